Background: an optimization exercise with open tools, aiming at small area. Do not read the settings as production practice.
In this exercise RTL edits were held to simulation tests only and were not proved equivalent to the original.
The runs stand in the order in which they began. Some may have run side by side, so a run need not build on the results above it, and the first need not be the original design.
Some runs may be left out. An edit can pass the tests and still lose a function that they never use.
No activity file was given, so power comes from the tool's default toggle rates.

<file path="flow/config.mk">
export PLATFORM = sky130hd
export DESIGN_NAME = dsp_slice_combined
export DESIGN_NICKNAME = dsp_slice_combined
export VERILOG_FILES = /design/flow/design.v
export SDC_FILE = /design/flow/constraint.sdc
export NUM_CORES = 4
export LEC_CHECK = 0
export CAP_MARGIN = 20
export CORE_MARGIN = 2
export CORE_UTILIZATION = 60
export GPL_TIMING_DRIVEN = 0
export SLEW_MARGIN = 20
</file>
<file path="flow/constraint.sdc">
create_clock -name core_clock -period 22.0 [get_ports {clk}]
set_input_delay 4.4000 -clock core_clock [delete_from_list [all_inputs] [get_ports {clk}]]
set_output_delay 4.4000 -clock core_clock [all_outputs]
set_load 0.01 [all_outputs]
</file>
<file path="flow/design.v">
`timescale 1ns / 1ps
module dsp_slice_combined (
  clk,
  reset,
  enable,
  loadconst,
  accumulate,
  negate,
  sub,
  mode,
  mux9_select,
  internal_coeffa,
  internal_coeffb,
  stream,
  chainin,
  coeffbank_addr,
  coeffbank_data,
  coeffbank_we,
  coeffbank_sel,
  constant,
  resulta,
  resultb,
  chainout
);
input clk;
input reset;
input enable;
input loadconst;
input accumulate;
input negate;
input sub;
input [2:0] mode;
input mux9_select;
input internal_coeffa;
input internal_coeffb;
input [115:0] stream;
input [63:0] chainin;
input [2:0] coeffbank_addr;
input [17:0] coeffbank_data;
input coeffbank_we;
input coeffbank_sel;
input [63:0] constant;
output [63:0] resulta;
output [36:0] resultb;
output [63:0] chainout;
reg lc2, acc2, neg2, sub2, m9s2;
reg [2:0] mode2;
reg [115:0] s2;
reg [36:0] ip1_2, ip2_2;
reg [1:0] mb2;
reg [31:0] m1o2;
reg lc1, acc1, neg1, sub1, m9s1, ica1, icb1;
reg [2:0] mode1;
reg [115:0] s1;
always @(posedge clk) begin
  if (reset) begin
    lc1 <= 0; acc1 <= 0; neg1 <= 0; sub1 <= 0; mode1 <= 0; s1 <= 0;
    m9s1 <= 0; ica1 <= 0; icb1 <= 0;
  end else begin
    lc1 <= loadconst; acc1 <= accumulate; neg1 <= negate; sub1 <= sub;
    mode1 <= mode; s1 <= stream; m9s1 <= mux9_select;
    ica1 <= internal_coeffa; icb1 <= internal_coeffb;
  end
end
reg [17:0] coeffbank_a [0:7];
reg [17:0] coeffbank_b [0:7];
always @(posedge clk) begin
  if (coeffbank_we && coeffbank_sel)  coeffbank_a[coeffbank_addr] <= coeffbank_data;
  if (coeffbank_we && ~coeffbank_sel) coeffbank_b[coeffbank_addr] <= coeffbank_data;
end
wire [17:0] cfa = coeffbank_a[s1[112:110]];
wire [17:0] cfb = coeffbank_b[s1[115:113]];
wire pm = mode1[0];
wire [18:0] pa_lo = s1[18:0];
wire [18:0] pb_lo = pm ? {s1[44:37], s1[36:27]} : {1'b0, s1[36:19]};
wire [18:0] pa_hi = pm ? {11'd0, s1[26:19]} : s1[55:37];
wire [18:0] pb_hi = pm ? {11'd0, s1[52:45]} : {1'b0, s1[73:56]};
wire [18:0] pre_lo, pre_hi;
wire pc_lo, pc_hi;
rca #(19) pre0 (.a(pa_lo), .b(pb_lo), .ci(1'b0), .s(pre_lo), .co(pc_lo));
rca #(19) pre1 (.a(pa_hi), .b(pb_hi), .ci(pm & pc_lo), .s(pre_hi), .co(pc_hi));
wire [37:0] pre = {pre_hi, pre_lo};
reg [36:0] ip1, ip2;
reg [1:0] mbit;
always @(*) begin
  if (mode1[2]) begin
    ip1 = {1'b0, s2[35:0]};
    ip2 = {1'b0, s2[71:36]};
    mbit = 2'b10;
  end else if (!mode1[0]) begin
    ip1 = {ica1 ? cfa : s1[91:74], pre[18:0]};
    ip2 = {icb1 ? cfb : s1[109:92], pre[37:19]};
    mbit = 2'b00;
  end else begin
    ip1 = {9'd0, pre[27:0]};
    ip2 = ica1 ? {10'd0, cfb[8:0], cfa} : {10'd0, s1[79:53]};
    mbit = 2'b01;
  end
end
wire [3:0] f1 = s1[99:96];
wire [3:0] h1 = s1[89:86];
wire msel1_16 = ~h1[0];
wire msel1_32 = (f1[1] & f1[0]) | (f1[3] & ~f1[1]) | (f1[2] & ~f1[0]);
wire [1:0] msel3_16;
assign msel3_16[1] = (~h1[3] & ~h1[2] & ~h1[1]) | (~h1[3] & ~h1[2] & ~h1[0]);
assign msel3_16[0] = h1[3] | (h1[2] & h1[0]) | (h1[2] & h1[1]);
wire msel3_32 = (f1[3] & ~f1[1]) | (f1[2] & f1[1] & f1[0]);
wire fp32op = (~f1[3] & ~f1[2] & ~f1[0]) | (~f1[3] & ~f1[1] & ~f1[0]) | (f1[3] & ~f1[1] & f1[0]);
wire [31:0] mux1_out = mode1[0] ? (msel1_16 ? chainin[31:0] : s1[85:54]) : (msel1_32 ? chainin[31:0] : s2[31:0]);
always @(posedge clk) begin
  if (reset) begin
    lc2 <= 0; acc2 <= 0; neg2 <= 0; sub2 <= 0; mode2 <= 0; m9s2 <= 0;
    s2[31:0] <= 0; ip1_2 <= 0; ip2_2 <= 0; mb2 <= 0;
  end else begin
    lc2 <= lc1; acc2 <= acc1; neg2 <= neg1; sub2 <= sub1; mode2 <= mode1; m9s2 <= m9s1;
    s2[31:0] <= s1[31:0]; ip1_2 <= ip1; ip2_2 <= ip2; mb2 <= mbit;
  end
end
always @(posedge clk) begin
  s2[115:32] <= s1[115:32]; m1o2 <= mux1_out;
end
reg [36:0] in1, in2;
always @(*) begin
  if (mode2[1]) begin
    if (!mode2[0]) begin
      in1 = {13'd1, s2[54:32]};
      in2 = {30'd1, s2[86:81]};
    end else begin
      in1 = {7'd0, 1'b1, s2[25:16], 8'd0, 1'b1, s2[9:0]};
      in2 = {7'd0, 1'b1, 4'd0, s2[53:48], 8'd0, 1'b1, s2[41:32]};
    end
  end else begin
    in1 = ip1_2;
    in2 = ip2_2;
  end
end
wire is01 = (mb2 == 2'b01);
wire is00 = (mb2 == 2'b00);
wire is1x = mb2[1];
reg [17:0] rs, rt;
reg [26:0] v1lo, v1hi;
reg [18:0] wlo, whi;
integer ri;
always @(*) begin
  for (ri = 0; ri < 18; ri = ri + 1) begin
    rs[ri] = is01 ? in1[ri] : (is00 ? in1[19+ri] : (ri < 9 ? in1[9+ri] : in1[18+ri]));
    rt[ri] = is01 ? in1[18 + (ri % 9)] : (is00 ? in2[19+ri] : (ri < 9 ? in2[9+ri] : in2[18+ri]));
  end
  v1lo = is01 ? in2[26:0] : (is00 ? {8'd0, in1[18:0]} : {18'd0, in1[8:0]});
  v1hi = is01 ? in2[26:0] : (is00 ? {8'd0, in1[18:0]} : {9'd0, in1[26:18], 9'd0});
  wlo = is01 ? {1'b0, in2[17:0]} : (is00 ? in2[18:0] : {10'd0, in2[8:0]});
  whi = is00 ? in2[18:0] : {1'b0, in2[26:18], 9'd0};
end
wire [73:0] mca, mcb;
wire [47:0] fca, fcb;
mulcore mc (
  .s1(rs), .v1lo(v1lo), .v1hi(v1hi),
  .t(rt), .wlo(wlo), .whi(whi),
  .p01(is01), .p00(is00), .p1x(is1x),
  .fa({1'b1, s2[54:32]}), .fb(s2[80:64]),
  .ma(mca), .mb(mcb), .fpa(fca), .fpb(fcb));
wire [73:0] mult_out;
wire mco_unused;
csel #(74, 19) mcpa (.a(mca), .b(mcb), .ci(1'b0), .s(mult_out), .co(mco_unused));
wire [47:0] mp;
wire fco_unused;
csel #(48, 16) fcpa (.a(fca), .b(fcb), .ci(1'b0), .s(mp), .co(fco_unused));
wire [22:0] fnm = mp[47] ? mp[46:24] : mp[45:23];
wire fgrs = (mp[23] & mp[24]) | (|mp[22:0]);
wire [23:0] fm;
inc #(23) fminc (.a(fnm), .ci(fgrs), .s(fm[22:0]), .co(fm[23]));
wire fovf = fm[23];
wire [7:0] fe0, fe;
wire fe0c, fec;
rca #(8) fea (.a(s2[62:55]), .b(s2[94:87]), .ci(1'b1), .s(fe0), .co(fe0c));
rca #(8) feb (.a(fe0), .b({6'b100000, mp[47] & fovf, mp[47] ^ fovf}), .ci(1'b0), .s(fe), .co(fec));
wire [31:0] mult_out_fp = {s2[63] ^ s2[95], fe, fm[22:0] | {fovf, 22'd0}};
wire fm_anan = &s2[62:55];
wire fm_bnan = (&s2[94:87]) & (|s2[86:64]);
wire [21:0] mp16a = mult_out[21:0];
wire [21:0] mp16b = mult_out[58:37];
wire [4:0] e16a0, e16a;
wire e16a0c, e16ac;
rca #(5) e16x (.a(s2[14:10]), .b(s2[30:26]), .ci(1'b1), .s(e16a0), .co(e16a0c));
inc #(5) e16y (.a(e16a0 ^ 5'b10000), .ci(mp16a[21]), .s(e16a), .co(e16ac));
wire [15:0] fp16_bot_mult = {s2[15] ^ s2[31], e16a, mp16a[21] ? mp16a[20:11] : mp16a[19:10]};
wire [4:0] e16b;
wire e16bc;
rca #(5) e16z (.a(s2[46:42]), .b(5'd17), .ci(mp16b[21]), .s(e16b), .co(e16bc));
wire [15:0] fp16_top_mult = {s2[47], e16b, mp16b[21] ? mp16b[20:11] : mp16b[19:10]};
wire f16a_anan = &s2[14:10];
wire f16a_bnan = (&s2[30:26]) & (|s2[25:16]);
wire f16b_anan = &s2[46:42];
reg lc3, acc3, neg3, sub3, m9s3;
reg [2:0] mode3;
reg [115:0] s3;
reg [73:0] mo3;
reg [31:0] mofp3, m1o3;
reg [15:0] f16bot3, f16top3;
reg [1:0] fl16a3, fl32m3;
reg fl16b3;
always @(posedge clk) begin
  if (reset) begin
    lc3 <= 0; acc3 <= 0; neg3 <= 0; sub3 <= 0; mode3 <= 0; m9s3 <= 0;
    mo3 <= 0;
  end else begin
    lc3 <= lc2; acc3 <= acc2; neg3 <= neg2; sub3 <= sub2; mode3 <= mode2; m9s3 <= m9s2;
    mo3 <= mult_out;
  end
end
always @(posedge clk) begin
  s3 <= s2; mofp3 <= mult_out_fp; m1o3 <= m1o2;
  f16bot3 <= fp16_bot_mult; f16top3 <= fp16_top_mult;
  fl16a3 <= {f16a_anan | f16a_bnan, f16a_anan};
  fl32m3 <= {fm_anan | fm_bnan, fm_anan};
  fl16b3 <= f16b_anan;
end
wire [15:0] fp16_sum_raw;
wire [4:0] flags_fp16add;
fp16add fadd16 (.a(f16top3), .b(f16bot3), .op(sub3), .result(fp16_sum_raw), .flags(flags_fp16add));
wire [15:0] fp16_sum = reset ? 16'd0 : fp16_sum_raw;
wire [31:0] fp32_conv;
fp16to32 conv (.a(fp16_sum), .b(fp32_conv));
wire [3:0] f2 = s3[99:96];
wire [3:0] h2 = s3[89:86];
wire [1:0] msel2_32;
assign msel2_32[1] = (~f2[3] & ~f2[2] & ~f2[1]) | (~f2[3] & ~f2[2] & ~f2[0]) | (f2[3] & f2[1] & f2[0]);
assign msel2_32[0] = f2[2] | (f2[3] & ~f2[1]) | (f2[1] & f2[0]);
wire msel2_16 = (h2[2] & h2[0]) ^ (h2[2] & h2[1]) ^ h2[3];   
reg [31:0] aa4;    
wire [31:0] mux2_out = mode3[0] ? (msel2_16 ? aa4 : fp32_conv)
                              : (msel2_32[1] ? (msel2_32[0] ? s3[31:0] : s3[63:32])
                                             : (msel2_32[0] ? mofp3 : 32'd0));
wire t_int = mode3[2];
wire t_27 = ~mode3[2] & mode3[0];
wire t_sub = ~mode3[2] & ~mode3[0] & sub3;
wire [19:0] isum01, isum23;
wire ic0, ic1;
rca #(18) ia0 (.a(mo3[17:0]), .b(mo3[35:18]), .ci(1'b0), .s(isum01[17:0]), .co(ic0));
rca #(18) ia1 (.a(mo3[53:36]), .b(mo3[71:54]), .ci(1'b0), .s(isum23[17:0]), .co(ic1));
assign isum01[19:18] = {1'b0, ic0};
assign isum23[19:18] = {1'b0, ic1};
wire [36:0] ta = t_int ? {17'd0, isum01} : mo3[36:0];
wire [36:0] tb = t_int ? {17'd0, isum23} : (t_27 ? 37'd0 : (mo3[73:37] ^ {37{t_sub}}));
wire [36:0] tlo;
wire tc37;
csel #(37, 19) tadd (.a(ta), .b(tb), .ci(t_sub), .s(tlo), .co(tc37));
wire [16:0] thi = t_27 ? mo3[53:37] : (t_sub ? {17{~tc37}} : {16'd0, tc37 & ~t_int});
wire [53:0] temp_signal = {thi, tlo};
reg lc4, acc4, neg4, sub4, m9s4;
reg [2:0] mode4;
reg [115:0] s4;
reg [73:0] mo4;
reg [37:0] t4;    
reg [31:0] m2o4, m1o4;
reg [1:0] fl16a4, fl32m4;
reg fl16b4;
reg [4:0] fl16add4;
always @(posedge clk) begin
  if (reset) begin
    lc4 <= 0; acc4 <= 0; neg4 <= 0; sub4 <= 0; mode4 <= 0; m9s4 <= 0;
    mo4 <= 0;
  end else begin
    lc4 <= lc3; acc4 <= acc3; neg4 <= neg3; sub4 <= sub3; mode4 <= mode3; m9s4 <= m9s3;
    mo4 <= mo3;
  end
end
always @(posedge clk) begin
  s4 <= s3; t4 <= temp_signal[37:0]; m2o4 <= mux2_out; m1o4 <= m1o3; aa4 <= s3[85:54];
  fl16a4 <= fl16a3; fl32m4 <= fl32m3; fl16b4 <= fl16b3; fl16add4 <= flags_fp16add;
end
reg [63:0] bank_lo;     
reg [31:0] resulta_fp5;
wire ne = ~mode4[2] & neg4;
wire [63:0] yop = acc4 ? bank_lo : ((mode4[2] | neg4) ? chainin : 64'd0);
wire [15:0] t4hi = (~mode4[2] & mode4[0]) ? mo4[53:38]
                 : ((~mode4[2] & ~mode4[0] & sub4) ? {16{t4[37]}} : 16'd0);
wire [63:0] nop = {10'd0, t4hi, t4} ^ {64{ne}};
wire [63:0] dsum;
wire dco_unused;
csel #(64, 16) dadd (.a(nop), .b(yop), .ci(ne), .s(dsum), .co(dco_unused));
wire [63:0] data_out = (lc4 & ~acc4) ? constant : dsum;
wire [99:0] mux9_out = m9s4 ? {36'd0, data_out} : {mo4[72:37], 28'd0, mo4[35:0]};
wire [31:0] adder_a_in = acc4 ? resulta_fp5 : m1o4;
wire [31:0] adder_out;
wire [4:0] flags_fp32add;
fp32add fadd32 (.a(adder_a_in), .b(m2o4), .op(fp32op), .result(adder_out), .flags(flags_fp32add));
wire [3:0] f3 = s4[99:96];
wire [3:0] h3 = s4[89:86];
wire msel5_16 = h3[3] | (h3[2] & ~h3[0]) | (~h3[1] & h3[0]);
wire msel5_32 = f3[3] | (~f3[2] & f3[0]) | (f3[2] & ~f3[0]) | (f3[2] & ~f3[1]);
wire [31:0] mux5_out = mode4[0] ? (msel5_16 ? adder_out : m2o4) : (msel5_32 ? adder_out : mofp3);
reg [35:0] bank_hi;
reg [1:0] fl16a5, fl32m5;
reg fl16b5;
reg [4:0] fl16add5;
reg [4:0] fl32add5;
always @(posedge clk) begin
  if (reset) begin
    bank_lo <= 0; bank_hi <= 0;
  end else begin
    bank_lo <= mux9_out[63:0]; bank_hi <= mux9_out[99:64];
  end
end
always @(posedge clk) begin
  resulta_fp5 <= mux5_out;
  fl16a5 <= fl16a4; fl32m5 <= fl32m4; fl16b5 <= fl16b4; fl16add5 <= fl16add4;
  fl32add5 <= flags_fp32add;
end
wire [31:0] mux3_out = mode3[0] ? (msel3_16[1] ? resulta_fp5 : (msel3_16[0] ? fp32_conv : s3[85:54]))
                                : (msel3_32 ? s2[31:0] : resulta_fp5);
assign resulta = mode4[2] ? {27'd0, bank_lo[36:0]} : (mode4[1] ? {32'd0, resulta_fp5} : bank_lo);
assign resultb = mode4[1] ? (mode4[0] ? {25'd0, fl16a5, 2'b00, fl16b5, fl16b5, 2'b00, fl16add5[4:3], fl16add5[1:0]}
                                      : {29'd0, fl32m5, 2'b00, fl32add5[4:3], fl32add5[1:0]})
                          : bank_hi;
assign chainout = mode4[1] ? {32'd0, mux3_out} : bank_lo;
endmodule
module mulcore(
  input [17:0] s1, input [26:0] v1lo, input [26:0] v1hi,
  input [17:0] t, input [18:0] wlo, input [18:0] whi,
  input p01, input p00, input p1x,
  input [23:0] fa, input [16:0] fb,
  output [73:0] ma, output [73:0] mb, output [47:0] fpa, output [47:0] fpb);
wire p1;
wire p2;
wire p3;
wire p4;
wire p5;
wire p6;
wire p7;
wire p8;
wire p9;
wire p10;
wire p11;
wire p12;
wire p13;
wire p14;
wire p15;
wire p16;
wire p17;
wire p18;
wire p19;
wire p20;
wire p21;
wire p22;
wire p23;
wire p24;
wire p25;
wire p26;
wire p27;
wire p28;
wire p29;
wire p30;
wire p31;
wire p32;
wire p33;
wire p34;
wire p35;
wire p36;
wire p37;
wire p38;
wire p39;
wire p40;
wire p41;
wire p42;
wire p43;
wire p44;
wire p45;
wire p46;
wire p47;
wire p48;
wire p49;
wire p50;
wire p51;
wire p52;
wire p53;
wire p54;
wire p55;
wire p56;
wire p57;
wire p58;
wire p59;
wire p60;
wire p61;
wire p62;
wire p63;
wire p64;
wire p65;
wire p66;
wire p67;
wire p68;
wire p69;
wire p70;
wire p71;
wire p72;
wire p73;
wire p74;
wire p75;
wire p76;
wire p77;
wire p78;
wire p79;
wire p80;
wire p81;
wire p82;
wire p83;
wire p84;
wire p85;
wire p86;
wire p87;
wire p88;
wire p89;
wire p90;
wire p91;
wire p92;
wire p93;
wire p94;
wire p95;
wire p96;
wire p97;
wire p98;
wire p99;
wire p100;
wire p101;
wire p102;
wire p103;
wire p104;
wire p105;
wire p106;
wire p107;
wire p108;
wire p109;
wire p110;
wire p111;
wire p112;
wire p113;
wire p114;
wire p115;
wire p116;
wire p117;
wire p118;
wire p119;
wire p120;
wire p121;
wire p122;
wire p123;
wire p124;
wire p125;
wire p126;
wire p127;
wire p128;
wire p129;
wire p130;
wire p131;
wire p132;
wire p133;
wire p134;
wire p135;
wire p136;
wire p137;
wire p138;
wire p139;
wire p140;
wire p141;
wire p142;
wire p143;
wire p144;
wire p145;
wire p146;
wire p147;
wire p148;
wire p149;
wire p150;
wire p151;
wire p152;
wire p153;
wire p154;
wire p155;
wire p156;
wire p157;
wire p158;
wire p159;
wire p160;
wire p161;
wire p162;
wire p163;
wire p164;
wire p165;
wire p166;
wire p167;
wire p168;
wire p169;
wire p170;
wire p171;
wire p172;
wire p173;
wire p174;
wire p175;
wire p176;
wire p177;
wire p178;
wire p179;
wire p180;
wire p181;
wire p182;
wire p183;
wire p184;
wire p185;
wire p186;
wire p187;
wire p188;
wire p189;
wire p190;
wire p191;
wire p192;
wire p193;
wire p194;
wire p195;
wire p196;
wire p197;
wire p198;
wire p199;
wire p200;
wire p201;
wire p202;
wire p203;
wire p204;
wire p205;
wire p206;
wire p207;
wire p208;
wire p209;
wire p210;
wire p211;
wire p212;
wire p213;
wire p214;
wire p215;
wire p216;
wire p217;
wire p218;
wire p219;
wire p220;
wire p221;
wire p222;
wire p223;
wire p224;
wire p225;
wire p226;
wire p227;
wire p228;
wire p229;
wire p230;
wire p231;
wire p232;
wire p233;
wire p234;
wire p235;
wire p236;
wire p237;
wire p238;
wire p239;
wire p240;
wire p241;
wire p242;
wire p243;
wire p244;
wire p245;
wire p246;
wire p247;
wire p248;
wire p249;
wire p250;
wire p251;
wire p252;
wire p253;
wire p254;
wire p255;
wire p256;
wire p257;
wire p258;
wire p259;
wire p260;
wire p261;
wire p262;
wire p263;
wire p264;
wire p265;
wire p266;
wire p267;
wire p268;
wire p269;
wire p270;
wire p271;
wire p272;
wire p273;
wire p274;
wire p275;
wire p276;
wire p277;
wire p278;
wire p279;
wire p280;
wire p281;
wire p282;
wire p283;
wire p284;
wire p285;
wire p286;
wire p287;
wire p288;
wire p289;
wire p290;
wire p291;
wire p292;
wire p293;
wire p294;
wire p295;
wire p296;
wire p297;
wire p298;
wire p299;
wire p300;
wire p301;
wire p302;
wire p303;
wire p304;
wire p305;
wire p306;
wire p307;
wire p308;
wire p309;
wire p310;
wire p311;
wire p312;
wire p313;
wire p314;
wire p315;
wire p316;
wire p317;
wire p318;
wire p319;
wire p320;
wire p321;
wire p322;
wire p323;
wire p324;
wire p325;
wire p326;
wire p327;
wire p328;
wire p329;
wire p330;
wire p331;
wire p332;
wire p333;
wire p334;
wire p335;
wire p336;
wire p337;
wire p338;
wire p339;
wire p340;
wire p341;
wire p342;
wire p343;
wire p344;
wire p345;
wire p346;
wire p347;
wire p348;
wire p349;
wire p350;
wire p351;
wire p352;
wire p353;
wire p354;
wire p355;
wire p356;
wire p357;
wire p358;
wire p359;
wire p360;
wire p361;
wire p362;
wire p363;
wire p364;
wire p365;
wire p366;
wire p367;
wire p368;
wire p369;
wire p370;
wire p371;
wire p372;
wire p373;
wire p374;
wire p375;
wire p376;
wire p377;
wire p378;
wire p379;
wire p380;
wire p381;
wire p382;
wire p383;
wire p384;
wire p385;
wire p386;
wire p387;
wire p388;
wire p389;
wire p390;
wire p391;
wire p392;
wire p393;
wire p394;
wire p395;
wire p396;
wire p397;
wire p398;
wire p399;
wire p400;
wire p401;
wire p402;
wire p403;
wire p404;
wire p405;
wire p406;
wire p407;
wire p408;
wire p409;
wire p410;
wire p411;
wire p412;
wire p413;
wire p414;
wire p415;
wire p416;
wire p417;
wire p418;
wire p419;
wire p420;
wire p421;
wire p422;
wire p423;
wire p424;
wire p425;
wire p426;
wire p427;
wire p428;
wire p429;
wire p430;
wire p431;
wire p432;
wire p433;
wire p434;
wire p435;
wire p436;
wire p437;
wire p438;
wire p439;
wire p440;
wire p441;
wire p442;
wire p443;
wire p444;
wire p445;
wire p446;
wire p447;
wire p448;
wire p449;
wire p450;
wire p451;
wire p452;
wire p453;
wire p454;
wire p455;
wire p456;
wire p457;
wire p458;
wire p459;
wire p460;
wire p461;
wire p462;
wire p463;
wire p464;
wire p465;
wire p466;
wire p467;
wire p468;
wire p469;
wire p470;
wire p471;
wire p472;
wire p473;
wire p474;
wire p475;
wire p476;
wire p477;
wire p478;
wire p479;
wire p480;
wire p481;
wire p482;
wire p483;
wire p484;
wire p485;
wire p486;
wire p487;
wire p488;
wire p489;
wire p490;
wire p491;
wire p492;
wire p493;
wire p494;
wire p495;
wire p496;
wire p497;
wire p498;
wire p499;
wire p500;
wire p501;
wire p502;
wire p503;
wire p504;
wire p505;
wire p506;
wire p507;
wire p508;
wire p509;
wire p510;
wire p511;
wire p512;
wire p513;
wire p514;
wire p515;
wire p516;
wire p517;
wire p518;
wire p519;
wire p520;
wire p521;
wire p522;
wire p523;
wire p524;
wire p525;
wire p526;
wire p527;
wire p528;
wire p529;
wire p530;
wire p531;
wire p532;
wire p533;
wire p534;
wire p535;
wire p536;
wire p537;
wire p538;
wire p539;
wire p540;
wire p541;
wire p542;
wire p543;
wire p544;
wire p545;
wire p546;
wire p547;
wire p548;
wire p549;
wire p550;
wire p551;
wire p552;
wire p553;
wire p554;
wire p555;
wire p556;
wire p557;
wire p558;
wire p559;
wire p560;
wire p561;
wire p562;
wire p563;
wire p564;
wire p565;
wire p566;
wire p567;
wire p568;
wire p569;
wire p570;
wire p571;
wire p572;
wire p573;
wire p574;
wire p575;
wire p576;
wire p577;
wire p578;
wire p579;
wire p580;
wire p581;
wire p582;
wire p583;
wire p584;
wire p585;
wire p586;
wire p587;
wire p588;
wire p589;
wire p590;
wire p591;
wire p592;
wire p593;
wire p594;
wire p595;
wire p596;
wire p597;
wire p598;
wire p599;
wire p600;
wire p601;
wire p602;
wire p603;
wire p604;
wire p605;
wire p606;
wire p607;
wire p608;
wire p609;
wire p610;
wire p611;
wire p612;
wire p613;
wire p614;
wire p615;
wire p616;
wire p617;
wire p618;
wire p619;
wire p620;
wire p621;
wire p622;
wire p623;
wire p624;
wire p625;
wire p626;
wire p627;
wire p628;
wire p629;
wire p630;
wire p631;
wire p632;
wire p633;
wire p634;
wire p635;
wire p636;
wire p637;
wire p638;
wire p639;
wire p640;
wire p641;
wire p642;
wire p643;
wire p644;
wire p645;
wire p646;
wire p647;
wire p648;
wire p649;
wire p650;
wire p651;
wire p652;
wire p653;
wire p654;
wire p655;
wire p656;
wire p657;
wire p658;
wire p659;
wire p660;
wire p661;
wire p662;
wire p663;
wire p664;
wire p665;
wire p666;
wire p667;
wire p668;
wire p669;
wire p670;
wire p671;
wire p672;
wire p673;
wire p674;
wire p675;
wire p676;
wire p677;
wire p678;
wire p679;
wire p680;
wire p681;
wire p682;
wire p683;
wire p684;
wire p685;
wire p686;
wire p687;
wire p688;
wire p689;
wire p690;
wire p691;
wire p692;
wire p693;
wire p694;
wire p695;
wire p696;
wire p697;
wire p698;
wire p699;
wire p700;
wire p701;
wire p702;
wire p703;
wire p704;
wire p705;
wire p706;
wire p707;
wire p708;
wire p709;
wire p710;
wire p711;
wire p712;
wire p713;
wire p714;
wire p715;
wire p716;
wire p717;
wire p718;
wire p719;
wire p720;
wire p721;
wire p722;
wire p723;
wire p724;
wire p725;
wire p726;
wire p727;
wire p728;
wire p729;
wire p730;
wire p731;
wire p732;
wire p733;
wire p734;
wire p735;
wire p736;
wire p737;
wire p738;
wire p739;
wire p740;
wire p741;
wire p742;
wire p743;
wire p744;
wire p745;
wire p746;
wire p747;
wire p748;
wire p749;
wire p750;
wire p751;
wire p752;
wire p753;
wire p754;
wire p755;
wire p756;
wire p757;
wire p758;
wire p759;
wire p760;
wire p761;
wire p762;
wire p763;
wire p764;
wire p765;
wire p766;
wire p767;
wire p768;
wire p769;
wire p770;
wire p771;
wire p772;
wire p773;
wire p774;
wire p775;
wire p776;
wire p777;
wire p778;
wire p779;
wire p780;
wire p781;
wire p782;
wire p783;
wire p784;
wire p785;
wire p786;
wire p787;
wire p788;
wire p789;
wire p790;
wire p791;
wire p792;
wire p793;
wire p794;
wire p795;
wire p796;
wire p797;
wire p798;
wire p799;
wire p800;
wire p801;
wire p802;
wire p803;
wire p804;
wire p805;
wire p806;
wire p807;
wire p808;
wire p809;
wire p810;
wire p811;
wire p812;
wire p813;
wire p814;
wire p815;
wire p816;
wire p817;
wire p818;
wire p819;
wire p820;
wire p821;
wire p822;
wire p823;
wire p824;
wire p825;
wire p826;
wire p827;
wire p828;
wire s829;
wire c830;
wire s831;
wire c832;
wire s833;
wire c834;
wire s835;
wire c836;
wire s837;
wire c838;
wire s839;
wire c840;
wire s841;
wire c842;
wire s843;
wire c844;
wire s845;
wire c846;
wire s847;
wire c848;
wire s849;
wire c850;
wire s851;
wire c852;
wire s853;
wire c854;
wire s855;
wire c856;
wire s857;
wire c858;
wire s859;
wire c860;
wire s861;
wire c862;
wire s863;
wire c864;
wire s865;
wire c866;
wire s867;
wire c868;
wire s869;
wire c870;
wire s871;
wire c872;
wire s873;
wire c874;
wire s875;
wire c876;
wire s877;
wire c878;
wire s879;
wire c880;
wire s881;
wire c882;
wire s883;
wire c884;
wire s885;
wire c886;
wire s887;
wire c888;
wire s889;
wire c890;
wire s891;
wire c892;
wire s893;
wire c894;
wire s895;
wire c896;
wire s897;
wire c898;
wire s899;
wire c900;
wire s901;
wire c902;
wire s903;
wire c904;
wire s905;
wire c906;
wire s907;
wire c908;
wire s909;
wire c910;
wire s911;
wire c912;
wire s913;
wire c914;
wire s915;
wire c916;
wire s917;
wire c918;
wire s919;
wire c920;
wire s921;
wire c922;
wire s923;
wire c924;
wire s925;
wire c926;
wire s927;
wire c928;
wire s929;
wire c930;
wire s931;
wire c932;
wire s933;
wire c934;
wire s935;
wire c936;
wire s937;
wire c938;
wire s939;
wire c940;
wire s941;
wire c942;
wire s943;
wire c944;
wire s945;
wire c946;
wire s947;
wire c948;
wire s949;
wire c950;
wire s951;
wire c952;
wire s953;
wire c954;
wire s955;
wire c956;
wire s957;
wire c958;
wire s959;
wire c960;
wire s961;
wire c962;
wire s963;
wire c964;
wire s965;
wire c966;
wire s967;
wire c968;
wire s969;
wire c970;
wire s971;
wire c972;
wire s973;
wire c974;
wire s975;
wire c976;
wire s977;
wire c978;
wire s979;
wire c980;
wire s981;
wire c982;
wire s983;
wire c984;
wire s985;
wire c986;
wire s987;
wire c988;
wire s989;
wire c990;
wire s991;
wire c992;
wire s993;
wire c994;
wire s995;
wire c996;
wire s997;
wire c998;
wire s999;
wire c1000;
wire s1001;
wire c1002;
wire s1003;
wire c1004;
wire s1005;
wire c1006;
wire s1007;
wire c1008;
wire s1009;
wire c1010;
wire s1011;
wire c1012;
wire s1013;
wire c1014;
wire s1015;
wire c1016;
wire s1017;
wire c1018;
wire s1019;
wire c1020;
wire s1021;
wire c1022;
wire s1023;
wire c1024;
wire s1025;
wire c1026;
wire s1027;
wire c1028;
wire s1029;
wire c1030;
wire s1031;
wire c1032;
wire s1033;
wire c1034;
wire s1035;
wire c1036;
wire s1037;
wire c1038;
wire s1039;
wire c1040;
wire s1041;
wire c1042;
wire s1043;
wire c1044;
wire s1045;
wire c1046;
wire s1047;
wire c1048;
wire s1049;
wire c1050;
wire s1051;
wire c1052;
wire s1053;
wire c1054;
wire s1055;
wire c1056;
wire s1057;
wire c1058;
wire s1059;
wire c1060;
wire s1061;
wire c1062;
wire s1063;
wire c1064;
wire s1065;
wire c1066;
wire s1067;
wire c1068;
wire s1069;
wire c1070;
wire s1071;
wire c1072;
wire s1073;
wire c1074;
wire s1075;
wire c1076;
wire s1077;
wire c1078;
wire s1079;
wire c1080;
wire s1081;
wire c1082;
wire s1083;
wire c1084;
wire s1085;
wire c1086;
wire s1087;
wire c1088;
wire s1089;
wire c1090;
wire s1091;
wire c1092;
wire s1093;
wire c1094;
wire s1095;
wire c1096;
wire s1097;
wire c1098;
wire s1099;
wire c1100;
wire s1101;
wire c1102;
wire s1103;
wire c1104;
wire s1105;
wire c1106;
wire s1107;
wire c1108;
wire s1109;
wire c1110;
wire s1111;
wire c1112;
wire s1113;
wire c1114;
wire s1115;
wire c1116;
wire s1117;
wire c1118;
wire s1119;
wire c1120;
wire s1121;
wire c1122;
wire s1123;
wire c1124;
wire s1125;
wire c1126;
wire s1127;
wire c1128;
wire s1129;
wire c1130;
wire s1131;
wire c1132;
wire s1133;
wire c1134;
wire s1135;
wire c1136;
wire s1137;
wire c1138;
wire s1139;
wire c1140;
wire s1141;
wire c1142;
wire s1143;
wire c1144;
wire s1145;
wire c1146;
wire s1147;
wire c1148;
wire s1149;
wire c1150;
wire s1151;
wire c1152;
wire s1153;
wire c1154;
wire s1155;
wire c1156;
wire s1157;
wire c1158;
wire s1159;
wire c1160;
wire s1161;
wire c1162;
wire s1163;
wire c1164;
wire s1165;
wire c1166;
wire s1167;
wire c1168;
wire s1169;
wire c1170;
wire s1171;
wire c1172;
wire s1173;
wire c1174;
wire s1175;
wire c1176;
wire s1177;
wire c1178;
wire s1179;
wire c1180;
wire s1181;
wire c1182;
wire s1183;
wire c1184;
wire s1185;
wire c1186;
wire s1187;
wire c1188;
wire s1189;
wire c1190;
wire s1191;
wire c1192;
wire s1193;
wire c1194;
wire s1195;
wire c1196;
wire s1197;
wire c1198;
wire s1199;
wire c1200;
wire s1201;
wire c1202;
wire s1203;
wire c1204;
wire s1205;
wire c1206;
wire s1207;
wire c1208;
wire s1209;
wire c1210;
wire s1211;
wire c1212;
wire s1213;
wire c1214;
wire s1215;
wire c1216;
wire s1217;
wire c1218;
wire s1219;
wire c1220;
wire s1221;
wire c1222;
wire s1223;
wire c1224;
wire s1225;
wire c1226;
wire s1227;
wire c1228;
wire s1229;
wire c1230;
wire s1231;
wire c1232;
wire s1233;
wire c1234;
wire s1235;
wire c1236;
wire s1237;
wire c1238;
wire s1239;
wire c1240;
wire s1241;
wire c1242;
wire s1243;
wire c1244;
wire s1245;
wire c1246;
wire s1247;
wire c1248;
wire s1249;
wire c1250;
wire s1251;
wire c1252;
wire s1253;
wire c1254;
wire s1255;
wire c1256;
wire s1257;
wire c1258;
wire s1259;
wire c1260;
wire s1261;
wire c1262;
wire s1263;
wire c1264;
wire s1265;
wire c1266;
wire s1267;
wire c1268;
wire s1269;
wire c1270;
wire s1271;
wire c1272;
wire s1273;
wire c1274;
wire s1275;
wire c1276;
wire s1277;
wire c1278;
wire s1279;
wire c1280;
wire s1281;
wire c1282;
wire s1283;
wire c1284;
wire s1285;
wire c1286;
wire s1287;
wire c1288;
wire s1289;
wire c1290;
wire s1291;
wire c1292;
wire s1293;
wire c1294;
wire s1295;
wire c1296;
wire s1297;
wire c1298;
wire s1299;
wire c1300;
wire s1301;
wire c1302;
wire s1303;
wire c1304;
wire s1305;
wire c1306;
wire s1307;
wire c1308;
wire s1309;
wire c1310;
wire s1311;
wire c1312;
wire s1313;
wire c1314;
wire s1315;
wire c1316;
wire s1317;
wire c1318;
wire s1319;
wire c1320;
wire s1321;
wire c1322;
wire s1323;
wire c1324;
wire s1325;
wire c1326;
wire s1327;
wire c1328;
wire s1329;
wire c1330;
wire s1331;
wire c1332;
wire s1333;
wire c1334;
wire s1335;
wire c1336;
wire s1337;
wire c1338;
wire s1339;
wire c1340;
wire s1341;
wire c1342;
wire s1343;
wire c1344;
wire s1345;
wire c1346;
wire s1347;
wire c1348;
wire s1349;
wire c1350;
wire s1351;
wire c1352;
wire s1353;
wire c1354;
wire s1355;
wire c1356;
wire s1357;
wire c1358;
wire s1359;
wire c1360;
wire s1361;
wire c1362;
wire s1363;
wire c1364;
wire s1365;
wire c1366;
wire s1367;
wire c1368;
wire s1369;
wire c1370;
wire s1371;
wire c1372;
wire s1373;
wire c1374;
wire s1375;
wire c1376;
wire s1377;
wire c1378;
wire s1379;
wire c1380;
wire s1381;
wire c1382;
wire s1383;
wire c1384;
wire s1385;
wire c1386;
wire s1387;
wire c1388;
wire s1389;
wire c1390;
wire s1391;
wire c1392;
wire s1393;
wire c1394;
wire s1395;
wire c1396;
wire s1397;
wire c1398;
wire s1399;
wire c1400;
wire s1401;
wire c1402;
wire s1403;
wire c1404;
wire q1405;
wire q1406;
wire q1407;
wire q1408;
wire q1409;
wire q1410;
wire q1411;
wire q1412;
wire q1413;
wire q1414;
wire q1415;
wire q1416;
wire q1417;
wire q1418;
wire q1419;
wire q1420;
wire q1421;
wire q1422;
wire q1423;
wire q1424;
wire q1425;
wire q1426;
wire q1427;
wire q1428;
wire q1429;
wire q1430;
wire q1431;
wire q1432;
wire q1433;
wire q1434;
wire q1435;
wire q1436;
wire q1437;
wire q1438;
wire q1439;
wire q1440;
wire q1441;
wire q1442;
wire q1443;
wire q1444;
wire q1445;
wire q1446;
wire q1447;
wire q1448;
wire q1449;
wire q1450;
wire q1451;
wire q1452;
wire q1453;
wire q1454;
wire q1455;
wire q1456;
wire q1457;
wire q1458;
wire q1459;
wire q1460;
wire q1461;
wire q1462;
wire q1463;
wire q1464;
wire q1465;
wire q1466;
wire q1467;
wire q1468;
wire q1469;
wire q1470;
wire q1471;
wire q1472;
wire q1473;
wire q1474;
wire q1475;
wire q1476;
wire q1477;
wire q1478;
wire q1479;
wire q1480;
wire q1481;
wire q1482;
wire q1483;
wire q1484;
wire q1485;
wire q1486;
wire q1487;
wire q1488;
wire q1489;
wire q1490;
wire q1491;
wire q1492;
wire q1493;
wire q1494;
wire q1495;
wire q1496;
wire q1497;
wire q1498;
wire q1499;
wire q1500;
wire q1501;
wire q1502;
wire q1503;
wire q1504;
wire q1505;
wire q1506;
wire q1507;
wire q1508;
wire q1509;
wire q1510;
wire q1511;
wire q1512;
wire q1513;
wire s1514;
wire c1515;
wire s1516;
wire c1517;
wire s1518;
wire c1519;
wire s1520;
wire c1521;
wire s1522;
wire c1523;
wire s1524;
wire c1525;
wire s1526;
wire c1527;
wire s1528;
wire c1529;
wire s1530;
wire c1531;
wire s1532;
wire c1533;
wire s1534;
wire c1535;
wire s1536;
wire c1537;
wire s1538;
wire c1539;
wire s1540;
wire c1541;
wire s1542;
wire c1543;
wire s1544;
wire c1545;
wire s1546;
wire c1547;
wire s1548;
wire c1549;
wire s1550;
wire c1551;
wire s1552;
wire c1553;
wire s1554;
wire c1555;
wire s1556;
wire c1557;
wire s1558;
wire c1559;
wire s1560;
wire c1561;
wire s1562;
wire c1563;
wire s1564;
wire c1565;
wire s1566;
wire c1567;
wire s1568;
wire c1569;
wire s1570;
wire c1571;
wire s1572;
wire c1573;
wire s1574;
wire c1575;
wire s1576;
wire c1577;
wire s1578;
wire c1579;
wire s1580;
wire c1581;
wire s1582;
wire c1583;
wire s1584;
wire c1585;
wire s1586;
wire c1587;
wire s1588;
wire c1589;
wire s1590;
wire c1591;
wire s1592;
wire c1593;
wire s1594;
wire c1595;
wire s1596;
wire c1597;
wire s1598;
wire c1599;
wire s1600;
wire c1601;
wire s1602;
wire c1603;
wire s1604;
wire c1605;
wire s1606;
wire c1607;
wire s1608;
wire c1609;
wire s1610;
wire c1611;
wire s1612;
wire c1613;
wire s1614;
wire c1615;
wire s1616;
wire c1617;
wire s1618;
wire c1619;
wire s1620;
wire c1621;
wire s1622;
wire c1623;
wire s1624;
wire c1625;
wire s1626;
wire c1627;
wire s1628;
wire c1629;
wire s1630;
wire c1631;
wire s1632;
wire c1633;
wire s1634;
wire c1635;
wire s1636;
wire c1637;
wire s1638;
wire c1639;
wire s1640;
wire c1641;
wire s1642;
wire c1643;
wire s1644;
wire c1645;
wire s1646;
wire c1647;
wire s1648;
wire c1649;
wire s1650;
wire c1651;
wire s1652;
wire c1653;
wire s1654;
wire c1655;
wire s1656;
wire c1657;
wire s1658;
wire c1659;
wire s1660;
wire c1661;
wire s1662;
wire c1663;
wire s1664;
wire c1665;
wire s1666;
wire c1667;
wire s1668;
wire c1669;
wire s1670;
wire c1671;
wire s1672;
wire c1673;
wire s1674;
wire c1675;
wire s1676;
wire c1677;
wire s1678;
wire c1679;
wire s1680;
wire c1681;
wire s1682;
wire c1683;
wire s1684;
wire c1685;
wire s1686;
wire c1687;
wire s1688;
wire c1689;
wire s1690;
wire c1691;
wire s1692;
wire c1693;
wire s1694;
wire c1695;
wire s1696;
wire c1697;
wire s1698;
wire c1699;
wire s1700;
wire c1701;
wire s1702;
wire c1703;
wire s1704;
wire c1705;
wire s1706;
wire c1707;
wire s1708;
wire c1709;
wire s1710;
wire c1711;
wire s1712;
wire c1713;
wire s1714;
wire c1715;
wire s1716;
wire c1717;
wire s1718;
wire c1719;
wire s1720;
wire c1721;
wire s1722;
wire c1723;
wire s1724;
wire c1725;
wire s1726;
wire c1727;
wire s1728;
wire c1729;
wire s1730;
wire c1731;
wire s1732;
wire c1733;
wire s1734;
wire c1735;
wire s1736;
wire c1737;
wire s1738;
wire c1739;
wire s1740;
wire c1741;
wire s1742;
wire c1743;
wire s1744;
wire c1745;
wire s1746;
wire c1747;
wire s1748;
wire c1749;
wire s1750;
wire c1751;
wire s1752;
wire c1753;
wire s1754;
wire c1755;
wire s1756;
wire c1757;
wire s1758;
wire c1759;
wire s1760;
wire c1761;
wire s1762;
wire c1763;
wire s1764;
wire c1765;
wire s1766;
wire c1767;
wire s1768;
wire c1769;
wire s1770;
wire c1771;
wire s1772;
wire c1773;
wire s1774;
wire c1775;
wire s1776;
wire c1777;
wire s1778;
wire c1779;
wire s1780;
wire c1781;
wire s1782;
wire c1783;
wire s1784;
wire c1785;
wire s1786;
wire c1787;
wire s1788;
wire c1789;
wire s1790;
wire c1791;
wire s1792;
wire c1793;
wire s1794;
wire c1795;
wire s1796;
wire c1797;
wire s1798;
wire c1799;
wire s1800;
wire c1801;
wire s1802;
wire c1803;
wire s1804;
wire c1805;
wire s1806;
wire c1807;
wire s1808;
wire c1809;
wire s1810;
wire c1811;
wire s1812;
wire c1813;
wire s1814;
wire c1815;
wire s1816;
wire c1817;
wire s1818;
wire c1819;
wire s1820;
wire c1821;
wire s1822;
wire c1823;
wire s1824;
wire c1825;
wire s1826;
wire c1827;
wire s1828;
wire c1829;
wire s1830;
wire c1831;
wire s1832;
wire c1833;
wire s1834;
wire c1835;
wire s1836;
wire c1837;
wire s1838;
wire c1839;
wire s1840;
wire c1841;
wire s1842;
wire c1843;
wire s1844;
wire c1845;
wire s1846;
wire c1847;
wire s1848;
wire c1849;
wire s1850;
wire c1851;
wire s1852;
wire c1853;
wire s1854;
wire c1855;
wire s1856;
wire c1857;
wire s1858;
wire c1859;
wire s1860;
wire c1861;
wire s1862;
wire c1863;
wire s1864;
wire c1865;
wire s1866;
wire c1867;
wire s1868;
wire c1869;
wire s1870;
wire c1871;
wire s1872;
wire c1873;
wire s1874;
wire c1875;
wire s1876;
wire c1877;
wire s1878;
wire c1879;
wire s1880;
wire c1881;
wire s1882;
wire c1883;
wire s1884;
wire c1885;
wire s1886;
wire c1887;
wire s1888;
wire c1889;
wire s1890;
wire c1891;
wire s1892;
wire c1893;
wire s1894;
wire c1895;
wire s1896;
wire c1897;
wire s1898;
wire c1899;
wire s1900;
wire c1901;
wire s1902;
wire c1903;
wire s1904;
wire c1905;
wire s1906;
wire c1907;
wire s1908;
wire c1909;
wire s1910;
wire c1911;
wire s1912;
wire c1913;
wire s1914;
wire c1915;
wire s1916;
wire c1917;
wire s1918;
wire c1919;
wire s1920;
wire c1921;
wire s1922;
wire c1923;
wire s1924;
wire c1925;
wire s1926;
wire c1927;
wire s1928;
wire c1929;
wire s1930;
wire c1931;
wire s1932;
wire c1933;
wire s1934;
wire c1935;
wire s1936;
wire c1937;
wire s1938;
wire c1939;
wire s1940;
wire c1941;
wire s1942;
wire c1943;
wire s1944;
wire c1945;
wire s1946;
wire c1947;
wire s1948;
wire c1949;
wire s1950;
wire c1951;
wire s1952;
wire c1953;
wire s1954;
wire c1955;
wire s1956;
wire c1957;
wire s1958;
wire c1959;
wire s1960;
wire c1961;
wire s1962;
wire c1963;
wire s1964;
wire c1965;
wire s1966;
wire c1967;
wire s1968;
wire c1969;
wire s1970;
wire c1971;
wire s1972;
wire c1973;
wire s1974;
wire c1975;
wire s1976;
wire c1977;
wire s1978;
wire c1979;
wire s1980;
wire c1981;
wire s1982;
wire c1983;
wire s1984;
wire c1985;
wire s1986;
wire c1987;
wire s1988;
wire c1989;
wire s1990;
wire c1991;
wire s1992;
wire c1993;
wire s1994;
wire c1995;
wire s1996;
wire c1997;
wire s1998;
wire c1999;
wire s2000;
wire c2001;
wire s2002;
wire c2003;
wire s2004;
wire c2005;
wire s2006;
wire c2007;
wire s2008;
wire c2009;
wire s2010;
wire c2011;
wire s2012;
wire c2013;
wire s2014;
wire c2015;
wire s2016;
wire c2017;
wire s2018;
wire c2019;
wire s2020;
wire c2021;
wire s2022;
wire c2023;
wire s2024;
wire c2025;
wire s2026;
wire c2027;
wire s2028;
wire c2029;
wire s2030;
wire c2031;
wire s2032;
wire c2033;
wire s2034;
wire c2035;
wire s2036;
wire c2037;
wire s2038;
wire c2039;
wire s2040;
wire c2041;
wire s2042;
wire c2043;
wire s2044;
wire c2045;
wire s2046;
wire c2047;
wire s2048;
wire c2049;
wire s2050;
wire c2051;
wire s2052;
wire c2053;
wire s2054;
wire c2055;
wire s2056;
wire c2057;
wire s2058;
wire c2059;
wire s2060;
wire c2061;
wire s2062;
wire c2063;
wire s2064;
wire c2065;
wire s2066;
wire c2067;
wire s2068;
wire c2069;
wire s2070;
wire c2071;
wire s2072;
wire c2073;
wire s2074;
wire c2075;
wire s2076;
wire c2077;
wire s2078;
wire c2079;
wire s2080;
wire c2081;
wire s2082;
wire c2083;
wire s2084;
wire c2085;
wire s2086;
wire c2087;
wire s2088;
wire c2089;
wire s2090;
wire c2091;
wire s2092;
wire c2093;
wire s2094;
wire c2095;
wire s2096;
wire c2097;
wire s2098;
wire c2099;
wire s2100;
wire c2101;
wire s2102;
wire c2103;
wire s2104;
wire c2105;
wire s2106;
wire c2107;
wire s2108;
wire c2109;
wire s2110;
wire c2111;
wire s2112;
wire c2113;
wire s2114;
wire c2115;
wire s2116;
wire c2117;
wire s2118;
wire c2119;
wire s2120;
wire c2121;
wire s2122;
wire c2123;
wire s2124;
wire c2125;
wire s2126;
wire c2127;
wire s2128;
wire c2129;
wire s2130;
wire c2131;
wire s2132;
wire c2133;
wire s2134;
wire c2135;
wire s2136;
wire c2137;
wire s2138;
wire c2139;
wire s2140;
wire c2141;
wire s2142;
wire c2143;
wire s2144;
wire c2145;
wire s2146;
wire c2147;
wire s2148;
wire c2149;
wire s2150;
wire c2151;
wire s2152;
wire c2153;
wire s2154;
wire c2155;
wire s2156;
wire c2157;
wire s2158;
wire c2159;
wire s2160;
wire c2161;
wire s2162;
wire c2163;
wire s2164;
wire c2165;
wire s2166;
wire c2167;
wire s2168;
wire c2169;
wire s2170;
wire c2171;
wire s2172;
wire c2173;
wire s2174;
wire c2175;
wire s2176;
wire c2177;
wire s2178;
wire c2179;
wire s2180;
wire c2181;
wire s2182;
wire c2183;
wire s2184;
wire c2185;
wire s2186;
wire c2187;
wire s2188;
wire c2189;
wire s2190;
wire c2191;
wire s2192;
wire c2193;
wire s2194;
wire c2195;
wire s2196;
wire c2197;
wire s2198;
wire c2199;
wire s2200;
wire c2201;
wire s2202;
wire c2203;
wire s2204;
wire c2205;
wire s2206;
wire c2207;
wire s2208;
wire c2209;
wire s2210;
wire c2211;
wire s2212;
wire c2213;
wire s2214;
wire c2215;
wire s2216;
wire c2217;
wire s2218;
wire c2219;
wire s2220;
wire c2221;
wire s2222;
wire c2223;
wire s2224;
wire c2225;
wire s2226;
wire c2227;
wire s2228;
wire c2229;
wire s2230;
wire c2231;
wire s2232;
wire c2233;
wire s2234;
wire c2235;
wire s2236;
wire c2237;
wire s2238;
wire c2239;
wire s2240;
wire c2241;
wire s2242;
wire c2243;
wire s2244;
wire c2245;
wire s2246;
wire c2247;
wire s2248;
wire c2249;
wire s2250;
wire c2251;
wire s2252;
wire c2253;
wire s2254;
wire c2255;
wire s2256;
wire c2257;
wire s2258;
wire c2259;
wire s2260;
wire c2261;
wire s2262;
wire c2263;
wire s2264;
wire c2265;
wire s2266;
wire c2267;
wire s2268;
wire c2269;
wire s2270;
wire c2271;
wire s2272;
wire c2273;
wire s2274;
wire c2275;
wire s2276;
wire c2277;
wire s2278;
wire c2279;
wire s2280;
wire c2281;
wire s2282;
wire c2283;
wire s2284;
wire c2285;
wire s2286;
wire c2287;
wire s2288;
wire c2289;
wire s2290;
wire c2291;
wire s2292;
wire c2293;
wire s2294;
wire c2295;
wire s2296;
wire c2297;
wire s2298;
wire c2299;
wire s2300;
wire c2301;
wire s2302;
wire c2303;
wire s2304;
wire c2305;
wire s2306;
wire c2307;
wire s2308;
wire c2309;
wire s2310;
wire c2311;
wire s2312;
wire c2313;
wire s2314;
wire c2315;
wire s2316;
wire c2317;
wire s2318;
wire c2319;
wire s2320;
wire c2321;
wire s2322;
wire c2323;
wire s2324;
wire c2325;
wire s2326;
wire c2327;
wire s2328;
wire c2329;
wire s2330;
wire c2331;
wire s2332;
wire c2333;
wire s2334;
wire c2335;
wire s2336;
wire c2337;
wire s2338;
wire c2339;
wire s2340;
wire c2341;
wire s2342;
wire c2343;
wire s2344;
wire c2345;
wire s2346;
wire c2347;
wire s2348;
wire c2349;
wire s2350;
wire c2351;
wire s2352;
wire c2353;
wire s2354;
wire c2355;
wire s2356;
wire c2357;
wire s2358;
wire c2359;
wire s2360;
wire c2361;
wire s2362;
wire c2363;
wire s2364;
wire c2365;
wire s2366;
wire c2367;
wire s2368;
wire c2369;
wire s2370;
wire c2371;
wire s2372;
wire c2373;
wire s2374;
wire c2375;
wire s2376;
wire c2377;
wire s2378;
wire c2379;
wire s2380;
wire c2381;
wire s2382;
wire c2383;
wire s2384;
wire c2385;
wire s2386;
wire c2387;
wire s2388;
wire c2389;
wire s2390;
wire c2391;
wire s2392;
wire c2393;
wire s2394;
wire c2395;
wire s2396;
wire c2397;
wire s2398;
wire c2399;
wire s2400;
wire c2401;
wire s2402;
wire c2403;
wire s2404;
wire c2405;
wire s2406;
wire c2407;
wire s2408;
wire c2409;
wire s2410;
wire c2411;
wire s2412;
wire c2413;
wire s2414;
wire c2415;
wire s2416;
wire c2417;
wire s2418;
wire c2419;
wire s2420;
wire c2421;
wire s2422;
wire c2423;
wire s2424;
wire c2425;
wire s2426;
wire c2427;
wire s2428;
wire c2429;
wire s2430;
wire c2431;
wire s2432;
wire c2433;
wire s2434;
wire c2435;
wire s2436;
wire c2437;
wire s2438;
wire c2439;
wire s2440;
wire c2441;
wire s2442;
wire c2443;
wire s2444;
wire c2445;
wire s2446;
wire c2447;
wire s2448;
wire c2449;
wire s2450;
wire c2451;
wire s2452;
wire c2453;
wire s2454;
wire c2455;
wire s2456;
wire c2457;
wire s2458;
wire c2459;
wire s2460;
wire c2461;
wire s2462;
wire c2463;
wire s2464;
wire c2465;
wire s2466;
wire c2467;
wire s2468;
wire c2469;
wire s2470;
wire c2471;
wire s2472;
wire c2473;
wire s2474;
wire c2475;
wire s2476;
wire c2477;
wire s2478;
wire c2479;
wire s2480;
wire c2481;
wire s2482;
wire c2483;
wire s2484;
wire c2485;
wire s2486;
wire c2487;
wire s2488;
wire c2489;
wire s2490;
wire c2491;
wire s2492;
wire c2493;
wire s2494;
wire c2495;
wire s2496;
wire c2497;
wire s2498;
wire c2499;
wire s2500;
wire c2501;
wire s2502;
wire c2503;
wire s2504;
wire c2505;
wire p2506;
wire p2507;
wire p2508;
wire p2509;
wire p2510;
wire p2511;
wire p2512;
wire p2513;
wire p2514;
wire p2515;
wire p2516;
wire p2517;
wire p2518;
wire p2519;
wire p2520;
wire p2521;
wire p2522;
wire p2523;
wire p2524;
wire p2525;
wire p2526;
wire p2527;
wire p2528;
wire p2529;
wire p2530;
wire p2531;
wire p2532;
wire p2533;
wire p2534;
wire p2535;
wire p2536;
wire p2537;
wire p2538;
wire p2539;
wire p2540;
wire p2541;
wire p2542;
wire p2543;
wire p2544;
wire p2545;
wire p2546;
wire p2547;
wire p2548;
wire p2549;
wire p2550;
wire p2551;
wire p2552;
wire p2553;
wire p2554;
wire p2555;
wire p2556;
wire p2557;
wire p2558;
wire p2559;
wire p2560;
wire p2561;
wire p2562;
wire p2563;
wire p2564;
wire p2565;
wire p2566;
wire p2567;
wire p2568;
wire p2569;
wire p2570;
wire p2571;
wire p2572;
wire p2573;
wire p2574;
wire p2575;
wire p2576;
wire p2577;
wire p2578;
wire p2579;
wire p2580;
wire p2581;
wire p2582;
wire p2583;
wire p2584;
wire p2585;
wire p2586;
wire p2587;
wire p2588;
wire p2589;
wire p2590;
wire p2591;
wire p2592;
wire p2593;
wire p2594;
wire p2595;
wire p2596;
wire p2597;
wire p2598;
wire p2599;
wire p2600;
wire p2601;
wire p2602;
wire p2603;
wire p2604;
wire p2605;
wire p2606;
wire p2607;
wire p2608;
wire p2609;
wire p2610;
wire p2611;
wire p2612;
wire p2613;
wire p2614;
wire p2615;
wire p2616;
wire p2617;
wire p2618;
wire p2619;
wire p2620;
wire p2621;
wire p2622;
wire p2623;
wire p2624;
wire p2625;
wire p2626;
wire p2627;
wire p2628;
wire p2629;
wire p2630;
wire p2631;
wire p2632;
wire p2633;
wire p2634;
wire p2635;
wire p2636;
wire p2637;
wire p2638;
wire p2639;
wire p2640;
wire p2641;
wire p2642;
wire p2643;
wire p2644;
wire p2645;
wire p2646;
wire p2647;
wire p2648;
wire p2649;
wire p2650;
wire p2651;
wire p2652;
wire p2653;
wire p2654;
wire p2655;
wire p2656;
wire p2657;
wire p2658;
wire p2659;
wire p2660;
wire p2661;
wire p2662;
wire p2663;
wire p2664;
wire p2665;
wire p2666;
wire p2667;
wire p2668;
wire p2669;
wire p2670;
wire p2671;
wire p2672;
wire p2673;
wire p2674;
wire p2675;
wire p2676;
wire p2677;
wire p2678;
wire p2679;
wire p2680;
wire p2681;
wire p2682;
wire p2683;
wire p2684;
wire p2685;
wire p2686;
wire p2687;
wire p2688;
wire p2689;
wire p2690;
wire p2691;
wire p2692;
wire p2693;
wire p2694;
wire p2695;
wire p2696;
wire p2697;
wire p2698;
wire p2699;
wire p2700;
wire p2701;
wire p2702;
wire p2703;
wire p2704;
wire p2705;
wire p2706;
wire p2707;
wire p2708;
wire p2709;
wire p2710;
wire p2711;
wire p2712;
wire p2713;
wire p2714;
wire p2715;
wire p2716;
wire p2717;
wire p2718;
wire p2719;
wire p2720;
wire p2721;
wire p2722;
wire p2723;
wire p2724;
wire p2725;
wire p2726;
wire p2727;
wire p2728;
wire p2729;
wire p2730;
wire p2731;
wire p2732;
wire p2733;
wire p2734;
wire p2735;
wire p2736;
wire p2737;
wire p2738;
wire p2739;
wire p2740;
wire p2741;
wire p2742;
wire p2743;
wire p2744;
wire p2745;
wire p2746;
wire p2747;
wire p2748;
wire p2749;
wire p2750;
wire p2751;
wire p2752;
wire p2753;
wire p2754;
wire p2755;
wire p2756;
wire p2757;
wire p2758;
wire p2759;
wire p2760;
wire p2761;
wire p2762;
wire p2763;
wire p2764;
wire p2765;
wire p2766;
wire p2767;
wire p2768;
wire p2769;
wire p2770;
wire p2771;
wire p2772;
wire p2773;
wire p2774;
wire p2775;
wire p2776;
wire p2777;
wire p2778;
wire p2779;
wire p2780;
wire p2781;
wire p2782;
wire p2783;
wire p2784;
wire p2785;
wire p2786;
wire p2787;
wire p2788;
wire p2789;
wire p2790;
wire p2791;
wire p2792;
wire p2793;
wire p2794;
wire p2795;
wire p2796;
wire p2797;
wire p2798;
wire p2799;
wire p2800;
wire p2801;
wire p2802;
wire p2803;
wire p2804;
wire p2805;
wire p2806;
wire p2807;
wire p2808;
wire p2809;
wire p2810;
wire p2811;
wire p2812;
wire p2813;
wire p2814;
wire p2815;
wire p2816;
wire p2817;
wire p2818;
wire p2819;
wire p2820;
wire p2821;
wire p2822;
wire p2823;
wire p2824;
wire p2825;
wire p2826;
wire p2827;
wire p2828;
wire p2829;
wire p2830;
wire p2831;
wire p2832;
wire p2833;
wire p2834;
wire p2835;
wire p2836;
wire p2837;
wire p2838;
wire p2839;
wire p2840;
wire p2841;
wire p2842;
wire p2843;
wire p2844;
wire p2845;
wire p2846;
wire p2847;
wire p2848;
wire p2849;
wire p2850;
wire p2851;
wire p2852;
wire p2853;
wire p2854;
wire p2855;
wire p2856;
wire p2857;
wire p2858;
wire p2859;
wire p2860;
wire p2861;
wire p2862;
wire p2863;
wire p2864;
wire p2865;
wire p2866;
wire p2867;
wire p2868;
wire p2869;
wire p2870;
wire p2871;
wire p2872;
wire p2873;
wire p2874;
wire p2875;
wire p2876;
wire p2877;
wire p2878;
wire p2879;
wire p2880;
wire p2881;
wire p2882;
wire p2883;
wire p2884;
wire p2885;
wire p2886;
wire p2887;
wire p2888;
wire p2889;
wire p2890;
wire p2891;
wire p2892;
wire p2893;
wire p2894;
wire p2895;
wire p2896;
wire p2897;
wire p2898;
wire p2899;
wire p2900;
wire p2901;
wire p2902;
wire p2903;
wire p2904;
wire p2905;
wire p2906;
wire p2907;
wire p2908;
wire p2909;
wire p2910;
wire p2911;
wire p2912;
wire p2913;
wire s2914;
wire c2915;
wire s2916;
wire c2917;
wire s2918;
wire c2919;
wire s2920;
wire c2921;
wire s2922;
wire c2923;
wire s2924;
wire c2925;
wire s2926;
wire c2927;
wire s2928;
wire c2929;
wire s2930;
wire c2931;
wire s2932;
wire c2933;
wire s2934;
wire c2935;
wire s2936;
wire c2937;
wire s2938;
wire c2939;
wire s2940;
wire c2941;
wire s2942;
wire c2943;
wire s2944;
wire c2945;
wire s2946;
wire c2947;
wire s2948;
wire c2949;
wire s2950;
wire c2951;
wire s2952;
wire c2953;
wire s2954;
wire c2955;
wire s2956;
wire c2957;
wire s2958;
wire c2959;
wire s2960;
wire c2961;
wire s2962;
wire c2963;
wire s2964;
wire c2965;
wire s2966;
wire c2967;
wire s2968;
wire c2969;
wire s2970;
wire c2971;
wire s2972;
wire c2973;
wire s2974;
wire c2975;
wire s2976;
wire c2977;
wire s2978;
wire c2979;
wire s2980;
wire c2981;
wire s2982;
wire c2983;
wire s2984;
wire c2985;
wire s2986;
wire c2987;
wire s2988;
wire c2989;
wire s2990;
wire c2991;
wire s2992;
wire c2993;
wire s2994;
wire c2995;
wire s2996;
wire c2997;
wire s2998;
wire c2999;
wire s3000;
wire c3001;
wire s3002;
wire c3003;
wire s3004;
wire c3005;
wire s3006;
wire c3007;
wire s3008;
wire c3009;
wire s3010;
wire c3011;
wire s3012;
wire c3013;
wire s3014;
wire c3015;
wire s3016;
wire c3017;
wire s3018;
wire c3019;
wire s3020;
wire c3021;
wire s3022;
wire c3023;
wire s3024;
wire c3025;
wire s3026;
wire c3027;
wire s3028;
wire c3029;
wire s3030;
wire c3031;
wire s3032;
wire c3033;
wire s3034;
wire c3035;
wire s3036;
wire c3037;
wire s3038;
wire c3039;
wire s3040;
wire c3041;
wire s3042;
wire c3043;
wire s3044;
wire c3045;
wire s3046;
wire c3047;
wire s3048;
wire c3049;
wire s3050;
wire c3051;
wire s3052;
wire c3053;
wire s3054;
wire c3055;
wire s3056;
wire c3057;
wire s3058;
wire c3059;
wire s3060;
wire c3061;
wire s3062;
wire c3063;
wire s3064;
wire c3065;
wire s3066;
wire c3067;
wire s3068;
wire c3069;
wire s3070;
wire c3071;
wire s3072;
wire c3073;
wire s3074;
wire c3075;
wire s3076;
wire c3077;
wire s3078;
wire c3079;
wire s3080;
wire c3081;
wire s3082;
wire c3083;
wire s3084;
wire c3085;
wire s3086;
wire c3087;
wire s3088;
wire c3089;
wire s3090;
wire c3091;
wire s3092;
wire c3093;
wire s3094;
wire c3095;
wire s3096;
wire c3097;
wire s3098;
wire c3099;
wire s3100;
wire c3101;
wire s3102;
wire c3103;
wire s3104;
wire c3105;
wire s3106;
wire c3107;
wire s3108;
wire c3109;
wire s3110;
wire c3111;
wire s3112;
wire c3113;
wire s3114;
wire c3115;
wire s3116;
wire c3117;
wire s3118;
wire c3119;
wire s3120;
wire c3121;
wire s3122;
wire c3123;
wire s3124;
wire c3125;
wire s3126;
wire c3127;
wire s3128;
wire c3129;
wire s3130;
wire c3131;
wire s3132;
wire c3133;
wire s3134;
wire c3135;
wire s3136;
wire c3137;
wire s3138;
wire c3139;
wire s3140;
wire c3141;
wire s3142;
wire c3143;
wire s3144;
wire c3145;
wire s3146;
wire c3147;
wire s3148;
wire c3149;
wire s3150;
wire c3151;
wire s3152;
wire c3153;
wire s3154;
wire c3155;
wire s3156;
wire c3157;
wire s3158;
wire c3159;
wire s3160;
wire c3161;
wire s3162;
wire c3163;
wire s3164;
wire c3165;
wire s3166;
wire c3167;
wire s3168;
wire c3169;
wire s3170;
wire c3171;
wire s3172;
wire c3173;
wire s3174;
wire c3175;
wire s3176;
wire c3177;
wire s3178;
wire c3179;
wire s3180;
wire c3181;
wire s3182;
wire c3183;
wire s3184;
wire c3185;
wire s3186;
wire c3187;
wire s3188;
wire c3189;
wire s3190;
wire c3191;
wire s3192;
wire c3193;
wire s3194;
wire c3195;
wire s3196;
wire c3197;
wire s3198;
wire c3199;
wire s3200;
wire c3201;
wire s3202;
wire c3203;
wire s3204;
wire c3205;
wire s3206;
wire c3207;
wire s3208;
wire c3209;
wire s3210;
wire c3211;
wire s3212;
wire c3213;
wire s3214;
wire c3215;
wire s3216;
wire c3217;
wire s3218;
wire c3219;
wire s3220;
wire c3221;
wire s3222;
wire c3223;
wire s3224;
wire c3225;
wire s3226;
wire c3227;
wire s3228;
wire c3229;
wire s3230;
wire c3231;
wire s3232;
wire c3233;
wire s3234;
wire c3235;
wire s3236;
wire c3237;
wire s3238;
wire c3239;
wire s3240;
wire c3241;
wire s3242;
wire c3243;
wire s3244;
wire c3245;
wire s3246;
wire c3247;
wire s3248;
wire c3249;
wire s3250;
wire c3251;
wire s3252;
wire c3253;
wire s3254;
wire c3255;
wire s3256;
wire c3257;
wire s3258;
wire c3259;
wire s3260;
wire c3261;
wire s3262;
wire c3263;
wire s3264;
wire c3265;
wire s3266;
wire c3267;
wire s3268;
wire c3269;
wire s3270;
wire c3271;
wire s3272;
wire c3273;
wire s3274;
wire c3275;
wire s3276;
wire c3277;
wire s3278;
wire c3279;
wire s3280;
wire c3281;
wire s3282;
wire c3283;
wire s3284;
wire c3285;
wire s3286;
wire c3287;
wire s3288;
wire c3289;
wire s3290;
wire c3291;
wire s3292;
wire c3293;
wire s3294;
wire c3295;
wire s3296;
wire c3297;
wire s3298;
wire c3299;
wire s3300;
wire c3301;
wire s3302;
wire c3303;
wire s3304;
wire c3305;
wire s3306;
wire c3307;
wire s3308;
wire c3309;
wire s3310;
wire c3311;
wire s3312;
wire c3313;
wire s3314;
wire c3315;
wire s3316;
wire c3317;
wire s3318;
wire c3319;
wire s3320;
wire c3321;
wire s3322;
wire c3323;
wire s3324;
wire c3325;
wire s3326;
wire c3327;
wire s3328;
wire c3329;
wire s3330;
wire c3331;
wire s3332;
wire c3333;
wire s3334;
wire c3335;
wire s3336;
wire c3337;
wire s3338;
wire c3339;
wire s3340;
wire c3341;
wire s3342;
wire c3343;
wire s3344;
wire c3345;
wire s3346;
wire c3347;
wire s3348;
wire c3349;
wire s3350;
wire c3351;
wire s3352;
wire c3353;
wire s3354;
wire c3355;
wire s3356;
wire c3357;
wire s3358;
wire c3359;
wire s3360;
wire c3361;
wire s3362;
wire c3363;
wire s3364;
wire c3365;
wire s3366;
wire c3367;
wire s3368;
wire c3369;
wire s3370;
wire c3371;
wire s3372;
wire c3373;
wire s3374;
wire c3375;
wire s3376;
wire c3377;
wire s3378;
wire c3379;
wire s3380;
wire c3381;
wire s3382;
wire c3383;
wire s3384;
wire c3385;
wire s3386;
wire c3387;
wire s3388;
wire c3389;
wire s3390;
wire c3391;
wire s3392;
wire c3393;
wire s3394;
wire c3395;
wire s3396;
wire c3397;
wire s3398;
wire c3399;
wire s3400;
wire c3401;
wire s3402;
wire c3403;
wire s3404;
wire c3405;
wire s3406;
wire c3407;
wire s3408;
wire c3409;
wire s3410;
wire c3411;
wire s3412;
wire c3413;
wire s3414;
wire c3415;
wire s3416;
wire c3417;
wire s3418;
wire c3419;
wire s3420;
wire c3421;
wire s3422;
wire c3423;
wire s3424;
wire c3425;
wire s3426;
wire c3427;
wire s3428;
wire c3429;
wire s3430;
wire c3431;
wire s3432;
wire c3433;
wire s3434;
wire c3435;
wire s3436;
wire c3437;
wire s3438;
wire c3439;
wire s3440;
wire c3441;
wire s3442;
wire c3443;
wire s3444;
wire c3445;
wire s3446;
wire c3447;
wire s3448;
wire c3449;
wire s3450;
wire c3451;
wire s3452;
wire c3453;
wire s3454;
wire c3455;
wire s3456;
wire c3457;
wire s3458;
wire c3459;
wire s3460;
wire c3461;
wire s3462;
wire c3463;
wire s3464;
wire c3465;
wire s3466;
wire c3467;
wire s3468;
wire c3469;
wire s3470;
wire c3471;
wire s3472;
wire c3473;
wire s3474;
wire c3475;
wire s3476;
wire c3477;
wire s3478;
wire c3479;
wire s3480;
wire c3481;
wire s3482;
wire c3483;
wire s3484;
wire c3485;
wire s3486;
wire c3487;
wire s3488;
wire c3489;
wire s3490;
wire c3491;
wire s3492;
wire c3493;
wire s3494;
wire c3495;
wire s3496;
wire c3497;
wire s3498;
wire c3499;
wire s3500;
wire c3501;
wire s3502;
wire c3503;
wire s3504;
wire c3505;
wire s3506;
wire c3507;
wire s3508;
wire c3509;
wire s3510;
wire c3511;
wire s3512;
wire c3513;
wire s3514;
wire c3515;
wire s3516;
wire c3517;
wire s3518;
wire c3519;
wire s3520;
wire c3521;
wire s3522;
wire c3523;
wire s3524;
wire c3525;
wire s3526;
wire c3527;
wire s3528;
wire c3529;
wire s3530;
wire c3531;
wire s3532;
wire c3533;
wire s3534;
wire c3535;
wire s3536;
wire c3537;
wire s3538;
wire c3539;
wire s3540;
wire c3541;
wire s3542;
wire c3543;
wire s3544;
wire c3545;
wire s3546;
wire c3547;
wire s3548;
wire c3549;
wire s3550;
wire c3551;
wire s3552;
wire c3553;
wire s3554;
wire c3555;
wire s3556;
wire c3557;
wire s3558;
wire c3559;
wire s3560;
wire c3561;
wire s3562;
wire c3563;
wire s3564;
wire c3565;
wire s3566;
wire c3567;
wire s3568;
wire c3569;
wire s3570;
wire c3571;
wire s3572;
wire c3573;
wire s3574;
wire c3575;
wire s3576;
wire c3577;
wire s3578;
wire c3579;
wire s3580;
wire c3581;
wire s3582;
wire c3583;
wire s3584;
wire c3585;
wire s3586;
wire c3587;
wire s3588;
wire c3589;
wire s3590;
wire c3591;
wire s3592;
wire c3593;
wire s3594;
wire c3595;
wire s3596;
wire c3597;
wire s3598;
wire c3599;
wire s3600;
wire c3601;
wire s3602;
wire c3603;
wire s3604;
wire c3605;
wire s3606;
wire c3607;
wire s3608;
wire c3609;
wire s3610;
wire c3611;
wire s3612;
wire c3613;
wire s3614;
wire c3615;
wire s3616;
wire c3617;
wire s3618;
wire c3619;
wire s3620;
wire c3621;
wire s3622;
wire c3623;
wire s3624;
wire c3625;
wire s3626;
wire c3627;
wire s3628;
wire c3629;
wire s3630;
wire c3631;
wire s3632;
wire c3633;
wire s3634;
wire c3635;
wire s3636;
wire c3637;
wire s3638;
wire c3639;
wire s3640;
wire c3641;
wire s3642;
wire c3643;
wire s3644;
wire c3645;
wire s3646;
wire c3647;
wire s3648;
wire c3649;
wire s3650;
wire c3651;
wire s3652;
wire c3653;
wire s3654;
wire c3655;
wire s3656;
wire c3657;
wire s3658;
wire c3659;
wire s3660;
wire c3661;
wire s3662;
wire c3663;
wire s3664;
wire c3665;
wire s3666;
wire c3667;
wire s3668;
wire c3669;
wire s3670;
wire c3671;
wire s3672;
wire c3673;
wire s3674;
wire c3675;
wire s3676;
wire c3677;
wire s3678;
wire c3679;
wire s3680;
wire c3681;
wire s3682;
wire c3683;
wire s3684;
wire c3685;
wire s3686;
wire c3687;
wire s3688;
wire c3689;
wire s3690;
wire c3691;
wire s3692;
wire c3693;
wire s3694;
wire c3695;
wire s3696;
wire c3697;
wire s3698;
wire c3699;
wire s3700;
wire c3701;
wire s3702;
wire c3703;
wire s3704;
wire c3705;
wire s3706;
wire c3707;
wire s3708;
wire c3709;
assign p1 = s1[0] & v1lo[0];
assign p2 = s1[0] & v1lo[1];
assign p3 = s1[0] & v1lo[2];
assign p4 = s1[0] & v1lo[3];
assign p5 = s1[0] & v1lo[4];
assign p6 = s1[0] & v1lo[5];
assign p7 = s1[0] & v1lo[6];
assign p8 = s1[0] & v1lo[7];
assign p9 = s1[0] & v1lo[8];
assign p10 = s1[0] & v1lo[9];
assign p11 = s1[0] & v1lo[10];
assign p12 = s1[0] & v1lo[11];
assign p13 = s1[0] & v1lo[12];
assign p14 = s1[0] & v1lo[13];
assign p15 = s1[0] & v1lo[14];
assign p16 = s1[0] & v1lo[15];
assign p17 = s1[0] & v1lo[16];
assign p18 = s1[0] & v1lo[17];
assign p19 = s1[0] & v1lo[18];
assign p20 = s1[0] & v1lo[19];
assign p21 = s1[0] & v1lo[20];
assign p22 = s1[0] & v1lo[21];
assign p23 = s1[0] & v1lo[22];
assign p24 = s1[0] & v1lo[23];
assign p25 = s1[0] & v1lo[24];
assign p26 = s1[0] & v1lo[25];
assign p27 = s1[0] & v1lo[26];
assign p28 = s1[1] & v1lo[0];
assign p29 = s1[1] & v1lo[1];
assign p30 = s1[1] & v1lo[2];
assign p31 = s1[1] & v1lo[3];
assign p32 = s1[1] & v1lo[4];
assign p33 = s1[1] & v1lo[5];
assign p34 = s1[1] & v1lo[6];
assign p35 = s1[1] & v1lo[7];
assign p36 = s1[1] & v1lo[8];
assign p37 = s1[1] & v1lo[9];
assign p38 = s1[1] & v1lo[10];
assign p39 = s1[1] & v1lo[11];
assign p40 = s1[1] & v1lo[12];
assign p41 = s1[1] & v1lo[13];
assign p42 = s1[1] & v1lo[14];
assign p43 = s1[1] & v1lo[15];
assign p44 = s1[1] & v1lo[16];
assign p45 = s1[1] & v1lo[17];
assign p46 = s1[1] & v1lo[18];
assign p47 = s1[1] & v1lo[19];
assign p48 = s1[1] & v1lo[20];
assign p49 = s1[1] & v1lo[21];
assign p50 = s1[1] & v1lo[22];
assign p51 = s1[1] & v1lo[23];
assign p52 = s1[1] & v1lo[24];
assign p53 = s1[1] & v1lo[25];
assign p54 = s1[1] & v1lo[26];
assign p55 = s1[2] & v1lo[0];
assign p56 = s1[2] & v1lo[1];
assign p57 = s1[2] & v1lo[2];
assign p58 = s1[2] & v1lo[3];
assign p59 = s1[2] & v1lo[4];
assign p60 = s1[2] & v1lo[5];
assign p61 = s1[2] & v1lo[6];
assign p62 = s1[2] & v1lo[7];
assign p63 = s1[2] & v1lo[8];
assign p64 = s1[2] & v1lo[9];
assign p65 = s1[2] & v1lo[10];
assign p66 = s1[2] & v1lo[11];
assign p67 = s1[2] & v1lo[12];
assign p68 = s1[2] & v1lo[13];
assign p69 = s1[2] & v1lo[14];
assign p70 = s1[2] & v1lo[15];
assign p71 = s1[2] & v1lo[16];
assign p72 = s1[2] & v1lo[17];
assign p73 = s1[2] & v1lo[18];
assign p74 = s1[2] & v1lo[19];
assign p75 = s1[2] & v1lo[20];
assign p76 = s1[2] & v1lo[21];
assign p77 = s1[2] & v1lo[22];
assign p78 = s1[2] & v1lo[23];
assign p79 = s1[2] & v1lo[24];
assign p80 = s1[2] & v1lo[25];
assign p81 = s1[2] & v1lo[26];
assign p82 = s1[3] & v1lo[0];
assign p83 = s1[3] & v1lo[1];
assign p84 = s1[3] & v1lo[2];
assign p85 = s1[3] & v1lo[3];
assign p86 = s1[3] & v1lo[4];
assign p87 = s1[3] & v1lo[5];
assign p88 = s1[3] & v1lo[6];
assign p89 = s1[3] & v1lo[7];
assign p90 = s1[3] & v1lo[8];
assign p91 = s1[3] & v1lo[9];
assign p92 = s1[3] & v1lo[10];
assign p93 = s1[3] & v1lo[11];
assign p94 = s1[3] & v1lo[12];
assign p95 = s1[3] & v1lo[13];
assign p96 = s1[3] & v1lo[14];
assign p97 = s1[3] & v1lo[15];
assign p98 = s1[3] & v1lo[16];
assign p99 = s1[3] & v1lo[17];
assign p100 = s1[3] & v1lo[18];
assign p101 = s1[3] & v1lo[19];
assign p102 = s1[3] & v1lo[20];
assign p103 = s1[3] & v1lo[21];
assign p104 = s1[3] & v1lo[22];
assign p105 = s1[3] & v1lo[23];
assign p106 = s1[3] & v1lo[24];
assign p107 = s1[3] & v1lo[25];
assign p108 = s1[3] & v1lo[26];
assign p109 = s1[4] & v1lo[0];
assign p110 = s1[4] & v1lo[1];
assign p111 = s1[4] & v1lo[2];
assign p112 = s1[4] & v1lo[3];
assign p113 = s1[4] & v1lo[4];
assign p114 = s1[4] & v1lo[5];
assign p115 = s1[4] & v1lo[6];
assign p116 = s1[4] & v1lo[7];
assign p117 = s1[4] & v1lo[8];
assign p118 = s1[4] & v1lo[9];
assign p119 = s1[4] & v1lo[10];
assign p120 = s1[4] & v1lo[11];
assign p121 = s1[4] & v1lo[12];
assign p122 = s1[4] & v1lo[13];
assign p123 = s1[4] & v1lo[14];
assign p124 = s1[4] & v1lo[15];
assign p125 = s1[4] & v1lo[16];
assign p126 = s1[4] & v1lo[17];
assign p127 = s1[4] & v1lo[18];
assign p128 = s1[4] & v1lo[19];
assign p129 = s1[4] & v1lo[20];
assign p130 = s1[4] & v1lo[21];
assign p131 = s1[4] & v1lo[22];
assign p132 = s1[4] & v1lo[23];
assign p133 = s1[4] & v1lo[24];
assign p134 = s1[4] & v1lo[25];
assign p135 = s1[4] & v1lo[26];
assign p136 = s1[5] & v1lo[0];
assign p137 = s1[5] & v1lo[1];
assign p138 = s1[5] & v1lo[2];
assign p139 = s1[5] & v1lo[3];
assign p140 = s1[5] & v1lo[4];
assign p141 = s1[5] & v1lo[5];
assign p142 = s1[5] & v1lo[6];
assign p143 = s1[5] & v1lo[7];
assign p144 = s1[5] & v1lo[8];
assign p145 = s1[5] & v1lo[9];
assign p146 = s1[5] & v1lo[10];
assign p147 = s1[5] & v1lo[11];
assign p148 = s1[5] & v1lo[12];
assign p149 = s1[5] & v1lo[13];
assign p150 = s1[5] & v1lo[14];
assign p151 = s1[5] & v1lo[15];
assign p152 = s1[5] & v1lo[16];
assign p153 = s1[5] & v1lo[17];
assign p154 = s1[5] & v1lo[18];
assign p155 = s1[5] & v1lo[19];
assign p156 = s1[5] & v1lo[20];
assign p157 = s1[5] & v1lo[21];
assign p158 = s1[5] & v1lo[22];
assign p159 = s1[5] & v1lo[23];
assign p160 = s1[5] & v1lo[24];
assign p161 = s1[5] & v1lo[25];
assign p162 = s1[5] & v1lo[26];
assign p163 = s1[6] & v1lo[0];
assign p164 = s1[6] & v1lo[1];
assign p165 = s1[6] & v1lo[2];
assign p166 = s1[6] & v1lo[3];
assign p167 = s1[6] & v1lo[4];
assign p168 = s1[6] & v1lo[5];
assign p169 = s1[6] & v1lo[6];
assign p170 = s1[6] & v1lo[7];
assign p171 = s1[6] & v1lo[8];
assign p172 = s1[6] & v1lo[9];
assign p173 = s1[6] & v1lo[10];
assign p174 = s1[6] & v1lo[11];
assign p175 = s1[6] & v1lo[12];
assign p176 = s1[6] & v1lo[13];
assign p177 = s1[6] & v1lo[14];
assign p178 = s1[6] & v1lo[15];
assign p179 = s1[6] & v1lo[16];
assign p180 = s1[6] & v1lo[17];
assign p181 = s1[6] & v1lo[18];
assign p182 = s1[6] & v1lo[19];
assign p183 = s1[6] & v1lo[20];
assign p184 = s1[6] & v1lo[21];
assign p185 = s1[6] & v1lo[22];
assign p186 = s1[6] & v1lo[23];
assign p187 = s1[6] & v1lo[24];
assign p188 = s1[6] & v1lo[25];
assign p189 = s1[6] & v1lo[26];
assign p190 = s1[7] & v1lo[0];
assign p191 = s1[7] & v1lo[1];
assign p192 = s1[7] & v1lo[2];
assign p193 = s1[7] & v1lo[3];
assign p194 = s1[7] & v1lo[4];
assign p195 = s1[7] & v1lo[5];
assign p196 = s1[7] & v1lo[6];
assign p197 = s1[7] & v1lo[7];
assign p198 = s1[7] & v1lo[8];
assign p199 = s1[7] & v1lo[9];
assign p200 = s1[7] & v1lo[10];
assign p201 = s1[7] & v1lo[11];
assign p202 = s1[7] & v1lo[12];
assign p203 = s1[7] & v1lo[13];
assign p204 = s1[7] & v1lo[14];
assign p205 = s1[7] & v1lo[15];
assign p206 = s1[7] & v1lo[16];
assign p207 = s1[7] & v1lo[17];
assign p208 = s1[7] & v1lo[18];
assign p209 = s1[7] & v1lo[19];
assign p210 = s1[7] & v1lo[20];
assign p211 = s1[7] & v1lo[21];
assign p212 = s1[7] & v1lo[22];
assign p213 = s1[7] & v1lo[23];
assign p214 = s1[7] & v1lo[24];
assign p215 = s1[7] & v1lo[25];
assign p216 = s1[7] & v1lo[26];
assign p217 = s1[8] & v1lo[0];
assign p218 = s1[8] & v1lo[1];
assign p219 = s1[8] & v1lo[2];
assign p220 = s1[8] & v1lo[3];
assign p221 = s1[8] & v1lo[4];
assign p222 = s1[8] & v1lo[5];
assign p223 = s1[8] & v1lo[6];
assign p224 = s1[8] & v1lo[7];
assign p225 = s1[8] & v1lo[8];
assign p226 = s1[8] & v1lo[9];
assign p227 = s1[8] & v1lo[10];
assign p228 = s1[8] & v1lo[11];
assign p229 = s1[8] & v1lo[12];
assign p230 = s1[8] & v1lo[13];
assign p231 = s1[8] & v1lo[14];
assign p232 = s1[8] & v1lo[15];
assign p233 = s1[8] & v1lo[16];
assign p234 = s1[8] & v1lo[17];
assign p235 = s1[8] & v1lo[18];
assign p236 = s1[8] & v1lo[19];
assign p237 = s1[8] & v1lo[20];
assign p238 = s1[8] & v1lo[21];
assign p239 = s1[8] & v1lo[22];
assign p240 = s1[8] & v1lo[23];
assign p241 = s1[8] & v1lo[24];
assign p242 = s1[8] & v1lo[25];
assign p243 = s1[8] & v1lo[26];
assign p244 = s1[9] & v1hi[0];
assign p245 = s1[9] & v1hi[1];
assign p246 = s1[9] & v1hi[2];
assign p247 = s1[9] & v1hi[3];
assign p248 = s1[9] & v1hi[4];
assign p249 = s1[9] & v1hi[5];
assign p250 = s1[9] & v1hi[6];
assign p251 = s1[9] & v1hi[7];
assign p252 = s1[9] & v1hi[8];
assign p253 = s1[9] & v1hi[9];
assign p254 = s1[9] & v1hi[10];
assign p255 = s1[9] & v1hi[11];
assign p256 = s1[9] & v1hi[12];
assign p257 = s1[9] & v1hi[13];
assign p258 = s1[9] & v1hi[14];
assign p259 = s1[9] & v1hi[15];
assign p260 = s1[9] & v1hi[16];
assign p261 = s1[9] & v1hi[17];
assign p262 = s1[9] & v1hi[18];
assign p263 = s1[9] & v1hi[19];
assign p264 = s1[9] & v1hi[20];
assign p265 = s1[9] & v1hi[21];
assign p266 = s1[9] & v1hi[22];
assign p267 = s1[9] & v1hi[23];
assign p268 = s1[9] & v1hi[24];
assign p269 = s1[9] & v1hi[25];
assign p270 = s1[9] & v1hi[26];
assign p271 = s1[10] & v1hi[0];
assign p272 = s1[10] & v1hi[1];
assign p273 = s1[10] & v1hi[2];
assign p274 = s1[10] & v1hi[3];
assign p275 = s1[10] & v1hi[4];
assign p276 = s1[10] & v1hi[5];
assign p277 = s1[10] & v1hi[6];
assign p278 = s1[10] & v1hi[7];
assign p279 = s1[10] & v1hi[8];
assign p280 = s1[10] & v1hi[9];
assign p281 = s1[10] & v1hi[10];
assign p282 = s1[10] & v1hi[11];
assign p283 = s1[10] & v1hi[12];
assign p284 = s1[10] & v1hi[13];
assign p285 = s1[10] & v1hi[14];
assign p286 = s1[10] & v1hi[15];
assign p287 = s1[10] & v1hi[16];
assign p288 = s1[10] & v1hi[17];
assign p289 = s1[10] & v1hi[18];
assign p290 = s1[10] & v1hi[19];
assign p291 = s1[10] & v1hi[20];
assign p292 = s1[10] & v1hi[21];
assign p293 = s1[10] & v1hi[22];
assign p294 = s1[10] & v1hi[23];
assign p295 = s1[10] & v1hi[24];
assign p296 = s1[10] & v1hi[25];
assign p297 = s1[10] & v1hi[26];
assign p298 = s1[11] & v1hi[0];
assign p299 = s1[11] & v1hi[1];
assign p300 = s1[11] & v1hi[2];
assign p301 = s1[11] & v1hi[3];
assign p302 = s1[11] & v1hi[4];
assign p303 = s1[11] & v1hi[5];
assign p304 = s1[11] & v1hi[6];
assign p305 = s1[11] & v1hi[7];
assign p306 = s1[11] & v1hi[8];
assign p307 = s1[11] & v1hi[9];
assign p308 = s1[11] & v1hi[10];
assign p309 = s1[11] & v1hi[11];
assign p310 = s1[11] & v1hi[12];
assign p311 = s1[11] & v1hi[13];
assign p312 = s1[11] & v1hi[14];
assign p313 = s1[11] & v1hi[15];
assign p314 = s1[11] & v1hi[16];
assign p315 = s1[11] & v1hi[17];
assign p316 = s1[11] & v1hi[18];
assign p317 = s1[11] & v1hi[19];
assign p318 = s1[11] & v1hi[20];
assign p319 = s1[11] & v1hi[21];
assign p320 = s1[11] & v1hi[22];
assign p321 = s1[11] & v1hi[23];
assign p322 = s1[11] & v1hi[24];
assign p323 = s1[11] & v1hi[25];
assign p324 = s1[11] & v1hi[26];
assign p325 = s1[12] & v1hi[0];
assign p326 = s1[12] & v1hi[1];
assign p327 = s1[12] & v1hi[2];
assign p328 = s1[12] & v1hi[3];
assign p329 = s1[12] & v1hi[4];
assign p330 = s1[12] & v1hi[5];
assign p331 = s1[12] & v1hi[6];
assign p332 = s1[12] & v1hi[7];
assign p333 = s1[12] & v1hi[8];
assign p334 = s1[12] & v1hi[9];
assign p335 = s1[12] & v1hi[10];
assign p336 = s1[12] & v1hi[11];
assign p337 = s1[12] & v1hi[12];
assign p338 = s1[12] & v1hi[13];
assign p339 = s1[12] & v1hi[14];
assign p340 = s1[12] & v1hi[15];
assign p341 = s1[12] & v1hi[16];
assign p342 = s1[12] & v1hi[17];
assign p343 = s1[12] & v1hi[18];
assign p344 = s1[12] & v1hi[19];
assign p345 = s1[12] & v1hi[20];
assign p346 = s1[12] & v1hi[21];
assign p347 = s1[12] & v1hi[22];
assign p348 = s1[12] & v1hi[23];
assign p349 = s1[12] & v1hi[24];
assign p350 = s1[12] & v1hi[25];
assign p351 = s1[12] & v1hi[26];
assign p352 = s1[13] & v1hi[0];
assign p353 = s1[13] & v1hi[1];
assign p354 = s1[13] & v1hi[2];
assign p355 = s1[13] & v1hi[3];
assign p356 = s1[13] & v1hi[4];
assign p357 = s1[13] & v1hi[5];
assign p358 = s1[13] & v1hi[6];
assign p359 = s1[13] & v1hi[7];
assign p360 = s1[13] & v1hi[8];
assign p361 = s1[13] & v1hi[9];
assign p362 = s1[13] & v1hi[10];
assign p363 = s1[13] & v1hi[11];
assign p364 = s1[13] & v1hi[12];
assign p365 = s1[13] & v1hi[13];
assign p366 = s1[13] & v1hi[14];
assign p367 = s1[13] & v1hi[15];
assign p368 = s1[13] & v1hi[16];
assign p369 = s1[13] & v1hi[17];
assign p370 = s1[13] & v1hi[18];
assign p371 = s1[13] & v1hi[19];
assign p372 = s1[13] & v1hi[20];
assign p373 = s1[13] & v1hi[21];
assign p374 = s1[13] & v1hi[22];
assign p375 = s1[13] & v1hi[23];
assign p376 = s1[13] & v1hi[24];
assign p377 = s1[13] & v1hi[25];
assign p378 = s1[13] & v1hi[26];
assign p379 = s1[14] & v1hi[0];
assign p380 = s1[14] & v1hi[1];
assign p381 = s1[14] & v1hi[2];
assign p382 = s1[14] & v1hi[3];
assign p383 = s1[14] & v1hi[4];
assign p384 = s1[14] & v1hi[5];
assign p385 = s1[14] & v1hi[6];
assign p386 = s1[14] & v1hi[7];
assign p387 = s1[14] & v1hi[8];
assign p388 = s1[14] & v1hi[9];
assign p389 = s1[14] & v1hi[10];
assign p390 = s1[14] & v1hi[11];
assign p391 = s1[14] & v1hi[12];
assign p392 = s1[14] & v1hi[13];
assign p393 = s1[14] & v1hi[14];
assign p394 = s1[14] & v1hi[15];
assign p395 = s1[14] & v1hi[16];
assign p396 = s1[14] & v1hi[17];
assign p397 = s1[14] & v1hi[18];
assign p398 = s1[14] & v1hi[19];
assign p399 = s1[14] & v1hi[20];
assign p400 = s1[14] & v1hi[21];
assign p401 = s1[14] & v1hi[22];
assign p402 = s1[14] & v1hi[23];
assign p403 = s1[14] & v1hi[24];
assign p404 = s1[14] & v1hi[25];
assign p405 = s1[14] & v1hi[26];
assign p406 = s1[15] & v1hi[0];
assign p407 = s1[15] & v1hi[1];
assign p408 = s1[15] & v1hi[2];
assign p409 = s1[15] & v1hi[3];
assign p410 = s1[15] & v1hi[4];
assign p411 = s1[15] & v1hi[5];
assign p412 = s1[15] & v1hi[6];
assign p413 = s1[15] & v1hi[7];
assign p414 = s1[15] & v1hi[8];
assign p415 = s1[15] & v1hi[9];
assign p416 = s1[15] & v1hi[10];
assign p417 = s1[15] & v1hi[11];
assign p418 = s1[15] & v1hi[12];
assign p419 = s1[15] & v1hi[13];
assign p420 = s1[15] & v1hi[14];
assign p421 = s1[15] & v1hi[15];
assign p422 = s1[15] & v1hi[16];
assign p423 = s1[15] & v1hi[17];
assign p424 = s1[15] & v1hi[18];
assign p425 = s1[15] & v1hi[19];
assign p426 = s1[15] & v1hi[20];
assign p427 = s1[15] & v1hi[21];
assign p428 = s1[15] & v1hi[22];
assign p429 = s1[15] & v1hi[23];
assign p430 = s1[15] & v1hi[24];
assign p431 = s1[15] & v1hi[25];
assign p432 = s1[15] & v1hi[26];
assign p433 = s1[16] & v1hi[0];
assign p434 = s1[16] & v1hi[1];
assign p435 = s1[16] & v1hi[2];
assign p436 = s1[16] & v1hi[3];
assign p437 = s1[16] & v1hi[4];
assign p438 = s1[16] & v1hi[5];
assign p439 = s1[16] & v1hi[6];
assign p440 = s1[16] & v1hi[7];
assign p441 = s1[16] & v1hi[8];
assign p442 = s1[16] & v1hi[9];
assign p443 = s1[16] & v1hi[10];
assign p444 = s1[16] & v1hi[11];
assign p445 = s1[16] & v1hi[12];
assign p446 = s1[16] & v1hi[13];
assign p447 = s1[16] & v1hi[14];
assign p448 = s1[16] & v1hi[15];
assign p449 = s1[16] & v1hi[16];
assign p450 = s1[16] & v1hi[17];
assign p451 = s1[16] & v1hi[18];
assign p452 = s1[16] & v1hi[19];
assign p453 = s1[16] & v1hi[20];
assign p454 = s1[16] & v1hi[21];
assign p455 = s1[16] & v1hi[22];
assign p456 = s1[16] & v1hi[23];
assign p457 = s1[16] & v1hi[24];
assign p458 = s1[16] & v1hi[25];
assign p459 = s1[16] & v1hi[26];
assign p460 = s1[17] & v1hi[0];
assign p461 = s1[17] & v1hi[1];
assign p462 = s1[17] & v1hi[2];
assign p463 = s1[17] & v1hi[3];
assign p464 = s1[17] & v1hi[4];
assign p465 = s1[17] & v1hi[5];
assign p466 = s1[17] & v1hi[6];
assign p467 = s1[17] & v1hi[7];
assign p468 = s1[17] & v1hi[8];
assign p469 = s1[17] & v1hi[9];
assign p470 = s1[17] & v1hi[10];
assign p471 = s1[17] & v1hi[11];
assign p472 = s1[17] & v1hi[12];
assign p473 = s1[17] & v1hi[13];
assign p474 = s1[17] & v1hi[14];
assign p475 = s1[17] & v1hi[15];
assign p476 = s1[17] & v1hi[16];
assign p477 = s1[17] & v1hi[17];
assign p478 = s1[17] & v1hi[18];
assign p479 = s1[17] & v1hi[19];
assign p480 = s1[17] & v1hi[20];
assign p481 = s1[17] & v1hi[21];
assign p482 = s1[17] & v1hi[22];
assign p483 = s1[17] & v1hi[23];
assign p484 = s1[17] & v1hi[24];
assign p485 = s1[17] & v1hi[25];
assign p486 = s1[17] & v1hi[26];
assign p487 = t[0] & wlo[0];
assign p488 = t[0] & wlo[1];
assign p489 = t[0] & wlo[2];
assign p490 = t[0] & wlo[3];
assign p491 = t[0] & wlo[4];
assign p492 = t[0] & wlo[5];
assign p493 = t[0] & wlo[6];
assign p494 = t[0] & wlo[7];
assign p495 = t[0] & wlo[8];
assign p496 = t[0] & wlo[9];
assign p497 = t[0] & wlo[10];
assign p498 = t[0] & wlo[11];
assign p499 = t[0] & wlo[12];
assign p500 = t[0] & wlo[13];
assign p501 = t[0] & wlo[14];
assign p502 = t[0] & wlo[15];
assign p503 = t[0] & wlo[16];
assign p504 = t[0] & wlo[17];
assign p505 = t[0] & wlo[18];
assign p506 = t[1] & wlo[0];
assign p507 = t[1] & wlo[1];
assign p508 = t[1] & wlo[2];
assign p509 = t[1] & wlo[3];
assign p510 = t[1] & wlo[4];
assign p511 = t[1] & wlo[5];
assign p512 = t[1] & wlo[6];
assign p513 = t[1] & wlo[7];
assign p514 = t[1] & wlo[8];
assign p515 = t[1] & wlo[9];
assign p516 = t[1] & wlo[10];
assign p517 = t[1] & wlo[11];
assign p518 = t[1] & wlo[12];
assign p519 = t[1] & wlo[13];
assign p520 = t[1] & wlo[14];
assign p521 = t[1] & wlo[15];
assign p522 = t[1] & wlo[16];
assign p523 = t[1] & wlo[17];
assign p524 = t[1] & wlo[18];
assign p525 = t[2] & wlo[0];
assign p526 = t[2] & wlo[1];
assign p527 = t[2] & wlo[2];
assign p528 = t[2] & wlo[3];
assign p529 = t[2] & wlo[4];
assign p530 = t[2] & wlo[5];
assign p531 = t[2] & wlo[6];
assign p532 = t[2] & wlo[7];
assign p533 = t[2] & wlo[8];
assign p534 = t[2] & wlo[9];
assign p535 = t[2] & wlo[10];
assign p536 = t[2] & wlo[11];
assign p537 = t[2] & wlo[12];
assign p538 = t[2] & wlo[13];
assign p539 = t[2] & wlo[14];
assign p540 = t[2] & wlo[15];
assign p541 = t[2] & wlo[16];
assign p542 = t[2] & wlo[17];
assign p543 = t[2] & wlo[18];
assign p544 = t[3] & wlo[0];
assign p545 = t[3] & wlo[1];
assign p546 = t[3] & wlo[2];
assign p547 = t[3] & wlo[3];
assign p548 = t[3] & wlo[4];
assign p549 = t[3] & wlo[5];
assign p550 = t[3] & wlo[6];
assign p551 = t[3] & wlo[7];
assign p552 = t[3] & wlo[8];
assign p553 = t[3] & wlo[9];
assign p554 = t[3] & wlo[10];
assign p555 = t[3] & wlo[11];
assign p556 = t[3] & wlo[12];
assign p557 = t[3] & wlo[13];
assign p558 = t[3] & wlo[14];
assign p559 = t[3] & wlo[15];
assign p560 = t[3] & wlo[16];
assign p561 = t[3] & wlo[17];
assign p562 = t[3] & wlo[18];
assign p563 = t[4] & wlo[0];
assign p564 = t[4] & wlo[1];
assign p565 = t[4] & wlo[2];
assign p566 = t[4] & wlo[3];
assign p567 = t[4] & wlo[4];
assign p568 = t[4] & wlo[5];
assign p569 = t[4] & wlo[6];
assign p570 = t[4] & wlo[7];
assign p571 = t[4] & wlo[8];
assign p572 = t[4] & wlo[9];
assign p573 = t[4] & wlo[10];
assign p574 = t[4] & wlo[11];
assign p575 = t[4] & wlo[12];
assign p576 = t[4] & wlo[13];
assign p577 = t[4] & wlo[14];
assign p578 = t[4] & wlo[15];
assign p579 = t[4] & wlo[16];
assign p580 = t[4] & wlo[17];
assign p581 = t[4] & wlo[18];
assign p582 = t[5] & wlo[0];
assign p583 = t[5] & wlo[1];
assign p584 = t[5] & wlo[2];
assign p585 = t[5] & wlo[3];
assign p586 = t[5] & wlo[4];
assign p587 = t[5] & wlo[5];
assign p588 = t[5] & wlo[6];
assign p589 = t[5] & wlo[7];
assign p590 = t[5] & wlo[8];
assign p591 = t[5] & wlo[9];
assign p592 = t[5] & wlo[10];
assign p593 = t[5] & wlo[11];
assign p594 = t[5] & wlo[12];
assign p595 = t[5] & wlo[13];
assign p596 = t[5] & wlo[14];
assign p597 = t[5] & wlo[15];
assign p598 = t[5] & wlo[16];
assign p599 = t[5] & wlo[17];
assign p600 = t[5] & wlo[18];
assign p601 = t[6] & wlo[0];
assign p602 = t[6] & wlo[1];
assign p603 = t[6] & wlo[2];
assign p604 = t[6] & wlo[3];
assign p605 = t[6] & wlo[4];
assign p606 = t[6] & wlo[5];
assign p607 = t[6] & wlo[6];
assign p608 = t[6] & wlo[7];
assign p609 = t[6] & wlo[8];
assign p610 = t[6] & wlo[9];
assign p611 = t[6] & wlo[10];
assign p612 = t[6] & wlo[11];
assign p613 = t[6] & wlo[12];
assign p614 = t[6] & wlo[13];
assign p615 = t[6] & wlo[14];
assign p616 = t[6] & wlo[15];
assign p617 = t[6] & wlo[16];
assign p618 = t[6] & wlo[17];
assign p619 = t[6] & wlo[18];
assign p620 = t[7] & wlo[0];
assign p621 = t[7] & wlo[1];
assign p622 = t[7] & wlo[2];
assign p623 = t[7] & wlo[3];
assign p624 = t[7] & wlo[4];
assign p625 = t[7] & wlo[5];
assign p626 = t[7] & wlo[6];
assign p627 = t[7] & wlo[7];
assign p628 = t[7] & wlo[8];
assign p629 = t[7] & wlo[9];
assign p630 = t[7] & wlo[10];
assign p631 = t[7] & wlo[11];
assign p632 = t[7] & wlo[12];
assign p633 = t[7] & wlo[13];
assign p634 = t[7] & wlo[14];
assign p635 = t[7] & wlo[15];
assign p636 = t[7] & wlo[16];
assign p637 = t[7] & wlo[17];
assign p638 = t[7] & wlo[18];
assign p639 = t[8] & wlo[0];
assign p640 = t[8] & wlo[1];
assign p641 = t[8] & wlo[2];
assign p642 = t[8] & wlo[3];
assign p643 = t[8] & wlo[4];
assign p644 = t[8] & wlo[5];
assign p645 = t[8] & wlo[6];
assign p646 = t[8] & wlo[7];
assign p647 = t[8] & wlo[8];
assign p648 = t[8] & wlo[9];
assign p649 = t[8] & wlo[10];
assign p650 = t[8] & wlo[11];
assign p651 = t[8] & wlo[12];
assign p652 = t[8] & wlo[13];
assign p653 = t[8] & wlo[14];
assign p654 = t[8] & wlo[15];
assign p655 = t[8] & wlo[16];
assign p656 = t[8] & wlo[17];
assign p657 = t[8] & wlo[18];
assign p658 = t[9] & whi[0];
assign p659 = t[9] & whi[1];
assign p660 = t[9] & whi[2];
assign p661 = t[9] & whi[3];
assign p662 = t[9] & whi[4];
assign p663 = t[9] & whi[5];
assign p664 = t[9] & whi[6];
assign p665 = t[9] & whi[7];
assign p666 = t[9] & whi[8];
assign p667 = t[9] & whi[9];
assign p668 = t[9] & whi[10];
assign p669 = t[9] & whi[11];
assign p670 = t[9] & whi[12];
assign p671 = t[9] & whi[13];
assign p672 = t[9] & whi[14];
assign p673 = t[9] & whi[15];
assign p674 = t[9] & whi[16];
assign p675 = t[9] & whi[17];
assign p676 = t[9] & whi[18];
assign p677 = t[10] & whi[0];
assign p678 = t[10] & whi[1];
assign p679 = t[10] & whi[2];
assign p680 = t[10] & whi[3];
assign p681 = t[10] & whi[4];
assign p682 = t[10] & whi[5];
assign p683 = t[10] & whi[6];
assign p684 = t[10] & whi[7];
assign p685 = t[10] & whi[8];
assign p686 = t[10] & whi[9];
assign p687 = t[10] & whi[10];
assign p688 = t[10] & whi[11];
assign p689 = t[10] & whi[12];
assign p690 = t[10] & whi[13];
assign p691 = t[10] & whi[14];
assign p692 = t[10] & whi[15];
assign p693 = t[10] & whi[16];
assign p694 = t[10] & whi[17];
assign p695 = t[10] & whi[18];
assign p696 = t[11] & whi[0];
assign p697 = t[11] & whi[1];
assign p698 = t[11] & whi[2];
assign p699 = t[11] & whi[3];
assign p700 = t[11] & whi[4];
assign p701 = t[11] & whi[5];
assign p702 = t[11] & whi[6];
assign p703 = t[11] & whi[7];
assign p704 = t[11] & whi[8];
assign p705 = t[11] & whi[9];
assign p706 = t[11] & whi[10];
assign p707 = t[11] & whi[11];
assign p708 = t[11] & whi[12];
assign p709 = t[11] & whi[13];
assign p710 = t[11] & whi[14];
assign p711 = t[11] & whi[15];
assign p712 = t[11] & whi[16];
assign p713 = t[11] & whi[17];
assign p714 = t[11] & whi[18];
assign p715 = t[12] & whi[0];
assign p716 = t[12] & whi[1];
assign p717 = t[12] & whi[2];
assign p718 = t[12] & whi[3];
assign p719 = t[12] & whi[4];
assign p720 = t[12] & whi[5];
assign p721 = t[12] & whi[6];
assign p722 = t[12] & whi[7];
assign p723 = t[12] & whi[8];
assign p724 = t[12] & whi[9];
assign p725 = t[12] & whi[10];
assign p726 = t[12] & whi[11];
assign p727 = t[12] & whi[12];
assign p728 = t[12] & whi[13];
assign p729 = t[12] & whi[14];
assign p730 = t[12] & whi[15];
assign p731 = t[12] & whi[16];
assign p732 = t[12] & whi[17];
assign p733 = t[12] & whi[18];
assign p734 = t[13] & whi[0];
assign p735 = t[13] & whi[1];
assign p736 = t[13] & whi[2];
assign p737 = t[13] & whi[3];
assign p738 = t[13] & whi[4];
assign p739 = t[13] & whi[5];
assign p740 = t[13] & whi[6];
assign p741 = t[13] & whi[7];
assign p742 = t[13] & whi[8];
assign p743 = t[13] & whi[9];
assign p744 = t[13] & whi[10];
assign p745 = t[13] & whi[11];
assign p746 = t[13] & whi[12];
assign p747 = t[13] & whi[13];
assign p748 = t[13] & whi[14];
assign p749 = t[13] & whi[15];
assign p750 = t[13] & whi[16];
assign p751 = t[13] & whi[17];
assign p752 = t[13] & whi[18];
assign p753 = t[14] & whi[0];
assign p754 = t[14] & whi[1];
assign p755 = t[14] & whi[2];
assign p756 = t[14] & whi[3];
assign p757 = t[14] & whi[4];
assign p758 = t[14] & whi[5];
assign p759 = t[14] & whi[6];
assign p760 = t[14] & whi[7];
assign p761 = t[14] & whi[8];
assign p762 = t[14] & whi[9];
assign p763 = t[14] & whi[10];
assign p764 = t[14] & whi[11];
assign p765 = t[14] & whi[12];
assign p766 = t[14] & whi[13];
assign p767 = t[14] & whi[14];
assign p768 = t[14] & whi[15];
assign p769 = t[14] & whi[16];
assign p770 = t[14] & whi[17];
assign p771 = t[14] & whi[18];
assign p772 = t[15] & whi[0];
assign p773 = t[15] & whi[1];
assign p774 = t[15] & whi[2];
assign p775 = t[15] & whi[3];
assign p776 = t[15] & whi[4];
assign p777 = t[15] & whi[5];
assign p778 = t[15] & whi[6];
assign p779 = t[15] & whi[7];
assign p780 = t[15] & whi[8];
assign p781 = t[15] & whi[9];
assign p782 = t[15] & whi[10];
assign p783 = t[15] & whi[11];
assign p784 = t[15] & whi[12];
assign p785 = t[15] & whi[13];
assign p786 = t[15] & whi[14];
assign p787 = t[15] & whi[15];
assign p788 = t[15] & whi[16];
assign p789 = t[15] & whi[17];
assign p790 = t[15] & whi[18];
assign p791 = t[16] & whi[0];
assign p792 = t[16] & whi[1];
assign p793 = t[16] & whi[2];
assign p794 = t[16] & whi[3];
assign p795 = t[16] & whi[4];
assign p796 = t[16] & whi[5];
assign p797 = t[16] & whi[6];
assign p798 = t[16] & whi[7];
assign p799 = t[16] & whi[8];
assign p800 = t[16] & whi[9];
assign p801 = t[16] & whi[10];
assign p802 = t[16] & whi[11];
assign p803 = t[16] & whi[12];
assign p804 = t[16] & whi[13];
assign p805 = t[16] & whi[14];
assign p806 = t[16] & whi[15];
assign p807 = t[16] & whi[16];
assign p808 = t[16] & whi[17];
assign p809 = t[16] & whi[18];
assign p810 = t[17] & whi[0];
assign p811 = t[17] & whi[1];
assign p812 = t[17] & whi[2];
assign p813 = t[17] & whi[3];
assign p814 = t[17] & whi[4];
assign p815 = t[17] & whi[5];
assign p816 = t[17] & whi[6];
assign p817 = t[17] & whi[7];
assign p818 = t[17] & whi[8];
assign p819 = t[17] & whi[9];
assign p820 = t[17] & whi[10];
assign p821 = t[17] & whi[11];
assign p822 = t[17] & whi[12];
assign p823 = t[17] & whi[13];
assign p824 = t[17] & whi[14];
assign p825 = t[17] & whi[15];
assign p826 = t[17] & whi[16];
assign p827 = t[17] & whi[17];
assign p828 = t[17] & whi[18];
assign s829 = p500 ^ p518;
assign c830 = p500 & p518;
assign s831 = p501 ^ p519 ^ p537;
assign c832 = (p501 & p519) | (p501 & p537) | (p519 & p537);
assign s833 = p555 ^ p573;
assign c834 = p555 & p573;
assign s835 = p502 ^ p520 ^ p538;
assign c836 = (p502 & p520) | (p502 & p538) | (p520 & p538);
assign s837 = p556 ^ p574 ^ p592;
assign c838 = (p556 & p574) | (p556 & p592) | (p574 & p592);
assign s839 = p610 ^ p628;
assign c840 = p610 & p628;
assign s841 = p503 ^ p521 ^ p539;
assign c842 = (p503 & p521) | (p503 & p539) | (p521 & p539);
assign s843 = p557 ^ p575 ^ p593;
assign c844 = (p557 & p575) | (p557 & p593) | (p575 & p593);
assign s845 = p611 ^ p629 ^ p647;
assign c846 = (p611 & p629) | (p611 & p647) | (p629 & p647);
assign s847 = p665 ^ p683;
assign c848 = p665 & p683;
assign s849 = p504 ^ p522 ^ p540;
assign c850 = (p504 & p522) | (p504 & p540) | (p522 & p540);
assign s851 = p558 ^ p576 ^ p594;
assign c852 = (p558 & p576) | (p558 & p594) | (p576 & p594);
assign s853 = p612 ^ p630 ^ p648;
assign c854 = (p612 & p630) | (p612 & p648) | (p630 & p648);
assign s855 = p666 ^ p684 ^ p702;
assign c856 = (p666 & p684) | (p666 & p702) | (p684 & p702);
assign s857 = p720 ^ p738;
assign c858 = p720 & p738;
assign s859 = p505 ^ p523 ^ p541;
assign c860 = (p505 & p523) | (p505 & p541) | (p523 & p541);
assign s861 = p559 ^ p577 ^ p595;
assign c862 = (p559 & p577) | (p559 & p595) | (p577 & p595);
assign s863 = p613 ^ p631 ^ p649;
assign c864 = (p613 & p631) | (p613 & p649) | (p631 & p649);
assign s865 = p667 ^ p685 ^ p703;
assign c866 = (p667 & p685) | (p667 & p703) | (p685 & p703);
assign s867 = p721 ^ p739 ^ p757;
assign c868 = (p721 & p739) | (p721 & p757) | (p739 & p757);
assign s869 = p524 ^ p542 ^ p560;
assign c870 = (p524 & p542) | (p524 & p560) | (p542 & p560);
assign s871 = p578 ^ p596 ^ p614;
assign c872 = (p578 & p596) | (p578 & p614) | (p596 & p614);
assign s873 = p632 ^ p650 ^ p668;
assign c874 = (p632 & p650) | (p632 & p668) | (p650 & p668);
assign s875 = p686 ^ p704 ^ p722;
assign c876 = (p686 & p704) | (p686 & p722) | (p704 & p722);
assign s877 = p740 ^ p758;
assign c878 = p740 & p758;
assign s879 = p543 ^ p561 ^ p579;
assign c880 = (p543 & p561) | (p543 & p579) | (p561 & p579);
assign s881 = p597 ^ p615 ^ p633;
assign c882 = (p597 & p615) | (p597 & p633) | (p615 & p633);
assign s883 = p651 ^ p669 ^ p687;
assign c884 = (p651 & p669) | (p651 & p687) | (p669 & p687);
assign s885 = p705 ^ p723 ^ p741;
assign c886 = (p705 & p723) | (p705 & p741) | (p723 & p741);
assign s887 = p562 ^ p580 ^ p598;
assign c888 = (p562 & p580) | (p562 & p598) | (p580 & p598);
assign s889 = p616 ^ p634 ^ p652;
assign c890 = (p616 & p634) | (p616 & p652) | (p634 & p652);
assign s891 = p670 ^ p688 ^ p706;
assign c892 = (p670 & p688) | (p670 & p706) | (p688 & p706);
assign s893 = p581 ^ p599 ^ p617;
assign c894 = (p581 & p599) | (p581 & p617) | (p599 & p617);
assign s895 = p635 ^ p653 ^ p671;
assign c896 = (p635 & p653) | (p635 & p671) | (p653 & p671);
assign s897 = p600 ^ p618 ^ p636;
assign c898 = (p600 & p618) | (p600 & p636) | (p618 & p636);
assign s899 = p496 ^ p514;
assign c900 = p496 & p514;
assign s901 = p497 ^ p515 ^ p533;
assign c902 = (p497 & p515) | (p497 & p533) | (p515 & p533);
assign s903 = p551 ^ p569;
assign c904 = p551 & p569;
assign s905 = p498 ^ p516 ^ p534;
assign c906 = (p498 & p516) | (p498 & p534) | (p516 & p534);
assign s907 = p552 ^ p570 ^ p588;
assign c908 = (p552 & p570) | (p552 & p588) | (p570 & p588);
assign s909 = p606 ^ p624;
assign c910 = p606 & p624;
assign s911 = p499 ^ p517 ^ p535;
assign c912 = (p499 & p517) | (p499 & p535) | (p517 & p535);
assign s913 = p553 ^ p571 ^ p589;
assign c914 = (p553 & p571) | (p553 & p589) | (p571 & p589);
assign s915 = p607 ^ p625 ^ p643;
assign c916 = (p607 & p625) | (p607 & p643) | (p625 & p643);
assign s917 = p661 ^ p679;
assign c918 = p661 & p679;
assign s919 = s829 ^ p536 ^ p554;
assign c920 = (s829 & p536) | (s829 & p554) | (p536 & p554);
assign s921 = p572 ^ p590 ^ p608;
assign c922 = (p572 & p590) | (p572 & p608) | (p590 & p608);
assign s923 = p626 ^ p644 ^ p662;
assign c924 = (p626 & p644) | (p626 & p662) | (p644 & p662);
assign s925 = p680 ^ p698 ^ p716;
assign c926 = (p680 & p698) | (p680 & p716) | (p698 & p716);
assign s927 = s831 ^ s833 ^ p591;
assign c928 = (s831 & s833) | (s831 & p591) | (s833 & p591);
assign s929 = p609 ^ p627 ^ p645;
assign c930 = (p609 & p627) | (p609 & p645) | (p627 & p645);
assign s931 = p663 ^ p681 ^ p699;
assign c932 = (p663 & p681) | (p663 & p699) | (p681 & p699);
assign s933 = p717 ^ p735 ^ p753;
assign c934 = (p717 & p735) | (p717 & p753) | (p735 & p753);
assign s935 = s835 ^ s837 ^ s839;
assign c936 = (s835 & s837) | (s835 & s839) | (s837 & s839);
assign s937 = p646 ^ p664 ^ p682;
assign c938 = (p646 & p664) | (p646 & p682) | (p664 & p682);
assign s939 = p700 ^ p718 ^ p736;
assign c940 = (p700 & p718) | (p700 & p736) | (p718 & p736);
assign s941 = p754 ^ p772 ^ c832;
assign c942 = (p754 & p772) | (p754 & c832) | (p772 & c832);
assign s943 = s841 ^ s843 ^ s845;
assign c944 = (s841 & s843) | (s841 & s845) | (s843 & s845);
assign s945 = s847 ^ p701 ^ p719;
assign c946 = (s847 & p701) | (s847 & p719) | (p701 & p719);
assign s947 = p737 ^ p755 ^ p773;
assign c948 = (p737 & p755) | (p737 & p773) | (p755 & p773);
assign s949 = p791 ^ c836 ^ c838;
assign c950 = (p791 & c836) | (p791 & c838) | (c836 & c838);
assign s951 = s849 ^ s851 ^ s853;
assign c952 = (s849 & s851) | (s849 & s853) | (s851 & s853);
assign s953 = s855 ^ s857 ^ p756;
assign c954 = (s855 & s857) | (s855 & p756) | (s857 & p756);
assign s955 = p774 ^ p792 ^ p810;
assign c956 = (p774 & p792) | (p774 & p810) | (p792 & p810);
assign s957 = c842 ^ c844 ^ c846;
assign c958 = (c842 & c844) | (c842 & c846) | (c844 & c846);
assign s959 = s859 ^ s861 ^ s863;
assign c960 = (s859 & s861) | (s859 & s863) | (s861 & s863);
assign s961 = s865 ^ s867 ^ p775;
assign c962 = (s865 & s867) | (s865 & p775) | (s867 & p775);
assign s963 = p793 ^ p811 ^ c850;
assign c964 = (p793 & p811) | (p793 & c850) | (p811 & c850);
assign s965 = c852 ^ c854 ^ c856;
assign c966 = (c852 & c854) | (c852 & c856) | (c854 & c856);
assign s967 = s869 ^ s871 ^ s873;
assign c968 = (s869 & s871) | (s869 & s873) | (s871 & s873);
assign s969 = s875 ^ s877 ^ p776;
assign c970 = (s875 & s877) | (s875 & p776) | (s877 & p776);
assign s971 = p794 ^ p812 ^ c860;
assign c972 = (p794 & p812) | (p794 & c860) | (p812 & c860);
assign s973 = c862 ^ c864 ^ c866;
assign c974 = (c862 & c864) | (c862 & c866) | (c864 & c866);
assign s975 = s879 ^ s881 ^ s883;
assign c976 = (s879 & s881) | (s879 & s883) | (s881 & s883);
assign s977 = s885 ^ p759 ^ p777;
assign c978 = (s885 & p759) | (s885 & p777) | (p759 & p777);
assign s979 = p795 ^ p813 ^ c870;
assign c980 = (p795 & p813) | (p795 & c870) | (p813 & c870);
assign s981 = c872 ^ c874 ^ c876;
assign c982 = (c872 & c874) | (c872 & c876) | (c874 & c876);
assign s983 = s887 ^ s889 ^ s891;
assign c984 = (s887 & s889) | (s887 & s891) | (s889 & s891);
assign s985 = p724 ^ p742 ^ p760;
assign c986 = (p724 & p742) | (p724 & p760) | (p742 & p760);
assign s987 = p778 ^ p796 ^ p814;
assign c988 = (p778 & p796) | (p778 & p814) | (p796 & p814);
assign s989 = c880 ^ c882 ^ c884;
assign c990 = (c880 & c882) | (c880 & c884) | (c882 & c884);
assign s991 = s893 ^ s895 ^ p689;
assign c992 = (s893 & s895) | (s893 & p689) | (s895 & p689);
assign s993 = p707 ^ p725 ^ p743;
assign c994 = (p707 & p725) | (p707 & p743) | (p725 & p743);
assign s995 = p761 ^ p779 ^ p797;
assign c996 = (p761 & p779) | (p761 & p797) | (p779 & p797);
assign s997 = p815 ^ c888 ^ c890;
assign c998 = (p815 & c888) | (p815 & c890) | (c888 & c890);
assign s999 = s897 ^ p654 ^ p672;
assign c1000 = (s897 & p654) | (s897 & p672) | (p654 & p672);
assign s1001 = p690 ^ p708 ^ p726;
assign c1002 = (p690 & p708) | (p690 & p726) | (p708 & p726);
assign s1003 = p744 ^ p762 ^ p780;
assign c1004 = (p744 & p762) | (p744 & p780) | (p762 & p780);
assign s1005 = p798 ^ p816 ^ c894;
assign c1006 = (p798 & p816) | (p798 & c894) | (p816 & c894);
assign s1007 = p619 ^ p637 ^ p655;
assign c1008 = (p619 & p637) | (p619 & p655) | (p637 & p655);
assign s1009 = p673 ^ p691 ^ p709;
assign c1010 = (p673 & p691) | (p673 & p709) | (p691 & p709);
assign s1011 = p727 ^ p745 ^ p763;
assign c1012 = (p727 & p745) | (p727 & p763) | (p745 & p763);
assign s1013 = p781 ^ p799 ^ p817;
assign c1014 = (p781 & p799) | (p781 & p817) | (p799 & p817);
assign s1015 = p638 ^ p656 ^ p674;
assign c1016 = (p638 & p656) | (p638 & p674) | (p656 & p674);
assign s1017 = p692 ^ p710 ^ p728;
assign c1018 = (p692 & p710) | (p692 & p728) | (p710 & p728);
assign s1019 = p746 ^ p764 ^ p782;
assign c1020 = (p746 & p764) | (p746 & p782) | (p764 & p782);
assign s1021 = p657 ^ p675 ^ p693;
assign c1022 = (p657 & p675) | (p657 & p693) | (p675 & p693);
assign s1023 = p711 ^ p729 ^ p747;
assign c1024 = (p711 & p729) | (p711 & p747) | (p729 & p747);
assign s1025 = p676 ^ p694 ^ p712;
assign c1026 = (p676 & p694) | (p676 & p712) | (p694 & p712);
assign s1027 = p493 ^ p511;
assign c1028 = p493 & p511;
assign s1029 = p494 ^ p512 ^ p530;
assign c1030 = (p494 & p512) | (p494 & p530) | (p512 & p530);
assign s1031 = p548 ^ p566;
assign c1032 = p548 & p566;
assign s1033 = p495 ^ p513 ^ p531;
assign c1034 = (p495 & p513) | (p495 & p531) | (p513 & p531);
assign s1035 = p549 ^ p567 ^ p585;
assign c1036 = (p549 & p567) | (p549 & p585) | (p567 & p585);
assign s1037 = p603 ^ p621;
assign c1038 = p603 & p621;
assign s1039 = s899 ^ p532 ^ p550;
assign c1040 = (s899 & p532) | (s899 & p550) | (p532 & p550);
assign s1041 = p568 ^ p586 ^ p604;
assign c1042 = (p568 & p586) | (p568 & p604) | (p586 & p604);
assign s1043 = p622 ^ p640 ^ p658;
assign c1044 = (p622 & p640) | (p622 & p658) | (p640 & p658);
assign s1045 = s901 ^ s903 ^ p587;
assign c1046 = (s901 & s903) | (s901 & p587) | (s903 & p587);
assign s1047 = p605 ^ p623 ^ p641;
assign c1048 = (p605 & p623) | (p605 & p641) | (p623 & p641);
assign s1049 = p659 ^ p677 ^ c900;
assign c1050 = (p659 & p677) | (p659 & c900) | (p677 & c900);
assign s1051 = s905 ^ s907 ^ s909;
assign c1052 = (s905 & s907) | (s905 & s909) | (s907 & s909);
assign s1053 = p642 ^ p660 ^ p678;
assign c1054 = (p642 & p660) | (p642 & p678) | (p660 & p678);
assign s1055 = p696 ^ c902 ^ c904;
assign c1056 = (p696 & c902) | (p696 & c904) | (c902 & c904);
assign s1057 = s911 ^ s913 ^ s915;
assign c1058 = (s911 & s913) | (s911 & s915) | (s913 & s915);
assign s1059 = s917 ^ p697 ^ p715;
assign c1060 = (s917 & p697) | (s917 & p715) | (p697 & p715);
assign s1061 = c906 ^ c908 ^ c910;
assign c1062 = (c906 & c908) | (c906 & c910) | (c908 & c910);
assign s1063 = s919 ^ s921 ^ s923;
assign c1064 = (s919 & s921) | (s919 & s923) | (s921 & s923);
assign s1065 = s925 ^ p734 ^ c912;
assign c1066 = (s925 & p734) | (s925 & c912) | (p734 & c912);
assign s1067 = c914 ^ c916 ^ c918;
assign c1068 = (c914 & c916) | (c914 & c918) | (c916 & c918);
assign s1069 = s927 ^ s929 ^ s931;
assign c1070 = (s927 & s929) | (s927 & s931) | (s929 & s931);
assign s1071 = s933 ^ c830 ^ c920;
assign c1072 = (s933 & c830) | (s933 & c920) | (c830 & c920);
assign s1073 = c922 ^ c924 ^ c926;
assign c1074 = (c922 & c924) | (c922 & c926) | (c924 & c926);
assign s1075 = s935 ^ s937 ^ s939;
assign c1076 = (s935 & s937) | (s935 & s939) | (s937 & s939);
assign s1077 = s941 ^ c834 ^ c928;
assign c1078 = (s941 & c834) | (s941 & c928) | (c834 & c928);
assign s1079 = c930 ^ c932 ^ c934;
assign c1080 = (c930 & c932) | (c930 & c934) | (c932 & c934);
assign s1081 = s943 ^ s945 ^ s947;
assign c1082 = (s943 & s945) | (s943 & s947) | (s945 & s947);
assign s1083 = s949 ^ c840 ^ c936;
assign c1084 = (s949 & c840) | (s949 & c936) | (c840 & c936);
assign s1085 = c938 ^ c940 ^ c942;
assign c1086 = (c938 & c940) | (c938 & c942) | (c940 & c942);
assign s1087 = s951 ^ s953 ^ s955;
assign c1088 = (s951 & s953) | (s951 & s955) | (s953 & s955);
assign s1089 = s957 ^ c848 ^ c944;
assign c1090 = (s957 & c848) | (s957 & c944) | (c848 & c944);
assign s1091 = c946 ^ c948 ^ c950;
assign c1092 = (c946 & c948) | (c946 & c950) | (c948 & c950);
assign s1093 = s959 ^ s961 ^ s963;
assign c1094 = (s959 & s961) | (s959 & s963) | (s961 & s963);
assign s1095 = s965 ^ c858 ^ c952;
assign c1096 = (s965 & c858) | (s965 & c952) | (c858 & c952);
assign s1097 = c954 ^ c956 ^ c958;
assign c1098 = (c954 & c956) | (c954 & c958) | (c956 & c958);
assign s1099 = s967 ^ s969 ^ s971;
assign c1100 = (s967 & s969) | (s967 & s971) | (s969 & s971);
assign s1101 = s973 ^ c868 ^ c960;
assign c1102 = (s973 & c868) | (s973 & c960) | (c868 & c960);
assign s1103 = c962 ^ c964 ^ c966;
assign c1104 = (c962 & c964) | (c962 & c966) | (c964 & c966);
assign s1105 = s975 ^ s977 ^ s979;
assign c1106 = (s975 & s977) | (s975 & s979) | (s977 & s979);
assign s1107 = s981 ^ c878 ^ c968;
assign c1108 = (s981 & c878) | (s981 & c968) | (c878 & c968);
assign s1109 = c970 ^ c972 ^ c974;
assign c1110 = (c970 & c972) | (c970 & c974) | (c972 & c974);
assign s1111 = s983 ^ s985 ^ s987;
assign c1112 = (s983 & s985) | (s983 & s987) | (s985 & s987);
assign s1113 = s989 ^ c886 ^ c976;
assign c1114 = (s989 & c886) | (s989 & c976) | (c886 & c976);
assign s1115 = c978 ^ c980 ^ c982;
assign c1116 = (c978 & c980) | (c978 & c982) | (c980 & c982);
assign s1117 = s991 ^ s993 ^ s995;
assign c1118 = (s991 & s993) | (s991 & s995) | (s993 & s995);
assign s1119 = s997 ^ c892 ^ c984;
assign c1120 = (s997 & c892) | (s997 & c984) | (c892 & c984);
assign s1121 = c986 ^ c988 ^ c990;
assign c1122 = (c986 & c988) | (c986 & c990) | (c988 & c990);
assign s1123 = s999 ^ s1001 ^ s1003;
assign c1124 = (s999 & s1001) | (s999 & s1003) | (s1001 & s1003);
assign s1125 = s1005 ^ c896 ^ c992;
assign c1126 = (s1005 & c896) | (s1005 & c992) | (c896 & c992);
assign s1127 = c994 ^ c996 ^ c998;
assign c1128 = (c994 & c996) | (c994 & c998) | (c996 & c998);
assign s1129 = s1007 ^ s1009 ^ s1011;
assign c1130 = (s1007 & s1009) | (s1007 & s1011) | (s1009 & s1011);
assign s1131 = s1013 ^ c898 ^ c1000;
assign c1132 = (s1013 & c898) | (s1013 & c1000) | (c898 & c1000);
assign s1133 = c1002 ^ c1004 ^ c1006;
assign c1134 = (c1002 & c1004) | (c1002 & c1006) | (c1004 & c1006);
assign s1135 = s1015 ^ s1017 ^ s1019;
assign c1136 = (s1015 & s1017) | (s1015 & s1019) | (s1017 & s1019);
assign s1137 = p800 ^ p818 ^ c1008;
assign c1138 = (p800 & p818) | (p800 & c1008) | (p818 & c1008);
assign s1139 = c1010 ^ c1012 ^ c1014;
assign c1140 = (c1010 & c1012) | (c1010 & c1014) | (c1012 & c1014);
assign s1141 = s1021 ^ s1023 ^ p765;
assign c1142 = (s1021 & s1023) | (s1021 & p765) | (s1023 & p765);
assign s1143 = p783 ^ p801 ^ p819;
assign c1144 = (p783 & p801) | (p783 & p819) | (p801 & p819);
assign s1145 = c1016 ^ c1018 ^ c1020;
assign c1146 = (c1016 & c1018) | (c1016 & c1020) | (c1018 & c1020);
assign s1147 = s1025 ^ p730 ^ p748;
assign c1148 = (s1025 & p730) | (s1025 & p748) | (p730 & p748);
assign s1149 = p766 ^ p784 ^ p802;
assign c1150 = (p766 & p784) | (p766 & p802) | (p784 & p802);
assign s1151 = p820 ^ c1022 ^ c1024;
assign c1152 = (p820 & c1022) | (p820 & c1024) | (c1022 & c1024);
assign s1153 = p695 ^ p713 ^ p731;
assign c1154 = (p695 & p713) | (p695 & p731) | (p713 & p731);
assign s1155 = p749 ^ p767 ^ p785;
assign c1156 = (p749 & p767) | (p749 & p785) | (p767 & p785);
assign s1157 = p803 ^ p821 ^ c1026;
assign c1158 = (p803 & p821) | (p803 & c1026) | (p821 & c1026);
assign s1159 = p714 ^ p732 ^ p750;
assign c1160 = (p714 & p732) | (p714 & p750) | (p732 & p750);
assign s1161 = p768 ^ p786 ^ p804;
assign c1162 = (p768 & p786) | (p768 & p804) | (p786 & p804);
assign s1163 = p733 ^ p751 ^ p769;
assign c1164 = (p733 & p751) | (p733 & p769) | (p751 & p769);
assign s1165 = p491 ^ p509;
assign c1166 = p491 & p509;
assign s1167 = p492 ^ p510 ^ p528;
assign c1168 = (p492 & p510) | (p492 & p528) | (p510 & p528);
assign s1169 = p546 ^ p564;
assign c1170 = p546 & p564;
assign s1171 = s1027 ^ p529 ^ p547;
assign c1172 = (s1027 & p529) | (s1027 & p547) | (p529 & p547);
assign s1173 = p565 ^ p583 ^ p601;
assign c1174 = (p565 & p583) | (p565 & p601) | (p583 & p601);
assign s1175 = s1029 ^ s1031 ^ p584;
assign c1176 = (s1029 & s1031) | (s1029 & p584) | (s1031 & p584);
assign s1177 = p602 ^ p620 ^ c1028;
assign c1178 = (p602 & p620) | (p602 & c1028) | (p620 & c1028);
assign s1179 = s1033 ^ s1035 ^ s1037;
assign c1180 = (s1033 & s1035) | (s1033 & s1037) | (s1035 & s1037);
assign s1181 = p639 ^ c1030 ^ c1032;
assign c1182 = (p639 & c1030) | (p639 & c1032) | (c1030 & c1032);
assign s1183 = s1039 ^ s1041 ^ s1043;
assign c1184 = (s1039 & s1041) | (s1039 & s1043) | (s1041 & s1043);
assign s1185 = c1034 ^ c1036 ^ c1038;
assign c1186 = (c1034 & c1036) | (c1034 & c1038) | (c1036 & c1038);
assign s1187 = s1045 ^ s1047 ^ s1049;
assign c1188 = (s1045 & s1047) | (s1045 & s1049) | (s1047 & s1049);
assign s1189 = c1040 ^ c1042 ^ c1044;
assign c1190 = (c1040 & c1042) | (c1040 & c1044) | (c1042 & c1044);
assign s1191 = s1051 ^ s1053 ^ s1055;
assign c1192 = (s1051 & s1053) | (s1051 & s1055) | (s1053 & s1055);
assign s1193 = c1046 ^ c1048 ^ c1050;
assign c1194 = (c1046 & c1048) | (c1046 & c1050) | (c1048 & c1050);
assign s1195 = s1057 ^ s1059 ^ s1061;
assign c1196 = (s1057 & s1059) | (s1057 & s1061) | (s1059 & s1061);
assign s1197 = c1052 ^ c1054 ^ c1056;
assign c1198 = (c1052 & c1054) | (c1052 & c1056) | (c1054 & c1056);
assign s1199 = s1063 ^ s1065 ^ s1067;
assign c1200 = (s1063 & s1065) | (s1063 & s1067) | (s1065 & s1067);
assign s1201 = c1058 ^ c1060 ^ c1062;
assign c1202 = (c1058 & c1060) | (c1058 & c1062) | (c1060 & c1062);
assign s1203 = s1069 ^ s1071 ^ s1073;
assign c1204 = (s1069 & s1071) | (s1069 & s1073) | (s1071 & s1073);
assign s1205 = c1064 ^ c1066 ^ c1068;
assign c1206 = (c1064 & c1066) | (c1064 & c1068) | (c1066 & c1068);
assign s1207 = s1075 ^ s1077 ^ s1079;
assign c1208 = (s1075 & s1077) | (s1075 & s1079) | (s1077 & s1079);
assign s1209 = c1070 ^ c1072 ^ c1074;
assign c1210 = (c1070 & c1072) | (c1070 & c1074) | (c1072 & c1074);
assign s1211 = s1081 ^ s1083 ^ s1085;
assign c1212 = (s1081 & s1083) | (s1081 & s1085) | (s1083 & s1085);
assign s1213 = c1076 ^ c1078 ^ c1080;
assign c1214 = (c1076 & c1078) | (c1076 & c1080) | (c1078 & c1080);
assign s1215 = s1087 ^ s1089 ^ s1091;
assign c1216 = (s1087 & s1089) | (s1087 & s1091) | (s1089 & s1091);
assign s1217 = c1082 ^ c1084 ^ c1086;
assign c1218 = (c1082 & c1084) | (c1082 & c1086) | (c1084 & c1086);
assign s1219 = s1093 ^ s1095 ^ s1097;
assign c1220 = (s1093 & s1095) | (s1093 & s1097) | (s1095 & s1097);
assign s1221 = c1088 ^ c1090 ^ c1092;
assign c1222 = (c1088 & c1090) | (c1088 & c1092) | (c1090 & c1092);
assign s1223 = s1099 ^ s1101 ^ s1103;
assign c1224 = (s1099 & s1101) | (s1099 & s1103) | (s1101 & s1103);
assign s1225 = c1094 ^ c1096 ^ c1098;
assign c1226 = (c1094 & c1096) | (c1094 & c1098) | (c1096 & c1098);
assign s1227 = s1105 ^ s1107 ^ s1109;
assign c1228 = (s1105 & s1107) | (s1105 & s1109) | (s1107 & s1109);
assign s1229 = c1100 ^ c1102 ^ c1104;
assign c1230 = (c1100 & c1102) | (c1100 & c1104) | (c1102 & c1104);
assign s1231 = s1111 ^ s1113 ^ s1115;
assign c1232 = (s1111 & s1113) | (s1111 & s1115) | (s1113 & s1115);
assign s1233 = c1106 ^ c1108 ^ c1110;
assign c1234 = (c1106 & c1108) | (c1106 & c1110) | (c1108 & c1110);
assign s1235 = s1117 ^ s1119 ^ s1121;
assign c1236 = (s1117 & s1119) | (s1117 & s1121) | (s1119 & s1121);
assign s1237 = c1112 ^ c1114 ^ c1116;
assign c1238 = (c1112 & c1114) | (c1112 & c1116) | (c1114 & c1116);
assign s1239 = s1123 ^ s1125 ^ s1127;
assign c1240 = (s1123 & s1125) | (s1123 & s1127) | (s1125 & s1127);
assign s1241 = c1118 ^ c1120 ^ c1122;
assign c1242 = (c1118 & c1120) | (c1118 & c1122) | (c1120 & c1122);
assign s1243 = s1129 ^ s1131 ^ s1133;
assign c1244 = (s1129 & s1131) | (s1129 & s1133) | (s1131 & s1133);
assign s1245 = c1124 ^ c1126 ^ c1128;
assign c1246 = (c1124 & c1126) | (c1124 & c1128) | (c1126 & c1128);
assign s1247 = s1135 ^ s1137 ^ s1139;
assign c1248 = (s1135 & s1137) | (s1135 & s1139) | (s1137 & s1139);
assign s1249 = c1130 ^ c1132 ^ c1134;
assign c1250 = (c1130 & c1132) | (c1130 & c1134) | (c1132 & c1134);
assign s1251 = s1141 ^ s1143 ^ s1145;
assign c1252 = (s1141 & s1143) | (s1141 & s1145) | (s1143 & s1145);
assign s1253 = c1136 ^ c1138 ^ c1140;
assign c1254 = (c1136 & c1138) | (c1136 & c1140) | (c1138 & c1140);
assign s1255 = s1147 ^ s1149 ^ s1151;
assign c1256 = (s1147 & s1149) | (s1147 & s1151) | (s1149 & s1151);
assign s1257 = c1142 ^ c1144 ^ c1146;
assign c1258 = (c1142 & c1144) | (c1142 & c1146) | (c1144 & c1146);
assign s1259 = s1153 ^ s1155 ^ s1157;
assign c1260 = (s1153 & s1155) | (s1153 & s1157) | (s1155 & s1157);
assign s1261 = c1148 ^ c1150 ^ c1152;
assign c1262 = (c1148 & c1150) | (c1148 & c1152) | (c1150 & c1152);
assign s1263 = s1159 ^ s1161 ^ p822;
assign c1264 = (s1159 & s1161) | (s1159 & p822) | (s1161 & p822);
assign s1265 = c1154 ^ c1156 ^ c1158;
assign c1266 = (c1154 & c1156) | (c1154 & c1158) | (c1156 & c1158);
assign s1267 = s1163 ^ p787 ^ p805;
assign c1268 = (s1163 & p787) | (s1163 & p805) | (p787 & p805);
assign s1269 = p823 ^ c1160 ^ c1162;
assign c1270 = (p823 & c1160) | (p823 & c1162) | (c1160 & c1162);
assign s1271 = p752 ^ p770 ^ p788;
assign c1272 = (p752 & p770) | (p752 & p788) | (p770 & p788);
assign s1273 = p806 ^ p824 ^ c1164;
assign c1274 = (p806 & p824) | (p806 & c1164) | (p824 & c1164);
assign s1275 = p771 ^ p789 ^ p807;
assign c1276 = (p771 & p789) | (p771 & p807) | (p789 & p807);
assign s1277 = p490 ^ p508;
assign c1278 = p490 & p508;
assign s1279 = s1165 ^ p527 ^ p545;
assign c1280 = (s1165 & p527) | (s1165 & p545) | (p527 & p545);
assign s1281 = s1167 ^ s1169 ^ p582;
assign c1282 = (s1167 & s1169) | (s1167 & p582) | (s1169 & p582);
assign s1283 = s1171 ^ s1173 ^ c1168;
assign c1284 = (s1171 & s1173) | (s1171 & c1168) | (s1173 & c1168);
assign s1285 = s1175 ^ s1177 ^ c1172;
assign c1286 = (s1175 & s1177) | (s1175 & c1172) | (s1177 & c1172);
assign s1287 = s1179 ^ s1181 ^ c1176;
assign c1288 = (s1179 & s1181) | (s1179 & c1176) | (s1181 & c1176);
assign s1289 = s1183 ^ s1185 ^ c1180;
assign c1290 = (s1183 & s1185) | (s1183 & c1180) | (s1185 & c1180);
assign s1291 = s1187 ^ s1189 ^ c1184;
assign c1292 = (s1187 & s1189) | (s1187 & c1184) | (s1189 & c1184);
assign s1293 = s1191 ^ s1193 ^ c1188;
assign c1294 = (s1191 & s1193) | (s1191 & c1188) | (s1193 & c1188);
assign s1295 = s1195 ^ s1197 ^ c1192;
assign c1296 = (s1195 & s1197) | (s1195 & c1192) | (s1197 & c1192);
assign s1297 = s1199 ^ s1201 ^ c1196;
assign c1298 = (s1199 & s1201) | (s1199 & c1196) | (s1201 & c1196);
assign s1299 = s1203 ^ s1205 ^ c1200;
assign c1300 = (s1203 & s1205) | (s1203 & c1200) | (s1205 & c1200);
assign s1301 = s1207 ^ s1209 ^ c1204;
assign c1302 = (s1207 & s1209) | (s1207 & c1204) | (s1209 & c1204);
assign s1303 = s1211 ^ s1213 ^ c1208;
assign c1304 = (s1211 & s1213) | (s1211 & c1208) | (s1213 & c1208);
assign s1305 = s1215 ^ s1217 ^ c1212;
assign c1306 = (s1215 & s1217) | (s1215 & c1212) | (s1217 & c1212);
assign s1307 = s1219 ^ s1221 ^ c1216;
assign c1308 = (s1219 & s1221) | (s1219 & c1216) | (s1221 & c1216);
assign s1309 = s1223 ^ s1225 ^ c1220;
assign c1310 = (s1223 & s1225) | (s1223 & c1220) | (s1225 & c1220);
assign s1311 = s1227 ^ s1229 ^ c1224;
assign c1312 = (s1227 & s1229) | (s1227 & c1224) | (s1229 & c1224);
assign s1313 = s1231 ^ s1233 ^ c1228;
assign c1314 = (s1231 & s1233) | (s1231 & c1228) | (s1233 & c1228);
assign s1315 = s1235 ^ s1237 ^ c1232;
assign c1316 = (s1235 & s1237) | (s1235 & c1232) | (s1237 & c1232);
assign s1317 = s1239 ^ s1241 ^ c1236;
assign c1318 = (s1239 & s1241) | (s1239 & c1236) | (s1241 & c1236);
assign s1319 = s1243 ^ s1245 ^ c1240;
assign c1320 = (s1243 & s1245) | (s1243 & c1240) | (s1245 & c1240);
assign s1321 = s1247 ^ s1249 ^ c1244;
assign c1322 = (s1247 & s1249) | (s1247 & c1244) | (s1249 & c1244);
assign s1323 = s1251 ^ s1253 ^ c1248;
assign c1324 = (s1251 & s1253) | (s1251 & c1248) | (s1253 & c1248);
assign s1325 = s1255 ^ s1257 ^ c1252;
assign c1326 = (s1255 & s1257) | (s1255 & c1252) | (s1257 & c1252);
assign s1327 = s1259 ^ s1261 ^ c1256;
assign c1328 = (s1259 & s1261) | (s1259 & c1256) | (s1261 & c1256);
assign s1329 = s1263 ^ s1265 ^ c1260;
assign c1330 = (s1263 & s1265) | (s1263 & c1260) | (s1265 & c1260);
assign s1331 = s1267 ^ s1269 ^ c1264;
assign c1332 = (s1267 & s1269) | (s1267 & c1264) | (s1269 & c1264);
assign s1333 = s1271 ^ s1273 ^ c1268;
assign c1334 = (s1271 & s1273) | (s1271 & c1268) | (s1273 & c1268);
assign s1335 = s1275 ^ p825 ^ c1272;
assign c1336 = (s1275 & p825) | (s1275 & c1272) | (p825 & c1272);
assign s1337 = p790 ^ p808 ^ p826;
assign c1338 = (p790 & p808) | (p790 & p826) | (p808 & p826);
assign s1339 = p489 ^ p507;
assign c1340 = p489 & p507;
assign s1341 = s1277 ^ p526 ^ p544;
assign c1342 = (s1277 & p526) | (s1277 & p544) | (p526 & p544);
assign s1343 = s1279 ^ p563 ^ c1278;
assign c1344 = (s1279 & p563) | (s1279 & c1278) | (p563 & c1278);
assign s1345 = s1281 ^ c1166 ^ c1280;
assign c1346 = (s1281 & c1166) | (s1281 & c1280) | (c1166 & c1280);
assign s1347 = s1283 ^ c1170 ^ c1282;
assign c1348 = (s1283 & c1170) | (s1283 & c1282) | (c1170 & c1282);
assign s1349 = s1285 ^ c1174 ^ c1284;
assign c1350 = (s1285 & c1174) | (s1285 & c1284) | (c1174 & c1284);
assign s1351 = s1287 ^ c1178 ^ c1286;
assign c1352 = (s1287 & c1178) | (s1287 & c1286) | (c1178 & c1286);
assign s1353 = s1289 ^ c1182 ^ c1288;
assign c1354 = (s1289 & c1182) | (s1289 & c1288) | (c1182 & c1288);
assign s1355 = s1291 ^ c1186 ^ c1290;
assign c1356 = (s1291 & c1186) | (s1291 & c1290) | (c1186 & c1290);
assign s1357 = s1293 ^ c1190 ^ c1292;
assign c1358 = (s1293 & c1190) | (s1293 & c1292) | (c1190 & c1292);
assign s1359 = s1295 ^ c1194 ^ c1294;
assign c1360 = (s1295 & c1194) | (s1295 & c1294) | (c1194 & c1294);
assign s1361 = s1297 ^ c1198 ^ c1296;
assign c1362 = (s1297 & c1198) | (s1297 & c1296) | (c1198 & c1296);
assign s1363 = s1299 ^ c1202 ^ c1298;
assign c1364 = (s1299 & c1202) | (s1299 & c1298) | (c1202 & c1298);
assign s1365 = s1301 ^ c1206 ^ c1300;
assign c1366 = (s1301 & c1206) | (s1301 & c1300) | (c1206 & c1300);
assign s1367 = s1303 ^ c1210 ^ c1302;
assign c1368 = (s1303 & c1210) | (s1303 & c1302) | (c1210 & c1302);
assign s1369 = s1305 ^ c1214 ^ c1304;
assign c1370 = (s1305 & c1214) | (s1305 & c1304) | (c1214 & c1304);
assign s1371 = s1307 ^ c1218 ^ c1306;
assign c1372 = (s1307 & c1218) | (s1307 & c1306) | (c1218 & c1306);
assign s1373 = s1309 ^ c1222 ^ c1308;
assign c1374 = (s1309 & c1222) | (s1309 & c1308) | (c1222 & c1308);
assign s1375 = s1311 ^ c1226 ^ c1310;
assign c1376 = (s1311 & c1226) | (s1311 & c1310) | (c1226 & c1310);
assign s1377 = s1313 ^ c1230 ^ c1312;
assign c1378 = (s1313 & c1230) | (s1313 & c1312) | (c1230 & c1312);
assign s1379 = s1315 ^ c1234 ^ c1314;
assign c1380 = (s1315 & c1234) | (s1315 & c1314) | (c1234 & c1314);
assign s1381 = s1317 ^ c1238 ^ c1316;
assign c1382 = (s1317 & c1238) | (s1317 & c1316) | (c1238 & c1316);
assign s1383 = s1319 ^ c1242 ^ c1318;
assign c1384 = (s1319 & c1242) | (s1319 & c1318) | (c1242 & c1318);
assign s1385 = s1321 ^ c1246 ^ c1320;
assign c1386 = (s1321 & c1246) | (s1321 & c1320) | (c1246 & c1320);
assign s1387 = s1323 ^ c1250 ^ c1322;
assign c1388 = (s1323 & c1250) | (s1323 & c1322) | (c1250 & c1322);
assign s1389 = s1325 ^ c1254 ^ c1324;
assign c1390 = (s1325 & c1254) | (s1325 & c1324) | (c1254 & c1324);
assign s1391 = s1327 ^ c1258 ^ c1326;
assign c1392 = (s1327 & c1258) | (s1327 & c1326) | (c1258 & c1326);
assign s1393 = s1329 ^ c1262 ^ c1328;
assign c1394 = (s1329 & c1262) | (s1329 & c1328) | (c1262 & c1328);
assign s1395 = s1331 ^ c1266 ^ c1330;
assign c1396 = (s1331 & c1266) | (s1331 & c1330) | (c1266 & c1330);
assign s1397 = s1333 ^ c1270 ^ c1332;
assign c1398 = (s1333 & c1270) | (s1333 & c1332) | (c1270 & c1332);
assign s1399 = s1335 ^ c1274 ^ c1334;
assign c1400 = (s1335 & c1274) | (s1335 & c1334) | (c1274 & c1334);
assign s1401 = s1337 ^ c1276 ^ c1336;
assign c1402 = (s1337 & c1276) | (s1337 & c1336) | (c1276 & c1336);
assign s1403 = p809 ^ p827 ^ c1338;
assign c1404 = (p809 & p827) | (p809 & c1338) | (p827 & c1338);
assign q1405 = (p01 & p487);
assign q1406 = (p01 & p488);
assign q1407 = (p01 & s1339);
assign q1408 = (p01 & s1341);
assign q1409 = (p01 & s1343);
assign q1410 = (p01 & s1345);
assign q1411 = (p01 & s1347);
assign q1412 = (p01 & s1349);
assign q1413 = (p01 & s1351);
assign q1414 = (p01 & s1353);
assign q1415 = (p01 & s1355);
assign q1416 = (p01 & s1357);
assign q1417 = (p01 & s1359);
assign q1418 = (p01 & s1361);
assign q1419 = (p01 & s1363);
assign q1420 = (p01 & s1365);
assign q1421 = (p01 & s1367);
assign q1422 = (p01 & s1369);
assign q1423 = (p01 & s1371) | (p1x & p487);
assign q1424 = (p01 & s1373) | (p00 & p487) | (p1x & p488);
assign q1425 = (p01 & s1375) | (p00 & p488) | (p1x & s1339);
assign q1426 = (p01 & s1377) | (p00 & s1339) | (p1x & s1341);
assign q1427 = (p01 & s1379) | (p00 & s1341) | (p1x & s1343);
assign q1428 = (p01 & s1381) | (p00 & s1343) | (p1x & s1345);
assign q1429 = (p01 & s1383) | (p00 & s1345) | (p1x & s1347);
assign q1430 = (p01 & s1385) | (p00 & s1347) | (p1x & s1349);
assign q1431 = (p01 & s1387) | (p00 & s1349) | (p1x & s1351);
assign q1432 = (p01 & s1389) | (p00 & s1351) | (p1x & s1353);
assign q1433 = (p01 & s1391) | (p00 & s1353) | (p1x & s1355);
assign q1434 = (p01 & s1393) | (p00 & s1355) | (p1x & s1357);
assign q1435 = (p01 & s1395) | (p00 & s1357) | (p1x & s1359);
assign q1436 = (p01 & s1397) | (p00 & s1359) | (p1x & s1361);
assign q1437 = (p01 & s1399) | (p00 & s1361) | (p1x & s1363);
assign q1438 = (p01 & s1401) | (p00 & s1363) | (p1x & s1365);
assign q1439 = (p01 & s1403) | (p00 & s1365) | (p1x & s1367);
assign q1440 = (p01 & p828) | (p00 & s1367) | (p1x & s1369);
assign q1441 = (p00 & s1369) | (p1x & s1371);
assign q1442 = (p00 & s1371) | (p1x & s1373);
assign q1443 = (p00 & s1373) | (p1x & s1375);
assign q1444 = (p00 & s1375) | (p1x & s1377);
assign q1445 = (p00 & s1377) | (p1x & s1379);
assign q1446 = (p00 & s1379) | (p1x & s1381);
assign q1447 = (p00 & s1381) | (p1x & s1383);
assign q1448 = (p00 & s1383) | (p1x & s1385);
assign q1449 = (p00 & s1385) | (p1x & s1387);
assign q1450 = (p00 & s1387) | (p1x & s1389);
assign q1451 = (p00 & s1389) | (p1x & s1391);
assign q1452 = (p00 & s1391) | (p1x & s1393);
assign q1453 = (p00 & s1393) | (p1x & s1395);
assign q1454 = (p00 & s1395) | (p1x & s1397);
assign q1455 = (p00 & s1397) | (p1x & s1399);
assign q1456 = (p00 & s1399) | (p1x & s1401);
assign q1457 = (p00 & s1401) | (p1x & s1403);
assign q1458 = (p00 & s1403) | (p1x & p828);
assign q1459 = (p00 & p828);
assign q1460 = (p01 & p506);
assign q1461 = (p01 & p525);
assign q1462 = (p01 & c1340);
assign q1463 = (p01 & c1342);
assign q1464 = (p01 & c1344);
assign q1465 = (p01 & c1346);
assign q1466 = (p01 & c1348);
assign q1467 = (p01 & c1350);
assign q1468 = (p01 & c1352);
assign q1469 = (p01 & c1354);
assign q1470 = (p01 & c1356);
assign q1471 = (p01 & c1358);
assign q1472 = (p01 & c1360);
assign q1473 = (p01 & c1362);
assign q1474 = (p01 & c1364);
assign q1475 = (p01 & c1366);
assign q1476 = (p01 & c1368);
assign q1477 = (p01 & c1370);
assign q1478 = (p01 & c1372) | (p1x & p506);
assign q1479 = (p01 & c1374) | (p00 & p506) | (p1x & p525);
assign q1480 = (p01 & c1376) | (p00 & p525) | (p1x & c1340);
assign q1481 = (p01 & c1378) | (p00 & c1340) | (p1x & c1342);
assign q1482 = (p01 & c1380) | (p00 & c1342) | (p1x & c1344);
assign q1483 = (p01 & c1382) | (p00 & c1344) | (p1x & c1346);
assign q1484 = (p01 & c1384) | (p00 & c1346) | (p1x & c1348);
assign q1485 = (p01 & c1386) | (p00 & c1348) | (p1x & c1350);
assign q1486 = (p01 & c1388) | (p00 & c1350) | (p1x & c1352);
assign q1487 = (p01 & c1390) | (p00 & c1352) | (p1x & c1354);
assign q1488 = (p01 & c1392) | (p00 & c1354) | (p1x & c1356);
assign q1489 = (p01 & c1394) | (p00 & c1356) | (p1x & c1358);
assign q1490 = (p01 & c1396) | (p00 & c1358) | (p1x & c1360);
assign q1491 = (p01 & c1398) | (p00 & c1360) | (p1x & c1362);
assign q1492 = (p01 & c1400) | (p00 & c1362) | (p1x & c1364);
assign q1493 = (p01 & c1402) | (p00 & c1364) | (p1x & c1366);
assign q1494 = (p01 & c1404) | (p00 & c1366) | (p1x & c1368);
assign q1495 = (p00 & c1368) | (p1x & c1370);
assign q1496 = (p00 & c1370) | (p1x & c1372);
assign q1497 = (p00 & c1372) | (p1x & c1374);
assign q1498 = (p00 & c1374) | (p1x & c1376);
assign q1499 = (p00 & c1376) | (p1x & c1378);
assign q1500 = (p00 & c1378) | (p1x & c1380);
assign q1501 = (p00 & c1380) | (p1x & c1382);
assign q1502 = (p00 & c1382) | (p1x & c1384);
assign q1503 = (p00 & c1384) | (p1x & c1386);
assign q1504 = (p00 & c1386) | (p1x & c1388);
assign q1505 = (p00 & c1388) | (p1x & c1390);
assign q1506 = (p00 & c1390) | (p1x & c1392);
assign q1507 = (p00 & c1392) | (p1x & c1394);
assign q1508 = (p00 & c1394) | (p1x & c1396);
assign q1509 = (p00 & c1396) | (p1x & c1398);
assign q1510 = (p00 & c1398) | (p1x & c1400);
assign q1511 = (p00 & c1400) | (p1x & c1402);
assign q1512 = (p00 & c1402) | (p1x & c1404);
assign q1513 = (p00 & c1404);
assign s1514 = p20 ^ p46;
assign c1515 = p20 & p46;
assign s1516 = p21 ^ p47 ^ p73;
assign c1517 = (p21 & p47) | (p21 & p73) | (p47 & p73);
assign s1518 = p22 ^ p48 ^ p74;
assign c1519 = (p22 & p48) | (p22 & p74) | (p48 & p74);
assign s1520 = p23 ^ p49 ^ p75;
assign c1521 = (p23 & p49) | (p23 & p75) | (p49 & p75);
assign s1522 = p24 ^ p50 ^ p76;
assign c1523 = (p24 & p50) | (p24 & p76) | (p50 & p76);
assign s1524 = p25 ^ p51 ^ p77;
assign c1525 = (p25 & p51) | (p25 & p77) | (p51 & p77);
assign s1526 = p26 ^ p52 ^ p78;
assign c1527 = (p26 & p52) | (p26 & p78) | (p52 & p78);
assign s1528 = p27 ^ p53 ^ p79;
assign c1529 = (p27 & p53) | (p27 & p79) | (p53 & p79);
assign s1530 = p54 ^ p80;
assign c1531 = p54 & p80;
assign s1532 = p14 ^ p40;
assign c1533 = p14 & p40;
assign s1534 = p15 ^ p41 ^ p67;
assign c1535 = (p15 & p41) | (p15 & p67) | (p41 & p67);
assign s1536 = p93 ^ p119;
assign c1537 = p93 & p119;
assign s1538 = p16 ^ p42 ^ p68;
assign c1539 = (p16 & p42) | (p16 & p68) | (p42 & p68);
assign s1540 = p94 ^ p120 ^ p146;
assign c1541 = (p94 & p120) | (p94 & p146) | (p120 & p146);
assign s1542 = p172 ^ p198;
assign c1543 = p172 & p198;
assign s1544 = p17 ^ p43 ^ p69;
assign c1545 = (p17 & p43) | (p17 & p69) | (p43 & p69);
assign s1546 = p95 ^ p121 ^ p147;
assign c1547 = (p95 & p121) | (p95 & p147) | (p121 & p147);
assign s1548 = p173 ^ p199 ^ p225;
assign c1549 = (p173 & p199) | (p173 & p225) | (p199 & p225);
assign s1550 = p251 ^ p277;
assign c1551 = p251 & p277;
assign s1552 = p18 ^ p44 ^ p70;
assign c1553 = (p18 & p44) | (p18 & p70) | (p44 & p70);
assign s1554 = p96 ^ p122 ^ p148;
assign c1555 = (p96 & p122) | (p96 & p148) | (p122 & p148);
assign s1556 = p174 ^ p200 ^ p226;
assign c1557 = (p174 & p200) | (p174 & p226) | (p200 & p226);
assign s1558 = p252 ^ p278 ^ p304;
assign c1559 = (p252 & p278) | (p252 & p304) | (p278 & p304);
assign s1560 = p330 ^ p356;
assign c1561 = p330 & p356;
assign s1562 = p19 ^ p45 ^ p71;
assign c1563 = (p19 & p45) | (p19 & p71) | (p45 & p71);
assign s1564 = p97 ^ p123 ^ p149;
assign c1565 = (p97 & p123) | (p97 & p149) | (p123 & p149);
assign s1566 = p175 ^ p201 ^ p227;
assign c1567 = (p175 & p201) | (p175 & p227) | (p201 & p227);
assign s1568 = p253 ^ p279 ^ p305;
assign c1569 = (p253 & p279) | (p253 & p305) | (p279 & p305);
assign s1570 = p331 ^ p357 ^ p383;
assign c1571 = (p331 & p357) | (p331 & p383) | (p357 & p383);
assign s1572 = p409 ^ p435;
assign c1573 = p409 & p435;
assign s1574 = s1514 ^ p72 ^ p98;
assign c1575 = (s1514 & p72) | (s1514 & p98) | (p72 & p98);
assign s1576 = p124 ^ p150 ^ p176;
assign c1577 = (p124 & p150) | (p124 & p176) | (p150 & p176);
assign s1578 = p202 ^ p228 ^ p254;
assign c1579 = (p202 & p228) | (p202 & p254) | (p228 & p254);
assign s1580 = p280 ^ p306 ^ p332;
assign c1581 = (p280 & p306) | (p280 & p332) | (p306 & p332);
assign s1582 = p358 ^ p384 ^ p410;
assign c1583 = (p358 & p384) | (p358 & p410) | (p384 & p410);
assign s1584 = p436 ^ p462 ^ q1406;
assign c1585 = (p436 & p462) | (p436 & q1406) | (p462 & q1406);
assign s1586 = s1516 ^ p99 ^ p125;
assign c1587 = (s1516 & p99) | (s1516 & p125) | (p99 & p125);
assign s1588 = p151 ^ p177 ^ p203;
assign c1589 = (p151 & p177) | (p151 & p203) | (p177 & p203);
assign s1590 = p229 ^ p255 ^ p281;
assign c1591 = (p229 & p255) | (p229 & p281) | (p255 & p281);
assign s1592 = p307 ^ p333 ^ p359;
assign c1593 = (p307 & p333) | (p307 & p359) | (p333 & p359);
assign s1594 = p385 ^ p411 ^ p437;
assign c1595 = (p385 & p411) | (p385 & p437) | (p411 & p437);
assign s1596 = p463 ^ q1407 ^ q1461;
assign c1597 = (p463 & q1407) | (p463 & q1461) | (q1407 & q1461);
assign s1598 = s1518 ^ p100 ^ p126;
assign c1599 = (s1518 & p100) | (s1518 & p126) | (p100 & p126);
assign s1600 = p152 ^ p178 ^ p204;
assign c1601 = (p152 & p178) | (p152 & p204) | (p178 & p204);
assign s1602 = p230 ^ p256 ^ p282;
assign c1603 = (p230 & p256) | (p230 & p282) | (p256 & p282);
assign s1604 = p308 ^ p334 ^ p360;
assign c1605 = (p308 & p334) | (p308 & p360) | (p334 & p360);
assign s1606 = p386 ^ p412 ^ p438;
assign c1607 = (p386 & p412) | (p386 & p438) | (p412 & p438);
assign s1608 = p464 ^ q1408 ^ q1462;
assign c1609 = (p464 & q1408) | (p464 & q1462) | (q1408 & q1462);
assign s1610 = s1520 ^ p101 ^ p127;
assign c1611 = (s1520 & p101) | (s1520 & p127) | (p101 & p127);
assign s1612 = p153 ^ p179 ^ p205;
assign c1613 = (p153 & p179) | (p153 & p205) | (p179 & p205);
assign s1614 = p231 ^ p257 ^ p283;
assign c1615 = (p231 & p257) | (p231 & p283) | (p257 & p283);
assign s1616 = p309 ^ p335 ^ p361;
assign c1617 = (p309 & p335) | (p309 & p361) | (p335 & p361);
assign s1618 = p387 ^ p413 ^ p439;
assign c1619 = (p387 & p413) | (p387 & p439) | (p413 & p439);
assign s1620 = p465 ^ q1409 ^ q1463;
assign c1621 = (p465 & q1409) | (p465 & q1463) | (q1409 & q1463);
assign s1622 = s1522 ^ p102 ^ p128;
assign c1623 = (s1522 & p102) | (s1522 & p128) | (p102 & p128);
assign s1624 = p154 ^ p180 ^ p206;
assign c1625 = (p154 & p180) | (p154 & p206) | (p180 & p206);
assign s1626 = p232 ^ p258 ^ p284;
assign c1627 = (p232 & p258) | (p232 & p284) | (p258 & p284);
assign s1628 = p310 ^ p336 ^ p362;
assign c1629 = (p310 & p336) | (p310 & p362) | (p336 & p362);
assign s1630 = p388 ^ p414 ^ p440;
assign c1631 = (p388 & p414) | (p388 & p440) | (p414 & p440);
assign s1632 = p466 ^ q1410 ^ q1464;
assign c1633 = (p466 & q1410) | (p466 & q1464) | (q1410 & q1464);
assign s1634 = s1524 ^ p103 ^ p129;
assign c1635 = (s1524 & p103) | (s1524 & p129) | (p103 & p129);
assign s1636 = p155 ^ p181 ^ p207;
assign c1637 = (p155 & p181) | (p155 & p207) | (p181 & p207);
assign s1638 = p233 ^ p259 ^ p285;
assign c1639 = (p233 & p259) | (p233 & p285) | (p259 & p285);
assign s1640 = p311 ^ p337 ^ p363;
assign c1641 = (p311 & p337) | (p311 & p363) | (p337 & p363);
assign s1642 = p389 ^ p415 ^ p441;
assign c1643 = (p389 & p415) | (p389 & p441) | (p415 & p441);
assign s1644 = p467 ^ q1411 ^ q1465;
assign c1645 = (p467 & q1411) | (p467 & q1465) | (q1411 & q1465);
assign s1646 = s1526 ^ p104 ^ p130;
assign c1647 = (s1526 & p104) | (s1526 & p130) | (p104 & p130);
assign s1648 = p156 ^ p182 ^ p208;
assign c1649 = (p156 & p182) | (p156 & p208) | (p182 & p208);
assign s1650 = p234 ^ p260 ^ p286;
assign c1651 = (p234 & p260) | (p234 & p286) | (p260 & p286);
assign s1652 = p312 ^ p338 ^ p364;
assign c1653 = (p312 & p338) | (p312 & p364) | (p338 & p364);
assign s1654 = p390 ^ p416 ^ p442;
assign c1655 = (p390 & p416) | (p390 & p442) | (p416 & p442);
assign s1656 = p468 ^ q1412 ^ q1466;
assign c1657 = (p468 & q1412) | (p468 & q1466) | (q1412 & q1466);
assign s1658 = s1528 ^ p105 ^ p131;
assign c1659 = (s1528 & p105) | (s1528 & p131) | (p105 & p131);
assign s1660 = p157 ^ p183 ^ p209;
assign c1661 = (p157 & p183) | (p157 & p209) | (p183 & p209);
assign s1662 = p235 ^ p261 ^ p287;
assign c1663 = (p235 & p261) | (p235 & p287) | (p261 & p287);
assign s1664 = p313 ^ p339 ^ p365;
assign c1665 = (p313 & p339) | (p313 & p365) | (p339 & p365);
assign s1666 = p391 ^ p417 ^ p443;
assign c1667 = (p391 & p417) | (p391 & p443) | (p417 & p443);
assign s1668 = p469 ^ q1413 ^ q1467;
assign c1669 = (p469 & q1413) | (p469 & q1467) | (q1413 & q1467);
assign s1670 = s1530 ^ p106 ^ p132;
assign c1671 = (s1530 & p106) | (s1530 & p132) | (p106 & p132);
assign s1672 = p158 ^ p184 ^ p210;
assign c1673 = (p158 & p184) | (p158 & p210) | (p184 & p210);
assign s1674 = p236 ^ p262 ^ p288;
assign c1675 = (p236 & p262) | (p236 & p288) | (p262 & p288);
assign s1676 = p314 ^ p340 ^ p366;
assign c1677 = (p314 & p340) | (p314 & p366) | (p340 & p366);
assign s1678 = p392 ^ p418 ^ p444;
assign c1679 = (p392 & p418) | (p392 & p444) | (p418 & p444);
assign s1680 = p470 ^ q1414 ^ q1468;
assign c1681 = (p470 & q1414) | (p470 & q1468) | (q1414 & q1468);
assign s1682 = p81 ^ p107 ^ p133;
assign c1683 = (p81 & p107) | (p81 & p133) | (p107 & p133);
assign s1684 = p159 ^ p185 ^ p211;
assign c1685 = (p159 & p185) | (p159 & p211) | (p185 & p211);
assign s1686 = p237 ^ p263 ^ p289;
assign c1687 = (p237 & p263) | (p237 & p289) | (p263 & p289);
assign s1688 = p315 ^ p341 ^ p367;
assign c1689 = (p315 & p341) | (p315 & p367) | (p341 & p367);
assign s1690 = p393 ^ p419 ^ p445;
assign c1691 = (p393 & p419) | (p393 & p445) | (p419 & p445);
assign s1692 = p471 ^ q1415 ^ q1469;
assign c1693 = (p471 & q1415) | (p471 & q1469) | (q1415 & q1469);
assign s1694 = p108 ^ p134 ^ p160;
assign c1695 = (p108 & p134) | (p108 & p160) | (p134 & p160);
assign s1696 = p186 ^ p212 ^ p238;
assign c1697 = (p186 & p212) | (p186 & p238) | (p212 & p238);
assign s1698 = p264 ^ p290 ^ p316;
assign c1699 = (p264 & p290) | (p264 & p316) | (p290 & p316);
assign s1700 = p342 ^ p368 ^ p394;
assign c1701 = (p342 & p368) | (p342 & p394) | (p368 & p394);
assign s1702 = p420 ^ p446 ^ p472;
assign c1703 = (p420 & p446) | (p420 & p472) | (p446 & p472);
assign s1704 = p135 ^ p161 ^ p187;
assign c1705 = (p135 & p161) | (p135 & p187) | (p161 & p187);
assign s1706 = p213 ^ p239 ^ p265;
assign c1707 = (p213 & p239) | (p213 & p265) | (p239 & p265);
assign s1708 = p291 ^ p317 ^ p343;
assign c1709 = (p291 & p317) | (p291 & p343) | (p317 & p343);
assign s1710 = p369 ^ p395 ^ p421;
assign c1711 = (p369 & p395) | (p369 & p421) | (p395 & p421);
assign s1712 = p162 ^ p188 ^ p214;
assign c1713 = (p162 & p188) | (p162 & p214) | (p188 & p214);
assign s1714 = p240 ^ p266 ^ p292;
assign c1715 = (p240 & p266) | (p240 & p292) | (p266 & p292);
assign s1716 = p318 ^ p344 ^ p370;
assign c1717 = (p318 & p344) | (p318 & p370) | (p344 & p370);
assign s1718 = p189 ^ p215 ^ p241;
assign c1719 = (p189 & p215) | (p189 & p241) | (p215 & p241);
assign s1720 = p267 ^ p293 ^ p319;
assign c1721 = (p267 & p293) | (p267 & p319) | (p293 & p319);
assign s1722 = p216 ^ p242 ^ p268;
assign c1723 = (p216 & p242) | (p216 & p268) | (p242 & p268);
assign s1724 = p10 ^ p36;
assign c1725 = p10 & p36;
assign s1726 = p11 ^ p37 ^ p63;
assign c1727 = (p11 & p37) | (p11 & p63) | (p37 & p63);
assign s1728 = p89 ^ p115;
assign c1729 = p89 & p115;
assign s1730 = p12 ^ p38 ^ p64;
assign c1731 = (p12 & p38) | (p12 & p64) | (p38 & p64);
assign s1732 = p90 ^ p116 ^ p142;
assign c1733 = (p90 & p116) | (p90 & p142) | (p116 & p142);
assign s1734 = p168 ^ p194;
assign c1735 = p168 & p194;
assign s1736 = p13 ^ p39 ^ p65;
assign c1737 = (p13 & p39) | (p13 & p65) | (p39 & p65);
assign s1738 = p91 ^ p117 ^ p143;
assign c1739 = (p91 & p117) | (p91 & p143) | (p117 & p143);
assign s1740 = p169 ^ p195 ^ p221;
assign c1741 = (p169 & p195) | (p169 & p221) | (p195 & p221);
assign s1742 = p247 ^ p273;
assign c1743 = p247 & p273;
assign s1744 = s1532 ^ p66 ^ p92;
assign c1745 = (s1532 & p66) | (s1532 & p92) | (p66 & p92);
assign s1746 = p118 ^ p144 ^ p170;
assign c1747 = (p118 & p144) | (p118 & p170) | (p144 & p170);
assign s1748 = p196 ^ p222 ^ p248;
assign c1749 = (p196 & p222) | (p196 & p248) | (p222 & p248);
assign s1750 = p274 ^ p300 ^ p326;
assign c1751 = (p274 & p300) | (p274 & p326) | (p300 & p326);
assign s1752 = s1534 ^ s1536 ^ p145;
assign c1753 = (s1534 & s1536) | (s1534 & p145) | (s1536 & p145);
assign s1754 = p171 ^ p197 ^ p223;
assign c1755 = (p171 & p197) | (p171 & p223) | (p197 & p223);
assign s1756 = p249 ^ p275 ^ p301;
assign c1757 = (p249 & p275) | (p249 & p301) | (p275 & p301);
assign s1758 = p327 ^ p353 ^ p379;
assign c1759 = (p327 & p353) | (p327 & p379) | (p353 & p379);
assign s1760 = s1538 ^ s1540 ^ s1542;
assign c1761 = (s1538 & s1540) | (s1538 & s1542) | (s1540 & s1542);
assign s1762 = p224 ^ p250 ^ p276;
assign c1763 = (p224 & p250) | (p224 & p276) | (p250 & p276);
assign s1764 = p302 ^ p328 ^ p354;
assign c1765 = (p302 & p328) | (p302 & p354) | (p328 & p354);
assign s1766 = p380 ^ p406 ^ c1535;
assign c1767 = (p380 & p406) | (p380 & c1535) | (p406 & c1535);
assign s1768 = s1544 ^ s1546 ^ s1548;
assign c1769 = (s1544 & s1546) | (s1544 & s1548) | (s1546 & s1548);
assign s1770 = s1550 ^ p303 ^ p329;
assign c1771 = (s1550 & p303) | (s1550 & p329) | (p303 & p329);
assign s1772 = p355 ^ p381 ^ p407;
assign c1773 = (p355 & p381) | (p355 & p407) | (p381 & p407);
assign s1774 = p433 ^ c1539 ^ c1541;
assign c1775 = (p433 & c1539) | (p433 & c1541) | (c1539 & c1541);
assign s1776 = s1552 ^ s1554 ^ s1556;
assign c1777 = (s1552 & s1554) | (s1552 & s1556) | (s1554 & s1556);
assign s1778 = s1558 ^ s1560 ^ p382;
assign c1779 = (s1558 & s1560) | (s1558 & p382) | (s1560 & p382);
assign s1780 = p408 ^ p434 ^ p460;
assign c1781 = (p408 & p434) | (p408 & p460) | (p434 & p460);
assign s1782 = c1545 ^ c1547 ^ c1549;
assign c1783 = (c1545 & c1547) | (c1545 & c1549) | (c1547 & c1549);
assign s1784 = s1562 ^ s1564 ^ s1566;
assign c1785 = (s1562 & s1564) | (s1562 & s1566) | (s1564 & s1566);
assign s1786 = s1568 ^ s1570 ^ s1572;
assign c1787 = (s1568 & s1570) | (s1568 & s1572) | (s1570 & s1572);
assign s1788 = p461 ^ q1405 ^ c1553;
assign c1789 = (p461 & q1405) | (p461 & c1553) | (q1405 & c1553);
assign s1790 = c1555 ^ c1557 ^ c1559;
assign c1791 = (c1555 & c1557) | (c1555 & c1559) | (c1557 & c1559);
assign s1792 = s1574 ^ s1576 ^ s1578;
assign c1793 = (s1574 & s1576) | (s1574 & s1578) | (s1576 & s1578);
assign s1794 = s1580 ^ s1582 ^ s1584;
assign c1795 = (s1580 & s1582) | (s1580 & s1584) | (s1582 & s1584);
assign s1796 = q1460 ^ c1563 ^ c1565;
assign c1797 = (q1460 & c1563) | (q1460 & c1565) | (c1563 & c1565);
assign s1798 = c1567 ^ c1569 ^ c1571;
assign c1799 = (c1567 & c1569) | (c1567 & c1571) | (c1569 & c1571);
assign s1800 = s1586 ^ s1588 ^ s1590;
assign c1801 = (s1586 & s1588) | (s1586 & s1590) | (s1588 & s1590);
assign s1802 = s1592 ^ s1594 ^ s1596;
assign c1803 = (s1592 & s1594) | (s1592 & s1596) | (s1594 & s1596);
assign s1804 = c1515 ^ c1575 ^ c1577;
assign c1805 = (c1515 & c1575) | (c1515 & c1577) | (c1575 & c1577);
assign s1806 = c1579 ^ c1581 ^ c1583;
assign c1807 = (c1579 & c1581) | (c1579 & c1583) | (c1581 & c1583);
assign s1808 = s1598 ^ s1600 ^ s1602;
assign c1809 = (s1598 & s1600) | (s1598 & s1602) | (s1600 & s1602);
assign s1810 = s1604 ^ s1606 ^ s1608;
assign c1811 = (s1604 & s1606) | (s1604 & s1608) | (s1606 & s1608);
assign s1812 = c1517 ^ c1587 ^ c1589;
assign c1813 = (c1517 & c1587) | (c1517 & c1589) | (c1587 & c1589);
assign s1814 = c1591 ^ c1593 ^ c1595;
assign c1815 = (c1591 & c1593) | (c1591 & c1595) | (c1593 & c1595);
assign s1816 = s1610 ^ s1612 ^ s1614;
assign c1817 = (s1610 & s1612) | (s1610 & s1614) | (s1612 & s1614);
assign s1818 = s1616 ^ s1618 ^ s1620;
assign c1819 = (s1616 & s1618) | (s1616 & s1620) | (s1618 & s1620);
assign s1820 = c1519 ^ c1599 ^ c1601;
assign c1821 = (c1519 & c1599) | (c1519 & c1601) | (c1599 & c1601);
assign s1822 = c1603 ^ c1605 ^ c1607;
assign c1823 = (c1603 & c1605) | (c1603 & c1607) | (c1605 & c1607);
assign s1824 = s1622 ^ s1624 ^ s1626;
assign c1825 = (s1622 & s1624) | (s1622 & s1626) | (s1624 & s1626);
assign s1826 = s1628 ^ s1630 ^ s1632;
assign c1827 = (s1628 & s1630) | (s1628 & s1632) | (s1630 & s1632);
assign s1828 = c1521 ^ c1611 ^ c1613;
assign c1829 = (c1521 & c1611) | (c1521 & c1613) | (c1611 & c1613);
assign s1830 = c1615 ^ c1617 ^ c1619;
assign c1831 = (c1615 & c1617) | (c1615 & c1619) | (c1617 & c1619);
assign s1832 = s1634 ^ s1636 ^ s1638;
assign c1833 = (s1634 & s1636) | (s1634 & s1638) | (s1636 & s1638);
assign s1834 = s1640 ^ s1642 ^ s1644;
assign c1835 = (s1640 & s1642) | (s1640 & s1644) | (s1642 & s1644);
assign s1836 = c1523 ^ c1623 ^ c1625;
assign c1837 = (c1523 & c1623) | (c1523 & c1625) | (c1623 & c1625);
assign s1838 = c1627 ^ c1629 ^ c1631;
assign c1839 = (c1627 & c1629) | (c1627 & c1631) | (c1629 & c1631);
assign s1840 = s1646 ^ s1648 ^ s1650;
assign c1841 = (s1646 & s1648) | (s1646 & s1650) | (s1648 & s1650);
assign s1842 = s1652 ^ s1654 ^ s1656;
assign c1843 = (s1652 & s1654) | (s1652 & s1656) | (s1654 & s1656);
assign s1844 = c1525 ^ c1635 ^ c1637;
assign c1845 = (c1525 & c1635) | (c1525 & c1637) | (c1635 & c1637);
assign s1846 = c1639 ^ c1641 ^ c1643;
assign c1847 = (c1639 & c1641) | (c1639 & c1643) | (c1641 & c1643);
assign s1848 = s1658 ^ s1660 ^ s1662;
assign c1849 = (s1658 & s1660) | (s1658 & s1662) | (s1660 & s1662);
assign s1850 = s1664 ^ s1666 ^ s1668;
assign c1851 = (s1664 & s1666) | (s1664 & s1668) | (s1666 & s1668);
assign s1852 = c1527 ^ c1647 ^ c1649;
assign c1853 = (c1527 & c1647) | (c1527 & c1649) | (c1647 & c1649);
assign s1854 = c1651 ^ c1653 ^ c1655;
assign c1855 = (c1651 & c1653) | (c1651 & c1655) | (c1653 & c1655);
assign s1856 = s1670 ^ s1672 ^ s1674;
assign c1857 = (s1670 & s1672) | (s1670 & s1674) | (s1672 & s1674);
assign s1858 = s1676 ^ s1678 ^ s1680;
assign c1859 = (s1676 & s1678) | (s1676 & s1680) | (s1678 & s1680);
assign s1860 = c1529 ^ c1659 ^ c1661;
assign c1861 = (c1529 & c1659) | (c1529 & c1661) | (c1659 & c1661);
assign s1862 = c1663 ^ c1665 ^ c1667;
assign c1863 = (c1663 & c1665) | (c1663 & c1667) | (c1665 & c1667);
assign s1864 = s1682 ^ s1684 ^ s1686;
assign c1865 = (s1682 & s1684) | (s1682 & s1686) | (s1684 & s1686);
assign s1866 = s1688 ^ s1690 ^ s1692;
assign c1867 = (s1688 & s1690) | (s1688 & s1692) | (s1690 & s1692);
assign s1868 = c1531 ^ c1671 ^ c1673;
assign c1869 = (c1531 & c1671) | (c1531 & c1673) | (c1671 & c1673);
assign s1870 = c1675 ^ c1677 ^ c1679;
assign c1871 = (c1675 & c1677) | (c1675 & c1679) | (c1677 & c1679);
assign s1872 = s1694 ^ s1696 ^ s1698;
assign c1873 = (s1694 & s1696) | (s1694 & s1698) | (s1696 & s1698);
assign s1874 = s1700 ^ s1702 ^ q1416;
assign c1875 = (s1700 & s1702) | (s1700 & q1416) | (s1702 & q1416);
assign s1876 = q1470 ^ c1683 ^ c1685;
assign c1877 = (q1470 & c1683) | (q1470 & c1685) | (c1683 & c1685);
assign s1878 = c1687 ^ c1689 ^ c1691;
assign c1879 = (c1687 & c1689) | (c1687 & c1691) | (c1689 & c1691);
assign s1880 = s1704 ^ s1706 ^ s1708;
assign c1881 = (s1704 & s1706) | (s1704 & s1708) | (s1706 & s1708);
assign s1882 = s1710 ^ p447 ^ p473;
assign c1883 = (s1710 & p447) | (s1710 & p473) | (p447 & p473);
assign s1884 = q1417 ^ q1471 ^ c1695;
assign c1885 = (q1417 & q1471) | (q1417 & c1695) | (q1471 & c1695);
assign s1886 = c1697 ^ c1699 ^ c1701;
assign c1887 = (c1697 & c1699) | (c1697 & c1701) | (c1699 & c1701);
assign s1888 = s1712 ^ s1714 ^ s1716;
assign c1889 = (s1712 & s1714) | (s1712 & s1716) | (s1714 & s1716);
assign s1890 = p396 ^ p422 ^ p448;
assign c1891 = (p396 & p422) | (p396 & p448) | (p422 & p448);
assign s1892 = p474 ^ q1418 ^ q1472;
assign c1893 = (p474 & q1418) | (p474 & q1472) | (q1418 & q1472);
assign s1894 = c1705 ^ c1707 ^ c1709;
assign c1895 = (c1705 & c1707) | (c1705 & c1709) | (c1707 & c1709);
assign s1896 = s1718 ^ s1720 ^ p345;
assign c1897 = (s1718 & s1720) | (s1718 & p345) | (s1720 & p345);
assign s1898 = p371 ^ p397 ^ p423;
assign c1899 = (p371 & p397) | (p371 & p423) | (p397 & p423);
assign s1900 = p449 ^ p475 ^ q1419;
assign c1901 = (p449 & p475) | (p449 & q1419) | (p475 & q1419);
assign s1902 = q1473 ^ c1713 ^ c1715;
assign c1903 = (q1473 & c1713) | (q1473 & c1715) | (c1713 & c1715);
assign s1904 = s1722 ^ p294 ^ p320;
assign c1905 = (s1722 & p294) | (s1722 & p320) | (p294 & p320);
assign s1906 = p346 ^ p372 ^ p398;
assign c1907 = (p346 & p372) | (p346 & p398) | (p372 & p398);
assign s1908 = p424 ^ p450 ^ p476;
assign c1909 = (p424 & p450) | (p424 & p476) | (p450 & p476);
assign s1910 = q1420 ^ q1474 ^ c1719;
assign c1911 = (q1420 & q1474) | (q1420 & c1719) | (q1474 & c1719);
assign s1912 = p243 ^ p269 ^ p295;
assign c1913 = (p243 & p269) | (p243 & p295) | (p269 & p295);
assign s1914 = p321 ^ p347 ^ p373;
assign c1915 = (p321 & p347) | (p321 & p373) | (p347 & p373);
assign s1916 = p399 ^ p425 ^ p451;
assign c1917 = (p399 & p425) | (p399 & p451) | (p425 & p451);
assign s1918 = p477 ^ q1421 ^ q1475;
assign c1919 = (p477 & q1421) | (p477 & q1475) | (q1421 & q1475);
assign s1920 = p270 ^ p296 ^ p322;
assign c1921 = (p270 & p296) | (p270 & p322) | (p296 & p322);
assign s1922 = p348 ^ p374 ^ p400;
assign c1923 = (p348 & p374) | (p348 & p400) | (p374 & p400);
assign s1924 = p426 ^ p452 ^ p478;
assign c1925 = (p426 & p452) | (p426 & p478) | (p452 & p478);
assign s1926 = p297 ^ p323 ^ p349;
assign c1927 = (p297 & p323) | (p297 & p349) | (p323 & p349);
assign s1928 = p375 ^ p401 ^ p427;
assign c1929 = (p375 & p401) | (p375 & p427) | (p401 & p427);
assign s1930 = p324 ^ p350 ^ p376;
assign c1931 = (p324 & p350) | (p324 & p376) | (p350 & p376);
assign s1932 = p7 ^ p33;
assign c1933 = p7 & p33;
assign s1934 = p8 ^ p34 ^ p60;
assign c1935 = (p8 & p34) | (p8 & p60) | (p34 & p60);
assign s1936 = p86 ^ p112;
assign c1937 = p86 & p112;
assign s1938 = p9 ^ p35 ^ p61;
assign c1939 = (p9 & p35) | (p9 & p61) | (p35 & p61);
assign s1940 = p87 ^ p113 ^ p139;
assign c1941 = (p87 & p113) | (p87 & p139) | (p113 & p139);
assign s1942 = p165 ^ p191;
assign c1943 = p165 & p191;
assign s1944 = s1724 ^ p62 ^ p88;
assign c1945 = (s1724 & p62) | (s1724 & p88) | (p62 & p88);
assign s1946 = p114 ^ p140 ^ p166;
assign c1947 = (p114 & p140) | (p114 & p166) | (p140 & p166);
assign s1948 = p192 ^ p218 ^ p244;
assign c1949 = (p192 & p218) | (p192 & p244) | (p218 & p244);
assign s1950 = s1726 ^ s1728 ^ p141;
assign c1951 = (s1726 & s1728) | (s1726 & p141) | (s1728 & p141);
assign s1952 = p167 ^ p193 ^ p219;
assign c1953 = (p167 & p193) | (p167 & p219) | (p193 & p219);
assign s1954 = p245 ^ p271 ^ c1725;
assign c1955 = (p245 & p271) | (p245 & c1725) | (p271 & c1725);
assign s1956 = s1730 ^ s1732 ^ s1734;
assign c1957 = (s1730 & s1732) | (s1730 & s1734) | (s1732 & s1734);
assign s1958 = p220 ^ p246 ^ p272;
assign c1959 = (p220 & p246) | (p220 & p272) | (p246 & p272);
assign s1960 = p298 ^ c1727 ^ c1729;
assign c1961 = (p298 & c1727) | (p298 & c1729) | (c1727 & c1729);
assign s1962 = s1736 ^ s1738 ^ s1740;
assign c1963 = (s1736 & s1738) | (s1736 & s1740) | (s1738 & s1740);
assign s1964 = s1742 ^ p299 ^ p325;
assign c1965 = (s1742 & p299) | (s1742 & p325) | (p299 & p325);
assign s1966 = c1731 ^ c1733 ^ c1735;
assign c1967 = (c1731 & c1733) | (c1731 & c1735) | (c1733 & c1735);
assign s1968 = s1744 ^ s1746 ^ s1748;
assign c1969 = (s1744 & s1746) | (s1744 & s1748) | (s1746 & s1748);
assign s1970 = s1750 ^ p352 ^ c1737;
assign c1971 = (s1750 & p352) | (s1750 & c1737) | (p352 & c1737);
assign s1972 = c1739 ^ c1741 ^ c1743;
assign c1973 = (c1739 & c1741) | (c1739 & c1743) | (c1741 & c1743);
assign s1974 = s1752 ^ s1754 ^ s1756;
assign c1975 = (s1752 & s1754) | (s1752 & s1756) | (s1754 & s1756);
assign s1976 = s1758 ^ c1533 ^ c1745;
assign c1977 = (s1758 & c1533) | (s1758 & c1745) | (c1533 & c1745);
assign s1978 = c1747 ^ c1749 ^ c1751;
assign c1979 = (c1747 & c1749) | (c1747 & c1751) | (c1749 & c1751);
assign s1980 = s1760 ^ s1762 ^ s1764;
assign c1981 = (s1760 & s1762) | (s1760 & s1764) | (s1762 & s1764);
assign s1982 = s1766 ^ c1537 ^ c1753;
assign c1983 = (s1766 & c1537) | (s1766 & c1753) | (c1537 & c1753);
assign s1984 = c1755 ^ c1757 ^ c1759;
assign c1985 = (c1755 & c1757) | (c1755 & c1759) | (c1757 & c1759);
assign s1986 = s1768 ^ s1770 ^ s1772;
assign c1987 = (s1768 & s1770) | (s1768 & s1772) | (s1770 & s1772);
assign s1988 = s1774 ^ c1543 ^ c1761;
assign c1989 = (s1774 & c1543) | (s1774 & c1761) | (c1543 & c1761);
assign s1990 = c1763 ^ c1765 ^ c1767;
assign c1991 = (c1763 & c1765) | (c1763 & c1767) | (c1765 & c1767);
assign s1992 = s1776 ^ s1778 ^ s1780;
assign c1993 = (s1776 & s1778) | (s1776 & s1780) | (s1778 & s1780);
assign s1994 = s1782 ^ c1551 ^ c1769;
assign c1995 = (s1782 & c1551) | (s1782 & c1769) | (c1551 & c1769);
assign s1996 = c1771 ^ c1773 ^ c1775;
assign c1997 = (c1771 & c1773) | (c1771 & c1775) | (c1773 & c1775);
assign s1998 = s1784 ^ s1786 ^ s1788;
assign c1999 = (s1784 & s1786) | (s1784 & s1788) | (s1786 & s1788);
assign s2000 = s1790 ^ c1561 ^ c1777;
assign c2001 = (s1790 & c1561) | (s1790 & c1777) | (c1561 & c1777);
assign s2002 = c1779 ^ c1781 ^ c1783;
assign c2003 = (c1779 & c1781) | (c1779 & c1783) | (c1781 & c1783);
assign s2004 = s1792 ^ s1794 ^ s1796;
assign c2005 = (s1792 & s1794) | (s1792 & s1796) | (s1794 & s1796);
assign s2006 = s1798 ^ c1573 ^ c1785;
assign c2007 = (s1798 & c1573) | (s1798 & c1785) | (c1573 & c1785);
assign s2008 = c1787 ^ c1789 ^ c1791;
assign c2009 = (c1787 & c1789) | (c1787 & c1791) | (c1789 & c1791);
assign s2010 = s1800 ^ s1802 ^ s1804;
assign c2011 = (s1800 & s1802) | (s1800 & s1804) | (s1802 & s1804);
assign s2012 = s1806 ^ c1585 ^ c1793;
assign c2013 = (s1806 & c1585) | (s1806 & c1793) | (c1585 & c1793);
assign s2014 = c1795 ^ c1797 ^ c1799;
assign c2015 = (c1795 & c1797) | (c1795 & c1799) | (c1797 & c1799);
assign s2016 = s1808 ^ s1810 ^ s1812;
assign c2017 = (s1808 & s1810) | (s1808 & s1812) | (s1810 & s1812);
assign s2018 = s1814 ^ c1597 ^ c1801;
assign c2019 = (s1814 & c1597) | (s1814 & c1801) | (c1597 & c1801);
assign s2020 = c1803 ^ c1805 ^ c1807;
assign c2021 = (c1803 & c1805) | (c1803 & c1807) | (c1805 & c1807);
assign s2022 = s1816 ^ s1818 ^ s1820;
assign c2023 = (s1816 & s1818) | (s1816 & s1820) | (s1818 & s1820);
assign s2024 = s1822 ^ c1609 ^ c1809;
assign c2025 = (s1822 & c1609) | (s1822 & c1809) | (c1609 & c1809);
assign s2026 = c1811 ^ c1813 ^ c1815;
assign c2027 = (c1811 & c1813) | (c1811 & c1815) | (c1813 & c1815);
assign s2028 = s1824 ^ s1826 ^ s1828;
assign c2029 = (s1824 & s1826) | (s1824 & s1828) | (s1826 & s1828);
assign s2030 = s1830 ^ c1621 ^ c1817;
assign c2031 = (s1830 & c1621) | (s1830 & c1817) | (c1621 & c1817);
assign s2032 = c1819 ^ c1821 ^ c1823;
assign c2033 = (c1819 & c1821) | (c1819 & c1823) | (c1821 & c1823);
assign s2034 = s1832 ^ s1834 ^ s1836;
assign c2035 = (s1832 & s1834) | (s1832 & s1836) | (s1834 & s1836);
assign s2036 = s1838 ^ c1633 ^ c1825;
assign c2037 = (s1838 & c1633) | (s1838 & c1825) | (c1633 & c1825);
assign s2038 = c1827 ^ c1829 ^ c1831;
assign c2039 = (c1827 & c1829) | (c1827 & c1831) | (c1829 & c1831);
assign s2040 = s1840 ^ s1842 ^ s1844;
assign c2041 = (s1840 & s1842) | (s1840 & s1844) | (s1842 & s1844);
assign s2042 = s1846 ^ c1645 ^ c1833;
assign c2043 = (s1846 & c1645) | (s1846 & c1833) | (c1645 & c1833);
assign s2044 = c1835 ^ c1837 ^ c1839;
assign c2045 = (c1835 & c1837) | (c1835 & c1839) | (c1837 & c1839);
assign s2046 = s1848 ^ s1850 ^ s1852;
assign c2047 = (s1848 & s1850) | (s1848 & s1852) | (s1850 & s1852);
assign s2048 = s1854 ^ c1657 ^ c1841;
assign c2049 = (s1854 & c1657) | (s1854 & c1841) | (c1657 & c1841);
assign s2050 = c1843 ^ c1845 ^ c1847;
assign c2051 = (c1843 & c1845) | (c1843 & c1847) | (c1845 & c1847);
assign s2052 = s1856 ^ s1858 ^ s1860;
assign c2053 = (s1856 & s1858) | (s1856 & s1860) | (s1858 & s1860);
assign s2054 = s1862 ^ c1669 ^ c1849;
assign c2055 = (s1862 & c1669) | (s1862 & c1849) | (c1669 & c1849);
assign s2056 = c1851 ^ c1853 ^ c1855;
assign c2057 = (c1851 & c1853) | (c1851 & c1855) | (c1853 & c1855);
assign s2058 = s1864 ^ s1866 ^ s1868;
assign c2059 = (s1864 & s1866) | (s1864 & s1868) | (s1866 & s1868);
assign s2060 = s1870 ^ c1681 ^ c1857;
assign c2061 = (s1870 & c1681) | (s1870 & c1857) | (c1681 & c1857);
assign s2062 = c1859 ^ c1861 ^ c1863;
assign c2063 = (c1859 & c1861) | (c1859 & c1863) | (c1861 & c1863);
assign s2064 = s1872 ^ s1874 ^ s1876;
assign c2065 = (s1872 & s1874) | (s1872 & s1876) | (s1874 & s1876);
assign s2066 = s1878 ^ c1693 ^ c1865;
assign c2067 = (s1878 & c1693) | (s1878 & c1865) | (c1693 & c1865);
assign s2068 = c1867 ^ c1869 ^ c1871;
assign c2069 = (c1867 & c1869) | (c1867 & c1871) | (c1869 & c1871);
assign s2070 = s1880 ^ s1882 ^ s1884;
assign c2071 = (s1880 & s1882) | (s1880 & s1884) | (s1882 & s1884);
assign s2072 = s1886 ^ c1703 ^ c1873;
assign c2073 = (s1886 & c1703) | (s1886 & c1873) | (c1703 & c1873);
assign s2074 = c1875 ^ c1877 ^ c1879;
assign c2075 = (c1875 & c1877) | (c1875 & c1879) | (c1877 & c1879);
assign s2076 = s1888 ^ s1890 ^ s1892;
assign c2077 = (s1888 & s1890) | (s1888 & s1892) | (s1890 & s1892);
assign s2078 = s1894 ^ c1711 ^ c1881;
assign c2079 = (s1894 & c1711) | (s1894 & c1881) | (c1711 & c1881);
assign s2080 = c1883 ^ c1885 ^ c1887;
assign c2081 = (c1883 & c1885) | (c1883 & c1887) | (c1885 & c1887);
assign s2082 = s1896 ^ s1898 ^ s1900;
assign c2083 = (s1896 & s1898) | (s1896 & s1900) | (s1898 & s1900);
assign s2084 = s1902 ^ c1717 ^ c1889;
assign c2085 = (s1902 & c1717) | (s1902 & c1889) | (c1717 & c1889);
assign s2086 = c1891 ^ c1893 ^ c1895;
assign c2087 = (c1891 & c1893) | (c1891 & c1895) | (c1893 & c1895);
assign s2088 = s1904 ^ s1906 ^ s1908;
assign c2089 = (s1904 & s1906) | (s1904 & s1908) | (s1906 & s1908);
assign s2090 = s1910 ^ c1721 ^ c1897;
assign c2091 = (s1910 & c1721) | (s1910 & c1897) | (c1721 & c1897);
assign s2092 = c1899 ^ c1901 ^ c1903;
assign c2093 = (c1899 & c1901) | (c1899 & c1903) | (c1901 & c1903);
assign s2094 = s1912 ^ s1914 ^ s1916;
assign c2095 = (s1912 & s1914) | (s1912 & s1916) | (s1914 & s1916);
assign s2096 = s1918 ^ c1723 ^ c1905;
assign c2097 = (s1918 & c1723) | (s1918 & c1905) | (c1723 & c1905);
assign s2098 = c1907 ^ c1909 ^ c1911;
assign c2099 = (c1907 & c1909) | (c1907 & c1911) | (c1909 & c1911);
assign s2100 = s1920 ^ s1922 ^ s1924;
assign c2101 = (s1920 & s1922) | (s1920 & s1924) | (s1922 & s1924);
assign s2102 = q1422 ^ q1476 ^ c1913;
assign c2103 = (q1422 & q1476) | (q1422 & c1913) | (q1476 & c1913);
assign s2104 = c1915 ^ c1917 ^ c1919;
assign c2105 = (c1915 & c1917) | (c1915 & c1919) | (c1917 & c1919);
assign s2106 = s1926 ^ s1928 ^ p453;
assign c2107 = (s1926 & s1928) | (s1926 & p453) | (s1928 & p453);
assign s2108 = p479 ^ q1423 ^ q1477;
assign c2109 = (p479 & q1423) | (p479 & q1477) | (q1423 & q1477);
assign s2110 = c1921 ^ c1923 ^ c1925;
assign c2111 = (c1921 & c1923) | (c1921 & c1925) | (c1923 & c1925);
assign s2112 = s1930 ^ p402 ^ p428;
assign c2113 = (s1930 & p402) | (s1930 & p428) | (p402 & p428);
assign s2114 = p454 ^ p480 ^ q1424;
assign c2115 = (p454 & p480) | (p454 & q1424) | (p480 & q1424);
assign s2116 = q1478 ^ c1927 ^ c1929;
assign c2117 = (q1478 & c1927) | (q1478 & c1929) | (c1927 & c1929);
assign s2118 = p351 ^ p377 ^ p403;
assign c2119 = (p351 & p377) | (p351 & p403) | (p377 & p403);
assign s2120 = p429 ^ p455 ^ p481;
assign c2121 = (p429 & p455) | (p429 & p481) | (p455 & p481);
assign s2122 = q1425 ^ q1479 ^ c1931;
assign c2123 = (q1425 & q1479) | (q1425 & c1931) | (q1479 & c1931);
assign s2124 = p378 ^ p404 ^ p430;
assign c2125 = (p378 & p404) | (p378 & p430) | (p404 & p430);
assign s2126 = p456 ^ p482 ^ q1426;
assign c2127 = (p456 & p482) | (p456 & q1426) | (p482 & q1426);
assign s2128 = p405 ^ p431 ^ p457;
assign c2129 = (p405 & p431) | (p405 & p457) | (p431 & p457);
assign s2130 = p5 ^ p31;
assign c2131 = p5 & p31;
assign s2132 = p6 ^ p32 ^ p58;
assign c2133 = (p6 & p32) | (p6 & p58) | (p32 & p58);
assign s2134 = p84 ^ p110;
assign c2135 = p84 & p110;
assign s2136 = s1932 ^ p59 ^ p85;
assign c2137 = (s1932 & p59) | (s1932 & p85) | (p59 & p85);
assign s2138 = p111 ^ p137 ^ p163;
assign c2139 = (p111 & p137) | (p111 & p163) | (p137 & p163);
assign s2140 = s1934 ^ s1936 ^ p138;
assign c2141 = (s1934 & s1936) | (s1934 & p138) | (s1936 & p138);
assign s2142 = p164 ^ p190 ^ c1933;
assign c2143 = (p164 & p190) | (p164 & c1933) | (p190 & c1933);
assign s2144 = s1938 ^ s1940 ^ s1942;
assign c2145 = (s1938 & s1940) | (s1938 & s1942) | (s1940 & s1942);
assign s2146 = p217 ^ c1935 ^ c1937;
assign c2147 = (p217 & c1935) | (p217 & c1937) | (c1935 & c1937);
assign s2148 = s1944 ^ s1946 ^ s1948;
assign c2149 = (s1944 & s1946) | (s1944 & s1948) | (s1946 & s1948);
assign s2150 = c1939 ^ c1941 ^ c1943;
assign c2151 = (c1939 & c1941) | (c1939 & c1943) | (c1941 & c1943);
assign s2152 = s1950 ^ s1952 ^ s1954;
assign c2153 = (s1950 & s1952) | (s1950 & s1954) | (s1952 & s1954);
assign s2154 = c1945 ^ c1947 ^ c1949;
assign c2155 = (c1945 & c1947) | (c1945 & c1949) | (c1947 & c1949);
assign s2156 = s1956 ^ s1958 ^ s1960;
assign c2157 = (s1956 & s1958) | (s1956 & s1960) | (s1958 & s1960);
assign s2158 = c1951 ^ c1953 ^ c1955;
assign c2159 = (c1951 & c1953) | (c1951 & c1955) | (c1953 & c1955);
assign s2160 = s1962 ^ s1964 ^ s1966;
assign c2161 = (s1962 & s1964) | (s1962 & s1966) | (s1964 & s1966);
assign s2162 = c1957 ^ c1959 ^ c1961;
assign c2163 = (c1957 & c1959) | (c1957 & c1961) | (c1959 & c1961);
assign s2164 = s1968 ^ s1970 ^ s1972;
assign c2165 = (s1968 & s1970) | (s1968 & s1972) | (s1970 & s1972);
assign s2166 = c1963 ^ c1965 ^ c1967;
assign c2167 = (c1963 & c1965) | (c1963 & c1967) | (c1965 & c1967);
assign s2168 = s1974 ^ s1976 ^ s1978;
assign c2169 = (s1974 & s1976) | (s1974 & s1978) | (s1976 & s1978);
assign s2170 = c1969 ^ c1971 ^ c1973;
assign c2171 = (c1969 & c1971) | (c1969 & c1973) | (c1971 & c1973);
assign s2172 = s1980 ^ s1982 ^ s1984;
assign c2173 = (s1980 & s1982) | (s1980 & s1984) | (s1982 & s1984);
assign s2174 = c1975 ^ c1977 ^ c1979;
assign c2175 = (c1975 & c1977) | (c1975 & c1979) | (c1977 & c1979);
assign s2176 = s1986 ^ s1988 ^ s1990;
assign c2177 = (s1986 & s1988) | (s1986 & s1990) | (s1988 & s1990);
assign s2178 = c1981 ^ c1983 ^ c1985;
assign c2179 = (c1981 & c1983) | (c1981 & c1985) | (c1983 & c1985);
assign s2180 = s1992 ^ s1994 ^ s1996;
assign c2181 = (s1992 & s1994) | (s1992 & s1996) | (s1994 & s1996);
assign s2182 = c1987 ^ c1989 ^ c1991;
assign c2183 = (c1987 & c1989) | (c1987 & c1991) | (c1989 & c1991);
assign s2184 = s1998 ^ s2000 ^ s2002;
assign c2185 = (s1998 & s2000) | (s1998 & s2002) | (s2000 & s2002);
assign s2186 = c1993 ^ c1995 ^ c1997;
assign c2187 = (c1993 & c1995) | (c1993 & c1997) | (c1995 & c1997);
assign s2188 = s2004 ^ s2006 ^ s2008;
assign c2189 = (s2004 & s2006) | (s2004 & s2008) | (s2006 & s2008);
assign s2190 = c1999 ^ c2001 ^ c2003;
assign c2191 = (c1999 & c2001) | (c1999 & c2003) | (c2001 & c2003);
assign s2192 = s2010 ^ s2012 ^ s2014;
assign c2193 = (s2010 & s2012) | (s2010 & s2014) | (s2012 & s2014);
assign s2194 = c2005 ^ c2007 ^ c2009;
assign c2195 = (c2005 & c2007) | (c2005 & c2009) | (c2007 & c2009);
assign s2196 = s2016 ^ s2018 ^ s2020;
assign c2197 = (s2016 & s2018) | (s2016 & s2020) | (s2018 & s2020);
assign s2198 = c2011 ^ c2013 ^ c2015;
assign c2199 = (c2011 & c2013) | (c2011 & c2015) | (c2013 & c2015);
assign s2200 = s2022 ^ s2024 ^ s2026;
assign c2201 = (s2022 & s2024) | (s2022 & s2026) | (s2024 & s2026);
assign s2202 = c2017 ^ c2019 ^ c2021;
assign c2203 = (c2017 & c2019) | (c2017 & c2021) | (c2019 & c2021);
assign s2204 = s2028 ^ s2030 ^ s2032;
assign c2205 = (s2028 & s2030) | (s2028 & s2032) | (s2030 & s2032);
assign s2206 = c2023 ^ c2025 ^ c2027;
assign c2207 = (c2023 & c2025) | (c2023 & c2027) | (c2025 & c2027);
assign s2208 = s2034 ^ s2036 ^ s2038;
assign c2209 = (s2034 & s2036) | (s2034 & s2038) | (s2036 & s2038);
assign s2210 = c2029 ^ c2031 ^ c2033;
assign c2211 = (c2029 & c2031) | (c2029 & c2033) | (c2031 & c2033);
assign s2212 = s2040 ^ s2042 ^ s2044;
assign c2213 = (s2040 & s2042) | (s2040 & s2044) | (s2042 & s2044);
assign s2214 = c2035 ^ c2037 ^ c2039;
assign c2215 = (c2035 & c2037) | (c2035 & c2039) | (c2037 & c2039);
assign s2216 = s2046 ^ s2048 ^ s2050;
assign c2217 = (s2046 & s2048) | (s2046 & s2050) | (s2048 & s2050);
assign s2218 = c2041 ^ c2043 ^ c2045;
assign c2219 = (c2041 & c2043) | (c2041 & c2045) | (c2043 & c2045);
assign s2220 = s2052 ^ s2054 ^ s2056;
assign c2221 = (s2052 & s2054) | (s2052 & s2056) | (s2054 & s2056);
assign s2222 = c2047 ^ c2049 ^ c2051;
assign c2223 = (c2047 & c2049) | (c2047 & c2051) | (c2049 & c2051);
assign s2224 = s2058 ^ s2060 ^ s2062;
assign c2225 = (s2058 & s2060) | (s2058 & s2062) | (s2060 & s2062);
assign s2226 = c2053 ^ c2055 ^ c2057;
assign c2227 = (c2053 & c2055) | (c2053 & c2057) | (c2055 & c2057);
assign s2228 = s2064 ^ s2066 ^ s2068;
assign c2229 = (s2064 & s2066) | (s2064 & s2068) | (s2066 & s2068);
assign s2230 = c2059 ^ c2061 ^ c2063;
assign c2231 = (c2059 & c2061) | (c2059 & c2063) | (c2061 & c2063);
assign s2232 = s2070 ^ s2072 ^ s2074;
assign c2233 = (s2070 & s2072) | (s2070 & s2074) | (s2072 & s2074);
assign s2234 = c2065 ^ c2067 ^ c2069;
assign c2235 = (c2065 & c2067) | (c2065 & c2069) | (c2067 & c2069);
assign s2236 = s2076 ^ s2078 ^ s2080;
assign c2237 = (s2076 & s2078) | (s2076 & s2080) | (s2078 & s2080);
assign s2238 = c2071 ^ c2073 ^ c2075;
assign c2239 = (c2071 & c2073) | (c2071 & c2075) | (c2073 & c2075);
assign s2240 = s2082 ^ s2084 ^ s2086;
assign c2241 = (s2082 & s2084) | (s2082 & s2086) | (s2084 & s2086);
assign s2242 = c2077 ^ c2079 ^ c2081;
assign c2243 = (c2077 & c2079) | (c2077 & c2081) | (c2079 & c2081);
assign s2244 = s2088 ^ s2090 ^ s2092;
assign c2245 = (s2088 & s2090) | (s2088 & s2092) | (s2090 & s2092);
assign s2246 = c2083 ^ c2085 ^ c2087;
assign c2247 = (c2083 & c2085) | (c2083 & c2087) | (c2085 & c2087);
assign s2248 = s2094 ^ s2096 ^ s2098;
assign c2249 = (s2094 & s2096) | (s2094 & s2098) | (s2096 & s2098);
assign s2250 = c2089 ^ c2091 ^ c2093;
assign c2251 = (c2089 & c2091) | (c2089 & c2093) | (c2091 & c2093);
assign s2252 = s2100 ^ s2102 ^ s2104;
assign c2253 = (s2100 & s2102) | (s2100 & s2104) | (s2102 & s2104);
assign s2254 = c2095 ^ c2097 ^ c2099;
assign c2255 = (c2095 & c2097) | (c2095 & c2099) | (c2097 & c2099);
assign s2256 = s2106 ^ s2108 ^ s2110;
assign c2257 = (s2106 & s2108) | (s2106 & s2110) | (s2108 & s2110);
assign s2258 = c2101 ^ c2103 ^ c2105;
assign c2259 = (c2101 & c2103) | (c2101 & c2105) | (c2103 & c2105);
assign s2260 = s2112 ^ s2114 ^ s2116;
assign c2261 = (s2112 & s2114) | (s2112 & s2116) | (s2114 & s2116);
assign s2262 = c2107 ^ c2109 ^ c2111;
assign c2263 = (c2107 & c2109) | (c2107 & c2111) | (c2109 & c2111);
assign s2264 = s2118 ^ s2120 ^ s2122;
assign c2265 = (s2118 & s2120) | (s2118 & s2122) | (s2120 & s2122);
assign s2266 = c2113 ^ c2115 ^ c2117;
assign c2267 = (c2113 & c2115) | (c2113 & c2117) | (c2115 & c2117);
assign s2268 = s2124 ^ s2126 ^ q1480;
assign c2269 = (s2124 & s2126) | (s2124 & q1480) | (s2126 & q1480);
assign s2270 = c2119 ^ c2121 ^ c2123;
assign c2271 = (c2119 & c2121) | (c2119 & c2123) | (c2121 & c2123);
assign s2272 = s2128 ^ p483 ^ q1427;
assign c2273 = (s2128 & p483) | (s2128 & q1427) | (p483 & q1427);
assign s2274 = q1481 ^ c2125 ^ c2127;
assign c2275 = (q1481 & c2125) | (q1481 & c2127) | (c2125 & c2127);
assign s2276 = p432 ^ p458 ^ p484;
assign c2277 = (p432 & p458) | (p432 & p484) | (p458 & p484);
assign s2278 = q1428 ^ q1482 ^ c2129;
assign c2279 = (q1428 & q1482) | (q1428 & c2129) | (q1482 & c2129);
assign s2280 = p459 ^ p485 ^ q1429;
assign c2281 = (p459 & p485) | (p459 & q1429) | (p485 & q1429);
assign s2282 = p4 ^ p30;
assign c2283 = p4 & p30;
assign s2284 = s2130 ^ p57 ^ p83;
assign c2285 = (s2130 & p57) | (s2130 & p83) | (p57 & p83);
assign s2286 = s2132 ^ s2134 ^ p136;
assign c2287 = (s2132 & s2134) | (s2132 & p136) | (s2134 & p136);
assign s2288 = s2136 ^ s2138 ^ c2133;
assign c2289 = (s2136 & s2138) | (s2136 & c2133) | (s2138 & c2133);
assign s2290 = s2140 ^ s2142 ^ c2137;
assign c2291 = (s2140 & s2142) | (s2140 & c2137) | (s2142 & c2137);
assign s2292 = s2144 ^ s2146 ^ c2141;
assign c2293 = (s2144 & s2146) | (s2144 & c2141) | (s2146 & c2141);
assign s2294 = s2148 ^ s2150 ^ c2145;
assign c2295 = (s2148 & s2150) | (s2148 & c2145) | (s2150 & c2145);
assign s2296 = s2152 ^ s2154 ^ c2149;
assign c2297 = (s2152 & s2154) | (s2152 & c2149) | (s2154 & c2149);
assign s2298 = s2156 ^ s2158 ^ c2153;
assign c2299 = (s2156 & s2158) | (s2156 & c2153) | (s2158 & c2153);
assign s2300 = s2160 ^ s2162 ^ c2157;
assign c2301 = (s2160 & s2162) | (s2160 & c2157) | (s2162 & c2157);
assign s2302 = s2164 ^ s2166 ^ c2161;
assign c2303 = (s2164 & s2166) | (s2164 & c2161) | (s2166 & c2161);
assign s2304 = s2168 ^ s2170 ^ c2165;
assign c2305 = (s2168 & s2170) | (s2168 & c2165) | (s2170 & c2165);
assign s2306 = s2172 ^ s2174 ^ c2169;
assign c2307 = (s2172 & s2174) | (s2172 & c2169) | (s2174 & c2169);
assign s2308 = s2176 ^ s2178 ^ c2173;
assign c2309 = (s2176 & s2178) | (s2176 & c2173) | (s2178 & c2173);
assign s2310 = s2180 ^ s2182 ^ c2177;
assign c2311 = (s2180 & s2182) | (s2180 & c2177) | (s2182 & c2177);
assign s2312 = s2184 ^ s2186 ^ c2181;
assign c2313 = (s2184 & s2186) | (s2184 & c2181) | (s2186 & c2181);
assign s2314 = s2188 ^ s2190 ^ c2185;
assign c2315 = (s2188 & s2190) | (s2188 & c2185) | (s2190 & c2185);
assign s2316 = s2192 ^ s2194 ^ c2189;
assign c2317 = (s2192 & s2194) | (s2192 & c2189) | (s2194 & c2189);
assign s2318 = s2196 ^ s2198 ^ c2193;
assign c2319 = (s2196 & s2198) | (s2196 & c2193) | (s2198 & c2193);
assign s2320 = s2200 ^ s2202 ^ c2197;
assign c2321 = (s2200 & s2202) | (s2200 & c2197) | (s2202 & c2197);
assign s2322 = s2204 ^ s2206 ^ c2201;
assign c2323 = (s2204 & s2206) | (s2204 & c2201) | (s2206 & c2201);
assign s2324 = s2208 ^ s2210 ^ c2205;
assign c2325 = (s2208 & s2210) | (s2208 & c2205) | (s2210 & c2205);
assign s2326 = s2212 ^ s2214 ^ c2209;
assign c2327 = (s2212 & s2214) | (s2212 & c2209) | (s2214 & c2209);
assign s2328 = s2216 ^ s2218 ^ c2213;
assign c2329 = (s2216 & s2218) | (s2216 & c2213) | (s2218 & c2213);
assign s2330 = s2220 ^ s2222 ^ c2217;
assign c2331 = (s2220 & s2222) | (s2220 & c2217) | (s2222 & c2217);
assign s2332 = s2224 ^ s2226 ^ c2221;
assign c2333 = (s2224 & s2226) | (s2224 & c2221) | (s2226 & c2221);
assign s2334 = s2228 ^ s2230 ^ c2225;
assign c2335 = (s2228 & s2230) | (s2228 & c2225) | (s2230 & c2225);
assign s2336 = s2232 ^ s2234 ^ c2229;
assign c2337 = (s2232 & s2234) | (s2232 & c2229) | (s2234 & c2229);
assign s2338 = s2236 ^ s2238 ^ c2233;
assign c2339 = (s2236 & s2238) | (s2236 & c2233) | (s2238 & c2233);
assign s2340 = s2240 ^ s2242 ^ c2237;
assign c2341 = (s2240 & s2242) | (s2240 & c2237) | (s2242 & c2237);
assign s2342 = s2244 ^ s2246 ^ c2241;
assign c2343 = (s2244 & s2246) | (s2244 & c2241) | (s2246 & c2241);
assign s2344 = s2248 ^ s2250 ^ c2245;
assign c2345 = (s2248 & s2250) | (s2248 & c2245) | (s2250 & c2245);
assign s2346 = s2252 ^ s2254 ^ c2249;
assign c2347 = (s2252 & s2254) | (s2252 & c2249) | (s2254 & c2249);
assign s2348 = s2256 ^ s2258 ^ c2253;
assign c2349 = (s2256 & s2258) | (s2256 & c2253) | (s2258 & c2253);
assign s2350 = s2260 ^ s2262 ^ c2257;
assign c2351 = (s2260 & s2262) | (s2260 & c2257) | (s2262 & c2257);
assign s2352 = s2264 ^ s2266 ^ c2261;
assign c2353 = (s2264 & s2266) | (s2264 & c2261) | (s2266 & c2261);
assign s2354 = s2268 ^ s2270 ^ c2265;
assign c2355 = (s2268 & s2270) | (s2268 & c2265) | (s2270 & c2265);
assign s2356 = s2272 ^ s2274 ^ c2269;
assign c2357 = (s2272 & s2274) | (s2272 & c2269) | (s2274 & c2269);
assign s2358 = s2276 ^ s2278 ^ c2273;
assign c2359 = (s2276 & s2278) | (s2276 & c2273) | (s2278 & c2273);
assign s2360 = s2280 ^ q1483 ^ c2277;
assign c2361 = (s2280 & q1483) | (s2280 & c2277) | (q1483 & c2277);
assign s2362 = p486 ^ q1430 ^ q1484;
assign c2363 = (p486 & q1430) | (p486 & q1484) | (q1430 & q1484);
assign s2364 = p3 ^ p29;
assign c2365 = p3 & p29;
assign s2366 = s2282 ^ p56 ^ p82;
assign c2367 = (s2282 & p56) | (s2282 & p82) | (p56 & p82);
assign s2368 = s2284 ^ p109 ^ c2283;
assign c2369 = (s2284 & p109) | (s2284 & c2283) | (p109 & c2283);
assign s2370 = s2286 ^ c2131 ^ c2285;
assign c2371 = (s2286 & c2131) | (s2286 & c2285) | (c2131 & c2285);
assign s2372 = s2288 ^ c2135 ^ c2287;
assign c2373 = (s2288 & c2135) | (s2288 & c2287) | (c2135 & c2287);
assign s2374 = s2290 ^ c2139 ^ c2289;
assign c2375 = (s2290 & c2139) | (s2290 & c2289) | (c2139 & c2289);
assign s2376 = s2292 ^ c2143 ^ c2291;
assign c2377 = (s2292 & c2143) | (s2292 & c2291) | (c2143 & c2291);
assign s2378 = s2294 ^ c2147 ^ c2293;
assign c2379 = (s2294 & c2147) | (s2294 & c2293) | (c2147 & c2293);
assign s2380 = s2296 ^ c2151 ^ c2295;
assign c2381 = (s2296 & c2151) | (s2296 & c2295) | (c2151 & c2295);
assign s2382 = s2298 ^ c2155 ^ c2297;
assign c2383 = (s2298 & c2155) | (s2298 & c2297) | (c2155 & c2297);
assign s2384 = s2300 ^ c2159 ^ c2299;
assign c2385 = (s2300 & c2159) | (s2300 & c2299) | (c2159 & c2299);
assign s2386 = s2302 ^ c2163 ^ c2301;
assign c2387 = (s2302 & c2163) | (s2302 & c2301) | (c2163 & c2301);
assign s2388 = s2304 ^ c2167 ^ c2303;
assign c2389 = (s2304 & c2167) | (s2304 & c2303) | (c2167 & c2303);
assign s2390 = s2306 ^ c2171 ^ c2305;
assign c2391 = (s2306 & c2171) | (s2306 & c2305) | (c2171 & c2305);
assign s2392 = s2308 ^ c2175 ^ c2307;
assign c2393 = (s2308 & c2175) | (s2308 & c2307) | (c2175 & c2307);
assign s2394 = s2310 ^ c2179 ^ c2309;
assign c2395 = (s2310 & c2179) | (s2310 & c2309) | (c2179 & c2309);
assign s2396 = s2312 ^ c2183 ^ c2311;
assign c2397 = (s2312 & c2183) | (s2312 & c2311) | (c2183 & c2311);
assign s2398 = s2314 ^ c2187 ^ c2313;
assign c2399 = (s2314 & c2187) | (s2314 & c2313) | (c2187 & c2313);
assign s2400 = s2316 ^ c2191 ^ c2315;
assign c2401 = (s2316 & c2191) | (s2316 & c2315) | (c2191 & c2315);
assign s2402 = s2318 ^ c2195 ^ c2317;
assign c2403 = (s2318 & c2195) | (s2318 & c2317) | (c2195 & c2317);
assign s2404 = s2320 ^ c2199 ^ c2319;
assign c2405 = (s2320 & c2199) | (s2320 & c2319) | (c2199 & c2319);
assign s2406 = s2322 ^ c2203 ^ c2321;
assign c2407 = (s2322 & c2203) | (s2322 & c2321) | (c2203 & c2321);
assign s2408 = s2324 ^ c2207 ^ c2323;
assign c2409 = (s2324 & c2207) | (s2324 & c2323) | (c2207 & c2323);
assign s2410 = s2326 ^ c2211 ^ c2325;
assign c2411 = (s2326 & c2211) | (s2326 & c2325) | (c2211 & c2325);
assign s2412 = s2328 ^ c2215 ^ c2327;
assign c2413 = (s2328 & c2215) | (s2328 & c2327) | (c2215 & c2327);
assign s2414 = s2330 ^ c2219 ^ c2329;
assign c2415 = (s2330 & c2219) | (s2330 & c2329) | (c2219 & c2329);
assign s2416 = s2332 ^ c2223 ^ c2331;
assign c2417 = (s2332 & c2223) | (s2332 & c2331) | (c2223 & c2331);
assign s2418 = s2334 ^ c2227 ^ c2333;
assign c2419 = (s2334 & c2227) | (s2334 & c2333) | (c2227 & c2333);
assign s2420 = s2336 ^ c2231 ^ c2335;
assign c2421 = (s2336 & c2231) | (s2336 & c2335) | (c2231 & c2335);
assign s2422 = s2338 ^ c2235 ^ c2337;
assign c2423 = (s2338 & c2235) | (s2338 & c2337) | (c2235 & c2337);
assign s2424 = s2340 ^ c2239 ^ c2339;
assign c2425 = (s2340 & c2239) | (s2340 & c2339) | (c2239 & c2339);
assign s2426 = s2342 ^ c2243 ^ c2341;
assign c2427 = (s2342 & c2243) | (s2342 & c2341) | (c2243 & c2341);
assign s2428 = s2344 ^ c2247 ^ c2343;
assign c2429 = (s2344 & c2247) | (s2344 & c2343) | (c2247 & c2343);
assign s2430 = s2346 ^ c2251 ^ c2345;
assign c2431 = (s2346 & c2251) | (s2346 & c2345) | (c2251 & c2345);
assign s2432 = s2348 ^ c2255 ^ c2347;
assign c2433 = (s2348 & c2255) | (s2348 & c2347) | (c2255 & c2347);
assign s2434 = s2350 ^ c2259 ^ c2349;
assign c2435 = (s2350 & c2259) | (s2350 & c2349) | (c2259 & c2349);
assign s2436 = s2352 ^ c2263 ^ c2351;
assign c2437 = (s2352 & c2263) | (s2352 & c2351) | (c2263 & c2351);
assign s2438 = s2354 ^ c2267 ^ c2353;
assign c2439 = (s2354 & c2267) | (s2354 & c2353) | (c2267 & c2353);
assign s2440 = s2356 ^ c2271 ^ c2355;
assign c2441 = (s2356 & c2271) | (s2356 & c2355) | (c2271 & c2355);
assign s2442 = s2358 ^ c2275 ^ c2357;
assign c2443 = (s2358 & c2275) | (s2358 & c2357) | (c2275 & c2357);
assign s2444 = s2360 ^ c2279 ^ c2359;
assign c2445 = (s2360 & c2279) | (s2360 & c2359) | (c2279 & c2359);
assign s2446 = s2362 ^ c2281 ^ c2361;
assign c2447 = (s2362 & c2281) | (s2362 & c2361) | (c2281 & c2361);
assign s2448 = q1431 ^ q1485 ^ c2363;
assign c2449 = (q1431 & q1485) | (q1431 & c2363) | (q1485 & c2363);
assign s2450 = q1432 ^ q1486;
assign c2451 = q1432 & q1486;
assign s2452 = q1433 ^ q1487;
assign c2453 = q1433 & q1487;
assign s2454 = q1434 ^ q1488;
assign c2455 = q1434 & q1488;
assign s2456 = q1435 ^ q1489;
assign c2457 = q1435 & q1489;
assign s2458 = q1436 ^ q1490;
assign c2459 = q1436 & q1490;
assign s2460 = q1437 ^ q1491;
assign c2461 = q1437 & q1491;
assign s2462 = q1438 ^ q1492;
assign c2463 = q1438 & q1492;
assign s2464 = q1439 ^ q1493;
assign c2465 = q1439 & q1493;
assign s2466 = q1440 ^ q1494;
assign c2467 = q1440 & q1494;
assign s2468 = q1441 ^ q1495;
assign c2469 = q1441 & q1495;
assign s2470 = q1442 ^ q1496;
assign c2471 = q1442 & q1496;
assign s2472 = q1443 ^ q1497;
assign c2473 = q1443 & q1497;
assign s2474 = q1444 ^ q1498;
assign c2475 = q1444 & q1498;
assign s2476 = q1445 ^ q1499;
assign c2477 = q1445 & q1499;
assign s2478 = q1446 ^ q1500;
assign c2479 = q1446 & q1500;
assign s2480 = q1447 ^ q1501;
assign c2481 = q1447 & q1501;
assign s2482 = q1448 ^ q1502;
assign c2483 = q1448 & q1502;
assign s2484 = q1449 ^ q1503;
assign c2485 = q1449 & q1503;
assign s2486 = q1450 ^ q1504;
assign c2487 = q1450 & q1504;
assign s2488 = q1451 ^ q1505;
assign c2489 = q1451 & q1505;
assign s2490 = q1452 ^ q1506;
assign c2491 = q1452 & q1506;
assign s2492 = q1453 ^ q1507;
assign c2493 = q1453 & q1507;
assign s2494 = q1454 ^ q1508;
assign c2495 = q1454 & q1508;
assign s2496 = q1455 ^ q1509;
assign c2497 = q1455 & q1509;
assign s2498 = q1456 ^ q1510;
assign c2499 = q1456 & q1510;
assign s2500 = q1457 ^ q1511;
assign c2501 = q1457 & q1511;
assign s2502 = q1458 ^ q1512;
assign c2503 = q1458 & q1512;
assign s2504 = q1459 ^ q1513;
assign c2505 = q1459 & q1513;
assign p2506 = fb[0] & fa[0];
assign p2507 = fb[0] & fa[1];
assign p2508 = fb[0] & fa[2];
assign p2509 = fb[0] & fa[3];
assign p2510 = fb[0] & fa[4];
assign p2511 = fb[0] & fa[5];
assign p2512 = fb[0] & fa[6];
assign p2513 = fb[0] & fa[7];
assign p2514 = fb[0] & fa[8];
assign p2515 = fb[0] & fa[9];
assign p2516 = fb[0] & fa[10];
assign p2517 = fb[0] & fa[11];
assign p2518 = fb[0] & fa[12];
assign p2519 = fb[0] & fa[13];
assign p2520 = fb[0] & fa[14];
assign p2521 = fb[0] & fa[15];
assign p2522 = fb[0] & fa[16];
assign p2523 = fb[0] & fa[17];
assign p2524 = fb[0] & fa[18];
assign p2525 = fb[0] & fa[19];
assign p2526 = fb[0] & fa[20];
assign p2527 = fb[0] & fa[21];
assign p2528 = fb[0] & fa[22];
assign p2529 = fb[0] & fa[23];
assign p2530 = fb[1] & fa[0];
assign p2531 = fb[1] & fa[1];
assign p2532 = fb[1] & fa[2];
assign p2533 = fb[1] & fa[3];
assign p2534 = fb[1] & fa[4];
assign p2535 = fb[1] & fa[5];
assign p2536 = fb[1] & fa[6];
assign p2537 = fb[1] & fa[7];
assign p2538 = fb[1] & fa[8];
assign p2539 = fb[1] & fa[9];
assign p2540 = fb[1] & fa[10];
assign p2541 = fb[1] & fa[11];
assign p2542 = fb[1] & fa[12];
assign p2543 = fb[1] & fa[13];
assign p2544 = fb[1] & fa[14];
assign p2545 = fb[1] & fa[15];
assign p2546 = fb[1] & fa[16];
assign p2547 = fb[1] & fa[17];
assign p2548 = fb[1] & fa[18];
assign p2549 = fb[1] & fa[19];
assign p2550 = fb[1] & fa[20];
assign p2551 = fb[1] & fa[21];
assign p2552 = fb[1] & fa[22];
assign p2553 = fb[1] & fa[23];
assign p2554 = fb[2] & fa[0];
assign p2555 = fb[2] & fa[1];
assign p2556 = fb[2] & fa[2];
assign p2557 = fb[2] & fa[3];
assign p2558 = fb[2] & fa[4];
assign p2559 = fb[2] & fa[5];
assign p2560 = fb[2] & fa[6];
assign p2561 = fb[2] & fa[7];
assign p2562 = fb[2] & fa[8];
assign p2563 = fb[2] & fa[9];
assign p2564 = fb[2] & fa[10];
assign p2565 = fb[2] & fa[11];
assign p2566 = fb[2] & fa[12];
assign p2567 = fb[2] & fa[13];
assign p2568 = fb[2] & fa[14];
assign p2569 = fb[2] & fa[15];
assign p2570 = fb[2] & fa[16];
assign p2571 = fb[2] & fa[17];
assign p2572 = fb[2] & fa[18];
assign p2573 = fb[2] & fa[19];
assign p2574 = fb[2] & fa[20];
assign p2575 = fb[2] & fa[21];
assign p2576 = fb[2] & fa[22];
assign p2577 = fb[2] & fa[23];
assign p2578 = fb[3] & fa[0];
assign p2579 = fb[3] & fa[1];
assign p2580 = fb[3] & fa[2];
assign p2581 = fb[3] & fa[3];
assign p2582 = fb[3] & fa[4];
assign p2583 = fb[3] & fa[5];
assign p2584 = fb[3] & fa[6];
assign p2585 = fb[3] & fa[7];
assign p2586 = fb[3] & fa[8];
assign p2587 = fb[3] & fa[9];
assign p2588 = fb[3] & fa[10];
assign p2589 = fb[3] & fa[11];
assign p2590 = fb[3] & fa[12];
assign p2591 = fb[3] & fa[13];
assign p2592 = fb[3] & fa[14];
assign p2593 = fb[3] & fa[15];
assign p2594 = fb[3] & fa[16];
assign p2595 = fb[3] & fa[17];
assign p2596 = fb[3] & fa[18];
assign p2597 = fb[3] & fa[19];
assign p2598 = fb[3] & fa[20];
assign p2599 = fb[3] & fa[21];
assign p2600 = fb[3] & fa[22];
assign p2601 = fb[3] & fa[23];
assign p2602 = fb[4] & fa[0];
assign p2603 = fb[4] & fa[1];
assign p2604 = fb[4] & fa[2];
assign p2605 = fb[4] & fa[3];
assign p2606 = fb[4] & fa[4];
assign p2607 = fb[4] & fa[5];
assign p2608 = fb[4] & fa[6];
assign p2609 = fb[4] & fa[7];
assign p2610 = fb[4] & fa[8];
assign p2611 = fb[4] & fa[9];
assign p2612 = fb[4] & fa[10];
assign p2613 = fb[4] & fa[11];
assign p2614 = fb[4] & fa[12];
assign p2615 = fb[4] & fa[13];
assign p2616 = fb[4] & fa[14];
assign p2617 = fb[4] & fa[15];
assign p2618 = fb[4] & fa[16];
assign p2619 = fb[4] & fa[17];
assign p2620 = fb[4] & fa[18];
assign p2621 = fb[4] & fa[19];
assign p2622 = fb[4] & fa[20];
assign p2623 = fb[4] & fa[21];
assign p2624 = fb[4] & fa[22];
assign p2625 = fb[4] & fa[23];
assign p2626 = fb[5] & fa[0];
assign p2627 = fb[5] & fa[1];
assign p2628 = fb[5] & fa[2];
assign p2629 = fb[5] & fa[3];
assign p2630 = fb[5] & fa[4];
assign p2631 = fb[5] & fa[5];
assign p2632 = fb[5] & fa[6];
assign p2633 = fb[5] & fa[7];
assign p2634 = fb[5] & fa[8];
assign p2635 = fb[5] & fa[9];
assign p2636 = fb[5] & fa[10];
assign p2637 = fb[5] & fa[11];
assign p2638 = fb[5] & fa[12];
assign p2639 = fb[5] & fa[13];
assign p2640 = fb[5] & fa[14];
assign p2641 = fb[5] & fa[15];
assign p2642 = fb[5] & fa[16];
assign p2643 = fb[5] & fa[17];
assign p2644 = fb[5] & fa[18];
assign p2645 = fb[5] & fa[19];
assign p2646 = fb[5] & fa[20];
assign p2647 = fb[5] & fa[21];
assign p2648 = fb[5] & fa[22];
assign p2649 = fb[5] & fa[23];
assign p2650 = fb[6] & fa[0];
assign p2651 = fb[6] & fa[1];
assign p2652 = fb[6] & fa[2];
assign p2653 = fb[6] & fa[3];
assign p2654 = fb[6] & fa[4];
assign p2655 = fb[6] & fa[5];
assign p2656 = fb[6] & fa[6];
assign p2657 = fb[6] & fa[7];
assign p2658 = fb[6] & fa[8];
assign p2659 = fb[6] & fa[9];
assign p2660 = fb[6] & fa[10];
assign p2661 = fb[6] & fa[11];
assign p2662 = fb[6] & fa[12];
assign p2663 = fb[6] & fa[13];
assign p2664 = fb[6] & fa[14];
assign p2665 = fb[6] & fa[15];
assign p2666 = fb[6] & fa[16];
assign p2667 = fb[6] & fa[17];
assign p2668 = fb[6] & fa[18];
assign p2669 = fb[6] & fa[19];
assign p2670 = fb[6] & fa[20];
assign p2671 = fb[6] & fa[21];
assign p2672 = fb[6] & fa[22];
assign p2673 = fb[6] & fa[23];
assign p2674 = fb[7] & fa[0];
assign p2675 = fb[7] & fa[1];
assign p2676 = fb[7] & fa[2];
assign p2677 = fb[7] & fa[3];
assign p2678 = fb[7] & fa[4];
assign p2679 = fb[7] & fa[5];
assign p2680 = fb[7] & fa[6];
assign p2681 = fb[7] & fa[7];
assign p2682 = fb[7] & fa[8];
assign p2683 = fb[7] & fa[9];
assign p2684 = fb[7] & fa[10];
assign p2685 = fb[7] & fa[11];
assign p2686 = fb[7] & fa[12];
assign p2687 = fb[7] & fa[13];
assign p2688 = fb[7] & fa[14];
assign p2689 = fb[7] & fa[15];
assign p2690 = fb[7] & fa[16];
assign p2691 = fb[7] & fa[17];
assign p2692 = fb[7] & fa[18];
assign p2693 = fb[7] & fa[19];
assign p2694 = fb[7] & fa[20];
assign p2695 = fb[7] & fa[21];
assign p2696 = fb[7] & fa[22];
assign p2697 = fb[7] & fa[23];
assign p2698 = fb[8] & fa[0];
assign p2699 = fb[8] & fa[1];
assign p2700 = fb[8] & fa[2];
assign p2701 = fb[8] & fa[3];
assign p2702 = fb[8] & fa[4];
assign p2703 = fb[8] & fa[5];
assign p2704 = fb[8] & fa[6];
assign p2705 = fb[8] & fa[7];
assign p2706 = fb[8] & fa[8];
assign p2707 = fb[8] & fa[9];
assign p2708 = fb[8] & fa[10];
assign p2709 = fb[8] & fa[11];
assign p2710 = fb[8] & fa[12];
assign p2711 = fb[8] & fa[13];
assign p2712 = fb[8] & fa[14];
assign p2713 = fb[8] & fa[15];
assign p2714 = fb[8] & fa[16];
assign p2715 = fb[8] & fa[17];
assign p2716 = fb[8] & fa[18];
assign p2717 = fb[8] & fa[19];
assign p2718 = fb[8] & fa[20];
assign p2719 = fb[8] & fa[21];
assign p2720 = fb[8] & fa[22];
assign p2721 = fb[8] & fa[23];
assign p2722 = fb[9] & fa[0];
assign p2723 = fb[9] & fa[1];
assign p2724 = fb[9] & fa[2];
assign p2725 = fb[9] & fa[3];
assign p2726 = fb[9] & fa[4];
assign p2727 = fb[9] & fa[5];
assign p2728 = fb[9] & fa[6];
assign p2729 = fb[9] & fa[7];
assign p2730 = fb[9] & fa[8];
assign p2731 = fb[9] & fa[9];
assign p2732 = fb[9] & fa[10];
assign p2733 = fb[9] & fa[11];
assign p2734 = fb[9] & fa[12];
assign p2735 = fb[9] & fa[13];
assign p2736 = fb[9] & fa[14];
assign p2737 = fb[9] & fa[15];
assign p2738 = fb[9] & fa[16];
assign p2739 = fb[9] & fa[17];
assign p2740 = fb[9] & fa[18];
assign p2741 = fb[9] & fa[19];
assign p2742 = fb[9] & fa[20];
assign p2743 = fb[9] & fa[21];
assign p2744 = fb[9] & fa[22];
assign p2745 = fb[9] & fa[23];
assign p2746 = fb[10] & fa[0];
assign p2747 = fb[10] & fa[1];
assign p2748 = fb[10] & fa[2];
assign p2749 = fb[10] & fa[3];
assign p2750 = fb[10] & fa[4];
assign p2751 = fb[10] & fa[5];
assign p2752 = fb[10] & fa[6];
assign p2753 = fb[10] & fa[7];
assign p2754 = fb[10] & fa[8];
assign p2755 = fb[10] & fa[9];
assign p2756 = fb[10] & fa[10];
assign p2757 = fb[10] & fa[11];
assign p2758 = fb[10] & fa[12];
assign p2759 = fb[10] & fa[13];
assign p2760 = fb[10] & fa[14];
assign p2761 = fb[10] & fa[15];
assign p2762 = fb[10] & fa[16];
assign p2763 = fb[10] & fa[17];
assign p2764 = fb[10] & fa[18];
assign p2765 = fb[10] & fa[19];
assign p2766 = fb[10] & fa[20];
assign p2767 = fb[10] & fa[21];
assign p2768 = fb[10] & fa[22];
assign p2769 = fb[10] & fa[23];
assign p2770 = fb[11] & fa[0];
assign p2771 = fb[11] & fa[1];
assign p2772 = fb[11] & fa[2];
assign p2773 = fb[11] & fa[3];
assign p2774 = fb[11] & fa[4];
assign p2775 = fb[11] & fa[5];
assign p2776 = fb[11] & fa[6];
assign p2777 = fb[11] & fa[7];
assign p2778 = fb[11] & fa[8];
assign p2779 = fb[11] & fa[9];
assign p2780 = fb[11] & fa[10];
assign p2781 = fb[11] & fa[11];
assign p2782 = fb[11] & fa[12];
assign p2783 = fb[11] & fa[13];
assign p2784 = fb[11] & fa[14];
assign p2785 = fb[11] & fa[15];
assign p2786 = fb[11] & fa[16];
assign p2787 = fb[11] & fa[17];
assign p2788 = fb[11] & fa[18];
assign p2789 = fb[11] & fa[19];
assign p2790 = fb[11] & fa[20];
assign p2791 = fb[11] & fa[21];
assign p2792 = fb[11] & fa[22];
assign p2793 = fb[11] & fa[23];
assign p2794 = fb[12] & fa[0];
assign p2795 = fb[12] & fa[1];
assign p2796 = fb[12] & fa[2];
assign p2797 = fb[12] & fa[3];
assign p2798 = fb[12] & fa[4];
assign p2799 = fb[12] & fa[5];
assign p2800 = fb[12] & fa[6];
assign p2801 = fb[12] & fa[7];
assign p2802 = fb[12] & fa[8];
assign p2803 = fb[12] & fa[9];
assign p2804 = fb[12] & fa[10];
assign p2805 = fb[12] & fa[11];
assign p2806 = fb[12] & fa[12];
assign p2807 = fb[12] & fa[13];
assign p2808 = fb[12] & fa[14];
assign p2809 = fb[12] & fa[15];
assign p2810 = fb[12] & fa[16];
assign p2811 = fb[12] & fa[17];
assign p2812 = fb[12] & fa[18];
assign p2813 = fb[12] & fa[19];
assign p2814 = fb[12] & fa[20];
assign p2815 = fb[12] & fa[21];
assign p2816 = fb[12] & fa[22];
assign p2817 = fb[12] & fa[23];
assign p2818 = fb[13] & fa[0];
assign p2819 = fb[13] & fa[1];
assign p2820 = fb[13] & fa[2];
assign p2821 = fb[13] & fa[3];
assign p2822 = fb[13] & fa[4];
assign p2823 = fb[13] & fa[5];
assign p2824 = fb[13] & fa[6];
assign p2825 = fb[13] & fa[7];
assign p2826 = fb[13] & fa[8];
assign p2827 = fb[13] & fa[9];
assign p2828 = fb[13] & fa[10];
assign p2829 = fb[13] & fa[11];
assign p2830 = fb[13] & fa[12];
assign p2831 = fb[13] & fa[13];
assign p2832 = fb[13] & fa[14];
assign p2833 = fb[13] & fa[15];
assign p2834 = fb[13] & fa[16];
assign p2835 = fb[13] & fa[17];
assign p2836 = fb[13] & fa[18];
assign p2837 = fb[13] & fa[19];
assign p2838 = fb[13] & fa[20];
assign p2839 = fb[13] & fa[21];
assign p2840 = fb[13] & fa[22];
assign p2841 = fb[13] & fa[23];
assign p2842 = fb[14] & fa[0];
assign p2843 = fb[14] & fa[1];
assign p2844 = fb[14] & fa[2];
assign p2845 = fb[14] & fa[3];
assign p2846 = fb[14] & fa[4];
assign p2847 = fb[14] & fa[5];
assign p2848 = fb[14] & fa[6];
assign p2849 = fb[14] & fa[7];
assign p2850 = fb[14] & fa[8];
assign p2851 = fb[14] & fa[9];
assign p2852 = fb[14] & fa[10];
assign p2853 = fb[14] & fa[11];
assign p2854 = fb[14] & fa[12];
assign p2855 = fb[14] & fa[13];
assign p2856 = fb[14] & fa[14];
assign p2857 = fb[14] & fa[15];
assign p2858 = fb[14] & fa[16];
assign p2859 = fb[14] & fa[17];
assign p2860 = fb[14] & fa[18];
assign p2861 = fb[14] & fa[19];
assign p2862 = fb[14] & fa[20];
assign p2863 = fb[14] & fa[21];
assign p2864 = fb[14] & fa[22];
assign p2865 = fb[14] & fa[23];
assign p2866 = fb[15] & fa[0];
assign p2867 = fb[15] & fa[1];
assign p2868 = fb[15] & fa[2];
assign p2869 = fb[15] & fa[3];
assign p2870 = fb[15] & fa[4];
assign p2871 = fb[15] & fa[5];
assign p2872 = fb[15] & fa[6];
assign p2873 = fb[15] & fa[7];
assign p2874 = fb[15] & fa[8];
assign p2875 = fb[15] & fa[9];
assign p2876 = fb[15] & fa[10];
assign p2877 = fb[15] & fa[11];
assign p2878 = fb[15] & fa[12];
assign p2879 = fb[15] & fa[13];
assign p2880 = fb[15] & fa[14];
assign p2881 = fb[15] & fa[15];
assign p2882 = fb[15] & fa[16];
assign p2883 = fb[15] & fa[17];
assign p2884 = fb[15] & fa[18];
assign p2885 = fb[15] & fa[19];
assign p2886 = fb[15] & fa[20];
assign p2887 = fb[15] & fa[21];
assign p2888 = fb[15] & fa[22];
assign p2889 = fb[15] & fa[23];
assign p2890 = fb[16] & fa[0];
assign p2891 = fb[16] & fa[1];
assign p2892 = fb[16] & fa[2];
assign p2893 = fb[16] & fa[3];
assign p2894 = fb[16] & fa[4];
assign p2895 = fb[16] & fa[5];
assign p2896 = fb[16] & fa[6];
assign p2897 = fb[16] & fa[7];
assign p2898 = fb[16] & fa[8];
assign p2899 = fb[16] & fa[9];
assign p2900 = fb[16] & fa[10];
assign p2901 = fb[16] & fa[11];
assign p2902 = fb[16] & fa[12];
assign p2903 = fb[16] & fa[13];
assign p2904 = fb[16] & fa[14];
assign p2905 = fb[16] & fa[15];
assign p2906 = fb[16] & fa[16];
assign p2907 = fb[16] & fa[17];
assign p2908 = fb[16] & fa[18];
assign p2909 = fb[16] & fa[19];
assign p2910 = fb[16] & fa[20];
assign p2911 = fb[16] & fa[21];
assign p2912 = fb[16] & fa[22];
assign p2913 = fb[16] & fa[23];
assign s2914 = p2519 ^ p2542;
assign c2915 = p2519 & p2542;
assign s2916 = p2520 ^ p2543 ^ p2566;
assign c2917 = (p2520 & p2543) | (p2520 & p2566) | (p2543 & p2566);
assign s2918 = p2589 ^ p2612;
assign c2919 = p2589 & p2612;
assign s2920 = p2521 ^ p2544 ^ p2567;
assign c2921 = (p2521 & p2544) | (p2521 & p2567) | (p2544 & p2567);
assign s2922 = p2590 ^ p2613 ^ p2636;
assign c2923 = (p2590 & p2613) | (p2590 & p2636) | (p2613 & p2636);
assign s2924 = p2659 ^ p2682;
assign c2925 = p2659 & p2682;
assign s2926 = p2522 ^ p2545 ^ p2568;
assign c2927 = (p2522 & p2545) | (p2522 & p2568) | (p2545 & p2568);
assign s2928 = p2591 ^ p2614 ^ p2637;
assign c2929 = (p2591 & p2614) | (p2591 & p2637) | (p2614 & p2637);
assign s2930 = p2660 ^ p2683 ^ p2706;
assign c2931 = (p2660 & p2683) | (p2660 & p2706) | (p2683 & p2706);
assign s2932 = p2729 ^ p2752;
assign c2933 = p2729 & p2752;
assign s2934 = p2523 ^ p2546 ^ p2569;
assign c2935 = (p2523 & p2546) | (p2523 & p2569) | (p2546 & p2569);
assign s2936 = p2592 ^ p2615 ^ p2638;
assign c2937 = (p2592 & p2615) | (p2592 & p2638) | (p2615 & p2638);
assign s2938 = p2661 ^ p2684 ^ p2707;
assign c2939 = (p2661 & p2684) | (p2661 & p2707) | (p2684 & p2707);
assign s2940 = p2730 ^ p2753 ^ p2776;
assign c2941 = (p2730 & p2753) | (p2730 & p2776) | (p2753 & p2776);
assign s2942 = p2524 ^ p2547 ^ p2570;
assign c2943 = (p2524 & p2547) | (p2524 & p2570) | (p2547 & p2570);
assign s2944 = p2593 ^ p2616 ^ p2639;
assign c2945 = (p2593 & p2616) | (p2593 & p2639) | (p2616 & p2639);
assign s2946 = p2662 ^ p2685 ^ p2708;
assign c2947 = (p2662 & p2685) | (p2662 & p2708) | (p2685 & p2708);
assign s2948 = p2731 ^ p2754 ^ p2777;
assign c2949 = (p2731 & p2754) | (p2731 & p2777) | (p2754 & p2777);
assign s2950 = p2525 ^ p2548 ^ p2571;
assign c2951 = (p2525 & p2548) | (p2525 & p2571) | (p2548 & p2571);
assign s2952 = p2594 ^ p2617 ^ p2640;
assign c2953 = (p2594 & p2617) | (p2594 & p2640) | (p2617 & p2640);
assign s2954 = p2663 ^ p2686 ^ p2709;
assign c2955 = (p2663 & p2686) | (p2663 & p2709) | (p2686 & p2709);
assign s2956 = p2732 ^ p2755 ^ p2778;
assign c2957 = (p2732 & p2755) | (p2732 & p2778) | (p2755 & p2778);
assign s2958 = p2526 ^ p2549 ^ p2572;
assign c2959 = (p2526 & p2549) | (p2526 & p2572) | (p2549 & p2572);
assign s2960 = p2595 ^ p2618 ^ p2641;
assign c2961 = (p2595 & p2618) | (p2595 & p2641) | (p2618 & p2641);
assign s2962 = p2664 ^ p2687 ^ p2710;
assign c2963 = (p2664 & p2687) | (p2664 & p2710) | (p2687 & p2710);
assign s2964 = p2733 ^ p2756 ^ p2779;
assign c2965 = (p2733 & p2756) | (p2733 & p2779) | (p2756 & p2779);
assign s2966 = p2527 ^ p2550 ^ p2573;
assign c2967 = (p2527 & p2550) | (p2527 & p2573) | (p2550 & p2573);
assign s2968 = p2596 ^ p2619 ^ p2642;
assign c2969 = (p2596 & p2619) | (p2596 & p2642) | (p2619 & p2642);
assign s2970 = p2665 ^ p2688 ^ p2711;
assign c2971 = (p2665 & p2688) | (p2665 & p2711) | (p2688 & p2711);
assign s2972 = p2734 ^ p2757 ^ p2780;
assign c2973 = (p2734 & p2757) | (p2734 & p2780) | (p2757 & p2780);
assign s2974 = p2528 ^ p2551 ^ p2574;
assign c2975 = (p2528 & p2551) | (p2528 & p2574) | (p2551 & p2574);
assign s2976 = p2597 ^ p2620 ^ p2643;
assign c2977 = (p2597 & p2620) | (p2597 & p2643) | (p2620 & p2643);
assign s2978 = p2666 ^ p2689 ^ p2712;
assign c2979 = (p2666 & p2689) | (p2666 & p2712) | (p2689 & p2712);
assign s2980 = p2735 ^ p2758 ^ p2781;
assign c2981 = (p2735 & p2758) | (p2735 & p2781) | (p2758 & p2781);
assign s2982 = p2529 ^ p2552 ^ p2575;
assign c2983 = (p2529 & p2552) | (p2529 & p2575) | (p2552 & p2575);
assign s2984 = p2598 ^ p2621 ^ p2644;
assign c2985 = (p2598 & p2621) | (p2598 & p2644) | (p2621 & p2644);
assign s2986 = p2667 ^ p2690 ^ p2713;
assign c2987 = (p2667 & p2690) | (p2667 & p2713) | (p2690 & p2713);
assign s2988 = p2736 ^ p2759 ^ p2782;
assign c2989 = (p2736 & p2759) | (p2736 & p2782) | (p2759 & p2782);
assign s2990 = p2553 ^ p2576 ^ p2599;
assign c2991 = (p2553 & p2576) | (p2553 & p2599) | (p2576 & p2599);
assign s2992 = p2622 ^ p2645 ^ p2668;
assign c2993 = (p2622 & p2645) | (p2622 & p2668) | (p2645 & p2668);
assign s2994 = p2691 ^ p2714 ^ p2737;
assign c2995 = (p2691 & p2714) | (p2691 & p2737) | (p2714 & p2737);
assign s2996 = p2760 ^ p2783;
assign c2997 = p2760 & p2783;
assign s2998 = p2577 ^ p2600 ^ p2623;
assign c2999 = (p2577 & p2600) | (p2577 & p2623) | (p2600 & p2623);
assign s3000 = p2646 ^ p2669 ^ p2692;
assign c3001 = (p2646 & p2669) | (p2646 & p2692) | (p2669 & p2692);
assign s3002 = p2715 ^ p2738 ^ p2761;
assign c3003 = (p2715 & p2738) | (p2715 & p2761) | (p2738 & p2761);
assign s3004 = p2601 ^ p2624 ^ p2647;
assign c3005 = (p2601 & p2624) | (p2601 & p2647) | (p2624 & p2647);
assign s3006 = p2670 ^ p2693 ^ p2716;
assign c3007 = (p2670 & p2693) | (p2670 & p2716) | (p2693 & p2716);
assign s3008 = p2625 ^ p2648 ^ p2671;
assign c3009 = (p2625 & p2648) | (p2625 & p2671) | (p2648 & p2671);
assign s3010 = p2515 ^ p2538;
assign c3011 = p2515 & p2538;
assign s3012 = p2516 ^ p2539 ^ p2562;
assign c3013 = (p2516 & p2539) | (p2516 & p2562) | (p2539 & p2562);
assign s3014 = p2585 ^ p2608;
assign c3015 = p2585 & p2608;
assign s3016 = p2517 ^ p2540 ^ p2563;
assign c3017 = (p2517 & p2540) | (p2517 & p2563) | (p2540 & p2563);
assign s3018 = p2586 ^ p2609 ^ p2632;
assign c3019 = (p2586 & p2609) | (p2586 & p2632) | (p2609 & p2632);
assign s3020 = p2655 ^ p2678;
assign c3021 = p2655 & p2678;
assign s3022 = p2518 ^ p2541 ^ p2564;
assign c3023 = (p2518 & p2541) | (p2518 & p2564) | (p2541 & p2564);
assign s3024 = p2587 ^ p2610 ^ p2633;
assign c3025 = (p2587 & p2610) | (p2587 & p2633) | (p2610 & p2633);
assign s3026 = p2656 ^ p2679 ^ p2702;
assign c3027 = (p2656 & p2679) | (p2656 & p2702) | (p2679 & p2702);
assign s3028 = p2725 ^ p2748;
assign c3029 = p2725 & p2748;
assign s3030 = s2914 ^ p2565 ^ p2588;
assign c3031 = (s2914 & p2565) | (s2914 & p2588) | (p2565 & p2588);
assign s3032 = p2611 ^ p2634 ^ p2657;
assign c3033 = (p2611 & p2634) | (p2611 & p2657) | (p2634 & p2657);
assign s3034 = p2680 ^ p2703 ^ p2726;
assign c3035 = (p2680 & p2703) | (p2680 & p2726) | (p2703 & p2726);
assign s3036 = p2749 ^ p2772 ^ p2795;
assign c3037 = (p2749 & p2772) | (p2749 & p2795) | (p2772 & p2795);
assign s3038 = s2916 ^ s2918 ^ p2635;
assign c3039 = (s2916 & s2918) | (s2916 & p2635) | (s2918 & p2635);
assign s3040 = p2658 ^ p2681 ^ p2704;
assign c3041 = (p2658 & p2681) | (p2658 & p2704) | (p2681 & p2704);
assign s3042 = p2727 ^ p2750 ^ p2773;
assign c3043 = (p2727 & p2750) | (p2727 & p2773) | (p2750 & p2773);
assign s3044 = p2796 ^ p2819 ^ p2842;
assign c3045 = (p2796 & p2819) | (p2796 & p2842) | (p2819 & p2842);
assign s3046 = s2920 ^ s2922 ^ s2924;
assign c3047 = (s2920 & s2922) | (s2920 & s2924) | (s2922 & s2924);
assign s3048 = p2705 ^ p2728 ^ p2751;
assign c3049 = (p2705 & p2728) | (p2705 & p2751) | (p2728 & p2751);
assign s3050 = p2774 ^ p2797 ^ p2820;
assign c3051 = (p2774 & p2797) | (p2774 & p2820) | (p2797 & p2820);
assign s3052 = p2843 ^ p2866 ^ c2917;
assign c3053 = (p2843 & p2866) | (p2843 & c2917) | (p2866 & c2917);
assign s3054 = s2926 ^ s2928 ^ s2930;
assign c3055 = (s2926 & s2928) | (s2926 & s2930) | (s2928 & s2930);
assign s3056 = s2932 ^ p2775 ^ p2798;
assign c3057 = (s2932 & p2775) | (s2932 & p2798) | (p2775 & p2798);
assign s3058 = p2821 ^ p2844 ^ p2867;
assign c3059 = (p2821 & p2844) | (p2821 & p2867) | (p2844 & p2867);
assign s3060 = p2890 ^ c2921 ^ c2923;
assign c3061 = (p2890 & c2921) | (p2890 & c2923) | (c2921 & c2923);
assign s3062 = s2934 ^ s2936 ^ s2938;
assign c3063 = (s2934 & s2936) | (s2934 & s2938) | (s2936 & s2938);
assign s3064 = s2940 ^ p2799 ^ p2822;
assign c3065 = (s2940 & p2799) | (s2940 & p2822) | (p2799 & p2822);
assign s3066 = p2845 ^ p2868 ^ p2891;
assign c3067 = (p2845 & p2868) | (p2845 & p2891) | (p2868 & p2891);
assign s3068 = c2927 ^ c2929 ^ c2931;
assign c3069 = (c2927 & c2929) | (c2927 & c2931) | (c2929 & c2931);
assign s3070 = s2942 ^ s2944 ^ s2946;
assign c3071 = (s2942 & s2944) | (s2942 & s2946) | (s2944 & s2946);
assign s3072 = s2948 ^ p2800 ^ p2823;
assign c3073 = (s2948 & p2800) | (s2948 & p2823) | (p2800 & p2823);
assign s3074 = p2846 ^ p2869 ^ p2892;
assign c3075 = (p2846 & p2869) | (p2846 & p2892) | (p2869 & p2892);
assign s3076 = c2935 ^ c2937 ^ c2939;
assign c3077 = (c2935 & c2937) | (c2935 & c2939) | (c2937 & c2939);
assign s3078 = s2950 ^ s2952 ^ s2954;
assign c3079 = (s2950 & s2952) | (s2950 & s2954) | (s2952 & s2954);
assign s3080 = s2956 ^ p2801 ^ p2824;
assign c3081 = (s2956 & p2801) | (s2956 & p2824) | (p2801 & p2824);
assign s3082 = p2847 ^ p2870 ^ p2893;
assign c3083 = (p2847 & p2870) | (p2847 & p2893) | (p2870 & p2893);
assign s3084 = c2943 ^ c2945 ^ c2947;
assign c3085 = (c2943 & c2945) | (c2943 & c2947) | (c2945 & c2947);
assign s3086 = s2958 ^ s2960 ^ s2962;
assign c3087 = (s2958 & s2960) | (s2958 & s2962) | (s2960 & s2962);
assign s3088 = s2964 ^ p2802 ^ p2825;
assign c3089 = (s2964 & p2802) | (s2964 & p2825) | (p2802 & p2825);
assign s3090 = p2848 ^ p2871 ^ p2894;
assign c3091 = (p2848 & p2871) | (p2848 & p2894) | (p2871 & p2894);
assign s3092 = c2951 ^ c2953 ^ c2955;
assign c3093 = (c2951 & c2953) | (c2951 & c2955) | (c2953 & c2955);
assign s3094 = s2966 ^ s2968 ^ s2970;
assign c3095 = (s2966 & s2968) | (s2966 & s2970) | (s2968 & s2970);
assign s3096 = s2972 ^ p2803 ^ p2826;
assign c3097 = (s2972 & p2803) | (s2972 & p2826) | (p2803 & p2826);
assign s3098 = p2849 ^ p2872 ^ p2895;
assign c3099 = (p2849 & p2872) | (p2849 & p2895) | (p2872 & p2895);
assign s3100 = c2959 ^ c2961 ^ c2963;
assign c3101 = (c2959 & c2961) | (c2959 & c2963) | (c2961 & c2963);
assign s3102 = s2974 ^ s2976 ^ s2978;
assign c3103 = (s2974 & s2976) | (s2974 & s2978) | (s2976 & s2978);
assign s3104 = s2980 ^ p2804 ^ p2827;
assign c3105 = (s2980 & p2804) | (s2980 & p2827) | (p2804 & p2827);
assign s3106 = p2850 ^ p2873 ^ p2896;
assign c3107 = (p2850 & p2873) | (p2850 & p2896) | (p2873 & p2896);
assign s3108 = c2967 ^ c2969 ^ c2971;
assign c3109 = (c2967 & c2969) | (c2967 & c2971) | (c2969 & c2971);
assign s3110 = s2982 ^ s2984 ^ s2986;
assign c3111 = (s2982 & s2984) | (s2982 & s2986) | (s2984 & s2986);
assign s3112 = s2988 ^ p2805 ^ p2828;
assign c3113 = (s2988 & p2805) | (s2988 & p2828) | (p2805 & p2828);
assign s3114 = p2851 ^ p2874 ^ p2897;
assign c3115 = (p2851 & p2874) | (p2851 & p2897) | (p2874 & p2897);
assign s3116 = c2975 ^ c2977 ^ c2979;
assign c3117 = (c2975 & c2977) | (c2975 & c2979) | (c2977 & c2979);
assign s3118 = s2990 ^ s2992 ^ s2994;
assign c3119 = (s2990 & s2992) | (s2990 & s2994) | (s2992 & s2994);
assign s3120 = s2996 ^ p2806 ^ p2829;
assign c3121 = (s2996 & p2806) | (s2996 & p2829) | (p2806 & p2829);
assign s3122 = p2852 ^ p2875 ^ p2898;
assign c3123 = (p2852 & p2875) | (p2852 & p2898) | (p2875 & p2898);
assign s3124 = c2983 ^ c2985 ^ c2987;
assign c3125 = (c2983 & c2985) | (c2983 & c2987) | (c2985 & c2987);
assign s3126 = s2998 ^ s3000 ^ s3002;
assign c3127 = (s2998 & s3000) | (s2998 & s3002) | (s3000 & s3002);
assign s3128 = p2784 ^ p2807 ^ p2830;
assign c3129 = (p2784 & p2807) | (p2784 & p2830) | (p2807 & p2830);
assign s3130 = p2853 ^ p2876 ^ p2899;
assign c3131 = (p2853 & p2876) | (p2853 & p2899) | (p2876 & p2899);
assign s3132 = c2991 ^ c2993 ^ c2995;
assign c3133 = (c2991 & c2993) | (c2991 & c2995) | (c2993 & c2995);
assign s3134 = s3004 ^ s3006 ^ p2739;
assign c3135 = (s3004 & s3006) | (s3004 & p2739) | (s3006 & p2739);
assign s3136 = p2762 ^ p2785 ^ p2808;
assign c3137 = (p2762 & p2785) | (p2762 & p2808) | (p2785 & p2808);
assign s3138 = p2831 ^ p2854 ^ p2877;
assign c3139 = (p2831 & p2854) | (p2831 & p2877) | (p2854 & p2877);
assign s3140 = p2900 ^ c2999 ^ c3001;
assign c3141 = (p2900 & c2999) | (p2900 & c3001) | (c2999 & c3001);
assign s3142 = s3008 ^ p2694 ^ p2717;
assign c3143 = (s3008 & p2694) | (s3008 & p2717) | (p2694 & p2717);
assign s3144 = p2740 ^ p2763 ^ p2786;
assign c3145 = (p2740 & p2763) | (p2740 & p2786) | (p2763 & p2786);
assign s3146 = p2809 ^ p2832 ^ p2855;
assign c3147 = (p2809 & p2832) | (p2809 & p2855) | (p2832 & p2855);
assign s3148 = p2878 ^ p2901 ^ c3005;
assign c3149 = (p2878 & p2901) | (p2878 & c3005) | (p2901 & c3005);
assign s3150 = p2649 ^ p2672 ^ p2695;
assign c3151 = (p2649 & p2672) | (p2649 & p2695) | (p2672 & p2695);
assign s3152 = p2718 ^ p2741 ^ p2764;
assign c3153 = (p2718 & p2741) | (p2718 & p2764) | (p2741 & p2764);
assign s3154 = p2787 ^ p2810 ^ p2833;
assign c3155 = (p2787 & p2810) | (p2787 & p2833) | (p2810 & p2833);
assign s3156 = p2856 ^ p2879 ^ p2902;
assign c3157 = (p2856 & p2879) | (p2856 & p2902) | (p2879 & p2902);
assign s3158 = p2673 ^ p2696 ^ p2719;
assign c3159 = (p2673 & p2696) | (p2673 & p2719) | (p2696 & p2719);
assign s3160 = p2742 ^ p2765 ^ p2788;
assign c3161 = (p2742 & p2765) | (p2742 & p2788) | (p2765 & p2788);
assign s3162 = p2811 ^ p2834 ^ p2857;
assign c3163 = (p2811 & p2834) | (p2811 & p2857) | (p2834 & p2857);
assign s3164 = p2697 ^ p2720 ^ p2743;
assign c3165 = (p2697 & p2720) | (p2697 & p2743) | (p2720 & p2743);
assign s3166 = p2766 ^ p2789 ^ p2812;
assign c3167 = (p2766 & p2789) | (p2766 & p2812) | (p2789 & p2812);
assign s3168 = p2721 ^ p2744 ^ p2767;
assign c3169 = (p2721 & p2744) | (p2721 & p2767) | (p2744 & p2767);
assign s3170 = p2512 ^ p2535;
assign c3171 = p2512 & p2535;
assign s3172 = p2513 ^ p2536 ^ p2559;
assign c3173 = (p2513 & p2536) | (p2513 & p2559) | (p2536 & p2559);
assign s3174 = p2582 ^ p2605;
assign c3175 = p2582 & p2605;
assign s3176 = p2514 ^ p2537 ^ p2560;
assign c3177 = (p2514 & p2537) | (p2514 & p2560) | (p2537 & p2560);
assign s3178 = p2583 ^ p2606 ^ p2629;
assign c3179 = (p2583 & p2606) | (p2583 & p2629) | (p2606 & p2629);
assign s3180 = p2652 ^ p2675;
assign c3181 = p2652 & p2675;
assign s3182 = s3010 ^ p2561 ^ p2584;
assign c3183 = (s3010 & p2561) | (s3010 & p2584) | (p2561 & p2584);
assign s3184 = p2607 ^ p2630 ^ p2653;
assign c3185 = (p2607 & p2630) | (p2607 & p2653) | (p2630 & p2653);
assign s3186 = p2676 ^ p2699 ^ p2722;
assign c3187 = (p2676 & p2699) | (p2676 & p2722) | (p2699 & p2722);
assign s3188 = s3012 ^ s3014 ^ p2631;
assign c3189 = (s3012 & s3014) | (s3012 & p2631) | (s3014 & p2631);
assign s3190 = p2654 ^ p2677 ^ p2700;
assign c3191 = (p2654 & p2677) | (p2654 & p2700) | (p2677 & p2700);
assign s3192 = p2723 ^ p2746 ^ c3011;
assign c3193 = (p2723 & p2746) | (p2723 & c3011) | (p2746 & c3011);
assign s3194 = s3016 ^ s3018 ^ s3020;
assign c3195 = (s3016 & s3018) | (s3016 & s3020) | (s3018 & s3020);
assign s3196 = p2701 ^ p2724 ^ p2747;
assign c3197 = (p2701 & p2724) | (p2701 & p2747) | (p2724 & p2747);
assign s3198 = p2770 ^ c3013 ^ c3015;
assign c3199 = (p2770 & c3013) | (p2770 & c3015) | (c3013 & c3015);
assign s3200 = s3022 ^ s3024 ^ s3026;
assign c3201 = (s3022 & s3024) | (s3022 & s3026) | (s3024 & s3026);
assign s3202 = s3028 ^ p2771 ^ p2794;
assign c3203 = (s3028 & p2771) | (s3028 & p2794) | (p2771 & p2794);
assign s3204 = c3017 ^ c3019 ^ c3021;
assign c3205 = (c3017 & c3019) | (c3017 & c3021) | (c3019 & c3021);
assign s3206 = s3030 ^ s3032 ^ s3034;
assign c3207 = (s3030 & s3032) | (s3030 & s3034) | (s3032 & s3034);
assign s3208 = s3036 ^ p2818 ^ c3023;
assign c3209 = (s3036 & p2818) | (s3036 & c3023) | (p2818 & c3023);
assign s3210 = c3025 ^ c3027 ^ c3029;
assign c3211 = (c3025 & c3027) | (c3025 & c3029) | (c3027 & c3029);
assign s3212 = s3038 ^ s3040 ^ s3042;
assign c3213 = (s3038 & s3040) | (s3038 & s3042) | (s3040 & s3042);
assign s3214 = s3044 ^ c2915 ^ c3031;
assign c3215 = (s3044 & c2915) | (s3044 & c3031) | (c2915 & c3031);
assign s3216 = c3033 ^ c3035 ^ c3037;
assign c3217 = (c3033 & c3035) | (c3033 & c3037) | (c3035 & c3037);
assign s3218 = s3046 ^ s3048 ^ s3050;
assign c3219 = (s3046 & s3048) | (s3046 & s3050) | (s3048 & s3050);
assign s3220 = s3052 ^ c2919 ^ c3039;
assign c3221 = (s3052 & c2919) | (s3052 & c3039) | (c2919 & c3039);
assign s3222 = c3041 ^ c3043 ^ c3045;
assign c3223 = (c3041 & c3043) | (c3041 & c3045) | (c3043 & c3045);
assign s3224 = s3054 ^ s3056 ^ s3058;
assign c3225 = (s3054 & s3056) | (s3054 & s3058) | (s3056 & s3058);
assign s3226 = s3060 ^ c2925 ^ c3047;
assign c3227 = (s3060 & c2925) | (s3060 & c3047) | (c2925 & c3047);
assign s3228 = c3049 ^ c3051 ^ c3053;
assign c3229 = (c3049 & c3051) | (c3049 & c3053) | (c3051 & c3053);
assign s3230 = s3062 ^ s3064 ^ s3066;
assign c3231 = (s3062 & s3064) | (s3062 & s3066) | (s3064 & s3066);
assign s3232 = s3068 ^ c2933 ^ c3055;
assign c3233 = (s3068 & c2933) | (s3068 & c3055) | (c2933 & c3055);
assign s3234 = c3057 ^ c3059 ^ c3061;
assign c3235 = (c3057 & c3059) | (c3057 & c3061) | (c3059 & c3061);
assign s3236 = s3070 ^ s3072 ^ s3074;
assign c3237 = (s3070 & s3072) | (s3070 & s3074) | (s3072 & s3074);
assign s3238 = s3076 ^ c2941 ^ c3063;
assign c3239 = (s3076 & c2941) | (s3076 & c3063) | (c2941 & c3063);
assign s3240 = c3065 ^ c3067 ^ c3069;
assign c3241 = (c3065 & c3067) | (c3065 & c3069) | (c3067 & c3069);
assign s3242 = s3078 ^ s3080 ^ s3082;
assign c3243 = (s3078 & s3080) | (s3078 & s3082) | (s3080 & s3082);
assign s3244 = s3084 ^ c2949 ^ c3071;
assign c3245 = (s3084 & c2949) | (s3084 & c3071) | (c2949 & c3071);
assign s3246 = c3073 ^ c3075 ^ c3077;
assign c3247 = (c3073 & c3075) | (c3073 & c3077) | (c3075 & c3077);
assign s3248 = s3086 ^ s3088 ^ s3090;
assign c3249 = (s3086 & s3088) | (s3086 & s3090) | (s3088 & s3090);
assign s3250 = s3092 ^ c2957 ^ c3079;
assign c3251 = (s3092 & c2957) | (s3092 & c3079) | (c2957 & c3079);
assign s3252 = c3081 ^ c3083 ^ c3085;
assign c3253 = (c3081 & c3083) | (c3081 & c3085) | (c3083 & c3085);
assign s3254 = s3094 ^ s3096 ^ s3098;
assign c3255 = (s3094 & s3096) | (s3094 & s3098) | (s3096 & s3098);
assign s3256 = s3100 ^ c2965 ^ c3087;
assign c3257 = (s3100 & c2965) | (s3100 & c3087) | (c2965 & c3087);
assign s3258 = c3089 ^ c3091 ^ c3093;
assign c3259 = (c3089 & c3091) | (c3089 & c3093) | (c3091 & c3093);
assign s3260 = s3102 ^ s3104 ^ s3106;
assign c3261 = (s3102 & s3104) | (s3102 & s3106) | (s3104 & s3106);
assign s3262 = s3108 ^ c2973 ^ c3095;
assign c3263 = (s3108 & c2973) | (s3108 & c3095) | (c2973 & c3095);
assign s3264 = c3097 ^ c3099 ^ c3101;
assign c3265 = (c3097 & c3099) | (c3097 & c3101) | (c3099 & c3101);
assign s3266 = s3110 ^ s3112 ^ s3114;
assign c3267 = (s3110 & s3112) | (s3110 & s3114) | (s3112 & s3114);
assign s3268 = s3116 ^ c2981 ^ c3103;
assign c3269 = (s3116 & c2981) | (s3116 & c3103) | (c2981 & c3103);
assign s3270 = c3105 ^ c3107 ^ c3109;
assign c3271 = (c3105 & c3107) | (c3105 & c3109) | (c3107 & c3109);
assign s3272 = s3118 ^ s3120 ^ s3122;
assign c3273 = (s3118 & s3120) | (s3118 & s3122) | (s3120 & s3122);
assign s3274 = s3124 ^ c2989 ^ c3111;
assign c3275 = (s3124 & c2989) | (s3124 & c3111) | (c2989 & c3111);
assign s3276 = c3113 ^ c3115 ^ c3117;
assign c3277 = (c3113 & c3115) | (c3113 & c3117) | (c3115 & c3117);
assign s3278 = s3126 ^ s3128 ^ s3130;
assign c3279 = (s3126 & s3128) | (s3126 & s3130) | (s3128 & s3130);
assign s3280 = s3132 ^ c2997 ^ c3119;
assign c3281 = (s3132 & c2997) | (s3132 & c3119) | (c2997 & c3119);
assign s3282 = c3121 ^ c3123 ^ c3125;
assign c3283 = (c3121 & c3123) | (c3121 & c3125) | (c3123 & c3125);
assign s3284 = s3134 ^ s3136 ^ s3138;
assign c3285 = (s3134 & s3136) | (s3134 & s3138) | (s3136 & s3138);
assign s3286 = s3140 ^ c3003 ^ c3127;
assign c3287 = (s3140 & c3003) | (s3140 & c3127) | (c3003 & c3127);
assign s3288 = c3129 ^ c3131 ^ c3133;
assign c3289 = (c3129 & c3131) | (c3129 & c3133) | (c3131 & c3133);
assign s3290 = s3142 ^ s3144 ^ s3146;
assign c3291 = (s3142 & s3144) | (s3142 & s3146) | (s3144 & s3146);
assign s3292 = s3148 ^ c3007 ^ c3135;
assign c3293 = (s3148 & c3007) | (s3148 & c3135) | (c3007 & c3135);
assign s3294 = c3137 ^ c3139 ^ c3141;
assign c3295 = (c3137 & c3139) | (c3137 & c3141) | (c3139 & c3141);
assign s3296 = s3150 ^ s3152 ^ s3154;
assign c3297 = (s3150 & s3152) | (s3150 & s3154) | (s3152 & s3154);
assign s3298 = s3156 ^ c3009 ^ c3143;
assign c3299 = (s3156 & c3009) | (s3156 & c3143) | (c3009 & c3143);
assign s3300 = c3145 ^ c3147 ^ c3149;
assign c3301 = (c3145 & c3147) | (c3145 & c3149) | (c3147 & c3149);
assign s3302 = s3158 ^ s3160 ^ s3162;
assign c3303 = (s3158 & s3160) | (s3158 & s3162) | (s3160 & s3162);
assign s3304 = p2880 ^ p2903 ^ c3151;
assign c3305 = (p2880 & p2903) | (p2880 & c3151) | (p2903 & c3151);
assign s3306 = c3153 ^ c3155 ^ c3157;
assign c3307 = (c3153 & c3155) | (c3153 & c3157) | (c3155 & c3157);
assign s3308 = s3164 ^ s3166 ^ p2835;
assign c3309 = (s3164 & s3166) | (s3164 & p2835) | (s3166 & p2835);
assign s3310 = p2858 ^ p2881 ^ p2904;
assign c3311 = (p2858 & p2881) | (p2858 & p2904) | (p2881 & p2904);
assign s3312 = c3159 ^ c3161 ^ c3163;
assign c3313 = (c3159 & c3161) | (c3159 & c3163) | (c3161 & c3163);
assign s3314 = s3168 ^ p2790 ^ p2813;
assign c3315 = (s3168 & p2790) | (s3168 & p2813) | (p2790 & p2813);
assign s3316 = p2836 ^ p2859 ^ p2882;
assign c3317 = (p2836 & p2859) | (p2836 & p2882) | (p2859 & p2882);
assign s3318 = p2905 ^ c3165 ^ c3167;
assign c3319 = (p2905 & c3165) | (p2905 & c3167) | (c3165 & c3167);
assign s3320 = p2745 ^ p2768 ^ p2791;
assign c3321 = (p2745 & p2768) | (p2745 & p2791) | (p2768 & p2791);
assign s3322 = p2814 ^ p2837 ^ p2860;
assign c3323 = (p2814 & p2837) | (p2814 & p2860) | (p2837 & p2860);
assign s3324 = p2883 ^ p2906 ^ c3169;
assign c3325 = (p2883 & p2906) | (p2883 & c3169) | (p2906 & c3169);
assign s3326 = p2769 ^ p2792 ^ p2815;
assign c3327 = (p2769 & p2792) | (p2769 & p2815) | (p2792 & p2815);
assign s3328 = p2838 ^ p2861 ^ p2884;
assign c3329 = (p2838 & p2861) | (p2838 & p2884) | (p2861 & p2884);
assign s3330 = p2793 ^ p2816 ^ p2839;
assign c3331 = (p2793 & p2816) | (p2793 & p2839) | (p2816 & p2839);
assign s3332 = p2510 ^ p2533;
assign c3333 = p2510 & p2533;
assign s3334 = p2511 ^ p2534 ^ p2557;
assign c3335 = (p2511 & p2534) | (p2511 & p2557) | (p2534 & p2557);
assign s3336 = p2580 ^ p2603;
assign c3337 = p2580 & p2603;
assign s3338 = s3170 ^ p2558 ^ p2581;
assign c3339 = (s3170 & p2558) | (s3170 & p2581) | (p2558 & p2581);
assign s3340 = p2604 ^ p2627 ^ p2650;
assign c3341 = (p2604 & p2627) | (p2604 & p2650) | (p2627 & p2650);
assign s3342 = s3172 ^ s3174 ^ p2628;
assign c3343 = (s3172 & s3174) | (s3172 & p2628) | (s3174 & p2628);
assign s3344 = p2651 ^ p2674 ^ c3171;
assign c3345 = (p2651 & p2674) | (p2651 & c3171) | (p2674 & c3171);
assign s3346 = s3176 ^ s3178 ^ s3180;
assign c3347 = (s3176 & s3178) | (s3176 & s3180) | (s3178 & s3180);
assign s3348 = p2698 ^ c3173 ^ c3175;
assign c3349 = (p2698 & c3173) | (p2698 & c3175) | (c3173 & c3175);
assign s3350 = s3182 ^ s3184 ^ s3186;
assign c3351 = (s3182 & s3184) | (s3182 & s3186) | (s3184 & s3186);
assign s3352 = c3177 ^ c3179 ^ c3181;
assign c3353 = (c3177 & c3179) | (c3177 & c3181) | (c3179 & c3181);
assign s3354 = s3188 ^ s3190 ^ s3192;
assign c3355 = (s3188 & s3190) | (s3188 & s3192) | (s3190 & s3192);
assign s3356 = c3183 ^ c3185 ^ c3187;
assign c3357 = (c3183 & c3185) | (c3183 & c3187) | (c3185 & c3187);
assign s3358 = s3194 ^ s3196 ^ s3198;
assign c3359 = (s3194 & s3196) | (s3194 & s3198) | (s3196 & s3198);
assign s3360 = c3189 ^ c3191 ^ c3193;
assign c3361 = (c3189 & c3191) | (c3189 & c3193) | (c3191 & c3193);
assign s3362 = s3200 ^ s3202 ^ s3204;
assign c3363 = (s3200 & s3202) | (s3200 & s3204) | (s3202 & s3204);
assign s3364 = c3195 ^ c3197 ^ c3199;
assign c3365 = (c3195 & c3197) | (c3195 & c3199) | (c3197 & c3199);
assign s3366 = s3206 ^ s3208 ^ s3210;
assign c3367 = (s3206 & s3208) | (s3206 & s3210) | (s3208 & s3210);
assign s3368 = c3201 ^ c3203 ^ c3205;
assign c3369 = (c3201 & c3203) | (c3201 & c3205) | (c3203 & c3205);
assign s3370 = s3212 ^ s3214 ^ s3216;
assign c3371 = (s3212 & s3214) | (s3212 & s3216) | (s3214 & s3216);
assign s3372 = c3207 ^ c3209 ^ c3211;
assign c3373 = (c3207 & c3209) | (c3207 & c3211) | (c3209 & c3211);
assign s3374 = s3218 ^ s3220 ^ s3222;
assign c3375 = (s3218 & s3220) | (s3218 & s3222) | (s3220 & s3222);
assign s3376 = c3213 ^ c3215 ^ c3217;
assign c3377 = (c3213 & c3215) | (c3213 & c3217) | (c3215 & c3217);
assign s3378 = s3224 ^ s3226 ^ s3228;
assign c3379 = (s3224 & s3226) | (s3224 & s3228) | (s3226 & s3228);
assign s3380 = c3219 ^ c3221 ^ c3223;
assign c3381 = (c3219 & c3221) | (c3219 & c3223) | (c3221 & c3223);
assign s3382 = s3230 ^ s3232 ^ s3234;
assign c3383 = (s3230 & s3232) | (s3230 & s3234) | (s3232 & s3234);
assign s3384 = c3225 ^ c3227 ^ c3229;
assign c3385 = (c3225 & c3227) | (c3225 & c3229) | (c3227 & c3229);
assign s3386 = s3236 ^ s3238 ^ s3240;
assign c3387 = (s3236 & s3238) | (s3236 & s3240) | (s3238 & s3240);
assign s3388 = c3231 ^ c3233 ^ c3235;
assign c3389 = (c3231 & c3233) | (c3231 & c3235) | (c3233 & c3235);
assign s3390 = s3242 ^ s3244 ^ s3246;
assign c3391 = (s3242 & s3244) | (s3242 & s3246) | (s3244 & s3246);
assign s3392 = c3237 ^ c3239 ^ c3241;
assign c3393 = (c3237 & c3239) | (c3237 & c3241) | (c3239 & c3241);
assign s3394 = s3248 ^ s3250 ^ s3252;
assign c3395 = (s3248 & s3250) | (s3248 & s3252) | (s3250 & s3252);
assign s3396 = c3243 ^ c3245 ^ c3247;
assign c3397 = (c3243 & c3245) | (c3243 & c3247) | (c3245 & c3247);
assign s3398 = s3254 ^ s3256 ^ s3258;
assign c3399 = (s3254 & s3256) | (s3254 & s3258) | (s3256 & s3258);
assign s3400 = c3249 ^ c3251 ^ c3253;
assign c3401 = (c3249 & c3251) | (c3249 & c3253) | (c3251 & c3253);
assign s3402 = s3260 ^ s3262 ^ s3264;
assign c3403 = (s3260 & s3262) | (s3260 & s3264) | (s3262 & s3264);
assign s3404 = c3255 ^ c3257 ^ c3259;
assign c3405 = (c3255 & c3257) | (c3255 & c3259) | (c3257 & c3259);
assign s3406 = s3266 ^ s3268 ^ s3270;
assign c3407 = (s3266 & s3268) | (s3266 & s3270) | (s3268 & s3270);
assign s3408 = c3261 ^ c3263 ^ c3265;
assign c3409 = (c3261 & c3263) | (c3261 & c3265) | (c3263 & c3265);
assign s3410 = s3272 ^ s3274 ^ s3276;
assign c3411 = (s3272 & s3274) | (s3272 & s3276) | (s3274 & s3276);
assign s3412 = c3267 ^ c3269 ^ c3271;
assign c3413 = (c3267 & c3269) | (c3267 & c3271) | (c3269 & c3271);
assign s3414 = s3278 ^ s3280 ^ s3282;
assign c3415 = (s3278 & s3280) | (s3278 & s3282) | (s3280 & s3282);
assign s3416 = c3273 ^ c3275 ^ c3277;
assign c3417 = (c3273 & c3275) | (c3273 & c3277) | (c3275 & c3277);
assign s3418 = s3284 ^ s3286 ^ s3288;
assign c3419 = (s3284 & s3286) | (s3284 & s3288) | (s3286 & s3288);
assign s3420 = c3279 ^ c3281 ^ c3283;
assign c3421 = (c3279 & c3281) | (c3279 & c3283) | (c3281 & c3283);
assign s3422 = s3290 ^ s3292 ^ s3294;
assign c3423 = (s3290 & s3292) | (s3290 & s3294) | (s3292 & s3294);
assign s3424 = c3285 ^ c3287 ^ c3289;
assign c3425 = (c3285 & c3287) | (c3285 & c3289) | (c3287 & c3289);
assign s3426 = s3296 ^ s3298 ^ s3300;
assign c3427 = (s3296 & s3298) | (s3296 & s3300) | (s3298 & s3300);
assign s3428 = c3291 ^ c3293 ^ c3295;
assign c3429 = (c3291 & c3293) | (c3291 & c3295) | (c3293 & c3295);
assign s3430 = s3302 ^ s3304 ^ s3306;
assign c3431 = (s3302 & s3304) | (s3302 & s3306) | (s3304 & s3306);
assign s3432 = c3297 ^ c3299 ^ c3301;
assign c3433 = (c3297 & c3299) | (c3297 & c3301) | (c3299 & c3301);
assign s3434 = s3308 ^ s3310 ^ s3312;
assign c3435 = (s3308 & s3310) | (s3308 & s3312) | (s3310 & s3312);
assign s3436 = c3303 ^ c3305 ^ c3307;
assign c3437 = (c3303 & c3305) | (c3303 & c3307) | (c3305 & c3307);
assign s3438 = s3314 ^ s3316 ^ s3318;
assign c3439 = (s3314 & s3316) | (s3314 & s3318) | (s3316 & s3318);
assign s3440 = c3309 ^ c3311 ^ c3313;
assign c3441 = (c3309 & c3311) | (c3309 & c3313) | (c3311 & c3313);
assign s3442 = s3320 ^ s3322 ^ s3324;
assign c3443 = (s3320 & s3322) | (s3320 & s3324) | (s3322 & s3324);
assign s3444 = c3315 ^ c3317 ^ c3319;
assign c3445 = (c3315 & c3317) | (c3315 & c3319) | (c3317 & c3319);
assign s3446 = s3326 ^ s3328 ^ p2907;
assign c3447 = (s3326 & s3328) | (s3326 & p2907) | (s3328 & p2907);
assign s3448 = c3321 ^ c3323 ^ c3325;
assign c3449 = (c3321 & c3323) | (c3321 & c3325) | (c3323 & c3325);
assign s3450 = s3330 ^ p2862 ^ p2885;
assign c3451 = (s3330 & p2862) | (s3330 & p2885) | (p2862 & p2885);
assign s3452 = p2908 ^ c3327 ^ c3329;
assign c3453 = (p2908 & c3327) | (p2908 & c3329) | (c3327 & c3329);
assign s3454 = p2817 ^ p2840 ^ p2863;
assign c3455 = (p2817 & p2840) | (p2817 & p2863) | (p2840 & p2863);
assign s3456 = p2886 ^ p2909 ^ c3331;
assign c3457 = (p2886 & p2909) | (p2886 & c3331) | (p2909 & c3331);
assign s3458 = p2841 ^ p2864 ^ p2887;
assign c3459 = (p2841 & p2864) | (p2841 & p2887) | (p2864 & p2887);
assign s3460 = p2509 ^ p2532;
assign c3461 = p2509 & p2532;
assign s3462 = s3332 ^ p2556 ^ p2579;
assign c3463 = (s3332 & p2556) | (s3332 & p2579) | (p2556 & p2579);
assign s3464 = s3334 ^ s3336 ^ p2626;
assign c3465 = (s3334 & s3336) | (s3334 & p2626) | (s3336 & p2626);
assign s3466 = s3338 ^ s3340 ^ c3335;
assign c3467 = (s3338 & s3340) | (s3338 & c3335) | (s3340 & c3335);
assign s3468 = s3342 ^ s3344 ^ c3339;
assign c3469 = (s3342 & s3344) | (s3342 & c3339) | (s3344 & c3339);
assign s3470 = s3346 ^ s3348 ^ c3343;
assign c3471 = (s3346 & s3348) | (s3346 & c3343) | (s3348 & c3343);
assign s3472 = s3350 ^ s3352 ^ c3347;
assign c3473 = (s3350 & s3352) | (s3350 & c3347) | (s3352 & c3347);
assign s3474 = s3354 ^ s3356 ^ c3351;
assign c3475 = (s3354 & s3356) | (s3354 & c3351) | (s3356 & c3351);
assign s3476 = s3358 ^ s3360 ^ c3355;
assign c3477 = (s3358 & s3360) | (s3358 & c3355) | (s3360 & c3355);
assign s3478 = s3362 ^ s3364 ^ c3359;
assign c3479 = (s3362 & s3364) | (s3362 & c3359) | (s3364 & c3359);
assign s3480 = s3366 ^ s3368 ^ c3363;
assign c3481 = (s3366 & s3368) | (s3366 & c3363) | (s3368 & c3363);
assign s3482 = s3370 ^ s3372 ^ c3367;
assign c3483 = (s3370 & s3372) | (s3370 & c3367) | (s3372 & c3367);
assign s3484 = s3374 ^ s3376 ^ c3371;
assign c3485 = (s3374 & s3376) | (s3374 & c3371) | (s3376 & c3371);
assign s3486 = s3378 ^ s3380 ^ c3375;
assign c3487 = (s3378 & s3380) | (s3378 & c3375) | (s3380 & c3375);
assign s3488 = s3382 ^ s3384 ^ c3379;
assign c3489 = (s3382 & s3384) | (s3382 & c3379) | (s3384 & c3379);
assign s3490 = s3386 ^ s3388 ^ c3383;
assign c3491 = (s3386 & s3388) | (s3386 & c3383) | (s3388 & c3383);
assign s3492 = s3390 ^ s3392 ^ c3387;
assign c3493 = (s3390 & s3392) | (s3390 & c3387) | (s3392 & c3387);
assign s3494 = s3394 ^ s3396 ^ c3391;
assign c3495 = (s3394 & s3396) | (s3394 & c3391) | (s3396 & c3391);
assign s3496 = s3398 ^ s3400 ^ c3395;
assign c3497 = (s3398 & s3400) | (s3398 & c3395) | (s3400 & c3395);
assign s3498 = s3402 ^ s3404 ^ c3399;
assign c3499 = (s3402 & s3404) | (s3402 & c3399) | (s3404 & c3399);
assign s3500 = s3406 ^ s3408 ^ c3403;
assign c3501 = (s3406 & s3408) | (s3406 & c3403) | (s3408 & c3403);
assign s3502 = s3410 ^ s3412 ^ c3407;
assign c3503 = (s3410 & s3412) | (s3410 & c3407) | (s3412 & c3407);
assign s3504 = s3414 ^ s3416 ^ c3411;
assign c3505 = (s3414 & s3416) | (s3414 & c3411) | (s3416 & c3411);
assign s3506 = s3418 ^ s3420 ^ c3415;
assign c3507 = (s3418 & s3420) | (s3418 & c3415) | (s3420 & c3415);
assign s3508 = s3422 ^ s3424 ^ c3419;
assign c3509 = (s3422 & s3424) | (s3422 & c3419) | (s3424 & c3419);
assign s3510 = s3426 ^ s3428 ^ c3423;
assign c3511 = (s3426 & s3428) | (s3426 & c3423) | (s3428 & c3423);
assign s3512 = s3430 ^ s3432 ^ c3427;
assign c3513 = (s3430 & s3432) | (s3430 & c3427) | (s3432 & c3427);
assign s3514 = s3434 ^ s3436 ^ c3431;
assign c3515 = (s3434 & s3436) | (s3434 & c3431) | (s3436 & c3431);
assign s3516 = s3438 ^ s3440 ^ c3435;
assign c3517 = (s3438 & s3440) | (s3438 & c3435) | (s3440 & c3435);
assign s3518 = s3442 ^ s3444 ^ c3439;
assign c3519 = (s3442 & s3444) | (s3442 & c3439) | (s3444 & c3439);
assign s3520 = s3446 ^ s3448 ^ c3443;
assign c3521 = (s3446 & s3448) | (s3446 & c3443) | (s3448 & c3443);
assign s3522 = s3450 ^ s3452 ^ c3447;
assign c3523 = (s3450 & s3452) | (s3450 & c3447) | (s3452 & c3447);
assign s3524 = s3454 ^ s3456 ^ c3451;
assign c3525 = (s3454 & s3456) | (s3454 & c3451) | (s3456 & c3451);
assign s3526 = s3458 ^ p2910 ^ c3455;
assign c3527 = (s3458 & p2910) | (s3458 & c3455) | (p2910 & c3455);
assign s3528 = p2865 ^ p2888 ^ p2911;
assign c3529 = (p2865 & p2888) | (p2865 & p2911) | (p2888 & p2911);
assign s3530 = p2508 ^ p2531;
assign c3531 = p2508 & p2531;
assign s3532 = s3460 ^ p2555 ^ p2578;
assign c3533 = (s3460 & p2555) | (s3460 & p2578) | (p2555 & p2578);
assign s3534 = s3462 ^ p2602 ^ c3461;
assign c3535 = (s3462 & p2602) | (s3462 & c3461) | (p2602 & c3461);
assign s3536 = s3464 ^ c3333 ^ c3463;
assign c3537 = (s3464 & c3333) | (s3464 & c3463) | (c3333 & c3463);
assign s3538 = s3466 ^ c3337 ^ c3465;
assign c3539 = (s3466 & c3337) | (s3466 & c3465) | (c3337 & c3465);
assign s3540 = s3468 ^ c3341 ^ c3467;
assign c3541 = (s3468 & c3341) | (s3468 & c3467) | (c3341 & c3467);
assign s3542 = s3470 ^ c3345 ^ c3469;
assign c3543 = (s3470 & c3345) | (s3470 & c3469) | (c3345 & c3469);
assign s3544 = s3472 ^ c3349 ^ c3471;
assign c3545 = (s3472 & c3349) | (s3472 & c3471) | (c3349 & c3471);
assign s3546 = s3474 ^ c3353 ^ c3473;
assign c3547 = (s3474 & c3353) | (s3474 & c3473) | (c3353 & c3473);
assign s3548 = s3476 ^ c3357 ^ c3475;
assign c3549 = (s3476 & c3357) | (s3476 & c3475) | (c3357 & c3475);
assign s3550 = s3478 ^ c3361 ^ c3477;
assign c3551 = (s3478 & c3361) | (s3478 & c3477) | (c3361 & c3477);
assign s3552 = s3480 ^ c3365 ^ c3479;
assign c3553 = (s3480 & c3365) | (s3480 & c3479) | (c3365 & c3479);
assign s3554 = s3482 ^ c3369 ^ c3481;
assign c3555 = (s3482 & c3369) | (s3482 & c3481) | (c3369 & c3481);
assign s3556 = s3484 ^ c3373 ^ c3483;
assign c3557 = (s3484 & c3373) | (s3484 & c3483) | (c3373 & c3483);
assign s3558 = s3486 ^ c3377 ^ c3485;
assign c3559 = (s3486 & c3377) | (s3486 & c3485) | (c3377 & c3485);
assign s3560 = s3488 ^ c3381 ^ c3487;
assign c3561 = (s3488 & c3381) | (s3488 & c3487) | (c3381 & c3487);
assign s3562 = s3490 ^ c3385 ^ c3489;
assign c3563 = (s3490 & c3385) | (s3490 & c3489) | (c3385 & c3489);
assign s3564 = s3492 ^ c3389 ^ c3491;
assign c3565 = (s3492 & c3389) | (s3492 & c3491) | (c3389 & c3491);
assign s3566 = s3494 ^ c3393 ^ c3493;
assign c3567 = (s3494 & c3393) | (s3494 & c3493) | (c3393 & c3493);
assign s3568 = s3496 ^ c3397 ^ c3495;
assign c3569 = (s3496 & c3397) | (s3496 & c3495) | (c3397 & c3495);
assign s3570 = s3498 ^ c3401 ^ c3497;
assign c3571 = (s3498 & c3401) | (s3498 & c3497) | (c3401 & c3497);
assign s3572 = s3500 ^ c3405 ^ c3499;
assign c3573 = (s3500 & c3405) | (s3500 & c3499) | (c3405 & c3499);
assign s3574 = s3502 ^ c3409 ^ c3501;
assign c3575 = (s3502 & c3409) | (s3502 & c3501) | (c3409 & c3501);
assign s3576 = s3504 ^ c3413 ^ c3503;
assign c3577 = (s3504 & c3413) | (s3504 & c3503) | (c3413 & c3503);
assign s3578 = s3506 ^ c3417 ^ c3505;
assign c3579 = (s3506 & c3417) | (s3506 & c3505) | (c3417 & c3505);
assign s3580 = s3508 ^ c3421 ^ c3507;
assign c3581 = (s3508 & c3421) | (s3508 & c3507) | (c3421 & c3507);
assign s3582 = s3510 ^ c3425 ^ c3509;
assign c3583 = (s3510 & c3425) | (s3510 & c3509) | (c3425 & c3509);
assign s3584 = s3512 ^ c3429 ^ c3511;
assign c3585 = (s3512 & c3429) | (s3512 & c3511) | (c3429 & c3511);
assign s3586 = s3514 ^ c3433 ^ c3513;
assign c3587 = (s3514 & c3433) | (s3514 & c3513) | (c3433 & c3513);
assign s3588 = s3516 ^ c3437 ^ c3515;
assign c3589 = (s3516 & c3437) | (s3516 & c3515) | (c3437 & c3515);
assign s3590 = s3518 ^ c3441 ^ c3517;
assign c3591 = (s3518 & c3441) | (s3518 & c3517) | (c3441 & c3517);
assign s3592 = s3520 ^ c3445 ^ c3519;
assign c3593 = (s3520 & c3445) | (s3520 & c3519) | (c3445 & c3519);
assign s3594 = s3522 ^ c3449 ^ c3521;
assign c3595 = (s3522 & c3449) | (s3522 & c3521) | (c3449 & c3521);
assign s3596 = s3524 ^ c3453 ^ c3523;
assign c3597 = (s3524 & c3453) | (s3524 & c3523) | (c3453 & c3523);
assign s3598 = s3526 ^ c3457 ^ c3525;
assign c3599 = (s3526 & c3457) | (s3526 & c3525) | (c3457 & c3525);
assign s3600 = s3528 ^ c3459 ^ c3527;
assign c3601 = (s3528 & c3459) | (s3528 & c3527) | (c3459 & c3527);
assign s3602 = p2889 ^ p2912 ^ c3529;
assign c3603 = (p2889 & p2912) | (p2889 & c3529) | (p2912 & c3529);
assign s3604 = s3562 ^ c3561;
assign c3605 = s3562 & c3561;
assign s3606 = s3564 ^ c3563 ^ s2364;
assign c3607 = (s3564 & c3563) | (s3564 & s2364) | (c3563 & s2364);
assign s3608 = s3566 ^ c3565 ^ s2366;
assign c3609 = (s3566 & c3565) | (s3566 & s2366) | (c3565 & s2366);
assign s3610 = s3568 ^ c3567 ^ s2368;
assign c3611 = (s3568 & c3567) | (s3568 & s2368) | (c3567 & s2368);
assign s3612 = s3570 ^ c3569 ^ s2370;
assign c3613 = (s3570 & c3569) | (s3570 & s2370) | (c3569 & s2370);
assign s3614 = s3572 ^ c3571 ^ s2372;
assign c3615 = (s3572 & c3571) | (s3572 & s2372) | (c3571 & s2372);
assign s3616 = s3574 ^ c3573 ^ s2374;
assign c3617 = (s3574 & c3573) | (s3574 & s2374) | (c3573 & s2374);
assign s3618 = s3576 ^ c3575 ^ s2376;
assign c3619 = (s3576 & c3575) | (s3576 & s2376) | (c3575 & s2376);
assign s3620 = s3578 ^ c3577 ^ s2378;
assign c3621 = (s3578 & c3577) | (s3578 & s2378) | (c3577 & s2378);
assign s3622 = s3580 ^ c3579 ^ s2380;
assign c3623 = (s3580 & c3579) | (s3580 & s2380) | (c3579 & s2380);
assign s3624 = s3582 ^ c3581 ^ s2382;
assign c3625 = (s3582 & c3581) | (s3582 & s2382) | (c3581 & s2382);
assign s3626 = s3584 ^ c3583 ^ s2384;
assign c3627 = (s3584 & c3583) | (s3584 & s2384) | (c3583 & s2384);
assign s3628 = s3586 ^ c3585 ^ s2386;
assign c3629 = (s3586 & c3585) | (s3586 & s2386) | (c3585 & s2386);
assign s3630 = s3588 ^ c3587 ^ s2388;
assign c3631 = (s3588 & c3587) | (s3588 & s2388) | (c3587 & s2388);
assign s3632 = s3590 ^ c3589 ^ s2390;
assign c3633 = (s3590 & c3589) | (s3590 & s2390) | (c3589 & s2390);
assign s3634 = s3592 ^ c3591 ^ s2392;
assign c3635 = (s3592 & c3591) | (s3592 & s2392) | (c3591 & s2392);
assign s3636 = s3594 ^ c3593 ^ s2394;
assign c3637 = (s3594 & c3593) | (s3594 & s2394) | (c3593 & s2394);
assign s3638 = s3596 ^ c3595 ^ s2396;
assign c3639 = (s3596 & c3595) | (s3596 & s2396) | (c3595 & s2396);
assign s3640 = s3598 ^ c3597 ^ s2398;
assign c3641 = (s3598 & c3597) | (s3598 & s2398) | (c3597 & s2398);
assign s3642 = s3600 ^ c3599 ^ s2400;
assign c3643 = (s3600 & c3599) | (s3600 & s2400) | (c3599 & s2400);
assign s3644 = s3602 ^ c3601 ^ s2402;
assign c3645 = (s3602 & c3601) | (s3602 & s2402) | (c3601 & s2402);
assign s3646 = p2913 ^ c3603 ^ s2404;
assign c3647 = (p2913 & c3603) | (p2913 & s2404) | (c3603 & s2404);
assign s3648 = s3560 ^ c3559;
assign c3649 = s3560 & c3559;
assign s3650 = s3604 ^ p2 ^ p28;
assign c3651 = (s3604 & p2) | (s3604 & p28) | (p2 & p28);
assign s3652 = s3606 ^ p55 ^ c3605;
assign c3653 = (s3606 & p55) | (s3606 & c3605) | (p55 & c3605);
assign s3654 = s3608 ^ c2365 ^ c3607;
assign c3655 = (s3608 & c2365) | (s3608 & c3607) | (c2365 & c3607);
assign s3656 = s3610 ^ c2367 ^ c3609;
assign c3657 = (s3610 & c2367) | (s3610 & c3609) | (c2367 & c3609);
assign s3658 = s3612 ^ c2369 ^ c3611;
assign c3659 = (s3612 & c2369) | (s3612 & c3611) | (c2369 & c3611);
assign s3660 = s3614 ^ c2371 ^ c3613;
assign c3661 = (s3614 & c2371) | (s3614 & c3613) | (c2371 & c3613);
assign s3662 = s3616 ^ c2373 ^ c3615;
assign c3663 = (s3616 & c2373) | (s3616 & c3615) | (c2373 & c3615);
assign s3664 = s3618 ^ c2375 ^ c3617;
assign c3665 = (s3618 & c2375) | (s3618 & c3617) | (c2375 & c3617);
assign s3666 = s3620 ^ c2377 ^ c3619;
assign c3667 = (s3620 & c2377) | (s3620 & c3619) | (c2377 & c3619);
assign s3668 = s3622 ^ c2379 ^ c3621;
assign c3669 = (s3622 & c2379) | (s3622 & c3621) | (c2379 & c3621);
assign s3670 = s3624 ^ c2381 ^ c3623;
assign c3671 = (s3624 & c2381) | (s3624 & c3623) | (c2381 & c3623);
assign s3672 = s3626 ^ c2383 ^ c3625;
assign c3673 = (s3626 & c2383) | (s3626 & c3625) | (c2383 & c3625);
assign s3674 = s3628 ^ c2385 ^ c3627;
assign c3675 = (s3628 & c2385) | (s3628 & c3627) | (c2385 & c3627);
assign s3676 = s3630 ^ c2387 ^ c3629;
assign c3677 = (s3630 & c2387) | (s3630 & c3629) | (c2387 & c3629);
assign s3678 = s3632 ^ c2389 ^ c3631;
assign c3679 = (s3632 & c2389) | (s3632 & c3631) | (c2389 & c3631);
assign s3680 = s3634 ^ c2391 ^ c3633;
assign c3681 = (s3634 & c2391) | (s3634 & c3633) | (c2391 & c3633);
assign s3682 = s3636 ^ c2393 ^ c3635;
assign c3683 = (s3636 & c2393) | (s3636 & c3635) | (c2393 & c3635);
assign s3684 = s3638 ^ c2395 ^ c3637;
assign c3685 = (s3638 & c2395) | (s3638 & c3637) | (c2395 & c3637);
assign s3686 = s3640 ^ c2397 ^ c3639;
assign c3687 = (s3640 & c2397) | (s3640 & c3639) | (c2397 & c3639);
assign s3688 = s3642 ^ c2399 ^ c3641;
assign c3689 = (s3642 & c2399) | (s3642 & c3641) | (c2399 & c3641);
assign s3690 = s3644 ^ c2401 ^ c3643;
assign c3691 = (s3644 & c2401) | (s3644 & c3643) | (c2401 & c3643);
assign s3692 = s3646 ^ c2403 ^ c3645;
assign c3693 = (s3646 & c2403) | (s3646 & c3645) | (c2403 & c3645);
assign s3694 = s2406 ^ c2405 ^ c3647;
assign c3695 = (s2406 & c2405) | (s2406 & c3647) | (c2405 & c3647);
assign s3696 = s2408 ^ c2407;
assign c3697 = s2408 & c2407;
assign s3698 = s2410 ^ c2409;
assign c3699 = s2410 & c2409;
assign s3700 = s2412 ^ c2411;
assign c3701 = s2412 & c2411;
assign s3702 = s2414 ^ c2413;
assign c3703 = s2414 & c2413;
assign s3704 = s2416 ^ c2415;
assign c3705 = s2416 & c2415;
assign s3706 = s2418 ^ c2417;
assign c3707 = s2418 & c2417;
assign s3708 = s2420 ^ c2419;
assign c3709 = s2420 & c2419;
assign ma = {c2505, s2504, s2502, s2500, s2498, s2496, s2494, s2492, s2490, s2488, s2486, s2484, s2482, s2480, s2478, s2476, s2474, s2472, s2470, s2468, s2466, s2464, s2462, s2460, s2458, s2456, s2454, s2452, s2450, s2448, s2446, s2444, s2442, s2440, s2438, s2436, s2434, s2432, s2430, s2428, s2426, s2424, s2422, s2420, s2418, s2416, s2414, s2412, s2410, s2408, s2406, s2404, s2402, s2400, s2398, s2396, s2394, s2392, s2390, s2388, s2386, s2384, s2382, s2380, s2378, s2376, s2374, s2372, s2370, s2368, s2366, s2364, p2, p1};
assign mb = {1'b0, c2503, c2501, c2499, c2497, c2495, c2493, c2491, c2489, c2487, c2485, c2483, c2481, c2479, c2477, c2475, c2473, c2471, c2469, c2467, c2465, c2463, c2461, c2459, c2457, c2455, c2453, c2451, c2449, c2447, c2445, c2443, c2441, c2439, c2437, c2435, c2433, c2431, c2429, c2427, c2425, c2423, c2421, c2419, c2417, c2415, c2413, c2411, c2409, c2407, c2405, c2403, c2401, c2399, c2397, c2395, c2393, c2391, c2389, c2387, c2385, c2383, c2381, c2379, c2377, c2375, c2373, c2371, c2369, c2367, c2365, p55, p28, 1'b0};
assign fpa = {s3708, s3706, s3704, s3702, s3700, s3698, s3696, s3694, s3692, s3690, s3688, s3686, s3684, s3682, s3680, s3678, s3676, s3674, s3672, s3670, s3668, s3666, s3664, s3662, s3660, s3658, s3656, s3654, s3652, s3650, s3648, s3558, s3556, s3554, s3552, s3550, s3548, s3546, s3544, s3542, s3540, s3538, s3536, s3534, s3532, s3530, p2507, p2506};
assign fpb = {c3707, c3705, c3703, c3701, c3699, c3697, c3695, c3693, c3691, c3689, c3687, c3685, c3683, c3681, c3679, c3677, c3675, c3673, c3671, c3669, c3667, c3665, c3663, c3661, c3659, c3657, c3655, c3653, c3651, c3649, p1, c3557, c3555, c3553, c3551, c3549, c3547, c3545, c3543, c3541, c3539, c3537, c3535, c3533, c3531, p2554, p2530, 1'b0};
endmodule
module rca #(parameter W = 8) (
  input  [W-1:0] a,
  input  [W-1:0] b,
  input          ci,
  output [W-1:0] s,
  output         co
);
  wire [W:0] c;
  assign c[0] = ci;
  genvar i;
  generate for (i = 0; i < W; i = i + 1) begin : g
    assign s[i] = a[i] ^ b[i] ^ c[i];
    assign c[i+1] = (a[i] & b[i]) | (a[i] & c[i]) | (b[i] & c[i]);
  end endgenerate
  assign co = c[W];
endmodule
module csel #(parameter W = 64, parameter B = 16) (
  input  [W-1:0] a,
  input  [W-1:0] b,
  input          ci,
  output [W-1:0] s,
  output         co
);
  localparam N = (W + B - 1) / B;
  wire [N:0] c;
  assign c[0] = ci;
  genvar k;
  generate for (k = 0; k < N; k = k + 1) begin : blk
    localparam LO = k * B;
    localparam HI = ((k + 1) * B > W) ? W : (k + 1) * B;
    localparam BW = HI - LO;
    if (k == 0) begin : first
      rca #(BW) r (.a(a[HI-1:LO]), .b(b[HI-1:LO]), .ci(c[0]), .s(s[HI-1:LO]), .co(c[1]));
    end else begin : incr
      wire [BW-1:0] s0;
      wire c0, ic;
      rca #(BW) r0 (.a(a[HI-1:LO]), .b(b[HI-1:LO]), .ci(1'b0), .s(s0), .co(c0));
      inc #(BW) i0 (.a(s0), .ci(c[k]), .s(s[HI-1:LO]), .co(ic));
      assign c[k+1] = c0 | ic;
    end
  end endgenerate
  assign co = c[N];
endmodule
module inc #(parameter W = 8) (
  input  [W-1:0] a,
  input          ci,
  output [W-1:0] s,
  output         co
);
  localparam N = (W + 3) / 4;
  wire [N:0] bc;
  assign bc[0] = ci;
  genvar k, i;
  generate for (k = 0; k < N; k = k + 1) begin : blk
    localparam LO = 4 * k;
    localparam HI = (4 * k + 4 > W) ? W : 4 * k + 4;
    wire [HI-LO:0] c;
    assign c[0] = bc[k];
    for (i = LO; i < HI; i = i + 1) begin : g
      assign s[i] = a[i] ^ c[i-LO];
      assign c[i-LO+1] = a[i] & c[i-LO];
    end
    assign bc[k+1] = bc[k] & (&a[HI-1:LO]);
  end endgenerate
  assign co = bc[N];
endmodule
`timescale 1ns / 1ps
module fp16add (
  input  [15:0] a,
  input  [15:0] b,
  input         op,
  output [15:0] result,
  output [4:0]  flags
);
  wire [4:0] ea = a[14:10];
  wire [4:0] eb = b[14:10];
  wire anan = (&ea) & (|a[9:0]);
  wire bnan = (&eb) & (|b[9:0]);
  wire ainf = (&ea) & ~(|a[9:0]);
  wire binf = (&eb) & ~(|b[9:0]);
  wire [4:0] exc = {anan | bnan | ainf | binf, anan, bnan, ainf, binf};
  wire maxab = a[14:0] < b[14:0];
  wire [4:0] ebig = maxab ? eb : ea;
  wire [4:0] esml = maxab ? ea : eb;
  wire [4:0] shift = ebig - esml;
  wire [9:0] mmin = maxab ? a[9:0] : b[9:0];
  wire [9:0] mmax = maxab ? b[9:0] : a[9:0];
  wire [10:0] m2 = shift[4] ? 11'd0 : ({1'b1, mmin} >> {shift[3:2], 2'b00});
  wire [10:0] m3 = m2 >> shift[1:0];
  wire sa = a[15];
  wire sb = b[15];
  wire opr = op ^ sa ^ sb;
  wire [11:0] sum;
  wire unused_co;
  rca #(12) add (.a({1'b0, 1'b1, mmax}), .b({1'b0, m3} ^ {12{opr}}), .ci(opr), .s(sum), .co(unused_co));
  reg [3:0] lz;
  integer i;
  always @(*) begin
    lz = 4'd13;
    for (i = 0; i < 12; i = i + 1)
      if (sum[i]) lz = 4'd11 - i;
  end
  wire zero = ~(|sum);
  wire [11:0] norm = sum << lz[3:0];
  wire [5:0] ebig1;
  wire ebig1c;
  inc #(6) eb1 (.a({1'b0, ebig}), .ci(1'b1), .s(ebig1), .co(ebig1c));
  wire [5:0] e2;
  wire e2co;
  rca #(6) ex (.a(ebig1), .b({2'b11, ~lz}), .ci(1'b1), .s(e2), .co(e2co));
  wire [9:0] normm = norm[10:1];
  wire roundup = norm[0] & normm[0];
  wire [9:0] roundm;
  wire roundof;
  inc #(10) rm (.a(normm), .ci(roundup), .s(roundm), .co(roundof));
  wire [5:0] e3;
  wire e3co;
  inc #(6) rf (.a(e2), .ci(roundof), .s(e3), .co(e3co));
  wire [5:0] rounde = zero ? 6'd0 : e3;
  wire ctrl = exc[4];
  wire fsgn = (zero & (sa ^ sb)) | (zero ? (sa & sb & ~ctrl) : ((~maxab & sa) | ((ctrl ^ sb) & (maxab | sa))));
  assign result = {fsgn, rounde[4:0], roundm};
  wire overflow = rounde[5] | exc[1] | exc[0];
  assign flags = {overflow, 1'b0, 1'b0, |exc[4:2], overflow};
endmodule
module fp16to32 (
  input  [15:0] a,
  output [31:0] b
);
  reg [31:0] r;
  reg [3:0] k;
  reg [9:0] sh;
  integer j;
  always @(*) begin
    k = 4'd0;
    for (j = 0; j < 10; j = j + 1)
      if (a[j]) k = 4'd9 - j;
    sh = a[9:0] << (k + 4'd1);
    if (a[14:0] == 15'd0)
      r = {a[15], 31'd0};
    else if (a[14:10] == 5'd0)
      r = {a[15], 8'd112 - {4'd0, k}, sh, 13'd0};
    else if (a[14:10] == 5'h1f)
      r = {a[15], 8'hff, a[9:0], 13'd0};
    else
      r = {a[15], 8'd112 + {3'd0, a[14:10]}, a[9:0], 13'd0};
  end
  assign b = r;
endmodule
module fp32add (
  input  [31:0] a,
  input  [31:0] b,
  input         op,
  output [31:0] result,
  output [4:0]  flags
);
  wire [7:0] ea = a[30:23];
  wire [7:0] eb = b[30:23];
  wire anan = (&ea) & (|a[22:0]);
  wire bnan = (&eb) & (|b[22:0]);
  wire ainf = (&ea) & ~(|a[22:0]);
  wire binf = (&eb) & ~(|b[22:0]);
  wire [4:0] exc = {anan | bnan | ainf | binf, anan, bnan, ainf, binf};
  wire maxab = a[30:0] < b[30:0];
  wire [7:0] cexp = maxab ? eb : ea;
  wire [4:0] esml = maxab ? ea[4:0] : eb[4:0];
  wire [4:0] shift = cexp[4:0] - esml;
  wire [22:0] mmin = maxab ? a[22:0] : b[22:0];
  wire [22:0] mmax = maxab ? b[22:0] : a[22:0];
  wire [23:0] lvl1 = shift[4] ? {16'd0, 1'b1, mmin[22:16]} : {1'b1, mmin};
  wire [23:0] x = (shift[3:2] != 2'b00) ? {1'b0, lvl1[22:0]} : lvl1;
  wire [23:0] m3 = x >> shift[3:0];
  wire sa = a[31];
  wire sb = b[31];
  wire opr = op ^ sa ^ sb;
  wire [24:0] sum;
  wire unused_co;
  csel #(25, 13) add (.a({1'b0, 1'b1, mmax}), .b({1'b0, m3} ^ {25{opr}}), .ci(opr), .s(sum), .co(unused_co));
  reg [4:0] lz;
  integer i;
  always @(*) begin
    lz = 5'd26;
    for (i = 0; i < 25; i = i + 1)
      if (sum[i]) lz = 5'd24 - i;
  end
  wire zero = ~(|sum);
  wire [24:0] norm = sum << lz;
  wire [8:0] cexp1;
  wire cexp1c;
  inc #(9) cx1 (.a({1'b0, cexp}), .ci(1'b1), .s(cexp1), .co(cexp1c));
  wire [8:0] e2;
  wire e2co;
  rca #(9) ex (.a(cexp1), .b({4'b1111, ~lz}), .ci(1'b1), .s(e2), .co(e2co));
  wire [22:0] normm = norm[23:1];
  wire roundup = norm[0] & normm[0];
  wire [22:0] roundm;
  wire roundof;
  inc #(23) rm (.a(normm), .ci(roundup), .s(roundm), .co(roundof));
  wire [8:0] e3;
  wire e3co;
  inc #(9) rf (.a(e2), .ci(roundof), .s(e3), .co(e3co));
  wire [8:0] rounde = zero ? 9'd0 : e3;
  wire fsgn = (zero & (sa ^ sb)) | (zero ? (sa & sb & ~op) : ((~maxab & sa) | ((op ^ sb) & (maxab | sa))));
  assign result = {fsgn, rounde[7:0], roundm};
  wire overflow = rounde[8] | exc[1] | exc[0];
  assign flags = {overflow, 1'b0, 1'b0, |exc[4:2], overflow};
endmodule
</file>
<file path="flow/run.sh">
#!/bin/bash
# synth_recipe.tcl (not shown) runs the flow's synth.tcl, then flattens the netlist and writes it again
# the make line also repeats each setting of config.mk as NAME=value (left out here)
make -C /OpenROAD-flow-scripts/flow DESIGN_CONFIG=/design/flow/config.mk WORK_HOME=/design/flow/orfs CLKGATE_MAP_FILE= SYNTH_SCRIPT=/design/flow/synth_recipe.tcl finish
</file>
==> summary.txt, run 1 <==
Synth
  • Post-synth EDFFs: 288
  • Post-synth ARST share: 0%
  • Post-synthesis cell type count: 104
  • Synthesis warning total: 4
  • Synth top area share: 27.7%
  • Yosys reg bits: about 1,300
  • Post-synth top cells: inv_1 (1,445), fa_1 (1,415), nor2_1 (1,268), dfxtp_1 (987), nand2_1 (855)
  • Synth Flop Type: dfxtp_1
  • Sequential fraction of the synthesis area: 27.7%
  • Mapped Nets: 12,700
  • Top cells by area, synth: fa_1 (28%), dfxtp_1 (19%), edfxtp_1 (8.4%), inv_1 (5.3%), nor2_1 (4.6%)
  • Gate Count Post-Synth: ~11,000
  • Mapped cell area: ~0.1 mm2
  • Most common cell in the synthesized netlist: inv_1
  • Syn Area/Cell: between 9 and 10 um2
  • Area leader, netlist: fa_1

STA
  • Slew HR: 7.72%
  • # setup viols final: 0
  • RSZ-0062 raised after global routing: false
  • Hold Vio Cnt, Final: 0
  • Max Clock Skew: 41.9 ps
  • Final min period: 21,400 ps
  • Max Slew Vio Count: 0
  • Crit share post-route: a little over nine tenths
  • Worst-Margin Slew: 1380 ps
  • Fmax: 46.7 MHz
  • Total Neg Setup Slack: 0 ps

Global routing
  • Initial antenna violation count: 32
  • Vias in the first global route: 89,100
  • Pin count of the biggest net entering global routing: 18
  • First-pass GRT wire length: roughly 620 mm
  • Grt total ovfl: 0
  • GR Util All Layers: 50.7%

Critical path
  • CP required: 22,750 ps
  • Worst path max stage delay: roughly 1100 ps
  • Slowest cell on the critical path: o21ai_0
  • FF-to-FF setup slack: between 600 and 700 ps
  • Crit path max fanout: 10
  • Most frequent CP cell: fa_1
  • Setup crit start kind: flop
  • Critical Path Sink Type: flop
  • Critical Path AT: 22,150 ps
  • Critical path class: reg2reg

Power and ir drop
  • Pwr dens: roughly 160 mW/mm2
  • Max VDD drop: between 150 and 200 uV
  • Pleak: 48.7 nW
  • Final Power: approximately 0.018 W

Floorplanning
  • Die height: 417 um
  • Row cnt: roughly 150
  • Die area: 0.174 mm2
  • # IOs: roughly 450
  • Core Region: 0.169 mm2
  • Initial Utilization: between 60% and 70%
  • Die Width: between 400 and 500 um

Clock tree
  • H-tree Lvls: 4
  • TritonCTS clock tree: done
  • Total clock sinks: 1,275
  • Reg clk slew, reported paths: 70 ps
  • Longest Clk Path Bufs: 3
  • Postcts setup bufs: 0
  • CTS Buf Count: 132
  • Clock root buffer: clkbuf_16
  • Clock latency at the later pin of the worst-skew pair: 840 ps

Cells and area
  • Final Net Count: about 13,000
  • Finished Cell Area: approximately 0.11 mm2
  • Core Util, Final: about two thirds
  • Finished Layout Cells: 13,600
  • Synth-to-layout area growth: 12.0%
  • Share of layout cells above drive strength 1: 5.51%
  • Fillers: 13,000

Placement
  • Final Wtd Congestion: 1.12
  • Placed cells: ~13,000
  • Detailed Place HPWL: 355 mm
  • IO buf count: 441
  • Placed Area: 0.110 mm2

Detailed routing
  • Via count: 88,800
  • Drt drc: 0
  • Post-route ant nets: 0
  • Final WL: roughly 440 mm
  • Drt first pass iters: 11
  • Drt wl/cell: between 30 and 40 um
  • DRT iter0 DRCs: between 10,000 and 15,000
  • Avg Vias per Cell: about 6.5

Run status
  • Status: complete, no violations

Flow run
  • Max-cap violations: 0

Hold path
  • Hold WC Path Type: reg2reg
worst paths after layout:
kind,from,endpoint,cells after the start
hold reg to reg,m1o2[27],m1o3[27],0
setup / recovery,mode2[1],mofp3[30],59
hold / removal,m1o2[27],m1o3[27],0
setup reg to reg,mode2[1],mofp3[30],59
placed cells by master, fill, tap and decap left out, types with 70 or more instances in the layout:
master,count
or2_2,74
nor3_1,85
ha_1,357
edfxtp_1,288
a211oi_1,126
dfxtp_1,987
inv_1,1445
clkbuf_1,512
xnor2_1,164
nand3_1,90
o21ai_0,235
clkdlybuf4s50_1,441
a22o_1,71
clkbuf_16,137
fa_1,1415
nor2_1,1255
a22oi_1,105
nor2b_1,361
mux4_2,88
mux2i_1,228
nand2b_1,87
a21oi_1,436
nand2_1,855
nand4_1,70
buf_1,77
mux2_2,112
and2_1,413
layout make-up:
type                       instances  area [um2]  area share, %
buffer                           587        2230           1.94
clock inverter                    70         788          0.687
antenna                           29        72.6         0.0633
inverter                        1453        5460           4.76
clock buffer                     171        3710           3.23
tap                             2218        2780           2.42
sequential                      1275       28400           24.8
multi-input combinational       7375       66500           58.0
timing repair buffer             471        4710           4.11
state kept, by name, summed over array words and instances, names as in the netlist, 34 cells and up:
register and count:
bank_hi 36, ip2_2 37, bank_lo 64, coeffbank_a 144, mo4 72, mo3 74
t4 38, s2 34, s3 94, s1 116, coeffbank_b 144, ip1_2 37
s4 40
metal layers:
metal	routed length, um	GRT usage (%)
met1	149000	60.1
met2	186000	74.0
met3	62500	18.0
met4	45900	41.9
met5	196	0.0556
stage by stage:
stage               worst slack, ps  hold slack [ps]
global route                    113              330
global placement                888              310
floorplan                      4560              310
finish                          602              320
detailed placement              686              312
CTS                             411              324
worst max-delay path, delay by kind of cell (launching register included):
family / cells / cell delay (ps)
AO/OA/AOI/OAI: 3 / 1910
flip-flops: 1 / 300
buffers and inverters: 13 / 2670
adder cells (fa/ha/maj): 30 / 12080
AND/OR/NAND/NOR: 9 / 2960
XOR/XNOR: 4 / 1360
cells by family (layout without fill, tap and decap cells):
| group | count (synthesis) | after routing | synth area share (%) |
|---|---|---|---|
| AOI/OAI and AO/OA | 1478 | 1478 | 9.44 |
| other | 1 | 30 | 0.00366 |
| muxes | 434 | 434 | 5.46 |
| buffers and inverters | 2043 | 2752 | 7.50 |
| xor gates and xnor gates | 225 | 225 | 1.92 |
| DFF | 1275 | 1275 | 27.7 |
| and+or+nand+nor | 3465 | 3465 | 15.9 |
| adders and majority gates | 1772 | 1772 | 32.0 |
power breakdown:
group / switching [W] / internal [W] / total, W
sequential: 0.000398 / 0.00269 / 0.00309
combinational: 0.00813 / 0.00429 / 0.0124
clock: 0.00105 / 0.00131 / 0.00235
what timing repair did:
item | CTS | global route
hold buffers | 0 | 0
setup endpoints to repair | 0 | 33
resized for setup | 0 | 13
==> inputs of run 2 (changes only) <==
--- a/flow/design.v
+++ b/flow/design.v
@@ -110,14 +110,15 @@
 always @(posedge clk) begin
   if (reset) begin
     lc2 <= 0; acc2 <= 0; neg2 <= 0; sub2 <= 0; mode2 <= 0; m9s2 <= 0;
-    s2[31:0] <= 0; ip1_2 <= 0; ip2_2 <= 0; mb2 <= 0;
+    s2[31:0] <= 0; mb2 <= 0;
   end else begin
     lc2 <= lc1; acc2 <= acc1; neg2 <= neg1; sub2 <= sub1; mode2 <= mode1; m9s2 <= m9s1;
-    s2[31:0] <= s1[31:0]; ip1_2 <= ip1; ip2_2 <= ip2; mb2 <= mbit;
+    s2[31:0] <= s1[31:0]; mb2 <= mbit;
   end
 end
 always @(posedge clk) begin
   s2[115:32] <= s1[115:32]; m1o2 <= mux1_out;
+  ip1_2 <= ip1; ip2_2 <= ip2;
 end
 reg [36:0] in1, in2;
 always @(*) begin
@@ -177,6 +178,9 @@
 wire [31:0] mult_out_fp = {s2[63] ^ s2[95], fe, fm[22:0] | {fovf, 22'd0}};
 wire fm_anan = &s2[62:55];
 wire fm_bnan = (&s2[94:87]) & (|s2[86:64]);
+wire [3:0] f2n = s2[99:96];
+wire pre_ax = f2n[2] | (f2n[3] & ~f2n[1]) | (f2n[1] & f2n[0]);
+wire [31:0] pre2 = pre_ax ? s2[31:0] : s2[63:32];
 wire [21:0] mp16a = mult_out[21:0];
 wire [21:0] mp16b = mult_out[58:37];
 wire [4:0] e16a0, e16a;
@@ -194,7 +198,9 @@
 reg lc3, acc3, neg3, sub3, m9s3;
 reg [2:0] mode3;
 reg [115:0] s3;
+reg [31:0] pre3;    
 reg [73:0] mo3;
+reg rd1;    
 reg [31:0] mofp3, m1o3;
 reg [15:0] f16bot3, f16top3;
 reg [1:0] fl16a3, fl32m3;
@@ -202,14 +208,17 @@
 always @(posedge clk) begin
   if (reset) begin
     lc3 <= 0; acc3 <= 0; neg3 <= 0; sub3 <= 0; mode3 <= 0; m9s3 <= 0;
-    mo3 <= 0;
   end else begin
     lc3 <= lc2; acc3 <= acc2; neg3 <= neg2; sub3 <= sub2; mode3 <= mode2; m9s3 <= m9s2;
-    mo3 <= mult_out;
   end
 end
+reg rd2, rd3;
 always @(posedge clk) begin
-  s3 <= s2; mofp3 <= mult_out_fp; m1o3 <= m1o2;
+  rd1 <= reset; rd2 <= rd1; rd3 <= rd2;
+  mo3 <= mult_out;
+end
+always @(posedge clk) begin
+  s3 <= s2; pre3 <= pre2; mofp3 <= mult_out_fp; m1o3 <= m1o2;
   f16bot3 <= fp16_bot_mult; f16top3 <= fp16_top_mult;
   fl16a3 <= {f16a_anan | f16a_bnan, f16a_anan};
   fl32m3 <= {fm_anan | fm_bnan, fm_anan};
@@ -229,7 +238,7 @@
 wire msel2_16 = (h2[2] & h2[0]) ^ (h2[2] & h2[1]) ^ h2[3];   
 reg [31:0] aa4;    
 wire [31:0] mux2_out = mode3[0] ? (msel2_16 ? aa4 : fp32_conv)
-                              : (msel2_32[1] ? (msel2_32[0] ? s3[31:0] : s3[63:32])
+                              : (msel2_32[1] ? pre3
                                              : (msel2_32[0] ? mofp3 : 32'd0));
 wire t_int = mode3[2];
 wire t_27 = ~mode3[2] & mode3[0];
@@ -259,14 +268,12 @@
 always @(posedge clk) begin
   if (reset) begin
     lc4 <= 0; acc4 <= 0; neg4 <= 0; sub4 <= 0; mode4 <= 0; m9s4 <= 0;
-    mo4 <= 0;
   end else begin
     lc4 <= lc3; acc4 <= acc3; neg4 <= neg3; sub4 <= sub3; mode4 <= mode3; m9s4 <= m9s3;
-    mo4 <= mo3;
   end
 end
 always @(posedge clk) begin
-  s4 <= s3; t4 <= temp_signal[37:0]; m2o4 <= mux2_out; m1o4 <= m1o3; aa4 <= s3[85:54];
+  s4 <= s3; t4 <= temp_signal[37:0]; mo4 <= mo3; m2o4 <= mux2_out; m1o4 <= m1o3; aa4 <= s3[85:54];
   fl16a4 <= fl16a3; fl32m4 <= fl32m3; fl16b4 <= fl16b3; fl16add4 <= flags_fp16add;
 end
 reg [63:0] bank_lo;     
@@ -296,7 +303,7 @@
 reg [4:0] fl16add5;
 reg [4:0] fl32add5;
 always @(posedge clk) begin
-  if (reset) begin
+  if (reset | rd1 | rd2 | rd3) begin
     bank_lo <= 0; bank_hi <= 0;
   end else begin
     bank_lo <= mux9_out[63:0]; bank_hi <= mux9_out[99:64];
==> flow/flow/run.sh (new file) <==
#!/bin/bash
set -euo pipefail
sed '1s/yosys synth -nofsm -noshare /yosys synth -nofsm -noshare -noabc /' synth_recipe.tcl > flow_synth.tcl
grep -q -- '-noabc' flow_synth.tcl
sed -e "s#SYNTH_SCRIPT=[^ ]*synth_recipe\.tcl#SYNTH_SCRIPT=$PWD/flow_synth.tcl#" \
    -e "s#CLKGATE_MAP_FILE= #CLKGATE_MAP_FILE= 'BUFFER_PORTS_ARGS=-buffer_cell sky130_fd_sc_hd__buf_1' 'CTS_ARGS=-sink_clustering_enable -repair_clock_nets -dont_use_dummy_load -sink_clustering_size 20 -sink_clustering_max_diameter 60' #" \
    standard.sh > flow_standard.sh
grep -q 'flow_synth\.tcl' flow_standard.sh
grep -q 'BUFFER_PORTS_ARGS' flow_standard.sh
grep -q 'CTS_ARGS' flow_standard.sh
bash flow_standard.sh finish > flow_make.log 2>&1
==> flow/standard.sh (new file) <==
#!/bin/bash
# synth_recipe.tcl (not shown) runs the flow's synth.tcl, then flattens the netlist and writes it again
# the make line also repeats each setting of config.mk as NAME=value (left out here)
make -C /OpenROAD-flow-scripts/flow DESIGN_CONFIG=/design/flow/config.mk WORK_HOME=/design/flow/orfs CLKGATE_MAP_FILE= SYNTH_SCRIPT=/design/flow/synth_recipe.tcl "${@:-finish}"
removed: flow/run.sh
==> summary.txt, run 2 <==
Synth
  • Top cells by area, synth: fa_1 (29%), dfxtp_1 (20%), edfxtp_1 (8.9%), nor2_1 (4.9%), ha_1 (4.8%)
  • Mapped cell area: 0.0968 mm2
  • Yosys reg bits: 1,257
  • Synthesis warning total: 4
  • Mapped Nets: 11,100
  • Gate Count Post-Synth: roughly 9,000
  • Post-synthesis cell type count: about 100
  • Synth Flop Type: dfxtp_1
  • Sequential fraction of the synthesis area: 29.0%
  • Post-synth top cells: fa_1 (1,420), nor2_1 (1,261), dfxtp_1 (969), nand2_1 (545), and2_1 (520)
  • Most common cell in the synthesized netlist: fa_1
  • Syn Area/Cell: approximately 11 um2
  • Area leader, netlist: fa_1
  • Post-synth ARST share: 0%
  • Post-synth EDFFs: 288
  • Synth top area share: 29.4%

Cells and area
  • Commonest non-fill, non-tap cell in the layout: fa_1
  • Synth-to-layout area growth: 7.86%
  • Most frequent cells in the layout: fa_1 (1,419), nor2_1 (1,246), dfxtp_1 (969)
  • Finished Layout Cells: 11,800
  • Biggest regs: coeffbank_a: 144 flops, coeffbank_b: 144 flops, s1: 116 flops
  • Core Util, Final: 65.1%
  • Share of layout cells above drive strength 1: 6.41%
  • Final Net Count: 11,700
  • Finished Cell Area: 0.104 mm2

Flow run
  • Max-cap violations: 0

Clock tree
  • Reg clk slew, reported paths: about 80 ps
  • H-tree Lvls: 3
  • Clock latency at the later pin of the worst-skew pair: roughly 800 ps
  • CTS Buf Count: 99
  • TritonCTS clock tree: done
  • Longest Clk Path Bufs: 3
  • Clock root buffer: clkbuf_16
  • Total clock sinks: 1,257

Floorplanning
  • # IOs: 445
  • Die Width: 406 um
  • Die height: 406 um
  • Row cnt: 147
  • Core Region: 0.160 mm2
  • Die area: 0.165 mm2
  • Initial Utilization: between 60 and 70%

Global routing
  • Pin count of the biggest net entering global routing: 21
  • GR Util All Layers: 50.5%
  • Vias in the first global route: 80,000
  • First-pass GRT wire length: just under 600 mm
  • Grt total ovfl: 0
  • Initial antenna violation count: 70

Placement
  • Place WS: 324 ps
  • Placed Area: between 0.1 and 0.15 mm2
  • Detailed Place HPWL: approximately 330 mm
  • IO buf count: roughly 440
  • Placed cells: 11,700
  • Final Wtd Congestion: between 1 and 1.5

Detailed routing
  • Drt first pass iters: 10
  • Via count: around 80,000
  • DRT iter0 DRCs: between 10,000 and 15,000
  • Final WL: about 420 mm
  • Avg Vias per Cell: 6.84
  • Drt drc: 0
  • Post-route ant nets: 0
  • Drt wl/cell: 35.5 um

STA
  • Worst-Margin Slew: 1350 ps
  • # setup viols final: 0
  • Crit share post-route: 97.0%
  • Final min period: 21,340 ps
  • Setup WS post-layout: 664 ps
  • Fmax: 46.9 MHz
  • Max Clock Skew: 77.8 ps
  • Slew HR: 10.0%
  • Max Slew Vio Count: 0
  • Hold Vio Cnt, Final: 0

Critical path
  • Most frequent CP cell: fa_1
  • Crit path max fanout: 10
  • Reg2Reg Depth: 52
  • CP required: 22,630 ps
  • FF-to-FF setup slack: 660 ps
  • Cell family with most CP delay: adder cells
  • RR Startpoint: mode2[1]
  • Critical path class: reg2reg
  • End of the worst register-to-register path: mofp3[30]
  • Setup crit start kind: flop
  • Worst path max stage delay: 870 ps
  • Critical Path Sink Type: flop
  • Critical Path AT: around 22,000 ps
  • Slowest cell on the critical path: xor2_1
  • Worst path bufs/invs: 6

Hold path
  • Hold_sp: m1o2[6]
  • WHS Path Cells: 0
  • WHS Endpoint: m1o3[6]
  • Hold WC Path Type: reg2reg

Run status
  • Status: complete, no violations
-- run 2: changes by cell type after synthesis, sizes merged, moves of 57 or more --
cell,change
or2,-60
nand2,-310
nand2b,-57
a21oi,-104
inv,-1234
a22oi,-70
mux2,+117
and2,+108
-- run 2: how the worst max path moves through the flow --
stage / to / cells past startpoint / from
finish: mofp3[30] / 52 / mode2[1]
global route: chainout[16] / 60 / f16bot3[8]
CTS: chainout[16] / 61 / f16bot3[8]
detailed placement: chainout[20] / 56 / f16bot3[8]
global placement: chainout[20] / 56 / f16bot3[8]
floorplan: chainout[16] / 57 / f16bot3[8]
-- run 2: cells by family (layout without fill, tap and decap cells) --
| logic type | after synthesis | count (layout) | share of synthesized area [%] |
|---|---|---|---|
| other cells | 1 | 67 | 0.00387 |
| flops | 1257 | 1257 | 29.0 |
| xor+xnor | 232 | 232 | 2.21 |
| buf+inv | 792 | 1363 | 3.13 |
| mux | 553 | 553 | 7.27 |
| compound gates | 1322 | 1322 | 9.09 |
| simple gates | 3073 | 3073 | 15.1 |
| fa+ha+maj | 1793 | 1793 | 34.2 |
-- run 2: per-stage QoR --
step,TNS (ps),hold slack [ps]
after global routing,-11.0,312
after floorplan,0,310
after global placement,0,311
final,0,310
after detailed placement,0,312
after CTS,0,312
-- run 2: layout make-up --
type,count,area [um2]
repair buffers,474,2010
plain buffers,570,2230
well taps,2160,2700
diodes,66,165
fillers,12600,56000
clock buffers,99,2480
multi-input cells,6974,66000
flip-flops and latches,1257,28000
inverters,220,826
-- run 2: per-layer routing --
layer / track usage [%] / share of wire [%] / vias to the layer above
met5: 0.565 / 0.14 / -
met4: 32.8 / 8.3 / 44
met3: 23.0 / 16 / 1695
met2: 70.9 / 41 / 7349
met1: 62.8 / 35 / 40000
li1: - / - / 31700
-- run 2: what timing repair did --
action                     in CTS  in global routing
hold buffers                    0                  0
gates resized for setup         4                 30
setup buffers                   0                  3
pin swaps                       0                  1
setup endpoints to repair       6                 35
cloned                          0                  0
Power of run 2 is left out: the tool's default activity adds up to more than one toggle a clock period on the data nets, which glitch-free logic cannot reach.

==> afterwards: timing with drivers on the ports <==
Ports are ideal in the flow. The routed layouts listed here were re-timed in OpenROAD.
Step 1 assumes that a clkbuf_16 drives the clock port and a buf_2 every other input.
Step 2 times the ports against the registers' clock, not the clock port: input delays grow and output delays shrink by t, the midpoint of the rising clock arrivals with the driver on.
Three values: ideal, step 1, step 2; two values: the first two.
| run | t, ns | setup WS [ns] | clock arrival spread, ns | slew at the worst register clock pin (ns) |
|---|---|---|---|---|
| run 1 | 0.916 | 0.602 / 0.602 / 0.602 | 0.042 / 0.042 | 0.08 / 0.08 |
| run 2 | 0.829 | 0.664 / 0.608 / 0.664 | 0.089 / 0.089 | 0.08 / 0.08 |
After both steps every run listed still meets setup and hold.
